Context: an optimization exercise on an open-source flow, tuned for small area. The choices shown serve that exercise and are no tape-out recipe.
Function was checked by simulation only, so behaviour that the tests miss may differ from the original.
Runs are listed by start time; runs that overlapped did not see each other's results, and the first one shown may already differ from the original design.
The series may have gaps, and a smaller design here may also do less where the tests do not look.
The clock port is modelled as an ideal driver; clocking choices that lean on that would not hold on a real chip.
No activity file was given, so power comes from the tool's default toggle rates.

==> design/flow/design.v <==
`timescale 1ns / 1ps
module draw_line(clk, rst_n, wea, x, y, m, b, dir, range, index_rd, line_x, line_y, finish);
input             clk, rst_n;
input             wea;
input      [31:0] x, y, m, b, dir, range;
input      [31:0] index_rd;
output     [31:0] line_x, line_y;
output     reg finish;
reg        [31:0] cnt, cnt_upd;
reg        [31:0] x_reg, m_reg, b_reg;
reg               inc, dec;
reg        [4:0]  idx;
always @(posedge clk or negedge rst_n) begin
    if (!rst_n) begin
        cnt     <= 32'd0;
        cnt_upd <= 32'd0;
        finish  <= 1'b0;
    end else begin
        cnt     <= (cnt < range) ? cnt_upd + 32'd1 : cnt_upd;
        cnt_upd <= cnt;
        finish  <= !(cnt < range);
    end
end
always @(posedge clk) begin
    if (wea && !rst_n) begin
        x_reg <= x;
        m_reg <= m;
        b_reg <= b;
        dec   <= (dir == 32'd0);
        inc   <= (dir == 32'd1);
    end
end
always @(posedge clk)
    idx <= index_rd[4:0];
assign line_x = dec ? x_reg - {27'd0, idx} :
                inc ? x_reg + {27'd0, idx} : x_reg;
assign line_y = m_reg * line_x + b_reg;
endmodule
==> design/flow/run.sh <==
#!/bin/bash
# synth_recipe.tcl (not shown) runs the flow's synth.tcl, then flattens the netlist and writes it again
# the make line also repeats each setting of config.mk as NAME=value (left out here)
make -C /OpenROAD-flow-scripts/flow DESIGN_CONFIG=/design/flow/config.mk WORK_HOME=/design/flow/orfs CLKGATE_MAP_FILE= SYNTH_SCRIPT=/design/flow/synth_recipe.tcl finish
==> design/flow/config.mk <==
export PLATFORM = sky130hd
export DESIGN_NAME = draw_line
export DESIGN_NICKNAME = draw_line
export VERILOG_FILES = /design/flow/design.v
export SDC_FILE = /design/flow/constraint.sdc
export NUM_CORES = 4
export LEC_CHECK = 0
export CAP_MARGIN = 20
export CORE_MARGIN = 2
export CORE_UTILIZATION = 40
export SLEW_MARGIN = 20
==> design/flow/constraint.sdc <==
create_clock -name core_clock -period 14.0 [get_ports {clk}]
set_input_delay 2.8000 -clock core_clock [delete_from_list [all_inputs] [get_ports {clk}]]
set_output_delay 2.8000 -clock core_clock [all_outputs]
set_load 0.01 [all_outputs]
==> results of run 1 <==
==> logic make-up after synthesis <==
family	Yosys count	synth area share [%]
and+or+nand+nor	742	15.2
buffers and inverters	630	9.90
adders and majority gates	606	45.3
DFF	168	19.4
AOI/OAI and AO/OA	150	4.34
xor gates and xnor gates	138	5.55
muxes	6	0.260
==> layer usage <==
layer,up-vias,wire [um]
li1,7812,-
met1,8969,28700
met2,542,32100
met3,66,3890
met4,4,1200
met5,-,24
==> placed cells by master (no fill, tap or decap), types with 14 or more instances in the layout <==
cell type / count
edfxtp_1: 98
ha_1: 166
nor2_1: 55
inv_1: 531
and2_1: 205
nand2_1: 341
and3_1: 14
a21oi_1: 38
nor3_1: 25
clkdlybuf4s50_1: 231
dfrtp_1: 65
nand3_1: 24
xnor2_1: 80
xor2_1: 38
nor2b_1: 16
fa_1: 440
buf_4: 56
a21o_1: 27
clkbuf_16: 17
==> stage by stage <==
stage               cell area [um^2]  hold slack [ps]  setup TNS, ps  util, %  std cells
CTS                            28100              375              0     47.4       3434
global placement               27500              355              0     46.4       3402
detailed placement             27500              356              0     46.4       3402
finish                         28200              374              0     47.5       3435
global route                   28200              396          -41.5     47.5       3434
floorplan                      24000              346              0        -       2440
==> worst min-delay path by stage <==
stage                      startpoint               endpoint  slack, ps  cells after the start
global placement     cnt[0]$_DFF_PN0_   cnt_upd[0]$_DFF_PN0_        360                      0
CTS                  cnt[0]$_DFF_PN0_   cnt_upd[0]$_DFF_PN0_        380                      0
detailed placement   cnt[0]$_DFF_PN0_   cnt_upd[0]$_DFF_PN0_        360                      0
finish              cnt[15]$_DFF_PN0_  cnt_upd[15]$_DFF_PN0_        370                      0
global route         cnt[3]$_DFF_PN0_   cnt_upd[3]$_DFF_PN0_        400                      0
floorplan            cnt[0]$_DFF_PN0_   cnt_upd[0]$_DFF_PN0_        350                      0
==> critical path: cells and delay by family, from the launching register on <==
family | cells | cell delay [ps]
AOI/OAI and AO/OA | 2 | 700
adders and majority gates | 9 | 4300
DFF | 1 | 430
and+or+nand+nor | 2 | 450
muxes | 1 | 280
buffers and inverters | 6 | 1080
xor gates and xnor gates | 12 | 3080
==> cell type report <==
type,count,area [um^2]
timing repair buffer,288,2740
inverter,531,1990
clock inverter,15,190
clock buffer,17,425
multi-input combinational,1642,17200
antenna,1,2.50
fill,5673,31100
tap,773,967
sequential,168,4670
==> timing repair <==
action                     4_1_cts  5_1_grt
setup endpoints to repair        0        3
gates resized for setup          0        9
hold buffers                     0        0
==> results.cfg, run 1 <==
[critical_path]
rr_worst_depth = 12
crit_path_frequent_cell = fa_1
cp_max_fo = 12
cp-startpoint = x_reg[2]$_DFFE_PP_
regToRegEndpoint = cnt[13]$_DFF_PN0_
critical_path_class = flip-flop to primary output
endpoint = line_y[31]
cp_slowest_cell = clkdlybuf4s50_1
cp_data_required_time_ps = 11200
reg2reg_slack_ps = 10750
reg2reg_from = cnt[17]$_DFF_PN0_
endpoint_kind = primary output
startpoint_type = flip-flop
cpPeakStageDelay_ps = 580
cp.arrival_ps = 10830

[grt]
track_usage_pct = 22.0
grtUsageMet1_pct = 29.3
grt.overflow.total = 0
use_met3_pct = 3.93
grt_pass1_vias = 19035
antenna_found_initial = 3
grt_max_degree = 73
top_usage_layer = met2
globalRouteMet2Util_pct = 37.4
grt_first_pass_wirelength_mm = 105

[clock_network]
clkLatencyLatePin_ps = 510
cts_setup_buffers = 0
htree_levels = 4
numCtsBuffers = 17
cts_tree = built
clkSinkCount = 168
clockRootBuffer = clkbuf_16
clockBufferDepth = 2
cts.clk_slew.worst_paths_ps = 110

[synthesis]
yosys.area.top_type_share_pct = 36.7
synthCells = 2440
yosysSeqAreaShare_pct = 19.4
synth_area_leaders = fa_1, edfxtp_1, ha_1
ys_warn_count = 1
synth_top_area_cell = fa_1
synth.top_cells.by_count = inv_1, fa_1, nand2_1
syn_area_um2 = 24000
syn_avg_cell_area_um2 = 9.85
synth-seq-cells = 168
synth_edf_count = 98
synthFlopType = edfxtp_1
netlist-cell-type-count = 72
synth_most_common_cell = inv_1
ys_async_sr_fraction_pct = 38.7

[finish]
nNetsFinal = 3481
areaGrowthSynthToFinish_pct = 17.2
drive_above_1_share_pct = 4.58

[sta]
period_share_pct = 97.4
slew_viol_final = 0
layout_min_cycle_time_ps = 13630
max-slew-margin-rel_pct = 24.4
hold_viol = 0
fin_ws_ps = 369
tightest_slew_ps = 1130
grt_setup_unrepaired = true
setup_violations = 0
finalClockSkew_ps = 26.3
fmax_mhz = 73.4

[die]
row_count = 89
dieWidth_um = 249
start_util_pct = 40.6
core_area_um2 = 59200
io_pins = 292
dieArea_um2 = 62100
die_h_um = 249

[run]
cap_violations = 0

[detailed_routing]
postRouteAntennaNets = 0
remaining_drc_errors = 0
wl_per_cell_um = 19.2
vias = 17393
drtPass1Iterations = 5
via_per_inst = 5.06
wl_mm = 65.9
drt-initial-drc-count = 1059

[place]
post-dp-hpwl_mm = 53.9
numPortBuffers = 232
pre_cts_ws_ps = 626
gp_congestion = 0.858

[min_path]
hold_class = flip-flop to flip-flop

[status]
outcome = timing/DRC/antenna clean
Power of run 1 is left out: the tool's default activity adds up to more than one toggle a clock period on the data nets, which glitch-free logic cannot reach.
==> run 2: changes to the inputs <==
--- a/design/flow/design.v
+++ b/design/flow/design.v
@@ -9,5 +9,6 @@
 reg        [31:0] cnt, cnt_upd;
-reg        [31:0] x_reg, m_reg, b_reg;
+reg        [31:0] x_reg, m_reg, acc;
 reg               inc, dec;
 reg        [4:0]  idx;
+reg        [1:0]  ph;
 always @(posedge clk or negedge rst_n) begin
@@ -23,16 +24,37 @@
 end
+always @(posedge clk or negedge rst_n) begin
+    if (!rst_n)
+        ph <= 2'd0;
+    else if (ph != 2'd2)
+        ph <= ph + 2'd1;
+end
+wire        dec_in = (dir == 32'd0);
+wire        inc_in = (dir == 32'd1);
+wire [31:0] xs_in  = x - {27'd0, {5{dec_in}}};
+wire s0   = !rst_n;                  
+wire s1   = rst_n && ph == 2'd0;     
+wire s2   = ph == 2'd1;              
+wire rd   = !wea || ph == 2'd2;      
+wire [4:0]  kk = inc ? idx : dec ? ~idx : 5'd0;
+wire [31:0] mop = rd ? m_reg :
+                  s0 ? m :
+                  s1 ? {m[20:0], 11'd0} : {m[9:0], 22'd0};
+wire [10:0] wop = rd ? {6'd0, kk} :
+                  s0 ? xs_in[10:0] :
+                  s1 ? xs_in[21:11] : {1'b0, xs_in[31:22]};
+wire [31:0] aop = (rd || !s0) ? acc : b;
+wire [31:0] mac = aop + mop * wop;
 always @(posedge clk) begin
     if (wea && !rst_n) begin
-        x_reg <= x;
+        x_reg <= xs_in;
         m_reg <= m;
-        b_reg <= b;
-        dec   <= (dir == 32'd0);
-        inc   <= (dir == 32'd1);
+        dec   <= dec_in;
+        inc   <= inc_in;
     end
+    if (!rd)
+        acc <= mac;
+    idx <= index_rd[4:0];
 end
-always @(posedge clk)
-    idx <= index_rd[4:0];
-assign line_x = dec ? x_reg - {27'd0, idx} :
-                inc ? x_reg + {27'd0, idx} : x_reg;
-assign line_y = m_reg * line_x + b_reg;
+assign line_x = x_reg + {27'd0, kk};
+assign line_y = mac;
 endmodule
==> results.cfg, run 2 <==
[grt]
grt_first_pass_wirelength_mm = 87.2
grt_max_degree = 80
grt_pass1_vias = 16267
track_usage_pct = 23.7
antenna_found_initial = 4
grt.overflow.total = 0

[synthesis]
ys_async_sr_fraction_pct = 39.4
yosys.area.top_type_share_pct = 27.4
synthFlopType = edfxtp_1
synthCells = 1918
synth-seq-cells = 170
synth.top_cells.by_count = inv_1, nand2_1, fa_1
synth_top_area_cell = fa_1
syn_avg_cell_area_um2 = 9.56
yosysSeqAreaShare_pct = 25.7
syn_area_um2 = 18300
ys_warn_count = 1
synth_area_leaders = fa_1, edfxtp_1, dfrtp_1
netlist-cell-type-count = 65
synth_most_common_cell = inv_1
synth_edf_count = 98

[die]
core_area_um2 = 45300
start_util_pct = 40.5
dieArea_um2 = 47600
row_count = 78
dieWidth_um = 218
die_h_um = 218
io_pins = 292

[detailed_routing]
postRouteAntennaNets = 0
remaining_drc_errors = 0
drt-initial-drc-count = 949
vias = 15203
wl_mm = 54.7
wl_per_cell_um = 18.2
via_per_inst = 5.05
drtPass1Iterations = 5

[place]
numPortBuffers = 232
gp_congestion = 0.875
dp.cells = 2925
post-dp-hpwl_mm = 43.5
pre_cts_ws_ps = -1540

[sta]
period_share_pct = 101
finalClockSkew_ps = 13.3
slew_viol_final = 0
layout_min_cycle_time_ps = 14130
max-slew-margin-rel_pct = 35.8
hold_viol = 0
grt_setup_unrepaired = true
tightest_slew_ps = 963
tns_ps = -165
fmax_mhz = 70.8
setup_violations = 2
fin_ws_ps = -128

[critical_path]
regToRegEndpoint = acc[31]$_DFFE_PN_
cp_data_required_time_ps = 11200
crit_path_frequent_cell = fa_1
cp_slowest_cell = fa_1
path_depth = 38
reg2reg_from = ph[0]$_DFFE_PN0N_
critical_path_class = primary input to primary output
cp_max_fo = 5
cp-startpoint = dir[27]
endpoint_kind = primary output
cpPeakStageDelay_ps = 570
endpoint = line_y[31]
startpoint_type = primary input
path_delay_family = adder cells
reg2reg_slack_ps = 5990
critPathBufInv = 9
cp.arrival_ps = 11330
rr_worst_depth = 31

[finish]
mostFrequentLayoutCell = inv_1
fin_cells = 3012
mostFrequentLayoutCells = inv_1, nand2_1, buf_4
nNetsFinal = 2969
n_fill_cell = 4063
areaGrowthSynthToFinish_pct = 35.5
utilization_pct = 54.9
drive_above_1_share_pct = 20.4

[clock_network]
clockRootBuffer = clkbuf_16
cts_hold_buf = 0
htree_levels = 4
cts.clk_slew.worst_paths_ps = 70
clkSinkCount = 170
cts_tree = built
numCtsBuffers = 17
clkLatencyLatePin_ps = 470
clockBufferDepth = 2

[run]
cap_violations = 0

[pwr]
peakVddDrop_uv = 114
p_per_area_nw_per_um2 = 128
p_leak_nw = 11.6

[min_path]
hold_class = flip-flop to flip-flop
holdPathStages = 0

[status]
so.violations = setup timing
outcome = finished with violations
-- run 2: per-layer routing --
layer | track usage [%] | vias to the layer above | routed length (um)
met4 | 7.78 | 2 | 1470
met3 | 3.52 | 82 | 2980
met1 | 32.1 | 7540 | 24100
li1 | - | 7140 | -
met2 | 39.1 | 439 | 26100
met5 | 0 | - | 12
-- run 2: how the worst min path moves through the flow --
stage | to | slack (ps) | startpoint
finish | cnt_upd[23]$_DFF_PN0_ | 380 | cnt[23]$_DFF_PN0_
detailed placement | cnt_upd[0]$_DFF_PN0_ | 370 | cnt[0]$_DFF_PN0_
global placement | cnt_upd[0]$_DFF_PN0_ | 350 | cnt[0]$_DFF_PN0_
CTS | cnt_upd[29]$_DFF_PN0_ | 390 | cnt[29]$_DFF_PN0_
global route | cnt_upd[29]$_DFF_PN0_ | 390 | cnt[29]$_DFF_PN0_
floorplan | cnt_upd[0]$_DFF_PN0_ | 350 | cnt[0]$_DFF_PN0_
-- run 2: cells by family after synthesis --
group / synth area share (%)
DFF: 25.7
and+or+nand+nor: 15.6
AOI/OAI and AO/OA: 7.03
adders and majority gates: 33.8
buffers and inverters: 8.45
muxes: 2.87
xor gates and xnor gates: 6.52
-- run 2: through the flow --
step / cell area (um^2) / hold WS [ps] / total power, mW
6_report: 24800 / 382 / 3.18
5_1_grt: 24800 / 392 / 3.41
2_1_floorplan: 18300 / 346 / 1.55
4_1_cts: 24500 / 389 / 3.11
3_5_place_dp: 23100 / 366 / 2.47
3_3_place_gp: 23100 / 353 / 2.45
-- run 2: layout make-up --
cell class / count / area (um^2) / area share (%)
Multi-Input combinational cell: 1336 / 12900 / 51.9
Sequential cell: 170 / 4720 / 19.0
Timing Repair Buffer: 522 / 4600 / 18.5
Inverter: 350 / 1320 / 5.30
Tap cell: 600 / 751 / 3.02
Clock buffer: 17 / 425 / 1.71
Clock inverter: 14 / 126 / 0.509
Antenna cell: 3 / 7.51 / 0.0302
-- run 2: worst reg2reg max path, delay by kind of cell, from the launching register on --
kind | cells | cell delay (ps)
xor+xnor | 1 | 150
buf+inv | 9 | 1500
fa+ha+maj | 7 | 2910
compound gates | 9 | 2200
flops | 1 | 400
simple gates | 5 | 600
-- run 2: repair_timing --
action / in CTS / in global routing
pin swaps: 62 / 35
cloned: 1 / 0
resized for setup: 159 / 125
endpoints found under the setup margin: 21 / 21
setup buffers: 37 / 17
-- run 2: where the power goes --
part           internal, mW  total [mW]  switching [mW]  leakage (nW)
registers             0.604       0.616          0.0116          1.79
logic                  1.07        2.09            1.03          9.50
clock network         0.234       0.469           0.236         0.279
==> run 3: changes to the inputs <==
==> design/flow/design.v (replaced) <==
`timescale 1ns / 1ps
module draw_line(clk, rst_n, wea, x, y, m, b, dir, range, index_rd, line_x, line_y, finish);
input             clk, rst_n;
input             wea;
input      [31:0] x, y, m, b, dir, range;
input      [31:0] index_rd;
output     [31:0] line_x, line_y;
output     reg finish;
reg        [31:0] cnt, cnt_upd;
reg        [31:0] x_reg, m_reg, acc;
reg               inc, dec;
reg        [4:0]  idx;
reg        [1:0]  ph;
always @(posedge clk or negedge rst_n) begin
    if (!rst_n) begin
        cnt     <= 32'd0;
        cnt_upd <= 32'd0;
        finish  <= 1'b0;
    end else begin
        cnt     <= (cnt < range) ? cnt_upd + 32'd1 : cnt_upd;
        cnt_upd <= cnt;
        finish  <= !(cnt < range);
    end
end
wire        start  = wea && !rst_n;
wire        dec_in = (dir == 32'd0);
wire        inc_in = (dir == 32'd1);
wire [31:0] xs_in  = x - {27'd0, {5{dec_in}}};
always @(posedge clk) begin
    if (start)
        ph <= 2'd0;
    else if (ph != 2'd3)
        ph <= ph + 2'd1;
end
wire [4:0]  kk = inc ? idx : dec ? ~idx : 5'd0;
reg  [31:0] mop;
reg  [7:0]  wop;
wire [31:0] aop = start ? b : acc;
always @(*) begin
    if (start) begin
        mop = m;                    wop = xs_in[7:0];
    end else case (ph)
        2'd0: begin mop = {m_reg[23:0], 8'd0};  wop = x_reg[15:8];  end
        2'd1: begin mop = {m_reg[15:0], 16'd0}; wop = x_reg[23:16]; end
        2'd2: begin mop = {m_reg[7:0], 24'd0};  wop = x_reg[31:24]; end
        default: begin mop = m_reg;             wop = {3'd0, kk};   end
    endcase
end
wire [31:0] mac;
wire [31:0] pp0 = mop[31:0] & {32{wop[0]}};
wire [30:0] pp1 = mop[30:0] & {31{wop[1]}};
wire [29:0] pp2 = mop[29:0] & {30{wop[2]}};
wire [28:0] pp3 = mop[28:0] & {29{wop[3]}};
wire [27:0] pp4 = mop[27:0] & {28{wop[4]}};
wire [26:0] pp5 = mop[26:0] & {27{wop[5]}};
wire [25:0] pp6 = mop[25:0] & {26{wop[6]}};
wire [24:0] pp7 = mop[24:0] & {25{wop[7]}};
wire t1;
wire t2;
dl_ha u2 (.a(aop[5]), .b(pp0[5]), .s(t1), .co(t2));
wire t3;
wire t4;
dl_fa u4 (.a(aop[6]), .b(pp0[6]), .c(pp1[5]), .s(t3), .co(t4));
wire t5;
wire t6;
dl_ha u6 (.a(pp2[4]), .b(pp3[3]), .s(t5), .co(t6));
wire t7;
wire t8;
dl_fa u8 (.a(aop[7]), .b(pp0[7]), .c(pp1[6]), .s(t7), .co(t8));
wire t9;
wire t10;
dl_fa u10 (.a(pp2[5]), .b(pp3[4]), .c(pp4[3]), .s(t9), .co(t10));
wire t11;
wire t12;
dl_ha u12 (.a(pp5[2]), .b(pp6[1]), .s(t11), .co(t12));
wire t13;
wire t14;
dl_fa u14 (.a(aop[8]), .b(pp0[8]), .c(pp1[7]), .s(t13), .co(t14));
wire t15;
wire t16;
dl_fa u16 (.a(pp2[6]), .b(pp3[5]), .c(pp4[4]), .s(t15), .co(t16));
wire t17;
wire t18;
dl_fa u18 (.a(pp5[3]), .b(pp6[2]), .c(pp7[1]), .s(t17), .co(t18));
wire t19;
wire t20;
dl_fa u20 (.a(aop[9]), .b(pp0[9]), .c(pp1[8]), .s(t19), .co(t20));
wire t21;
wire t22;
dl_fa u22 (.a(pp2[7]), .b(pp3[6]), .c(pp4[5]), .s(t21), .co(t22));
wire t23;
wire t24;
dl_fa u24 (.a(pp5[4]), .b(pp6[3]), .c(pp7[2]), .s(t23), .co(t24));
wire t25;
wire t26;
dl_fa u26 (.a(aop[10]), .b(pp0[10]), .c(pp1[9]), .s(t25), .co(t26));
wire t27;
wire t28;
dl_fa u28 (.a(pp2[8]), .b(pp3[7]), .c(pp4[6]), .s(t27), .co(t28));
wire t29;
wire t30;
dl_fa u30 (.a(pp5[5]), .b(pp6[4]), .c(pp7[3]), .s(t29), .co(t30));
wire t31;
wire t32;
dl_fa u32 (.a(aop[11]), .b(pp0[11]), .c(pp1[10]), .s(t31), .co(t32));
wire t33;
wire t34;
dl_fa u34 (.a(pp2[9]), .b(pp3[8]), .c(pp4[7]), .s(t33), .co(t34));
wire t35;
wire t36;
dl_fa u36 (.a(pp5[6]), .b(pp6[5]), .c(pp7[4]), .s(t35), .co(t36));
wire t37;
wire t38;
dl_fa u38 (.a(aop[12]), .b(pp0[12]), .c(pp1[11]), .s(t37), .co(t38));
wire t39;
wire t40;
dl_fa u40 (.a(pp2[10]), .b(pp3[9]), .c(pp4[8]), .s(t39), .co(t40));
wire t41;
wire t42;
dl_fa u42 (.a(pp5[7]), .b(pp6[6]), .c(pp7[5]), .s(t41), .co(t42));
wire t43;
wire t44;
dl_fa u44 (.a(aop[13]), .b(pp0[13]), .c(pp1[12]), .s(t43), .co(t44));
wire t45;
wire t46;
dl_fa u46 (.a(pp2[11]), .b(pp3[10]), .c(pp4[9]), .s(t45), .co(t46));
wire t47;
wire t48;
dl_fa u48 (.a(pp5[8]), .b(pp6[7]), .c(pp7[6]), .s(t47), .co(t48));
wire t49;
wire t50;
dl_fa u50 (.a(aop[14]), .b(pp0[14]), .c(pp1[13]), .s(t49), .co(t50));
wire t51;
wire t52;
dl_fa u52 (.a(pp2[12]), .b(pp3[11]), .c(pp4[10]), .s(t51), .co(t52));
wire t53;
wire t54;
dl_fa u54 (.a(pp5[9]), .b(pp6[8]), .c(pp7[7]), .s(t53), .co(t54));
wire t55;
wire t56;
dl_fa u56 (.a(aop[15]), .b(pp0[15]), .c(pp1[14]), .s(t55), .co(t56));
wire t57;
wire t58;
dl_fa u58 (.a(pp2[13]), .b(pp3[12]), .c(pp4[11]), .s(t57), .co(t58));
wire t59;
wire t60;
dl_fa u60 (.a(pp5[10]), .b(pp6[9]), .c(pp7[8]), .s(t59), .co(t60));
wire t61;
wire t62;
dl_fa u62 (.a(aop[16]), .b(pp0[16]), .c(pp1[15]), .s(t61), .co(t62));
wire t63;
wire t64;
dl_fa u64 (.a(pp2[14]), .b(pp3[13]), .c(pp4[12]), .s(t63), .co(t64));
wire t65;
wire t66;
dl_fa u66 (.a(pp5[11]), .b(pp6[10]), .c(pp7[9]), .s(t65), .co(t66));
wire t67;
wire t68;
dl_fa u68 (.a(aop[17]), .b(pp0[17]), .c(pp1[16]), .s(t67), .co(t68));
wire t69;
wire t70;
dl_fa u70 (.a(pp2[15]), .b(pp3[14]), .c(pp4[13]), .s(t69), .co(t70));
wire t71;
wire t72;
dl_fa u72 (.a(pp5[12]), .b(pp6[11]), .c(pp7[10]), .s(t71), .co(t72));
wire t73;
wire t74;
dl_fa u74 (.a(aop[18]), .b(pp0[18]), .c(pp1[17]), .s(t73), .co(t74));
wire t75;
wire t76;
dl_fa u76 (.a(pp2[16]), .b(pp3[15]), .c(pp4[14]), .s(t75), .co(t76));
wire t77;
wire t78;
dl_fa u78 (.a(pp5[13]), .b(pp6[12]), .c(pp7[11]), .s(t77), .co(t78));
wire t79;
wire t80;
dl_fa u80 (.a(aop[19]), .b(pp0[19]), .c(pp1[18]), .s(t79), .co(t80));
wire t81;
wire t82;
dl_fa u82 (.a(pp2[17]), .b(pp3[16]), .c(pp4[15]), .s(t81), .co(t82));
wire t83;
wire t84;
dl_fa u84 (.a(pp5[14]), .b(pp6[13]), .c(pp7[12]), .s(t83), .co(t84));
wire t85;
wire t86;
dl_fa u86 (.a(aop[20]), .b(pp0[20]), .c(pp1[19]), .s(t85), .co(t86));
wire t87;
wire t88;
dl_fa u88 (.a(pp2[18]), .b(pp3[17]), .c(pp4[16]), .s(t87), .co(t88));
wire t89;
wire t90;
dl_fa u90 (.a(pp5[15]), .b(pp6[14]), .c(pp7[13]), .s(t89), .co(t90));
wire t91;
wire t92;
dl_fa u92 (.a(aop[21]), .b(pp0[21]), .c(pp1[20]), .s(t91), .co(t92));
wire t93;
wire t94;
dl_fa u94 (.a(pp2[19]), .b(pp3[18]), .c(pp4[17]), .s(t93), .co(t94));
wire t95;
wire t96;
dl_fa u96 (.a(pp5[16]), .b(pp6[15]), .c(pp7[14]), .s(t95), .co(t96));
wire t97;
wire t98;
dl_fa u98 (.a(aop[22]), .b(pp0[22]), .c(pp1[21]), .s(t97), .co(t98));
wire t99;
wire t100;
dl_fa u100 (.a(pp2[20]), .b(pp3[19]), .c(pp4[18]), .s(t99), .co(t100));
wire t101;
wire t102;
dl_fa u102 (.a(pp5[17]), .b(pp6[16]), .c(pp7[15]), .s(t101), .co(t102));
wire t103;
wire t104;
dl_fa u104 (.a(aop[23]), .b(pp0[23]), .c(pp1[22]), .s(t103), .co(t104));
wire t105;
wire t106;
dl_fa u106 (.a(pp2[21]), .b(pp3[20]), .c(pp4[19]), .s(t105), .co(t106));
wire t107;
wire t108;
dl_fa u108 (.a(pp5[18]), .b(pp6[17]), .c(pp7[16]), .s(t107), .co(t108));
wire t109;
wire t110;
dl_fa u110 (.a(aop[24]), .b(pp0[24]), .c(pp1[23]), .s(t109), .co(t110));
wire t111;
wire t112;
dl_fa u112 (.a(pp2[22]), .b(pp3[21]), .c(pp4[20]), .s(t111), .co(t112));
wire t113;
wire t114;
dl_fa u114 (.a(pp5[19]), .b(pp6[18]), .c(pp7[17]), .s(t113), .co(t114));
wire t115;
wire t116;
dl_fa u116 (.a(aop[25]), .b(pp0[25]), .c(pp1[24]), .s(t115), .co(t116));
wire t117;
wire t118;
dl_fa u118 (.a(pp2[23]), .b(pp3[22]), .c(pp4[21]), .s(t117), .co(t118));
wire t119;
wire t120;
dl_fa u120 (.a(pp5[20]), .b(pp6[19]), .c(pp7[18]), .s(t119), .co(t120));
wire t121;
wire t122;
dl_fa u122 (.a(aop[26]), .b(pp0[26]), .c(pp1[25]), .s(t121), .co(t122));
wire t123;
wire t124;
dl_fa u124 (.a(pp2[24]), .b(pp3[23]), .c(pp4[22]), .s(t123), .co(t124));
wire t125;
wire t126;
dl_fa u126 (.a(pp5[21]), .b(pp6[20]), .c(pp7[19]), .s(t125), .co(t126));
wire t127;
wire t128;
dl_fa u128 (.a(aop[27]), .b(pp0[27]), .c(pp1[26]), .s(t127), .co(t128));
wire t129;
wire t130;
dl_fa u130 (.a(pp2[25]), .b(pp3[24]), .c(pp4[23]), .s(t129), .co(t130));
wire t131;
wire t132;
dl_fa u132 (.a(pp5[22]), .b(pp6[21]), .c(pp7[20]), .s(t131), .co(t132));
wire t133;
wire t134;
dl_fa u134 (.a(aop[28]), .b(pp0[28]), .c(pp1[27]), .s(t133), .co(t134));
wire t135;
wire t136;
dl_fa u136 (.a(pp2[26]), .b(pp3[25]), .c(pp4[24]), .s(t135), .co(t136));
wire t137;
wire t138;
dl_fa u138 (.a(pp5[23]), .b(pp6[22]), .c(pp7[21]), .s(t137), .co(t138));
wire t139;
wire t140;
dl_fa u140 (.a(aop[29]), .b(pp0[29]), .c(pp1[28]), .s(t139), .co(t140));
wire t141;
wire t142;
dl_fa u142 (.a(pp2[27]), .b(pp3[26]), .c(pp4[25]), .s(t141), .co(t142));
wire t143;
wire t144;
dl_fa u144 (.a(pp5[24]), .b(pp6[23]), .c(pp7[22]), .s(t143), .co(t144));
wire t145;
wire t146;
dl_fa u146 (.a(aop[30]), .b(pp0[30]), .c(pp1[29]), .s(t145), .co(t146));
wire t147;
wire t148;
dl_fa u148 (.a(pp2[28]), .b(pp3[27]), .c(pp4[26]), .s(t147), .co(t148));
wire t149;
wire t150;
dl_fa u150 (.a(pp5[25]), .b(pp6[24]), .c(pp7[23]), .s(t149), .co(t150));
wire t151;
dl_fa u151 (.a(aop[31]), .b(pp0[31]), .c(pp1[30]), .s(t151), .co());
wire t152;
dl_fa u152 (.a(pp2[29]), .b(pp3[28]), .c(pp4[27]), .s(t152), .co());
wire t153;
dl_fa u153 (.a(pp5[26]), .b(pp6[25]), .c(pp7[24]), .s(t153), .co());
wire t154;
wire t155;
dl_ha u155 (.a(aop[3]), .b(pp0[3]), .s(t154), .co(t155));
wire t156;
wire t157;
dl_fa u157 (.a(aop[4]), .b(pp0[4]), .c(pp1[3]), .s(t156), .co(t157));
wire t158;
wire t159;
dl_ha u159 (.a(pp2[2]), .b(pp3[1]), .s(t158), .co(t159));
wire t160;
wire t161;
dl_fa u161 (.a(pp1[4]), .b(pp2[3]), .c(pp3[2]), .s(t160), .co(t161));
wire t162;
wire t163;
dl_fa u163 (.a(pp4[1]), .b(pp5[0]), .c(t1), .s(t162), .co(t163));
wire t164;
wire t165;
dl_fa u165 (.a(pp4[2]), .b(pp5[1]), .c(pp6[0]), .s(t164), .co(t165));
wire t166;
wire t167;
dl_fa u167 (.a(t2), .b(t3), .c(t5), .s(t166), .co(t167));
wire t168;
wire t169;
dl_fa u169 (.a(pp7[0]), .b(t4), .c(t6), .s(t168), .co(t169));
wire t170;
wire t171;
dl_fa u171 (.a(t7), .b(t9), .c(t11), .s(t170), .co(t171));
wire t172;
wire t173;
dl_fa u173 (.a(t8), .b(t10), .c(t12), .s(t172), .co(t173));
wire t174;
wire t175;
dl_fa u175 (.a(t13), .b(t15), .c(t17), .s(t174), .co(t175));
wire t176;
wire t177;
dl_fa u177 (.a(t14), .b(t16), .c(t18), .s(t176), .co(t177));
wire t178;
wire t179;
dl_fa u179 (.a(t19), .b(t21), .c(t23), .s(t178), .co(t179));
wire t180;
wire t181;
dl_fa u181 (.a(t20), .b(t22), .c(t24), .s(t180), .co(t181));
wire t182;
wire t183;
dl_fa u183 (.a(t25), .b(t27), .c(t29), .s(t182), .co(t183));
wire t184;
wire t185;
dl_fa u185 (.a(t26), .b(t28), .c(t30), .s(t184), .co(t185));
wire t186;
wire t187;
dl_fa u187 (.a(t31), .b(t33), .c(t35), .s(t186), .co(t187));
wire t188;
wire t189;
dl_fa u189 (.a(t32), .b(t34), .c(t36), .s(t188), .co(t189));
wire t190;
wire t191;
dl_fa u191 (.a(t37), .b(t39), .c(t41), .s(t190), .co(t191));
wire t192;
wire t193;
dl_fa u193 (.a(t38), .b(t40), .c(t42), .s(t192), .co(t193));
wire t194;
wire t195;
dl_fa u195 (.a(t43), .b(t45), .c(t47), .s(t194), .co(t195));
wire t196;
wire t197;
dl_fa u197 (.a(t44), .b(t46), .c(t48), .s(t196), .co(t197));
wire t198;
wire t199;
dl_fa u199 (.a(t49), .b(t51), .c(t53), .s(t198), .co(t199));
wire t200;
wire t201;
dl_fa u201 (.a(t50), .b(t52), .c(t54), .s(t200), .co(t201));
wire t202;
wire t203;
dl_fa u203 (.a(t55), .b(t57), .c(t59), .s(t202), .co(t203));
wire t204;
wire t205;
dl_fa u205 (.a(t56), .b(t58), .c(t60), .s(t204), .co(t205));
wire t206;
wire t207;
dl_fa u207 (.a(t61), .b(t63), .c(t65), .s(t206), .co(t207));
wire t208;
wire t209;
dl_fa u209 (.a(t62), .b(t64), .c(t66), .s(t208), .co(t209));
wire t210;
wire t211;
dl_fa u211 (.a(t67), .b(t69), .c(t71), .s(t210), .co(t211));
wire t212;
wire t213;
dl_fa u213 (.a(t68), .b(t70), .c(t72), .s(t212), .co(t213));
wire t214;
wire t215;
dl_fa u215 (.a(t73), .b(t75), .c(t77), .s(t214), .co(t215));
wire t216;
wire t217;
dl_fa u217 (.a(t74), .b(t76), .c(t78), .s(t216), .co(t217));
wire t218;
wire t219;
dl_fa u219 (.a(t79), .b(t81), .c(t83), .s(t218), .co(t219));
wire t220;
wire t221;
dl_fa u221 (.a(t80), .b(t82), .c(t84), .s(t220), .co(t221));
wire t222;
wire t223;
dl_fa u223 (.a(t85), .b(t87), .c(t89), .s(t222), .co(t223));
wire t224;
wire t225;
dl_fa u225 (.a(t86), .b(t88), .c(t90), .s(t224), .co(t225));
wire t226;
wire t227;
dl_fa u227 (.a(t91), .b(t93), .c(t95), .s(t226), .co(t227));
wire t228;
wire t229;
dl_fa u229 (.a(t92), .b(t94), .c(t96), .s(t228), .co(t229));
wire t230;
wire t231;
dl_fa u231 (.a(t97), .b(t99), .c(t101), .s(t230), .co(t231));
wire t232;
wire t233;
dl_fa u233 (.a(t98), .b(t100), .c(t102), .s(t232), .co(t233));
wire t234;
wire t235;
dl_fa u235 (.a(t103), .b(t105), .c(t107), .s(t234), .co(t235));
wire t236;
wire t237;
dl_fa u237 (.a(t104), .b(t106), .c(t108), .s(t236), .co(t237));
wire t238;
wire t239;
dl_fa u239 (.a(t109), .b(t111), .c(t113), .s(t238), .co(t239));
wire t240;
wire t241;
dl_fa u241 (.a(t110), .b(t112), .c(t114), .s(t240), .co(t241));
wire t242;
wire t243;
dl_fa u243 (.a(t115), .b(t117), .c(t119), .s(t242), .co(t243));
wire t244;
wire t245;
dl_fa u245 (.a(t116), .b(t118), .c(t120), .s(t244), .co(t245));
wire t246;
wire t247;
dl_fa u247 (.a(t121), .b(t123), .c(t125), .s(t246), .co(t247));
wire t248;
wire t249;
dl_fa u249 (.a(t122), .b(t124), .c(t126), .s(t248), .co(t249));
wire t250;
wire t251;
dl_fa u251 (.a(t127), .b(t129), .c(t131), .s(t250), .co(t251));
wire t252;
wire t253;
dl_fa u253 (.a(t128), .b(t130), .c(t132), .s(t252), .co(t253));
wire t254;
wire t255;
dl_fa u255 (.a(t133), .b(t135), .c(t137), .s(t254), .co(t255));
wire t256;
wire t257;
dl_fa u257 (.a(t134), .b(t136), .c(t138), .s(t256), .co(t257));
wire t258;
wire t259;
dl_fa u259 (.a(t139), .b(t141), .c(t143), .s(t258), .co(t259));
wire t260;
wire t261;
dl_fa u261 (.a(t140), .b(t142), .c(t144), .s(t260), .co(t261));
wire t262;
wire t263;
dl_fa u263 (.a(t145), .b(t147), .c(t149), .s(t262), .co(t263));
wire t264;
dl_fa u264 (.a(t146), .b(t148), .c(t150), .s(t264), .co());
wire t265;
dl_fa u265 (.a(t151), .b(t152), .c(t153), .s(t265), .co());
wire t266;
wire t267;
dl_ha u267 (.a(aop[2]), .b(pp0[2]), .s(t266), .co(t267));
wire t268;
wire t269;
dl_fa u269 (.a(pp1[2]), .b(pp2[1]), .c(pp3[0]), .s(t268), .co(t269));
wire t270;
wire t271;
dl_fa u271 (.a(pp4[0]), .b(t155), .c(t156), .s(t270), .co(t271));
wire t272;
wire t273;
dl_fa u273 (.a(t157), .b(t159), .c(t160), .s(t272), .co(t273));
wire t274;
wire t275;
dl_fa u275 (.a(t161), .b(t163), .c(t164), .s(t274), .co(t275));
wire t276;
wire t277;
dl_fa u277 (.a(t165), .b(t167), .c(t168), .s(t276), .co(t277));
wire t278;
wire t279;
dl_fa u279 (.a(t169), .b(t171), .c(t172), .s(t278), .co(t279));
wire t280;
wire t281;
dl_fa u281 (.a(t173), .b(t175), .c(t176), .s(t280), .co(t281));
wire t282;
wire t283;
dl_fa u283 (.a(t177), .b(t179), .c(t180), .s(t282), .co(t283));
wire t284;
wire t285;
dl_fa u285 (.a(t181), .b(t183), .c(t184), .s(t284), .co(t285));
wire t286;
wire t287;
dl_fa u287 (.a(t185), .b(t187), .c(t188), .s(t286), .co(t287));
wire t288;
wire t289;
dl_fa u289 (.a(t189), .b(t191), .c(t192), .s(t288), .co(t289));
wire t290;
wire t291;
dl_fa u291 (.a(t193), .b(t195), .c(t196), .s(t290), .co(t291));
wire t292;
wire t293;
dl_fa u293 (.a(t197), .b(t199), .c(t200), .s(t292), .co(t293));
wire t294;
wire t295;
dl_fa u295 (.a(t201), .b(t203), .c(t204), .s(t294), .co(t295));
wire t296;
wire t297;
dl_fa u297 (.a(t205), .b(t207), .c(t208), .s(t296), .co(t297));
wire t298;
wire t299;
dl_fa u299 (.a(t209), .b(t211), .c(t212), .s(t298), .co(t299));
wire t300;
wire t301;
dl_fa u301 (.a(t213), .b(t215), .c(t216), .s(t300), .co(t301));
wire t302;
wire t303;
dl_fa u303 (.a(t217), .b(t219), .c(t220), .s(t302), .co(t303));
wire t304;
wire t305;
dl_fa u305 (.a(t221), .b(t223), .c(t224), .s(t304), .co(t305));
wire t306;
wire t307;
dl_fa u307 (.a(t225), .b(t227), .c(t228), .s(t306), .co(t307));
wire t308;
wire t309;
dl_fa u309 (.a(t229), .b(t231), .c(t232), .s(t308), .co(t309));
wire t310;
wire t311;
dl_fa u311 (.a(t233), .b(t235), .c(t236), .s(t310), .co(t311));
wire t312;
wire t313;
dl_fa u313 (.a(t237), .b(t239), .c(t240), .s(t312), .co(t313));
wire t314;
wire t315;
dl_fa u315 (.a(t241), .b(t243), .c(t244), .s(t314), .co(t315));
wire t316;
wire t317;
dl_fa u317 (.a(t245), .b(t247), .c(t248), .s(t316), .co(t317));
wire t318;
wire t319;
dl_fa u319 (.a(t249), .b(t251), .c(t252), .s(t318), .co(t319));
wire t320;
wire t321;
dl_fa u321 (.a(t253), .b(t255), .c(t256), .s(t320), .co(t321));
wire t322;
wire t323;
dl_fa u323 (.a(t257), .b(t259), .c(t260), .s(t322), .co(t323));
wire t324;
dl_fa u324 (.a(t261), .b(t263), .c(t264), .s(t324), .co());
wire t325;
wire t326;
dl_ha u326 (.a(aop[1]), .b(pp0[1]), .s(t325), .co(t326));
wire t327;
wire t328;
dl_fa u328 (.a(pp1[1]), .b(pp2[0]), .c(t266), .s(t327), .co(t328));
wire t329;
wire t330;
dl_fa u330 (.a(t154), .b(t267), .c(t268), .s(t329), .co(t330));
wire t331;
wire t332;
dl_fa u332 (.a(t158), .b(t269), .c(t270), .s(t331), .co(t332));
wire t333;
wire t334;
dl_fa u334 (.a(t162), .b(t271), .c(t272), .s(t333), .co(t334));
wire t335;
wire t336;
dl_fa u336 (.a(t166), .b(t273), .c(t274), .s(t335), .co(t336));
wire t337;
wire t338;
dl_fa u338 (.a(t170), .b(t275), .c(t276), .s(t337), .co(t338));
wire t339;
wire t340;
dl_fa u340 (.a(t174), .b(t277), .c(t278), .s(t339), .co(t340));
wire t341;
wire t342;
dl_fa u342 (.a(t178), .b(t279), .c(t280), .s(t341), .co(t342));
wire t343;
wire t344;
dl_fa u344 (.a(t182), .b(t281), .c(t282), .s(t343), .co(t344));
wire t345;
wire t346;
dl_fa u346 (.a(t186), .b(t283), .c(t284), .s(t345), .co(t346));
wire t347;
wire t348;
dl_fa u348 (.a(t190), .b(t285), .c(t286), .s(t347), .co(t348));
wire t349;
wire t350;
dl_fa u350 (.a(t194), .b(t287), .c(t288), .s(t349), .co(t350));
wire t351;
wire t352;
dl_fa u352 (.a(t198), .b(t289), .c(t290), .s(t351), .co(t352));
wire t353;
wire t354;
dl_fa u354 (.a(t202), .b(t291), .c(t292), .s(t353), .co(t354));
wire t355;
wire t356;
dl_fa u356 (.a(t206), .b(t293), .c(t294), .s(t355), .co(t356));
wire t357;
wire t358;
dl_fa u358 (.a(t210), .b(t295), .c(t296), .s(t357), .co(t358));
wire t359;
wire t360;
dl_fa u360 (.a(t214), .b(t297), .c(t298), .s(t359), .co(t360));
wire t361;
wire t362;
dl_fa u362 (.a(t218), .b(t299), .c(t300), .s(t361), .co(t362));
wire t363;
wire t364;
dl_fa u364 (.a(t222), .b(t301), .c(t302), .s(t363), .co(t364));
wire t365;
wire t366;
dl_fa u366 (.a(t226), .b(t303), .c(t304), .s(t365), .co(t366));
wire t367;
wire t368;
dl_fa u368 (.a(t230), .b(t305), .c(t306), .s(t367), .co(t368));
wire t369;
wire t370;
dl_fa u370 (.a(t234), .b(t307), .c(t308), .s(t369), .co(t370));
wire t371;
wire t372;
dl_fa u372 (.a(t238), .b(t309), .c(t310), .s(t371), .co(t372));
wire t373;
wire t374;
dl_fa u374 (.a(t242), .b(t311), .c(t312), .s(t373), .co(t374));
wire t375;
wire t376;
dl_fa u376 (.a(t246), .b(t313), .c(t314), .s(t375), .co(t376));
wire t377;
wire t378;
dl_fa u378 (.a(t250), .b(t315), .c(t316), .s(t377), .co(t378));
wire t379;
wire t380;
dl_fa u380 (.a(t254), .b(t317), .c(t318), .s(t379), .co(t380));
wire t381;
wire t382;
dl_fa u382 (.a(t258), .b(t319), .c(t320), .s(t381), .co(t382));
wire t383;
wire t384;
dl_fa u384 (.a(t262), .b(t321), .c(t322), .s(t383), .co(t384));
wire t385;
dl_fa u385 (.a(t265), .b(t323), .c(t324), .s(t385), .co());
wire [31:0] sum0 = {t384, t382, t380, t378, t376, t374, t372, t370, t368, t366, t364, t362, t360, t358, t356, t354, t352, t350, t348, t346, t344, t342, t340, t338, t336, t334, t332, t330, t328, t326, pp1[0], aop[0]};
wire [31:0] sum1 = {t385, t383, t381, t379, t377, t375, t373, t371, t369, t367, t365, t363, t361, t359, t357, t355, t353, t351, t349, t347, t345, t343, t341, t339, t337, t335, t333, t331, t329, t327, t325, pp0[0]};
assign mac = sum0 + sum1;
always @(posedge clk) begin
    if (start) begin
        x_reg <= xs_in;
        m_reg <= m;
        dec   <= dec_in;
        inc   <= inc_in;
    end
    if (start || ph != 2'd3)
        acc <= mac;
    idx <= index_rd[4:0];
end
assign line_x = x_reg + {27'd0, kk};
assign line_y = mac;
endmodule
module dl_fa(a, b, c, s, co);
input  a, b, c;
output s, co;
assign s  = a ^ b ^ c;
assign co = (a & b) | (a & c) | (b & c);
endmodule
module dl_ha(a, b, s, co);
input  a, b;
output s, co;
assign s  = a ^ b;
assign co = a & b;
endmodule
--- a/design/flow/config.mk
+++ b/design/flow/config.mk
@@ -11 +11,3 @@
 export SLEW_MARGIN = 20
+export SYNTH_HIERARCHICAL = 1
+export SYNTH_MINIMUM_KEEP_SIZE = 0
==> results.cfg, run 3 <==
[sta]
layout_min_cycle_time_ps = 13490
tightest_slew_ps = 971
slew_viol_final = 0
holdWs_ps = 382
hold_viol = 0
setup_violations = 0
finalClockSkew_ps = 11.0
max-slew-margin-rel_pct = 35.2
fmax_mhz = 74.1
fin_ws_ps = 509
period_share_pct = 96.4
tns_ps = 0

[clock_network]
clkSinkCount = 170
cts_setup_buffers = 0
clockRootBuffer = clkbuf_16
clockBufferDepth = 2
postCtsResizedCells = 0
cts_hold_buf = 0
clkLatencyLatePin_ps = 450
cts.clk_slew.worst_paths_ps = 70
cts_tree = built
numCtsBuffers = 17
htree_levels = 4

[critical_path]
cp_max_fo = 9
critical_path_class = primary input to primary output
cp_data_required_time_ps = 11200
reg2reg_from = ph[0]$_SDFFE_PP0P_
reg2reg_slack_ps = 6810
endpoint_kind = primary output
regToRegEndpoint = acc[31]$_DFFE_PP_
rr_worst_depth = 21
startpoint_type = primary input
cp.arrival_ps = 10690
cp-startpoint = dir[8]

[detailed_routing]
remaining_drc_errors = 0
postRouteAntennaNets = 0
drt-initial-drc-count = 1209
vias = 12872
wl_per_cell_um = 19.7
wl_mm = 46.6
drtPass1Iterations = 6
via_per_inst = 5.45

[die]
io_pins = 292
dieWidth_um = 203
die_h_um = 203
dieArea_um2 = 41100
start_util_pct = 40.7
row_count = 72
core_area_um2 = 38800

[place]
dpl_cell_area_um2 = 18900
pre_cts_ws_ps = 94.0
numPortBuffers = 232
gp_congestion = 0.861
post-dp-hpwl_mm = 35.7

[finish]
mostFrequentLayoutCell = nor2_1
area.sequential_um2 = 4710
multiInputGateArea_um2 = 10700
n_fill_cell = 3520
mostFrequentLayoutCells = nor2_1, clkdlybuf4s50_1, fa_1
areaGrowthSynthToFinish_pct = 23.5
design_area_um2 = 19500
drive_above_1_share_pct = 6.10
nNetsFinal = 2328

[grt]
grt.overflow.total = 0
antenna_found_initial = 4
grt_pass1_vias = 13312
grt_first_pass_wirelength_mm = 73.5
track_usage_pct = 23.3
grt_max_degree = 82

[synthesis]
ys_warn_count = 7
synth_most_common_cell = nor2_1
syn_avg_cell_area_um2 = 9.91
syn_area_um2 = 15800
synth.top_cells.by_count = nor2_1, fa_1, nand2_1
synth_area_leaders = fa_1, edfxtp_1, dfrtp_1
synth-seq-cells = 170
synth_top_area_cell = fa_1
synthCells = 1595
yosys.area.top_type_share_pct = 24.3
netlist-cell-type-count = 63
synth_edf_count = 98
ys_async_sr_fraction_pct = 38.2
synthFlopType = edfxtp_1
yosysSeqAreaShare_pct = 29.8

[min_path]
holdCritStartpoint = cnt[14]$_DFF_PN0_
hold_class = flip-flop to flip-flop
holdPathStages = 0
hold_end = cnt_upd[14]$_DFF_PN0_

[status]
outcome = timing/DRC/antenna clean

[run]
cap_violations = 0
[run 3: cell type report]
type                    count  area share [%]
multi-input cells        1295            54.7
flip-flops and latches    170            24.1
repair buffers            277            13.7
well taps                 518            3.32
clock buffers              21            2.42
inverters                  63            1.24
clock inverters            11           0.513
diodes                      6          0.0769
[run 3: stage by stage]
step,cells,util (%)
after floorplan,1595,-
after global placement,2323,48.7
after detailed placement,2323,48.7
after CTS,2355,50.1
after global routing,2359,50.3
final,2361,50.3
[run 3: cells by family after synthesis]
family	after synthesis	share of synthesized area, %
AOI/OAI and AO/OA	247	10.6
xor gates and xnor gates	116	6.43
DFF	170	29.8
adders and majority gates	277	31.0
buffers and inverters	130	3.16
and+or+nand+nor	651	18.7
muxes	4	0.261
[run 3: per-module statistics from Yosys, one instance, submodules excluded]
module	flops+latches	times used	cell area, um^2	cells inside
draw_line	170	1	11900	1399
dl_fa	0	189	20.0	1
dl_ha	0	7	12.5	1
[run 3: routing by layer]
| metal | track usage, % | share of wire (%) |
|---|---|---|
| met1 | 30.9 | 43 |
| met2 | 37.8 | 48 |
| met3 | 4.56 | 6.7 |
| met4 | 8.94 | 2.5 |
| met5 | 0 | 0 |
[run 3: critical path: stages]
cell	delay [ps]
clkdlybuf4s50_1	430
nor4_1	280
nand4_1	160
or3_1	480
ha_1	300
nor2b_1	120
o21ai_0	220
a21boi_0	190
o21ai_0	350
nand2_1	250
xnor2_4	370
and3_1	230
fa_1	430
fa_1	420
fa_1	540
fa_1	420
ha_1	300
a21o_1	180
or2_2	310
o21ai_0	550
nand2_1	260
a21boi_0	290
xnor2_1	200
clkdlybuf4s50_1	590
[run 3: worst max-delay path by stage]
stage,to,slack [ps],cells past startpoint
6_report,line_y[17],510,24
5_1_grt,line_y[30],-0.1,30
4_1_cts,line_y[25],50,26
3_5_place_dp,line_y[25],90,26
3_3_place_gp,line_y[25],260,26
2_1_floorplan,line_y[27],1990,26
Power of run 3 is not shown: default switching activity piles up to over one toggle a cycle in this logic, so the estimate is an artifact.
==> run 4: changes to the inputs <==
==> design/flow/flow/run.sh (new file) <==
#!/bin/bash
# The standard layout (standard.sh: the standard synthesis and ORFS
# from floorplan to finish), with two changes to how the layout is made:
#  - the port buffers that global placement adds to every input and output
#    are sky130_fd_sc_hd__buf_1 cells instead of the default buffer;
#  - clock tree synthesis adds no dummy loads.
# make's full output goes to flow_make.log in this folder.
set -euo pipefail
bash standard.sh \
  "BUFFER_PORTS_ARGS=-buffer_cell sky130_fd_sc_hd__buf_1" \
  "CTS_ARGS=-sink_clustering_enable -repair_clock_nets -dont_use_dummy_load" \
  finish > flow_make.log 2>&1
==> design/flow/standard.sh (new file) <==
#!/bin/bash
# synth_recipe.tcl (not shown) runs the flow's synth.tcl, then flattens the netlist and writes it again
# the make line also repeats each setting of config.mk as NAME=value (left out here)
make -C /OpenROAD-flow-scripts/flow DESIGN_CONFIG=/design/flow/config.mk WORK_HOME=/design/flow/orfs CLKGATE_MAP_FILE= SYNTH_SCRIPT=/design/flow/synth_recipe.tcl "${@:-finish}"
removed: design/flow/run.sh
==> results.cfg, run 4 <==
[status]
outcome = timing/DRC/antenna clean

[clock_network]
postCtsResizedCells = 0
cts.clk_slew.worst_paths_ps = 80
cts_setup_buffers = 0
cts_hold_buf = 0
htree_levels = 4
clockRootBuffer = clkbuf_16
numCtsBuffers = 17
clockBufferDepth = 2
cts_tree = built
clkSinkCount = 170
clkLatencyLatePin_ps = 480

[sta]
grt_setup_unrepaired = false
max-slew-margin-rel_pct = 25.4
layout_min_cycle_time_ps = 13370
tns_ps = 0
fmax_mhz = 74.8
slew_viol_final = 0
fin_ws_ps = 633
tightest_slew_ps = 1120
setup_violations = 0
hold_viol = 0
finalClockSkew_ps = 28.1
period_share_pct = 95.5

[place]
gp_congestion = 0.914
pre_cts_ws_ps = 643
numPortBuffers = 232
dp.cells = 2305
post-dp-hpwl_mm = 35.2

[finish]
utilization_pct = 45.7
fin_cells = 2326
drive_above_1_share_pct = 4.27
mostFrequentLayoutCells = nor2_1, buf_1, fa_1
nNetsFinal = 2310
mostFrequentLayoutCell = nor2_1
areaGrowthSynthToFinish_pct = 12.2
n_fill_cell = 3796

[critical_path]
cp_data_required_time_ps = 11200
cp_max_fo = 9
reg2reg_slack_ps = 6710
startpoint_type = primary input
critical_path_class = primary input to primary output
endpoint_kind = primary output
reg2reg_from = ph[0]$_SDFFE_PP0P_
cp.arrival_ps = 10570
regToRegEndpoint = acc[25]$_DFFE_PP_
rr_worst_depth = 20

[min_path]
hold_end = cnt_upd[13]$_DFF_PN0_
hold_class = flip-flop to flip-flop
holdCritStartpoint = cnt[13]$_DFF_PN0_
holdPathStages = 0

[detailed_routing]
via_per_inst = 5.48
postRouteAntennaNets = 0
drtPass1Iterations = 6
vias = 12754
remaining_drc_errors = 0
wl_per_cell_um = 19.4
wl_mm = 45.1
drt-initial-drc-count = 945

[synthesis]
synth_edf_count = 98
synth_fa_ha_area_share_pct = 31.0
synth-compound-area-share_pct = 10.6
synth-simple-area-share_pct = 18.7
synthCells = 1595
ys_async_sr_fraction_pct = 38.2
yosys.area.top_type_share_pct = 24.3
netlist-cell-type-count = 63
synth_top_area_cell = fa_1
syn_avg_cell_area_um2 = 9.91
synthFlopType = edfxtp_1
synth-seq-cells = 170
synth_top_family_by_area = adder cells
muxShareOfSynthArea_pct = 0.261
synth_most_common_cell = nor2_1
synth_xor_area_share_pct = 6.43
synth_area_leaders = fa_1, edfxtp_1, dfrtp_1
ys_warn_count = 7
synth.top_cells.by_count = nor2_1, fa_1, nand2_1
syn_area_um2 = 15800
yosysSeqAreaShare_pct = 29.8

[grt]
grt.overflow.total = 0
grt_pass1_vias = 13207
grt_max_degree = 66
track_usage_pct = 22.9
grt_first_pass_wirelength_mm = 71.9
antenna_found_initial = 10

[die]
row_count = 72
start_util_pct = 40.7
dieWidth_um = 203
dieArea_um2 = 41100
io_pins = 292
die_h_um = 203
core_area_um2 = 38800

[run]
cap_violations = 0
==> run 4: Yosys stat by module, one instance, submodules excluded <==
module	times used	cells inside
dl_fa	189	1
draw_line	1	1399
dl_ha	7	1
==> run 4: routing by layer <==
| metal | wire, um | up-vias | track usage (%) |
|---|---|---|---|
| met2 | 21300 | 418 | 37.1 |
| li1 | - | 5913 | - |
| met5 | 81 | - | 0 |
| met3 | 2730 | 80 | 5.09 |
| met1 | 19500 | 6331 | 30.0 |
| met4 | 1540 | 12 | 9.23 |
==> run 4: worst max-delay path: stages <==
cell and delay (ps):
buf_1 70, nor4_1 300, nand4_1 140, or3_1 470, ha_1 300, nor2b_1 130, o21ai_0 210, a21boi_0 200
o21ai_0 430, nand2_1 180, xnor2_1 760, and3_1 280, fa_1 440, fa_1 430, fa_1 530, fa_1 410
ha_1 370, a21o_1 210, a21o_1 190, or3_1 350, o21ba_2 260, a211oi_1 430, o21ai_0 220, xor2_1 230
buf_1 210
==> run 4: area by class of cell <==
cell class | count | area [um^2] | area share (%)
multi-input cells | 1295 | 10600 | 59.9
diodes | 4 | 10.0 | 0.0564
clock buffers | 17 | 425 | 2.40
well taps | 518 | 648 | 3.65
inverters | 63 | 241 | 1.36
repair buffers | 259 | 1070 | 6.06
flip-flops and latches | 170 | 4710 | 26.6
==> run 4: how the worst max path moves through the flow <==
| stage | start | to | cells past startpoint |
|---|---|---|---|
| floorplan | dir[8] | line_y[27] | 26 |
| global placement | dir[5] | line_y[22] | 25 |
| detailed placement | dir[5] | line_y[31] | 26 |
| CTS | dir[5] | line_y[31] | 26 |
| global route | dir[24] | line_y[22] | 26 |
| finish | dir[5] | line_y[22] | 25 |
==> run 4: cell families after synthesis <==
family          after synthesis
flops                       170
simple gates                651
mux                           4
fa+ha+maj                   277
xor+xnor                    116
buf+inv                     130
compound gates              247
==> run 4: stage by stage <==
step	area (um^2)	hold slack, ps
after floorplan	15800	354
after global placement	17300	362
after detailed placement	17300	366
after CTS	17700	381
after global routing	17700	398
final	17700	377
Power of run 4 is left out for the same reason.
==> run 5: changes to the inputs <==
==> design/flow/design.v (replaced) <==
`timescale 1ns / 1ps
module draw_line(clk, rst_n, wea, x, y, m, b, dir, range, index_rd, line_x, line_y, finish);
input             clk, rst_n;
input             wea;
input      [31:0] x, y, m, b, dir, range;
input      [31:0] index_rd;
output     [31:0] line_x, line_y;
output     reg finish;
reg        [31:0] cnt, cnt_upd;
reg        [31:0] x_reg, m_reg, acc;
reg               inc, dec;
reg        [4:0]  idx;
reg        [1:0]  ph;
wire        lt = cnt < range;
wire [32:0] cch;
assign cch[0] = lt;
genvar gi;
generate for (gi = 0; gi < 32; gi = gi + 1) begin : g_cnt
    assign cch[gi+1] = cch[gi] & cnt_upd[gi];
end endgenerate
always @(posedge clk or negedge rst_n) begin
    if (!rst_n) begin
        cnt     <= 32'd0;
        cnt_upd <= 32'd0;
        finish  <= 1'b0;
    end else begin
        cnt     <= cnt_upd ^ cch[31:0];
        cnt_upd <= cnt;
        finish  <= !lt;
    end
end
wire        start  = wea && !rst_n;
wire        dec_in = (dir == 32'd0);
wire        inc_in = (dir == 32'd1);
wire [7:0]  xl_m31 = x[7:0] - 8'd31;
wire [31:0] xs_in;
wire [24:0] xsb;
assign xsb[0] = dec_in && (x[7:0] < 8'd31);
assign xs_in[7:0] = dec_in ? xl_m31 : x[7:0];
generate for (gi = 0; gi < 24; gi = gi + 1) begin : g_xs
    assign xs_in[8+gi] = x[8+gi] ^ xsb[gi];
    assign xsb[gi+1]   = xsb[gi] & ~x[8+gi];
end endgenerate
always @(posedge clk) begin
    if (start)
        ph <= 2'd0;
    else if (ph != 2'd3)
        ph <= ph + 2'd1;
end
wire [4:0]  kk = inc ? idx : dec ? ~idx : 5'd0;
reg  [31:0] mop;
reg  [7:0]  wop;
reg         wm1;
wire [31:0] aop = start ? b : acc;
always @(*) begin
    if (start) begin
        mop = m;                    wop = xs_in[7:0];  wm1 = 1'b0;
    end else case (ph)
        2'd0: begin mop = {m_reg[23:0], 8'd0};  wop = x_reg[15:8];  wm1 = x_reg[7];  end
        2'd1: begin mop = {m_reg[15:0], 16'd0}; wop = x_reg[23:16]; wm1 = x_reg[15]; end
        2'd2: begin mop = {m_reg[7:0], 24'd0};  wop = x_reg[31:24]; wm1 = x_reg[23]; end
        default: begin mop = m_reg;             wop = {3'd0, kk};   wm1 = 1'b0; end
    endcase
end
wire [31:0] mac;
wire [3:0] one, two, neg;
wire [8:0] wx = {wop, wm1};
assign one[0] = wx[1] ^ wx[0];
assign two[0] = (wx[2] & ~wx[1] & ~wx[0]) | (~wx[2] & wx[1] & wx[0]);
assign neg[0] = wx[2];
wire [31:0] bp0;
dl_bpp b0_0 (.m1(mop[0]), .m0(1'b0), .one(one[0]), .two(two[0]), .neg(neg[0]), .p(bp0[0]));
dl_bpp b0_1 (.m1(mop[1]), .m0(mop[0]), .one(one[0]), .two(two[0]), .neg(neg[0]), .p(bp0[1]));
dl_bpp b0_2 (.m1(mop[2]), .m0(mop[1]), .one(one[0]), .two(two[0]), .neg(neg[0]), .p(bp0[2]));
dl_bpp b0_3 (.m1(mop[3]), .m0(mop[2]), .one(one[0]), .two(two[0]), .neg(neg[0]), .p(bp0[3]));
dl_bpp b0_4 (.m1(mop[4]), .m0(mop[3]), .one(one[0]), .two(two[0]), .neg(neg[0]), .p(bp0[4]));
dl_bpp b0_5 (.m1(mop[5]), .m0(mop[4]), .one(one[0]), .two(two[0]), .neg(neg[0]), .p(bp0[5]));
dl_bpp b0_6 (.m1(mop[6]), .m0(mop[5]), .one(one[0]), .two(two[0]), .neg(neg[0]), .p(bp0[6]));
dl_bpp b0_7 (.m1(mop[7]), .m0(mop[6]), .one(one[0]), .two(two[0]), .neg(neg[0]), .p(bp0[7]));
dl_bpp b0_8 (.m1(mop[8]), .m0(mop[7]), .one(one[0]), .two(two[0]), .neg(neg[0]), .p(bp0[8]));
dl_bpp b0_9 (.m1(mop[9]), .m0(mop[8]), .one(one[0]), .two(two[0]), .neg(neg[0]), .p(bp0[9]));
dl_bpp b0_10 (.m1(mop[10]), .m0(mop[9]), .one(one[0]), .two(two[0]), .neg(neg[0]), .p(bp0[10]));
dl_bpp b0_11 (.m1(mop[11]), .m0(mop[10]), .one(one[0]), .two(two[0]), .neg(neg[0]), .p(bp0[11]));
dl_bpp b0_12 (.m1(mop[12]), .m0(mop[11]), .one(one[0]), .two(two[0]), .neg(neg[0]), .p(bp0[12]));
dl_bpp b0_13 (.m1(mop[13]), .m0(mop[12]), .one(one[0]), .two(two[0]), .neg(neg[0]), .p(bp0[13]));
dl_bpp b0_14 (.m1(mop[14]), .m0(mop[13]), .one(one[0]), .two(two[0]), .neg(neg[0]), .p(bp0[14]));
dl_bpp b0_15 (.m1(mop[15]), .m0(mop[14]), .one(one[0]), .two(two[0]), .neg(neg[0]), .p(bp0[15]));
dl_bpp b0_16 (.m1(mop[16]), .m0(mop[15]), .one(one[0]), .two(two[0]), .neg(neg[0]), .p(bp0[16]));
dl_bpp b0_17 (.m1(mop[17]), .m0(mop[16]), .one(one[0]), .two(two[0]), .neg(neg[0]), .p(bp0[17]));
dl_bpp b0_18 (.m1(mop[18]), .m0(mop[17]), .one(one[0]), .two(two[0]), .neg(neg[0]), .p(bp0[18]));
dl_bpp b0_19 (.m1(mop[19]), .m0(mop[18]), .one(one[0]), .two(two[0]), .neg(neg[0]), .p(bp0[19]));
dl_bpp b0_20 (.m1(mop[20]), .m0(mop[19]), .one(one[0]), .two(two[0]), .neg(neg[0]), .p(bp0[20]));
dl_bpp b0_21 (.m1(mop[21]), .m0(mop[20]), .one(one[0]), .two(two[0]), .neg(neg[0]), .p(bp0[21]));
dl_bpp b0_22 (.m1(mop[22]), .m0(mop[21]), .one(one[0]), .two(two[0]), .neg(neg[0]), .p(bp0[22]));
dl_bpp b0_23 (.m1(mop[23]), .m0(mop[22]), .one(one[0]), .two(two[0]), .neg(neg[0]), .p(bp0[23]));
dl_bpp b0_24 (.m1(mop[24]), .m0(mop[23]), .one(one[0]), .two(two[0]), .neg(neg[0]), .p(bp0[24]));
dl_bpp b0_25 (.m1(mop[25]), .m0(mop[24]), .one(one[0]), .two(two[0]), .neg(neg[0]), .p(bp0[25]));
dl_bpp b0_26 (.m1(mop[26]), .m0(mop[25]), .one(one[0]), .two(two[0]), .neg(neg[0]), .p(bp0[26]));
dl_bpp b0_27 (.m1(mop[27]), .m0(mop[26]), .one(one[0]), .two(two[0]), .neg(neg[0]), .p(bp0[27]));
dl_bpp b0_28 (.m1(mop[28]), .m0(mop[27]), .one(one[0]), .two(two[0]), .neg(neg[0]), .p(bp0[28]));
dl_bpp b0_29 (.m1(mop[29]), .m0(mop[28]), .one(one[0]), .two(two[0]), .neg(neg[0]), .p(bp0[29]));
dl_bpp b0_30 (.m1(mop[30]), .m0(mop[29]), .one(one[0]), .two(two[0]), .neg(neg[0]), .p(bp0[30]));
dl_bpp b0_31 (.m1(mop[31]), .m0(mop[30]), .one(one[0]), .two(two[0]), .neg(neg[0]), .p(bp0[31]));
assign one[1] = wx[3] ^ wx[2];
assign two[1] = (wx[4] & ~wx[3] & ~wx[2]) | (~wx[4] & wx[3] & wx[2]);
assign neg[1] = wx[4];
wire [29:0] bp1;
dl_bpp b1_0 (.m1(mop[0]), .m0(1'b0), .one(one[1]), .two(two[1]), .neg(neg[1]), .p(bp1[0]));
dl_bpp b1_1 (.m1(mop[1]), .m0(mop[0]), .one(one[1]), .two(two[1]), .neg(neg[1]), .p(bp1[1]));
dl_bpp b1_2 (.m1(mop[2]), .m0(mop[1]), .one(one[1]), .two(two[1]), .neg(neg[1]), .p(bp1[2]));
dl_bpp b1_3 (.m1(mop[3]), .m0(mop[2]), .one(one[1]), .two(two[1]), .neg(neg[1]), .p(bp1[3]));
dl_bpp b1_4 (.m1(mop[4]), .m0(mop[3]), .one(one[1]), .two(two[1]), .neg(neg[1]), .p(bp1[4]));
dl_bpp b1_5 (.m1(mop[5]), .m0(mop[4]), .one(one[1]), .two(two[1]), .neg(neg[1]), .p(bp1[5]));
dl_bpp b1_6 (.m1(mop[6]), .m0(mop[5]), .one(one[1]), .two(two[1]), .neg(neg[1]), .p(bp1[6]));
dl_bpp b1_7 (.m1(mop[7]), .m0(mop[6]), .one(one[1]), .two(two[1]), .neg(neg[1]), .p(bp1[7]));
dl_bpp b1_8 (.m1(mop[8]), .m0(mop[7]), .one(one[1]), .two(two[1]), .neg(neg[1]), .p(bp1[8]));
dl_bpp b1_9 (.m1(mop[9]), .m0(mop[8]), .one(one[1]), .two(two[1]), .neg(neg[1]), .p(bp1[9]));
dl_bpp b1_10 (.m1(mop[10]), .m0(mop[9]), .one(one[1]), .two(two[1]), .neg(neg[1]), .p(bp1[10]));
dl_bpp b1_11 (.m1(mop[11]), .m0(mop[10]), .one(one[1]), .two(two[1]), .neg(neg[1]), .p(bp1[11]));
dl_bpp b1_12 (.m1(mop[12]), .m0(mop[11]), .one(one[1]), .two(two[1]), .neg(neg[1]), .p(bp1[12]));
dl_bpp b1_13 (.m1(mop[13]), .m0(mop[12]), .one(one[1]), .two(two[1]), .neg(neg[1]), .p(bp1[13]));
dl_bpp b1_14 (.m1(mop[14]), .m0(mop[13]), .one(one[1]), .two(two[1]), .neg(neg[1]), .p(bp1[14]));
dl_bpp b1_15 (.m1(mop[15]), .m0(mop[14]), .one(one[1]), .two(two[1]), .neg(neg[1]), .p(bp1[15]));
dl_bpp b1_16 (.m1(mop[16]), .m0(mop[15]), .one(one[1]), .two(two[1]), .neg(neg[1]), .p(bp1[16]));
dl_bpp b1_17 (.m1(mop[17]), .m0(mop[16]), .one(one[1]), .two(two[1]), .neg(neg[1]), .p(bp1[17]));
dl_bpp b1_18 (.m1(mop[18]), .m0(mop[17]), .one(one[1]), .two(two[1]), .neg(neg[1]), .p(bp1[18]));
dl_bpp b1_19 (.m1(mop[19]), .m0(mop[18]), .one(one[1]), .two(two[1]), .neg(neg[1]), .p(bp1[19]));
dl_bpp b1_20 (.m1(mop[20]), .m0(mop[19]), .one(one[1]), .two(two[1]), .neg(neg[1]), .p(bp1[20]));
dl_bpp b1_21 (.m1(mop[21]), .m0(mop[20]), .one(one[1]), .two(two[1]), .neg(neg[1]), .p(bp1[21]));
dl_bpp b1_22 (.m1(mop[22]), .m0(mop[21]), .one(one[1]), .two(two[1]), .neg(neg[1]), .p(bp1[22]));
dl_bpp b1_23 (.m1(mop[23]), .m0(mop[22]), .one(one[1]), .two(two[1]), .neg(neg[1]), .p(bp1[23]));
dl_bpp b1_24 (.m1(mop[24]), .m0(mop[23]), .one(one[1]), .two(two[1]), .neg(neg[1]), .p(bp1[24]));
dl_bpp b1_25 (.m1(mop[25]), .m0(mop[24]), .one(one[1]), .two(two[1]), .neg(neg[1]), .p(bp1[25]));
dl_bpp b1_26 (.m1(mop[26]), .m0(mop[25]), .one(one[1]), .two(two[1]), .neg(neg[1]), .p(bp1[26]));
dl_bpp b1_27 (.m1(mop[27]), .m0(mop[26]), .one(one[1]), .two(two[1]), .neg(neg[1]), .p(bp1[27]));
dl_bpp b1_28 (.m1(mop[28]), .m0(mop[27]), .one(one[1]), .two(two[1]), .neg(neg[1]), .p(bp1[28]));
dl_bpp b1_29 (.m1(mop[29]), .m0(mop[28]), .one(one[1]), .two(two[1]), .neg(neg[1]), .p(bp1[29]));
assign one[2] = wx[5] ^ wx[4];
assign two[2] = (wx[6] & ~wx[5] & ~wx[4]) | (~wx[6] & wx[5] & wx[4]);
assign neg[2] = wx[6];
wire [27:0] bp2;
dl_bpp b2_0 (.m1(mop[0]), .m0(1'b0), .one(one[2]), .two(two[2]), .neg(neg[2]), .p(bp2[0]));
dl_bpp b2_1 (.m1(mop[1]), .m0(mop[0]), .one(one[2]), .two(two[2]), .neg(neg[2]), .p(bp2[1]));
dl_bpp b2_2 (.m1(mop[2]), .m0(mop[1]), .one(one[2]), .two(two[2]), .neg(neg[2]), .p(bp2[2]));
dl_bpp b2_3 (.m1(mop[3]), .m0(mop[2]), .one(one[2]), .two(two[2]), .neg(neg[2]), .p(bp2[3]));
dl_bpp b2_4 (.m1(mop[4]), .m0(mop[3]), .one(one[2]), .two(two[2]), .neg(neg[2]), .p(bp2[4]));
dl_bpp b2_5 (.m1(mop[5]), .m0(mop[4]), .one(one[2]), .two(two[2]), .neg(neg[2]), .p(bp2[5]));
dl_bpp b2_6 (.m1(mop[6]), .m0(mop[5]), .one(one[2]), .two(two[2]), .neg(neg[2]), .p(bp2[6]));
dl_bpp b2_7 (.m1(mop[7]), .m0(mop[6]), .one(one[2]), .two(two[2]), .neg(neg[2]), .p(bp2[7]));
dl_bpp b2_8 (.m1(mop[8]), .m0(mop[7]), .one(one[2]), .two(two[2]), .neg(neg[2]), .p(bp2[8]));
dl_bpp b2_9 (.m1(mop[9]), .m0(mop[8]), .one(one[2]), .two(two[2]), .neg(neg[2]), .p(bp2[9]));
dl_bpp b2_10 (.m1(mop[10]), .m0(mop[9]), .one(one[2]), .two(two[2]), .neg(neg[2]), .p(bp2[10]));
dl_bpp b2_11 (.m1(mop[11]), .m0(mop[10]), .one(one[2]), .two(two[2]), .neg(neg[2]), .p(bp2[11]));
dl_bpp b2_12 (.m1(mop[12]), .m0(mop[11]), .one(one[2]), .two(two[2]), .neg(neg[2]), .p(bp2[12]));
dl_bpp b2_13 (.m1(mop[13]), .m0(mop[12]), .one(one[2]), .two(two[2]), .neg(neg[2]), .p(bp2[13]));
dl_bpp b2_14 (.m1(mop[14]), .m0(mop[13]), .one(one[2]), .two(two[2]), .neg(neg[2]), .p(bp2[14]));
dl_bpp b2_15 (.m1(mop[15]), .m0(mop[14]), .one(one[2]), .two(two[2]), .neg(neg[2]), .p(bp2[15]));
dl_bpp b2_16 (.m1(mop[16]), .m0(mop[15]), .one(one[2]), .two(two[2]), .neg(neg[2]), .p(bp2[16]));
dl_bpp b2_17 (.m1(mop[17]), .m0(mop[16]), .one(one[2]), .two(two[2]), .neg(neg[2]), .p(bp2[17]));
dl_bpp b2_18 (.m1(mop[18]), .m0(mop[17]), .one(one[2]), .two(two[2]), .neg(neg[2]), .p(bp2[18]));
dl_bpp b2_19 (.m1(mop[19]), .m0(mop[18]), .one(one[2]), .two(two[2]), .neg(neg[2]), .p(bp2[19]));
dl_bpp b2_20 (.m1(mop[20]), .m0(mop[19]), .one(one[2]), .two(two[2]), .neg(neg[2]), .p(bp2[20]));
dl_bpp b2_21 (.m1(mop[21]), .m0(mop[20]), .one(one[2]), .two(two[2]), .neg(neg[2]), .p(bp2[21]));
dl_bpp b2_22 (.m1(mop[22]), .m0(mop[21]), .one(one[2]), .two(two[2]), .neg(neg[2]), .p(bp2[22]));
dl_bpp b2_23 (.m1(mop[23]), .m0(mop[22]), .one(one[2]), .two(two[2]), .neg(neg[2]), .p(bp2[23]));
dl_bpp b2_24 (.m1(mop[24]), .m0(mop[23]), .one(one[2]), .two(two[2]), .neg(neg[2]), .p(bp2[24]));
dl_bpp b2_25 (.m1(mop[25]), .m0(mop[24]), .one(one[2]), .two(two[2]), .neg(neg[2]), .p(bp2[25]));
dl_bpp b2_26 (.m1(mop[26]), .m0(mop[25]), .one(one[2]), .two(two[2]), .neg(neg[2]), .p(bp2[26]));
dl_bpp b2_27 (.m1(mop[27]), .m0(mop[26]), .one(one[2]), .two(two[2]), .neg(neg[2]), .p(bp2[27]));
assign one[3] = wx[7] ^ wx[6];
assign two[3] = (wx[8] & ~wx[7] & ~wx[6]) | (~wx[8] & wx[7] & wx[6]);
assign neg[3] = wx[8];
wire [25:0] bp3;
dl_bpp b3_0 (.m1(mop[0]), .m0(1'b0), .one(one[3]), .two(two[3]), .neg(neg[3]), .p(bp3[0]));
dl_bpp b3_1 (.m1(mop[1]), .m0(mop[0]), .one(one[3]), .two(two[3]), .neg(neg[3]), .p(bp3[1]));
dl_bpp b3_2 (.m1(mop[2]), .m0(mop[1]), .one(one[3]), .two(two[3]), .neg(neg[3]), .p(bp3[2]));
dl_bpp b3_3 (.m1(mop[3]), .m0(mop[2]), .one(one[3]), .two(two[3]), .neg(neg[3]), .p(bp3[3]));
dl_bpp b3_4 (.m1(mop[4]), .m0(mop[3]), .one(one[3]), .two(two[3]), .neg(neg[3]), .p(bp3[4]));
dl_bpp b3_5 (.m1(mop[5]), .m0(mop[4]), .one(one[3]), .two(two[3]), .neg(neg[3]), .p(bp3[5]));
dl_bpp b3_6 (.m1(mop[6]), .m0(mop[5]), .one(one[3]), .two(two[3]), .neg(neg[3]), .p(bp3[6]));
dl_bpp b3_7 (.m1(mop[7]), .m0(mop[6]), .one(one[3]), .two(two[3]), .neg(neg[3]), .p(bp3[7]));
dl_bpp b3_8 (.m1(mop[8]), .m0(mop[7]), .one(one[3]), .two(two[3]), .neg(neg[3]), .p(bp3[8]));
dl_bpp b3_9 (.m1(mop[9]), .m0(mop[8]), .one(one[3]), .two(two[3]), .neg(neg[3]), .p(bp3[9]));
dl_bpp b3_10 (.m1(mop[10]), .m0(mop[9]), .one(one[3]), .two(two[3]), .neg(neg[3]), .p(bp3[10]));
dl_bpp b3_11 (.m1(mop[11]), .m0(mop[10]), .one(one[3]), .two(two[3]), .neg(neg[3]), .p(bp3[11]));
dl_bpp b3_12 (.m1(mop[12]), .m0(mop[11]), .one(one[3]), .two(two[3]), .neg(neg[3]), .p(bp3[12]));
dl_bpp b3_13 (.m1(mop[13]), .m0(mop[12]), .one(one[3]), .two(two[3]), .neg(neg[3]), .p(bp3[13]));
dl_bpp b3_14 (.m1(mop[14]), .m0(mop[13]), .one(one[3]), .two(two[3]), .neg(neg[3]), .p(bp3[14]));
dl_bpp b3_15 (.m1(mop[15]), .m0(mop[14]), .one(one[3]), .two(two[3]), .neg(neg[3]), .p(bp3[15]));
dl_bpp b3_16 (.m1(mop[16]), .m0(mop[15]), .one(one[3]), .two(two[3]), .neg(neg[3]), .p(bp3[16]));
dl_bpp b3_17 (.m1(mop[17]), .m0(mop[16]), .one(one[3]), .two(two[3]), .neg(neg[3]), .p(bp3[17]));
dl_bpp b3_18 (.m1(mop[18]), .m0(mop[17]), .one(one[3]), .two(two[3]), .neg(neg[3]), .p(bp3[18]));
dl_bpp b3_19 (.m1(mop[19]), .m0(mop[18]), .one(one[3]), .two(two[3]), .neg(neg[3]), .p(bp3[19]));
dl_bpp b3_20 (.m1(mop[20]), .m0(mop[19]), .one(one[3]), .two(two[3]), .neg(neg[3]), .p(bp3[20]));
dl_bpp b3_21 (.m1(mop[21]), .m0(mop[20]), .one(one[3]), .two(two[3]), .neg(neg[3]), .p(bp3[21]));
dl_bpp b3_22 (.m1(mop[22]), .m0(mop[21]), .one(one[3]), .two(two[3]), .neg(neg[3]), .p(bp3[22]));
dl_bpp b3_23 (.m1(mop[23]), .m0(mop[22]), .one(one[3]), .two(two[3]), .neg(neg[3]), .p(bp3[23]));
dl_bpp b3_24 (.m1(mop[24]), .m0(mop[23]), .one(one[3]), .two(two[3]), .neg(neg[3]), .p(bp3[24]));
dl_bpp b3_25 (.m1(mop[25]), .m0(mop[24]), .one(one[3]), .two(two[3]), .neg(neg[3]), .p(bp3[25]));
wire t1;
wire t2;
dl_ha u2 (.a(aop[4]), .b(bp0[4]), .s(t1), .co(t2));
wire t3;
wire t4;
dl_ha u4 (.a(aop[5]), .b(bp0[5]), .s(t3), .co(t4));
wire t5;
wire t6;
dl_fa u6 (.a(aop[6]), .b(bp0[6]), .c(bp1[4]), .s(t5), .co(t6));
wire t7;
wire t8;
dl_ha u8 (.a(bp2[2]), .b(neg[3]), .s(t7), .co(t8));
wire t9;
wire t10;
dl_fa u10 (.a(aop[7]), .b(bp0[7]), .c(bp1[5]), .s(t9), .co(t10));
wire t11;
wire t12;
dl_ha u12 (.a(bp2[3]), .b(bp3[1]), .s(t11), .co(t12));
wire t13;
wire t14;
dl_fa u14 (.a(aop[8]), .b(bp0[8]), .c(bp1[6]), .s(t13), .co(t14));
wire t15;
wire t16;
dl_ha u16 (.a(bp2[4]), .b(bp3[2]), .s(t15), .co(t16));
wire t17;
wire t18;
dl_fa u18 (.a(aop[9]), .b(bp0[9]), .c(bp1[7]), .s(t17), .co(t18));
wire t19;
wire t20;
dl_ha u20 (.a(bp2[5]), .b(bp3[3]), .s(t19), .co(t20));
wire t21;
wire t22;
dl_fa u22 (.a(aop[10]), .b(bp0[10]), .c(bp1[8]), .s(t21), .co(t22));
wire t23;
wire t24;
dl_ha u24 (.a(bp2[6]), .b(bp3[4]), .s(t23), .co(t24));
wire t25;
wire t26;
dl_fa u26 (.a(aop[11]), .b(bp0[11]), .c(bp1[9]), .s(t25), .co(t26));
wire t27;
wire t28;
dl_ha u28 (.a(bp2[7]), .b(bp3[5]), .s(t27), .co(t28));
wire t29;
wire t30;
dl_fa u30 (.a(aop[12]), .b(bp0[12]), .c(bp1[10]), .s(t29), .co(t30));
wire t31;
wire t32;
dl_ha u32 (.a(bp2[8]), .b(bp3[6]), .s(t31), .co(t32));
wire t33;
wire t34;
dl_fa u34 (.a(aop[13]), .b(bp0[13]), .c(bp1[11]), .s(t33), .co(t34));
wire t35;
wire t36;
dl_ha u36 (.a(bp2[9]), .b(bp3[7]), .s(t35), .co(t36));
wire t37;
wire t38;
dl_fa u38 (.a(aop[14]), .b(bp0[14]), .c(bp1[12]), .s(t37), .co(t38));
wire t39;
wire t40;
dl_ha u40 (.a(bp2[10]), .b(bp3[8]), .s(t39), .co(t40));
wire t41;
wire t42;
dl_fa u42 (.a(aop[15]), .b(bp0[15]), .c(bp1[13]), .s(t41), .co(t42));
wire t43;
wire t44;
dl_ha u44 (.a(bp2[11]), .b(bp3[9]), .s(t43), .co(t44));
wire t45;
wire t46;
dl_fa u46 (.a(aop[16]), .b(bp0[16]), .c(bp1[14]), .s(t45), .co(t46));
wire t47;
wire t48;
dl_ha u48 (.a(bp2[12]), .b(bp3[10]), .s(t47), .co(t48));
wire t49;
wire t50;
dl_fa u50 (.a(aop[17]), .b(bp0[17]), .c(bp1[15]), .s(t49), .co(t50));
wire t51;
wire t52;
dl_ha u52 (.a(bp2[13]), .b(bp3[11]), .s(t51), .co(t52));
wire t53;
wire t54;
dl_fa u54 (.a(aop[18]), .b(bp0[18]), .c(bp1[16]), .s(t53), .co(t54));
wire t55;
wire t56;
dl_ha u56 (.a(bp2[14]), .b(bp3[12]), .s(t55), .co(t56));
wire t57;
wire t58;
dl_fa u58 (.a(aop[19]), .b(bp0[19]), .c(bp1[17]), .s(t57), .co(t58));
wire t59;
wire t60;
dl_ha u60 (.a(bp2[15]), .b(bp3[13]), .s(t59), .co(t60));
wire t61;
wire t62;
dl_fa u62 (.a(aop[20]), .b(bp0[20]), .c(bp1[18]), .s(t61), .co(t62));
wire t63;
wire t64;
dl_ha u64 (.a(bp2[16]), .b(bp3[14]), .s(t63), .co(t64));
wire t65;
wire t66;
dl_fa u66 (.a(aop[21]), .b(bp0[21]), .c(bp1[19]), .s(t65), .co(t66));
wire t67;
wire t68;
dl_ha u68 (.a(bp2[17]), .b(bp3[15]), .s(t67), .co(t68));
wire t69;
wire t70;
dl_fa u70 (.a(aop[22]), .b(bp0[22]), .c(bp1[20]), .s(t69), .co(t70));
wire t71;
wire t72;
dl_ha u72 (.a(bp2[18]), .b(bp3[16]), .s(t71), .co(t72));
wire t73;
wire t74;
dl_fa u74 (.a(aop[23]), .b(bp0[23]), .c(bp1[21]), .s(t73), .co(t74));
wire t75;
wire t76;
dl_ha u76 (.a(bp2[19]), .b(bp3[17]), .s(t75), .co(t76));
wire t77;
wire t78;
dl_fa u78 (.a(aop[24]), .b(bp0[24]), .c(bp1[22]), .s(t77), .co(t78));
wire t79;
wire t80;
dl_ha u80 (.a(bp2[20]), .b(bp3[18]), .s(t79), .co(t80));
wire t81;
wire t82;
dl_fa u82 (.a(aop[25]), .b(bp0[25]), .c(bp1[23]), .s(t81), .co(t82));
wire t83;
wire t84;
dl_ha u84 (.a(bp2[21]), .b(bp3[19]), .s(t83), .co(t84));
wire t85;
wire t86;
dl_fa u86 (.a(aop[26]), .b(bp0[26]), .c(bp1[24]), .s(t85), .co(t86));
wire t87;
wire t88;
dl_ha u88 (.a(bp2[22]), .b(bp3[20]), .s(t87), .co(t88));
wire t89;
wire t90;
dl_fa u90 (.a(aop[27]), .b(bp0[27]), .c(bp1[25]), .s(t89), .co(t90));
wire t91;
wire t92;
dl_ha u92 (.a(bp2[23]), .b(bp3[21]), .s(t91), .co(t92));
wire t93;
wire t94;
dl_fa u94 (.a(aop[28]), .b(bp0[28]), .c(bp1[26]), .s(t93), .co(t94));
wire t95;
wire t96;
dl_ha u96 (.a(bp2[24]), .b(bp3[22]), .s(t95), .co(t96));
wire t97;
wire t98;
dl_fa u98 (.a(aop[29]), .b(bp0[29]), .c(bp1[27]), .s(t97), .co(t98));
wire t99;
wire t100;
dl_ha u100 (.a(bp2[25]), .b(bp3[23]), .s(t99), .co(t100));
wire t101;
wire t102;
dl_fa u102 (.a(aop[30]), .b(bp0[30]), .c(bp1[28]), .s(t101), .co(t102));
wire t103;
wire t104;
dl_ha u104 (.a(bp2[26]), .b(bp3[24]), .s(t103), .co(t104));
wire t105;
dl_fa u105 (.a(aop[31]), .b(bp0[31]), .c(bp1[29]), .s(t105), .co());
wire t106;
assign t106 = bp2[27] ^ bp3[25];
wire t107;
wire t108;
dl_ha u108 (.a(aop[2]), .b(bp0[2]), .s(t107), .co(t108));
wire t109;
wire t110;
dl_ha u110 (.a(aop[3]), .b(bp0[3]), .s(t109), .co(t110));
wire t111;
wire t112;
dl_fa u112 (.a(bp1[2]), .b(neg[2]), .c(bp2[0]), .s(t111), .co(t112));
wire t113;
wire t114;
dl_fa u114 (.a(bp1[3]), .b(bp2[1]), .c(t2), .s(t113), .co(t114));
wire t115;
wire t116;
dl_fa u116 (.a(bp3[0]), .b(t4), .c(t5), .s(t115), .co(t116));
wire t117;
wire t118;
dl_fa u118 (.a(t6), .b(t8), .c(t9), .s(t117), .co(t118));
wire t119;
wire t120;
dl_fa u120 (.a(t10), .b(t12), .c(t13), .s(t119), .co(t120));
wire t121;
wire t122;
dl_fa u122 (.a(t14), .b(t16), .c(t17), .s(t121), .co(t122));
wire t123;
wire t124;
dl_fa u124 (.a(t18), .b(t20), .c(t21), .s(t123), .co(t124));
wire t125;
wire t126;
dl_fa u126 (.a(t22), .b(t24), .c(t25), .s(t125), .co(t126));
wire t127;
wire t128;
dl_fa u128 (.a(t26), .b(t28), .c(t29), .s(t127), .co(t128));
wire t129;
wire t130;
dl_fa u130 (.a(t30), .b(t32), .c(t33), .s(t129), .co(t130));
wire t131;
wire t132;
dl_fa u132 (.a(t34), .b(t36), .c(t37), .s(t131), .co(t132));
wire t133;
wire t134;
dl_fa u134 (.a(t38), .b(t40), .c(t41), .s(t133), .co(t134));
wire t135;
wire t136;
dl_fa u136 (.a(t42), .b(t44), .c(t45), .s(t135), .co(t136));
wire t137;
wire t138;
dl_fa u138 (.a(t46), .b(t48), .c(t49), .s(t137), .co(t138));
wire t139;
wire t140;
dl_fa u140 (.a(t50), .b(t52), .c(t53), .s(t139), .co(t140));
wire t141;
wire t142;
dl_fa u142 (.a(t54), .b(t56), .c(t57), .s(t141), .co(t142));
wire t143;
wire t144;
dl_fa u144 (.a(t58), .b(t60), .c(t61), .s(t143), .co(t144));
wire t145;
wire t146;
dl_fa u146 (.a(t62), .b(t64), .c(t65), .s(t145), .co(t146));
wire t147;
wire t148;
dl_fa u148 (.a(t66), .b(t68), .c(t69), .s(t147), .co(t148));
wire t149;
wire t150;
dl_fa u150 (.a(t70), .b(t72), .c(t73), .s(t149), .co(t150));
wire t151;
wire t152;
dl_fa u152 (.a(t74), .b(t76), .c(t77), .s(t151), .co(t152));
wire t153;
wire t154;
dl_fa u154 (.a(t78), .b(t80), .c(t81), .s(t153), .co(t154));
wire t155;
wire t156;
dl_fa u156 (.a(t82), .b(t84), .c(t85), .s(t155), .co(t156));
wire t157;
wire t158;
dl_fa u158 (.a(t86), .b(t88), .c(t89), .s(t157), .co(t158));
wire t159;
wire t160;
dl_fa u160 (.a(t90), .b(t92), .c(t93), .s(t159), .co(t160));
wire t161;
wire t162;
dl_fa u162 (.a(t94), .b(t96), .c(t97), .s(t161), .co(t162));
wire t163;
wire t164;
dl_fa u164 (.a(t98), .b(t100), .c(t101), .s(t163), .co(t164));
wire t165;
dl_fa u165 (.a(t102), .b(t104), .c(t105), .s(t165), .co());
wire t166;
wire t167;
dl_ha u167 (.a(aop[0]), .b(neg[0]), .s(t166), .co(t167));
wire t168;
wire t169;
dl_ha u169 (.a(aop[1]), .b(bp0[1]), .s(t168), .co(t169));
wire t170;
wire t171;
dl_fa u171 (.a(neg[1]), .b(bp1[0]), .c(t107), .s(t170), .co(t171));
wire t172;
wire t173;
dl_fa u173 (.a(bp1[1]), .b(t108), .c(t109), .s(t172), .co(t173));
wire t174;
wire t175;
dl_fa u175 (.a(t1), .b(t110), .c(t111), .s(t174), .co(t175));
wire t176;
wire t177;
dl_fa u177 (.a(t3), .b(t112), .c(t113), .s(t176), .co(t177));
wire t178;
wire t179;
dl_fa u179 (.a(t7), .b(t114), .c(t115), .s(t178), .co(t179));
wire t180;
wire t181;
dl_fa u181 (.a(t11), .b(t116), .c(t117), .s(t180), .co(t181));
wire t182;
wire t183;
dl_fa u183 (.a(t15), .b(t118), .c(t119), .s(t182), .co(t183));
wire t184;
wire t185;
dl_fa u185 (.a(t19), .b(t120), .c(t121), .s(t184), .co(t185));
wire t186;
wire t187;
dl_fa u187 (.a(t23), .b(t122), .c(t123), .s(t186), .co(t187));
wire t188;
wire t189;
dl_fa u189 (.a(t27), .b(t124), .c(t125), .s(t188), .co(t189));
wire t190;
wire t191;
dl_fa u191 (.a(t31), .b(t126), .c(t127), .s(t190), .co(t191));
wire t192;
wire t193;
dl_fa u193 (.a(t35), .b(t128), .c(t129), .s(t192), .co(t193));
wire t194;
wire t195;
dl_fa u195 (.a(t39), .b(t130), .c(t131), .s(t194), .co(t195));
wire t196;
wire t197;
dl_fa u197 (.a(t43), .b(t132), .c(t133), .s(t196), .co(t197));
wire t198;
wire t199;
dl_fa u199 (.a(t47), .b(t134), .c(t135), .s(t198), .co(t199));
wire t200;
wire t201;
dl_fa u201 (.a(t51), .b(t136), .c(t137), .s(t200), .co(t201));
wire t202;
wire t203;
dl_fa u203 (.a(t55), .b(t138), .c(t139), .s(t202), .co(t203));
wire t204;
wire t205;
dl_fa u205 (.a(t59), .b(t140), .c(t141), .s(t204), .co(t205));
wire t206;
wire t207;
dl_fa u207 (.a(t63), .b(t142), .c(t143), .s(t206), .co(t207));
wire t208;
wire t209;
dl_fa u209 (.a(t67), .b(t144), .c(t145), .s(t208), .co(t209));
wire t210;
wire t211;
dl_fa u211 (.a(t71), .b(t146), .c(t147), .s(t210), .co(t211));
wire t212;
wire t213;
dl_fa u213 (.a(t75), .b(t148), .c(t149), .s(t212), .co(t213));
wire t214;
wire t215;
dl_fa u215 (.a(t79), .b(t150), .c(t151), .s(t214), .co(t215));
wire t216;
wire t217;
dl_fa u217 (.a(t83), .b(t152), .c(t153), .s(t216), .co(t217));
wire t218;
wire t219;
dl_fa u219 (.a(t87), .b(t154), .c(t155), .s(t218), .co(t219));
wire t220;
wire t221;
dl_fa u221 (.a(t91), .b(t156), .c(t157), .s(t220), .co(t221));
wire t222;
wire t223;
dl_fa u223 (.a(t95), .b(t158), .c(t159), .s(t222), .co(t223));
wire t224;
wire t225;
dl_fa u225 (.a(t99), .b(t160), .c(t161), .s(t224), .co(t225));
wire t226;
wire t227;
dl_fa u227 (.a(t103), .b(t162), .c(t163), .s(t226), .co(t227));
wire t228;
dl_fa u228 (.a(t106), .b(t164), .c(t165), .s(t228), .co());
wire t229;
wire t230;
dl_ha u230 (.a(bp0[0]), .b(t166), .s(t229), .co(t230));
wire t231;
wire t232;
dl_fa u232 (.a(t167), .b(t168), .c(t230), .s(t231), .co(t232));
wire t233;
wire t234;
dl_fa u234 (.a(t169), .b(t170), .c(t232), .s(t233), .co(t234));
wire t235;
wire t236;
dl_fa u236 (.a(t171), .b(t172), .c(t234), .s(t235), .co(t236));
wire t237;
wire t238;
dl_fa u238 (.a(t173), .b(t174), .c(t236), .s(t237), .co(t238));
wire t239;
wire t240;
dl_fa u240 (.a(t175), .b(t176), .c(t238), .s(t239), .co(t240));
wire t241;
wire t242;
dl_fa u242 (.a(t177), .b(t178), .c(t240), .s(t241), .co(t242));
wire t243;
wire t244;
dl_fa u244 (.a(t179), .b(t180), .c(t242), .s(t243), .co(t244));
wire t245;
wire t246;
dl_ha u246 (.a(t181), .b(t182), .s(t245), .co(t246));
wire t247;
wire t248;
dl_fa u248 (.a(t183), .b(t184), .c(t246), .s(t247), .co(t248));
wire t249;
wire t250;
dl_fa u250 (.a(t185), .b(t186), .c(t248), .s(t249), .co(t250));
wire t251;
wire t252;
dl_fa u252 (.a(t187), .b(t188), .c(t250), .s(t251), .co(t252));
wire t253;
wire t254;
dl_fa u254 (.a(t189), .b(t190), .c(t252), .s(t253), .co(t254));
wire t255;
wire t256;
dl_fa u256 (.a(t191), .b(t192), .c(t254), .s(t255), .co(t256));
wire t257;
wire t258;
dl_fa u258 (.a(t193), .b(t194), .c(t256), .s(t257), .co(t258));
wire t259;
wire t260;
dl_fa u260 (.a(t195), .b(t196), .c(t258), .s(t259), .co(t260));
wire t261;
assign t261 = t245 ^ t244;
wire t262;
assign t262 = t247 ^ (t244 & t245);
wire t263;
assign t263 = t245 & t247;
wire t264;
assign t264 = t249 ^ (t244 & t263);
wire t265;
assign t265 = t263 & t249;
wire t266;
assign t266 = t251 ^ (t244 & t265);
wire t267;
assign t267 = t265 & t251;
wire t268;
assign t268 = t253 ^ (t244 & t267);
wire t269;
assign t269 = t267 & t253;
wire t270;
assign t270 = t255 ^ (t244 & t269);
wire t271;
assign t271 = t269 & t255;
wire t272;
assign t272 = t257 ^ (t244 & t271);
wire t273;
assign t273 = t271 & t257;
wire t274;
assign t274 = t259 ^ (t244 & t273);
wire t275;
assign t275 = t273 & t259;
wire t276;
assign t276 = t260 | (t244 & t275);
wire t277;
wire t278;
dl_ha u278 (.a(t197), .b(t198), .s(t277), .co(t278));
wire t279;
wire t280;
dl_fa u280 (.a(t199), .b(t200), .c(t278), .s(t279), .co(t280));
wire t281;
wire t282;
dl_fa u282 (.a(t201), .b(t202), .c(t280), .s(t281), .co(t282));
wire t283;
wire t284;
dl_fa u284 (.a(t203), .b(t204), .c(t282), .s(t283), .co(t284));
wire t285;
wire t286;
dl_fa u286 (.a(t205), .b(t206), .c(t284), .s(t285), .co(t286));
wire t287;
wire t288;
dl_fa u288 (.a(t207), .b(t208), .c(t286), .s(t287), .co(t288));
wire t289;
wire t290;
dl_fa u290 (.a(t209), .b(t210), .c(t288), .s(t289), .co(t290));
wire t291;
wire t292;
dl_fa u292 (.a(t211), .b(t212), .c(t290), .s(t291), .co(t292));
wire t293;
assign t293 = t277 ^ t276;
wire t294;
assign t294 = t279 ^ (t276 & t277);
wire t295;
assign t295 = t277 & t279;
wire t296;
assign t296 = t281 ^ (t276 & t295);
wire t297;
assign t297 = t295 & t281;
wire t298;
assign t298 = t283 ^ (t276 & t297);
wire t299;
assign t299 = t297 & t283;
wire t300;
assign t300 = t285 ^ (t276 & t299);
wire t301;
assign t301 = t299 & t285;
wire t302;
assign t302 = t287 ^ (t276 & t301);
wire t303;
assign t303 = t301 & t287;
wire t304;
assign t304 = t289 ^ (t276 & t303);
wire t305;
assign t305 = t303 & t289;
wire t306;
assign t306 = t291 ^ (t276 & t305);
wire t307;
assign t307 = t305 & t291;
wire t308;
assign t308 = t292 | (t276 & t307);
wire t309;
wire t310;
dl_ha u310 (.a(t213), .b(t214), .s(t309), .co(t310));
wire t311;
wire t312;
dl_fa u312 (.a(t215), .b(t216), .c(t310), .s(t311), .co(t312));
wire t313;
wire t314;
dl_fa u314 (.a(t217), .b(t218), .c(t312), .s(t313), .co(t314));
wire t315;
wire t316;
dl_fa u316 (.a(t219), .b(t220), .c(t314), .s(t315), .co(t316));
wire t317;
wire t318;
dl_fa u318 (.a(t221), .b(t222), .c(t316), .s(t317), .co(t318));
wire t319;
wire t320;
dl_fa u320 (.a(t223), .b(t224), .c(t318), .s(t319), .co(t320));
wire t321;
wire t322;
dl_fa u322 (.a(t225), .b(t226), .c(t320), .s(t321), .co(t322));
wire t323;
dl_fa u323 (.a(t227), .b(t228), .c(t322), .s(t323), .co());
wire t324;
assign t324 = t309 ^ t308;
wire t325;
assign t325 = t311 ^ (t308 & t309);
wire t326;
assign t326 = t309 & t311;
wire t327;
assign t327 = t313 ^ (t308 & t326);
wire t328;
assign t328 = t326 & t313;
wire t329;
assign t329 = t315 ^ (t308 & t328);
wire t330;
assign t330 = t328 & t315;
wire t331;
assign t331 = t317 ^ (t308 & t330);
wire t332;
assign t332 = t330 & t317;
wire t333;
assign t333 = t319 ^ (t308 & t332);
wire t334;
assign t334 = t332 & t319;
wire t335;
assign t335 = t321 ^ (t308 & t334);
wire t336;
assign t336 = t334 & t321;
wire t337;
assign t337 = t323 ^ (t308 & t336);
assign mac = {t337, t335, t333, t331, t329, t327, t325, t324, t306, t304, t302, t300, t298, t296, t294, t293, t274, t272, t270, t268, t266, t264, t262, t261, t243, t241, t239, t237, t235, t233, t231, t229};
always @(posedge clk) begin
    if (start) begin
        x_reg <= xs_in;
        m_reg <= m;
        dec   <= dec_in;
        inc   <= inc_in;
    end
    if (start || ph != 2'd3)
        acc <= mac;
    idx <= index_rd[4:0];
end
wire [5:0]  lx_lo = {1'b0, x_reg[4:0]} + {1'b0, kk};
wire [27:0] lxc;
assign lxc[0] = lx_lo[5];
assign line_x[4:0] = lx_lo[4:0];
generate for (gi = 0; gi < 27; gi = gi + 1) begin : g_lx
    assign line_x[5+gi] = x_reg[5+gi] ^ lxc[gi];
    assign lxc[gi+1]    = lxc[gi] & x_reg[5+gi];
end endgenerate
assign line_y = mac;
endmodule
module dl_fa(a, b, c, s, co);
input  a, b, c;
output s, co;
assign s  = a ^ b ^ c;
assign co = (a & b) | (a & c) | (b & c);
endmodule
module dl_ha(a, b, s, co);
input  a, b;
output s, co;
assign s  = a ^ b;
assign co = a & b;
endmodule
module dl_bpp(m1, m0, one, two, neg, p);
input  m1, m0, one, two, neg;
output p;
assign p = ((m1 & one) | (m0 & two)) ^ neg;
endmodule
==> results.cfg, run 5 <==
[status]
outcome = timing/DRC/antenna clean

[clock_network]
clockBufferDepth = 2
clkLatencyLatePin_ps = 450
htree_levels = 4
numCtsBuffers = 17
cts.clk_slew.worst_paths_ps = 70
cts_tree = built
clockRootBuffer = clkbuf_16
clkSinkCount = 170

[detailed_routing]
vias = 10497
drtPass1Iterations = 7
wl_per_cell_um = 18.7
via_per_inst = 5.24
drt-initial-drc-count = 587
postRouteAntennaNets = 0
wl_mm = 37.4
remaining_drc_errors = 0

[grt]
grt_pass1_vias = 10930
grt.overflow.total = 0
track_usage_pct = 20.4
antenna_found_initial = 7
grt_first_pass_wirelength_mm = 59.9
grt_max_degree = 66

[critical_path]
cp_data_required_time_ps = 11200
cp_max_fo = 13
path_delay_family = adder cells
critPathBufInv = 2
cpPeakStageDelay_ps = 620
critical_path_class = primary input to primary output
startpoint_type = primary input
crit_path_frequent_cell = fa_1
cp_slowest_cell = or4_4
endpoint_kind = primary output
reg2reg_slack_ps = 5450
cp.arrival_ps = 10680

[finish]
fin_cells = 2003
areaGrowthSynthToFinish_pct = 16.4
nNetsFinal = 2032
mostFrequentLayoutCells = buf_1, nand2_1, ha_1
drive_above_1_share_pct = 16.5
mostFrequentLayoutCell = buf_1

[die]
row_count = 70
start_util_pct = 40.3
io_pins = 292
dieArea_um2 = 38300
core_area_um2 = 36400
dieWidth_um = 196
die_h_um = 196

[synthesis]
synth_top_area_cell = edfxtp_1
yosys.area.top_type_share_pct = 20.0
ys_async_sr_fraction_pct = 38.2
synth_edf_count = 98
synth.top_cells.by_count = nand2_1, ha_1, xnor2_1
synth_most_common_cell = nand2_1
synth_area_leaders = edfxtp_1, fa_1, ha_1
netlist-cell-type-count = 60
synthFlopType = edfxtp_1
synthCells = 1274
yosysSeqAreaShare_pct = 32.0
syn_avg_cell_area_um2 = 11.5
synth-seq-cells = 170
syn_area_um2 = 14700
ys_warn_count = 7

[run]
cap_violations = 0

[sta]
tightest_slew_ps = 1090
max-slew-margin-rel_pct = 26.7
fin_ws_ps = 517
finalClockSkew_ps = 26.9
layout_min_cycle_time_ps = 13480
grt_setup_unrepaired = false
setup_violations = 0
period_share_pct = 96.3
slew_viol_final = 0
hold_viol = 0
holdWs_ps = 382
fmax_mhz = 74.2
tns_ps = 0

[place]
numPortBuffers = 232
post-dp-hpwl_mm = 29.3
gp_congestion = 0.847
dp.cells = 1972
pre_cts_ws_ps = 6.49

[min_path]
hold_class = flip-flop to flip-flop
-- run 5: cell count changes in the layout (fill, tap and decap cells not counted), sizes merged, moves of 18 or more --
cell / change
nor2: -270
a22oi: +108
fa: -79
ha: +75
xnor2: +64
a21oi: -47
buf: +38
inv: +31
xor2: -26
o21ai: -19
nor3: -18
-- run 5: final timing paths --
check | from | cells past startpoint | to
min in group asynchronous | rst_n | 2 | cnt[21]$_DFF_PN0_
max in group asynchronous | rst_n | 2 | cnt[25]$_DFF_PN0_
worst min-delay path | cnt[25]$_DFF_PN0_ | 0 | cnt_upd[25]$_DFF_PN0_
worst min register to register | cnt[25]$_DFF_PN0_ | 0 | cnt_upd[25]$_DFF_PN0_
worst max-delay path | dir[8] | 27 | line_y[31]
worst max register to register | ph[0]$_SDFFE_PP0P_ | 29 | acc[22]$_DFFE_PP_
-- run 5: layer usage --
| layer | up-vias | global-route usage, % | part of all wire, % |
|---|---|---|---|
| li1 | 4993 | - | - |
| met1 | 5170 | 27.0 | 44 |
| met2 | 278 | 34.0 | 48 |
| met3 | 52 | 4.04 | 5.5 |
| met4 | 4 | 6.17 | 2.5 |
| met5 | - | 0 | 0.072 |
-- run 5: logic make-up (layout without fill, tap and decap cells) --
family,count (synthesis),in the layout,synth area share [%]
multiplexers,5,5,0.349
XOR/XNOR,154,154,9.18
flip-flops,170,170,32.0
AO/OA/AOI/OAI,241,241,16.2
AND/OR/NAND/NOR,273,273,8.42
adder cells (fa/ha/maj),273,273,29.0
buffers and inverters,157,410,4.83
other,1,9,0.0255
-- run 5: cell type report --
class,count,area (um^2)
fillers,3408,19300
multi-input cells,950,9540
flip-flops and latches,170,4710
repair buffers,299,1480
well taps,468,586
clock buffers,17,425
inverters,94,358
diodes,5,12.5
-- run 5: per-stage QoR --
step	cell area [um^2]	util [%]
finish	17100	47.0
global route	17100	46.9
CTS	16900	46.4
detailed placement	16500	45.3
global placement	16500	45.3
floorplan	14900	-
-- run 5: worst register-to-register path, delay by kind of cell, from the launching register on --
family	cells	cell delay (ps)
adder cells (fa/ha/maj)	12	4680
buffers and inverters	2	280
AO/OA/AOI/OAI	6	1450
flip-flops	1	420
AND/OR/NAND/NOR	6	930
XOR/XNOR	2	330
multiplexers	1	180
-- run 5: what timing repair did --
item | CTS | global route
resized for setup | 0 | 11
setup buffers | 0 | 9
hold buffers | 0 | 0
setup endpoints to repair | 0 | 8
-- run 5: modules after synthesis (local to each module, per instance) --
module / cells / area (um^2) / times used / flip-flops and latches
dl_ha: 1 / 12.5 / 35 / 0
draw_line: 895 / 9550 / 1 / 170
dl_fa: 1 / 20.0 / 112 / 0
dl_bpp: 2 / 21.3 / 116 / 0
Power of run 5 is left out for the same reason.
==> run 6: changes to the inputs <==
--- a/design/flow/config.mk
+++ b/design/flow/config.mk
@@ -10,2 +10,3 @@
 export CORE_UTILIZATION = 40
+export CTS_BUF_LIST = sky130_fd_sc_hd__clkbuf_4
 export SLEW_MARGIN = 20
==> results.cfg, run 6 <==
[detailed_routing]
remaining_drc_errors = 0
via_per_inst = 5.24
vias = 10497
drt-initial-drc-count = 587
postRouteAntennaNets = 0
wl_per_cell_um = 18.7
wl_mm = 37.4
drtPass1Iterations = 7

[synthesis]
syn_area_um2 = 14700
synth_most_common_cell = nand2_1
synth-seq-cells = 170
yosysSeqAreaShare_pct = 32.0
syn_avg_cell_area_um2 = 11.5
netlist-cell-type-count = 60
synthFlopType = edfxtp_1
synthCells = 1274
ys_warn_count = 7
yosys.area.top_type_share_pct = 20.0
ys_async_sr_fraction_pct = 38.2
synth_top_area_cell = edfxtp_1
synth.top_cells.by_count = nand2_1, ha_1, xnor2_1
synth_area_leaders = edfxtp_1, fa_1, ha_1
synth_edf_count = 98

[clock_network]
clockRootBuffer = clkbuf_16
clkSinkCount = 170
cts_hold_buf = 0
cts_tree = built
clkLatencyLatePin_ps = 450
clockBufferDepth = 2
cts.clk_slew.worst_paths_ps = 70
numCtsBuffers = 17
htree_levels = 4

[grt]
antenna_found_initial = 7
grt.overflow.total = 0
grt_max_degree = 66
grt_pass1_vias = 10930
track_usage_pct = 20.4
grt_first_pass_wirelength_mm = 59.9

[critical_path]
cp_max_fo = 13
startpoint_type = primary input
crit_path_frequent_cell = fa_1
cpPeakStageDelay_ps = 620
cp_slowest_cell = or4_4
critical_path_class = primary input to primary output
path_delay_family = adder cells
critPathBufInv = 2
cp_data_required_time_ps = 11200
reg2reg_slack_ps = 5450
cp.arrival_ps = 10680
endpoint_kind = primary output

[sta]
finalClockSkew_ps = 26.9
tns_ps = 0
tightest_slew_ps = 1090
hold_viol = 0
grt_setup_unrepaired = false
layout_min_cycle_time_ps = 13480
setup_violations = 0
slew_viol_final = 0
period_share_pct = 96.3
fmax_mhz = 74.2
holdWs_ps = 382
max-slew-margin-rel_pct = 26.7

[run]
cap_violations = 0

[finish]
drive_above_1_share_pct = 16.5
areaGrowthSynthToFinish_pct = 16.4
mostFrequentLayoutCells = buf_1, nand2_1, ha_1
nNetsFinal = 2032
n_fill_cell = 3408
design_area_um2 = 17100
mostFrequentLayoutCell = buf_1
multiInputGateArea_um2 = 9540
area.sequential_um2 = 4710

[die]
start_util_pct = 40.3
core_area_um2 = 36400
die_h_um = 196
row_count = 70
dieArea_um2 = 38300
dieWidth_um = 196
io_pins = 292

[min_path]
hold_class = flip-flop to flip-flop

[place]
numPortBuffers = 232
dpl_cell_area_um2 = 16500
gp_congestion = 0.847
post-dp-hpwl_mm = 29.3

[status]
outcome = timing/DRC/antenna clean
## run 6: cell counts in the layout (fill, tap and decap cells not counted)
Identical to the previous run, type by type.
## run 6: per-stage QoR
stage          cells  worst slack [ps]  utilization, %
6_report        2003               517            47.0
5_1_grt         2000              17.7            46.9
4_1_cts         1989              36.2            46.4
3_5_place_dp    1972              6.49            45.3
3_3_place_gp    1972              57.1            45.3
2_1_floorplan   1277              -159               -
## run 6: Yosys stat by module (local to each module, per instance)
module,copies in the design,cells inside
draw_line,1,895
dl_bpp,116,2
dl_fa,112,1
dl_ha,35,1
## run 6: what timing repair did
action | CTS | global route
resized for setup | 0 | 11
endpoints found under the setup margin | 0 | 8
setup buffers | 0 | 9
## run 6: metal layers
layer  up-vias  global-route usage [%]  wire [um]
met2       278                    34.0      17800
met4         4                    6.17        944
met1      5170                    27.0      16500
li1       4993                       -          -
met5         -                       0         27
met3        52                    4.04       2040
## run 6: worst paths after layout
path,depth (start not counted),endpoint,start
worst min-delay path,0,cnt_upd[25]$_DFF_PN0_,cnt[25]$_DFF_PN0_
max in group asynchronous,2,cnt[25]$_DFF_PN0_,rst_n
worst max register to register,29,acc[22]$_DFFE_PP_,ph[0]$_SDFFE_PP0P_
min in group asynchronous,2,cnt[21]$_DFF_PN0_,rst_n
worst min register to register,0,cnt_upd[25]$_DFF_PN0_,cnt[25]$_DFF_PN0_
worst max-delay path,27,line_y[31],dir[8]
## run 6: cell type report
type | count | share of cell area (%)
clock buffers | 17 | 2.49
repair buffers | 299 | 8.64
inverters | 94 | 2.09
well taps | 468 | 3.42
diodes | 5 | 0.0731
flip-flops and latches | 170 | 27.5
multi-input cells | 950 | 55.8
## run 6: kinds of logic (layout without fill, tap and decap cells)
logic type                 count (synthesis)  count (layout)  share of synthesized area, %
AOI/OAI and AO/OA                        241             241                          16.2
xor gates and xnor gates                 154             154                          9.18
adders and majority gates                273             273                          29.0
buffers and inverters                    157             410                          4.83
DFF                                      170             170                          32.0
muxes                                      5               5                         0.349
other                                      1               9                        0.0255
and+or+nand+nor                          273             273                          8.42
## run 6: worst reg2reg max path: cells and delay by family (launching register included)
kind	cells	cell delay, ps
xor gates and xnor gates	2	330
DFF	1	420
AOI/OAI and AO/OA	6	1450
adders and majority gates	12	4680
buffers and inverters	2	280
muxes	1	180
and+or+nand+nor	6	930
Power of run 6 is left out for the same reason.
==> run 7: changes to the inputs <==
--- a/design/flow/design.v
+++ b/design/flow/design.v
@@ -10,5 +10,6 @@
 reg        [31:0] x_reg, m_reg, acc;
-reg               inc, dec;
+reg               mv, dec;
 reg        [4:0]  idx;
 reg        [1:0]  ph;
+genvar gi;
 wire        lt = cnt < range;
@@ -16,3 +17,2 @@
 assign cch[0] = lt;
-genvar gi;
 generate for (gi = 0; gi < 32; gi = gi + 1) begin : g_cnt
@@ -32,13 +32,2 @@
 wire        start  = wea && !rst_n;
-wire        dec_in = (dir == 32'd0);
-wire        inc_in = (dir == 32'd1);
-wire [7:0]  xl_m31 = x[7:0] - 8'd31;
-wire [31:0] xs_in;
-wire [24:0] xsb;
-assign xsb[0] = dec_in && (x[7:0] < 8'd31);
-assign xs_in[7:0] = dec_in ? xl_m31 : x[7:0];
-generate for (gi = 0; gi < 24; gi = gi + 1) begin : g_xs
-    assign xs_in[8+gi] = x[8+gi] ^ xsb[gi];
-    assign xsb[gi+1]   = xsb[gi] & ~x[8+gi];
-end endgenerate
 always @(posedge clk) begin
@@ -49,3 +38,5 @@
 end
-wire [4:0]  kk = inc ? idx : dec ? ~idx : 5'd0;
+wire        rd   = !start && ph == 2'd3;
+wire        dneg = rd && dec;
+wire [4:0]  kz   = mv ? idx : 5'd0;
 reg  [31:0] mop;
@@ -56,3 +47,3 @@
     if (start) begin
-        mop = m;                    wop = xs_in[7:0];  wm1 = 1'b0;
+        mop = m;                    wop = x[7:0];  wm1 = 1'b0;
     end else case (ph)
@@ -61,3 +52,3 @@
         2'd2: begin mop = {m_reg[7:0], 24'd0};  wop = x_reg[31:24]; wm1 = x_reg[23]; end
-        default: begin mop = m_reg;             wop = {3'd0, kk};   wm1 = 1'b0; end
+        default: begin mop = m_reg;             wop = {3'd0, kz};   wm1 = 1'b0; end
     endcase
@@ -69,3 +60,3 @@
 assign two[0] = (wx[2] & ~wx[1] & ~wx[0]) | (~wx[2] & wx[1] & wx[0]);
-assign neg[0] = wx[2];
+assign neg[0] = wx[2] ^ dneg;
 wire [31:0] bp0;
@@ -105,3 +96,3 @@
 assign two[1] = (wx[4] & ~wx[3] & ~wx[2]) | (~wx[4] & wx[3] & wx[2]);
-assign neg[1] = wx[4];
+assign neg[1] = wx[4] ^ dneg;
 wire [29:0] bp1;
@@ -139,3 +130,3 @@
 assign two[2] = (wx[6] & ~wx[5] & ~wx[4]) | (~wx[6] & wx[5] & wx[4]);
-assign neg[2] = wx[6];
+assign neg[2] = wx[6] ^ dneg;
 wire [27:0] bp2;
@@ -171,3 +162,3 @@
 assign two[3] = (wx[8] & ~wx[7] & ~wx[6]) | (~wx[8] & wx[7] & wx[6]);
-assign neg[3] = wx[8];
+assign neg[3] = wx[8] ^ dneg;
 wire [25:0] bp3;
@@ -733,6 +724,6 @@
     if (start) begin
-        x_reg <= xs_in;
+        x_reg <= x;
         m_reg <= m;
-        dec   <= dec_in;
-        inc   <= inc_in;
+        dec   <= (dir == 32'd0);
+        mv    <= (dir == 32'd0) || (dir == 32'd1);
     end
@@ -742,5 +733,5 @@
 end
-wire [5:0]  lx_lo = {1'b0, x_reg[4:0]} + {1'b0, kk};
+wire [5:0]  lx_lo = {1'b0, x_reg[4:0]} + {1'b0, kz ^ {5{dec}}} + {5'd0, dec};
 wire [27:0] lxc;
-assign lxc[0] = lx_lo[5];
+assign lxc[0] = lx_lo[5] ^ dec;
 assign line_x[4:0] = lx_lo[4:0];
@@ -748,3 +739,3 @@
     assign line_x[5+gi] = x_reg[5+gi] ^ lxc[gi];
-    assign lxc[gi+1]    = lxc[gi] & x_reg[5+gi];
+    assign lxc[gi+1]    = lxc[gi] & (x_reg[5+gi] ^ dec);
 end endgenerate
--- a/design/flow/config.mk
+++ b/design/flow/config.mk
@@ -10,3 +10,2 @@
 export CORE_UTILIZATION = 40
-export CTS_BUF_LIST = sky130_fd_sc_hd__clkbuf_4
 export SLEW_MARGIN = 20
==> results.cfg, run 7 <==
[detailed_routing]
drt-initial-drc-count = 774
wl_mm = 37.9
vias = 10508
drtPass1Iterations = 5
wl_per_cell_um = 19.1
via_per_inst = 5.31
remaining_drc_errors = 0
postRouteAntennaNets = 0

[synthesis]
yosys.area.top_type_share_pct = 20.3
synth_top_area_cell = edfxtp_1
syn_avg_cell_area_um2 = 11.5
synth_edf_count = 98
ys_async_sr_fraction_pct = 38.2
synthCells = 1259
synth_most_common_cell = nand2_1
synth.top_cells.by_count = nand2_1, xnor2_1, a22oi_2
synthFlopType = edfxtp_1
syn_area_um2 = 14500
synth-seq-cells = 170
ys_warn_count = 7
yosysSeqAreaShare_pct = 32.4
synth_area_leaders = edfxtp_1, fa_1, dfrtp_1
netlist-cell-type-count = 61

[clock_network]
numCtsBuffers = 17
clockBufferDepth = 2
htree_levels = 4
cts.clk_slew.worst_paths_ps = 70
cts_tree = built
clkSinkCount = 170
clkLatencyLatePin_ps = 460
clockRootBuffer = clkbuf_16

[critical_path]
reg2reg_from = ph[0]$_SDFFE_PP0P_
endpoint_kind = primary output
endpoint = line_y[31]
cp_data_required_time_ps = 11200
cp.arrival_ps = 10690
critical_path_class = primary input to primary output
cp_max_fo = 28
regToRegEndpoint = acc[31]$_DFFE_PP_
startpoint_type = primary input
cp-startpoint = rst_n
reg2reg_slack_ps = 5200
rr_worst_depth = 26

[sta]
fin_ws_ps = 509
tightest_slew_ps = 893
max-slew-margin-rel_pct = 39.9
finalClockSkew_ps = 23.7
slew_viol_final = 0
layout_min_cycle_time_ps = 13490
hold_viol = 0
grt_setup_unrepaired = false
period_share_pct = 96.4
fmax_mhz = 74.1
tns_ps = 0
setup_violations = 0

[finish]
nNetsFinal = 1965
mostFrequentLayoutCells = buf_1, nand2_1, xnor2_1
fin_cells = 1980
mostFrequentLayoutCell = buf_1
areaGrowthSynthToFinish_pct = 16.1
drive_above_1_share_pct = 16.1

[die]
dieArea_um2 = 37900
dieWidth_um = 195
row_count = 69
core_area_um2 = 35700
start_util_pct = 40.7
io_pins = 292
die_h_um = 195

[grt]
track_usage_pct = 20.7
grt_max_degree = 66
grt_first_pass_wirelength_mm = 60.9
grt_pass1_vias = 10931
antenna_found_initial = 5
grt.overflow.total = 0

[place]
numPortBuffers = 232
gp_congestion = 0.833
pre_cts_ws_ps = 199
post-dp-hpwl_mm = 29.3
dp.cells = 1953

[run]
cap_violations = 0

[status]
outcome = timing/DRC/antenna clean

[min_path]
hold_class = flip-flop to flip-flop
[run 7: changes by cell type in the layout (fill, tap and decap cells not counted), sizes merged, moves of 10 or more]
cell | before | now
inv | 94 | 37
nand4 | 7 | 18
buf | 296 | 310
ha | 160 | 109
xnor2 | 136 | 163
nand2 | 173 | 183
[run 7: cell families after synthesis]
logic type | count (synthesis) | share of synthesized area, %
flip-flops | 170 | 32.4
other | 1 | 0.0258
buffers and inverters | 115 | 4.06
AND/OR/NAND/NOR | 300 | 9.65
multiplexers | 11 | 0.904
AO/OA/AOI/OAI | 250 | 16.5
XOR/XNOR | 190 | 11.5
adder cells (fa/ha/maj) | 222 | 25.0
[run 7: what timing repair did]
action / in CTS / in global routing
hold buffers: 0 / 0
resized for setup: 0 / 6
endpoints found under the hold margin: 0 / 0
buffers inserted: 0 / 5
endpoints found under the setup margin: 0 / 4
[run 7: area by class of cell]
type	count	area [um^2]
tap	461	577
antenna	5	12.5
multi-input combinational	977	9450
clock buffer	17	425
timing repair buffer	311	1540
inverter	39	159
fill	3346	18800
sequential	170	4710
[run 7: per-stage QoR]
step	area (um^2)	util [%]	hold WS, ps
4_1_cts	16800	47.0	384
3_5_place_dp	16300	45.8	367
3_3_place_gp	16300	45.8	363
5_1_grt	16900	47.3	385
2_1_floorplan	14600	-	346
6_report	16900	47.3	378
[run 7: per-layer routing]
layer	vias to the layer above	track usage, %	wire length (um)
li1	4992	-	-
met1	5203	28.4	17100
met2	267	33.7	18300
met3	44	3.00	1660
met4	2	6.50	842
met5	-	0	14
[run 7: Yosys stat by module (local to each module, per instance)]
module	cell area (um^2)	times used	flip-flops and latches
draw_line	9380	1	170
dl_fa	20.0	112	0
dl_bpp	21.3	116	0
dl_ha	12.5	35	0
[run 7: how the worst min path moves through the flow]
stage / start / end / cells past startpoint
finish: cnt[0]$_DFF_PN0_ / cnt_upd[0]$_DFF_PN0_ / 0
global route: cnt[4]$_DFF_PN0_ / cnt_upd[4]$_DFF_PN0_ / 0
CTS: cnt[4]$_DFF_PN0_ / cnt_upd[4]$_DFF_PN0_ / 0
detailed placement: cnt[6]$_DFF_PN0_ / cnt_upd[6]$_DFF_PN0_ / 0
global placement: cnt[31]$_DFF_PN0_ / cnt_upd[31]$_DFF_PN0_ / 0
floorplan: cnt[0]$_DFF_PN0_ / cnt_upd[0]$_DFF_PN0_ / 0
[run 7: worst max-delay path, stage by stage]
cell and delay, ps:
clkbuf_2 120, nand2b_4 250, clkinv_8 190, a211oi_1 220, a21oi_1 90, buf_4 170, o22ai_4 270, buf_12 160
a22oi_2 50, xnor2_1 210, fa_1 450, fa_1 510, fa_1 420, ha_1 200, fa_1 390, fa_1 390
fa_1 390, fa_1 390, fa_1 380, fa_1 380, fa_1 530, nand2_1 50, or4_1 420, o21ba_2 270
nor3b_4 270, nand4_1 170, xnor2_1 260, buf_1 260
Power of run 7 is left out for the same reason.
==> run 8: changes to the inputs <==
--- a/design/flow/design.v
+++ b/design/flow/design.v
@@ -14,3 +14,8 @@
 genvar gi;
-wire        lt = cnt < range;
+wire [32:0] ltc;
+assign ltc[0] = 1'b0;
+generate for (gi = 0; gi < 32; gi = gi + 1) begin : g_lt
+    assign ltc[gi+1] = (range[gi] & ~cnt[gi]) | (range[gi] & ltc[gi]) | (~cnt[gi] & ltc[gi]);
+end endgenerate
+wire        lt = ltc[32];
 wire [32:0] cch;
==> results.cfg, run 8 <==
[finish]
fin_cells = 1955
multiInputGateArea_um2 = 9280
design_area_um2 = 16500
n_fill_cell = 3357
area.sequential_um2 = 4710
nNetsFinal = 1913
drive_above_1_share_pct = 15.3
areaGrowthSynthToFinish_pct = 15.1
mostFrequentLayoutCell = buf_1
mostFrequentLayoutCells = buf_1, nand2_1, xnor2_1

[sta]
hold_viol = 0
period_share_pct = 96.7
max-slew-margin-rel_pct = 34.6
fin_ws_ps = 459
tns_ps = 0
setup_violations = 0
grt_setup_unrepaired = false
slew_viol_final = 0
tightest_slew_ps = 981
layout_min_cycle_time_ps = 13540
finalClockSkew_ps = 16.7
fmax_mhz = 73.8

[grt]
grt_max_degree = 68
antenna_found_initial = 2
grt.overflow.total = 0
grt_pass1_vias = 10467
track_usage_pct = 20.3
grt_first_pass_wirelength_mm = 57.5

[die]
start_util_pct = 40.4
dieArea_um2 = 37300
io_pins = 292
die_h_um = 193
dieWidth_um = 193
core_area_um2 = 35400
row_count = 69

[detailed_routing]
drtPass1Iterations = 8
drt-initial-drc-count = 689
postRouteAntennaNets = 0
wl_per_cell_um = 18.7
vias = 10289
wl_mm = 36.6
via_per_inst = 5.26
remaining_drc_errors = 0

[clock_network]
cts_hold_buf = 0
cts_tree = built
clkLatencyLatePin_ps = 430
cts.clk_slew.worst_paths_ps = 70
numCtsBuffers = 17
clockBufferDepth = 2
clkSinkCount = 170
clockRootBuffer = clkbuf_16
htree_levels = 4

[synthesis]
synth_fa_ha_area_share_pct = 23.4
ys_warn_count = 7
synth_top_area_cell = edfxtp_1
synth_area_leaders = edfxtp_1, fa_1, dfrtp_1
synth-compound-area-share_pct = 17.2
syn_area_um2 = 14300
synth-simple-area-share_pct = 10.4
synthFlopType = edfxtp_1
syn_avg_cell_area_um2 = 11.4
muxShareOfSynthArea_pct = 0.822
synth_edf_count = 98
synth_most_common_cell = nand2_1
synth_top_family_by_area = adder cells
synth_xor_area_share_pct = 11.6
ys_async_sr_fraction_pct = 38.2
yosys.area.top_type_share_pct = 20.6
synth-seq-cells = 170
synth.top_cells.by_count = nand2_1, xnor2_1, a22oi_2
yosysSeqAreaShare_pct = 32.9
netlist-cell-type-count = 64
synthCells = 1251

[place]
post-dp-hpwl_mm = 28.5
dp.cells = 1935
pre_cts_ws_ps = 286
dpl_cell_area_um2 = 16000
gp_congestion = 0.838
numPortBuffers = 232

[min_path]
hold_class = flip-flop to flip-flop
hold_end = cnt_upd[19]$_DFF_PN0_
holdPathStages = 0
holdCritStartpoint = cnt[19]$_DFF_PN0_

[critical_path]
cp_max_fo = 17
cp_slowest_cell = fa_1
cpPeakStageDelay_ps = 560
cp_data_required_time_ps = 11200
startpoint_type = primary input
endpoint_kind = primary output
crit_path_frequent_cell = fa_1
cp.arrival_ps = 10740
rr_worst_depth = 28
critical_path_class = primary input to primary output
reg2reg_from = ph[0]$_SDFFE_PP0P_
regToRegEndpoint = acc[28]$_DFFE_PP_
reg2reg_slack_ps = 4830

[run]
cap_violations = 0

[status]
outcome = timing/DRC/antenna clean
## run 8: changes by cell type in the layout (fill, tap and decap cells not counted), sizes merged, moves of 7 or more
cell / before / now
nand2: 183 / 176
nor2: 18 / 29
maj3: 0 / 10
ha: 109 / 78
o22ai: 1 / 10
nand2b: 7 / 14
nor2b: 1 / 12
buf: 310 / 293
nand4: 18 / 7
## run 8: area by class of cell
cell class	instances	area share, %
clock buffers	17	2.58
multi-input cells	979	56.3
inverters	33	0.782
repair buffers	294	8.20
flip-flops and latches	170	28.6
diodes	1	0.0152
well taps	461	3.50
## run 8: worst max path at each step
stage	startpoint	to	slack (ps)	cells past startpoint
3_3_place_gp	rst_n	line_y[30]	380	27
5_1_grt	rst_n	line_y[28]	50	29
3_5_place_dp	rst_n	line_y[30]	290	27
4_1_cts	rst_n	line_y[30]	260	27
6_report	rst_n	line_y[30]	460	28
2_1_floorplan	rst_n	line_y[30]	40	26
## run 8: Yosys stat by module, one instance, submodules excluded
module	cells	times used	flops+latches
draw_line	872	1	170
dl_bpp	2	116	0
dl_fa	1	112	0
dl_ha	1	35	0
## run 8: layer usage
layer / GRT usage, % / routed length, um / part of all wire [%] / up-vias
li1: - / - / - / 4931
met1: 27.3 / 16400 / 45 / 5111
met2: 34.2 / 18100 / 49 / 223
met3: 3.62 / 1620 / 4.4 / 22
met4: 4.28 / 448 / 1.2 / 2
met5: 0 / 19 / 0.052 / -
## run 8: cells by family (layout without fill, tap and decap cells)
kind of cell	after synthesis	in the layout
AND/OR/NAND/NOR	318	318
AO/OA/AOI/OAI	255	255
adder cells (fa/ha/maj)	201	201
XOR/XNOR	190	190
flip-flops	170	170
buffers and inverters	105	344
multiplexers	11	11
other	1	5
## run 8: per-stage QoR
| step | utilization, % | hold slack, ps |
|---|---|---|
| 3_3_place_gp | 45.3 | 361 |
| 5_1_grt | 46.5 | 387 |
| 6_report | 46.5 | 366 |
| 4_1_cts | 46.5 | 371 |
| 2_1_floorplan | - | 354 |
| 3_5_place_dp | 45.3 | 367 |
## run 8: worst max-delay path, delay by kind of cell
family | cells | cell delay (ps)
XOR/XNOR | 2 | 430
AO/OA/AOI/OAI | 6 | 1180
buffers and inverters | 5 | 1010
AND/OR/NAND/NOR | 5 | 970
adder cells (fa/ha/maj) | 10 | 4320
## run 8: timing repair
item                                    in CTS  in global routing
endpoints found under the hold margin        0                  0
gates resized for setup                      0                  2
setup buffers                                0                  2
endpoints found under the setup margin       0                  3
Power of run 8 is left out for the same reason.
==> run 9: changes to the inputs <==
==> design/flow/flow/run.sh (replaced) <==
#!/bin/bash
# The standard layout (standard.sh: the standard synthesis and ORFS
# from floorplan to finish), with these changes to how the layout is made:
#  - at the start of the floorplan step, flow/downsize.tcl swaps every
#    combinational cell for the smallest cell of the same function; the
#    timing repair of the floorplan and later steps sizes up what is needed;
#  - the port buffers that global placement adds to every input and output
#    are sky130_fd_sc_hd__buf_1 cells instead of the default buffer;
#  - clock tree synthesis adds no dummy loads and uses clkbuf_8 buffers.
# make's full output goes to flow_make.log in this folder.
set -euo pipefail
here=$(pwd)
bash standard.sh \
  "PRE_FLOORPLAN_TCL=$here/flow/downsize.tcl" \
  "BUFFER_PORTS_ARGS=-buffer_cell sky130_fd_sc_hd__buf_1" \
  "CTS_ARGS=-sink_clustering_enable -repair_clock_nets -dont_use_dummy_load -buf_list sky130_fd_sc_hd__clkbuf_8" \
  finish > flow_make.log 2>&1
==> design/flow/flow/downsize.tcl (new file) <==
# Sized-down start for the resizer: every combinational cell of the
# synthesized netlist is swapped for the smallest cell of the same function
# (same name but for the drive-strength suffix). Registers, tie cells and
# buffers are left as they are. The floorplan's and later stages' timing
# repair then size up what the timing needs.
set db [ord::get_db]
set n 0
set saved 0.0
foreach inst [[ord::get_db_block] getInsts] {
  set mname [[$inst getMaster] getName]
  if {![regexp {^(sky130_fd_sc_hd__([a-z0-9]+))_([0-9]+)$} $mname -> base func drive]} { continue }
  if {[regexp {^(df|edf|sdf|sed|dl|conb|buf|clkbuf|clkdly|dlygate|tap|fill|decap|diode)} $func]} { continue }
  set cur [$inst getMaster]
  set best $cur
  set best_area [expr {[$cur getWidth] * [$cur getHeight]}]
  foreach d {0 1 2 4 6 8 12 16} {
    set cand [$db findMaster "${base}_$d"]
    if {$cand == "NULL" || $cand == ""} { continue }
    set a [expr {[$cand getWidth] * [$cand getHeight]}]
    if {$a < $best_area} { set best $cand; set best_area $a }
  }
  if {$best != $cur} {
    set saved [expr {$saved + [$cur getWidth] * [$cur getHeight] - $best_area}]
    $inst swapMaster $best
    incr n
  }
}
puts "downsize.tcl: swapped $n cells to their smallest size, [expr {$saved / 1e6}] um2 less"
==> results.cfg, run 9 <==
[status]
outcome = timing/DRC/antenna clean

[clock_network]
clockRootBuffer = clkbuf_8
cts.clk_slew.worst_paths_ps = 80
numCtsBuffers = 17
cts_hold_buf = 0
clkLatencyLatePin_ps = 490
clockBufferDepth = 2
htree_levels = 4
clkSinkCount = 170
cts_tree = built

[critical_path]
cp_max_fo = 27
cp.arrival_ps = 10790
reg2reg_slack_ps = 4840
endpoint_kind = primary output
critical_path_class = primary input to primary output
cp_data_required_time_ps = 11200
startpoint_type = primary input

[detailed_routing]
wl_mm = 35.7
drtPass1Iterations = 7
via_per_inst = 5.39
drt-initial-drc-count = 872
vias = 10390
postRouteAntennaNets = 0
wl_per_cell_um = 18.5
remaining_drc_errors = 0

[place]
gp_congestion = 0.841
numPortBuffers = 232
pre_cts_ws_ps = -41.5
post-dp-hpwl_mm = 27.2

[finish]
n_fill_cell = 3230
mostFrequentLayoutCell = buf_1
area.sequential_um2 = 4710
mostFrequentLayoutCells = buf_1, nand2_1, xnor2_1
nNetsFinal = 1897
drive_above_1_share_pct = 5.96
utilization_pct = 46.2
multiInputGateArea_um2 = 8610

[sta]
finalClockSkew_ps = 35.8
layout_min_cycle_time_ps = 13590
fmax_mhz = 73.6
slew_viol_final = 0
max-slew-margin-rel_pct = 29.9
hold_viol = 0
setup_violations = 0
tightest_slew_ps = 1040
grt_setup_unrepaired = false
period_share_pct = 97.1
fin_ws_ps = 411

[die]
die_h_um = 189
io_pins = 292
start_util_pct = 40.7
dieWidth_um = 189
row_count = 67
core_area_um2 = 33600
dieArea_um2 = 35700

[grt]
grt_pass1_vias = 10188
grt_max_degree = 105
grt.overflow.total = 0
grt_first_pass_wirelength_mm = 55.4
antenna_found_initial = 4
track_usage_pct = 20.0

[run]
cap_violations = 0

[synthesis]
ys_warn_count = 7
synthCells = 1251

[min_path]
hold_class = flip-flop to flip-flop
## run 9: cell count changes in the layout (fill, tap and decap cells not counted), sizes merged
cell / before / now
clkbuf: 18 / 19
buf: 293 / 276
diode: 1 / 3
## run 9: final timing paths
kind / cells past startpoint / endpoint / start
worst max-delay path: 27 / line_y[31] / rst_n
worst min-delay path: 0 / cnt_upd[0]$_DFF_PN0_ / cnt[0]$_DFF_PN0_
worst max register to register: 29 / acc[31]$_DFFE_PP_ / ph[0]$_SDFFE_PP0P_
worst min register to register: 0 / cnt_upd[0]$_DFF_PN0_ / cnt[0]$_DFF_PN0_
max in group asynchronous: 2 / cnt[10]$_DFF_PN0_ / rst_n
min in group asynchronous: 2 / cnt_upd[20]$_DFF_PN0_ / rst_n
## run 9: layer usage
metal | wire, um | share of wire, % | GRT usage (%) | vias to the layer above
li1 | - | - | - | 4908
met1 | 16200 | 45 | 28.0 | 5083
met2 | 16700 | 47 | 31.9 | 362
met3 | 2070 | 5.8 | 3.48 | 35
met4 | 677 | 1.9 | 6.19 | 2
met5 | 9 | 0.025 | 0 | -
## run 9: cell type report
type | count | area share, %
Clock buffer | 17 | 1.51
Tap cell | 448 | 3.61
Sequential cell | 170 | 30.3
Multi-Input combinational cell | 979 | 55.5
Inverter | 33 | 0.846
Antenna cell | 3 | 0.0484
Timing Repair Buffer | 278 | 8.16
## run 9: critical path, stage by stage
cell and delay (ps):
clkbuf_2 120, nand2b_4 240, buf_6 280, nand3_1 240, buf_4 270, xor2_4 250
buf_4 280, xnor2_1 160, fa_1 460, fa_1 510, fa_1 430, fa_1 420
fa_1 390, fa_1 390, fa_1 400, fa_1 390, fa_1 390, fa_1 570
nand3_1 90, o31ai_1 300, buf_4 210, a31oi_1 170, nor3b_2 230, buf_4 160
nand3_1 110, xnor2_1 250, buf_1 250
## run 9: timing repair
| action | in CTS | in global routing |
|---|---|---|
| gates cloned | 0 | 1 |
| pin swaps | 0 | 2 |
| buffers inserted | 0 | 5 |
| setup endpoints to repair | 1 | 5 |
| gates resized for setup | 1 | 14 |
## run 9: through the flow
step | hold slack (ps) | std cells | area (um^2) | TNS [ps]
2_1_floorplan | 354 | 1254 | 13800 | 0
3_3_place_gp | 361 | 1902 | 15200 | -35.3
3_5_place_dp | 368 | 1902 | 15200 | -41.5
4_1_cts | 390 | 1919 | 15400 | 0
5_1_grt | 402 | 1928 | 15500 | 0
6_report | 387 | 1928 | 15500 | 0
Power of run 9 is left out for the same reason.
==> run 10: changes to the inputs <==
--- a/design/flow/config.mk
+++ b/design/flow/config.mk
@@ -10,2 +10,3 @@
 export CORE_UTILIZATION = 40
+export GPL_TIMING_DRIVEN = 0
 export SLEW_MARGIN = 20
==> results.cfg, run 10 <==
[sta]
period_share_pct = 97.1
tightest_slew_ps = 1040
layout_min_cycle_time_ps = 13590
fmax_mhz = 73.6
slew_viol_final = 0
max-slew-margin-rel_pct = 29.9
finalClockSkew_ps = 29.8
hold_viol = 0
setup_violations = 0

[place]
gp_congestion = 0.863
dpl_cell_area_um2 = 15600
numPortBuffers = 232
post-dp-hpwl_mm = 29.3

[critical_path]
cp.arrival_ps = 10790
cp_slowest_cell = fa_2
endpoint_kind = primary output
critical_path_class = primary input to primary output
startpoint_type = primary input
cp_max_fo = 15
rr_worst_depth = 25
cp_data_required_time_ps = 11200
crit_path_frequent_cell = fa_1
cpPeakStageDelay_ps = 580

[min_path]
holdPathStages = 0
hold_class = flip-flop to flip-flop

[grt]
grt_max_degree = 38
grt_first_pass_wirelength_mm = 61.7
track_usage_pct = 22.5
grt_pass1_vias = 11142
antenna_found_initial = 7
grt.overflow.total = 0

[clock_network]
clockRootBuffer = clkbuf_8
clockBufferDepth = 2
clkLatencyLatePin_ps = 510
cts.clk_slew.worst_paths_ps = 100
cts_tree = built
numCtsBuffers = 17
htree_levels = 4
clkSinkCount = 170
cts_hold_buf = 0

[finish]
drive_above_1_share_pct = 10.7
mostFrequentLayoutCell = buf_1
design_area_um2 = 16500
n_fill_cell = 3183
mostFrequentLayoutCells = buf_1, nand2_1, xnor2_1
nNetsFinal = 1972

[detailed_routing]
vias = 10867
via_per_inst = 5.43
drt-initial-drc-count = 878
wl_per_cell_um = 19.5
drtPass1Iterations = 8
wl_mm = 39.0
remaining_drc_errors = 0
postRouteAntennaNets = 0

[die]
dieArea_um2 = 35700
io_pins = 292
dieWidth_um = 189
die_h_um = 189
core_area_um2 = 33600
row_count = 67
start_util_pct = 40.7

[synthesis]
synthCells = 1251
ys_warn_count = 7

[status]
outcome = timing/DRC/antenna clean

[run]
cap_violations = 0
run 10: worst paths after layout:
path | to | slack, ps | from
worst max-delay path | line_y[30] | 410 | rst_n
worst min-delay path | cnt_upd[8]$_DFF_PN0_ | 370 | cnt[8]$_DFF_PN0_
worst max register to register | acc[30]$_DFFE_PP_ | 4660 | ph[0]$_SDFFE_PP0P_
worst min register to register | cnt_upd[8]$_DFF_PN0_ | 370 | cnt[8]$_DFF_PN0_
max in group asynchronous | cnt[8]$_DFF_PN0_ | 11360 | rst_n
min in group asynchronous | cnt_upd[23]$_DFF_PN0_ | 2080 | rst_n
run 10: layer usage:
layer / wire (um) / up-vias / GRT usage [%]
met5: 48 / - / 0
met4: 873 / 8 / 6.94
met3: 2730 / 62 / 4.62
met2: 18200 / 374 / 36.1
met1: 17100 / 5365 / 30.7
li1: - / 5058 / -
run 10: critical path: cells and delay by family:
family,cells,cell delay [ps]
adder cells (fa/ha/maj),10,4390
AO/OA/AOI/OAI,5,980
buffers and inverters,9,1330
AND/OR/NAND/NOR,4,660
XOR/XNOR,3,600
run 10: area by class of cell:
| cell class | instances | area (um^2) | area share (%) |
|---|---|---|---|
| clock buffers | 17 | 234 | 1.42 |
| well taps | 448 | 561 | 3.40 |
| multi-input cells | 982 | 8930 | 54.2 |
| plain buffers | 72 | 468 | 2.84 |
| repair buffers | 278 | 1460 | 8.83 |
| inverters | 33 | 124 | 0.751 |
| diodes | 3 | 7.51 | 0.0455 |
| flip-flops and latches | 170 | 4710 | 28.6 |
run 10: stage by stage:
| stage | util, % | std cells | TNS, ps | hold WS [ps] | setup slack [ps] |
|---|---|---|---|---|---|
| after detailed placement | 46.4 | 1948 | -21050 | 370 | -2160 |
| after global routing | 49.0 | 2001 | -28.8 | 382 | -28.8 |
| after floorplan | - | 1254 | 0 | 354 | 1.88 |
| after CTS | 48.5 | 1989 | 0 | 369 | 19.1 |
| final | 49.0 | 2003 | 0 | 368 | 406 |
| after global placement | 45.2 | 1934 | -118560 | 360 | -5280 |
run 10: repair_timing:
item,CTS,global route
resized for setup,58,17
buffers inserted,19,10
hold endpoints to repair,0,0
gates cloned,5,1
pin swaps,13,8
endpoints found under the setup margin,17,10
Power of run 10 is left out for the same reason.
==> run 11: changes to the inputs <==
--- a/design/flow/config.mk
+++ b/design/flow/config.mk
@@ -7,3 +7,3 @@
 export LEC_CHECK = 0
-export CAP_MARGIN = 20
+export CAP_MARGIN = 5
 export CORE_MARGIN = 2
@@ -11,3 +11,3 @@
 export GPL_TIMING_DRIVEN = 0
-export SLEW_MARGIN = 20
+export SLEW_MARGIN = 5
 export SYNTH_HIERARCHICAL = 1
==> results.cfg, run 11 <==
[status]
outcome = timing/DRC/antenna clean

[critical_path]
cp_max_fo = 15
endpoint_kind = primary output
cp_slowest_cell = fa_2
startpoint_type = primary input
cp.arrival_ps = 10790
cp_data_required_time_ps = 11200
critPathBufInv = 8
path_delay_family = adder cells
critical_path_class = primary input to primary output
crit_path_frequent_cell = fa_1
cpPeakStageDelay_ps = 590

[detailed_routing]
drtPass1Iterations = 8
postRouteAntennaNets = 0
remaining_drc_errors = 0
vias = 10802
via_per_inst = 5.37
drt-initial-drc-count = 962
wl_per_cell_um = 19.3
wl_mm = 38.8

[die]
row_count = 67
start_util_pct = 40.7
dieWidth_um = 189
dieArea_um2 = 35700
core_area_um2 = 33600
die_h_um = 189
io_pins = 292

[clock_network]
cts_tree = built
clkSinkCount = 170
cts.clk_slew.worst_paths_ps = 90
cts_hold_buf = 0
htree_levels = 4
clockBufferDepth = 2
numCtsBuffers = 17
clockRootBuffer = clkbuf_8
clkLatencyLatePin_ps = 500

[place]
dpl_cell_area_um2 = 15500
post-dp-hpwl_mm = 29.3
pre_cts_ws_ps = -2170
gp_congestion = 0.863
numPortBuffers = 232
dp.cells = 1947

[run]
cap_violations = 0

[sta]
fin_ws_ps = 407
period_share_pct = 97.1
slew_viol_final = 0
max-slew-margin-rel_pct = 17.1
layout_min_cycle_time_ps = 13590
finalClockSkew_ps = 30.3
setup_violations = 0
hold_viol = 0
holdWs_ps = 382
fmax_mhz = 73.6
tightest_slew_ps = 1230

[synthesis]
synthCells = 1251
ys_warn_count = 7

[finish]
nNetsFinal = 1982
n_fill_cell = 3168
drive_above_1_share_pct = 11.2
mostFrequentLayoutCell = buf_1
fin_cells = 2013
mostFrequentLayoutCells = buf_1, nand2_1, xnor2_1
design_area_um2 = 16600

[grt]
grt_first_pass_wirelength_mm = 60.8
antenna_found_initial = 7
grt_max_degree = 38
grt.overflow.total = 0
track_usage_pct = 22.2
grt_pass1_vias = 11120

[min_path]
hold_class = flip-flop to flip-flop
-- run 11: worst register-to-register path: stages (launching register included) --
cell,delay (ps)
dfxtp_1,430
ha_1,340
clkbuf_1,650
clkbuf_1,420
clkbuf_1,420
a21oi_1,110
o21ai_0,850
a22oi_1,250
xnor2_1,190
fa_1,400
fa_1,560
fa_1,410
ha_1,210
fa_1,380
fa_1,400
fa_1,390
fa_1,390
fa_1,390
fa_1,390
fa_1,580
a31oi_4,120
nor3b_2,180
buf_4,150
buf_4,110
nand3_1,110
xnor2_2,180
buf_4,130
-- run 11: path summary, 6_finish.rpt --
path	from	slack [ps]	cells after the start	endpoint
hold reg to reg	cnt[8]$_DFF_PN0_	380	0	cnt_upd[8]$_DFF_PN0_
hold / removal	cnt[8]$_DFF_PN0_	380	0	cnt_upd[8]$_DFF_PN0_
min in group asynchronous	rst_n	2100	1	cnt[4]$_DFF_PN0_
setup reg to reg	ph[0]$_SDFFE_PP0P_	4650	26	acc[29]$_DFFE_PP_
setup / recovery	rst_n	410	31	line_y[29]
max in group asynchronous	rst_n	11310	4	cnt[8]$_DFF_PN0_
-- run 11: per-layer routing --
metal / track usage (%) / wire [um]
met5: 0 / 64
met4: 7.75 / 1020
met3: 4.89 / 2520
met2: 35.0 / 18000
met1: 30.3 / 17200
-- run 11: area by class of cell --
cell class              count  area (um^2)  share of cell area [%]
repair buffers            289         1520                    9.20
well taps                 448          561                    3.38
flip-flops and latches    170         4710                    28.4
plain buffers              72          470                    2.84
inverters                  33          124                   0.748
clock buffers              17          234                    1.41
multi-input cells         981         8930                    53.9
diodes                      3         7.51                  0.0453
-- run 11: repair_timing --
item                       in CTS  in global routing
cloned                          4                  1
hold endpoints to repair        0                  0
setup buffers                  22                 19
gates resized for setup        55                 26
pin swaps                      12                 15
setup endpoints to repair      16                 10
-- run 11: through the flow --
step / setup TNS, ps / utilization, %
4_1_cts: 0 / 48.3
2_1_floorplan: 0 / -
6_report: 0 / 49.3
5_1_grt: -28.7 / 49.3
3_5_place_dp: -21040 / 46.3
3_3_place_gp: -118560 / 45.2
Power of run 11 is left out for the same reason.
==> run 12: changes to the inputs <==
--- a/design/flow/config.mk
+++ b/design/flow/config.mk
@@ -10,3 +10,2 @@
 export CORE_UTILIZATION = 40
-export GPL_TIMING_DRIVEN = 0
 export SLEW_MARGIN = 5
==> results.cfg, run 12 <==
[finish]
mostFrequentLayoutCell = buf_1
nNetsFinal = 1897
drive_above_1_share_pct = 5.96
design_area_um2 = 15500
mostFrequentLayoutCells = buf_1, nand2_1, xnor2_1

[critical_path]
critical_path_class = primary input to primary output
crit_path_frequent_cell = fa_1
cp_slowest_cell = fa_1
critPathBufInv = 7
reg2reg_from = ph[0]$_SDFFE_PP0P_
endpoint_kind = primary output
cpPeakStageDelay_ps = 570
cp_data_required_time_ps = 11200
cp_max_fo = 27
rr_worst_depth = 29
startpoint_type = primary input
cp.arrival_ps = 10790
regToRegEndpoint = acc[31]$_DFFE_PP_
reg2reg_slack_ps = 4840
path_delay_family = adder cells

[sta]
fmax_mhz = 73.6
hold_viol = 0
layout_min_cycle_time_ps = 13590
period_share_pct = 97.1
finalClockSkew_ps = 35.8
max-slew-margin-rel_pct = 29.9
slew_viol_final = 0
tightest_slew_ps = 1040
grt_setup_unrepaired = false
setup_violations = 0
tns_ps = 0

[die]
dieWidth_um = 189
dieArea_um2 = 35700
die_h_um = 189
start_util_pct = 40.7
row_count = 67
core_area_um2 = 33600
io_pins = 292

[grt]
grt_max_degree = 105
track_usage_pct = 20.0
grt_pass1_vias = 10188
grt_first_pass_wirelength_mm = 55.4
grt.overflow.total = 0
antenna_found_initial = 4

[synthesis]
ys_warn_count = 7
synthCells = 1251

[detailed_routing]
drtPass1Iterations = 7
via_per_inst = 5.39
wl_mm = 35.7
drt-initial-drc-count = 872
vias = 10390
remaining_drc_errors = 0
postRouteAntennaNets = 0
wl_per_cell_um = 18.5

[place]
numPortBuffers = 232
dpl_cell_area_um2 = 15200
gp_congestion = 0.841
post-dp-hpwl_mm = 27.2

[run]
cap_violations = 0

[min_path]
holdPathStages = 0
holdCritStartpoint = cnt[0]$_DFF_PN0_
hold_class = flip-flop to flip-flop
hold_end = cnt_upd[0]$_DFF_PN0_

[clock_network]
clockRootBuffer = clkbuf_8
clockBufferDepth = 2
htree_levels = 4
clkLatencyLatePin_ps = 490
cts.clk_slew.worst_paths_ps = 80
cts_tree = built
numCtsBuffers = 17
clkSinkCount = 170

[status]
outcome = timing/DRC/antenna clean
run 12: worst max-delay path by stage:
stage	startpoint	to	slack (ps)	cells past startpoint
4_1_cts	rst_n	line_y[31]	4	29
6_report	rst_n	line_y[31]	410	27
2_1_floorplan	rst_n	line_y[30]	2	24
3_5_place_dp	rst_n	line_y[31]	-40	27
5_1_grt	rst_n	line_y[31]	8	27
3_3_place_gp	rst_n	line_y[31]	-40	27
run 12: cell type report:
cell class	count	area, um^2
inverter	33	131
timing repair buffer	278	1270
fill	3230	18100
multi-input combinational	979	8610
sequential	170	4710
tap	448	561
antenna	3	7.51
clock buffer	17	234
run 12: timing repair:
item / in CTS / in global routing
gates resized for setup: 1 / 14
setup endpoints to repair: 1 / 5
gates cloned: 0 / 1
hold buffers: 0 / 0
buffers inserted: 0 / 5
pin swaps: 0 / 2
run 12: stage by stage:
stage / hold WS [ps] / util, % / setup slack [ps] / std cells
floorplan: 354 / - / 1.88 / 1254
global placement: 361 / 45.1 / -35.3 / 1902
detailed placement: 368 / 45.1 / -41.5 / 1902
CTS: 390 / 45.8 / 3.84 / 1919
global route: 402 / 46.2 / 7.77 / 1928
finish: 387 / 46.2 / 411 / 1928
run 12: per-layer routing:
metal / up-vias / global-route usage, % / routed length [um]
met4: 2 / 6.19 / 677
li1: 4908 / - / -
met2: 362 / 31.9 / 16700
met5: - / 0 / 9
met3: 35 / 3.48 / 2070
met1: 5083 / 28.0 / 16200
Power of run 12 is left out for the same reason.
==> run 13: changes to the inputs <==
--- a/design/flow/config.mk
+++ b/design/flow/config.mk
@@ -7,6 +7,6 @@
 export LEC_CHECK = 0
-export CAP_MARGIN = 5
+export CAP_MARGIN = 20
 export CORE_MARGIN = 2
-export CORE_UTILIZATION = 40
-export SLEW_MARGIN = 5
+export CORE_UTILIZATION = 65
+export SLEW_MARGIN = 20
 export SYNTH_HIERARCHICAL = 1
==> results.cfg, run 13 <==
[sta]
max-slew-margin-rel_pct = 26.6
hold_viol = 0
period_share_pct = 97.2
slew_viol_final = 0
layout_min_cycle_time_ps = 13610
fmax_mhz = 73.5
tightest_slew_ps = 1090
setup_violations = 0
finalClockSkew_ps = 45.4

[finish]
nNetsFinal = 1915
mostFrequentLayoutCell = buf_1
fin_cells = 1771
drive_above_1_share_pct = 7.22
mostFrequentLayoutCells = buf_1, nand2_1, xnor2_1

[grt]
grt_max_degree = 66
top_usage_layer = met2
grtUsageMet1_pct = 43.4
globalRouteMet2Util_pct = 48.9
grt.overflow.total = 0
grt_pass1_vias = 10345
antenna_found_initial = 1
track_usage_pct = 30.5
grt_first_pass_wirelength_mm = 52.2
use_met3_pct = 4.95

[min_path]
holdCritStartpoint = cnt[21]$_DFF_PN0_
hold_class = flip-flop to flip-flop
holdPathStages = 0
hold_end = cnt_upd[21]$_DFF_PN0_

[synthesis]
ys_warn_count = 7
synthCells = 1251

[status]
outcome = timing/DRC/antenna clean

[clock_network]
clockRootBuffer = clkbuf_8
clkSinkCount = 170
numCtsBuffers = 17
htree_levels = 4
cts.clk_slew.worst_paths_ps = 90
clockBufferDepth = 2
cts_tree = built
clkLatencyLatePin_ps = 480

[detailed_routing]
wl_mm = 33.1
vias = 10582
via_per_inst = 5.98
drt-initial-drc-count = 849
wl_per_cell_um = 18.7
postRouteAntennaNets = 0
remaining_drc_errors = 0
drtPass1Iterations = 6

[die]
io_pins = 292
dieWidth_um = 149
dieArea_um2 = 22200
die_h_um = 149
row_count = 53
core_area_um2 = 20800
start_util_pct = 65.7

[critical_path]
cp_data_required_time_ps = 11200
startpoint_type = primary input
regToRegEndpoint = acc[30]$_DFFE_PP_
cp.arrival_ps = 10810
reg2reg_slack_ps = 4850
critical_path_class = primary input to primary output
cp_slowest_cell = fa_1
crit_path_frequent_cell = fa_1
reg2reg_from = ph[0]$_SDFFE_PP0P_
cp_max_fo = 22
rr_worst_depth = 28
cpPeakStageDelay_ps = 570
endpoint_kind = primary output

[place]
gp_congestion = 0.856
numPortBuffers = 232
post-dp-hpwl_mm = 24.9
dp.cells = 1730

[run]
cap_violations = 0
run 13: worst max-delay path by stage:
stage / start / to / slack [ps] / cells past startpoint
after floorplan: rst_n / line_y[30] / 2 / 24
after global placement: rst_n / line_y[31] / 140 / 28
after detailed placement: rst_n / line_y[31] / 40 / 29
after CTS: rst_n / line_y[31] / 10 / 29
after global routing: rst_n / line_y[31] / -60 / 29
final: rst_n / line_y[31] / 390 / 29
run 13: final cells by class:
| class | instances | area [um^2] |
|---|---|---|
| Multi-Input combinational cell | 979 | 8620 |
| Clock buffer | 17 | 234 |
| Tap cell | 275 | 344 |
| Fill cell | 1621 | 5410 |
| Timing Repair Buffer | 296 | 1370 |
| Sequential cell | 170 | 4710 |
| Inverter | 33 | 129 |
| Antenna cell | 1 | 2.50 |
run 13: per-stage QoR:
step	setup WS (ps)	TNS [ps]	hold WS (ps)	util, %	instance area (um^2)
6_report	386	0	373	74.0	15400
5_1_grt	-62.6	-106	391	74.0	15400
4_1_cts	14.1	0	375	72.8	15200
3_5_place_dp	40.5	0	369	71.7	14900
3_3_place_gp	141	0	360	71.7	14900
2_1_floorplan	1.88	0	354	-	13800
run 13: repair_timing:
item	CTS	global route
endpoints found under the setup margin	0	6
hold buffers	0	0
setup buffers	0	23
resized for setup	0	15
run 13: metal layers:
| layer | vias up | share of wire (%) | wire length, um |
|---|---|---|---|
| met3 | 51 | 7.1 | 2360 |
| met2 | 430 | 48 | 15900 |
| met1 | 5165 | 43 | 14100 |
| met4 | 0 | 2.2 | 729 |
| li1 | 4936 | - | - |
| met5 | - | 0 | 0 |
run 13: worst max-delay path: cells and delay by family:
family                   cells  cell delay, ps
adder cells (fa/ha/maj)     10            4340
buffers and inverters        6            1110
AO/OA/AOI/OAI                6            1220
XOR/XNOR                     2             440
AND/OR/NAND/NOR              5             850
Power of run 13 is left out for the same reason.
==> run 14: changes to the inputs <==
--- a/design/flow/design.v
+++ b/design/flow/design.v
@@ -565,3 +565,3 @@
 wire t246;
-dl_ha u246 (.a(t181), .b(t182), .s(t245), .co(t246));
+dl_fa u246 (.a(t181), .b(t182), .c(t244), .s(t245), .co(t246));
 wire t247;
@@ -577,3 +577,3 @@
 wire t254;
-dl_fa u254 (.a(t189), .b(t190), .c(t252), .s(t253), .co(t254));
+dl_ha u254 (.a(t189), .b(t190), .s(t253), .co(t254));
 wire t255;
@@ -588,141 +588,125 @@
 wire t261;
-assign t261 = t245 ^ t244;
 wire t262;
-assign t262 = t247 ^ (t244 & t245);
+dl_fa u262 (.a(t197), .b(t198), .c(t260), .s(t261), .co(t262));
 wire t263;
-assign t263 = t245 & t247;
 wire t264;
-assign t264 = t249 ^ (t244 & t263);
+dl_fa u264 (.a(t199), .b(t200), .c(t262), .s(t263), .co(t264));
 wire t265;
-assign t265 = t263 & t249;
 wire t266;
-assign t266 = t251 ^ (t244 & t265);
+dl_fa u266 (.a(t201), .b(t202), .c(t264), .s(t265), .co(t266));
 wire t267;
-assign t267 = t265 & t251;
 wire t268;
-assign t268 = t253 ^ (t244 & t267);
+dl_fa u268 (.a(t203), .b(t204), .c(t266), .s(t267), .co(t268));
 wire t269;
-assign t269 = t267 & t253;
 wire t270;
-assign t270 = t255 ^ (t244 & t269);
+dl_fa u270 (.a(t205), .b(t206), .c(t268), .s(t269), .co(t270));
 wire t271;
-assign t271 = t269 & t255;
 wire t272;
-assign t272 = t257 ^ (t244 & t271);
+dl_fa u272 (.a(t207), .b(t208), .c(t270), .s(t271), .co(t272));
 wire t273;
-assign t273 = t271 & t257;
+assign t273 = t253 ^ t252;
 wire t274;
-assign t274 = t259 ^ (t244 & t273);
+assign t274 = t255 ^ (t252 & t253);
 wire t275;
-assign t275 = t273 & t259;
+assign t275 = t253 & t255;
 wire t276;
-assign t276 = t260 | (t244 & t275);
+assign t276 = t257 ^ (t252 & t275);
 wire t277;
+assign t277 = t275 & t257;
 wire t278;
-dl_ha u278 (.a(t197), .b(t198), .s(t277), .co(t278));
+assign t278 = t259 ^ (t252 & t277);
 wire t279;
+assign t279 = t277 & t259;
 wire t280;
-dl_fa u280 (.a(t199), .b(t200), .c(t278), .s(t279), .co(t280));
+assign t280 = t261 ^ (t252 & t279);
 wire t281;
+assign t281 = t279 & t261;
 wire t282;
-dl_fa u282 (.a(t201), .b(t202), .c(t280), .s(t281), .co(t282));
+assign t282 = t263 ^ (t252 & t281);
 wire t283;
+assign t283 = t281 & t263;
 wire t284;
-dl_fa u284 (.a(t203), .b(t204), .c(t282), .s(t283), .co(t284));
+assign t284 = t265 ^ (t252 & t283);
 wire t285;
+assign t285 = t283 & t265;
 wire t286;
-dl_fa u286 (.a(t205), .b(t206), .c(t284), .s(t285), .co(t286));
+assign t286 = t267 ^ (t252 & t285);
 wire t287;
+assign t287 = t285 & t267;
 wire t288;
-dl_fa u288 (.a(t207), .b(t208), .c(t286), .s(t287), .co(t288));
+assign t288 = t269 ^ (t252 & t287);
 wire t289;
+assign t289 = t287 & t269;
 wire t290;
-dl_fa u290 (.a(t209), .b(t210), .c(t288), .s(t289), .co(t290));
+assign t290 = t271 ^ (t252 & t289);
 wire t291;
+assign t291 = t289 & t271;
 wire t292;
-dl_fa u292 (.a(t211), .b(t212), .c(t290), .s(t291), .co(t292));
+assign t292 = t272 | (t252 & t291);
 wire t293;
-assign t293 = t277 ^ t276;
 wire t294;
-assign t294 = t279 ^ (t276 & t277);
+dl_ha u294 (.a(t209), .b(t210), .s(t293), .co(t294));
 wire t295;
-assign t295 = t277 & t279;
 wire t296;
-assign t296 = t281 ^ (t276 & t295);
+dl_fa u296 (.a(t211), .b(t212), .c(t294), .s(t295), .co(t296));
 wire t297;
-assign t297 = t295 & t281;
 wire t298;
-assign t298 = t283 ^ (t276 & t297);
+dl_fa u298 (.a(t213), .b(t214), .c(t296), .s(t297), .co(t298));
 wire t299;
-assign t299 = t297 & t283;
 wire t300;
-assign t300 = t285 ^ (t276 & t299);
+dl_fa u300 (.a(t215), .b(t216), .c(t298), .s(t299), .co(t300));
 wire t301;
-assign t301 = t299 & t285;
 wire t302;
-assign t302 = t287 ^ (t276 & t301);
+dl_fa u302 (.a(t217), .b(t218), .c(t300), .s(t301), .co(t302));
 wire t303;
-assign t303 = t301 & t287;
 wire t304;
-assign t304 = t289 ^ (t276 & t303);
+dl_fa u304 (.a(t219), .b(t220), .c(t302), .s(t303), .co(t304));
 wire t305;
-assign t305 = t303 & t289;
 wire t306;
-assign t306 = t291 ^ (t276 & t305);
+dl_fa u306 (.a(t221), .b(t222), .c(t304), .s(t305), .co(t306));
 wire t307;
-assign t307 = t305 & t291;
 wire t308;
-assign t308 = t292 | (t276 & t307);
+dl_fa u308 (.a(t223), .b(t224), .c(t306), .s(t307), .co(t308));
 wire t309;
 wire t310;
-dl_ha u310 (.a(t213), .b(t214), .s(t309), .co(t310));
+dl_fa u310 (.a(t225), .b(t226), .c(t308), .s(t309), .co(t310));
 wire t311;
+dl_fa u311 (.a(t227), .b(t228), .c(t310), .s(t311), .co());
 wire t312;
-dl_fa u312 (.a(t215), .b(t216), .c(t310), .s(t311), .co(t312));
+assign t312 = t293 ^ t292;
 wire t313;
+assign t313 = t295 ^ (t292 & t293);
 wire t314;
-dl_fa u314 (.a(t217), .b(t218), .c(t312), .s(t313), .co(t314));
+assign t314 = t293 & t295;
 wire t315;
+assign t315 = t297 ^ (t292 & t314);
 wire t316;
-dl_fa u316 (.a(t219), .b(t220), .c(t314), .s(t315), .co(t316));
+assign t316 = t314 & t297;
 wire t317;
+assign t317 = t299 ^ (t292 & t316);
 wire t318;
-dl_fa u318 (.a(t221), .b(t222), .c(t316), .s(t317), .co(t318));
+assign t318 = t316 & t299;
 wire t319;
+assign t319 = t301 ^ (t292 & t318);
 wire t320;
-dl_fa u320 (.a(t223), .b(t224), .c(t318), .s(t319), .co(t320));
+assign t320 = t318 & t301;
 wire t321;
+assign t321 = t303 ^ (t292 & t320);
 wire t322;
-dl_fa u322 (.a(t225), .b(t226), .c(t320), .s(t321), .co(t322));
+assign t322 = t320 & t303;
 wire t323;
-dl_fa u323 (.a(t227), .b(t228), .c(t322), .s(t323), .co());
+assign t323 = t305 ^ (t292 & t322);
 wire t324;
-assign t324 = t309 ^ t308;
+assign t324 = t322 & t305;
 wire t325;
-assign t325 = t311 ^ (t308 & t309);
+assign t325 = t307 ^ (t292 & t324);
 wire t326;
-assign t326 = t309 & t311;
+assign t326 = t324 & t307;
 wire t327;
-assign t327 = t313 ^ (t308 & t326);
+assign t327 = t309 ^ (t292 & t326);
 wire t328;
-assign t328 = t326 & t313;
+assign t328 = t326 & t309;
 wire t329;
-assign t329 = t315 ^ (t308 & t328);
-wire t330;
-assign t330 = t328 & t315;
-wire t331;
-assign t331 = t317 ^ (t308 & t330);
-wire t332;
-assign t332 = t330 & t317;
-wire t333;
-assign t333 = t319 ^ (t308 & t332);
-wire t334;
-assign t334 = t332 & t319;
-wire t335;
-assign t335 = t321 ^ (t308 & t334);
-wire t336;
-assign t336 = t334 & t321;
-wire t337;
-assign t337 = t323 ^ (t308 & t336);
-assign mac = {t337, t335, t333, t331, t329, t327, t325, t324, t306, t304, t302, t300, t298, t296, t294, t293, t274, t272, t270, t268, t266, t264, t262, t261, t243, t241, t239, t237, t235, t233, t231, t229};
+assign t329 = t311 ^ (t292 & t328);
+assign mac = {t329, t327, t325, t323, t321, t319, t317, t315, t313, t312, t290, t288, t286, t284, t282, t280, t278, t276, t274, t273, t251, t249, t247, t245, t243, t241, t239, t237, t235, t233, t231, t229};
 always @(posedge clk) begin
--- a/design/flow/config.mk
+++ b/design/flow/config.mk
@@ -9,3 +9,3 @@
 export CORE_MARGIN = 2
-export CORE_UTILIZATION = 65
+export CORE_UTILIZATION = 40
 export SLEW_MARGIN = 20
==> results.cfg, run 14 <==
[clock_network]
clockBufferDepth = 2
clkSinkCount = 170
cts_tree = built
cts_hold_buf = 0
htree_levels = 4
cts.clk_slew.worst_paths_ps = 80
numCtsBuffers = 17
clkLatencyLatePin_ps = 500
clockRootBuffer = clkbuf_8

[critical_path]
reg2reg_from = ph[1]$_SDFFE_PP0P_
critPathBufInv = 7
critical_path_class = primary input to primary output
cpPeakStageDelay_ps = 520
cp_data_required_time_ps = 11200
cp_max_fo = 10
endpoint_kind = primary output
cp.arrival_ps = 10800
cp_slowest_cell = fa_1
path_depth = 30
regToRegEndpoint = acc[23]$_DFFE_PP_
cp-startpoint = rst_n
path_delay_family = adder cells
startpoint_type = primary input
reg2reg_slack_ps = 4910
crit_path_frequent_cell = fa_1
rr_worst_depth = 32
endpoint = line_y[29]

[finish]
drive_above_1_share_pct = 9.99
n_fill_cell = 3190
nNetsFinal = 1931
utilization_pct = 47.6
mostFrequentLayoutCells = buf_1, nand2_1, xnor2_1
mostFrequentLayoutCell = buf_1

[grt]
antenna_found_initial = 4
grt_max_degree = 69
track_usage_pct = 20.8
grt.overflow.total = 0
grt_pass1_vias = 10728
grt_first_pass_wirelength_mm = 57.4

[sta]
tightest_slew_ps = 1120
fin_ws_ps = 403
finalClockSkew_ps = 30.8
layout_min_cycle_time_ps = 13600
max-slew-margin-rel_pct = 24.4
hold_viol = 0
period_share_pct = 97.1
slew_viol_final = 0
setup_violations = 0
holdWs_ps = 385
fmax_mhz = 73.5

[die]
io_pins = 292
die_h_um = 189
row_count = 67
dieArea_um2 = 35600
dieWidth_um = 189
start_util_pct = 40.6
core_area_um2 = 33500

[place]
pre_cts_ws_ps = -30.8
gp_congestion = 0.819
post-dp-hpwl_mm = 28.0
numPortBuffers = 232

[synthesis]
synthCells = 1241
ys_warn_count = 7

[run]
cap_violations = 0

[detailed_routing]
postRouteAntennaNets = 0
drt-initial-drc-count = 920
via_per_inst = 5.35
wl_per_cell_um = 18.4
vias = 10502
drtPass1Iterations = 7
wl_mm = 36.1
remaining_drc_errors = 0

[status]
outcome = timing/DRC/antenna clean

[min_path]
hold_class = flip-flop to flip-flop
holdCritStartpoint = cnt[16]$_DFF_PN0_
-- run 14: worst min-delay path by stage --
stage,endpoint,cells after the start
floorplan,cnt_upd[0]$_DFF_PN0_,0
global placement,cnt_upd[0]$_DFF_PN0_,0
detailed placement,cnt_upd[21]$_DFF_PN0_,0
CTS,cnt_upd[16]$_DFF_PN0_,0
global route,cnt_upd[0]$_DFF_PN0_,0
finish,cnt_upd[16]$_DFF_PN0_,0
-- run 14: timing repair --
item	CTS	global route
hold endpoints to repair	0	0
endpoints found under the setup margin	0	9
gates resized for setup	0	31
setup buffers	0	16
-- run 14: routing by layer --
layer / part of all wire, % / wire length, um / vias to the layer above / GRT usage, %
met5: 0.022 / 8 / - / 0
met3: 5.4 / 1940 / 54 / 3.74
met4: 2.3 / 823 / 2 / 6.85
met2: 47 / 17200 / 336 / 33.6
li1: - / - / 4964 / -
met1: 45 / 16200 / 5146 / 28.4
-- run 14: area by class of cell --
| cell class | instances | area [um^2] | share of cell area [%] |
|---|---|---|---|
| Multi-Input combinational cell | 965 | 8680 | 54.3 |
| Sequential cell | 170 | 4710 | 29.5 |
| Timing Repair Buffer | 323 | 1620 | 10.2 |
| Tap cell | 448 | 561 | 3.51 |
| Clock buffer | 17 | 234 | 1.47 |
| Inverter | 37 | 151 | 0.948 |
| Antenna cell | 4 | 10.0 | 0.0627 |
-- run 14: per-stage QoR --
| stage | cells | setup TNS, ps | area (um^2) |
|---|---|---|---|
| floorplan | 1244 | 0 | 13800 |
| detailed placement | 1926 | -61.3 | 15400 |
| CTS | 1943 | 0 | 15700 |
| finish | 1964 | 0 | 16000 |
| global route | 1962 | -1.19 | 16000 |
| global placement | 1926 | 0 | 15400 |
-- run 14: worst reg2reg max path, delay by kind of cell (launching register included) --
kind	cells	cell delay (ps)
flops	1	420
buf+inv	4	780
compound gates	5	1180
simple gates	6	790
fa+ha+maj	14	5150
xor+xnor	2	330
mux	1	240
Power of run 14 is left out for the same reason.
==> run 15: changes to the inputs <==
--- a/design/flow/design.v
+++ b/design/flow/design.v
@@ -571,3 +571,3 @@
 wire t250;
-dl_fa u250 (.a(t185), .b(t186), .c(t248), .s(t249), .co(t250));
+dl_ha u250 (.a(t185), .b(t186), .s(t249), .co(t250));
 wire t251;
@@ -577,3 +577,3 @@
 wire t254;
-dl_ha u254 (.a(t189), .b(t190), .s(t253), .co(t254));
+dl_fa u254 (.a(t189), .b(t190), .c(t252), .s(t253), .co(t254));
 wire t255;
@@ -594,119 +594,127 @@
 wire t265;
+assign t265 = t249 ^ t248;
 wire t266;
-dl_fa u266 (.a(t201), .b(t202), .c(t264), .s(t265), .co(t266));
+assign t266 = t251 ^ (t248 & t249);
 wire t267;
+assign t267 = t249 & t251;
 wire t268;
-dl_fa u268 (.a(t203), .b(t204), .c(t266), .s(t267), .co(t268));
+assign t268 = t253 ^ (t248 & t267);
 wire t269;
+assign t269 = t267 & t253;
 wire t270;
-dl_fa u270 (.a(t205), .b(t206), .c(t268), .s(t269), .co(t270));
+assign t270 = t255 ^ (t248 & t269);
 wire t271;
+assign t271 = t269 & t255;
 wire t272;
-dl_fa u272 (.a(t207), .b(t208), .c(t270), .s(t271), .co(t272));
+assign t272 = t257 ^ (t248 & t271);
 wire t273;
-assign t273 = t253 ^ t252;
+assign t273 = t271 & t257;
 wire t274;
-assign t274 = t255 ^ (t252 & t253);
+assign t274 = t259 ^ (t248 & t273);
 wire t275;
-assign t275 = t253 & t255;
+assign t275 = t273 & t259;
 wire t276;
-assign t276 = t257 ^ (t252 & t275);
+assign t276 = t261 ^ (t248 & t275);
 wire t277;
-assign t277 = t275 & t257;
+assign t277 = t275 & t261;
 wire t278;
-assign t278 = t259 ^ (t252 & t277);
+assign t278 = t263 ^ (t248 & t277);
 wire t279;
-assign t279 = t277 & t259;
+assign t279 = t277 & t263;
 wire t280;
-assign t280 = t261 ^ (t252 & t279);
+assign t280 = t264 | (t248 & t279);
 wire t281;
-assign t281 = t279 & t261;
 wire t282;
-assign t282 = t263 ^ (t252 & t281);
+dl_ha u282 (.a(t201), .b(t202), .s(t281), .co(t282));
 wire t283;
-assign t283 = t281 & t263;
 wire t284;
-assign t284 = t265 ^ (t252 & t283);
+dl_fa u284 (.a(t203), .b(t204), .c(t282), .s(t283), .co(t284));
 wire t285;
-assign t285 = t283 & t265;
 wire t286;
-assign t286 = t267 ^ (t252 & t285);
+dl_fa u286 (.a(t205), .b(t206), .c(t284), .s(t285), .co(t286));
 wire t287;
-assign t287 = t285 & t267;
 wire t288;
-assign t288 = t269 ^ (t252 & t287);
+dl_fa u288 (.a(t207), .b(t208), .c(t286), .s(t287), .co(t288));
 wire t289;
-assign t289 = t287 & t269;
 wire t290;
-assign t290 = t271 ^ (t252 & t289);
+dl_fa u290 (.a(t209), .b(t210), .c(t288), .s(t289), .co(t290));
 wire t291;
-assign t291 = t289 & t271;
 wire t292;
-assign t292 = t272 | (t252 & t291);
+dl_fa u292 (.a(t211), .b(t212), .c(t290), .s(t291), .co(t292));
 wire t293;
 wire t294;
-dl_ha u294 (.a(t209), .b(t210), .s(t293), .co(t294));
+dl_fa u294 (.a(t213), .b(t214), .c(t292), .s(t293), .co(t294));
 wire t295;
+assign t295 = t281 ^ t280;
 wire t296;
-dl_fa u296 (.a(t211), .b(t212), .c(t294), .s(t295), .co(t296));
+assign t296 = t283 ^ (t280 & t281);
 wire t297;
+assign t297 = t281 & t283;
 wire t298;
-dl_fa u298 (.a(t213), .b(t214), .c(t296), .s(t297), .co(t298));
+assign t298 = t285 ^ (t280 & t297);
 wire t299;
+assign t299 = t297 & t285;
 wire t300;
-dl_fa u300 (.a(t215), .b(t216), .c(t298), .s(t299), .co(t300));
+assign t300 = t287 ^ (t280 & t299);
 wire t301;
+assign t301 = t299 & t287;
 wire t302;
-dl_fa u302 (.a(t217), .b(t218), .c(t300), .s(t301), .co(t302));
+assign t302 = t289 ^ (t280 & t301);
 wire t303;
+assign t303 = t301 & t289;
 wire t304;
-dl_fa u304 (.a(t219), .b(t220), .c(t302), .s(t303), .co(t304));
+assign t304 = t291 ^ (t280 & t303);
 wire t305;
+assign t305 = t303 & t291;
 wire t306;
-dl_fa u306 (.a(t221), .b(t222), .c(t304), .s(t305), .co(t306));
+assign t306 = t293 ^ (t280 & t305);
 wire t307;
+assign t307 = t305 & t293;
 wire t308;
-dl_fa u308 (.a(t223), .b(t224), .c(t306), .s(t307), .co(t308));
+assign t308 = t294 | (t280 & t307);
 wire t309;
 wire t310;
-dl_fa u310 (.a(t225), .b(t226), .c(t308), .s(t309), .co(t310));
+dl_ha u310 (.a(t215), .b(t216), .s(t309), .co(t310));
 wire t311;
-dl_fa u311 (.a(t227), .b(t228), .c(t310), .s(t311), .co());
 wire t312;
-assign t312 = t293 ^ t292;
+dl_fa u312 (.a(t217), .b(t218), .c(t310), .s(t311), .co(t312));
 wire t313;
-assign t313 = t295 ^ (t292 & t293);
 wire t314;
-assign t314 = t293 & t295;
+dl_fa u314 (.a(t219), .b(t220), .c(t312), .s(t313), .co(t314));
 wire t315;
-assign t315 = t297 ^ (t292 & t314);
 wire t316;
-assign t316 = t314 & t297;
+dl_fa u316 (.a(t221), .b(t222), .c(t314), .s(t315), .co(t316));
 wire t317;
-assign t317 = t299 ^ (t292 & t316);
 wire t318;
-assign t318 = t316 & t299;
+dl_fa u318 (.a(t223), .b(t224), .c(t316), .s(t317), .co(t318));
 wire t319;
-assign t319 = t301 ^ (t292 & t318);
 wire t320;
-assign t320 = t318 & t301;
+dl_fa u320 (.a(t225), .b(t226), .c(t318), .s(t319), .co(t320));
 wire t321;
-assign t321 = t303 ^ (t292 & t320);
+dl_fa u321 (.a(t227), .b(t228), .c(t320), .s(t321), .co());
 wire t322;
-assign t322 = t320 & t303;
+assign t322 = t309 ^ t308;
 wire t323;
-assign t323 = t305 ^ (t292 & t322);
+assign t323 = t311 ^ (t308 & t309);
 wire t324;
-assign t324 = t322 & t305;
+assign t324 = t309 & t311;
 wire t325;
-assign t325 = t307 ^ (t292 & t324);
+assign t325 = t313 ^ (t308 & t324);
 wire t326;
-assign t326 = t324 & t307;
+assign t326 = t324 & t313;
 wire t327;
-assign t327 = t309 ^ (t292 & t326);
+assign t327 = t315 ^ (t308 & t326);
 wire t328;
-assign t328 = t326 & t309;
+assign t328 = t326 & t315;
 wire t329;
-assign t329 = t311 ^ (t292 & t328);
-assign mac = {t329, t327, t325, t323, t321, t319, t317, t315, t313, t312, t290, t288, t286, t284, t282, t280, t278, t276, t274, t273, t251, t249, t247, t245, t243, t241, t239, t237, t235, t233, t231, t229};
+assign t329 = t317 ^ (t308 & t328);
+wire t330;
+assign t330 = t328 & t317;
+wire t331;
+assign t331 = t319 ^ (t308 & t330);
+wire t332;
+assign t332 = t330 & t319;
+wire t333;
+assign t333 = t321 ^ (t308 & t332);
+assign mac = {t333, t331, t329, t327, t325, t323, t322, t306, t304, t302, t300, t298, t296, t295, t278, t276, t274, t272, t270, t268, t266, t265, t247, t245, t243, t241, t239, t237, t235, t233, t231, t229};
 always @(posedge clk) begin
==> results.cfg, run 15 <==
[critical_path]
cp_data_required_time_ps = 11200
reg2reg_slack_ps = 5030
startpoint_type = primary input
endpoint_kind = primary output
rr_worst_depth = 28
cp.arrival_ps = 10690
critical_path_class = primary input to primary output
reg2reg_from = ph[0]$_SDFFE_PP0P_
regToRegEndpoint = acc[26]$_DFFE_PP_
cp_max_fo = 29

[finish]
utilization_pct = 45.9
nNetsFinal = 1892
n_fill_cell = 3262
drive_above_1_share_pct = 5.57
mostFrequentLayoutCell = buf_1
mostFrequentLayoutCells = buf_1, nand2_1, xnor2_1

[min_path]
hold_end = cnt_upd[14]$_DFF_PN0_
hold_class = flip-flop to flip-flop
holdCritStartpoint = cnt[14]$_DFF_PN0_
holdPathStages = 0

[grt]
track_usage_pct = 20.8
grt.overflow.total = 0
grt_max_degree = 67
grt_first_pass_wirelength_mm = 57.6
grt_pass1_vias = 10595
antenna_found_initial = 3

[detailed_routing]
wl_per_cell_um = 18.8
postRouteAntennaNets = 0
drtPass1Iterations = 9
vias = 10478
via_per_inst = 5.45
wl_mm = 36.2
remaining_drc_errors = 0
drt-initial-drc-count = 803

[clock_network]
clkLatencyLatePin_ps = 490
clockBufferDepth = 2
cts.clk_slew.worst_paths_ps = 90
clockRootBuffer = clkbuf_8
numCtsBuffers = 17
htree_levels = 4
clkSinkCount = 170
cts_tree = built

[sta]
fmax_mhz = 74.1
period_share_pct = 96.3
finalClockSkew_ps = 24.7
setup_violations = 0
tightest_slew_ps = 1060
layout_min_cycle_time_ps = 13490
max-slew-margin-rel_pct = 28.6
grt_setup_unrepaired = false
tns_ps = 0
hold_viol = 0
slew_viol_final = 0

[die]
io_pins = 292
core_area_um2 = 33600
row_count = 67
die_h_um = 189
start_util_pct = 40.7
dieArea_um2 = 35700
dieWidth_um = 189

[synthesis]
ys_warn_count = 7
synthCells = 1250

[run]
cap_violations = 0

[place]
post-dp-hpwl_mm = 28.0
gp_congestion = 0.833
numPortBuffers = 232

[status]
outcome = timing/DRC/antenna clean
-- run 15: worst max path at each step --
stage / start / end / slack (ps) / cells past startpoint
5_1_grt: rst_n / line_y[27] / 70 / 28
3_3_place_gp: rst_n / line_y[31] / 230 / 28
3_5_place_dp: rst_n / line_y[31] / 120 / 28
2_1_floorplan: rst_n / line_y[31] / 130 / 26
4_1_cts: rst_n / line_y[31] / 140 / 28
6_report: rst_n / line_y[26] / 510 / 28
-- run 15: area by class of cell --
class	instances	area, um^2	area share (%)
timing repair buffer	274	1200	7.81
sequential	170	4710	30.5
inverter	36	140	0.909
tap	448	561	3.64
antenna	2	5.00	0.0325
multi-input combinational	975	8560	55.5
clock buffer	17	234	1.52
-- run 15: layer usage --
| metal | global-route usage [%] | vias up | part of all wire, % | wire [um] |
|---|---|---|---|---|
| met5 | 0 | - | 0.030 | 11 |
| met3 | 3.82 | 41 | 5.5 | 1980 |
| met2 | 33.6 | 350 | 47 | 17000 |
| met1 | 28.5 | 5179 | 45 | 16300 |
| met4 | 6.73 | 2 | 2.5 | 896 |
| li1 | - | 4906 | - | - |
-- run 15: timing repair --
action	in CTS	in global routing
hold buffers	0	0
buffers inserted	0	0
resized for setup	0	5
endpoints found under the setup margin	0	6
-- run 15: worst max-delay path, cell delays in order --
cell and delay (ps):
clkbuf_2 110, nand2b_2 310, inv_6 210, buf_6 290
nand2_1 90, o31ai_1 70, buf_4 240, xor2_1 360
buf_4 340, a22oi_1 140, xnor2_1 160, ha_1 230
fa_1 520, fa_1 430, fa_1 420, fa_1 390
fa_1 390, fa_1 390, fa_1 390, fa_1 390
fa_1 460, a21oi_1 380, inv_1 150, a41oi_2 320
inv_1 100, ha_1 200, xor2_1 210, buf_1 180
-- run 15: through the flow --
step,instance area (um^2),setup WS (ps),hold WS (ps),instances
2_1_floorplan,13700,129,346,1253
6_report,15400,511,384,1922
5_1_grt,15400,69.3,393,1922
4_1_cts,15400,139,386,1920
3_5_place_dp,15100,116,364,1903
3_3_place_gp,15100,226,358,1903
Power of run 15 is left out for the same reason.
## Run 16: large edit since run 15, in outline
design/flow/design.v: 757 -> 766 lines; modules unchanged: 2
  draw_line: edited, 739 -> 748 lines, shown in part
  dl_bpp: edited, 5 -> 5 lines
==> module draw_line as of run 16, first 55 of 748 lines <==
module draw_line(clk, rst_n, wea, x, y, m, b, dir, range, index_rd, line_x, line_y, finish);
input             clk, rst_n;
input             wea;
input      [31:0] x, y, m, b, dir, range;
input      [31:0] index_rd;
output     [31:0] line_x, line_y;
output     reg finish;
reg        [31:0] cnt, cnt_upd;
reg        [31:0] x_reg, m_reg, acc;
reg               mv, dec;
reg        [4:0]  idx;
reg        [1:0]  ph;
genvar gi;
wire [32:0] ltc;
assign ltc[0] = 1'b0;
generate for (gi = 0; gi < 32; gi = gi + 1) begin : g_lt
    assign ltc[gi+1] = (range[gi] & ~cnt[gi]) | (range[gi] & ltc[gi]) | (~cnt[gi] & ltc[gi]);
end endgenerate
wire        lt = ltc[32];
wire [32:0] cch;
assign cch[0] = lt;
generate for (gi = 0; gi < 32; gi = gi + 1) begin : g_cnt
    assign cch[gi+1] = cch[gi] & cnt_upd[gi];
end endgenerate
always @(posedge clk or negedge rst_n) begin
    if (!rst_n) begin
        cnt     <= 32'd0;
        cnt_upd <= 32'd0;
        finish  <= 1'b0;
    end else begin
        cnt     <= cnt_upd ^ cch[31:0];
        cnt_upd <= cnt;
        finish  <= !lt;
    end
end
wire        start  = wea && !rst_n;
always @(posedge clk) begin
    if (start)
        ph <= 2'd0;
    else if (ph != 2'd3)
        ph <= ph + 2'd1;
end
wire        rd   = !start && ph == 2'd3;
wire        dneg = rd && dec;
wire [4:0]  kz   = mv ? idx : 5'd0;
reg  [31:0] mop;
reg  [7:0]  wop;
reg         wm1;
wire [31:0] aop = start ? b : acc;
always @(*) begin
    if (start) begin
        mop = m;                    wop = x[7:0];  wm1 = 1'b0;
    end else case (ph)
        2'd0: begin mop = {m_reg[23:0], 8'd0};  wop = x_reg[15:8];  wm1 = x_reg[7];  end
        2'd1: begin mop = {m_reg[15:0], 16'd0}; wop = x_reg[23:16]; wm1 = x_reg[15]; end
==> module dl_bpp as of run 16 <==
module dl_bpp(mn1, mn0, onen, twon, neg, p);
input  mn1, mn0, onen, twon, neg;
output p;
assign p = ~((mn1 | onen) & (mn0 | twon)) ^ neg;
endmodule
==> results.cfg, run 16 <==
[grt]
antenna_found_initial = 4
grt_first_pass_wirelength_mm = 57.4
track_usage_pct = 20.9
grt_pass1_vias = 10431
grt_max_degree = 84
grt.overflow.total = 0

[detailed_routing]
remaining_drc_errors = 0
via_per_inst = 5.42
postRouteAntennaNets = 0
vias = 10380
drtPass1Iterations = 6
wl_per_cell_um = 18.9
drt-initial-drc-count = 854
wl_mm = 36.1

[critical_path]
cp_data_required_time_ps = 11200
cp_slowest_cell = xnor2_2
cp-startpoint = rst_n
endpoint = line_y[25]
rr_worst_depth = 28
cpPeakStageDelay_ps = 620
startpoint_type = primary input
regToRegEndpoint = acc[25]$_DFFE_PP_
cp_max_fo = 70
endpoint_kind = primary output
reg2reg_slack_ps = 4950
reg2reg_from = ph[0]$_SDFFE_PP0P_
cp.arrival_ps = 10720
crit_path_frequent_cell = fa_1
critical_path_class = primary input to primary output

[clock_network]
cts_tree = built
cts_setup_buffers = 0
numCtsBuffers = 17
clockBufferDepth = 2
cts.clk_slew.worst_paths_ps = 110
clkLatencyLatePin_ps = 480
clkSinkCount = 170
postCtsResizedCells = 0
htree_levels = 4
clockRootBuffer = clkbuf_8
cts_hold_buf = 0

[status]
outcome = timing/DRC/antenna clean

[finish]
nNetsFinal = 1886
drive_above_1_share_pct = 5.59
mostFrequentLayoutCells = buf_1, nand2_1, xor2_1
utilization_pct = 45.7
mostFrequentLayoutCell = buf_1
antenna_cells = 0
design_area_um2 = 15200

[min_path]
hold_class = flip-flop to flip-flop

[sta]
holdWs_ps = 356
period_share_pct = 96.5
max-slew-margin-rel_pct = 29.2
layout_min_cycle_time_ps = 13520
slew_viol_final = 0
hold_viol = 0
tightest_slew_ps = 1050
finalClockSkew_ps = 33.8
grt_setup_unrepaired = false
tns_ps = 0
fmax_mhz = 74.0
setup_violations = 0

[die]
dieWidth_um = 188
start_util_pct = 40.5
dieArea_um2 = 35300
die_h_um = 188
io_pins = 292
core_area_um2 = 33400
row_count = 67

[synthesis]
synthCells = 1245
ys_warn_count = 7

[place]
dpl_cell_area_um2 = 15000
numPortBuffers = 232
gp_congestion = 0.852
post-dp-hpwl_mm = 27.5

[run]
cap_violations = 0
run 16: worst max-delay path, delay by kind of cell:
kind                     cells  cell delay, ps
buffers and inverters        5             850
XOR/XNOR                     3            1010
adder cells (fa/ha/maj)     12            4610
AND/OR/NAND/NOR              2             380
AO/OA/AOI/OAI                4             990
run 16: cell type report:
class	instances	area, um^2
clock buffers	17	234
fillers	3263	18100
inverters	39	149
multi-input cells	965	8370
flip-flops and latches	170	4710
well taps	448	561
repair buffers	275	1220
run 16: per-stage QoR:
| step | std cells | worst slack, ps |
|---|---|---|
| final | 1914 | 484 |
| after global routing | 1914 | 148 |
| after CTS | 1914 | 406 |
| after detailed placement | 1897 | 426 |
| after global placement | 1897 | 487 |
| after floorplan | 1248 | 271 |
run 16: layer usage:
metal | share of wire, % | track usage, %
met1 | 45 | 28.8
met3 | 5.9 | 3.80
met2 | 47 | 33.7
met5 | 0.14 | 0
met4 | 2.1 | 6.00
run 16: how the worst min path moves through the flow:
stage               slack (ps)                    end              start  cells after the start
detailed placement         360   cnt_upd[0]$_DFF_PN0_   cnt[0]$_DFF_PN0_                      0
global placement           360  cnt_upd[26]$_DFF_PN0_  cnt[26]$_DFF_PN0_                      0
CTS                        360  cnt_upd[16]$_DFF_PN0_  cnt[16]$_DFF_PN0_                      0
finish                     360  cnt_upd[16]$_DFF_PN0_  cnt[16]$_DFF_PN0_                      0
global route               370  cnt_upd[16]$_DFF_PN0_  cnt[16]$_DFF_PN0_                      0
floorplan                  350   cnt_upd[0]$_DFF_PN0_   cnt[0]$_DFF_PN0_                      0
Power of run 16 is left out for the same reason.
## Run 17: large edit since run 16, in outline
design/flow/design.v: 766 -> 773 lines; modules unchanged: 2
  draw_line: edited, 748 -> 755 lines, shown in part
  dl_bpp: edited, 5 -> 5 lines
==> module draw_line as of run 17, first 55 of 755 lines <==
module draw_line(clk, rst_n, wea, x, y, m, b, dir, range, index_rd, line_x, line_y, finish);
input             clk, rst_n;
input             wea;
input      [31:0] x, y, m, b, dir, range;
input      [31:0] index_rd;
output     [31:0] line_x, line_y;
output     reg finish;
reg        [31:0] cnt, cnt_upd;
reg        [31:0] x_reg, m_reg, acc;
reg               mv, dec;
reg        [4:0]  idx;
reg        [1:0]  ph;
genvar gi;
wire [32:0] ltc;
assign ltc[0] = 1'b0;
generate for (gi = 0; gi < 32; gi = gi + 1) begin : g_lt
    assign ltc[gi+1] = (range[gi] & ~cnt[gi]) | (range[gi] & ltc[gi]) | (~cnt[gi] & ltc[gi]);
end endgenerate
wire        lt = ltc[32];
wire [32:0] cch;
assign cch[0] = lt;
generate for (gi = 0; gi < 32; gi = gi + 1) begin : g_cnt
    assign cch[gi+1] = cch[gi] & cnt_upd[gi];
end endgenerate
always @(posedge clk or negedge rst_n) begin
    if (!rst_n) begin
        cnt     <= 32'd0;
        cnt_upd <= 32'd0;
        finish  <= 1'b0;
    end else begin
        cnt     <= cnt_upd ^ cch[31:0];
        cnt_upd <= cnt;
        finish  <= !lt;
    end
end
wire        start  = wea && !rst_n;
always @(posedge clk) begin
    if (start)
        ph <= 2'd0;
    else if (ph != 2'd3)
        ph <= ph + 2'd1;
end
wire        rd   = !start && ph == 2'd3;
wire        dneg = rd && dec;
wire [4:0]  kz   = mv ? idx : 5'd0;
reg  [31:0] mop;
reg  [7:0]  wop;
reg         wm1;
wire [31:0] aop = start ? b : acc;
always @(*) begin
    if (start) begin
        mop = m;                    wop = x[7:0];  wm1 = 1'b0;
    end else case (ph)
        2'd0: begin mop = {m_reg[23:0], 8'd0};  wop = x_reg[15:8];  wm1 = x_reg[7];  end
        2'd1: begin mop = {m_reg[15:0], 16'd0}; wop = x_reg[23:16]; wm1 = x_reg[15]; end
==> module dl_bpp as of run 17 <==
module dl_bpp(m1, m0, one, two, neg, p);
input  m1, m0, one, two, neg;
output p;
assign p = ((m1 & one) | (m0 & two)) ^ neg;
endmodule
==> results.cfg, run 17 <==
[status]
outcome = timing/DRC/antenna clean

[sta]
setup_violations = 0
tightest_slew_ps = 1150
layout_min_cycle_time_ps = 13440
period_share_pct = 96.0
hold_viol = 0
fmax_mhz = 74.4
slew_viol_final = 0
finalClockSkew_ps = 33.1
tns_ps = 0
grt_setup_unrepaired = false
max-slew-margin-rel_pct = 22.8

[min_path]
hold_class = flip-flop to flip-flop
holdCritStartpoint = cnt[23]$_DFF_PN0_
holdPathStages = 0

[place]
numPortBuffers = 232
gp_congestion = 0.823
post-dp-hpwl_mm = 27.5
dp.cells = 1915

[finish]
multiInputGateArea_um2 = 8580
mostFrequentLayoutCell = buf_1
mostFrequentLayoutCells = buf_1, nand2_1, xnor2_1
fin_cells = 1938
area.sequential_um2 = 4710
n_fill_cell = 3205
drive_above_1_share_pct = 6.12
nNetsFinal = 1909

[clock_network]
clkLatencyLatePin_ps = 480
cts_hold_buf = 0
htree_levels = 4
cts_tree = built
clockBufferDepth = 2
cts.clk_slew.worst_paths_ps = 90
clockRootBuffer = clkbuf_8
numCtsBuffers = 17
clkSinkCount = 170

[detailed_routing]
wl_per_cell_um = 18.2
vias = 10348
remaining_drc_errors = 0
drtPass1Iterations = 6
wl_mm = 35.2
drt-initial-drc-count = 935
via_per_inst = 5.34
postRouteAntennaNets = 0

[grt]
antenna_found_initial = 2
grt_max_degree = 66
grt_pass1_vias = 10282
track_usage_pct = 20.3
grt_first_pass_wirelength_mm = 56.0
grt.overflow.total = 0

[synthesis]
synthCells = 1256
ys_warn_count = 7

[critical_path]
cp.arrival_ps = 10640
cp-startpoint = rst_n
cp_data_required_time_ps = 11200
cp_max_fo = 52
startpoint_type = primary input
critical_path_class = primary input to primary output
endpoint_kind = primary output
reg2reg_slack_ps = 4940
reg2reg_from = ph[0]$_SDFFE_PP0P_
rr_worst_depth = 27

[die]
start_util_pct = 40.7
dieWidth_um = 189
dieArea_um2 = 35700
core_area_um2 = 33600
io_pins = 292
die_h_um = 189
row_count = 67

[run]
cap_violations = 0
run 17: critical path, cell delays in order:
cell and delay (ps):
clkbuf_2 120, nand2b_4 240, clkinv_8 170, buf_12 230
o21ai_0 560, clkbuf_2 290, a22oi_1 110, xnor2_1 210
fa_1 470, fa_1 520, fa_1 420, ha_1 210
fa_1 380, fa_1 390, fa_1 390, fa_1 400
fa_1 390, fa_1 530, nand3_1 110, nor3_1 200
a21oi_1 200, o31ai_2 350, and4_1 320, nand3_1 140
xnor2_1 250, buf_1 250
run 17: timing repair:
action | CTS | global route
setup endpoints to repair | 0 | 4
resized for setup | 0 | 11
setup buffers | 0 | 2
run 17: final timing paths:
path                                         endpoint
min in group asynchronous        cnt_upd[0]$_DFF_PN0_
max in group asynchronous       cnt_upd[24]$_DFF_PN0_
worst max register to register      acc[31]$_DFFE_PP_
worst max-delay path                       line_y[31]
worst min register to register  cnt_upd[23]$_DFF_PN0_
worst min-delay path            cnt_upd[23]$_DFF_PN0_
run 17: area by class of cell:
| type | instances | share of cell area, % |
|---|---|---|
| Timing Repair Buffer | 284 | 8.21 |
| Inverter | 36 | 0.952 |
| Sequential cell | 170 | 30.4 |
| Multi-Input combinational cell | 981 | 55.3 |
| Antenna cell | 2 | 0.0323 |
| Tap cell | 448 | 3.61 |
| Clock buffer | 17 | 1.51 |
run 17: per-layer routing:
| layer | up-vias | wire [um] | share of wire [%] | track usage [%] |
|---|---|---|---|---|
| met4 | 0 | 802 | 2.3 | 6.22 |
| met3 | 40 | 2030 | 5.8 | 3.15 |
| met1 | 5034 | 15900 | 45 | 28.4 |
| met5 | - | 0 | 0 | 0 |
| met2 | 342 | 16500 | 47 | 32.4 |
| li1 | 4932 | - | - | - |
run 17: stage by stage:
step / hold slack (ps) / instance area [um^2] / setup slack, ps / utilization [%]
6_report: 374 / 15500 / 558 / 46.1
5_1_grt: 377 / 15500 / 80.2 / 46.1
4_1_cts: 384 / 15400 / 61.5 / 45.9
3_5_place_dp: 367 / 15200 / 45.9 / 45.2
3_3_place_gp: 354 / 15200 / 205 / 45.2
2_1_floorplan: 346 / 13700 / 36.3 / -
Power of run 17 is left out for the same reason.
==> run 18: too many edits to list; what changed since run 17 <==
design/flow/design.v: 773 -> 758 lines; modules unchanged: 2
  draw_line: edited, 755 -> 740 lines, shown in part
  dl_bpp: edited, 5 -> 5 lines
==> module draw_line as of run 18, first 55 of 740 lines <==
module draw_line(clk, rst_n, wea, x, y, m, b, dir, range, index_rd, line_x, line_y, finish);
input             clk, rst_n;
input             wea;
input      [31:0] x, y, m, b, dir, range;
input      [31:0] index_rd;
output     [31:0] line_x, line_y;
output     reg finish;
reg        [31:0] cnt, cnt_upd;
reg        [31:0] x_reg, m_reg, acc;
reg               mv, dec;
reg        [4:0]  idx;
reg        [1:0]  ph;
genvar gi;
wire [32:0] ltc;
assign ltc[0] = 1'b0;
generate for (gi = 0; gi < 32; gi = gi + 1) begin : g_lt
    assign ltc[gi+1] = (range[gi] & ~cnt[gi]) | (range[gi] & ltc[gi]) | (~cnt[gi] & ltc[gi]);
end endgenerate
wire        lt = ltc[32];
wire [32:0] cch;
assign cch[0] = lt;
generate for (gi = 0; gi < 32; gi = gi + 1) begin : g_cnt
    assign cch[gi+1] = cch[gi] & cnt_upd[gi];
end endgenerate
always @(posedge clk or negedge rst_n) begin
    if (!rst_n) begin
        cnt     <= 32'd0;
        cnt_upd <= 32'd0;
        finish  <= 1'b0;
    end else begin
        cnt     <= cnt_upd ^ cch[31:0];
        cnt_upd <= cnt;
        finish  <= !lt;
    end
end
wire        start  = wea && !rst_n;
always @(posedge clk) begin
    if (start)
        ph <= 2'd0;
    else if (ph != 2'd3)
        ph <= ph + 2'd1;
end
wire        rd   = !start && ph == 2'd3;
wire        dneg = rd && dec;
wire [4:0]  kz   = mv ? idx : 5'd0;
reg  [31:0] mop;
reg  [7:0]  wop;
reg         wm1;
wire [31:0] aop = start ? b : acc;
always @(*) begin
    if (start) begin
        mop = m;                    wop = x[7:0];  wm1 = 1'b0;
    end else case (ph)
        2'd0: begin mop = {m_reg[23:0], 8'd0};  wop = x_reg[15:8];  wm1 = x_reg[7];  end
        2'd1: begin mop = {m_reg[15:0], 16'd0}; wop = x_reg[23:16]; wm1 = x_reg[15]; end
==> module dl_bpp as of run 18 <==
module dl_bpp(mn1, mn0, onen, twon, neg, p);
input  mn1, mn0, onen, twon, neg;
output p;
assign p = ~((mn1 | onen) & (mn0 | twon)) ^ neg;
endmodule
==> results.cfg, run 18 <==
[sta]
holdWs_ps = 366
hold_viol = 0
layout_min_cycle_time_ps = 13460
setup_violations = 0
finalClockSkew_ps = 35.5
period_share_pct = 96.1
max-slew-margin-rel_pct = 23.3
grt_setup_unrepaired = false
tns_ps = 0
fmax_mhz = 74.3
tightest_slew_ps = 1140
slew_viol_final = 0

[place]
dpl_cell_area_um2 = 15000
post-dp-hpwl_mm = 26.9
gp_congestion = 0.810
numPortBuffers = 232

[detailed_routing]
via_per_inst = 5.38
remaining_drc_errors = 0
wl_mm = 35.1
postRouteAntennaNets = 0
wl_per_cell_um = 18.2
drt-initial-drc-count = 855
drtPass1Iterations = 9
vias = 10344

[die]
io_pins = 292
dieArea_um2 = 35200
start_util_pct = 40.5
row_count = 67
dieWidth_um = 188
core_area_um2 = 33400
die_h_um = 188

[finish]
nNetsFinal = 1889
mostFrequentLayoutCells = buf_1, nand2_1, xor2_1
design_area_um2 = 15300
drive_above_1_share_pct = 6.33
mostFrequentLayoutCell = buf_1

[min_path]
holdPathStages = 0
hold_class = flip-flop to flip-flop
holdCritStartpoint = cnt[19]$_DFF_PN0_
hold_end = cnt_upd[19]$_DFF_PN0_

[critical_path]
cp_max_fo = 11
startpoint_type = primary input
cp_data_required_time_ps = 11200
regToRegEndpoint = acc[26]$_DFFE_PP_
critical_path_class = primary input to primary output
endpoint_kind = primary output
reg2reg_slack_ps = 4860
rr_worst_depth = 24
reg2reg_from = ph[0]$_SDFFE_PP0P_
cp.arrival_ps = 10660

[grt]
track_usage_pct = 20.5
grt_pass1_vias = 10470
grt.overflow.total = 0
top_usage_layer = met2
antenna_found_initial = 8
grt_max_degree = 66
globalRouteMet2Util_pct = 33.5
grt_first_pass_wirelength_mm = 56.4
grtUsageMet1_pct = 27.1
use_met3_pct = 4.45

[clock_network]
cts_tree = built
clockRootBuffer = clkbuf_8
clockBufferDepth = 2
cts.clk_slew.worst_paths_ps = 100
clkLatencyLatePin_ps = 470
htree_levels = 4
numCtsBuffers = 17
clkSinkCount = 170

[synthesis]
synthCells = 1237
ys_warn_count = 7

[run]
cap_violations = 0

[status]
outcome = timing/DRC/antenna clean
run 18: through the flow:
stage	util [%]	worst slack (ps)	cells
after floorplan	-	101	1240
after global placement	44.9	-66.7	1893
after detailed placement	44.9	-201	1893
after CTS	45.6	15.7	1910
after global routing	45.9	113	1919
final	45.9	544	1923
run 18: worst max-delay path by stage:
| stage | end | slack [ps] | depth (start not counted) | startpoint |
|---|---|---|---|---|
| finish | line_y[31] | 540 | 25 | rst_n |
| global route | line_y[31] | 110 | 29 | rst_n |
| CTS | line_y[31] | 20 | 27 | rst_n |
| detailed placement | line_y[31] | -200 | 27 | rst_n |
| global placement | line_y[31] | -70 | 26 | rst_n |
| floorplan | line_y[26] | 100 | 26 | rst_n |
run 18: metal layers:
layer | vias up | wire length, um
li1 | 4897 | -
met1 | 5100 | 15500
met2 | 298 | 16800
met3 | 43 | 2020
met4 | 6 | 662
met5 | - | 33
run 18: cell type report:
type / count / area, um^2
sequential: 170 / 4710
multi-input combinational: 965 / 8400
clock buffer: 17 / 234
timing repair buffer: 286 / 1290
fill: 3212 / 18000
inverter: 31 / 119
tap: 448 / 561
antenna: 6 / 15.0
run 18: what timing repair did:
item / in CTS / in global routing
hold buffers: 0 / 0
buffers inserted: 0 / 7
gates resized for setup: 2 / 4
endpoints found under the setup margin: 7 / 7
gates cloned: 0 / 0
pin swaps: 0 / 1
run 18: critical path, stage by stage:
cell      delay, ps
clkbuf_2        100
nand2b_2        200
inv_4            90
or3_1           430
xnor2_2         570
buf_4           270
o22ai_1         110
xor2_1          270
fa_1            490
fa_1            510
fa_1            430
fa_1            420
fa_1            390
fa_1            390
fa_1            390
fa_1            400
fa_1            390
fa_1            550
a31oi_2         150
inv_1           150
a41oi_2         250
nor3b_2         360
nand2_1         110
xnor2_1         200
buf_1           240
Power of run 18 is left out for the same reason.
==> run 19: changes to the inputs <==
==> design/flow/design.v: back to that of run 16 <==
--- a/design/flow/flow/run.sh
+++ b/design/flow/flow/run.sh
@@ -8,3 +8,3 @@
 #    are sky130_fd_sc_hd__buf_1 cells instead of the default buffer;
-#  - clock tree synthesis adds no dummy loads and uses clkbuf_8 buffers.
+#  - clock tree synthesis adds no dummy loads and uses clkbuf_8 buffers for clusters of up to 30 sinks.
 # make's full output goes to flow_make.log in this folder.
@@ -15,3 +15,3 @@
   "BUFFER_PORTS_ARGS=-buffer_cell sky130_fd_sc_hd__buf_1" \
-  "CTS_ARGS=-sink_clustering_enable -repair_clock_nets -dont_use_dummy_load -buf_list sky130_fd_sc_hd__clkbuf_8" \
+  "CTS_ARGS=-sink_clustering_enable -repair_clock_nets -dont_use_dummy_load -buf_list sky130_fd_sc_hd__clkbuf_8 -sink_clustering_size 30 -sink_clustering_max_diameter 150" \
   finish > flow_make.log 2>&1
==> results.cfg, run 19 <==
[status]
outcome = timing/DRC/antenna clean

[place]
pre_cts_ws_ps = 426
post-dp-hpwl_mm = 27.5
numPortBuffers = 232
gp_congestion = 0.852
dpl_cell_area_um2 = 15000

[finish]
antenna_cells = 0
drive_above_1_share_pct = 5.59
mostFrequentLayoutCells = buf_1, nand2_1, xor2_1
mostFrequentLayoutCell = buf_1
design_area_um2 = 15200
nNetsFinal = 1886

[die]
dieArea_um2 = 35300
io_pins = 292
row_count = 67
die_h_um = 188
start_util_pct = 40.5
core_area_um2 = 33400
dieWidth_um = 188

[clock_network]
cts_setup_buffers = 0
cts_tree = built
htree_levels = 4
clkSinkCount = 170
cts.clk_slew.worst_paths_ps = 110
postCtsResizedCells = 0
cts_hold_buf = 0
clockRootBuffer = clkbuf_8
clockBufferDepth = 2
clkLatencyLatePin_ps = 480
numCtsBuffers = 17

[detailed_routing]
via_per_inst = 5.42
postRouteAntennaNets = 0
drt-initial-drc-count = 854
drtPass1Iterations = 6
vias = 10380
remaining_drc_errors = 0
wl_mm = 36.1
wl_per_cell_um = 18.9

[sta]
finalClockSkew_ps = 33.8
fmax_mhz = 74.0
tightest_slew_ps = 1050
fin_ws_ps = 484
layout_min_cycle_time_ps = 13520
slew_viol_final = 0
period_share_pct = 96.5
tns_ps = 0
grt_setup_unrepaired = false
max-slew-margin-rel_pct = 29.2
setup_violations = 0
hold_viol = 0

[grt]
track_usage_pct = 20.9
grt_pass1_vias = 10431
grt.overflow.total = 0
grt_first_pass_wirelength_mm = 57.4
antenna_found_initial = 4
grt_max_degree = 84

[min_path]
hold_class = flip-flop to flip-flop

[critical_path]
cp_data_required_time_ps = 11200
endpoint_kind = primary output
cp_max_fo = 70
critical_path_class = primary input to primary output
crit_path_frequent_cell = fa_1
cp.arrival_ps = 10720
cpPeakStageDelay_ps = 620
cp_slowest_cell = xnor2_2
startpoint_type = primary input

[synthesis]
synthCells = 1245
ys_warn_count = 7

[run]
cap_violations = 0
[run 19: cell types whose count changed in the layout (fill, tap and decap cells not counted), sizes merged, moves of 4 or more]
cell    change
nor2       +11
o221ai      +4
nand2      -10
nor4        +4
nand4       -6
o21ai       -8
diode       -6
a21oi       +8
xor2        +8
nand2b     -10
buf        -11
inv         +8
xnor2       -6
[run 19: final cells by class]
class                      instances  area [um^2]
clock buffer                      17          234
multi-input combinational        965         8370
tap                              448          561
inverter                          39          149
sequential                       170         4710
timing repair buffer             275         1220
fill                            3263        18100
[run 19: critical path, delay by kind of cell]
family | cells | cell delay [ps]
fa+ha+maj | 12 | 4610
compound gates | 4 | 990
simple gates | 2 | 380
xor+xnor | 3 | 1010
buf+inv | 5 | 850
[run 19: worst paths after layout]
path,slack [ps],to,cells past startpoint,from
setup / recovery,480,line_y[25],26,rst_n
hold / removal,360,cnt_upd[16]$_DFF_PN0_,0,cnt[16]$_DFF_PN0_
setup reg to reg,4950,acc[25]$_DFFE_PP_,28,ph[0]$_SDFFE_PP0P_
hold reg to reg,360,cnt_upd[16]$_DFF_PN0_,0,cnt[16]$_DFF_PN0_
max in group asynchronous,10960,cnt[12]$_DFF_PN0_,2,rst_n
min in group asynchronous,2530,cnt[27]$_DFF_PN0_,2,rst_n
[run 19: metal layers]
metal  up-vias  global-route usage (%)  part of all wire [%]  wire, um
met5         -                       0                  0.14        51
met1      5074                    28.8                    45     16100
met4         8                    6.00                   2.1       742
met2       340                    33.7                    47     17100
li1       4914                       -                     -         -
met3        44                    3.80                   5.9      2140
[run 19: stage by stage]
stage	cells	hold slack (ps)	utilization, %
2_1_floorplan	1248	346	-
3_3_place_gp	1897	361	45.0
3_5_place_dp	1897	359	45.0
4_1_cts	1914	360	45.7
5_1_grt	1914	371	45.7
6_report	1914	356	45.7
Power of run 19 is left out for the same reason.
==> run 20: changes to the inputs <==
--- a/design/flow/design.v
+++ b/design/flow/design.v
@@ -46,3 +46,10 @@
 wire [4:0]  kz   = mv ? idx : 5'd0;
-reg  [31:0] mop;
+always @(posedge clk) begin
+    if (start || ph != 2'd3)
+        m_reg <= start ? {m[23:0], m[31:24]} : {m_reg[23:0], m_reg[31:24]};
+end
+wire [31:0] mmask = (ph == 2'd0) ? 32'hFFFFFF00 :
+                    (ph == 2'd1) ? 32'hFFFF0000 :
+                    (ph == 2'd2) ? 32'hFF000000 : 32'hFFFFFFFF;
+wire [31:0] mop = start ? m : (m_reg & mmask);
 reg  [7:0]  wop;
@@ -52,8 +59,8 @@
     if (start) begin
-        mop = m;                    wop = x[7:0];  wm1 = 1'b0;
+        wop = x[7:0];  wm1 = 1'b0;
     end else case (ph)
-        2'd0: begin mop = {m_reg[23:0], 8'd0};  wop = x_reg[15:8];  wm1 = x_reg[7];  end
-        2'd1: begin mop = {m_reg[15:0], 16'd0}; wop = x_reg[23:16]; wm1 = x_reg[15]; end
-        2'd2: begin mop = {m_reg[7:0], 24'd0};  wop = x_reg[31:24]; wm1 = x_reg[23]; end
-        default: begin mop = m_reg;             wop = {3'd0, kz};   wm1 = 1'b0; end
+        2'd0: begin wop = x_reg[15:8];  wm1 = x_reg[7];  end
+        2'd1: begin wop = x_reg[23:16]; wm1 = x_reg[15]; end
+        2'd2: begin wop = x_reg[31:24]; wm1 = x_reg[23]; end
+        default: begin wop = {3'd0, kz}; wm1 = 1'b0; end
     endcase
@@ -731,3 +738,2 @@
         x_reg <= x;
-        m_reg <= m;
         dec   <= (dir == 32'd0);
--- a/design/flow/flow/run.sh
+++ b/design/flow/flow/run.sh
@@ -8,3 +8,3 @@
 #    are sky130_fd_sc_hd__buf_1 cells instead of the default buffer;
-#  - clock tree synthesis adds no dummy loads and uses clkbuf_8 buffers for clusters of up to 30 sinks.
+#  - clock tree synthesis adds no dummy loads and uses clkbuf_8 buffers.
 # make's full output goes to flow_make.log in this folder.
@@ -15,3 +15,3 @@
   "BUFFER_PORTS_ARGS=-buffer_cell sky130_fd_sc_hd__buf_1" \
-  "CTS_ARGS=-sink_clustering_enable -repair_clock_nets -dont_use_dummy_load -buf_list sky130_fd_sc_hd__clkbuf_8 -sink_clustering_size 30 -sink_clustering_max_diameter 150" \
+  "CTS_ARGS=-sink_clustering_enable -repair_clock_nets -dont_use_dummy_load -buf_list sky130_fd_sc_hd__clkbuf_8" \
   finish > flow_make.log 2>&1
==> results.cfg, run 20 <==
[clock_network]
clockBufferDepth = 2
cts.clk_slew.worst_paths_ps = 90
clockRootBuffer = clkbuf_8
cts_tree = built
htree_levels = 4
cts_hold_buf = 0
clkLatencyLatePin_ps = 480
numCtsBuffers = 17
clkSinkCount = 170

[finish]
drive_above_1_share_pct = 7.23
mostFrequentLayoutCell = buf_1
n_fill_cell = 3180
nNetsFinal = 1901
antenna_cells = 0
mostFrequentLayoutCells = buf_1, nand2_1, xor2_1

[critical_path]
crit_path_frequent_cell = fa_1
cp.arrival_ps = 10740
cp_max_fo = 17
cpPeakStageDelay_ps = 580
critical_path_class = primary input to primary output
endpoint_kind = primary output
cp_slowest_cell = fa_1
cp_data_required_time_ps = 11200
startpoint_type = primary input

[sta]
tightest_slew_ps = 1060
layout_min_cycle_time_ps = 13540
grt_setup_unrepaired = false
fmax_mhz = 73.9
setup_violations = 0
finalClockSkew_ps = 34.6
slew_viol_final = 0
hold_viol = 0
period_share_pct = 96.7
tns_ps = 0
max-slew-margin-rel_pct = 28.9

[die]
row_count = 66
dieArea_um2 = 34900
die_h_um = 187
start_util_pct = 40.8
io_pins = 292
dieWidth_um = 187
core_area_um2 = 32700

[place]
numPortBuffers = 232
gp_congestion = 0.852
post-dp-hpwl_mm = 26.5

[detailed_routing]
postRouteAntennaNets = 0
wl_per_cell_um = 18.1
vias = 10168
via_per_inst = 5.29
drtPass1Iterations = 6
remaining_drc_errors = 0
drt-initial-drc-count = 586
wl_mm = 34.8

[grt]
grt_first_pass_wirelength_mm = 56.2
antenna_found_initial = 0
grt.overflow.total = 0
grt_pass1_vias = 10415
grt_max_degree = 66
track_usage_pct = 20.4

[synthesis]
synthCells = 1237
ys_warn_count = 7

[run]
cap_violations = 0

[min_path]
hold_class = flip-flop to flip-flop

[status]
outcome = timing/DRC/antenna clean
[run 20: layout make-up]
type / count / area (um^2) / area share (%)
clock buffer: 17 / 234 / 1.53
timing repair buffer: 285 / 1320 / 8.62
multi-input combinational: 967 / 8350 / 54.5
inverter: 41 / 161 / 1.05
tap: 442 / 553 / 3.61
sequential: 170 / 4710 / 30.7
[run 20: routing by layer]
layer	vias to the layer above	track usage [%]	share of wire, %
li1	4794	-	-
met1	5013	28.4	46
met2	317	32.1	46
met3	44	4.01	5.3
met4	0	6.41	2.3
met5	-	0	0
[run 20: path summary, 6_finish.rpt]
check | startpoint | end | slack [ps] | cells past startpoint
max | rst_n | line_y[31] | 460 | 29
min | cnt[21]$_DFF_PN0_ | cnt_upd[21]$_DFF_PN0_ | 380 | 0
max reg2reg | ph[0]$_SDFFE_PP0P_ | acc[30]$_DFFE_PP_ | 5130 | 29
min reg2reg | cnt[21]$_DFF_PN0_ | cnt_upd[21]$_DFF_PN0_ | 380 | 0
max in group asynchronous | rst_n | cnt[30]$_DFF_PN0_ | 10960 | 2
min in group asynchronous | rst_n | cnt[2]$_DFF_PN0_ | 2500 | 2
[run 20: per-stage QoR]
stage	setup WS (ps)	instance area (um^2)	instances	hold WS (ps)	util [%]
final	464	15300	1922	382	46.9
after global routing	18.5	15300	1922	392	46.9
after CTS	16.5	15200	1917	382	46.4
after detailed placement	-101	14900	1900	363	45.6
after global placement	-95.8	14900	1900	357	45.6
after floorplan	2.82	13400	1240	354	-
[run 20: worst max-delay path: cells and delay by family]
| family | cells | cell delay, ps |
|---|---|---|
| xor gates and xnor gates | 3 | 650 |
| buffers and inverters | 8 | 1490 |
| AOI/OAI and AO/OA | 4 | 750 |
| and+or+nand+nor | 4 | 680 |
| adders and majority gates | 10 | 4330 |
[run 20: timing repair]
action	in CTS	in global routing
buffers inserted	0	4
gates cloned	0	1
setup endpoints to repair	4	5
pin swaps	1	2
gates resized for setup	6	22
Power of run 20 is left out for the same reason.
==> run 21: changes to the inputs <==
--- a/design/flow/design.v
+++ b/design/flow/design.v
@@ -745,9 +745,12 @@
 end
-wire [5:0]  lx_lo = {1'b0, x_reg[4:0]} + {1'b0, kz ^ {5{dec}}} + {5'd0, dec};
-wire [27:0] lxc;
-assign lxc[0] = lx_lo[5] ^ dec;
-assign line_x[4:0] = lx_lo[4:0];
-generate for (gi = 0; gi < 27; gi = gi + 1) begin : g_lx
-    assign line_x[5+gi] = x_reg[5+gi] ^ lxc[gi];
-    assign lxc[gi+1]    = lxc[gi] & (x_reg[5+gi] ^ dec);
+wire [32:0] lxc;
+assign lxc[0] = dec;
+generate for (gi = 0; gi < 5; gi = gi + 1) begin : g_lxl
+    dl_fa u (.a(x_reg[gi]), .b(kz[gi] ^ dec), .c(lxc[gi]), .s(line_x[gi]), .co(lxc[gi+1]));
+end endgenerate
+wire        lxu = lxc[5] ^ dec;
+wire [27:0] lxh;
+assign lxh[0] = lxu;
+generate for (gi = 0; gi < 27; gi = gi + 1) begin : g_lxh
+    dl_ud u (.x(x_reg[5+gi]), .dec(dec), .c(lxh[gi]), .y(line_x[5+gi]), .co(lxh[gi+1]));
 end endgenerate
@@ -767,2 +770,8 @@
 endmodule
+module dl_ud(x, dec, c, y, co);
+input  x, dec, c;
+output y, co;
+assign y  = x ^ c;
+assign co = c & (x ^ dec);
+endmodule
 module dl_bpp(mn1, mn0, onen, twon, neg, p);
==> results.cfg, run 21 <==
[critical_path]
cpPeakStageDelay_ps = 870
endpoint_kind = primary output
crit_path_frequent_cell = fa_1
critical_path_class = primary input to primary output
startpoint_type = primary input
critPathBufInv = 5
cp_slowest_cell = a21boi_0
path_delay_family = adder cells
cp.arrival_ps = 10780
cp_max_fo = 38
cp_data_required_time_ps = 11200

[detailed_routing]
wl_per_cell_um = 17.8
drtPass1Iterations = 8
remaining_drc_errors = 0
via_per_inst = 5.16
drt-initial-drc-count = 695
postRouteAntennaNets = 0
wl_mm = 33.1
vias = 9624

[synthesis]
synthCells = 1174
syn_area_um2 = 13100
ys_warn_count = 7
syn_avg_cell_area_um2 = 11.1

[sta]
layout_min_cycle_time_ps = 13580
grt_setup_unrepaired = false
tightest_slew_ps = 1070
tns_ps = 0
fmax_mhz = 73.6
finalClockSkew_ps = 38.2
slew_viol_final = 0
max-slew-margin-rel_pct = 28.1
holdWs_ps = 383
setup_violations = 0
period_share_pct = 97.0
hold_viol = 0

[place]
dpl_cell_area_um2 = 14700
numPortBuffers = 232
post-dp-hpwl_mm = 25.7
gp_congestion = 0.815

[finish]
areaGrowthSynthToFinish_pct = 14.3
n_fill_cell = 3143
drive_above_1_share_pct = 5.92
design_area_um2 = 15000
nNetsFinal = 1841
utilization_pct = 46.2
mostFrequentLayoutCell = buf_1
mostFrequentLayoutCells = buf_1, nand2_1, xor2_1

[grt]
track_usage_pct = 19.7
grt_max_degree = 66
grt_first_pass_wirelength_mm = 51.2
antenna_found_initial = 1
grt.overflow.total = 0
grt_pass1_vias = 9547

[die]
io_pins = 292
core_area_um2 = 32400
dieWidth_um = 185
row_count = 66
dieArea_um2 = 34200
start_util_pct = 40.4
die_h_um = 185

[status]
outcome = timing/DRC/antenna clean

[clock_network]
cts.clk_slew.worst_paths_ps = 100
clkSinkCount = 170
numCtsBuffers = 17
clkLatencyLatePin_ps = 500
cts_tree = built
htree_levels = 4
clockBufferDepth = 2
cts_setup_buffers = 0
clockRootBuffer = clkbuf_8

[min_path]
hold_class = flip-flop to flip-flop

[run]
cap_violations = 0
run 21: path summary, 6_finish.rpt:
| kind | from | to | slack, ps | cells past startpoint |
|---|---|---|---|---|
| worst max register to register | ph[0]$_SDFFE_PP0P_ | acc[28]$_DFFE_PP_ | 5180 | 28 |
| max in group asynchronous | rst_n | cnt_upd[31]$_DFF_PN0_ | 10920 | 2 |
| min in group asynchronous | rst_n | cnt[16]$_DFF_PN0_ | 2540 | 2 |
| worst max-delay path | rst_n | line_y[31] | 420 | 26 |
| worst min-delay path | cnt[10]$_DFF_PN0_ | cnt_upd[10]$_DFF_PN0_ | 380 | 0 |
| worst min register to register | cnt[10]$_DFF_PN0_ | cnt_upd[10]$_DFF_PN0_ | 380 | 0 |
run 21: what timing repair did:
item | 4_1_cts | 5_1_grt
setup endpoints to repair | 0 | 6
hold buffers | 0 | 0
hold endpoints to repair | 0 | 0
resized for setup | 0 | 8
run 21: worst register-to-register path: cells and delay by family, from the launching register on:
kind                     cells  cell delay [ps]
AO/OA/AOI/OAI                6             1720
XOR/XNOR                     2              370
adder cells (fa/ha/maj)     12             4820
buffers and inverters        4              700
flip-flops                   1              430
AND/OR/NAND/NOR              4              520
run 21: layout make-up:
class	instances	area, um^2	share of cell area (%)
Multi-Input combinational cell	911	8030	53.7
Inverter	39	149	0.996
Antenna cell	2	5.00	0.0335
Tap cell	442	553	3.70
Clock buffer	17	234	1.56
Sequential cell	170	4710	31.5
Timing Repair Buffer	283	1280	8.55
run 21: routing by layer:
| layer | routed length, um | global-route usage (%) | vias to the layer above |
|---|---|---|---|
| li1 | - | - | 4548 |
| met1 | 14800 | 26.7 | 4722 |
| met2 | 15700 | 32.3 | 311 |
| met3 | 1750 | 3.20 | 43 |
| met4 | 860 | 6.73 | 0 |
| met5 | 0 | 0 | - |
run 21: through the flow:
step	std cells	worst slack, ps
6_report	1864	418
4_1_cts	1862	128
5_1_grt	1863	32.7
2_1_floorplan	1177	265
3_5_place_dp	1845	118
3_3_place_gp	1845	210
Power of run 21 is left out for the same reason.
==> run 22: changes to the inputs <==
--- a/design/flow/design.v
+++ b/design/flow/design.v
@@ -205,532 +205,437 @@
 wire t2;
-dl_ha u2 (.a(aop[4]), .b(bp0[4]), .s(t1), .co(t2));
+dl_fa u2 (.a(aop[2]), .b(bp0[2]), .c(bp1[0]), .s(t1), .co(t2));
 wire t3;
 wire t4;
-dl_ha u4 (.a(aop[5]), .b(bp0[5]), .s(t3), .co(t4));
+dl_fa u4 (.a(aop[3]), .b(bp0[3]), .c(bp1[1]), .s(t3), .co(t4));
 wire t5;
 wire t6;
-dl_fa u6 (.a(aop[6]), .b(bp0[6]), .c(bp1[4]), .s(t5), .co(t6));
+dl_fa u6 (.a(aop[4]), .b(bp0[4]), .c(bp1[2]), .s(t5), .co(t6));
 wire t7;
 wire t8;
-dl_ha u8 (.a(bp2[2]), .b(neg[3]), .s(t7), .co(t8));
+dl_fa u8 (.a(bp2[0]), .b(neg[2]), .c(t4), .s(t7), .co(t8));
 wire t9;
 wire t10;
-dl_fa u10 (.a(aop[7]), .b(bp0[7]), .c(bp1[5]), .s(t9), .co(t10));
+dl_fa u10 (.a(aop[5]), .b(bp0[5]), .c(bp1[3]), .s(t9), .co(t10));
 wire t11;
 wire t12;
-dl_ha u12 (.a(bp2[3]), .b(bp3[1]), .s(t11), .co(t12));
+dl_fa u12 (.a(bp2[1]), .b(t6), .c(t9), .s(t11), .co(t12));
 wire t13;
 wire t14;
-dl_fa u14 (.a(aop[8]), .b(bp0[8]), .c(bp1[6]), .s(t13), .co(t14));
+dl_fa u14 (.a(aop[6]), .b(bp0[6]), .c(bp1[4]), .s(t13), .co(t14));
 wire t15;
 wire t16;
-dl_ha u16 (.a(bp2[4]), .b(bp3[2]), .s(t15), .co(t16));
+dl_fa u16 (.a(bp2[2]), .b(bp3[0]), .c(neg[3]), .s(t15), .co(t16));
 wire t17;
 wire t18;
-dl_fa u18 (.a(aop[9]), .b(bp0[9]), .c(bp1[7]), .s(t17), .co(t18));
+dl_fa u18 (.a(t10), .b(t13), .c(t15), .s(t17), .co(t18));
 wire t19;
 wire t20;
-dl_ha u20 (.a(bp2[5]), .b(bp3[3]), .s(t19), .co(t20));
+dl_fa u20 (.a(aop[7]), .b(bp0[7]), .c(bp1[5]), .s(t19), .co(t20));
 wire t21;
 wire t22;
-dl_fa u22 (.a(aop[10]), .b(bp0[10]), .c(bp1[8]), .s(t21), .co(t22));
+dl_fa u22 (.a(bp2[3]), .b(bp3[1]), .c(t14), .s(t21), .co(t22));
 wire t23;
 wire t24;
-dl_ha u24 (.a(bp2[6]), .b(bp3[4]), .s(t23), .co(t24));
+dl_fa u24 (.a(t16), .b(t19), .c(t18), .s(t23), .co(t24));
 wire t25;
 wire t26;
-dl_fa u26 (.a(aop[11]), .b(bp0[11]), .c(bp1[9]), .s(t25), .co(t26));
+dl_fa u26 (.a(aop[8]), .b(bp0[8]), .c(bp1[6]), .s(t25), .co(t26));
 wire t27;
 wire t28;
-dl_ha u28 (.a(bp2[7]), .b(bp3[5]), .s(t27), .co(t28));
+dl_fa u28 (.a(bp2[4]), .b(bp3[2]), .c(t20), .s(t27), .co(t28));
 wire t29;
 wire t30;
-dl_fa u30 (.a(aop[12]), .b(bp0[12]), .c(bp1[10]), .s(t29), .co(t30));
+dl_fa u30 (.a(t25), .b(t22), .c(t27), .s(t29), .co(t30));
 wire t31;
 wire t32;
-dl_ha u32 (.a(bp2[8]), .b(bp3[6]), .s(t31), .co(t32));
+dl_fa u32 (.a(aop[9]), .b(bp0[9]), .c(bp1[7]), .s(t31), .co(t32));
 wire t33;
 wire t34;
-dl_fa u34 (.a(aop[13]), .b(bp0[13]), .c(bp1[11]), .s(t33), .co(t34));
+dl_fa u34 (.a(bp2[5]), .b(bp3[3]), .c(t26), .s(t33), .co(t34));
 wire t35;
 wire t36;
-dl_ha u36 (.a(bp2[9]), .b(bp3[7]), .s(t35), .co(t36));
+dl_fa u36 (.a(t31), .b(t28), .c(t33), .s(t35), .co(t36));
 wire t37;
 wire t38;
-dl_fa u38 (.a(aop[14]), .b(bp0[14]), .c(bp1[12]), .s(t37), .co(t38));
+dl_fa u38 (.a(aop[10]), .b(bp0[10]), .c(bp1[8]), .s(t37), .co(t38));
 wire t39;
 wire t40;
-dl_ha u40 (.a(bp2[10]), .b(bp3[8]), .s(t39), .co(t40));
+dl_fa u40 (.a(bp2[6]), .b(bp3[4]), .c(t32), .s(t39), .co(t40));
 wire t41;
 wire t42;
-dl_fa u42 (.a(aop[15]), .b(bp0[15]), .c(bp1[13]), .s(t41), .co(t42));
+dl_fa u42 (.a(t37), .b(t34), .c(t39), .s(t41), .co(t42));
 wire t43;
 wire t44;
-dl_ha u44 (.a(bp2[11]), .b(bp3[9]), .s(t43), .co(t44));
+dl_fa u44 (.a(aop[11]), .b(bp0[11]), .c(bp1[9]), .s(t43), .co(t44));
 wire t45;
 wire t46;
-dl_fa u46 (.a(aop[16]), .b(bp0[16]), .c(bp1[14]), .s(t45), .co(t46));
+dl_fa u46 (.a(bp2[7]), .b(bp3[5]), .c(t38), .s(t45), .co(t46));
 wire t47;
 wire t48;
-dl_ha u48 (.a(bp2[12]), .b(bp3[10]), .s(t47), .co(t48));
+dl_fa u48 (.a(t43), .b(t40), .c(t45), .s(t47), .co(t48));
 wire t49;
 wire t50;
-dl_fa u50 (.a(aop[17]), .b(bp0[17]), .c(bp1[15]), .s(t49), .co(t50));
+dl_fa u50 (.a(aop[12]), .b(bp0[12]), .c(bp1[10]), .s(t49), .co(t50));
 wire t51;
 wire t52;
-dl_ha u52 (.a(bp2[13]), .b(bp3[11]), .s(t51), .co(t52));
+dl_fa u52 (.a(bp2[8]), .b(bp3[6]), .c(t44), .s(t51), .co(t52));
 wire t53;
 wire t54;
-dl_fa u54 (.a(aop[18]), .b(bp0[18]), .c(bp1[16]), .s(t53), .co(t54));
+dl_fa u54 (.a(t49), .b(t46), .c(t51), .s(t53), .co(t54));
 wire t55;
 wire t56;
-dl_ha u56 (.a(bp2[14]), .b(bp3[12]), .s(t55), .co(t56));
+dl_fa u56 (.a(aop[13]), .b(bp0[13]), .c(bp1[11]), .s(t55), .co(t56));
 wire t57;
 wire t58;
-dl_fa u58 (.a(aop[19]), .b(bp0[19]), .c(bp1[17]), .s(t57), .co(t58));
+dl_fa u58 (.a(bp2[9]), .b(bp3[7]), .c(t50), .s(t57), .co(t58));
 wire t59;
 wire t60;
-dl_ha u60 (.a(bp2[15]), .b(bp3[13]), .s(t59), .co(t60));
+dl_fa u60 (.a(t55), .b(t52), .c(t57), .s(t59), .co(t60));
 wire t61;
 wire t62;
-dl_fa u62 (.a(aop[20]), .b(bp0[20]), .c(bp1[18]), .s(t61), .co(t62));
+dl_fa u62 (.a(aop[14]), .b(bp0[14]), .c(bp1[12]), .s(t61), .co(t62));
 wire t63;
 wire t64;
-dl_ha u64 (.a(bp2[16]), .b(bp3[14]), .s(t63), .co(t64));
+dl_fa u64 (.a(bp2[10]), .b(bp3[8]), .c(t56), .s(t63), .co(t64));
 wire t65;
 wire t66;
-dl_fa u66 (.a(aop[21]), .b(bp0[21]), .c(bp1[19]), .s(t65), .co(t66));
+dl_fa u66 (.a(t61), .b(t58), .c(t63), .s(t65), .co(t66));
 wire t67;
 wire t68;
-dl_ha u68 (.a(bp2[17]), .b(bp3[15]), .s(t67), .co(t68));
+dl_fa u68 (.a(aop[15]), .b(bp0[15]), .c(bp1[13]), .s(t67), .co(t68));
 wire t69;
 wire t70;
-dl_fa u70 (.a(aop[22]), .b(bp0[22]), .c(bp1[20]), .s(t69), .co(t70));
+dl_fa u70 (.a(bp2[11]), .b(bp3[9]), .c(t62), .s(t69), .co(t70));
 wire t71;
 wire t72;
-dl_ha u72 (.a(bp2[18]), .b(bp3[16]), .s(t71), .co(t72));
+dl_fa u72 (.a(t67), .b(t64), .c(t69), .s(t71), .co(t72));
 wire t73;
 wire t74;
-dl_fa u74 (.a(aop[23]), .b(bp0[23]), .c(bp1[21]), .s(t73), .co(t74));
+dl_fa u74 (.a(aop[16]), .b(bp0[16]), .c(bp1[14]), .s(t73), .co(t74));
 wire t75;
 wire t76;
-dl_ha u76 (.a(bp2[19]), .b(bp3[17]), .s(t75), .co(t76));
+dl_fa u76 (.a(bp2[12]), .b(bp3[10]), .c(t68), .s(t75), .co(t76));
 wire t77;
 wire t78;
-dl_fa u78 (.a(aop[24]), .b(bp0[24]), .c(bp1[22]), .s(t77), .co(t78));
+dl_fa u78 (.a(t73), .b(t70), .c(t75), .s(t77), .co(t78));
 wire t79;
 wire t80;
-dl_ha u80 (.a(bp2[20]), .b(bp3[18]), .s(t79), .co(t80));
+dl_fa u80 (.a(aop[17]), .b(bp0[17]), .c(bp1[15]), .s(t79), .co(t80));
 wire t81;
 wire t82;
-dl_fa u82 (.a(aop[25]), .b(bp0[25]), .c(bp1[23]), .s(t81), .co(t82));
+dl_fa u82 (.a(bp2[13]), .b(bp3[11]), .c(t74), .s(t81), .co(t82));
 wire t83;
 wire t84;
-dl_ha u84 (.a(bp2[21]), .b(bp3[19]), .s(t83), .co(t84));
+dl_fa u84 (.a(t79), .b(t76), .c(t81), .s(t83), .co(t84));
 wire t85;
 wire t86;
-dl_fa u86 (.a(aop[26]), .b(bp0[26]), .c(bp1[24]), .s(t85), .co(t86));
+dl_fa u86 (.a(aop[18]), .b(bp0[18]), .c(bp1[16]), .s(t85), .co(t86));
 wire t87;
 wire t88;
-dl_ha u88 (.a(bp2[22]), .b(bp3[20]), .s(t87), .co(t88));
+dl_fa u88 (.a(bp2[14]), .b(bp3[12]), .c(t80), .s(t87), .co(t88));
 wire t89;
 wire t90;
-dl_fa u90 (.a(aop[27]), .b(bp0[27]), .c(bp1[25]), .s(t89), .co(t90));
+dl_fa u90 (.a(t85), .b(t82), .c(t87), .s(t89), .co(t90));
 wire t91;
 wire t92;
-dl_ha u92 (.a(bp2[23]), .b(bp3[21]), .s(t91), .co(t92));
+dl_fa u92 (.a(aop[19]), .b(bp0[19]), .c(bp1[17]), .s(t91), .co(t92));
 wire t93;
 wire t94;
-dl_fa u94 (.a(aop[28]), .b(bp0[28]), .c(bp1[26]), .s(t93), .co(t94));
+dl_fa u94 (.a(bp2[15]), .b(bp3[13]), .c(t86), .s(t93), .co(t94));
 wire t95;
 wire t96;
-dl_ha u96 (.a(bp2[24]), .b(bp3[22]), .s(t95), .co(t96));
+dl_fa u96 (.a(t91), .b(t88), .c(t93), .s(t95), .co(t96));
 wire t97;
 wire t98;
-dl_fa u98 (.a(aop[29]), .b(bp0[29]), .c(bp1[27]), .s(t97), .co(t98));
+dl_fa u98 (.a(aop[20]), .b(bp0[20]), .c(bp1[18]), .s(t97), .co(t98));
 wire t99;
 wire t100;
-dl_ha u100 (.a(bp2[25]), .b(bp3[23]), .s(t99), .co(t100));
+dl_fa u100 (.a(bp2[16]), .b(bp3[14]), .c(t92), .s(t99), .co(t100));
 wire t101;
 wire t102;
-dl_fa u102 (.a(aop[30]), .b(bp0[30]), .c(bp1[28]), .s(t101), .co(t102));
+dl_fa u102 (.a(t97), .b(t94), .c(t99), .s(t101), .co(t102));
 wire t103;
 wire t104;
-dl_ha u104 (.a(bp2[26]), .b(bp3[24]), .s(t103), .co(t104));
+dl_fa u104 (.a(aop[21]), .b(bp0[21]), .c(bp1[19]), .s(t103), .co(t104));
 wire t105;
-dl_fa u105 (.a(aop[31]), .b(bp0[31]), .c(bp1[29]), .s(t105), .co());
 wire t106;
-assign t106 = bp2[27] ^ bp3[25];
+dl_fa u106 (.a(bp2[17]), .b(bp3[15]), .c(t103), .s(t105), .co(t106));
 wire t107;
 wire t108;
-dl_ha u108 (.a(aop[2]), .b(bp0[2]), .s(t107), .co(t108));
+dl_fa u108 (.a(t98), .b(t100), .c(t105), .s(t107), .co(t108));
 wire t109;
 wire t110;
-dl_ha u110 (.a(aop[3]), .b(bp0[3]), .s(t109), .co(t110));
+dl_fa u110 (.a(aop[22]), .b(bp0[22]), .c(bp1[20]), .s(t109), .co(t110));
 wire t111;
 wire t112;
-dl_fa u112 (.a(bp1[2]), .b(neg[2]), .c(bp2[0]), .s(t111), .co(t112));
+dl_fa u112 (.a(bp2[18]), .b(bp3[16]), .c(t104), .s(t111), .co(t112));
 wire t113;
 wire t114;
-dl_fa u114 (.a(bp1[3]), .b(bp2[1]), .c(t2), .s(t113), .co(t114));
+dl_fa u114 (.a(t109), .b(t106), .c(t111), .s(t113), .co(t114));
 wire t115;
 wire t116;
-dl_fa u116 (.a(bp3[0]), .b(t4), .c(t5), .s(t115), .co(t116));
+dl_fa u116 (.a(aop[23]), .b(bp0[23]), .c(bp1[21]), .s(t115), .co(t116));
 wire t117;
 wire t118;
-dl_fa u118 (.a(t6), .b(t8), .c(t9), .s(t117), .co(t118));
+dl_fa u118 (.a(bp2[19]), .b(bp3[17]), .c(t110), .s(t117), .co(t118));
 wire t119;
 wire t120;
-dl_fa u120 (.a(t10), .b(t12), .c(t13), .s(t119), .co(t120));
+dl_fa u120 (.a(t115), .b(t112), .c(t117), .s(t119), .co(t120));
 wire t121;
 wire t122;
-dl_fa u122 (.a(t14), .b(t16), .c(t17), .s(t121), .co(t122));
+dl_fa u122 (.a(aop[24]), .b(bp0[24]), .c(bp1[22]), .s(t121), .co(t122));
 wire t123;
 wire t124;
-dl_fa u124 (.a(t18), .b(t20), .c(t21), .s(t123), .co(t124));
+dl_fa u124 (.a(bp2[20]), .b(bp3[18]), .c(t116), .s(t123), .co(t124));
 wire t125;
 wire t126;
-dl_fa u126 (.a(t22), .b(t24), .c(t25), .s(t125), .co(t126));
+dl_fa u126 (.a(t121), .b(t118), .c(t123), .s(t125), .co(t126));
 wire t127;
 wire t128;
-dl_fa u128 (.a(t26), .b(t28), .c(t29), .s(t127), .co(t128));
+dl_fa u128 (.a(aop[25]), .b(bp0[25]), .c(bp1[23]), .s(t127), .co(t128));
 wire t129;
 wire t130;
-dl_fa u130 (.a(t30), .b(t32), .c(t33), .s(t129), .co(t130));
+dl_fa u130 (.a(bp2[21]), .b(bp3[19]), .c(t122), .s(t129), .co(t130));
 wire t131;
 wire t132;
-dl_fa u132 (.a(t34), .b(t36), .c(t37), .s(t131), .co(t132));
+dl_fa u132 (.a(t127), .b(t124), .c(t129), .s(t131), .co(t132));
 wire t133;
 wire t134;
-dl_fa u134 (.a(t38), .b(t40), .c(t41), .s(t133), .co(t134));
+dl_fa u134 (.a(aop[26]), .b(bp0[26]), .c(bp1[24]), .s(t133), .co(t134));
 wire t135;
 wire t136;
-dl_fa u136 (.a(t42), .b(t44), .c(t45), .s(t135), .co(t136));
+dl_fa u136 (.a(bp2[22]), .b(bp3[20]), .c(t128), .s(t135), .co(t136));
 wire t137;
 wire t138;
-dl_fa u138 (.a(t46), .b(t48), .c(t49), .s(t137), .co(t138));
+dl_fa u138 (.a(t133), .b(t130), .c(t135), .s(t137), .co(t138));
 wire t139;
 wire t140;
-dl_fa u140 (.a(t50), .b(t52), .c(t53), .s(t139), .co(t140));
+dl_fa u140 (.a(aop[27]), .b(bp0[27]), .c(bp1[25]), .s(t139), .co(t140));
 wire t141;
 wire t142;
-dl_fa u142 (.a(t54), .b(t56), .c(t57), .s(t141), .co(t142));
+dl_fa u142 (.a(bp2[23]), .b(bp3[21]), .c(t134), .s(t141), .co(t142));
 wire t143;
 wire t144;
-dl_fa u144 (.a(t58), .b(t60), .c(t61), .s(t143), .co(t144));
+dl_fa u144 (.a(t139), .b(t136), .c(t141), .s(t143), .co(t144));
 wire t145;
 wire t146;
-dl_fa u146 (.a(t62), .b(t64), .c(t65), .s(t145), .co(t146));
+dl_fa u146 (.a(aop[28]), .b(bp0[28]), .c(bp1[26]), .s(t145), .co(t146));
 wire t147;
 wire t148;
-dl_fa u148 (.a(t66), .b(t68), .c(t69), .s(t147), .co(t148));
+dl_fa u148 (.a(bp2[24]), .b(bp3[22]), .c(t140), .s(t147), .co(t148));
 wire t149;
 wire t150;
-dl_fa u150 (.a(t70), .b(t72), .c(t73), .s(t149), .co(t150));
+dl_fa u150 (.a(t145), .b(t142), .c(t147), .s(t149), .co(t150));
 wire t151;
 wire t152;
-dl_fa u152 (.a(t74), .b(t76), .c(t77), .s(t151), .co(t152));
+dl_fa u152 (.a(aop[29]), .b(bp0[29]), .c(bp1[27]), .s(t151), .co(t152));
 wire t153;
 wire t154;
-dl_fa u154 (.a(t78), .b(t80), .c(t81), .s(t153), .co(t154));
+dl_fa u154 (.a(bp2[25]), .b(bp3[23]), .c(t146), .s(t153), .co(t154));
 wire t155;
 wire t156;
-dl_fa u156 (.a(t82), .b(t84), .c(t85), .s(t155), .co(t156));
+dl_fa u156 (.a(t151), .b(t148), .c(t153), .s(t155), .co(t156));
 wire t157;
 wire t158;
-dl_fa u158 (.a(t86), .b(t88), .c(t89), .s(t157), .co(t158));
+dl_fa u158 (.a(aop[30]), .b(bp0[30]), .c(bp1[28]), .s(t157), .co(t158));
 wire t159;
 wire t160;
-dl_fa u160 (.a(t90), .b(t92), .c(t93), .s(t159), .co(t160));
+dl_fa u160 (.a(bp2[26]), .b(bp3[24]), .c(t152), .s(t159), .co(t160));
 wire t161;
 wire t162;
-dl_fa u162 (.a(t94), .b(t96), .c(t97), .s(t161), .co(t162));
+dl_fa u162 (.a(t157), .b(t154), .c(t159), .s(t161), .co(t162));
 wire t163;
+dl_fa u163 (.a(aop[31]), .b(bp0[31]), .c(bp1[29]), .s(t163), .co());
 wire t164;
-dl_fa u164 (.a(t98), .b(t100), .c(t101), .s(t163), .co(t164));
+dl_fa u164 (.a(bp2[27]), .b(bp3[25]), .c(t158), .s(t164), .co());
 wire t165;
-dl_fa u165 (.a(t102), .b(t104), .c(t105), .s(t165), .co());
+dl_fa u165 (.a(t163), .b(t160), .c(t164), .s(t165), .co());
 wire t166;
 wire t167;
-dl_ha u167 (.a(aop[0]), .b(neg[0]), .s(t166), .co(t167));
+dl_fa u167 (.a(aop[0]), .b(bp0[0]), .c(neg[0]), .s(t166), .co(t167));
 wire t168;
 wire t169;
-dl_ha u169 (.a(aop[1]), .b(bp0[1]), .s(t168), .co(t169));
+dl_fa u169 (.a(aop[1]), .b(bp0[1]), .c(t167), .s(t168), .co(t169));
 wire t170;
 wire t171;
-dl_fa u171 (.a(neg[1]), .b(bp1[0]), .c(t107), .s(t170), .co(t171));
+dl_fa u171 (.a(neg[1]), .b(t1), .c(t169), .s(t170), .co(t171));
 wire t172;
 wire t173;
-dl_fa u173 (.a(bp1[1]), .b(t108), .c(t109), .s(t172), .co(t173));
+dl_fa u173 (.a(t2), .b(t3), .c(t171), .s(t172), .co(t173));
 wire t174;
 wire t175;
-dl_fa u175 (.a(t1), .b(t110), .c(t111), .s(t174), .co(t175));
+dl_fa u175 (.a(t5), .b(t7), .c(t173), .s(t174), .co(t175));
 wire t176;
 wire t177;
-dl_fa u177 (.a(t3), .b(t112), .c(t113), .s(t176), .co(t177));
+dl_fa u177 (.a(t11), .b(t8), .c(t175), .s(t176), .co(t177));
 wire t178;
 wire t179;
-dl_fa u179 (.a(t7), .b(t114), .c(t115), .s(t178), .co(t179));
+dl_fa u179 (.a(t12), .b(t17), .c(t177), .s(t178), .co(t179));
 wire t180;
 wire t181;
-dl_fa u181 (.a(t11), .b(t116), .c(t117), .s(t180), .co(t181));
+dl_fa u181 (.a(t21), .b(t23), .c(t179), .s(t180), .co(t181));
 wire t182;
 wire t183;
-dl_fa u183 (.a(t15), .b(t118), .c(t119), .s(t182), .co(t183));
+dl_ha u183 (.a(t24), .b(t29), .s(t182), .co(t183));
 wire t184;
 wire t185;
-dl_fa u185 (.a(t19), .b(t120), .c(t121), .s(t184), .co(t185));
+dl_fa u185 (.a(t30), .b(t35), .c(t183), .s(t184), .co(t185));
 wire t186;
 wire t187;
-dl_fa u187 (.a(t23), .b(t122), .c(t123), .s(t186), .co(t187));
+dl_fa u187 (.a(t36), .b(t41), .c(t185), .s(t186), .co(t187));
 wire t188;
 wire t189;
-dl_fa u189 (.a(t27), .b(t124), .c(t125), .s(t188), .co(t189));
+dl_fa u189 (.a(t42), .b(t47), .c(t187), .s(t188), .co(t189));
 wire t190;
 wire t191;
-dl_fa u191 (.a(t31), .b(t126), .c(t127), .s(t190), .co(t191));
+dl_fa u191 (.a(t48), .b(t53), .c(t189), .s(t190), .co(t191));
 wire t192;
 wire t193;
-dl_fa u193 (.a(t35), .b(t128), .c(t129), .s(t192), .co(t193));
+dl_fa u193 (.a(t54), .b(t59), .c(t191), .s(t192), .co(t193));
 wire t194;
 wire t195;
-dl_fa u195 (.a(t39), .b(t130), .c(t131), .s(t194), .co(t195));
+dl_fa u195 (.a(t60), .b(t65), .c(t193), .s(t194), .co(t195));
 wire t196;
 wire t197;
-dl_fa u197 (.a(t43), .b(t132), .c(t133), .s(t196), .co(t197));
+dl_fa u197 (.a(t66), .b(t71), .c(t195), .s(t196), .co(t197));
 wire t198;
+assign t198 = t182 ^ t181;
 wire t199;
-dl_fa u199 (.a(t47), .b(t134), .c(t135), .s(t198), .co(t199));
+assign t199 = t184 ^ (t181 & t182);
 wire t200;
+assign t200 = t182 & t184;
 wire t201;
-dl_fa u201 (.a(t51), .b(t136), .c(t137), .s(t200), .co(t201));
+assign t201 = t186 ^ (t181 & t200);
 wire t202;
+assign t202 = t200 & t186;
 wire t203;
-dl_fa u203 (.a(t55), .b(t138), .c(t139), .s(t202), .co(t203));
+assign t203 = t188 ^ (t181 & t202);
 wire t204;
+assign t204 = t202 & t188;
 wire t205;
-dl_fa u205 (.a(t59), .b(t140), .c(t141), .s(t204), .co(t205));
+assign t205 = t190 ^ (t181 & t204);
 wire t206;
+assign t206 = t204 & t190;
 wire t207;
-dl_fa u207 (.a(t63), .b(t142), .c(t143), .s(t206), .co(t207));
+assign t207 = t192 ^ (t181 & t206);
 wire t208;
+assign t208 = t206 & t192;
 wire t209;
-dl_fa u209 (.a(t67), .b(t144), .c(t145), .s(t208), .co(t209));
+assign t209 = t194 ^ (t181 & t208);
 wire t210;
+assign t210 = t208 & t194;
 wire t211;
-dl_fa u211 (.a(t71), .b(t146), .c(t147), .s(t210), .co(t211));
+assign t211 = t196 ^ (t181 & t210);
 wire t212;
+assign t212 = t210 & t196;
 wire t213;
-dl_fa u213 (.a(t75), .b(t148), .c(t149), .s(t212), .co(t213));
+assign t213 = t197 | (t181 & t212);
 wire t214;
 wire t215;
-dl_fa u215 (.a(t79), .b(t150), .c(t151), .s(t214), .co(t215));
+dl_ha u215 (.a(t72), .b(t77), .s(t214), .co(t215));
 wire t216;
 wire t217;
-dl_fa u217 (.a(t83), .b(t152), .c(t153), .s(t216), .co(t217));
+dl_fa u217 (.a(t78), .b(t83), .c(t215), .s(t216), .co(t217));
 wire t218;
 wire t219;
-dl_fa u219 (.a(t87), .b(t154), .c(t155), .s(t218), .co(t219));
+dl_fa u219 (.a(t84), .b(t89), .c(t217), .s(t218), .co(t219));
 wire t220;
 wire t221;
-dl_fa u221 (.a(t91), .b(t156), .c(t157), .s(t220), .co(t221));
+dl_fa u221 (.a(t90), .b(t95), .c(t219), .s(t220), .co(t221));
 wire t222;
 wire t223;
-dl_fa u223 (.a(t95), .b(t158), .c(t159), .s(t222), .co(t223));
+dl_fa u223 (.a(t101), .b(t96), .c(t221), .s(t222), .co(t223));
 wire t224;
 wire t225;
-dl_fa u225 (.a(t99), .b(t160), .c(t161), .s(t224), .co(t225));
+dl_fa u225 (.a(t102), .b(t107), .c(t223), .s(t224), .co(t225));
 wire t226;
 wire t227;
-dl_fa u227 (.a(t103), .b(t162), .c(t163), .s(t226), .co(t227));
+dl_fa u227 (.a(t108), .b(t113), .c(t225), .s(t226), .co(t227));
 wire t228;
-dl_fa u228 (.a(t106), .b(t164), .c(t165), .s(t228), .co());
 wire t229;
+dl_fa u229 (.a(t114), .b(t119), .c(t227), .s(t228), .co(t229));
 wire t230;
-dl_ha u230 (.a(bp0[0]), .b(t166), .s(t229), .co(t230));
+assign t230 = t214 ^ t213;
 wire t231;
+assign t231 = t216 ^ (t213 & t214);
 wire t232;
-dl_fa u232 (.a(t167), .b(t168), .c(t230), .s(t231), .co(t232));
+assign t232 = t214 & t216;
 wire t233;
+assign t233 = t218 ^ (t213 & t232);
 wire t234;
-dl_fa u234 (.a(t169), .b(t170), .c(t232), .s(t233), .co(t234));
+assign t234 = t232 & t218;
 wire t235;
+assign t235 = t220 ^ (t213 & t234);
 wire t236;
-dl_fa u236 (.a(t171), .b(t172), .c(t234), .s(t235), .co(t236));
+assign t236 = t234 & t220;
 wire t237;
+assign t237 = t222 ^ (t213 & t236);
 wire t238;
-dl_fa u238 (.a(t173), .b(t174), .c(t236), .s(t237), .co(t238));
+assign t238 = t236 & t222;
 wire t239;
+assign t239 = t224 ^ (t213 & t238);
 wire t240;
-dl_fa u240 (.a(t175), .b(t176), .c(t238), .s(t239), .co(t240));
+assign t240 = t238 & t224;
 wire t241;
+assign t241 = t226 ^ (t213 & t240);
 wire t242;
-dl_fa u242 (.a(t177), .b(t178), .c(t240), .s(t241), .co(t242));
+assign t242 = t240 & t226;
 wire t243;
+assign t243 = t228 ^ (t213 & t242);
 wire t244;
-dl_fa u244 (.a(t179), .b(t180), .c(t242), .s(t243), .co(t244));
+assign t244 = t242 & t228;
 wire t245;
+assign t245 = t229 | (t213 & t244);
 wire t246;
-dl_ha u246 (.a(t181), .b(t182), .s(t245), .co(t246));
 wire t247;
+dl_ha u247 (.a(t120), .b(t125), .s(t246), .co(t247));
 wire t248;
-dl_fa u248 (.a(t183), .b(t184), .c(t246), .s(t247), .co(t248));
 wire t249;
+dl_fa u249 (.a(t126), .b(t131), .c(t247), .s(t248), .co(t249));
 wire t250;
-dl_fa u250 (.a(t185), .b(t186), .c(t248), .s(t249), .co(t250));
 wire t251;
+dl_fa u251 (.a(t132), .b(t137), .c(t249), .s(t250), .co(t251));
 wire t252;
-dl_fa u252 (.a(t187), .b(t188), .c(t250), .s(t251), .co(t252));
 wire t253;
+dl_fa u253 (.a(t138), .b(t143), .c(t251), .s(t252), .co(t253));
 wire t254;
-dl_fa u254 (.a(t189), .b(t190), .c(t252), .s(t253), .co(t254));
 wire t255;
+dl_fa u255 (.a(t144), .b(t149), .c(t253), .s(t254), .co(t255));
 wire t256;
-dl_fa u256 (.a(t191), .b(t192), .c(t254), .s(t255), .co(t256));
 wire t257;
+dl_fa u257 (.a(t150), .b(t155), .c(t255), .s(t256), .co(t257));
 wire t258;
-dl_fa u258 (.a(t193), .b(t194), .c(t256), .s(t257), .co(t258));
 wire t259;
+dl_fa u259 (.a(t156), .b(t161), .c(t257), .s(t258), .co(t259));
 wire t260;
-dl_fa u260 (.a(t195), .b(t196), .c(t258), .s(t259), .co(t260));
+dl_fa u260 (.a(t162), .b(t165), .c(t259), .s(t260), .co());
 wire t261;
-assign t261 = t245 ^ t244;
+assign t261 = t246 ^ t245;
 wire t262;
-assign t262 = t247 ^ (t244 & t245);
+assign t262 = t248 ^ (t245 & t246);
 wire t263;
-assign t263 = t245 & t247;
+assign t263 = t246 & t248;
 wire t264;
-assign t264 = t249 ^ (t244 & t263);
+assign t264 = t250 ^ (t245 & t263);
 wire t265;
-assign t265 = t263 & t249;
+assign t265 = t263 & t250;
 wire t266;
-assign t266 = t251 ^ (t244 & t265);
+assign t266 = t252 ^ (t245 & t265);
 wire t267;
-assign t267 = t265 & t251;
+assign t267 = t265 & t252;
 wire t268;
-assign t268 = t253 ^ (t244 & t267);
+assign t268 = t254 ^ (t245 & t267);
 wire t269;
-assign t269 = t267 & t253;
+assign t269 = t267 & t254;
 wire t270;
-assign t270 = t255 ^ (t244 & t269);
+assign t270 = t256 ^ (t245 & t269);
 wire t271;
-assign t271 = t269 & t255;
+assign t271 = t269 & t256;
 wire t272;
-assign t272 = t257 ^ (t244 & t271);
+assign t272 = t258 ^ (t245 & t271);
 wire t273;
-assign t273 = t271 & t257;
+assign t273 = t271 & t258;
 wire t274;
-assign t274 = t259 ^ (t244 & t273);
-wire t275;
-assign t275 = t273 & t259;
-wire t276;
-assign t276 = t260 | (t244 & t275);
-wire t277;
-wire t278;
-dl_ha u278 (.a(t197), .b(t198), .s(t277), .co(t278));
-wire t279;
-wire t280;
-dl_fa u280 (.a(t199), .b(t200), .c(t278), .s(t279), .co(t280));
-wire t281;
-wire t282;
-dl_fa u282 (.a(t201), .b(t202), .c(t280), .s(t281), .co(t282));
-wire t283;
-wire t284;
-dl_fa u284 (.a(t203), .b(t204), .c(t282), .s(t283), .co(t284));
-wire t285;
-wire t286;
-dl_fa u286 (.a(t205), .b(t206), .c(t284), .s(t285), .co(t286));
-wire t287;
-wire t288;
-dl_fa u288 (.a(t207), .b(t208), .c(t286), .s(t287), .co(t288));
-wire t289;
-wire t290;
-dl_fa u290 (.a(t209), .b(t210), .c(t288), .s(t289), .co(t290));
-wire t291;
-wire t292;
-dl_fa u292 (.a(t211), .b(t212), .c(t290), .s(t291), .co(t292));
-wire t293;
-assign t293 = t277 ^ t276;
-wire t294;
-assign t294 = t279 ^ (t276 & t277);
-wire t295;
-assign t295 = t277 & t279;
-wire t296;
-assign t296 = t281 ^ (t276 & t295);
-wire t297;
-assign t297 = t295 & t281;
-wire t298;
-assign t298 = t283 ^ (t276 & t297);
-wire t299;
-assign t299 = t297 & t283;
-wire t300;
-assign t300 = t285 ^ (t276 & t299);
-wire t301;
-assign t301 = t299 & t285;
-wire t302;
-assign t302 = t287 ^ (t276 & t301);
-wire t303;
-assign t303 = t301 & t287;
-wire t304;
-assign t304 = t289 ^ (t276 & t303);
-wire t305;
-assign t305 = t303 & t289;
-wire t306;
-assign t306 = t291 ^ (t276 & t305);
-wire t307;
-assign t307 = t305 & t291;
-wire t308;
-assign t308 = t292 | (t276 & t307);
-wire t309;
-wire t310;
-dl_ha u310 (.a(t213), .b(t214), .s(t309), .co(t310));
-wire t311;
-wire t312;
-dl_fa u312 (.a(t215), .b(t216), .c(t310), .s(t311), .co(t312));
-wire t313;
-wire t314;
-dl_fa u314 (.a(t217), .b(t218), .c(t312), .s(t313), .co(t314));
-wire t315;
-wire t316;
-dl_fa u316 (.a(t219), .b(t220), .c(t314), .s(t315), .co(t316));
-wire t317;
-wire t318;
-dl_fa u318 (.a(t221), .b(t222), .c(t316), .s(t317), .co(t318));
-wire t319;
-wire t320;
-dl_fa u320 (.a(t223), .b(t224), .c(t318), .s(t319), .co(t320));
-wire t321;
-wire t322;
-dl_fa u322 (.a(t225), .b(t226), .c(t320), .s(t321), .co(t322));
-wire t323;
-dl_fa u323 (.a(t227), .b(t228), .c(t322), .s(t323), .co());
-wire t324;
-assign t324 = t309 ^ t308;
-wire t325;
-assign t325 = t311 ^ (t308 & t309);
-wire t326;
-assign t326 = t309 & t311;
-wire t327;
-assign t327 = t313 ^ (t308 & t326);
-wire t328;
-assign t328 = t326 & t313;
-wire t329;
-assign t329 = t315 ^ (t308 & t328);
-wire t330;
-assign t330 = t328 & t315;
-wire t331;
-assign t331 = t317 ^ (t308 & t330);
-wire t332;
-assign t332 = t330 & t317;
-wire t333;
-assign t333 = t319 ^ (t308 & t332);
-wire t334;
-assign t334 = t332 & t319;
-wire t335;
-assign t335 = t321 ^ (t308 & t334);
-wire t336;
-assign t336 = t334 & t321;
-wire t337;
-assign t337 = t323 ^ (t308 & t336);
-assign mac = {t337, t335, t333, t331, t329, t327, t325, t324, t306, t304, t302, t300, t298, t296, t294, t293, t274, t272, t270, t268, t266, t264, t262, t261, t243, t241, t239, t237, t235, t233, t231, t229};
+assign t274 = t260 ^ (t245 & t273);
+assign mac = {t274, t272, t270, t268, t266, t264, t262, t261, t243, t241, t239, t237, t235, t233, t231, t230, t211, t209, t207, t205, t203, t201, t199, t198, t180, t178, t176, t174, t172, t170, t168, t166};
 always @(posedge clk) begin
==> results.cfg, run 22 <==
[status]
outcome = timing/DRC/antenna clean

[grt]
antenna_found_initial = 0
grt_pass1_vias = 9343
grt_first_pass_wirelength_mm = 50.7
track_usage_pct = 19.9
grt_max_degree = 66
grt.overflow.total = 0

[critical_path]
cpPeakStageDelay_ps = 560
cp_max_fo = 24
critPathBufInv = 5
crit_path_frequent_cell = fa_1
cp.arrival_ps = 10650
endpoint_kind = primary output
regToRegEndpoint = acc[31]$_DFFE_PP_
critical_path_class = primary input to primary output
reg2reg_from = ph[0]$_SDFFE_PP0P_
startpoint_type = primary input
path_delay_family = adder cells
reg2reg_slack_ps = 5340
cp_data_required_time_ps = 11200
cp_slowest_cell = fa_1
rr_worst_depth = 28

[detailed_routing]
wl_mm = 31.9
postRouteAntennaNets = 0
vias = 9288
drt-initial-drc-count = 576
wl_per_cell_um = 17.9
remaining_drc_errors = 0
via_per_inst = 5.21
drtPass1Iterations = 6

[clock_network]
cts.clk_slew.worst_paths_ps = 90
postCtsResizedCells = 0
clkLatencyLatePin_ps = 480
clockBufferDepth = 2
cts_tree = built
htree_levels = 4
numCtsBuffers = 17
clockRootBuffer = clkbuf_8
cts_hold_buf = 0
cts_setup_buffers = 0
clkSinkCount = 170

[sta]
tns_ps = 0
setup_violations = 0
tightest_slew_ps = 911
fmax_mhz = 74.4
period_share_pct = 96.1
max-slew-margin-rel_pct = 39.3
grt_setup_unrepaired = false
layout_min_cycle_time_ps = 13450
slew_viol_final = 0
hold_viol = 0
finalClockSkew_ps = 26.4

[synthesis]
syn_area_um2 = 12700
synthCells = 1143
ys_warn_count = 7
syn_avg_cell_area_um2 = 11.1

[die]
row_count = 65
io_pins = 292
dieWidth_um = 182
die_h_um = 182
core_area_um2 = 31400
dieArea_um2 = 33200
start_util_pct = 40.5

[place]
post-dp-hpwl_mm = 24.6
gp_congestion = 0.824
numPortBuffers = 232

[finish]
nNetsFinal = 1771
multiInputGateArea_um2 = 7650
n_fill_cell = 3043
drive_above_1_share_pct = 5.50
area.sequential_um2 = 4710
mostFrequentLayoutCells = buf_1, nand2_1, xor2_1
antenna_cells = 0
areaGrowthSynthToFinish_pct = 13.6
mostFrequentLayoutCell = buf_1

[min_path]
holdPathStages = 0
hold_end = cnt_upd[3]$_DFF_PN0_
holdCritStartpoint = cnt[3]$_DFF_PN0_
hold_class = flip-flop to flip-flop

[run]
cap_violations = 0
run 22: final cells by class:
| cell class | instances | share of cell area [%] |
|---|---|---|
| repair buffers | 274 | 8.29 |
| inverters | 38 | 1.01 |
| clock buffers | 17 | 1.62 |
| well taps | 402 | 3.48 |
| flip-flops and latches | 170 | 32.6 |
| multi-input cells | 882 | 53.0 |
run 22: how the worst max path moves through the flow:
| stage | startpoint | end | slack (ps) | cells past startpoint |
|---|---|---|---|---|
| after global routing | rst_n | line_y[31] | 1 | 26 |
| after CTS | rst_n | line_y[25] | 240 | 27 |
| after global placement | rst_n | line_y[25] | 330 | 27 |
| after floorplan | rst_n | line_y[31] | 340 | 24 |
| final | rst_n | line_y[31] | 550 | 26 |
| after detailed placement | rst_n | line_y[31] | 230 | 26 |
run 22: stage by stage:
step / hold slack, ps / worst slack (ps) / cell area [um^2] / utilization [%] / instances
after CTS: 390 / 245 / 14400 / 45.9 / 1782
after detailed placement: 368 / 228 / 14200 / 45.2 / 1765
after floorplan: 354 / 340 / 12700 / - / 1146
after global placement: 364 / 332 / 14200 / 45.2 / 1765
final: 385 / 551 / 14400 / 46.0 / 1783
after global routing: 407 / 1.15 / 14400 / 46.0 / 1783
run 22: layer usage:
metal  routed length, um  GRT usage [%]  vias up
li1                    -              -     4409
met1               14500           28.0     4543
met2               14900           31.7      300
met3                1740           3.49       36
met4                 699           5.87        0
met5                   0              0        -
Power of run 22 is left out for the same reason.
==> run 23: changes to the inputs <==
--- a/design/flow/design.v
+++ b/design/flow/design.v
@@ -478,3 +478,3 @@
 wire t183;
-dl_ha u183 (.a(t24), .b(t29), .s(t182), .co(t183));
+dl_fa u183 (.a(t24), .b(t29), .c(t181), .s(t182), .co(t183));
 wire t184;
@@ -490,3 +490,3 @@
 wire t191;
-dl_fa u191 (.a(t48), .b(t53), .c(t189), .s(t190), .co(t191));
+dl_ha u191 (.a(t48), .b(t53), .s(t190), .co(t191));
 wire t192;
@@ -501,141 +501,125 @@
 wire t198;
-assign t198 = t182 ^ t181;
 wire t199;
-assign t199 = t184 ^ (t181 & t182);
+dl_fa u199 (.a(t72), .b(t77), .c(t197), .s(t198), .co(t199));
 wire t200;
-assign t200 = t182 & t184;
 wire t201;
-assign t201 = t186 ^ (t181 & t200);
+dl_fa u201 (.a(t78), .b(t83), .c(t199), .s(t200), .co(t201));
 wire t202;
-assign t202 = t200 & t186;
 wire t203;
-assign t203 = t188 ^ (t181 & t202);
+dl_fa u203 (.a(t84), .b(t89), .c(t201), .s(t202), .co(t203));
 wire t204;
-assign t204 = t202 & t188;
 wire t205;
-assign t205 = t190 ^ (t181 & t204);
+dl_fa u205 (.a(t90), .b(t95), .c(t203), .s(t204), .co(t205));
 wire t206;
-assign t206 = t204 & t190;
 wire t207;
-assign t207 = t192 ^ (t181 & t206);
+dl_fa u207 (.a(t101), .b(t96), .c(t205), .s(t206), .co(t207));
 wire t208;
-assign t208 = t206 & t192;
 wire t209;
-assign t209 = t194 ^ (t181 & t208);
+dl_fa u209 (.a(t102), .b(t107), .c(t207), .s(t208), .co(t209));
 wire t210;
-assign t210 = t208 & t194;
+assign t210 = t190 ^ t189;
 wire t211;
-assign t211 = t196 ^ (t181 & t210);
+assign t211 = t192 ^ (t189 & t190);
 wire t212;
-assign t212 = t210 & t196;
+assign t212 = t190 & t192;
 wire t213;
-assign t213 = t197 | (t181 & t212);
+assign t213 = t194 ^ (t189 & t212);
 wire t214;
+assign t214 = t212 & t194;
 wire t215;
-dl_ha u215 (.a(t72), .b(t77), .s(t214), .co(t215));
+assign t215 = t196 ^ (t189 & t214);
 wire t216;
+assign t216 = t214 & t196;
 wire t217;
-dl_fa u217 (.a(t78), .b(t83), .c(t215), .s(t216), .co(t217));
+assign t217 = t198 ^ (t189 & t216);
 wire t218;
+assign t218 = t216 & t198;
 wire t219;
-dl_fa u219 (.a(t84), .b(t89), .c(t217), .s(t218), .co(t219));
+assign t219 = t200 ^ (t189 & t218);
 wire t220;
+assign t220 = t218 & t200;
 wire t221;
-dl_fa u221 (.a(t90), .b(t95), .c(t219), .s(t220), .co(t221));
+assign t221 = t202 ^ (t189 & t220);
 wire t222;
+assign t222 = t220 & t202;
 wire t223;
-dl_fa u223 (.a(t101), .b(t96), .c(t221), .s(t222), .co(t223));
+assign t223 = t204 ^ (t189 & t222);
 wire t224;
+assign t224 = t222 & t204;
 wire t225;
-dl_fa u225 (.a(t102), .b(t107), .c(t223), .s(t224), .co(t225));
+assign t225 = t206 ^ (t189 & t224);
 wire t226;
+assign t226 = t224 & t206;
 wire t227;
-dl_fa u227 (.a(t108), .b(t113), .c(t225), .s(t226), .co(t227));
+assign t227 = t208 ^ (t189 & t226);
 wire t228;
+assign t228 = t226 & t208;
 wire t229;
-dl_fa u229 (.a(t114), .b(t119), .c(t227), .s(t228), .co(t229));
+assign t229 = t209 | (t189 & t228);
 wire t230;
-assign t230 = t214 ^ t213;
 wire t231;
-assign t231 = t216 ^ (t213 & t214);
+dl_ha u231 (.a(t108), .b(t113), .s(t230), .co(t231));
 wire t232;
-assign t232 = t214 & t216;
 wire t233;
-assign t233 = t218 ^ (t213 & t232);
+dl_fa u233 (.a(t114), .b(t119), .c(t231), .s(t232), .co(t233));
 wire t234;
-assign t234 = t232 & t218;
 wire t235;
-assign t235 = t220 ^ (t213 & t234);
+dl_fa u235 (.a(t120), .b(t125), .c(t233), .s(t234), .co(t235));
 wire t236;
-assign t236 = t234 & t220;
 wire t237;
-assign t237 = t222 ^ (t213 & t236);
+dl_fa u237 (.a(t126), .b(t131), .c(t235), .s(t236), .co(t237));
 wire t238;
-assign t238 = t236 & t222;
 wire t239;
-assign t239 = t224 ^ (t213 & t238);
+dl_fa u239 (.a(t132), .b(t137), .c(t237), .s(t238), .co(t239));
 wire t240;
-assign t240 = t238 & t224;
 wire t241;
-assign t241 = t226 ^ (t213 & t240);
+dl_fa u241 (.a(t138), .b(t143), .c(t239), .s(t240), .co(t241));
 wire t242;
-assign t242 = t240 & t226;
 wire t243;
-assign t243 = t228 ^ (t213 & t242);
+dl_fa u243 (.a(t144), .b(t149), .c(t241), .s(t242), .co(t243));
 wire t244;
-assign t244 = t242 & t228;
 wire t245;
-assign t245 = t229 | (t213 & t244);
+dl_fa u245 (.a(t150), .b(t155), .c(t243), .s(t244), .co(t245));
 wire t246;
 wire t247;
-dl_ha u247 (.a(t120), .b(t125), .s(t246), .co(t247));
+dl_fa u247 (.a(t156), .b(t161), .c(t245), .s(t246), .co(t247));
 wire t248;
+dl_fa u248 (.a(t162), .b(t165), .c(t247), .s(t248), .co());
 wire t249;
-dl_fa u249 (.a(t126), .b(t131), .c(t247), .s(t248), .co(t249));
+assign t249 = t230 ^ t229;
 wire t250;
+assign t250 = t232 ^ (t229 & t230);
 wire t251;
-dl_fa u251 (.a(t132), .b(t137), .c(t249), .s(t250), .co(t251));
+assign t251 = t230 & t232;
 wire t252;
+assign t252 = t234 ^ (t229 & t251);
 wire t253;
-dl_fa u253 (.a(t138), .b(t143), .c(t251), .s(t252), .co(t253));
+assign t253 = t251 & t234;
 wire t254;
+assign t254 = t236 ^ (t229 & t253);
 wire t255;
-dl_fa u255 (.a(t144), .b(t149), .c(t253), .s(t254), .co(t255));
+assign t255 = t253 & t236;
 wire t256;
+assign t256 = t238 ^ (t229 & t255);
 wire t257;
-dl_fa u257 (.a(t150), .b(t155), .c(t255), .s(t256), .co(t257));
+assign t257 = t255 & t238;
 wire t258;
+assign t258 = t240 ^ (t229 & t257);
 wire t259;
-dl_fa u259 (.a(t156), .b(t161), .c(t257), .s(t258), .co(t259));
+assign t259 = t257 & t240;
 wire t260;
-dl_fa u260 (.a(t162), .b(t165), .c(t259), .s(t260), .co());
+assign t260 = t242 ^ (t229 & t259);
 wire t261;
-assign t261 = t246 ^ t245;
+assign t261 = t259 & t242;
 wire t262;
-assign t262 = t248 ^ (t245 & t246);
+assign t262 = t244 ^ (t229 & t261);
 wire t263;
-assign t263 = t246 & t248;
+assign t263 = t261 & t244;
 wire t264;
-assign t264 = t250 ^ (t245 & t263);
+assign t264 = t246 ^ (t229 & t263);
 wire t265;
-assign t265 = t263 & t250;
+assign t265 = t263 & t246;
 wire t266;
-assign t266 = t252 ^ (t245 & t265);
-wire t267;
-assign t267 = t265 & t252;
-wire t268;
-assign t268 = t254 ^ (t245 & t267);
-wire t269;
-assign t269 = t267 & t254;
-wire t270;
-assign t270 = t256 ^ (t245 & t269);
-wire t271;
-assign t271 = t269 & t256;
-wire t272;
-assign t272 = t258 ^ (t245 & t271);
-wire t273;
-assign t273 = t271 & t258;
-wire t274;
-assign t274 = t260 ^ (t245 & t273);
-assign mac = {t274, t272, t270, t268, t266, t264, t262, t261, t243, t241, t239, t237, t235, t233, t231, t230, t211, t209, t207, t205, t203, t201, t199, t198, t180, t178, t176, t174, t172, t170, t168, t166};
+assign t266 = t248 ^ (t229 & t265);
+assign mac = {t266, t264, t262, t260, t258, t256, t254, t252, t250, t249, t227, t225, t223, t221, t219, t217, t215, t213, t211, t210, t188, t186, t184, t182, t180, t178, t176, t174, t172, t170, t168, t166};
 always @(posedge clk) begin
==> results.cfg, run 23 <==
[grt]
antenna_found_initial = 0
track_usage_pct = 20.6
grt.overflow.total = 0
grt_first_pass_wirelength_mm = 52.1
grt_pass1_vias = 9702
grt_max_degree = 66

[sta]
period_share_pct = 96.6
layout_min_cycle_time_ps = 13530
tns_ps = 0
tightest_slew_ps = 920
slew_viol_final = 0
setup_violations = 0
grt_setup_unrepaired = false
finalClockSkew_ps = 29.7
hold_viol = 0
fmax_mhz = 73.9
max-slew-margin-rel_pct = 38.6

[critical_path]
path_delay_family = adder cells
endpoint = line_y[23]
reg2reg_from = ph[0]$_SDFFE_PP0P_
startpoint_type = primary input
cp-startpoint = rst_n
critPathBufInv = 5
cp_data_required_time_ps = 11200
crit_path_frequent_cell = fa_1
path_depth = 27
endpoint_kind = primary output
rr_worst_depth = 25
cp_max_fo = 13
critical_path_class = primary input to primary output
regToRegEndpoint = acc[23]$_DFFE_PP_
cp.arrival_ps = 10730
cpPeakStageDelay_ps = 480
cp_slowest_cell = or3_1
reg2reg_slack_ps = 5190

[detailed_routing]
drt-initial-drc-count = 734
vias = 9384
drtPass1Iterations = 7
via_per_inst = 5.18
wl_per_cell_um = 18.0
wl_mm = 32.7
postRouteAntennaNets = 0
remaining_drc_errors = 0

[finish]
n_fill_cell = 2969
design_area_um2 = 14700
areaGrowthSynthToFinish_pct = 16.4
mostFrequentLayoutCell = buf_1
nNetsFinal = 1798
multiInputGateArea_um2 = 7620
mostFrequentLayoutCells = buf_1, nand2_1, xor2_1
drive_above_1_share_pct = 8.37
area.sequential_um2 = 4710

[place]
gp_congestion = 0.839
dpl_cell_area_um2 = 14400
post-dp-hpwl_mm = 25.5
numPortBuffers = 232

[clock_network]
numCtsBuffers = 17
clockBufferDepth = 2
clkLatencyLatePin_ps = 490
cts_tree = built
cts.clk_slew.worst_paths_ps = 80
htree_levels = 4
cts_hold_buf = 0
clkSinkCount = 170
clockRootBuffer = clkbuf_8

[die]
dieArea_um2 = 33000
start_util_pct = 40.4
die_h_um = 182
dieWidth_um = 182
io_pins = 292
core_area_um2 = 31300
row_count = 65

[synthesis]
ys_warn_count = 7
syn_avg_cell_area_um2 = 11.2
synthCells = 1133
syn_area_um2 = 12600

[min_path]
hold_class = flip-flop to flip-flop

[status]
outcome = timing/DRC/antenna clean

[run]
cap_violations = 0
-- run 23: cell types whose count changed in the layout (fill, tap and decap cells not counted), sizes merged, moves of 2 or more --
cell,before,now
buf,272,311
nand2,199,196
xor2,185,182
and3,4,2
ha,43,41
-- run 23: worst min-delay path by stage --
stage | start | end | slack (ps) | cells after the start
4_1_cts | cnt[31]$_DFF_PN0_ | cnt_upd[31]$_DFF_PN0_ | 380 | 0
3_5_place_dp | cnt[3]$_DFF_PN0_ | cnt_upd[3]$_DFF_PN0_ | 360 | 0
3_3_place_gp | cnt[1]$_DFF_PN0_ | cnt_upd[1]$_DFF_PN0_ | 360 | 0
2_1_floorplan | cnt[1]$_DFF_PN0_ | cnt_upd[1]$_DFF_PN0_ | 350 | 0
5_1_grt | cnt[31]$_DFF_PN0_ | cnt_upd[31]$_DFF_PN0_ | 400 | 0
6_report | cnt[31]$_DFF_PN0_ | cnt_upd[31]$_DFF_PN0_ | 380 | 0
-- run 23: metal layers --
layer / wire length, um / GRT usage (%) / vias to the layer above / share of wire [%]
li1: - / - / 4461 / -
met3: 1970 / 4.27 / 41 / 6.0
met1: 14300 / 27.8 / 4567 / 44
met4: 714 / 6.18 / 0 / 2.2
met5: 0 / 0 / - / 0
met2: 15700 / 33.4 / 315 / 48
-- run 23: cell type report --
cell class	count	area share, %
well taps	402	3.42
inverters	38	0.986
flip-flops and latches	170	32.0
multi-input cells	872	51.8
repair buffers	312	10.2
diodes	1	0.0170
clock buffers	17	1.59
-- run 23: repair_timing --
item,CTS,global route
pin swaps,0,3
setup buffers,0,8
resized for setup,2,13
endpoints found under the setup margin,3,9
-- run 23: metrics by stage --
step                std cells  hold WS (ps)  setup slack [ps]  util (%)
floorplan                1136           354              13.0         -
global placement         1786           363             -92.8      45.9
detailed placement       1786           363              -218      45.9
CTS                      1803           383              21.6      46.7
global route             1811           399              15.4      47.0
finish                   1812           379               469      47.0
-- run 23: worst reg2reg max path, stage by stage (launching register included) --
cell	delay, ps
dfxtp_1	430
inv_1	120
ha_1	360
a222oi_1	560
o211ai_1	180
o21ai_2	160
buf_4	210
xor2_4	270
buf_4	410
xor2_1	220
fa_1	460
fa_1	430
fa_1	400
fa_1	400
fa_1	400
fa_1	400
fa_1	390
fa_1	390
fa_1	390
fa_1	390
fa_1	420
and4_2	320
and2_1	200
a41o_1	250
ha_1	210
xor2_2	190
Power of run 23 is left out for the same reason.
==> run 24: changes to the inputs <==
--- a/design/flow/design.v
+++ b/design/flow/design.v
@@ -490,3 +490,3 @@
 wire t191;
-dl_ha u191 (.a(t48), .b(t53), .s(t190), .co(t191));
+dl_fa u191 (.a(t48), .b(t53), .c(t189), .s(t190), .co(t191));
 wire t192;
@@ -502,3 +502,3 @@
 wire t199;
-dl_fa u199 (.a(t72), .b(t77), .c(t197), .s(t198), .co(t199));
+dl_ha u199 (.a(t72), .b(t77), .s(t198), .co(t199));
 wire t200;
@@ -519,107 +519,91 @@
 wire t210;
-assign t210 = t190 ^ t189;
 wire t211;
-assign t211 = t192 ^ (t189 & t190);
+dl_fa u211 (.a(t108), .b(t113), .c(t209), .s(t210), .co(t211));
 wire t212;
-assign t212 = t190 & t192;
 wire t213;
-assign t213 = t194 ^ (t189 & t212);
+dl_fa u213 (.a(t114), .b(t119), .c(t211), .s(t212), .co(t213));
 wire t214;
-assign t214 = t212 & t194;
+assign t214 = t198 ^ t197;
 wire t215;
-assign t215 = t196 ^ (t189 & t214);
+assign t215 = t200 ^ (t197 & t198);
 wire t216;
-assign t216 = t214 & t196;
+assign t216 = t198 & t200;
 wire t217;
-assign t217 = t198 ^ (t189 & t216);
+assign t217 = t202 ^ (t197 & t216);
 wire t218;
-assign t218 = t216 & t198;
+assign t218 = t216 & t202;
 wire t219;
-assign t219 = t200 ^ (t189 & t218);
+assign t219 = t204 ^ (t197 & t218);
 wire t220;
-assign t220 = t218 & t200;
+assign t220 = t218 & t204;
 wire t221;
-assign t221 = t202 ^ (t189 & t220);
+assign t221 = t206 ^ (t197 & t220);
 wire t222;
-assign t222 = t220 & t202;
+assign t222 = t220 & t206;
 wire t223;
-assign t223 = t204 ^ (t189 & t222);
+assign t223 = t208 ^ (t197 & t222);
 wire t224;
-assign t224 = t222 & t204;
+assign t224 = t222 & t208;
 wire t225;
-assign t225 = t206 ^ (t189 & t224);
+assign t225 = t210 ^ (t197 & t224);
 wire t226;
-assign t226 = t224 & t206;
+assign t226 = t224 & t210;
 wire t227;
-assign t227 = t208 ^ (t189 & t226);
+assign t227 = t212 ^ (t197 & t226);
 wire t228;
-assign t228 = t226 & t208;
+assign t228 = t226 & t212;
 wire t229;
-assign t229 = t209 | (t189 & t228);
+assign t229 = t213 | (t197 & t228);
 wire t230;
 wire t231;
-dl_ha u231 (.a(t108), .b(t113), .s(t230), .co(t231));
+dl_ha u231 (.a(t120), .b(t125), .s(t230), .co(t231));
 wire t232;
 wire t233;
-dl_fa u233 (.a(t114), .b(t119), .c(t231), .s(t232), .co(t233));
+dl_fa u233 (.a(t126), .b(t131), .c(t231), .s(t232), .co(t233));
 wire t234;
 wire t235;
-dl_fa u235 (.a(t120), .b(t125), .c(t233), .s(t234), .co(t235));
+dl_fa u235 (.a(t132), .b(t137), .c(t233), .s(t234), .co(t235));
 wire t236;
 wire t237;
-dl_fa u237 (.a(t126), .b(t131), .c(t235), .s(t236), .co(t237));
+dl_fa u237 (.a(t138), .b(t143), .c(t235), .s(t236), .co(t237));
 wire t238;
 wire t239;
-dl_fa u239 (.a(t132), .b(t137), .c(t237), .s(t238), .co(t239));
+dl_fa u239 (.a(t144), .b(t149), .c(t237), .s(t238), .co(t239));
 wire t240;
 wire t241;
-dl_fa u241 (.a(t138), .b(t143), .c(t239), .s(t240), .co(t241));
+dl_fa u241 (.a(t150), .b(t155), .c(t239), .s(t240), .co(t241));
 wire t242;
 wire t243;
-dl_fa u243 (.a(t144), .b(t149), .c(t241), .s(t242), .co(t243));
+dl_fa u243 (.a(t156), .b(t161), .c(t241), .s(t242), .co(t243));
 wire t244;
+dl_fa u244 (.a(t162), .b(t165), .c(t243), .s(t244), .co());
 wire t245;
-dl_fa u245 (.a(t150), .b(t155), .c(t243), .s(t244), .co(t245));
+assign t245 = t230 ^ t229;
 wire t246;
+assign t246 = t232 ^ (t229 & t230);
 wire t247;
-dl_fa u247 (.a(t156), .b(t161), .c(t245), .s(t246), .co(t247));
+assign t247 = t230 & t232;
 wire t248;
-dl_fa u248 (.a(t162), .b(t165), .c(t247), .s(t248), .co());
+assign t248 = t234 ^ (t229 & t247);
 wire t249;
-assign t249 = t230 ^ t229;
+assign t249 = t247 & t234;
 wire t250;
-assign t250 = t232 ^ (t229 & t230);
+assign t250 = t236 ^ (t229 & t249);
 wire t251;
-assign t251 = t230 & t232;
+assign t251 = t249 & t236;
 wire t252;
-assign t252 = t234 ^ (t229 & t251);
+assign t252 = t238 ^ (t229 & t251);
 wire t253;
-assign t253 = t251 & t234;
+assign t253 = t251 & t238;
 wire t254;
-assign t254 = t236 ^ (t229 & t253);
+assign t254 = t240 ^ (t229 & t253);
 wire t255;
-assign t255 = t253 & t236;
+assign t255 = t253 & t240;
 wire t256;
-assign t256 = t238 ^ (t229 & t255);
+assign t256 = t242 ^ (t229 & t255);
 wire t257;
-assign t257 = t255 & t238;
+assign t257 = t255 & t242;
 wire t258;
-assign t258 = t240 ^ (t229 & t257);
-wire t259;
-assign t259 = t257 & t240;
-wire t260;
-assign t260 = t242 ^ (t229 & t259);
-wire t261;
-assign t261 = t259 & t242;
-wire t262;
-assign t262 = t244 ^ (t229 & t261);
-wire t263;
-assign t263 = t261 & t244;
-wire t264;
-assign t264 = t246 ^ (t229 & t263);
-wire t265;
-assign t265 = t263 & t246;
-wire t266;
-assign t266 = t248 ^ (t229 & t265);
-assign mac = {t266, t264, t262, t260, t258, t256, t254, t252, t250, t249, t227, t225, t223, t221, t219, t217, t215, t213, t211, t210, t188, t186, t184, t182, t180, t178, t176, t174, t172, t170, t168, t166};
+assign t258 = t244 ^ (t229 & t257);
+assign mac = {t258, t256, t254, t252, t250, t248, t246, t245, t227, t225, t223, t221, t219, t217, t215, t214, t196, t194, t192, t190, t188, t186, t184, t182, t180, t178, t176, t174, t172, t170, t168, t166};
 always @(posedge clk) begin
==> results.cfg, run 24 <==
[place]
dpl_cell_area_um2 = 14400
post-dp-hpwl_mm = 25.1
numPortBuffers = 232
gp_congestion = 0.868

[finish]
utilization_pct = 47.7
n_fill_cell = 2899
design_area_um2 = 14700
mostFrequentLayoutCell = buf_1
drive_above_1_share_pct = 9.63
antenna_cells = 0
areaGrowthSynthToFinish_pct = 16.8
mostFrequentLayoutCells = buf_1, nand2_1, xor2_1
nNetsFinal = 1781

[detailed_routing]
top_layer = met4
drt-initial-drc-count = 653
wl_met2_mm = 15.6
drtPass1Iterations = 8
wl_met1_mm = 14.1
wl_met3_mm = 1.80
remaining_drc_errors = 0
wl_per_cell_um = 18.2
via_per_inst = 5.25
wl_mm = 32.5
postRouteAntennaNets = 0
vias = 9390

[min_path]
hold_end = cnt_upd[0]$_DFF_PN0_
holdPathStages = 0
holdCritStartpoint = cnt[0]$_DFF_PN0_
hold_class = flip-flop to flip-flop

[sta]
slew_viol_final = 0
holdWs_ps = 379
tns_ps = 0
setup_violations = 0
grt_setup_unrepaired = false
layout_min_cycle_time_ps = 13730
hold_viol = 0
tightest_slew_ps = 916
fmax_mhz = 72.8
max-slew-margin-rel_pct = 38.9
finalClockSkew_ps = 36.4
period_share_pct = 98.1

[grt]
grt.overflow.total = 0
grt_max_degree = 66
grt_pass1_vias = 9652
track_usage_pct = 20.5
grt_first_pass_wirelength_mm = 52.1
antenna_found_initial = 0

[clock_network]
cts_tree = built
htree_levels = 4
cts.clk_slew.worst_paths_ps = 90
clockRootBuffer = clkbuf_8
clkSinkCount = 170
numCtsBuffers = 17
clockBufferDepth = 2
clkLatencyLatePin_ps = 500
cts_hold_buf = 0

[die]
row_count = 64
io_pins = 292
core_area_um2 = 30700
die_h_um = 181
start_util_pct = 40.9
dieArea_um2 = 32800
dieWidth_um = 181

[status]
outcome = timing/DRC/antenna clean

[critical_path]
cp_slowest_cell = or3_4
cp_max_fo = 6
cpPeakStageDelay_ps = 410
cp_data_required_time_ps = 11200
cp.arrival_ps = 10930
startpoint_type = primary input
reg2reg_from = ph[0]$_SDFFE_PP0P_
crit_path_frequent_cell = fa_2
critical_path_class = primary input to primary output
endpoint_kind = primary output
rr_worst_depth = 31
reg2reg_slack_ps = 4980
regToRegEndpoint = acc[31]$_DFFE_PP_

[synthesis]
synthCells = 1122
syn_avg_cell_area_um2 = 11.2
ys_warn_count = 7
syn_area_um2 = 12600

[run]
cap_violations = 0
==> run 24: through the flow <==
step	instances	worst slack (ps)
2_1_floorplan	1125	9.62
3_3_place_gp	1770	-120
3_5_place_dp	1770	-213
4_1_cts	1787	9.14
5_1_grt	1788	27.4
6_report	1788	266
==> run 24: critical path: cells and delay by family <==
family          cells  cell delay [ps]
compound gates      2              290
xor+xnor            3              500
fa+ha+maj          16             5660
buf+inv             3              330
simple gates        6             1320
==> run 24: timing repair <==
item / 4_1_cts / 5_1_grt
setup endpoints to repair: 6 / 8
endpoints found under the hold margin: 0 / 0
buffers inserted: 0 / 1
gates resized for setup: 5 / 8
gates cloned: 0 / 0
pin swaps: 0 / 2
==> run 24: worst max-delay path by stage <==
stage,startpoint,to
6_report,rst_n,line_y[31]
5_1_grt,rst_n,line_y[31]
4_1_cts,rst_n,line_y[29]
3_5_place_dp,rst_n,line_y[31]
3_3_place_gp,rst_n,line_y[31]
2_1_floorplan,rst_n,line_y[31]
==> run 24: layout make-up <==
cell class	count	area, um^2	area share (%)
Sequential cell	170	4710	32.1
Inverter	38	145	0.989
Clock buffer	17	234	1.59
Timing Repair Buffer	306	1460	9.94
Tap cell	396	495	3.38
Multi-Input combinational cell	861	7640	52.0
==> run 24: metal layers <==
layer	GRT usage [%]	vias to the layer above
met2	33.6	327
met3	3.77	46
met5	0	-
met4	6.80	0
met1	27.6	4620
li1	-	4397
Power of run 24 is left out for the same reason.
==> run 25: changes to the inputs <==
==> design/flow/design.v: back to that of run 22 <==
--- a/design/flow/flow/run.sh
+++ b/design/flow/flow/run.sh
@@ -8,4 +8,2 @@
 #    are sky130_fd_sc_hd__buf_1 cells instead of the default buffer;
-#  - clock tree synthesis adds no dummy loads and uses clkbuf_8 buffers.
-# make's full output goes to flow_make.log in this folder.
 set -euo pipefail
@@ -14,2 +12,3 @@
   "PRE_FLOORPLAN_TCL=$here/flow/downsize.tcl" \
+  "POST_CTS_TCL=$here/flow/clkfix.tcl" \
   "BUFFER_PORTS_ARGS=-buffer_cell sky130_fd_sc_hd__buf_1" \
==> design/flow/flow/clkfix.tcl (new file) <==
estimate_parasitics -placement
set fix [dict create]
foreach p [get_pins -hierarchical */CLK] {
  set v [get_property $p slew_max_rise]
  set v2 [get_property $p slew_max_fall]
  if {$v2 > $v} { set v $v2 }
  if {$v > 0.115} {
    foreach d [get_pins -of_objects [get_nets -of_objects $p] -filter "direction==output"] {
      dict set fix [get_full_name [get_cells -of_objects $d]] 1
    }
  }
}
set n 0
foreach name [dict keys $fix] {
  set inst [get_cells $name]
  if {[string match "sky130_fd_sc_hd__clkbuf_*" [get_property $inst ref_name]] &&
      [get_property $inst ref_name] ne "sky130_fd_sc_hd__clkbuf_16"} {
    replace_cell $inst sky130_fd_sc_hd__clkbuf_16
    incr n
  }
}
if {$n > 0} {
  detailed_placement
  estimate_parasitics -placement
}
puts "clkfix.tcl: swapped $n clock buffers for clkbuf_16"
==> results.cfg, run 25 <==
[critical_path]
startpoint_type = primary input
endpoint_kind = primary output
crit_path_frequent_cell = fa_1
cpPeakStageDelay_ps = 560
cp_max_fo = 24
critical_path_class = primary input to primary output
cp_slowest_cell = fa_1
cp_data_required_time_ps = 11200
path_delay_family = adder cells
cp.arrival_ps = 10650
reg2reg_slack_ps = 5340
critPathBufInv = 5

[grt]
track_usage_pct = 19.9
grt.overflow.total = 0
grt_first_pass_wirelength_mm = 50.7
grt_max_degree = 66
grt_pass1_vias = 9343
antenna_found_initial = 0

[sta]
layout_min_cycle_time_ps = 13450
grt_setup_unrepaired = false
setup_violations = 0
tightest_slew_ps = 911
fmax_mhz = 74.4
max-slew-margin-rel_pct = 39.3
period_share_pct = 96.1
fin_ws_ps = 551
tns_ps = 0
hold_viol = 0
finalClockSkew_ps = 26.4
slew_viol_final = 0

[die]
dieArea_um2 = 33200
dieWidth_um = 182
die_h_um = 182
start_util_pct = 40.5
core_area_um2 = 31400
row_count = 65
io_pins = 292

[synthesis]
syn_avg_cell_area_um2 = 11.1
syn_area_um2 = 12700
ys_warn_count = 7
synthCells = 1143

[status]
outcome = timing/DRC/antenna clean

[place]
gp_congestion = 0.824
numPortBuffers = 232
pre_cts_ws_ps = 228
post-dp-hpwl_mm = 24.6

[detailed_routing]
remaining_drc_errors = 0
drt-initial-drc-count = 576
via_per_inst = 5.21
wl_per_cell_um = 17.9
wl_mm = 31.9
vias = 9288
postRouteAntennaNets = 0
drtPass1Iterations = 6

[min_path]
hold_class = flip-flop to flip-flop

[finish]
mostFrequentLayoutCell = buf_1
n_fill_cell = 3043
nNetsFinal = 1771
mostFrequentLayoutCells = buf_1, nand2_1, xor2_1
drive_above_1_share_pct = 5.50
antenna_cells = 0
areaGrowthSynthToFinish_pct = 13.6

[clock_network]
clkLatencyLatePin_ps = 480
cts.clk_slew.worst_paths_ps = 90
cts_tree = built
clkSinkCount = 170

[run]
cap_violations = 0
## run 25: stage by stage
| stage | utilization [%] | cell area, um^2 | cells | hold WS [ps] |
|---|---|---|---|---|
| after floorplan | - | 12700 | 1146 | 354 |
| after global placement | 45.2 | 14200 | 1765 | 364 |
| after detailed placement | 45.2 | 14200 | 1765 | 368 |
| after global routing | 46.0 | 14400 | 1783 | 407 |
| final | 46.0 | 14400 | 1783 | 385 |
## run 25: worst register-to-register path, delay by kind of cell, from the launching register on
family	cells	cell delay, ps
flip-flops	1	440
adder cells (fa/ha/maj)	12	4830
buffers and inverters	4	850
AND/OR/NAND/NOR	4	460
XOR/XNOR	2	350
AO/OA/AOI/OAI	6	1500
## run 25: routing by layer
layer  vias to the layer above  part of all wire [%]  global-route usage, %
li1                       4409                     -                      -
met2                       300                    47                   31.7
met3                        36                   5.5                   3.49
met5                         -                     0                      0
met1                      4543                    45                   28.0
met4                         0                   2.2                   5.87
## run 25: worst paths after layout
kind	endpoint	cells past startpoint	start
max	line_y[31]	26	rst_n
min	cnt_upd[3]$_DFF_PN0_	0	cnt[3]$_DFF_PN0_
max reg2reg	acc[31]$_DFFE_PP_	28	ph[0]$_SDFFE_PP0P_
min reg2reg	cnt_upd[3]$_DFF_PN0_	0	cnt[3]$_DFF_PN0_
max in group asynchronous	cnt[15]$_DFF_PN0_	2	rst_n
min in group asynchronous	cnt[29]$_DFF_PN0_	2	rst_n
## run 25: area by class of cell
type | instances | area [um^2] | share of cell area (%)
Clock buffer | 17 | 234 | 1.62
Inverter | 38 | 145 | 1.01
Multi-Input combinational cell | 882 | 7650 | 53.0
Sequential cell | 170 | 4710 | 32.6
Tap cell | 402 | 503 | 3.48
Timing Repair Buffer | 274 | 1200 | 8.29
Power of run 25 is left out for the same reason.
==> run 26: changes to the inputs <==
--- a/design/flow/design.v
+++ b/design/flow/design.v
@@ -43,13 +43,14 @@
 end
-wire        rd   = !start && ph == 2'd3;
-wire        dneg = rd && dec;
+wire        dneg = !wea && ph == 2'd3 && dec;
 wire [4:0]  kz   = mv ? idx : 5'd0;
+wire [31:0] msel = start ? m : m_reg;
 always @(posedge clk) begin
     if (start || ph != 2'd3)
-        m_reg <= start ? {m[23:0], m[31:24]} : {m_reg[23:0], m_reg[31:24]};
+        m_reg <= {msel[23:0], msel[31:24]};
 end
-wire [31:0] mmask = (ph == 2'd0) ? 32'hFFFFFF00 :
-                    (ph == 2'd1) ? 32'hFFFF0000 :
-                    (ph == 2'd2) ? 32'hFF000000 : 32'hFFFFFFFF;
-wire [31:0] mop = start ? m : (m_reg & mmask);
+wire [2:0]  keep;
+assign keep[0] = start || ph == 2'd3;
+assign keep[1] = start || ph == 2'd3 || ph == 2'd0;
+assign keep[2] = start || ph != 2'd2;
+wire [31:0] mop = msel & {8'hFF, {8{keep[2]}}, {8{keep[1]}}, {8{keep[0]}}};
 reg  [7:0]  wop;
==> results.cfg, run 26 <==
[synthesis]
ys_warn_count = 7
synthCells = 1138
syn_area_um2 = 12600
syn_avg_cell_area_um2 = 11.1

[status]
outcome = timing/DRC/antenna clean

[detailed_routing]
drt-initial-drc-count = 644
wl_per_cell_um = 18.1
drtPass1Iterations = 9
postRouteAntennaNets = 0
wl_met1_mm = 13.8
remaining_drc_errors = 0
wl_met2_mm = 15.7
vias = 9357
top_layer = met4
via_per_inst = 5.26
wl_mm = 32.3
wl_met3_mm = 1.89

[sta]
fmax_mhz = 74.3
max-slew-margin-rel_pct = 39.1
finalClockSkew_ps = 27.2
grt_setup_unrepaired = false
hold_viol = 0
tns_ps = 0
period_share_pct = 96.1
tightest_slew_ps = 913
layout_min_cycle_time_ps = 13460
slew_viol_final = 0
setup_violations = 0

[critical_path]
critical_path_class = primary input to primary output
cp_data_required_time_ps = 11200
cp_slowest_cell = fa_1
startpoint_type = primary input
crit_path_frequent_cell = fa_1
cpPeakStageDelay_ps = 530
cp_max_fo = 16
cp.arrival_ps = 10660
endpoint_kind = primary output

[place]
post-dp-hpwl_mm = 24.7
dpl_cell_area_um2 = 14100
gp_congestion = 0.843
numPortBuffers = 232
dp.cells = 1760

[finish]
fin_cells = 1778
mostFrequentLayoutCell = buf_1
areaGrowthSynthToFinish_pct = 13.5
design_area_um2 = 14300
drive_above_1_share_pct = 5.38
nNetsFinal = 1763
mostFrequentLayoutCells = buf_1, nand2_1, xor2_1

[grt]
grt_first_pass_wirelength_mm = 51.4
grt_pass1_vias = 9535
grt.overflow.total = 0
grt_max_degree = 66
antenna_found_initial = 1
track_usage_pct = 20.3

[clock_network]
cts_tree = built
clkSinkCount = 170
clkLatencyLatePin_ps = 490
cts.clk_slew.worst_paths_ps = 100

[die]
core_area_um2 = 31300
dieArea_um2 = 33000
row_count = 65
start_util_pct = 40.3
dieWidth_um = 182
io_pins = 292
die_h_um = 182

[min_path]
hold_class = flip-flop to flip-flop

[run]
cap_violations = 0
==> run 26: cell count changes in the layout (fill, tap and decap cells not counted), moves of 2 or more <==
cell      change
buf_4         +2
o21ai_0       -2
nand2_1      +11
nor2_1        -3
nand3_1       +2
and3_1        -2
a21boi_1      -5
inv_1         +2
xor2_1        -3
xnor2_1       +3
ha_1          -2
a21boi_0      -9
==> run 26: worst max-delay path, delay by kind of cell <==
kind	cells	cell delay, ps
AOI/OAI and AO/OA	4	810
xor gates and xnor gates	2	390
adders and majority gates	10	4280
buffers and inverters	7	1470
and+or+nand+nor	5	870
==> run 26: final timing paths <==
kind                                     from                     to  slack, ps  cells past startpoint
setup / recovery                        rst_n             line_y[31]        540                     28
hold / removal              cnt[30]$_DFF_PN0_  cnt_upd[30]$_DFF_PN0_        380                      0
setup reg to reg           ph[0]$_SDFFE_PP0N_      acc[31]$_DFFE_PP_       5250                     25
hold reg to reg             cnt[30]$_DFF_PN0_  cnt_upd[30]$_DFF_PN0_        380                      0
max in group asynchronous               rst_n      cnt[31]$_DFF_PN0_      10930                      2
min in group asynchronous               rst_n      cnt[16]$_DFF_PN0_       2520                      2
==> run 26: layout make-up <==
type	count	area, um^2
Clock buffer	17	234
Timing Repair Buffer	275	1210
Tap cell	402	503
Multi-Input combinational cell	873	7500
Sequential cell	170	4710
Inverter	40	153
Antenna cell	1	2.50
Fill cell	3006	17000
==> run 26: metrics by stage <==
step	worst slack (ps)	hold WS, ps	util (%)
2_1_floorplan	176	354	-
3_3_place_gp	402	362	44.9
6_report	540	376	45.7
5_1_grt	83.4	379	45.7
3_5_place_dp	345	361	44.9
==> run 26: routing by layer <==
layer  vias to the layer above  global-route usage (%)
li1                       4390                       -
met5                         -                       0
met3                        54                    3.07
met2                       363                    33.7
met4                         0                    7.38
met1                      4550                    27.1
Power of run 26 is left out for the same reason.
==> run 27: changes to the inputs <==
--- a/design/flow/flow/run.sh
+++ b/design/flow/flow/run.sh
@@ -6,2 +6,4 @@
 #    timing repair of the floorplan and later steps sizes up what is needed;
+#  - timing-driven global placement does not keep the buffers and sizes
+#    of its virtual repair (GPL_KEEP_OVERFLOW=0);
 #  - the port buffers that global placement adds to every input and output
@@ -13,2 +15,3 @@
   "POST_CTS_TCL=$here/flow/clkfix.tcl" \
+  "GPL_KEEP_OVERFLOW=0" \
   "BUFFER_PORTS_ARGS=-buffer_cell sky130_fd_sc_hd__buf_1" \
==> results.cfg, run 27 <==
[status]
outcome = timing/DRC/antenna clean

[synthesis]
syn_avg_cell_area_um2 = 11.1
syn_area_um2 = 12600
synthCells = 1138
ys_warn_count = 7

[sta]
finalClockSkew_ps = 28.1
setup_violations = 0
grt_setup_unrepaired = false
fmax_mhz = 73.3
tightest_slew_ps = 908
holdWs_ps = 388
tns_ps = 0
max-slew-margin-rel_pct = 37.7
fin_ws_ps = 362
slew_viol_final = 0
layout_min_cycle_time_ps = 13640
hold_viol = 0
period_share_pct = 97.4

[finish]
drive_above_1_share_pct = 6.01
mostFrequentLayoutCells = buf_1, nand2_1, xor2_1
mostFrequentLayoutCell = buf_1
fin_cells = 1767
areaGrowthSynthToFinish_pct = 17.0
nNetsFinal = 1752

[critical_path]
cp_data_required_time_ps = 11200
endpoint = line_y[31]
reg2reg_slack_ps = 5220
cp_slowest_cell = fa_1
reg2reg_from = ph[0]$_SDFFE_PP0N_
rr_worst_depth = 25
cpPeakStageDelay_ps = 540
cp-startpoint = rst_n
cp_max_fo = 38
cp.arrival_ps = 10840
regToRegEndpoint = acc[31]$_DFFE_PP_
startpoint_type = primary input
crit_path_frequent_cell = fa_1
critical_path_class = primary input to primary output
endpoint_kind = primary output

[detailed_routing]
postRouteAntennaNets = 0
drt-initial-drc-count = 657
vias = 9443
remaining_drc_errors = 0
drtPass1Iterations = 5
via_per_inst = 5.34
wl_per_cell_um = 19.2
wl_mm = 34.0

[place]
gp_congestion = 0.820
dp.cells = 1735
post-dp-hpwl_mm = 25.0
numPortBuffers = 232
pre_cts_ws_ps = -2020

[min_path]
hold_class = flip-flop to flip-flop

[clock_network]
cts.clk_slew.worst_paths_ps = 80
clkLatencyLatePin_ps = 490
cts_tree = built
clkSinkCount = 170

[grt]
grt_first_pass_wirelength_mm = 53.9
track_usage_pct = 21.3
grt.overflow.total = 0
grt_pass1_vias = 9775
antenna_found_initial = 1
grt_max_degree = 39

[die]
start_util_pct = 40.3
io_pins = 292
dieArea_um2 = 33000
core_area_um2 = 31300
row_count = 65
die_h_um = 182
dieWidth_um = 182

[run]
cap_violations = 0
==> run 27: layout make-up <==
cell class,count,area [um^2]
Timing Repair Buffer,261,1440
Tap cell,402,503
Sequential cell,170,4710
Clock buffer,17,234
Multi-Input combinational cell,876,7700
Antenna cell,1,2.50
Fill cell,2924,16600
Inverter,40,158
==> run 27: stage by stage <==
stage	area (um^2)	utilization, %
finish	14700	47.1
floorplan	12600	-
global route	14700	47.1
detailed placement	14200	45.3
global placement	13700	43.6
==> run 27: metal layers <==
metal,GRT usage (%),vias up,share of wire [%]
met5,0,-,0
met4,8.94,0,3.2
met3,3.83,55,5.8
met2,34.6,368,48
met1,28.4,4656,43
li1,-,4364,-
==> run 27: worst min-delay path by stage <==
stage / slack [ps] / cells after the start / startpoint / to
finish: 390 / 0 / cnt[29]$_DFF_PN0_ / cnt_upd[29]$_DFF_PN0_
global route: 400 / 0 / cnt[29]$_DFF_PN0_ / cnt_upd[29]$_DFF_PN0_
detailed placement: 360 / 0 / cnt[29]$_DFF_PN0_ / cnt_upd[29]$_DFF_PN0_
global placement: 360 / 0 / cnt[30]$_DFF_PN0_ / cnt_upd[30]$_DFF_PN0_
floorplan: 350 / 0 / cnt[1]$_DFF_PN0_ / cnt_upd[1]$_DFF_PN0_
==> run 27: critical path, delay by kind of cell <==
| kind | cells | cell delay, ps |
|---|---|---|
| adders and majority gates | 11 | 4420 |
| buffers and inverters | 7 | 1260 |
| AOI/OAI and AO/OA | 2 | 450 |
| and+or+nand+nor | 5 | 1110 |
| xor gates and xnor gates | 3 | 720 |
Power of run 27 is left out for the same reason.
==> run 28: changes to the inputs <==
--- a/design/flow/design.v
+++ b/design/flow/design.v
@@ -12,3 +12,3 @@
 reg        [4:0]  idx;
-reg        [1:0]  ph;
+reg        [2:0]  ph;
 genvar gi;
@@ -39,29 +39,30 @@
     if (start)
-        ph <= 2'd0;
-    else if (ph != 2'd3)
-        ph <= ph + 2'd1;
+        ph <= 3'd0;
+    else if (!ph[2])
+        ph <= ph + 3'd1;
 end
-wire        dneg = !wea && ph == 2'd3 && dec;
+wire        rd   = ph[2];
+wire [1:0]  st   = ph[1:0];
+wire        dneg = rd && dec;
 wire [4:0]  kz   = mv ? idx : 5'd0;
-wire [31:0] msel = start ? m : m_reg;
 always @(posedge clk) begin
-    if (start || ph != 2'd3)
-        m_reg <= {msel[23:0], msel[31:24]};
+    if (start || !rd)
+        m_reg <= start ? m : {m_reg[23:0], m_reg[31:24]};
 end
 wire [2:0]  keep;
-assign keep[0] = start || ph == 2'd3;
-assign keep[1] = start || ph == 2'd3 || ph == 2'd0;
-assign keep[2] = start || ph != 2'd2;
-wire [31:0] mop = msel & {8'hFF, {8{keep[2]}}, {8{keep[1]}}, {8{keep[0]}}};
+assign keep[0] = rd || st == 2'd0;
+assign keep[1] = rd || st <= 2'd1;
+assign keep[2] = rd || st <= 2'd2;
+wire [31:0] mop = m_reg & {8'hFF, {8{keep[2]}}, {8{keep[1]}}, {8{keep[0]}}};
+wire [31:0] aop = acc;
 reg  [7:0]  wop;
 reg         wm1;
-wire [31:0] aop = start ? b : acc;
 always @(*) begin
-    if (start) begin
-        wop = x[7:0];  wm1 = 1'b0;
-    end else case (ph)
-        2'd0: begin wop = x_reg[15:8];  wm1 = x_reg[7];  end
-        2'd1: begin wop = x_reg[23:16]; wm1 = x_reg[15]; end
-        2'd2: begin wop = x_reg[31:24]; wm1 = x_reg[23]; end
-        default: begin wop = {3'd0, kz}; wm1 = 1'b0; end
+    if (rd) begin
+        wop = {3'd0, kz};      wm1 = 1'b0;
+    end else case (st)
+        2'd0: begin wop = x_reg[7:0];   wm1 = 1'b0;      end
+        2'd1: begin wop = x_reg[15:8];  wm1 = x_reg[7];  end
+        2'd2: begin wop = x_reg[23:16]; wm1 = x_reg[15]; end
+        default: begin wop = x_reg[31:24]; wm1 = x_reg[23]; end
     endcase
@@ -647,7 +648,7 @@
     end
-    if (start || ph != 2'd3)
-        acc <= mac;
+    if (start || !rd)
+        acc <= start ? b : mac;
     idx <= index_rd[4:0];
 end
-wire [32:0] lxc;
+wire [5:0]  lxc;
 assign lxc[0] = dec;
--- a/design/flow/flow/run.sh
+++ b/design/flow/flow/run.sh
@@ -6,4 +6,2 @@
 #    timing repair of the floorplan and later steps sizes up what is needed;
-#  - timing-driven global placement does not keep the buffers and sizes
-#    of its virtual repair (GPL_KEEP_OVERFLOW=0);
 #  - the port buffers that global placement adds to every input and output
@@ -15,3 +13,2 @@
   "POST_CTS_TCL=$here/flow/clkfix.tcl" \
-  "GPL_KEEP_OVERFLOW=0" \
   "BUFFER_PORTS_ARGS=-buffer_cell sky130_fd_sc_hd__buf_1" \
==> results.cfg, run 28 <==
[status]
outcome = timing/DRC/antenna clean

[critical_path]
rr_worst_depth = 26
regToRegEndpoint = acc[26]$_DFFE_PP_
cp_max_fo = 25
critical_path_class = flip-flop to primary output
cp_data_required_time_ps = 11200
cp.arrival_ps = 10100
reg2reg_from = ph[2]$_SDFF_PP0_
startpoint_type = flip-flop
endpoint_kind = primary output
reg2reg_slack_ps = 4080

[finish]
mostFrequentLayoutCells = buf_1, xor2_1, nand2_1
drive_above_1_share_pct = 4.51
areaGrowthSynthToFinish_pct = 11.9
nNetsFinal = 1741
mostFrequentLayoutCell = buf_1
n_fill_cell = 3039

[sta]
max-slew-margin-rel_pct = 29.3
period_share_pct = 92.2
tns_ps = 0
layout_min_cycle_time_ps = 12900
fmax_mhz = 77.5
slew_viol_final = 0
hold_viol = 0
tightest_slew_ps = 1060
setup_violations = 0
grt_setup_unrepaired = false
finalClockSkew_ps = 32.8

[grt]
top_usage_layer = met2
grt_max_degree = 66
grt.overflow.total = 0
grt_first_pass_wirelength_mm = 50.8
grt_pass1_vias = 9538
grtUsageMet1_pct = 25.9
track_usage_pct = 19.8
globalRouteMet2Util_pct = 32.9
use_met3_pct = 4.97
antenna_found_initial = 4

[die]
row_count = 65
dieArea_um2 = 33100
start_util_pct = 40.3
core_area_um2 = 31400
io_pins = 292
die_h_um = 182
dieWidth_um = 182

[synthesis]
synthCells = 1139
syn_avg_cell_area_um2 = 11.1
syn_area_um2 = 12700
ys_warn_count = 7

[min_path]
hold_class = flip-flop to flip-flop
holdPathStages = 0
holdCritStartpoint = cnt[31]$_DFF_PN0_
hold_end = cnt_upd[31]$_DFF_PN0_

[place]
gp_congestion = 0.824
numPortBuffers = 232
post-dp-hpwl_mm = 24.1

[detailed_routing]
wl_mm = 31.9
via_per_inst = 5.22
vias = 9169
drtPass1Iterations = 5
drt-initial-drc-count = 563
postRouteAntennaNets = 0
remaining_drc_errors = 0
wl_per_cell_um = 18.2

[clock_network]
cts.clk_slew.worst_paths_ps = 80
cts_tree = built
clkLatencyLatePin_ps = 490
clkSinkCount = 171

[run]
cap_violations = 0
## run 28: cell types whose count changed in the layout (fill, tap and decap cells not counted), moves of 6 or more
cell,change
nand3_1,-9
o21ai_0,+6
nor2_1,+43
mux2i_1,-8
buf_16,-10
mux2_2,+11
buf_4,+7
nand2_1,-44
## run 28: through the flow
| stage | cells | setup slack, ps | hold WS (ps) | area [um^2] | utilization [%] |
|---|---|---|---|---|---|
| floorplan | 1142 | 1830 | 346 | 12700 | - |
| global route | 1754 | 418 | 404 | 14200 | 45.1 |
| finish | 1757 | 1100 | 377 | 14200 | 45.1 |
| global placement | 1736 | 1670 | 367 | 13900 | 44.3 |
| detailed placement | 1736 | 1610 | 360 | 13900 | 44.3 |
## run 28: worst max path at each step
stage                       start         end  slack, ps  cells past startpoint
2_1_floorplan  ph[1]$_SDFFE_PP0N_  line_y[25]       1830                     26
3_3_place_gp     ph[2]$_SDFF_PP0_  line_y[30]       1670                     25
3_5_place_dp     ph[2]$_SDFF_PP0_  line_y[26]       1610                     26
5_1_grt          ph[2]$_SDFF_PP0_  line_y[26]        420                     26
6_report         ph[2]$_SDFF_PP0_  line_y[25]       1100                     26
## run 28: layout make-up
cell class	instances	area [um^2]	share of cell area (%)
timing repair buffer	249	1000	7.08
inverter	41	155	1.10
clock buffer	17	245	1.73
sequential	171	4730	33.4
multi-input combinational	874	7520	53.1
antenna	3	7.51	0.0530
tap	402	503	3.55
## run 28: metal layers
metal  up-vias  part of all wire [%]
met4         2                   1.3
met1      4462                    43
li1       4350                     -
met3        30                   7.0
met2       325                    48
met5         -                 0.050
## run 28: worst max-delay path: stages (launching register included)
cell      delay [ps]
dfxtp_1          870
nor2_1           210
nand2_1          110
a221oi_1          50
a221oi_1         850
nor3_1           170
nor2_2           830
o22ai_1          250
xor2_1           220
fa_1             510
fa_1             430
fa_1             400
ha_1             220
fa_1             390
fa_1             400
fa_1             400
fa_1             400
fa_1             390
fa_1             390
fa_1             480
a31oi_1          410
inv_2            130
a31oi_1          410
inv_1            100
ha_1             200
xor2_1           210
buf_1            180
Power of run 28 is left out for the same reason.
==> run 29: changes to the inputs <==
--- a/design/flow/design.v
+++ b/design/flow/design.v
@@ -480,3 +480,3 @@
 wire t183;
-dl_ha u183 (.a(t24), .b(t29), .s(t182), .co(t183));
+dl_fa u183 (.a(t24), .b(t29), .c(t181), .s(t182), .co(t183));
 wire t184;
@@ -492,3 +492,3 @@
 wire t191;
-dl_fa u191 (.a(t48), .b(t53), .c(t189), .s(t190), .co(t191));
+dl_ha u191 (.a(t48), .b(t53), .s(t190), .co(t191));
 wire t192;
@@ -503,141 +503,125 @@
 wire t198;
-assign t198 = t182 ^ t181;
 wire t199;
-assign t199 = t184 ^ (t181 & t182);
+dl_fa u199 (.a(t72), .b(t77), .c(t197), .s(t198), .co(t199));
 wire t200;
-assign t200 = t182 & t184;
 wire t201;
-assign t201 = t186 ^ (t181 & t200);
+dl_fa u201 (.a(t78), .b(t83), .c(t199), .s(t200), .co(t201));
 wire t202;
-assign t202 = t200 & t186;
 wire t203;
-assign t203 = t188 ^ (t181 & t202);
+dl_fa u203 (.a(t84), .b(t89), .c(t201), .s(t202), .co(t203));
 wire t204;
-assign t204 = t202 & t188;
 wire t205;
-assign t205 = t190 ^ (t181 & t204);
+dl_fa u205 (.a(t90), .b(t95), .c(t203), .s(t204), .co(t205));
 wire t206;
-assign t206 = t204 & t190;
 wire t207;
-assign t207 = t192 ^ (t181 & t206);
+dl_fa u207 (.a(t101), .b(t96), .c(t205), .s(t206), .co(t207));
 wire t208;
-assign t208 = t206 & t192;
 wire t209;
-assign t209 = t194 ^ (t181 & t208);
+dl_fa u209 (.a(t102), .b(t107), .c(t207), .s(t208), .co(t209));
 wire t210;
-assign t210 = t208 & t194;
+assign t210 = t190 ^ t189;
 wire t211;
-assign t211 = t196 ^ (t181 & t210);
+assign t211 = t192 ^ (t189 & t190);
 wire t212;
-assign t212 = t210 & t196;
+assign t212 = t190 & t192;
 wire t213;
-assign t213 = t197 | (t181 & t212);
+assign t213 = t194 ^ (t189 & t212);
 wire t214;
+assign t214 = t212 & t194;
 wire t215;
-dl_ha u215 (.a(t72), .b(t77), .s(t214), .co(t215));
+assign t215 = t196 ^ (t189 & t214);
 wire t216;
+assign t216 = t214 & t196;
 wire t217;
-dl_fa u217 (.a(t78), .b(t83), .c(t215), .s(t216), .co(t217));
+assign t217 = t198 ^ (t189 & t216);
 wire t218;
+assign t218 = t216 & t198;
 wire t219;
-dl_fa u219 (.a(t84), .b(t89), .c(t217), .s(t218), .co(t219));
+assign t219 = t200 ^ (t189 & t218);
 wire t220;
+assign t220 = t218 & t200;
 wire t221;
-dl_fa u221 (.a(t90), .b(t95), .c(t219), .s(t220), .co(t221));
+assign t221 = t202 ^ (t189 & t220);
 wire t222;
+assign t222 = t220 & t202;
 wire t223;
-dl_fa u223 (.a(t101), .b(t96), .c(t221), .s(t222), .co(t223));
+assign t223 = t204 ^ (t189 & t222);
 wire t224;
+assign t224 = t222 & t204;
 wire t225;
-dl_fa u225 (.a(t102), .b(t107), .c(t223), .s(t224), .co(t225));
+assign t225 = t206 ^ (t189 & t224);
 wire t226;
+assign t226 = t224 & t206;
 wire t227;
-dl_fa u227 (.a(t108), .b(t113), .c(t225), .s(t226), .co(t227));
+assign t227 = t208 ^ (t189 & t226);
 wire t228;
+assign t228 = t226 & t208;
 wire t229;
-dl_fa u229 (.a(t114), .b(t119), .c(t227), .s(t228), .co(t229));
+assign t229 = t209 | (t189 & t228);
 wire t230;
-assign t230 = t214 ^ t213;
 wire t231;
-assign t231 = t216 ^ (t213 & t214);
+dl_ha u231 (.a(t108), .b(t113), .s(t230), .co(t231));
 wire t232;
-assign t232 = t214 & t216;
 wire t233;
-assign t233 = t218 ^ (t213 & t232);
+dl_fa u233 (.a(t114), .b(t119), .c(t231), .s(t232), .co(t233));
 wire t234;
-assign t234 = t232 & t218;
 wire t235;
-assign t235 = t220 ^ (t213 & t234);
+dl_fa u235 (.a(t120), .b(t125), .c(t233), .s(t234), .co(t235));
 wire t236;
-assign t236 = t234 & t220;
 wire t237;
-assign t237 = t222 ^ (t213 & t236);
+dl_fa u237 (.a(t126), .b(t131), .c(t235), .s(t236), .co(t237));
 wire t238;
-assign t238 = t236 & t222;
 wire t239;
-assign t239 = t224 ^ (t213 & t238);
+dl_fa u239 (.a(t132), .b(t137), .c(t237), .s(t238), .co(t239));
 wire t240;
-assign t240 = t238 & t224;
 wire t241;
-assign t241 = t226 ^ (t213 & t240);
+dl_fa u241 (.a(t138), .b(t143), .c(t239), .s(t240), .co(t241));
 wire t242;
-assign t242 = t240 & t226;
 wire t243;
-assign t243 = t228 ^ (t213 & t242);
+dl_fa u243 (.a(t144), .b(t149), .c(t241), .s(t242), .co(t243));
 wire t244;
-assign t244 = t242 & t228;
 wire t245;
-assign t245 = t229 | (t213 & t244);
+dl_fa u245 (.a(t150), .b(t155), .c(t243), .s(t244), .co(t245));
 wire t246;
 wire t247;
-dl_ha u247 (.a(t120), .b(t125), .s(t246), .co(t247));
+dl_fa u247 (.a(t156), .b(t161), .c(t245), .s(t246), .co(t247));
 wire t248;
+dl_fa u248 (.a(t162), .b(t165), .c(t247), .s(t248), .co());
 wire t249;
-dl_fa u249 (.a(t126), .b(t131), .c(t247), .s(t248), .co(t249));
+assign t249 = t230 ^ t229;
 wire t250;
+assign t250 = t232 ^ (t229 & t230);
 wire t251;
-dl_fa u251 (.a(t132), .b(t137), .c(t249), .s(t250), .co(t251));
+assign t251 = t230 & t232;
 wire t252;
+assign t252 = t234 ^ (t229 & t251);
 wire t253;
-dl_fa u253 (.a(t138), .b(t143), .c(t251), .s(t252), .co(t253));
+assign t253 = t251 & t234;
 wire t254;
+assign t254 = t236 ^ (t229 & t253);
 wire t255;
-dl_fa u255 (.a(t144), .b(t149), .c(t253), .s(t254), .co(t255));
+assign t255 = t253 & t236;
 wire t256;
+assign t256 = t238 ^ (t229 & t255);
 wire t257;
-dl_fa u257 (.a(t150), .b(t155), .c(t255), .s(t256), .co(t257));
+assign t257 = t255 & t238;
 wire t258;
+assign t258 = t240 ^ (t229 & t257);
 wire t259;
-dl_fa u259 (.a(t156), .b(t161), .c(t257), .s(t258), .co(t259));
+assign t259 = t257 & t240;
 wire t260;
-dl_fa u260 (.a(t162), .b(t165), .c(t259), .s(t260), .co());
+assign t260 = t242 ^ (t229 & t259);
 wire t261;
-assign t261 = t246 ^ t245;
+assign t261 = t259 & t242;
 wire t262;
-assign t262 = t248 ^ (t245 & t246);
+assign t262 = t244 ^ (t229 & t261);
 wire t263;
-assign t263 = t246 & t248;
+assign t263 = t261 & t244;
 wire t264;
-assign t264 = t250 ^ (t245 & t263);
+assign t264 = t246 ^ (t229 & t263);
 wire t265;
-assign t265 = t263 & t250;
+assign t265 = t263 & t246;
 wire t266;
-assign t266 = t252 ^ (t245 & t265);
-wire t267;
-assign t267 = t265 & t252;
-wire t268;
-assign t268 = t254 ^ (t245 & t267);
-wire t269;
-assign t269 = t267 & t254;
-wire t270;
-assign t270 = t256 ^ (t245 & t269);
-wire t271;
-assign t271 = t269 & t256;
-wire t272;
-assign t272 = t258 ^ (t245 & t271);
-wire t273;
-assign t273 = t271 & t258;
-wire t274;
-assign t274 = t260 ^ (t245 & t273);
-assign mac = {t274, t272, t270, t268, t266, t264, t262, t261, t243, t241, t239, t237, t235, t233, t231, t230, t211, t209, t207, t205, t203, t201, t199, t198, t180, t178, t176, t174, t172, t170, t168, t166};
+assign t266 = t248 ^ (t229 & t265);
+assign mac = {t266, t264, t262, t260, t258, t256, t254, t252, t250, t249, t227, t225, t223, t221, t219, t217, t215, t213, t211, t210, t188, t186, t184, t182, t180, t178, t176, t174, t172, t170, t168, t166};
 always @(posedge clk) begin
==> results.cfg, run 29 <==
[status]
outcome = timing/DRC/antenna clean

[sta]
layout_min_cycle_time_ps = 13270
period_share_pct = 94.8
max-slew-margin-rel_pct = 22.6
grt_setup_unrepaired = false
tightest_slew_ps = 1150
fmax_mhz = 75.4
tns_ps = 0
slew_viol_final = 0
setup_violations = 0
finalClockSkew_ps = 38.8
hold_viol = 0

[detailed_routing]
remaining_drc_errors = 0
via_per_inst = 5.22
wl_mm = 32.0
postRouteAntennaNets = 0
drt-initial-drc-count = 583
wl_per_cell_um = 18.2
vias = 9170
drtPass1Iterations = 6

[grt]
grt_max_degree = 99
track_usage_pct = 20.3
grt.overflow.total = 0
antenna_found_initial = 8
grt_pass1_vias = 9622
grt_first_pass_wirelength_mm = 51.6

[synthesis]
syn_area_um2 = 12600
synthCells = 1137
ys_warn_count = 7
syn_avg_cell_area_um2 = 11.1

[finish]
mostFrequentLayoutCells = buf_1, xor2_1, nand2_1
drive_above_1_share_pct = 4.52
areaGrowthSynthToFinish_pct = 11.9
nNetsFinal = 1739
mostFrequentLayoutCell = buf_1

[critical_path]
cpPeakStageDelay_ps = 730
cp.arrival_ps = 10470
cp_max_fo = 14
cp_data_required_time_ps = 11200
startpoint_type = flip-flop
cp_slowest_cell = nor4b_1
rr_worst_depth = 28
path_delay_family = adder cells
path_depth = 28
critPathBufInv = 2
critical_path_class = flip-flop to primary output
crit_path_frequent_cell = fa_1
regToRegEndpoint = acc[31]$_DFFE_PP_
reg2reg_from = ph[0]$_SDFFE_PP0N_
reg2reg_slack_ps = 3730
endpoint_kind = primary output

[die]
dieArea_um2 = 33000
start_util_pct = 40.3
core_area_um2 = 31300
io_pins = 292
dieWidth_um = 182
row_count = 65
die_h_um = 182

[clock_network]
clkLatencyLatePin_ps = 490
clkSinkCount = 171
cts.clk_slew.worst_paths_ps = 90
cts_tree = built

[min_path]
hold_class = flip-flop to flip-flop
holdCritStartpoint = cnt[3]$_DFF_PN0_
hold_end = cnt_upd[3]$_DFF_PN0_
holdPathStages = 0

[run]
cap_violations = 0

[place]
post-dp-hpwl_mm = 24.5
numPortBuffers = 232
gp_congestion = 0.816
## run 29: worst max path at each step
stage | to | from | slack, ps
3_3_place_gp | line_y[31] | ph[0]$_SDFFE_PP0N_ | 1250
5_1_grt | line_y[31] | ph[2]$_SDFF_PP0_ | 60
2_1_floorplan | line_y[31] | ph[1]$_SDFFE_PP0N_ | 290
3_5_place_dp | line_y[31] | ph[0]$_SDFFE_PP0N_ | 1110
6_report | line_y[31] | ph[0]$_SDFFE_PP0N_ | 730
## run 29: stage by stage
step / worst slack, ps / cell area [um^2] / utilization (%) / instances / hold slack (ps)
3_3_place_gp: 1250 / 13900 / 44.3 / 1736 / 355
5_1_grt: 60.7 / 14100 / 45.1 / 1754 / 397
3_5_place_dp: 1110 / 13900 / 44.3 / 1736 / 364
2_1_floorplan: 290 / 12600 / - / 1140 / 354
6_report: 729 / 14100 / 45.1 / 1757 / 381
## run 29: layout make-up
| class | count | area (um^2) |
|---|---|---|
| clock buffers | 17 | 234 |
| flip-flops and latches | 171 | 4730 |
| well taps | 402 | 503 |
| inverters | 37 | 140 |
| diodes | 4 | 10.0 |
| fillers | 3012 | 17200 |
| multi-input cells | 876 | 7500 |
| repair buffers | 250 | 1010 |
## run 29: worst register-to-register path, delay by kind of cell (launching register included)
kind | cells | cell delay [ps]
compound gates | 6 | 1960
buf+inv | 1 | 100
mux | 1 | 300
xor+xnor | 2 | 400
simple gates | 4 | 1260
flops | 1 | 440
fa+ha+maj | 14 | 5620
## run 29: layer usage
layer  part of all wire, %  global-route usage (%)  wire, um
met5                  0.18                       0        57
met4                   1.8                    5.89       584
met3                   7.1                    5.62      2280
met1                    43                    26.3     13600
met2                    48                    33.4     15500
Power of run 29 is left out for the same reason.
==> run 30: changes to the inputs <==
--- a/design/flow/design.v
+++ b/design/flow/design.v
@@ -492,3 +492,3 @@
 wire t191;
-dl_ha u191 (.a(t48), .b(t53), .s(t190), .co(t191));
+dl_fa u191 (.a(t48), .b(t53), .c(t189), .s(t190), .co(t191));
 wire t192;
@@ -504,3 +504,3 @@
 wire t199;
-dl_fa u199 (.a(t72), .b(t77), .c(t197), .s(t198), .co(t199));
+dl_ha u199 (.a(t72), .b(t77), .s(t198), .co(t199));
 wire t200;
@@ -521,107 +521,91 @@
 wire t210;
-assign t210 = t190 ^ t189;
 wire t211;
-assign t211 = t192 ^ (t189 & t190);
+dl_fa u211 (.a(t108), .b(t113), .c(t209), .s(t210), .co(t211));
 wire t212;
-assign t212 = t190 & t192;
 wire t213;
-assign t213 = t194 ^ (t189 & t212);
+dl_fa u213 (.a(t114), .b(t119), .c(t211), .s(t212), .co(t213));
 wire t214;
-assign t214 = t212 & t194;
 wire t215;
-assign t215 = t196 ^ (t189 & t214);
+dl_fa u215 (.a(t120), .b(t125), .c(t213), .s(t214), .co(t215));
 wire t216;
-assign t216 = t214 & t196;
 wire t217;
-assign t217 = t198 ^ (t189 & t216);
+dl_fa u217 (.a(t126), .b(t131), .c(t215), .s(t216), .co(t217));
 wire t218;
-assign t218 = t216 & t198;
 wire t219;
-assign t219 = t200 ^ (t189 & t218);
+dl_fa u219 (.a(t132), .b(t137), .c(t217), .s(t218), .co(t219));
 wire t220;
-assign t220 = t218 & t200;
 wire t221;
-assign t221 = t202 ^ (t189 & t220);
+dl_fa u221 (.a(t138), .b(t143), .c(t219), .s(t220), .co(t221));
 wire t222;
-assign t222 = t220 & t202;
 wire t223;
-assign t223 = t204 ^ (t189 & t222);
+dl_fa u223 (.a(t144), .b(t149), .c(t221), .s(t222), .co(t223));
 wire t224;
-assign t224 = t222 & t204;
 wire t225;
-assign t225 = t206 ^ (t189 & t224);
+dl_fa u225 (.a(t150), .b(t155), .c(t223), .s(t224), .co(t225));
 wire t226;
-assign t226 = t224 & t206;
 wire t227;
-assign t227 = t208 ^ (t189 & t226);
+dl_fa u227 (.a(t156), .b(t161), .c(t225), .s(t226), .co(t227));
 wire t228;
-assign t228 = t226 & t208;
+dl_fa u228 (.a(t162), .b(t165), .c(t227), .s(t228), .co());
 wire t229;
-assign t229 = t209 | (t189 & t228);
+assign t229 = t198 ^ t197;
 wire t230;
+assign t230 = t200 ^ (t197 & t198);
 wire t231;
-dl_ha u231 (.a(t108), .b(t113), .s(t230), .co(t231));
+assign t231 = t198 & t200;
 wire t232;
+assign t232 = t202 ^ (t197 & t231);
 wire t233;
-dl_fa u233 (.a(t114), .b(t119), .c(t231), .s(t232), .co(t233));
+assign t233 = t231 & t202;
 wire t234;
+assign t234 = t204 ^ (t197 & t233);
 wire t235;
-dl_fa u235 (.a(t120), .b(t125), .c(t233), .s(t234), .co(t235));
+assign t235 = t233 & t204;
 wire t236;
+assign t236 = t206 ^ (t197 & t235);
 wire t237;
-dl_fa u237 (.a(t126), .b(t131), .c(t235), .s(t236), .co(t237));
+assign t237 = t235 & t206;
 wire t238;
+assign t238 = t208 ^ (t197 & t237);
 wire t239;
-dl_fa u239 (.a(t132), .b(t137), .c(t237), .s(t238), .co(t239));
+assign t239 = t237 & t208;
 wire t240;
+assign t240 = t210 ^ (t197 & t239);
 wire t241;
-dl_fa u241 (.a(t138), .b(t143), .c(t239), .s(t240), .co(t241));
+assign t241 = t239 & t210;
 wire t242;
+assign t242 = t212 ^ (t197 & t241);
 wire t243;
-dl_fa u243 (.a(t144), .b(t149), .c(t241), .s(t242), .co(t243));
+assign t243 = t241 & t212;
 wire t244;
+assign t244 = t214 ^ (t197 & t243);
 wire t245;
-dl_fa u245 (.a(t150), .b(t155), .c(t243), .s(t244), .co(t245));
+assign t245 = t243 & t214;
 wire t246;
+assign t246 = t216 ^ (t197 & t245);
 wire t247;
-dl_fa u247 (.a(t156), .b(t161), .c(t245), .s(t246), .co(t247));
+assign t247 = t245 & t216;
 wire t248;
-dl_fa u248 (.a(t162), .b(t165), .c(t247), .s(t248), .co());
+assign t248 = t218 ^ (t197 & t247);
 wire t249;
-assign t249 = t230 ^ t229;
+assign t249 = t247 & t218;
 wire t250;
-assign t250 = t232 ^ (t229 & t230);
+assign t250 = t220 ^ (t197 & t249);
 wire t251;
-assign t251 = t230 & t232;
+assign t251 = t249 & t220;
 wire t252;
-assign t252 = t234 ^ (t229 & t251);
+assign t252 = t222 ^ (t197 & t251);
 wire t253;
-assign t253 = t251 & t234;
+assign t253 = t251 & t222;
 wire t254;
-assign t254 = t236 ^ (t229 & t253);
+assign t254 = t224 ^ (t197 & t253);
 wire t255;
-assign t255 = t253 & t236;
+assign t255 = t253 & t224;
 wire t256;
-assign t256 = t238 ^ (t229 & t255);
+assign t256 = t226 ^ (t197 & t255);
 wire t257;
-assign t257 = t255 & t238;
+assign t257 = t255 & t226;
 wire t258;
-assign t258 = t240 ^ (t229 & t257);
-wire t259;
-assign t259 = t257 & t240;
-wire t260;
-assign t260 = t242 ^ (t229 & t259);
-wire t261;
-assign t261 = t259 & t242;
-wire t262;
-assign t262 = t244 ^ (t229 & t261);
-wire t263;
-assign t263 = t261 & t244;
-wire t264;
-assign t264 = t246 ^ (t229 & t263);
-wire t265;
-assign t265 = t263 & t246;
-wire t266;
-assign t266 = t248 ^ (t229 & t265);
-assign mac = {t266, t264, t262, t260, t258, t256, t254, t252, t250, t249, t227, t225, t223, t221, t219, t217, t215, t213, t211, t210, t188, t186, t184, t182, t180, t178, t176, t174, t172, t170, t168, t166};
+assign t258 = t228 ^ (t197 & t257);
+assign mac = {t258, t256, t254, t252, t250, t248, t246, t244, t242, t240, t238, t236, t234, t232, t230, t229, t196, t194, t192, t190, t188, t186, t184, t182, t180, t178, t176, t174, t172, t170, t168, t166};
 always @(posedge clk) begin
==> results.cfg, run 30 <==
[sta]
hold_viol = 0
grt_setup_unrepaired = false
max-slew-margin-rel_pct = 34.4
slew_viol_final = 0
finalClockSkew_ps = 36.3
layout_min_cycle_time_ps = 13480
fmax_mhz = 74.2
setup_violations = 0
period_share_pct = 96.3
tightest_slew_ps = 980
tns_ps = 0

[critical_path]
rr_worst_depth = 32
cp_max_fo = 8
cpPeakStageDelay_ps = 510
critical_path_class = flip-flop to primary output
critPathBufInv = 4
path_delay_family = adder cells
startpoint_type = flip-flop
endpoint = line_y[31]
cp_data_required_time_ps = 11200
cp-startpoint = ph[0]$_SDFFE_PP0N_
regToRegEndpoint = acc[31]$_DFFE_PP_
reg2reg_slack_ps = 3500
cp.arrival_ps = 10680
path_depth = 32
crit_path_frequent_cell = fa_1
endpoint_kind = primary output
reg2reg_from = ph[0]$_SDFFE_PP0N_
cp_slowest_cell = fa_1

[place]
numPortBuffers = 232
post-dp-hpwl_mm = 24.3
gp_congestion = 0.849

[detailed_routing]
wl_mm = 31.6
vias = 9176
drtPass1Iterations = 6
via_per_inst = 5.21
drt-initial-drc-count = 637
postRouteAntennaNets = 0
remaining_drc_errors = 0
wl_per_cell_um = 18.0

[clock_network]
clkSinkCount = 171
cts_tree = built
cts.clk_slew.worst_paths_ps = 100
clkLatencyLatePin_ps = 490

[grt]
antenna_found_initial = 8
track_usage_pct = 19.8
grt_first_pass_wirelength_mm = 50.5
grt_pass1_vias = 9474
grt.overflow.total = 0
grt_max_degree = 67

[finish]
drive_above_1_share_pct = 5.94
nNetsFinal = 1750
mostFrequentLayoutCell = buf_1
mostFrequentLayoutCells = buf_1, nand2_1, xor2_1
utilization_pct = 46.1
areaGrowthSynthToFinish_pct = 13.1

[die]
dieArea_um2 = 32800
core_area_um2 = 30700
dieWidth_um = 181
io_pins = 292
start_util_pct = 40.8
die_h_um = 181
row_count = 64

[synthesis]
synthCells = 1134
syn_avg_cell_area_um2 = 11.1
ys_warn_count = 7
syn_area_um2 = 12500

[min_path]
hold_class = flip-flop to flip-flop

[status]
outcome = timing/DRC/antenna clean

[run]
cap_violations = 0
-- run 30: layer usage --
layer	wire length, um	share of wire (%)	global-route usage, %
met1	13900	44	26.4
met5	55	0.17	0
met3	2480	7.9	5.52
met2	14800	47	32.1
met4	459	1.5	4.62
-- run 30: worst register-to-register path, delay by kind of cell, from the launching register on --
| family | cells | cell delay, ps |
|---|---|---|
| flops | 1 | 390 |
| compound gates | 5 | 1100 |
| simple gates | 1 | 160 |
| xor+xnor | 2 | 350 |
| mux | 1 | 260 |
| fa+ha+maj | 20 | 7610 |
| buf+inv | 3 | 440 |
-- run 30: through the flow --
step | cell area [um^2] | std cells | setup WS (ps) | hold slack, ps
after floorplan | 12600 | 1137 | 146 | 354
after global placement | 13900 | 1739 | 621 | 358
after detailed placement | 13900 | 1739 | 478 | 366
after global routing | 14200 | 1759 | 19.3 | 394
final | 14200 | 1762 | 517 | 380
-- run 30: layout make-up --
cell class	instances	area (um^2)
diodes	3	7.51
clock buffers	17	234
fillers	3020	16600
inverters	41	155
multi-input cells	868	7420
flip-flops and latches	171	4730
well taps	396	495
repair buffers	266	1130
-- run 30: worst min path at each step --
| stage | start | end | slack (ps) | depth (start not counted) |
|---|---|---|---|---|
| detailed placement | cnt[4]$_DFF_PN0_ | cnt_upd[4]$_DFF_PN0_ | 370 | 0 |
| floorplan | cnt[1]$_DFF_PN0_ | cnt_upd[1]$_DFF_PN0_ | 350 | 0 |
| global route | cnt[23]$_DFF_PN0_ | cnt_upd[23]$_DFF_PN0_ | 390 | 0 |
| finish | cnt[23]$_DFF_PN0_ | cnt_upd[23]$_DFF_PN0_ | 380 | 0 |
| global placement | cnt[1]$_DFF_PN0_ | cnt_upd[1]$_DFF_PN0_ | 360 | 0 |
Power of run 30 is left out for the same reason.
==> run 31: changes to the inputs <==
--- a/design/flow/design.v
+++ b/design/flow/design.v
@@ -47,5 +47,16 @@
 wire [4:0]  kz   = mv ? idx : 5'd0;
+wire        s_ld   = start;
+wire        s_step = !start && !rd;
+wire        s_hold = !start && rd;
+wire [31:0] m_nx, acc_nx;
+wire [31:0] mac;
+generate for (gi = 0; gi < 32; gi = gi + 1) begin : g_mx
+    dl_mux3 um (.h(m_reg[gi]), .l(m[gi]), .r(m_reg[(gi + 24) % 32]),
+                .sh(s_hold), .sl(s_ld), .sr(s_step), .y(m_nx[gi]));
+    dl_mux3 ua (.h(acc[gi]), .l(b[gi]), .r(mac[gi]),
+                .sh(s_hold), .sl(s_ld), .sr(s_step), .y(acc_nx[gi]));
+end endgenerate
 always @(posedge clk) begin
-    if (start || !rd)
-        m_reg <= start ? m : {m_reg[23:0], m_reg[31:24]};
+    m_reg <= m_nx;
+    acc   <= acc_nx;
 end
@@ -69,3 +80,2 @@
 end
-wire [31:0] mac;
 wire [3:0] one, two, neg;
@@ -492,3 +502,3 @@
 wire t191;
-dl_fa u191 (.a(t48), .b(t53), .c(t189), .s(t190), .co(t191));
+dl_ha u191 (.a(t48), .b(t53), .s(t190), .co(t191));
 wire t192;
@@ -504,3 +514,3 @@
 wire t199;
-dl_ha u199 (.a(t72), .b(t77), .s(t198), .co(t199));
+dl_fa u199 (.a(t72), .b(t77), .c(t197), .s(t198), .co(t199));
 wire t200;
@@ -521,91 +531,107 @@
 wire t210;
+assign t210 = t190 ^ t189;
 wire t211;
-dl_fa u211 (.a(t108), .b(t113), .c(t209), .s(t210), .co(t211));
+assign t211 = t192 ^ (t189 & t190);
 wire t212;
+assign t212 = t190 & t192;
 wire t213;
-dl_fa u213 (.a(t114), .b(t119), .c(t211), .s(t212), .co(t213));
+assign t213 = t194 ^ (t189 & t212);
 wire t214;
+assign t214 = t212 & t194;
 wire t215;
-dl_fa u215 (.a(t120), .b(t125), .c(t213), .s(t214), .co(t215));
+assign t215 = t196 ^ (t189 & t214);
 wire t216;
+assign t216 = t214 & t196;
 wire t217;
-dl_fa u217 (.a(t126), .b(t131), .c(t215), .s(t216), .co(t217));
+assign t217 = t198 ^ (t189 & t216);
 wire t218;
+assign t218 = t216 & t198;
 wire t219;
-dl_fa u219 (.a(t132), .b(t137), .c(t217), .s(t218), .co(t219));
+assign t219 = t200 ^ (t189 & t218);
 wire t220;
+assign t220 = t218 & t200;
 wire t221;
-dl_fa u221 (.a(t138), .b(t143), .c(t219), .s(t220), .co(t221));
+assign t221 = t202 ^ (t189 & t220);
 wire t222;
+assign t222 = t220 & t202;
 wire t223;
-dl_fa u223 (.a(t144), .b(t149), .c(t221), .s(t222), .co(t223));
+assign t223 = t204 ^ (t189 & t222);
 wire t224;
+assign t224 = t222 & t204;
 wire t225;
-dl_fa u225 (.a(t150), .b(t155), .c(t223), .s(t224), .co(t225));
+assign t225 = t206 ^ (t189 & t224);
 wire t226;
+assign t226 = t224 & t206;
 wire t227;
-dl_fa u227 (.a(t156), .b(t161), .c(t225), .s(t226), .co(t227));
+assign t227 = t208 ^ (t189 & t226);
 wire t228;
-dl_fa u228 (.a(t162), .b(t165), .c(t227), .s(t228), .co());
+assign t228 = t226 & t208;
 wire t229;
-assign t229 = t198 ^ t197;
+assign t229 = t209 | (t189 & t228);
 wire t230;
-assign t230 = t200 ^ (t197 & t198);
 wire t231;
-assign t231 = t198 & t200;
+dl_ha u231 (.a(t108), .b(t113), .s(t230), .co(t231));
 wire t232;
-assign t232 = t202 ^ (t197 & t231);
 wire t233;
-assign t233 = t231 & t202;
+dl_fa u233 (.a(t114), .b(t119), .c(t231), .s(t232), .co(t233));
 wire t234;
-assign t234 = t204 ^ (t197 & t233);
 wire t235;
-assign t235 = t233 & t204;
+dl_fa u235 (.a(t120), .b(t125), .c(t233), .s(t234), .co(t235));
 wire t236;
-assign t236 = t206 ^ (t197 & t235);
 wire t237;
-assign t237 = t235 & t206;
+dl_fa u237 (.a(t126), .b(t131), .c(t235), .s(t236), .co(t237));
 wire t238;
-assign t238 = t208 ^ (t197 & t237);
 wire t239;
-assign t239 = t237 & t208;
+dl_fa u239 (.a(t132), .b(t137), .c(t237), .s(t238), .co(t239));
 wire t240;
-assign t240 = t210 ^ (t197 & t239);
 wire t241;
-assign t241 = t239 & t210;
+dl_fa u241 (.a(t138), .b(t143), .c(t239), .s(t240), .co(t241));
 wire t242;
-assign t242 = t212 ^ (t197 & t241);
 wire t243;
-assign t243 = t241 & t212;
+dl_fa u243 (.a(t144), .b(t149), .c(t241), .s(t242), .co(t243));
 wire t244;
-assign t244 = t214 ^ (t197 & t243);
 wire t245;
-assign t245 = t243 & t214;
+dl_fa u245 (.a(t150), .b(t155), .c(t243), .s(t244), .co(t245));
 wire t246;
-assign t246 = t216 ^ (t197 & t245);
 wire t247;
-assign t247 = t245 & t216;
+dl_fa u247 (.a(t156), .b(t161), .c(t245), .s(t246), .co(t247));
 wire t248;
-assign t248 = t218 ^ (t197 & t247);
+dl_fa u248 (.a(t162), .b(t165), .c(t247), .s(t248), .co());
 wire t249;
-assign t249 = t247 & t218;
+assign t249 = t230 ^ t229;
 wire t250;
-assign t250 = t220 ^ (t197 & t249);
+assign t250 = t232 ^ (t229 & t230);
 wire t251;
-assign t251 = t249 & t220;
+assign t251 = t230 & t232;
 wire t252;
-assign t252 = t222 ^ (t197 & t251);
+assign t252 = t234 ^ (t229 & t251);
 wire t253;
-assign t253 = t251 & t222;
+assign t253 = t251 & t234;
 wire t254;
-assign t254 = t224 ^ (t197 & t253);
+assign t254 = t236 ^ (t229 & t253);
 wire t255;
-assign t255 = t253 & t224;
+assign t255 = t253 & t236;
 wire t256;
-assign t256 = t226 ^ (t197 & t255);
+assign t256 = t238 ^ (t229 & t255);
 wire t257;
-assign t257 = t255 & t226;
+assign t257 = t255 & t238;
 wire t258;
-assign t258 = t228 ^ (t197 & t257);
-assign mac = {t258, t256, t254, t252, t250, t248, t246, t244, t242, t240, t238, t236, t234, t232, t230, t229, t196, t194, t192, t190, t188, t186, t184, t182, t180, t178, t176, t174, t172, t170, t168, t166};
+assign t258 = t240 ^ (t229 & t257);
+wire t259;
+assign t259 = t257 & t240;
+wire t260;
+assign t260 = t242 ^ (t229 & t259);
+wire t261;
+assign t261 = t259 & t242;
+wire t262;
+assign t262 = t244 ^ (t229 & t261);
+wire t263;
+assign t263 = t261 & t244;
+wire t264;
+assign t264 = t246 ^ (t229 & t263);
+wire t265;
+assign t265 = t263 & t246;
+wire t266;
+assign t266 = t248 ^ (t229 & t265);
+assign mac = {t266, t264, t262, t260, t258, t256, t254, t252, t250, t249, t227, t225, t223, t221, t219, t217, t215, t213, t211, t210, t188, t186, t184, t182, t180, t178, t176, t174, t172, t170, t168, t166};
 always @(posedge clk) begin
@@ -616,4 +642,2 @@
     end
-    if (start || !rd)
-        acc <= start ? b : mac;
     idx <= index_rd[4:0];
@@ -633,2 +657,7 @@
 endmodule
+module dl_mux3(h, l, r, sh, sl, sr, y);
+input  h, l, r, sh, sl, sr;
+output y;
+assign y = (h & sh) | (l & sl) | (r & sr);
+endmodule
 module dl_fa(a, b, c, s, co);
==> results.cfg, run 31 <==
[min_path]
holdPathStages = 0
hold_end = cnt_upd[29]$_DFF_PN0_
hold_class = flip-flop to flip-flop
holdCritStartpoint = cnt[29]$_DFF_PN0_

[finish]
fin_cells = 1702
areaGrowthSynthToFinish_pct = 13.0
nNetsFinal = 1699
mostFrequentLayoutCells = buf_1, xor2_1, o22ai_1
drive_above_1_share_pct = 4.12
mostFrequentLayoutCell = buf_1

[sta]
max-slew-margin-rel_pct = 48.6
layout_min_cycle_time_ps = 12770
hold_viol = 0
tightest_slew_ps = 751
grt_setup_unrepaired = false
tns_ps = 0
slew_viol_final = 0
period_share_pct = 91.2
finalClockSkew_ps = 39.8
setup_violations = 0
fmax_mhz = 78.3

[die]
row_count = 63
core_area_um2 = 29700
start_util_pct = 40.7
dieArea_um2 = 31600
io_pins = 292
dieWidth_um = 178
die_h_um = 178

[critical_path]
startpoint_type = flip-flop
critical_path_class = flip-flop to primary output
cp_max_fo = 12
cpPeakStageDelay_ps = 540
regToRegEndpoint = acc[30]$_DFF_P_
cp_data_required_time_ps = 11200
reg2reg_from = ph[0]$_SDFFE_PP0N_
reg2reg_slack_ps = 4310
cp.arrival_ps = 9970
rr_worst_depth = 30
endpoint_kind = primary output
cp_slowest_cell = fa_1
crit_path_frequent_cell = fa_1

[place]
gp_congestion = 0.874
dp.cells = 1684
post-dp-hpwl_mm = 23.7
numPortBuffers = 232

[run]
cap_violations = 0

[detailed_routing]
postRouteAntennaNets = 0
vias = 9285
via_per_inst = 5.46
drtPass1Iterations = 10
wl_mm = 31.2
remaining_drc_errors = 0
drt-initial-drc-count = 900
wl_per_cell_um = 18.3

[grt]
grt_max_degree = 66
top_usage_layer = met2
grt_pass1_vias = 9322
globalRouteMet2Util_pct = 32.0
use_met3_pct = 4.37
grt.overflow.total = 0
track_usage_pct = 20.4
antenna_found_initial = 3
grtUsageMet1_pct = 28.0
grt_first_pass_wirelength_mm = 49.7

[status]
outcome = timing/DRC/antenna clean

[synthesis]
synthCells = 1081
syn_area_um2 = 12100
ys_warn_count = 7
syn_avg_cell_area_um2 = 11.2

[clock_network]
clkLatencyLatePin_ps = 500
cts_tree = built
clkSinkCount = 171
cts.clk_slew.worst_paths_ps = 100
## run 31: worst max-delay path by stage
| stage | start | to | slack, ps | cells after the start |
|---|---|---|---|---|
| floorplan | ph[1]$_SDFFE_PP0N_ | line_y[30] | 200 | 26 |
| global placement | ph[0]$_SDFFE_PP0N_ | line_y[30] | 1740 | 29 |
| detailed placement | ph[0]$_SDFFE_PP0N_ | line_y[30] | 1660 | 29 |
| global route | ph[0]$_SDFFE_PP0N_ | line_y[30] | 510 | 29 |
| finish | ph[0]$_SDFFE_PP0N_ | line_y[30] | 1230 | 29 |
## run 31: worst max-delay path, delay by kind of cell (launching register included)
kind | cells | cell delay (ps)
adders and majority gates | 14 | 5560
xor gates and xnor gates | 2 | 420
and+or+nand+nor | 4 | 720
DFF | 1 | 430
buffers and inverters | 3 | 530
AOI/OAI and AO/OA | 6 | 1820
## run 31: metrics by stage
step	util [%]	hold WS, ps	cell area, um^2	setup WS, ps
6_report	45.9	357	13700	1230
5_1_grt	45.9	371	13700	510
3_5_place_dp	45.2	358	13400	1660
3_3_place_gp	45.2	360	13400	1740
2_1_floorplan	-	354	12100	200
## run 31: final cells by class
| type | count | area, um^2 |
|---|---|---|
| Tap cell | 390 | 488 |
| Fill cell | 2832 | 16100 |
| Sequential cell | 171 | 4090 |
| Antenna cell | 1 | 2.50 |
| Multi-Input combinational cell | 766 | 7420 |
| Timing Repair Buffer | 253 | 1030 |
| Clock buffer | 17 | 234 |
| Inverter | 104 | 390 |
## run 31: routing by layer
metal	share of wire, %	up-vias
met4	1.8	4
met5	0.087	-
met3	8.0	34
li1	-	4314
met2	46	357
met1	44	4576
Power of run 31 is left out for the same reason.
==> run 32: changes to the inputs <==
--- a/design/flow/config.mk
+++ b/design/flow/config.mk
@@ -9,3 +9,3 @@
 export CORE_MARGIN = 2
-export CORE_UTILIZATION = 40
+export CORE_UTILIZATION = 50
 export SLEW_MARGIN = 20
==> results.cfg, run 32 <==
[status]
outcome = timing/DRC/antenna clean

[critical_path]
cp_data_required_time_ps = 11200
endpoint = line_y[31]
rr_worst_depth = 28
reg2reg_from = ph[0]$_SDFFE_PP0N_
regToRegEndpoint = acc[31]$_DFF_P_
cpPeakStageDelay_ps = 780
crit_path_frequent_cell = fa_1
cp.arrival_ps = 10350
cp_max_fo = 10
cp-startpoint = ph[0]$_SDFFE_PP0N_
startpoint_type = flip-flop
reg2reg_slack_ps = 3930
critical_path_class = flip-flop to primary output
endpoint_kind = primary output
cp_slowest_cell = nor3b_1

[clock_network]
clkSinkCount = 171
cts_tree = built
clkLatencyLatePin_ps = 480
cts.clk_slew.worst_paths_ps = 90

[finish]
multiInputGateArea_um2 = 7410
drive_above_1_share_pct = 3.75
nNetsFinal = 1695
areaGrowthSynthToFinish_pct = 12.0
area.sequential_um2 = 4090
mostFrequentLayoutCell = buf_1
n_fill_cell = 2120
mostFrequentLayoutCells = buf_1, xor2_1, o22ai_1

[grt]
grt_first_pass_wirelength_mm = 50.3
antenna_found_initial = 1
grt_pass1_vias = 9302
grt.overflow.total = 0
track_usage_pct = 24.9
grt_max_degree = 88

[die]
io_pins = 292
dieArea_um2 = 25400
row_count = 56
dieWidth_um = 159
die_h_um = 159
core_area_um2 = 23600
start_util_pct = 51.2

[detailed_routing]
postRouteAntennaNets = 0
wl_per_cell_um = 19.0
drt-initial-drc-count = 847
via_per_inst = 5.71
wl_mm = 31.0
vias = 9296
drtPass1Iterations = 10
remaining_drc_errors = 0

[sta]
fmax_mhz = 76.0
setup_violations = 0
tightest_slew_ps = 1060
slew_viol_final = 0
grt_setup_unrepaired = false
max-slew-margin-rel_pct = 29.3
layout_min_cycle_time_ps = 13150
hold_viol = 0
period_share_pct = 93.9
finalClockSkew_ps = 52.3
tns_ps = 0

[synthesis]
syn_avg_cell_area_um2 = 11.2
syn_area_um2 = 12100
synthCells = 1081
ys_warn_count = 7

[min_path]
hold_class = flip-flop to flip-flop

[run]
cap_violations = 0

[place]
post-dp-hpwl_mm = 22.9
numPortBuffers = 232
gp_congestion = 0.843
==> run 32: per-layer routing <==
metal	part of all wire [%]	vias to the layer above	GRT usage (%)
met5	0	-	0
met4	1.6	0	6.36
met3	6.9	31	4.43
met2	48	375	40.0
met1	44	4582	35.1
li1	-	4308	-
==> run 32: area by class of cell <==
| type | instances | share of cell area [%] |
|---|---|---|
| multi-input cells | 766 | 54.7 |
| repair buffers | 249 | 7.39 |
| flip-flops and latches | 171 | 30.2 |
| inverters | 104 | 2.88 |
| clock buffers | 17 | 1.81 |
| diodes | 1 | 0.0185 |
| well taps | 319 | 2.95 |
==> run 32: worst max-delay path, delay by kind of cell (launching register included) <==
family | cells | cell delay, ps
AND/OR/NAND/NOR | 4 | 1230
AO/OA/AOI/OAI | 6 | 1810
adder cells (fa/ha/maj) | 14 | 5760
buffers and inverters | 1 | 230
flip-flops | 1 | 430
XOR/XNOR | 2 | 460
==> run 32: how the worst min path moves through the flow <==
stage / startpoint / end / cells after the start
after floorplan: cnt[1]$_DFF_PN0_ / cnt_upd[1]$_DFF_PN0_ / 0
final: cnt[29]$_DFF_PN0_ / cnt_upd[29]$_DFF_PN0_ / 0
after global placement: cnt[0]$_DFF_PN0_ / cnt_upd[0]$_DFF_PN0_ / 0
after global routing: cnt[20]$_DFF_PN0_ / cnt_upd[20]$_DFF_PN0_ / 0
after detailed placement: cnt[31]$_DFF_PN0_ / cnt_upd[31]$_DFF_PN0_ / 0
==> run 32: through the flow <==
| step | std cells | hold WS (ps) | area (um^2) | setup WS (ps) | util, % |
|---|---|---|---|---|---|
| finish | 1627 | 385 | 13500 | 849 | 57.3 |
| global placement | 1609 | 368 | 13300 | 1380 | 56.3 |
| detailed placement | 1609 | 365 | 13300 | 1160 | 56.3 |
| floorplan | 1084 | 354 | 12100 | 200 | - |
| global route | 1627 | 407 | 13500 | 266 | 57.3 |
Power of run 32 is left out for the same reason.
==> run 33: changes to the inputs <==
--- a/design/flow/design.v
+++ b/design/flow/design.v
@@ -490,3 +490,3 @@
 wire t183;
-dl_fa u183 (.a(t24), .b(t29), .c(t181), .s(t182), .co(t183));
+dl_ha u183 (.a(t24), .b(t29), .s(t182), .co(t183));
 wire t184;
@@ -502,3 +502,3 @@
 wire t191;
-dl_ha u191 (.a(t48), .b(t53), .s(t190), .co(t191));
+dl_fa u191 (.a(t48), .b(t53), .c(t189), .s(t190), .co(t191));
 wire t192;
@@ -513,125 +513,141 @@
 wire t198;
+assign t198 = t182 ^ t181;
 wire t199;
-dl_fa u199 (.a(t72), .b(t77), .c(t197), .s(t198), .co(t199));
+assign t199 = t184 ^ (t181 & t182);
 wire t200;
+assign t200 = t182 & t184;
 wire t201;
-dl_fa u201 (.a(t78), .b(t83), .c(t199), .s(t200), .co(t201));
+assign t201 = t186 ^ (t181 & t200);
 wire t202;
+assign t202 = t200 & t186;
 wire t203;
-dl_fa u203 (.a(t84), .b(t89), .c(t201), .s(t202), .co(t203));
+assign t203 = t188 ^ (t181 & t202);
 wire t204;
+assign t204 = t202 & t188;
 wire t205;
-dl_fa u205 (.a(t90), .b(t95), .c(t203), .s(t204), .co(t205));
+assign t205 = t190 ^ (t181 & t204);
 wire t206;
+assign t206 = t204 & t190;
 wire t207;
-dl_fa u207 (.a(t101), .b(t96), .c(t205), .s(t206), .co(t207));
+assign t207 = t192 ^ (t181 & t206);
 wire t208;
+assign t208 = t206 & t192;
 wire t209;
-dl_fa u209 (.a(t102), .b(t107), .c(t207), .s(t208), .co(t209));
+assign t209 = t194 ^ (t181 & t208);
 wire t210;
-assign t210 = t190 ^ t189;
+assign t210 = t208 & t194;
 wire t211;
-assign t211 = t192 ^ (t189 & t190);
+assign t211 = t196 ^ (t181 & t210);
 wire t212;
-assign t212 = t190 & t192;
+assign t212 = t210 & t196;
 wire t213;
-assign t213 = t194 ^ (t189 & t212);
+assign t213 = t197 | (t181 & t212);
 wire t214;
-assign t214 = t212 & t194;
 wire t215;
-assign t215 = t196 ^ (t189 & t214);
+dl_ha u215 (.a(t72), .b(t77), .s(t214), .co(t215));
 wire t216;
-assign t216 = t214 & t196;
 wire t217;
-assign t217 = t198 ^ (t189 & t216);
+dl_fa u217 (.a(t78), .b(t83), .c(t215), .s(t216), .co(t217));
 wire t218;
-assign t218 = t216 & t198;
 wire t219;
-assign t219 = t200 ^ (t189 & t218);
+dl_fa u219 (.a(t84), .b(t89), .c(t217), .s(t218), .co(t219));
 wire t220;
-assign t220 = t218 & t200;
 wire t221;
-assign t221 = t202 ^ (t189 & t220);
+dl_fa u221 (.a(t90), .b(t95), .c(t219), .s(t220), .co(t221));
 wire t222;
-assign t222 = t220 & t202;
 wire t223;
-assign t223 = t204 ^ (t189 & t222);
+dl_fa u223 (.a(t101), .b(t96), .c(t221), .s(t222), .co(t223));
 wire t224;
-assign t224 = t222 & t204;
 wire t225;
-assign t225 = t206 ^ (t189 & t224);
+dl_fa u225 (.a(t102), .b(t107), .c(t223), .s(t224), .co(t225));
 wire t226;
-assign t226 = t224 & t206;
 wire t227;
-assign t227 = t208 ^ (t189 & t226);
+dl_fa u227 (.a(t108), .b(t113), .c(t225), .s(t226), .co(t227));
 wire t228;
-assign t228 = t226 & t208;
 wire t229;
-assign t229 = t209 | (t189 & t228);
+dl_fa u229 (.a(t114), .b(t119), .c(t227), .s(t228), .co(t229));
 wire t230;
+assign t230 = t214 ^ t213;
 wire t231;
-dl_ha u231 (.a(t108), .b(t113), .s(t230), .co(t231));
+assign t231 = t216 ^ (t213 & t214);
 wire t232;
+assign t232 = t214 & t216;
 wire t233;
-dl_fa u233 (.a(t114), .b(t119), .c(t231), .s(t232), .co(t233));
+assign t233 = t218 ^ (t213 & t232);
 wire t234;
+assign t234 = t232 & t218;
 wire t235;
-dl_fa u235 (.a(t120), .b(t125), .c(t233), .s(t234), .co(t235));
+assign t235 = t220 ^ (t213 & t234);
 wire t236;
+assign t236 = t234 & t220;
 wire t237;
-dl_fa u237 (.a(t126), .b(t131), .c(t235), .s(t236), .co(t237));
+assign t237 = t222 ^ (t213 & t236);
 wire t238;
+assign t238 = t236 & t222;
 wire t239;
-dl_fa u239 (.a(t132), .b(t137), .c(t237), .s(t238), .co(t239));
+assign t239 = t224 ^ (t213 & t238);
 wire t240;
+assign t240 = t238 & t224;
 wire t241;
-dl_fa u241 (.a(t138), .b(t143), .c(t239), .s(t240), .co(t241));
+assign t241 = t226 ^ (t213 & t240);
 wire t242;
+assign t242 = t240 & t226;
 wire t243;
-dl_fa u243 (.a(t144), .b(t149), .c(t241), .s(t242), .co(t243));
+assign t243 = t228 ^ (t213 & t242);
 wire t244;
+assign t244 = t242 & t228;
 wire t245;
-dl_fa u245 (.a(t150), .b(t155), .c(t243), .s(t244), .co(t245));
+assign t245 = t229 | (t213 & t244);
 wire t246;
 wire t247;
-dl_fa u247 (.a(t156), .b(t161), .c(t245), .s(t246), .co(t247));
+dl_ha u247 (.a(t120), .b(t125), .s(t246), .co(t247));
 wire t248;
-dl_fa u248 (.a(t162), .b(t165), .c(t247), .s(t248), .co());
 wire t249;
-assign t249 = t230 ^ t229;
+dl_fa u249 (.a(t126), .b(t131), .c(t247), .s(t248), .co(t249));
 wire t250;
-assign t250 = t232 ^ (t229 & t230);
 wire t251;
-assign t251 = t230 & t232;
+dl_fa u251 (.a(t132), .b(t137), .c(t249), .s(t250), .co(t251));
 wire t252;
-assign t252 = t234 ^ (t229 & t251);
 wire t253;
-assign t253 = t251 & t234;
+dl_fa u253 (.a(t138), .b(t143), .c(t251), .s(t252), .co(t253));
 wire t254;
-assign t254 = t236 ^ (t229 & t253);
 wire t255;
-assign t255 = t253 & t236;
+dl_fa u255 (.a(t144), .b(t149), .c(t253), .s(t254), .co(t255));
 wire t256;
-assign t256 = t238 ^ (t229 & t255);
 wire t257;
-assign t257 = t255 & t238;
+dl_fa u257 (.a(t150), .b(t155), .c(t255), .s(t256), .co(t257));
 wire t258;
-assign t258 = t240 ^ (t229 & t257);
 wire t259;
-assign t259 = t257 & t240;
+dl_fa u259 (.a(t156), .b(t161), .c(t257), .s(t258), .co(t259));
 wire t260;
-assign t260 = t242 ^ (t229 & t259);
+dl_fa u260 (.a(t162), .b(t165), .c(t259), .s(t260), .co());
 wire t261;
-assign t261 = t259 & t242;
+assign t261 = t246 ^ t245;
 wire t262;
-assign t262 = t244 ^ (t229 & t261);
+assign t262 = t248 ^ (t245 & t246);
 wire t263;
-assign t263 = t261 & t244;
+assign t263 = t246 & t248;
 wire t264;
-assign t264 = t246 ^ (t229 & t263);
+assign t264 = t250 ^ (t245 & t263);
 wire t265;
-assign t265 = t263 & t246;
+assign t265 = t263 & t250;
 wire t266;
-assign t266 = t248 ^ (t229 & t265);
-assign mac = {t266, t264, t262, t260, t258, t256, t254, t252, t250, t249, t227, t225, t223, t221, t219, t217, t215, t213, t211, t210, t188, t186, t184, t182, t180, t178, t176, t174, t172, t170, t168, t166};
+assign t266 = t252 ^ (t245 & t265);
+wire t267;
+assign t267 = t265 & t252;
+wire t268;
+assign t268 = t254 ^ (t245 & t267);
+wire t269;
+assign t269 = t267 & t254;
+wire t270;
+assign t270 = t256 ^ (t245 & t269);
+wire t271;
+assign t271 = t269 & t256;
+wire t272;
+assign t272 = t258 ^ (t245 & t271);
+wire t273;
+assign t273 = t271 & t258;
+wire t274;
+assign t274 = t260 ^ (t245 & t273);
+assign mac = {t274, t272, t270, t268, t266, t264, t262, t261, t243, t241, t239, t237, t235, t233, t231, t230, t211, t209, t207, t205, t203, t201, t199, t198, t180, t178, t176, t174, t172, t170, t168, t166};
 always @(posedge clk) begin
--- a/design/flow/config.mk
+++ b/design/flow/config.mk
@@ -9,3 +9,3 @@
 export CORE_MARGIN = 2
-export CORE_UTILIZATION = 50
+export CORE_UTILIZATION = 40
 export SLEW_MARGIN = 20
==> results.cfg, run 33 <==
[status]
outcome = timing/DRC/antenna clean

[critical_path]
cp_data_required_time_ps = 11200
reg2reg_from = ph[0]$_SDFFE_PP0N_
cp-startpoint = ph[0]$_SDFFE_PP0N_
endpoint_kind = primary output
rr_worst_depth = 28
startpoint_type = flip-flop
regToRegEndpoint = acc[31]$_DFF_P_
critical_path_class = flip-flop to primary output
reg2reg_slack_ps = 4780
cp.arrival_ps = 9520
endpoint = line_y[31]
cp_max_fo = 25

[finish]
n_fill_cell = 2827
mostFrequentLayoutCell = buf_1
drive_above_1_share_pct = 4.02
areaGrowthSynthToFinish_pct = 12.9
nNetsFinal = 1707
mostFrequentLayoutCells = buf_1, xor2_1, o22ai_1

[detailed_routing]
remaining_drc_errors = 0
via_per_inst = 5.48
drtPass1Iterations = 11
drt-initial-drc-count = 841
postRouteAntennaNets = 0
wl_per_cell_um = 18.6
vias = 9391
wl_mm = 31.8

[die]
start_util_pct = 40.8
io_pins = 292
die_h_um = 178
row_count = 63
core_area_um2 = 29800
dieArea_um2 = 31800
dieWidth_um = 178

[sta]
hold_viol = 0
layout_min_cycle_time_ps = 12320
max-slew-margin-rel_pct = 33.2
fmax_mhz = 81.2
tns_ps = 0
holdWs_ps = 363
tightest_slew_ps = 1000
period_share_pct = 88.0
setup_violations = 0
slew_viol_final = 0
finalClockSkew_ps = 40.4
grt_setup_unrepaired = false

[grt]
track_usage_pct = 20.8
grt_max_degree = 67
grt_pass1_vias = 9443
grt_first_pass_wirelength_mm = 50.7
grt.overflow.total = 0
antenna_found_initial = 7

[synthesis]
syn_avg_cell_area_um2 = 11.1
synthCells = 1091
syn_area_um2 = 12200
ys_warn_count = 7

[place]
post-dp-hpwl_mm = 24.1
numPortBuffers = 232
gp_congestion = 0.818

[clock_network]
clkSinkCount = 171
cts_tree = built
cts.clk_slew.worst_paths_ps = 110
clkLatencyLatePin_ps = 500

[run]
cap_violations = 0

[min_path]
hold_class = flip-flop to flip-flop
holdCritStartpoint = cnt[29]$_DFF_PN0_
-- run 33: cell types whose count changed in the layout (fill, tap and decap cells not counted), moves of 2 or more --
cell     change
and3_1       -2
and4_1       +2
buf_4        +2
diode_2      +5
ha_1         +2
inv_1        -2
nand2_1      +3
xor2_1       +3
-- run 33: layer usage --
layer | track usage, % | part of all wire (%) | routed length, um | up-vias
met5 | 0 | 0.041 | 13 | -
met1 | 27.6 | 42 | 13400 | 4631
li1 | - | - | - | 4345
met4 | 5.35 | 1.3 | 407 | 2
met3 | 6.18 | 9.6 | 3040 | 30
met2 | 33.4 | 47 | 14900 | 383
-- run 33: worst min-delay path by stage --
stage	end	slack, ps	cells after the start
2_1_floorplan	cnt_upd[1]$_DFF_PN0_	350	0
3_3_place_gp	cnt_upd[1]$_DFF_PN0_	360	0
3_5_place_dp	cnt_upd[30]$_DFF_PN0_	360	0
5_1_grt	cnt_upd[29]$_DFF_PN0_	370	0
6_report	cnt_upd[29]$_DFF_PN0_	360	0
-- run 33: worst max-delay path, stage by stage, from the launching register on --
cell and delay (ps):
dfxtp_1 430, inv_1 90, ha_1 340, a222oi_1 370, nand2_1 90, o21ai_0 190, o21ai_0 360, xnor2_2 450
buf_4 380, o22ai_1 160, xor2_1 180, fa_1 410, fa_1 510, fa_1 410, ha_1 200, fa_1 380
fa_1 400, fa_1 400, fa_1 420, fa_1 410, fa_1 410, fa_1 530, a31o_2 260, a41o_1 300
nor3b_1 380, nand2_1 120, xnor2_1 210, buf_1 240
-- run 33: cell type report --
cell class | instances | area, um^2 | area share (%)
multi-input combinational | 777 | 7490 | 54.6
sequential | 171 | 4090 | 29.8
timing repair buffer | 251 | 1010 | 7.40
tap | 390 | 488 | 3.56
inverter | 102 | 383 | 2.79
clock buffer | 17 | 234 | 1.71
antenna | 6 | 15.0 | 0.109
-- run 33: through the flow --
stage	setup WS [ps]	cells	cell area, um^2	util, %
global route	1110	1710	13700	46.0
finish	1680	1714	13700	46.0
detailed placement	2190	1691	13500	45.2
global placement	2230	1691	13500	45.2
floorplan	1090	1094	12200	-
Power of run 33 is left out for the same reason.
==> run 34: changes to the inputs <==
--- a/design/flow/design.v
+++ b/design/flow/design.v
@@ -490,3 +490,3 @@
 wire t183;
-dl_ha u183 (.a(t24), .b(t29), .s(t182), .co(t183));
+dl_fa u183 (.a(t24), .b(t29), .c(t181), .s(t182), .co(t183));
 wire t184;
@@ -502,3 +502,3 @@
 wire t191;
-dl_fa u191 (.a(t48), .b(t53), .c(t189), .s(t190), .co(t191));
+dl_ha u191 (.a(t48), .b(t53), .s(t190), .co(t191));
 wire t192;
@@ -513,141 +513,125 @@
 wire t198;
-assign t198 = t182 ^ t181;
 wire t199;
-assign t199 = t184 ^ (t181 & t182);
+dl_fa u199 (.a(t72), .b(t77), .c(t197), .s(t198), .co(t199));
 wire t200;
-assign t200 = t182 & t184;
 wire t201;
-assign t201 = t186 ^ (t181 & t200);
+dl_fa u201 (.a(t78), .b(t83), .c(t199), .s(t200), .co(t201));
 wire t202;
-assign t202 = t200 & t186;
 wire t203;
-assign t203 = t188 ^ (t181 & t202);
+dl_fa u203 (.a(t84), .b(t89), .c(t201), .s(t202), .co(t203));
 wire t204;
-assign t204 = t202 & t188;
 wire t205;
-assign t205 = t190 ^ (t181 & t204);
+dl_fa u205 (.a(t90), .b(t95), .c(t203), .s(t204), .co(t205));
 wire t206;
-assign t206 = t204 & t190;
 wire t207;
-assign t207 = t192 ^ (t181 & t206);
+dl_fa u207 (.a(t101), .b(t96), .c(t205), .s(t206), .co(t207));
 wire t208;
-assign t208 = t206 & t192;
 wire t209;
-assign t209 = t194 ^ (t181 & t208);
+dl_fa u209 (.a(t102), .b(t107), .c(t207), .s(t208), .co(t209));
 wire t210;
-assign t210 = t208 & t194;
+assign t210 = t190 ^ t189;
 wire t211;
-assign t211 = t196 ^ (t181 & t210);
+assign t211 = t192 ^ (t189 & t190);
 wire t212;
-assign t212 = t210 & t196;
+assign t212 = t190 & t192;
 wire t213;
-assign t213 = t197 | (t181 & t212);
+assign t213 = t194 ^ (t189 & t212);
 wire t214;
+assign t214 = t212 & t194;
 wire t215;
-dl_ha u215 (.a(t72), .b(t77), .s(t214), .co(t215));
+assign t215 = t196 ^ (t189 & t214);
 wire t216;
+assign t216 = t214 & t196;
 wire t217;
-dl_fa u217 (.a(t78), .b(t83), .c(t215), .s(t216), .co(t217));
+assign t217 = t198 ^ (t189 & t216);
 wire t218;
+assign t218 = t216 & t198;
 wire t219;
-dl_fa u219 (.a(t84), .b(t89), .c(t217), .s(t218), .co(t219));
+assign t219 = t200 ^ (t189 & t218);
 wire t220;
+assign t220 = t218 & t200;
 wire t221;
-dl_fa u221 (.a(t90), .b(t95), .c(t219), .s(t220), .co(t221));
+assign t221 = t202 ^ (t189 & t220);
 wire t222;
+assign t222 = t220 & t202;
 wire t223;
-dl_fa u223 (.a(t101), .b(t96), .c(t221), .s(t222), .co(t223));
+assign t223 = t204 ^ (t189 & t222);
 wire t224;
+assign t224 = t222 & t204;
 wire t225;
-dl_fa u225 (.a(t102), .b(t107), .c(t223), .s(t224), .co(t225));
+assign t225 = t206 ^ (t189 & t224);
 wire t226;
+assign t226 = t224 & t206;
 wire t227;
-dl_fa u227 (.a(t108), .b(t113), .c(t225), .s(t226), .co(t227));
+assign t227 = t208 ^ (t189 & t226);
 wire t228;
+assign t228 = t226 & t208;
 wire t229;
-dl_fa u229 (.a(t114), .b(t119), .c(t227), .s(t228), .co(t229));
+assign t229 = t209 | (t189 & t228);
 wire t230;
-assign t230 = t214 ^ t213;
 wire t231;
-assign t231 = t216 ^ (t213 & t214);
+dl_ha u231 (.a(t108), .b(t113), .s(t230), .co(t231));
 wire t232;
-assign t232 = t214 & t216;
 wire t233;
-assign t233 = t218 ^ (t213 & t232);
+dl_fa u233 (.a(t114), .b(t119), .c(t231), .s(t232), .co(t233));
 wire t234;
-assign t234 = t232 & t218;
 wire t235;
-assign t235 = t220 ^ (t213 & t234);
+dl_fa u235 (.a(t120), .b(t125), .c(t233), .s(t234), .co(t235));
 wire t236;
-assign t236 = t234 & t220;
 wire t237;
-assign t237 = t222 ^ (t213 & t236);
+dl_fa u237 (.a(t126), .b(t131), .c(t235), .s(t236), .co(t237));
 wire t238;
-assign t238 = t236 & t222;
 wire t239;
-assign t239 = t224 ^ (t213 & t238);
+dl_fa u239 (.a(t132), .b(t137), .c(t237), .s(t238), .co(t239));
 wire t240;
-assign t240 = t238 & t224;
 wire t241;
-assign t241 = t226 ^ (t213 & t240);
+dl_fa u241 (.a(t138), .b(t143), .c(t239), .s(t240), .co(t241));
 wire t242;
-assign t242 = t240 & t226;
 wire t243;
-assign t243 = t228 ^ (t213 & t242);
+dl_fa u243 (.a(t144), .b(t149), .c(t241), .s(t242), .co(t243));
 wire t244;
-assign t244 = t242 & t228;
 wire t245;
-assign t245 = t229 | (t213 & t244);
+dl_fa u245 (.a(t150), .b(t155), .c(t243), .s(t244), .co(t245));
 wire t246;
 wire t247;
-dl_ha u247 (.a(t120), .b(t125), .s(t246), .co(t247));
+dl_fa u247 (.a(t156), .b(t161), .c(t245), .s(t246), .co(t247));
 wire t248;
+dl_fa u248 (.a(t162), .b(t165), .c(t247), .s(t248), .co());
 wire t249;
-dl_fa u249 (.a(t126), .b(t131), .c(t247), .s(t248), .co(t249));
+assign t249 = t230 ^ t229;
 wire t250;
+assign t250 = t232 ^ (t229 & t230);
 wire t251;
-dl_fa u251 (.a(t132), .b(t137), .c(t249), .s(t250), .co(t251));
+assign t251 = t230 & t232;
 wire t252;
+assign t252 = t234 ^ (t229 & t251);
 wire t253;
-dl_fa u253 (.a(t138), .b(t143), .c(t251), .s(t252), .co(t253));
+assign t253 = t251 & t234;
 wire t254;
+assign t254 = t236 ^ (t229 & t253);
 wire t255;
-dl_fa u255 (.a(t144), .b(t149), .c(t253), .s(t254), .co(t255));
+assign t255 = t253 & t236;
 wire t256;
+assign t256 = t238 ^ (t229 & t255);
 wire t257;
-dl_fa u257 (.a(t150), .b(t155), .c(t255), .s(t256), .co(t257));
+assign t257 = t255 & t238;
 wire t258;
+assign t258 = t240 ^ (t229 & t257);
 wire t259;
-dl_fa u259 (.a(t156), .b(t161), .c(t257), .s(t258), .co(t259));
+assign t259 = t257 & t240;
 wire t260;
-dl_fa u260 (.a(t162), .b(t165), .c(t259), .s(t260), .co());
+assign t260 = t242 ^ (t229 & t259);
 wire t261;
-assign t261 = t246 ^ t245;
+assign t261 = t259 & t242;
 wire t262;
-assign t262 = t248 ^ (t245 & t246);
+assign t262 = t244 ^ (t229 & t261);
 wire t263;
-assign t263 = t246 & t248;
+assign t263 = t261 & t244;
 wire t264;
-assign t264 = t250 ^ (t245 & t263);
+assign t264 = t246 ^ (t229 & t263);
 wire t265;
-assign t265 = t263 & t250;
+assign t265 = t263 & t246;
 wire t266;
-assign t266 = t252 ^ (t245 & t265);
-wire t267;
-assign t267 = t265 & t252;
-wire t268;
-assign t268 = t254 ^ (t245 & t267);
-wire t269;
-assign t269 = t267 & t254;
-wire t270;
-assign t270 = t256 ^ (t245 & t269);
-wire t271;
-assign t271 = t269 & t256;
-wire t272;
-assign t272 = t258 ^ (t245 & t271);
-wire t273;
-assign t273 = t271 & t258;
-wire t274;
-assign t274 = t260 ^ (t245 & t273);
-assign mac = {t274, t272, t270, t268, t266, t264, t262, t261, t243, t241, t239, t237, t235, t233, t231, t230, t211, t209, t207, t205, t203, t201, t199, t198, t180, t178, t176, t174, t172, t170, t168, t166};
+assign t266 = t248 ^ (t229 & t265);
+assign mac = {t266, t264, t262, t260, t258, t256, t254, t252, t250, t249, t227, t225, t223, t221, t219, t217, t215, t213, t211, t210, t188, t186, t184, t182, t180, t178, t176, t174, t172, t170, t168, t166};
 always @(posedge clk) begin
@@ -669,3 +653,7 @@
 generate for (gi = 0; gi < 27; gi = gi + 1) begin : g_lxh
-    dl_ud u (.x(x_reg[5+gi]), .dec(dec), .c(lxh[gi]), .y(line_x[5+gi]), .co(lxh[gi+1]));
+    if (gi % 2 == 0) begin : e
+        dl_ud_p u (.x(x_reg[5+gi]), .dec(dec), .c(lxh[gi]), .y(line_x[5+gi]), .con(lxh[gi+1]));
+    end else begin : o
+        dl_ud_n u (.x(x_reg[5+gi]), .dec(dec), .cn(lxh[gi]), .y(line_x[5+gi]), .co(lxh[gi+1]));
+    end
 end endgenerate
@@ -690,7 +678,13 @@
 endmodule
-module dl_ud(x, dec, c, y, co);
+module dl_ud_p(x, dec, c, y, con);
 input  x, dec, c;
+output y, con;
+assign y   = x ^ c;
+assign con = ~(c & (x ^ dec));
+endmodule
+module dl_ud_n(x, dec, cn, y, co);
+input  x, dec, cn;
 output y, co;
-assign y  = x ^ c;
-assign co = c & (x ^ dec);
+assign y  = ~(x ^ cn);
+assign co = ~(cn | ~(x ^ dec));
 endmodule
==> design/flow/flow/clkfix.tcl (replaced) <==
proc clkfix_slew {p} {
  set v [get_property $p slew_max_rise]
  set v2 [get_property $p slew_max_fall]
  if {$v2 > $v} { set v $v2 }
  return $v
}
# the flip-flop clock pins that an instance drives
proc clkfix_sinks {inst} {
  set pins {}
  foreach op [get_pins -of_objects $inst -filter "direction==output"] {
    foreach p [get_pins -of_objects [get_nets -of_objects $op] -filter "direction==input"] {
      if {[get_property $p lib_pin_name] eq "CLK"} { lappend pins $p }
    }
  }
  return $pins
}
proc clkfix_worst {pins} {
  set w 0
  foreach p $pins {
    set v [clkfix_slew $p]
    if {$v > $w} { set w $v }
  }
  return $w
}
estimate_parasitics -placement
set up [dict create]
foreach p [get_pins -hierarchical */CLK] {
  if {[clkfix_slew $p] > 0.115} {
    foreach d [get_pins -of_objects [get_nets -of_objects $p] -filter "direction==output"] {
      dict set up [get_full_name [get_cells -of_objects $d]] 1
    }
  }
}
set n_up 0
foreach name [dict keys $up] {
  set inst [get_cells $name]
  if {[string match "sky130_fd_sc_hd__clkbuf_*" [get_property $inst ref_name]] &&
      [get_property $inst ref_name] ne "sky130_fd_sc_hd__clkbuf_16"} {
    replace_cell $inst sky130_fd_sc_hd__clkbuf_16
    incr n_up
  }
}
estimate_parasitics -placement
set n_down 0
foreach inst [get_cells *] {
  if {[get_property $inst ref_name] ne "sky130_fd_sc_hd__clkbuf_8"} { continue }
  set sinks [clkfix_sinks $inst]
  if {[llength $sinks] == 0} { continue }
  replace_cell $inst sky130_fd_sc_hd__clkbuf_4
  estimate_parasitics -placement
  if {[clkfix_worst $sinks] > 0.110} {
    replace_cell $inst sky130_fd_sc_hd__clkbuf_8
    estimate_parasitics -placement
  } else {
    incr n_down
  }
}
if {$n_up > 0 || $n_down > 0} {
  detailed_placement
  estimate_parasitics -placement
}
puts "clkfix.tcl: $n_up clock buffers now clkbuf_16, $n_down now clkbuf_4; worst flip-flop clock pin slew [clkfix_worst [get_pins -hierarchical */CLK]] ns"
--- a/design/flow/config.mk
+++ b/design/flow/config.mk
@@ -9,3 +9,3 @@
 export CORE_MARGIN = 2
-export CORE_UTILIZATION = 40
+export CORE_UTILIZATION = 50
 export SLEW_MARGIN = 20
==> results.cfg, run 34 <==
[status]
outcome = timing/DRC/antenna clean

[grt]
grt_pass1_vias = 9288
grt_first_pass_wirelength_mm = 48.7
grt_max_degree = 67
antenna_found_initial = 2
grt.overflow.total = 0
track_usage_pct = 24.1

[detailed_routing]
wl_mm = 30.3
drt-initial-drc-count = 904
via_per_inst = 5.73
wl_per_cell_um = 18.6
drtPass1Iterations = 9
wl_met3_mm = 2.27
wl_met2_mm = 14.6
wl_met1_mm = 13.1
top_layer = met4
remaining_drc_errors = 0
vias = 9345
postRouteAntennaNets = 0

[place]
post-dp-hpwl_mm = 22.6
numPortBuffers = 232
gp_congestion = 0.854

[sta]
hold_viol = 0
max-slew-margin-rel_pct = 47.6
period_share_pct = 90.5
tns_ps = 0
grt_setup_unrepaired = false
layout_min_cycle_time_ps = 12670
slew_viol_final = 0
setup_violations = 0
tightest_slew_ps = 766
fmax_mhz = 78.9
finalClockSkew_ps = 32.5

[finish]
areaGrowthSynthToFinish_pct = 12.1
mostFrequentLayoutCell = buf_1
drive_above_1_share_pct = 4.12
mostFrequentLayoutCells = buf_1, xor2_1, o22ai_1
nNetsFinal = 1699
n_fill_cell = 2207

[die]
die_h_um = 159
io_pins = 292
dieArea_um2 = 25300
row_count = 56
core_area_um2 = 23500
start_util_pct = 51.0
dieWidth_um = 159

[clock_network]
cts_tree = built
cts.clk_slew.worst_paths_ps = 100
clkLatencyLatePin_ps = 460
clkSinkCount = 171

[critical_path]
endpoint_kind = primary output
cp_data_required_time_ps = 11200
critical_path_class = flip-flop to primary output
cp.arrival_ps = 9870
critPathBufInv = 3
cpPeakStageDelay_ps = 730
cp_max_fo = 13
crit_path_frequent_cell = fa_1
path_delay_family = adder cells
cp_slowest_cell = xnor2_2
startpoint_type = flip-flop

[synthesis]
syn_area_um2 = 12000
synthCells = 1081
syn_avg_cell_area_um2 = 11.1
ys_warn_count = 7

[min_path]
hold_class = flip-flop to flip-flop

[run]
cap_violations = 0
==> run 34: changes by cell type in the layout (fill, tap and decap cells not counted), sizes merged, moves of 4 or more <==
| cell | delta |
|---|---|
| and2 | -27 |
| diode | -4 |
| nand2 | +10 |
| nor2 | +12 |
| xnor2 | +26 |
| xor2 | -29 |
==> run 34: routing by layer <==
layer  vias to the layer above  global-route usage, %
li1                       4323                      -
met1                      4672                   32.9
met2                       323                   38.8
met3                        27                   5.63
met4                         0                   6.28
met5                         -                      0
==> run 34: per-stage QoR <==
| step | hold WS (ps) | instance area [um^2] | util (%) | setup slack (ps) | instances |
|---|---|---|---|---|---|
| floorplan | 354 | 12000 | - | 200 | 1084 |
| detailed placement | 361 | 13300 | 56.3 | 1700 | 1613 |
| global placement | 360 | 13300 | 56.3 | 1890 | 1613 |
| global route | 382 | 13500 | 57.2 | 780 | 1632 |
| finish | 366 | 13500 | 57.2 | 1330 | 1632 |
==> run 34: worst reg2reg max path: cells and delay by family, from the launching register on <==
kind | cells | cell delay [ps]
adders and majority gates | 14 | 5590
DFF | 1 | 430
buffers and inverters | 3 | 330
and+or+nand+nor | 3 | 470
xor gates and xnor gates | 3 | 1080
AOI/OAI and AO/OA | 6 | 1640
==> run 34: path summary, 6_finish.rpt <==
| check | startpoint | endpoint | slack [ps] | depth (start not counted) |
|---|---|---|---|---|
| min in group asynchronous | rst_n | cnt_upd[1]$_DFF_PN0_ | 2500 | 2 |
| setup / recovery | ph[0]$_SDFFE_PP0N_ | line_y[30] | 1330 | 28 |
| hold reg to reg | cnt[1]$_DFF_PN0_ | cnt_upd[1]$_DFF_PN0_ | 370 | 0 |
| setup reg to reg | ph[0]$_SDFFE_PP0N_ | acc[30]$_DFF_P_ | 4350 | 29 |
| hold / removal | cnt[1]$_DFF_PN0_ | cnt_upd[1]$_DFF_PN0_ | 370 | 0 |
| max in group asynchronous | rst_n | cnt_upd[30]$_DFF_PN0_ | 10940 | 2 |
==> run 34: final cells by class <==
cell class | instances | area [um^2] | share of cell area (%)
multi-input combinational | 766 | 7360 | 54.6
sequential | 171 | 4090 | 30.4
timing repair buffer | 253 | 1030 | 7.64
tap | 319 | 399 | 2.96
inverter | 104 | 390 | 2.90
clock buffer | 17 | 203 | 1.50
antenna | 2 | 5.00 | 0.0372
Power of run 34 is left out for the same reason.
==> run 35: changes to the inputs <==
--- a/design/flow/flow/run.sh
+++ b/design/flow/flow/run.sh
@@ -12,2 +12,3 @@
   "PRE_FLOORPLAN_TCL=$here/flow/downsize.tcl" \
+  "PRE_GLOBAL_PLACE_TCL=$here/flow/rmbuf.tcl" \
   "POST_CTS_TCL=$here/flow/clkfix.tcl" \
==> design/flow/flow/rmbuf.tcl (new file) <==
# With timing-driven global placement off, remove the buffers that synthesis
# inserted, as the standard flow does before timing-driven placement.
remove_buffers
--- a/design/flow/config.mk
+++ b/design/flow/config.mk
@@ -10,2 +10,3 @@
 export CORE_UTILIZATION = 50
+export GPL_TIMING_DRIVEN = 0
 export SLEW_MARGIN = 20
==> results.cfg, run 35 <==
[die]
die_h_um = 159
row_count = 56
io_pins = 292
start_util_pct = 51.0
core_area_um2 = 23500
dieArea_um2 = 25300
dieWidth_um = 159

[synthesis]
ys_warn_count = 7
synthCells = 1081
syn_avg_cell_area_um2 = 11.1
syn_area_um2 = 12000

[sta]
finalClockSkew_ps = 30.9
tightest_slew_ps = 777
period_share_pct = 93.1
fmax_mhz = 76.7
holdWs_ps = 386
max-slew-margin-rel_pct = 48.0
grt_setup_unrepaired = false
hold_viol = 0
layout_min_cycle_time_ps = 13040
slew_viol_final = 0
setup_violations = 0

[grt]
grt_max_degree = 34
grt_pass1_vias = 9519
grt.overflow.total = 0
antenna_found_initial = 2
track_usage_pct = 24.7
grt_first_pass_wirelength_mm = 50.3

[finish]
drive_above_1_share_pct = 4.64
area.sequential_um2 = 4090
n_fill_cell = 2125
mostFrequentLayoutCells = buf_1, xor2_1, o22ai_1
mostFrequentLayoutCell = buf_1
nNetsFinal = 1702
areaGrowthSynthToFinish_pct = 14.8
utilization_pct = 58.6
multiInputGateArea_um2 = 7380

[status]
outcome = timing/DRC/antenna clean

[critical_path]
reg2reg_slack_ps = 3980
cp_max_fo = 13
crit_path_frequent_cell = fa_1
cp.arrival_ps = 10240
cp_slowest_cell = o21ai_0
critPathBufInv = 3
path_delay_family = adder cells
endpoint_kind = primary output
critical_path_class = flip-flop to primary output
reg2reg_from = ph[1]$_SDFFE_PP0N_
cpPeakStageDelay_ps = 630
rr_worst_depth = 30
regToRegEndpoint = acc[30]$_DFF_P_
cp_data_required_time_ps = 11200
startpoint_type = flip-flop

[detailed_routing]
postRouteAntennaNets = 0
wl_mm = 30.7
wl_per_cell_um = 18.8
via_per_inst = 5.69
vias = 9306
drtPass1Iterations = 9
drt-initial-drc-count = 1011
remaining_drc_errors = 0

[place]
gp_congestion = 0.828
numPortBuffers = 232
post-dp-hpwl_mm = 23.8

[min_path]
hold_end = cnt_upd[1]$_DFF_PN0_
holdCritStartpoint = cnt[1]$_DFF_PN0_
holdPathStages = 0
hold_class = flip-flop to flip-flop

[clock_network]
cts_tree = built
clkLatencyLatePin_ps = 450
cts.clk_slew.worst_paths_ps = 100
clkSinkCount = 171

[run]
cap_violations = 0
## run 35: through the flow
| stage | setup TNS [ps] | instances | cell area [um^2] | worst slack (ps) |
|---|---|---|---|---|
| after floorplan | 0 | 1084 | 12000 | 200 |
| after global placement | -365680 | 1592 | 13000 | -5370 |
| after detailed placement | 0 | 1616 | 13600 | 919 |
| after global routing | 0 | 1635 | 13800 | 263 |
| final | 0 | 1635 | 13800 | 960 |
## run 35: worst max path at each step
stage / startpoint / to / cells after the start
final: ph[1]$_SDFFE_PP0N_ / line_y[30] / 29
after detailed placement: ph[2]$_SDFF_PP0_ / line_y[31] / 27
after global placement: rst_n / acc[0]$_DFF_P_ / 5
after floorplan: ph[1]$_SDFFE_PP0N_ / line_y[30] / 26
after global routing: ph[1]$_SDFFE_PP0N_ / line_y[31] / 29
## run 35: area by class of cell
type | count | share of cell area [%]
Timing Repair Buffer | 256 | 9.60
Inverter | 104 | 2.83
Sequential cell | 171 | 29.7
Antenna cell | 2 | 0.0363
Multi-Input combinational cell | 766 | 53.5
Tap cell | 319 | 2.89
Clock buffer | 17 | 1.46
## run 35: routing by layer
layer	part of all wire (%)	track usage [%]	up-vias
met2	49	40.3	342
li1	-	-	4343
met3	7.3	5.13	30
met4	1.3	6.45	0
met1	43	33.9	4591
met5	0	0	-
## run 35: worst reg2reg max path, delay by kind of cell (launching register included)
kind	cells	cell delay, ps
fa+ha+maj	14	5630
compound gates	7	2120
simple gates	4	970
buf+inv	3	430
xor+xnor	2	380
flops	1	370
Power of run 35 is left out for the same reason.

what the ideal ports hide:
The results above use ideal ports. As a check the final layouts listed here were re-extracted and re-timed, cells and wires unchanged.
Step 1: set_driving_cell puts a clkbuf_16 on clk and a buf_2 on each other input, an assumption about the parent block.
Step 2 adds t to the input delays and takes it off the output delays; t is the mean of the earliest and latest rising clock arrival at the registers after step 1. Input paths then give back, and output paths get back, about the clock's delay inside the block.
a / b / c = ideal ports / drivers / drivers and shift; a / b = the first two.
| run | t (ns) | slack for setup (ns) | slew at the worst register clock pin (ns) | worst slew at a driven data input, ns |
|---|---|---|---|---|
| run 1 | 0.552 | 0.369 / 0.308 / 0.860 | 0.11 / 0.11 | 0.12 |
| run 2 | 0.519 | -0.128 / -0.150 / -0.150 | 0.08 / 0.08 | 0.13 |
| run 3 | 0.502 | 0.509 / 0.485 / 0.485 | 0.08 / 0.08 | 0.09 |
| run 4 | 0.520 | 0.633 / 0.613 / 0.613 | 0.08 / 0.08 | 0.10 |
| run 5 | 0.485 | 0.517 / 0.496 / 0.496 | 0.08 / 0.08 | 0.12 |
| run 6 | 0.485 | 0.517 / 0.496 / 0.496 | 0.08 / 0.08 | 0.12 |
| run 7 | 0.485 | 0.510 / 0.485 / 0.485 | 0.08 / 0.08 | 0.09 |
| run 8 | 0.479 | 0.459 / 0.430 / 0.430 | 0.07 / 0.07 | 0.08 |
| run 9 | 0.520 | 0.411 / 0.386 / 0.386 | 0.11 / 0.11 | 0.09 |
| run 10 | 0.539 | 0.406 / 0.353 / 0.353 | 0.11 / 0.11 | 0.09 |
| run 11 | 0.538 | 0.407 / 0.366 / 0.366 | 0.11 / 0.11 | 0.10 |
| run 12 | 0.520 | 0.411 / 0.386 / 0.386 | 0.11 / 0.11 | 0.09 |
| run 13 | 0.502 | 0.386 / 0.362 / 0.362 | 0.12 / 0.12 | 0.09 |
| run 14 | 0.534 | 0.403 / 0.377 / 0.377 | 0.11 / 0.11 | 0.10 |
| run 15 | 0.520 | 0.511 / 0.491 / 0.491 | 0.10 / 0.10 | 0.10 |
| run 16 | 0.518 | 0.484 / 0.463 / 0.463 | 0.11 / 0.11 | 0.08 |
| run 17 | 0.520 | 0.558 / 0.527 / 0.527 | 0.10 / 0.10 | 0.09 |
| run 18 | 0.503 | 0.544 / 0.508 / 0.508 | 0.11 / 0.11 | 0.10 |
| run 19 | 0.518 | 0.484 / 0.463 / 0.463 | 0.11 / 0.11 | 0.08 |
| run 20 | 0.514 | 0.464 / 0.440 / 0.440 | 0.11 / 0.11 | 0.07 |
| run 21 | 0.528 | 0.418 / 0.398 / 0.398 | 0.10 / 0.10 | 0.08 |
| run 22 | 0.518 | 0.551 / 0.527 / 0.527 | 0.10 / 0.10 | 0.07 |
| run 23 | 0.528 | 0.469 / 0.445 / 0.445 | 0.10 / 0.10 | 0.07 |
| run 24 | 0.527 | 0.266 / 0.228 / 0.228 | 0.11 / 0.11 | 0.07 |
| run 25 | 0.518 | 0.551 / 0.527 / 0.527 | 0.10 / 0.10 | 0.07 |
| run 26 | 0.526 | 0.540 / 0.494 / 0.494 | 0.10 / 0.10 | 0.08 |
| run 27 | 0.522 | 0.362 / 0.231 / 0.231 | 0.10 / 0.10 | 0.13 |
| run 28 | 0.524 | 1.095 / 1.047 / 1.572 | 0.10 / 0.10 | 0.10 |
| run 29 | 0.518 | 0.729 / 0.685 / 1.204 | 0.11 / 0.11 | 0.08 |
| run 30 | 0.521 | 0.517 / 0.471 / 0.992 | 0.10 / 0.10 | 0.08 |
| run 31 | 0.520 | 1.228 / 1.187 / 1.707 | 0.10 / 0.10 | 0.07 |
| run 32 | 0.496 | 0.849 / 0.802 / 1.298 | 0.11 / 0.11 | 0.07 |
| run 33 | 0.527 | 1.685 / 1.642 / 2.169 | 0.11 / 0.11 | 0.09 |
| run 34 | 0.480 | 1.329 / 1.289 / 1.769 | 0.11 / 0.11 | 0.08 |
| run 35 | 0.475 | 0.960 / 0.918 / 1.392 | 0.10 / 0.10 | 0.10 |
For run 27, which loses most, drivers alone change the setup slack by -0.131 ns; drivers and shift together by -0.131 ns.
